What follows belongs to an exercise in optimizing a design on an open flow for small area, a short achievable clock period and few clock cycles; a production flow would make more cautious choices.
Where RTL was checked, it was by simulation tests only, not by an equivalence proof against the original.
Order is by start time. A run may have started before the one above it ended, and the first run may already hold edits.
The series may have gaps, and a smaller design here may also do less where the tests do not look.
Only the layout flow was run in runs 2 to 5, 13 to 16, 26 and 29 to 32; the RTL was not checked for function there.

File: config.mk
export PLATFORM = sky130hd
export DESIGN_NAME = fft8_top
export DESIGN_NICKNAME = fft8_top
export VERILOG_FILES = /design/flow/design.v
export SDC_FILE = /design/flow/constraint.sdc
export NUM_CORES = 4
export LEC_CHECK = 0
export CAP_MARGIN = 20
export CORE_MARGIN = 2
export CORE_UTILIZATION = 40
export SLEW_MARGIN = 20
File: constraint.sdc
create_clock -name core_clock -period 15.0 [get_ports {clk}]
set_input_delay 3.0000 -clock core_clock [delete_from_list [all_inputs] [get_ports {clk}]]
set_output_delay 3.0000 -clock core_clock [all_outputs]
set_load 0.01 [all_outputs]
File: design.v
module fft8_ctrl #(
    parameter N        = 8,
    parameter WIDTH    = 12,
    parameter FRACTION = 8
)(
    input  wire clk,
    input  wire rst,
    input  wire start,
    output reg  done,
    output reg  [$clog2(N)-1:0] raddr1,
    output reg  [$clog2(N)-1:0] raddr2,
    output reg                  we1,
    output reg  [$clog2(N)-1:0] waddr1,
    output reg                  we2,
    output reg  [$clog2(N)-1:0] waddr2,
    output reg  [1:0]           tw_addr
);
    localparam IDLE  = 2'd0;
    localparam STAGE = 2'd1;
    localparam DONE  = 2'd2;
    reg [1:0] state;
    reg [1:0] stage;          
    reg [2:0] butterfly_idx;  
    always @(posedge clk or posedge rst) begin
        if (rst) begin
            state <= IDLE;
            stage <= 0;
            butterfly_idx <= 0;
            done <= 0;
        end else begin
            case (state)
                IDLE: begin
                    done <= 0;
                    if (start) begin
                        stage <= 0;
                        butterfly_idx <= 0;
                        state <= STAGE;
                    end
                end
                STAGE: begin
                    if (butterfly_idx == 3 ) begin      
                        butterfly_idx <= 0;
                        if (stage == 2) begin
                            state <= DONE;
                        end else begin
                            stage <= stage + 1;
                        end
                    end else begin
                        butterfly_idx <= butterfly_idx + 1;
                    end
                end
                DONE: begin
                    done <= 1;
                    state <= IDLE;
                end
            endcase
        end
    end
    always @(*) begin
        raddr1 = 0;
        raddr2 = 0;
        waddr1 = 0;
        waddr2 = 0;
        we1    = 0;
        we2    = 0;
        tw_addr = 0;
        if (state == STAGE) begin
            case (stage)
                2'd0: begin
                    raddr1  = {butterfly_idx[1:0], 1'b0};
                    raddr2  = {butterfly_idx[1:0], 1'b1};
                    tw_addr = 2'd0;
                end
                2'd1: begin
                    raddr1  = {butterfly_idx[1], 1'b0, butterfly_idx[0]};
                    raddr2  = {butterfly_idx[1], 1'b1, butterfly_idx[0]};
                    tw_addr = {butterfly_idx[0], 1'b0};
                end
                default: begin
                    raddr1  = {1'b0, butterfly_idx[1:0]};
                    raddr2  = {1'b1, butterfly_idx[1:0]};
                    tw_addr = butterfly_idx[1:0];
                end
            endcase
            waddr1 = raddr1;
            waddr2 = raddr2;
            we1 = 1;
            we2 = 1;
        end
    end
endmodule
module twiddle_rom #(
    parameter WIDTH    = 12,
    parameter FRACTION = 8
)(
    input  wire [1:0] addr,                   
    output reg  signed [WIDTH-1:0] w_re,      
    output reg  signed [WIDTH-1:0] w_im       
);
    always @(*) begin
        case (addr)
            2'd0: begin
                w_re = 12'sd256;    
                w_im = 12'sd0;      
            end
            2'd1: begin
                w_re = 12'sd181;    
                w_im = -12'sd181;   
            end
            2'd2: begin
                w_re = 12'sd0;      
                w_im = -12'sd256;   
            end
            2'd3: begin
                w_re = -12'sd181;   
                w_im = -12'sd181;   
            end
            default: begin
                w_re = 12'sd0;
                w_im = 12'sd0;
            end
        endcase
    end
endmodule
module regfile_fft #(
    parameter N        = 8,    
    parameter WIDTH    = 12,   
    parameter FRACTION = 8     
)(
    input  wire clk,
    input  wire rst,
    input  wire load,
    input  wire [$clog2(N)-1:0] load_addr,
    input  wire signed [WIDTH-1:0] load_re,
    input  wire signed [WIDTH-1:0] load_im,
    input  wire [$clog2(N)-1:0] raddr1,
    input  wire [$clog2(N)-1:0] raddr2,
    output reg  signed [WIDTH-1:0] rdata1_re,
    output reg  signed [WIDTH-1:0] rdata1_im,
    output reg  signed [WIDTH-1:0] rdata2_re,
    output reg  signed [WIDTH-1:0] rdata2_im,
    input  wire we1,
    input  wire [$clog2(N)-1:0] waddr1,
    input  wire signed [WIDTH-1:0] wdata1_re,
    input  wire signed [WIDTH-1:0] wdata1_im,
    input  wire we2,
    input  wire [$clog2(N)-1:0] waddr2,
    input  wire signed [WIDTH-1:0] wdata2_re,
    input  wire signed [WIDTH-1:0] wdata2_im,
    input  wire [$clog2(N)-1:0] out_addr,
    output reg  signed [WIDTH-1:0] out_data_re,
    output reg  signed [WIDTH-1:0] out_data_im
);
    reg signed [WIDTH-1:0] mem_re [0:N-1];
    reg signed [WIDTH-1:0] mem_im [0:N-1];
    integer i;
    always @(posedge clk or posedge rst) begin
        if (rst) begin
            for (i = 0; i < N; i = i + 1) begin
                mem_re[i] <= 0;
                mem_im[i] <= 0;
            end
        end else begin
            if (load) begin
                mem_re[load_addr] <= load_re;
                mem_im[load_addr] <= load_im;
            end else begin
                if (we1) begin
                    mem_re[waddr1] <= wdata1_re;
                    mem_im[waddr1] <= wdata1_im;
                end
                if (we2) begin
                    mem_re[waddr2] <= wdata2_re;
                    mem_im[waddr2] <= wdata2_im;
                end
            end
        end
    end
    always @(*) begin
        rdata1_re = mem_re[raddr1];
        rdata1_im = mem_im[raddr1];
        rdata2_re = mem_re[raddr2];
        rdata2_im = mem_im[raddr2];
        out_data_re = mem_re[out_addr];
        out_data_im = mem_im[out_addr];
    end
endmodule
module butterfly #(
    parameter WIDTH    = 12,  
    parameter FRACTION = 8    
)(
    input  signed [WIDTH-1:0] u_re,
    input  signed [WIDTH-1:0] u_im,
    input  signed [WIDTH-1:0] v_re,
    input  signed [WIDTH-1:0] v_im,
    input  signed [WIDTH-1:0] w_re,
    input  signed [WIDTH-1:0] w_im,
    output signed [WIDTH-1:0] out1_re,
    output signed [WIDTH-1:0] out1_im,
    output signed [WIDTH-1:0] out2_re,
    output signed [WIDTH-1:0] out2_im
);
    wire signed [2*WIDTH-1:0] mult_re = (v_re * w_re) - (v_im * w_im);
    wire signed [2*WIDTH-1:0] mult_im = (v_re * w_im) + (v_im * w_re);
    wire signed [WIDTH-1:0] t_re = mult_re >>> FRACTION;   
    wire signed [WIDTH-1:0] t_im = mult_im >>> FRACTION;
    assign out1_re = u_re + t_re;
    assign out1_im = u_im + t_im;
    assign out2_re = u_re - t_re;
    assign out2_im = u_im - t_im;
endmodule
module fft8_top #(
parameter N= 8,
parameter WIDTH= 12,
parameter FRACTION = 8
)(
input  wire clk,
input  wire rst,
input  wire start,
input  wire load,
input  wire [$clog2(N)-1:0] load_addr,
input  wire signed [WIDTH-1:0] data_in_re,
input  wire signed [WIDTH-1:0] data_in_im,
input  wire [$clog2(N)-1:0] out_addr,
output wire done,
output wire signed [WIDTH-1:0] data_out_re,
output wire signed [WIDTH-1:0] data_out_im
);
wire [$clog2(N)-1:0] raddr1, raddr2, waddr1, waddr2;
wire we1, we2;
wire signed [WIDTH-1:0] u_re, u_im, v_re, v_im;
wire signed [WIDTH-1:0] out1_re, out1_im, out2_re, out2_im;
wire [1:0] tw_addr;
wire signed [WIDTH-1:0] tw_re, tw_im;
fft8_ctrl #(.N(N)) ctrl (
.clk(clk), .rst(rst), .start(start), .done(done),
.raddr1(raddr1), .raddr2(raddr2),
.we1(we1), .waddr1(waddr1),
.we2(we2), .waddr2(waddr2),
.tw_addr(tw_addr)
);
twiddle_rom #(.WIDTH(WIDTH), .FRACTION(FRACTION)) rom (
.addr(tw_addr),
.w_re(tw_re),
.w_im(tw_im)
);
regfile_fft #(.N(N), .WIDTH(WIDTH), .FRACTION(FRACTION)) regs (
.clk(clk), .rst(rst),
.load(load), .load_addr(load_addr),
.load_re(data_in_re), .load_im(data_in_im),
.raddr1(raddr1), .raddr2(raddr2),
.rdata1_re(u_re), .rdata1_im(u_im),
.rdata2_re(v_re), .rdata2_im(v_im),
.we1(we1), .waddr1(waddr1),
.wdata1_re(out1_re), .wdata1_im(out1_im),
.we2(we2), .waddr2(waddr2),
.wdata2_re(out2_re), .wdata2_im(out2_im),
.out_addr(out_addr),
.out_data_re(data_out_re),
.out_data_im(data_out_im)
);
butterfly #(.WIDTH(WIDTH), .FRACTION(FRACTION)) bfly (
.u_re(u_re), .u_im(u_im),
.v_re(v_re), .v_im(v_im),
.w_re(tw_re), .w_im(tw_im),
.out1_re(out1_re), .out1_im(out1_im),
.out2_re(out2_re), .out2_im(out2_im)
);
endmodule
File: run.sh
#!/bin/bash
# synth_recipe.tcl (not shown) runs the flow's synth.tcl, then flattens the netlist and writes it again
# the make line also repeats each setting of config.mk as NAME=value (left out here)
make -C /OpenROAD-flow-scripts/flow DESIGN_CONFIG=/design/flow/config.mk WORK_HOME=/design/flow/orfs CLKGATE_MAP_FILE= SYNTH_SCRIPT=/design/flow/synth_recipe.tcl finish
==> results.toml, run 1 <==
[place]
io_buffers = 58
post-place-ws_ns = 2.11
hpwl_um = 92600
gp_congestion = 0.998

[worst_setup_path]
crit_arrival_ns = 13.69
crit_type = "flop to flop"
crit_fanout = 23
cp_slowest_cell = "a2111oi_0"
cp_top_family = "compound AO/OA/AOI/OAI gates"
start_kind = "flop"
r2r_cells = 42
crit_buf_inv = 7
slowest_delay_ns = 0.88
end_kind = "flop"
cp.depth = 42
crit_top_cell = "inv_1"
cp.required_ns = 15.39

[cts]
clk_pin_slew_ns = 0.08
h-tree-depth = 4
post_cts_buffers = 0
cts-hold-fix-buffers = 0
cts-resized-gates = 0
cts_buffers = 17
cts_sinks = 200
cts-root-buf = "clkbuf_16"
cts_tree = "yes"
clockBufferDepth = 2
clk_latency_ns = 0.49

[sta]
worst_slew_pin_slew_ns = 1.25
tns_ns = 0
finClkSkew_ns = 0.0186
drv_slew = 0
layout_setup_ws_ns = 1.70
clock.fmax_mhz = 75.2
finalCriticalPeriod_ns = 13.30
finalHoldViolCount = 0
setup_violations = 0
finalCritPeriodShare_pct = 88.6
rsz0062_at_grt = "false"
slew_headroom_pct = 16.6

[route]
drc = 0
post_drt_via_cell_ratio = 6.19
drtIter0Drc = 4250
wire_per_inst_um = 27.4
drtPass1Iterations = 10
drt-total-wl_um = 129000
vias = 29100
antenna_left = 0

[floorplan]
start_util_pct = 40.3
dieHeight_um = 288
core_area_um2 = 80300
die-area_um2 = 83200
ioPinCount = 59
num_rows = 104
die-width_um = 288

[synth]
yosys.area_share.simple_pct = 11.2
synth_cells = 3670
synth_compound_area_share_pct = 19.9
synth_top_area_share_pct = 24.5
synth_warnings = 5
synthTopCellsByArea = "fa_1 (24%), dfrtp_1 (15%), ha_1 (11%)"
synth-adder-area-share_pct = 35.8
synth_mux_area_share_pct = 3.71
ys_seq_area_share_pct = 15.5
syn_area_um2 = 32400
synth_cell_types = 88
synth_area_leader_cell = "fa_1"
synth_seq_cells = 200
synth-edff-count = 0
syn_area_per_cell_um2 = 8.82
synth_top_family_by_area = "adder cells"
synth_xor_area_share_pct = 3.77
synthFlopType = "dfrtp_1"
ys_async_sr_fraction_pct = 100

[global_route]
grt.total_usage_pct = 31.2
grt_overflow = 0
grt_pass1_wl_um = 192000
grt_max_degree = 81
antenna_found_initial = 4
grt_pass1_vias = 29300

[final_layout]
syn2layout_area_growth_pct = 7.46
drive_gt1_share_pct = 6.66
fillers = 7960
final_nets = 4358

[worst_hold_path]
hold_class = "flop to flop"
worstHoldPathCells = 1

[run_status]
status = "timing/DRC/antenna clean"

[flow_run]
max_cap_viol_count = 0
## per-stage QoR
| step | hold slack [ns] | std cells | utilization (%) | instance area (µm²) |
|---|---|---|---|---|
| 5_1_grt | 0.509 | 4709 | 43.3 | 34800 |
| 2_1_floorplan | 0.452 | 3670 | - | 32400 |
| 4_1_cts | 0.489 | 4707 | 43.3 | 34700 |
| 3_3_place_gp | 0.465 | 4675 | 42.6 | 34200 |
| 3_5_place_dp | 0.471 | 4675 | 42.6 | 34200 |
| 6_report | 0.485 | 4710 | 43.3 | 34800 |
## path summary, 6_finish.rpt
path / to / start / slack [ns]
min in group asynchronous: regs.mem_re[4][2] / rst / 3.01
setup reg to reg: regs.mem_im[4][11] / ctrl.stage[1] / 1.70
setup / recovery: regs.mem_im[4][11] / ctrl.stage[1] / 1.70
hold reg to reg: ctrl.done / ctrl.done / 0.49
hold / removal: ctrl.done / ctrl.done / 0.49
max in group asynchronous: regs.mem_re[0][6] / rst / 10.53
## synth_stat cells, types with 18 or more instances
library cell	instances
and2_1	27
nor3_1	22
mux4_2	20
o22ai_1	21
buf_1	23
dfrtp_1	200
clkbuf_1	160
o221ai_1	32
o31ai_1	18
mux2_2	24
xor2_1	25
nor2_1	311
nand2b_1	38
fa_1	396
o211ai_1	53
inv_1	667
o21ai_0	137
a221oi_1	50
a211oi_1	38
a22o_1	25
a31oi_1	49
a222oi_1	55
nand3_1	55
a22oi_1	48
a21oi_1	171
ha_1	292
and3_1	18
o21bai_1	34
mux2i_1	48
a221o_1	28
a21o_1	25
o21a_1	20
nand2_1	248
or2_2	21
xnor2_1	84
## routing by layer
metal | routed length [µm] | vias up | GRT usage (%) | share of wire (%)
met5 | 34 | - | 0.0568 | 0.026
li1 | - | 12400 | - | -
met4 | 8430 | 6 | 17.0 | 6.5
met3 | 15000 | 507 | 8.37 | 12
met1 | 49600 | 14300 | 40.0 | 38
met2 | 56000 | 1955 | 47.9 | 43
## layout by cell type, fill, tap and decap left out, types with 16 or more instances in the layout
master           count
o21a_1              20
o21bai_1            34
and3_1              16
ha_1               292
nand3_1             55
a21o_1              25
mux4_2              20
a221oi_1            50
o22ai_1             21
o221ai_1            32
clkbuf_16           17
a21oi_1            171
a222oi_1            55
clkdlybuf4s50_1     54
nand2_1            247
dfrtp_1            200
nor2_1             305
o21ai_0            136
inv_1              666
xor2_1              24
or2_2               21
a31oi_1             49
a22oi_1             48
mux2_2              24
nand2b_1            38
and2_1              25
a211oi_1            37
a221o_1             28
o211ai_1            53
buf_4               86
a22o_1              25
mux2i_1             48
xnor2_1             83
o31ai_1             17
fa_1               396
nor3_1              20
## sequential cells by signal, indices dropped and copies added, names as in the netlist
signal and cells:
ctrl.stage 2, ctrl.butterfly_idx 3, ctrl.state 2, regs.mem_re 96, regs.mem_im 96, ctrl.done 1
## area by class of cell
| type | count | area, µm² | share of cell area (%) |
|---|---|---|---|
| antenna | 1 | 2.50 | 0.00720 |
| clock buffer | 19 | 433 | 1.24 |
| inverter | 667 | 2510 | 7.22 |
| sequential | 200 | 5000 | 14.4 |
| multi-input combinational | 2604 | 24100 | 69.4 |
| timing repair buffer | 146 | 1240 | 3.57 |
| clock inverter | 13 | 113 | 0.324 |
| tap | 1060 | 1330 | 3.81 |
## logic make-up after synthesis
family | after synthesis
AOI/OAI and AO/OA | 902
xor gates and xnor gates | 122
muxes | 92
and+or+nand+nor | 799
DFF | 200
buffers and inverters | 866
adders and majority gates | 689
Testbench counts, summed over its fixed seeds: cycles 9,600.
Power of run 1 is not shown: default switching activity piles up to over one toggle a cycle in this logic, so the estimate is an artifact.
==> run 2: changes to the inputs <==
==> design.v (replaced) <==
module rca #(parameter W = 12) (
    input  wire [W-1:0] a,
    input  wire [W-1:0] b,
    input  wire         ci,
    output wire [W-1:0] s
);
    wire [W:0] c;
    assign c[0] = ci;
    genvar i;
    generate for (i = 0; i < W; i = i + 1) begin : g
        assign s[i]   = a[i] ^ b[i] ^ c[i];
        assign c[i+1] = (a[i] & b[i]) | (c[i] & (a[i] ^ b[i]));
    end endgenerate
endmodule
module accum (
    input  wire [11:0] acc,
    input  wire        clr,
    input  wire [11:0] op,
    input  wire        neg,
    output wire [11:0] nxt
);
    rca #(12) add (.a(acc & {12{~clr}}), .b(op ^ {12{neg}}), .ci(neg), .s(nxt));
endmodule
module tw_bfly (
    input  wire signed [11:0] ur, ui, vr, vi,
    input  wire               m,
    output wire [11:0]        ar, ai, br, bi
);
    wire signed [12:0] S = vr + vi;
    wire signed [12:0] D = vi - vr;
    wire signed [20:0] P1 = S * 181;
    wire signed [20:0] P2 = D * 181;
    wire [11:0] F1 = P1[19:8];
    wire [11:0] F2 = P2[19:8];
    wire nzS = m & (|S[7:0]);
    wire nzD = m & (|D[7:0]);
    rca #(12) a0 (.a(ur), .b(F1),  .ci(nzS),  .s(ar));
    rca #(12) a1 (.a(ur), .b(~F1), .ci(~nzS), .s(br));
    rca #(12) a2 (.a(ui), .b(F2),  .ci(nzD),  .s(ai));
    rca #(12) a3 (.a(ui), .b(~F2), .ci(~nzD), .s(bi));
endmodule
module fft8_top #(
parameter N= 8,
parameter WIDTH= 12,
parameter FRACTION = 8
)(
input  wire clk,
input  wire rst,
input  wire start,
input  wire load,
input  wire [$clog2(N)-1:0] load_addr,
input  wire signed [WIDTH-1:0] data_in_re,
input  wire signed [WIDTH-1:0] data_in_im,
input  wire [$clog2(N)-1:0] out_addr,
output reg  done,
output reg  signed [WIDTH-1:0] data_out_re,
output reg  signed [WIDTH-1:0] data_out_im
);
reg fresh;    
reg ph1;      
always @(posedge clk or posedge rst) begin
    if (rst) begin
        done  <= 1'b0;
        ph1   <= 1'b0;
        fresh <= 1'b1;
    end else begin
        ph1  <= start;
        done <= ph1;
        if (start) fresh <= 1'b1;
        else if (load) fresh <= 1'b0;
    end
end
wire [2:0]  e   = load_addr;
wire        clr = load & fresh;
wire [11:0] xr  = data_in_re & {12{load}};
wire [11:0] xi  = data_in_im & {12{load}};
wire [11:0] pr  = xr, pi_ = xi;
wire [11:0] ar_ = e[2] ? xi : xr, ai_ = e[2] ? xr : xi;
wire        lo  = ~e[2], hi = e[2];
wire [11:0] br_ = e[1] ? xi : xr, bi_ = e[1] ? xr : xi;
wire [11:0] blr = br_ & {12{lo}}, bli = bi_ & {12{lo}};
wire [11:0] bhr = br_ & {12{hi}}, bhi = bi_ & {12{hi}};
wire n4    = e[2];
wire n2r   = e[2] ? e[1]  : e[1];      
wire n2i   = e[2] ? ~e[1] : e[1];
wire n6r   = e[2] ? ~e[1] : e[1];      
wire n6i   = e[2] ? e[1]  : e[1];
wire nc1r  = e[0];
wire nc1i  = e[1] ? ~e[0] : e[0];
wire nc3r  = e[1] ? ~e[0] : e[0];
wire nc3i  = e[0];
reg [11:0] q0r, q0i, q2r, q2i, q4r, q4i, q6r, q6i;
reg [11:0] uar, uai, var_, vai, ucr, uci, vcr, vci;
wire [11:0] n0r, n0i, n2r_, n2i_, n4r, n4i, n6r_, n6i_;
wire [11:0] nuar, nuai, nvar, nvai, nucr, nuci, nvcr, nvci;
accum A0r (.acc(q0r), .clr(clr), .op(pr),  .neg(1'b0), .nxt(n0r));
accum A0i (.acc(q0i), .clr(clr), .op(pi_), .neg(1'b0), .nxt(n0i));
accum A4r (.acc(q4r), .clr(clr), .op(pr),  .neg(n4),   .nxt(n4r));
accum A4i (.acc(q4i), .clr(clr), .op(pi_), .neg(n4),   .nxt(n4i));
accum A2r (.acc(q2r), .clr(clr), .op(ar_), .neg(n2r),  .nxt(n2r_));
accum A2i (.acc(q2i), .clr(clr), .op(ai_), .neg(n2i),  .nxt(n2i_));
accum A6r (.acc(q6r), .clr(clr), .op(ar_), .neg(n6r),  .nxt(n6r_));
accum A6i (.acc(q6i), .clr(clr), .op(ai_), .neg(n6i),  .nxt(n6i_));
accum Aur (.acc(uar), .clr(clr), .op(blr), .neg(nc1r), .nxt(nuar));
accum Aui (.acc(uai), .clr(clr), .op(bli), .neg(nc1i), .nxt(nuai));
accum Avr (.acc(var_),.clr(clr), .op(bhr), .neg(nc1r), .nxt(nvar));
accum Avi (.acc(vai), .clr(clr), .op(bhi), .neg(nc1i), .nxt(nvai));
accum Acr (.acc(ucr), .clr(clr), .op(blr), .neg(nc3r), .nxt(nucr));
accum Aci (.acc(uci), .clr(clr), .op(bli), .neg(nc3i), .nxt(nuci));
accum Adr (.acc(vcr), .clr(clr), .op(bhr), .neg(nc3r), .nxt(nvcr));
accum Adi (.acc(vci), .clr(clr), .op(bhi), .neg(nc3i), .nxt(nvci));
wire [11:0] tar, tai, tbr, tbi;
tw_bfly tw (.ur(uar), .ui(uai), .vr(var_), .vi(vai), .m(ph1),
            .ar(tar), .ai(tai), .br(tbr), .bi(tbi));
always @(posedge clk) begin
    q0r <= n0r;  q0i <= n0i;
    q2r <= n2r_; q2i <= n2i_;
    q4r <= n4r;  q4i <= n4i;
    q6r <= n6r_; q6i <= n6i_;
    if (start) begin
        ucr <= tar;  uci <= tai;
        vcr <= tbr;  vci <= tbi;
        uar <= uci;  uai <= ucr;
        var_ <= vci; vai <= vcr;
    end else if (ph1) begin
        uar <= tbi;  uai <= tbr;
        var_ <= tai; vai <= tar;
        ucr <= nucr; uci <= nuci;
        vcr <= nvcr; vci <= nvci;
    end else begin
        uar <= nuar; uai <= nuai;
        var_ <= nvar; vai <= nvai;
        ucr <= nucr; uci <= nuci;
        vcr <= nvcr; vci <= nvci;
    end
end
always @(*) begin
    case (out_addr)
        3'd0: begin data_out_re = q0r;  data_out_im = q0i; end
        3'd1: begin data_out_re = ucr;  data_out_im = uci; end
        3'd2: begin data_out_re = q2r;  data_out_im = q2i; end
        3'd3: begin data_out_re = uar;  data_out_im = uai; end
        3'd4: begin data_out_re = q4r;  data_out_im = q4i; end
        3'd5: begin data_out_re = vcr;  data_out_im = vci; end
        3'd6: begin data_out_re = q6r;  data_out_im = q6i; end
        default: begin data_out_re = var_; data_out_im = vai; end
    endcase
end
endmodule
==> results.toml, run 2 <==
[run_status]
status = "timing/DRC/antenna clean"

[final_layout]
final_cell_mix = "nand2_1 (291), fa_1 (272), inv_1 (255)"
final_common_cell = "nand2_1"
fillers = 5028
final_nets = 2667
syn2layout_area_growth_pct = 8.24
drive_gt1_share_pct = 6.00

[route]
post_drt_via_cell_ratio = 5.26
drtIter0Drc = 1500
drt-total-wl_um = 58700
wire_per_inst_um = 20.1
drc = 0
antenna_left = 0
vias = 15400
drtPass1Iterations = 7

[worst_setup_path]
startpoint = "var_[2]"
crit_fanout = 7
r2r_cells = 38
crit_top_cell = "fa_1"
start_kind = "flop"
cp_slowest_cell = "fa_1"
endpoint = "uai[10]"
r2r_slack_ns = 4.46
crit_arrival_ns = 10.92
rr_endpoint = "uai[10]"
cp.required_ns = 15.38
crit_type = "flop to flop"
r2r-start = "var_[2]"
slowest_delay_ns = 0.51
end_kind = "flop"

[sta]
rsz0062_at_grt = "false"
slew_headroom_pct = 27.3
drv_slew = 0
finalHoldViolCount = 0
finClkSkew_ns = 0.0164
setup_violations = 0
tns_ns = 0
worst_slew_pin_slew_ns = 1.09
clock.fmax_mhz = 94.9
finalCriticalPeriod_ns = 10.54
finalCritPeriodShare_pct = 70.2

[floorplan]
die-area_um2 = 53300
core_area_um2 = 51100
die-width_um = 231
num_rows = 83
start_util_pct = 40.3
ioPinCount = 59
dieHeight_um = 231

[synth]
synth_area_leader_cell = "fa_1"
ys_async_sr_fraction_pct = 1.54
synth-edff-count = 0
yosysMostFrequentCell = "nand2_1"
synth_cell_types = 68
ys_seq_area_share_pct = 19.1
synth_seq_cells = 195
synthTopCellsByArea = "fa_1 (26%), dfxtp_1 (19%), ha_1 (8.4%)"
syn_area_um2 = 20600
syn_area_per_cell_um2 = 9.14
ys_top_cells_by_count = "nand2_1 (292), fa_1 (272), inv_1 (255)"
synthFlopType = "dfxtp_1"
synth_top_area_share_pct = 26.5
synth_cells = 2252
synth_warnings = 1

[cts]
post_cts_buffers = 0
clk_latency_ns = 0.47
cts-hold-fix-buffers = 0
cts-resized-gates = 0
cts_sinks = 195
cts-root-buf = "clkbuf_16"
cts_tree = "yes"
h-tree-depth = 4
clk_pin_slew_ns = 0.08
cts_buffers = 17
clockBufferDepth = 2

[global_route]
grt_max_degree = 101
grt.total_usage_pct = 22.6
grt_overflow = 0
grt_pass1_wl_um = 91700
antenna_found_initial = 0
grt_pass1_vias = 15700

[place]
gp_congestion = 0.903
hpwl_um = 46600
io_buffers = 58

[flow_run]
max_cap_viol_count = 0

[worst_hold_path]
hold_class = "flop to flop"
[run 2: changes by cell type in the layout (fill, tap and decap cells not counted), moves of 55 or more]
cell | before | now
inv_1 | 666 | 255
dfrtp_1 | 200 | 1
dfxtp_1 | 0 | 192
nor2_1 | 305 | 121
ha_1 | 292 | 138
fa_1 | 396 | 272
xnor2_1 | 83 | 194
buf_4 | 86 | 18
a21oi_1 | 171 | 110
a222oi_1 | 55 | 0
[run 2: cell type report]
type / count / area, µm² / share of cell area (%)
diodes: 2 / 5.00 / 0.0225
repair buffers: 75 / 677 / 3.04
multi-input cells: 1677 / 15200 / 68.4
clock buffers: 21 / 460 / 2.07
inverters: 257 / 965 / 4.33
well taps: 680 / 851 / 3.82
clock inverters: 10 / 158 / 0.708
flip-flops and latches: 195 / 3920 / 17.6
[run 2: cell families after synthesis]
family | Yosys count | synth area share [%]
multiplexers | 113 | 6.25
buffers and inverters | 380 | 6.98
XOR/XNOR | 249 | 10.6
AND/OR/NAND/NOR | 541 | 11.4
flip-flops | 195 | 19.1
adder cells (fa/ha/maj) | 410 | 34.9
AO/OA/AOI/OAI | 364 | 10.8
[run 2: metal layers]
| metal | up-vias | GRT usage (%) | wire length (µm) |
|---|---|---|---|
| met4 | 0 | 5.52 | 1090 |
| met2 | 494 | 35.8 | 27000 |
| met3 | 51 | 2.63 | 3670 |
| met1 | 7614 | 32.9 | 27000 |
| li1 | 7193 | - | - |
| met5 | - | 0 | 0 |
[run 2: worst min path at each step]
stage,from,end,slack [ns],cells after the start
6_report,vci[7],var_[7],0.50,2
5_1_grt,vci[7],var_[7],0.52,2
4_1_cts,uci[9],uar[9],0.50,2
3_5_place_dp,uci[1],uar[1],0.47,2
3_3_place_gp,uci[1],uar[1],0.47,2
2_1_floorplan,ph1,done,0.37,0
[run 2: per-stage QoR]
step / utilization (%) / hold WS, ns / setup WS [ns] / cells / area (µm²)
2_1_floorplan: - / 0.370 / 5.49 / 2252 / 20600
3_3_place_gp: 42.4 / 0.466 / 4.44 / 2884 / 21600
3_5_place_dp: 42.4 / 0.474 / 4.35 / 2884 / 21600
4_1_cts: 43.6 / 0.497 / 4.35 / 2915 / 22300
5_1_grt: 43.6 / 0.524 / 3.94 / 2915 / 22300
6_report: 43.6 / 0.500 / 4.46 / 2917 / 22300
[run 2: worst max-delay path, delay by kind of cell, from the launching register on]
kind                     cells  cell delay (ns)
AND/OR/NAND/NOR              6             0.81
XOR/XNOR                     1             0.50
adder cells (fa/ha/maj)     17             6.72
flip-flops                   1             0.39
buffers and inverters        7             0.57
multiplexers                 1             0.25
AO/OA/AOI/OAI                6             1.21
Power of run 2 is left out for the same reason.
==> run 3: changes to the inputs <==
==> design.v (replaced) <==
module rca #(parameter W = 6) (
    input  wire [W-1:0] a,
    input  wire [W-1:0] b,
    input  wire         ci,
    output wire [W-1:0] s,
    output wire         co
);
    wire [W:0] c;
    assign c[0] = ci;
    genvar i;
    generate for (i = 0; i < W; i = i + 1) begin : g
        assign s[i]   = a[i] ^ b[i] ^ c[i];
        assign c[i+1] = (a[i] & b[i]) | (c[i] & (a[i] ^ b[i]));
    end endgenerate
    assign co = c[W];
endmodule
module accum (
    input  wire [11:0] acc,
    input  wire        pend,
    input  wire        clr,
    input  wire [11:0] op,
    input  wire        neg,
    output wire [11:0] nxt,
    output wire        npend
);
    wire [11:0] a = acc & {12{~clr}};
    wire [11:0] b = op ^ {12{neg}};
    wire        unused;
    rca #(6) lo (.a(a[5:0]),  .b(b[5:0]),  .ci(neg),          .s(nxt[5:0]),  .co(npend));
    rca #(6) hi (.a(a[11:6]), .b(b[11:6]), .ci(pend & ~clr),  .s(nxt[11:6]), .co(unused));
endmodule
module resolve (
    input  wire [11:0] acc,
    input  wire        pend,
    output wire [11:0] v
);
    assign v = {acc[11:6] + {5'b0, pend}, acc[5:0]};
endmodule
function [11:0] f181;
    input [12:0] x;
    reg [19:0] p;
    begin
        p = ({7'b0, x} << 7) + ({7'b0, x} << 5) + ({7'b0, x} << 4) + ({7'b0, x} << 2) + {7'b0, x}
            + (x[12] ? 20'h96000 : 20'h0);
        f181 = p[19:8];
    end
endfunction
module tw_bfly (
    input  wire signed [11:0] ur, ui, vr, vi,
    input  wire               m,
    output wire [11:0]        ar, ai, br, bi
);
    wire signed [12:0] S = vr + vi;
    wire signed [12:0] D = vi - vr;
    wire [11:0] F1 = f181(S);
    wire [11:0] F2 = f181(D);
    wire nzS = m & (|S[7:0]);
    wire nzD = m & (|D[7:0]);
    assign ar = ur + F1 + nzS;
    assign br = ur + ~F1 + !nzS;
    assign ai = ui + F2 + nzD;
    assign bi = ui + ~F2 + !nzD;
endmodule
module fft8_top #(
parameter N= 8,
parameter WIDTH= 12,
parameter FRACTION = 8
)(
input  wire clk,
input  wire rst,
input  wire start,
input  wire load,
input  wire [$clog2(N)-1:0] load_addr,
input  wire signed [WIDTH-1:0] data_in_re,
input  wire signed [WIDTH-1:0] data_in_im,
input  wire [$clog2(N)-1:0] out_addr,
output reg  done,
output reg  signed [WIDTH-1:0] data_out_re,
output reg  signed [WIDTH-1:0] data_out_im
);
reg fresh;    
reg ph1;      
always @(posedge clk or posedge rst) begin
    if (rst) begin
        done  <= 1'b0;
        ph1   <= 1'b0;
        fresh <= 1'b1;
    end else begin
        ph1  <= start;
        done <= ph1;
        if (start) fresh <= 1'b1;
        else if (load) fresh <= 1'b0;
    end
end
wire [2:0]  e   = load_addr;
wire        clr = load & fresh;
wire [11:0] xr  = data_in_re & {12{load}};
wire [11:0] xi  = data_in_im & {12{load}};
wire [11:0] ar_ = e[2] ? xi : xr, ai_ = e[2] ? xr : xi;
wire [11:0] br_ = e[1] ? xi : xr, bi_ = e[1] ? xr : xi;
wire [11:0] blr = br_ & {12{~e[2]}}, bli = bi_ & {12{~e[2]}};
wire [11:0] bhr = br_ & {12{e[2]}},  bhi = bi_ & {12{e[2]}};
wire n4   = load & e[2];
wire n2r  = load & e[1];                    
wire n2i  = load & (e[2] ^ e[1]);
wire n6r  = load & (e[2] ^ e[1]);           
wire n6i  = load & e[1];
wire nc1r = load & e[0];
wire nc1i = load & (e[1] ^ e[0]);
wire nc3r = load & (e[1] ^ e[0]);
wire nc3i = load & e[0];
reg [11:0] q0r, q0i, q2r, q2i, q4r, q4i, q6r, q6i;
reg [11:0] uar, uai, var_, vai, ucr, uci, vcr, vci;
reg [15:0] pend;    
wire [11:0] n0r, n0i, n2r_, n2i_, n4r, n4i, n6r_, n6i_;
wire [11:0] nuar, nuai, nvar, nvai, nucr, nuci, nvcr, nvci;
wire [15:0] npend;
accum A0r (.acc(q0r), .pend(pend[0]),  .clr(clr), .op(xr),  .neg(1'b0), .nxt(n0r),  .npend(npend[0]));
accum A0i (.acc(q0i), .pend(pend[1]),  .clr(clr), .op(xi),  .neg(1'b0), .nxt(n0i),  .npend(npend[1]));
accum A4r (.acc(q4r), .pend(pend[2]),  .clr(clr), .op(xr),  .neg(n4),   .nxt(n4r),  .npend(npend[2]));
accum A4i (.acc(q4i), .pend(pend[3]),  .clr(clr), .op(xi),  .neg(n4),   .nxt(n4i),  .npend(npend[3]));
accum A2r (.acc(q2r), .pend(pend[4]),  .clr(clr), .op(ar_), .neg(n2r),  .nxt(n2r_), .npend(npend[4]));
accum A2i (.acc(q2i), .pend(pend[5]),  .clr(clr), .op(ai_), .neg(n2i),  .nxt(n2i_), .npend(npend[5]));
accum A6r (.acc(q6r), .pend(pend[6]),  .clr(clr), .op(ar_), .neg(n6r),  .nxt(n6r_), .npend(npend[6]));
accum A6i (.acc(q6i), .pend(pend[7]),  .clr(clr), .op(ai_), .neg(n6i),  .nxt(n6i_), .npend(npend[7]));
accum Aur (.acc(uar), .pend(pend[8]),  .clr(clr), .op(blr), .neg(nc1r), .nxt(nuar), .npend(npend[8]));
accum Aui (.acc(uai), .pend(pend[9]),  .clr(clr), .op(bli), .neg(nc1i), .nxt(nuai), .npend(npend[9]));
accum Avr (.acc(var_),.pend(pend[10]), .clr(clr), .op(bhr), .neg(nc1r), .nxt(nvar), .npend(npend[10]));
accum Avi (.acc(vai), .pend(pend[11]), .clr(clr), .op(bhi), .neg(nc1i), .nxt(nvai), .npend(npend[11]));
accum Acr (.acc(ucr), .pend(pend[12]), .clr(clr), .op(blr), .neg(nc3r), .nxt(nucr), .npend(npend[12]));
accum Aci (.acc(uci), .pend(pend[13]), .clr(clr), .op(bli), .neg(nc3i), .nxt(nuci), .npend(npend[13]));
accum Adr (.acc(vcr), .pend(pend[14]), .clr(clr), .op(bhr), .neg(nc3r), .nxt(nvcr), .npend(npend[14]));
accum Adi (.acc(vci), .pend(pend[15]), .clr(clr), .op(bhi), .neg(nc3i), .nxt(nvci), .npend(npend[15]));
wire [11:0] rur, rui, rvr, rvi;
resolve Rur (.acc(uar),  .pend(pend[8]),  .v(rur));
resolve Rui (.acc(uai),  .pend(pend[9]),  .v(rui));
resolve Rvr (.acc(var_), .pend(pend[10]), .v(rvr));
resolve Rvi (.acc(vai),  .pend(pend[11]), .v(rvi));
wire [11:0] tar, tai, tbr, tbi;
tw_bfly tw (.ur(rur), .ui(rui), .vr(rvr), .vi(rvi), .m(ph1),
            .ar(tar), .ai(tai), .br(tbr), .bi(tbi));
always @(posedge clk) begin
    pend <= npend;
    q0r <= n0r;  q0i <= n0i;
    q2r <= n2r_; q2i <= n2i_;
    q4r <= n4r;  q4i <= n4i;
    q6r <= n6r_; q6i <= n6i_;
    if (start) begin
        ucr <= tar;  uci <= tai;
        vcr <= tbr;  vci <= tbi;
        uar <= nuci; uai <= nucr;
        var_ <= nvci; vai <= nvcr;
    end else if (ph1) begin
        uar <= tbi;  uai <= tbr;
        var_ <= tai; vai <= tar;
        ucr <= nucr; uci <= nuci;
        vcr <= nvcr; vci <= nvci;
    end else begin
        uar <= nuar; uai <= nuai;
        var_ <= nvar; vai <= nvai;
        ucr <= nucr; uci <= nuci;
        vcr <= nvcr; vci <= nvci;
    end
end
always @(*) begin
    case (out_addr)
        3'd0: begin data_out_re = q0r;  data_out_im = q0i; end
        3'd1: begin data_out_re = ucr;  data_out_im = uci; end
        3'd2: begin data_out_re = q2r;  data_out_im = q2i; end
        3'd3: begin data_out_re = uar;  data_out_im = uai; end
        3'd4: begin data_out_re = q4r;  data_out_im = q4i; end
        3'd5: begin data_out_re = vcr;  data_out_im = vci; end
        3'd6: begin data_out_re = q6r;  data_out_im = q6i; end
        default: begin data_out_re = var_; data_out_im = vai; end
    endcase
end
endmodule
==> results.toml, run 3 <==
[route]
post_drt_via_cell_ratio = 5.29
wire_per_inst_um = 19.1
drc = 0
vias = 16900
drtIter0Drc = 1369
drtPass1Iterations = 6
drt-total-wl_um = 61000
antenna_left = 0

[final_layout]
top_register = "pend"
drive_gt1_share_pct = 5.22
final_common_cell = "nand2_1"
largest_reg_flops = 16
final_cell_mix = "nand2_1 (296), inv_1 (263), fa_1 (216)"
antenna_cells = 0
syn2layout_area_growth_pct = 8.34
final_nets = 2864

[sta]
slew_headroom_pct = 32.3
drv_slew = 0
finalCriticalPeriod_ns = 8.87
layout_setup_ws_ns = 6.13
rsz0062_at_grt = "false"
worst_slew_pin_slew_ns = 1.00
tns_ns = 0
clock.fmax_mhz = 113
finClkSkew_ns = 0.0214
finalHoldViolCount = 0
finalCritPeriodShare_pct = 59.1
setup_violations = 0

[flow_run]
max_cap_viol_count = 0

[worst_setup_path]
cp_top_family = "simple AND/OR/NAND/NOR gates"
path_cells = "buf_2 > buf_4 > nand2b_1 > nor2_1 > a21oi_1 > nand3_1 > o21ai_0 > a22oi_1 > clkdlybuf4s50_1"
start_kind = "input port"
cp_slowest_cell = "clkdlybuf4s50_1"
startpoint = "out_addr[0]"
crit_fanout = 54
crit_buf_inv = 3
crit_arrival_ns = 5.87
end_kind = "primary output"
slowest_delay_ns = 0.61
cp.required_ns = 12.00
crit_type = "input port to primary output"
r2r-start = "var_[2]"

[cts]
cts-hold-fix-buffers = 0
cts-resized-gates = 0
clk_latency_ns = 0.55
cts-root-buf = "clkbuf_16"
clockBufferDepth = 3
post_cts_buffers = 0
cts_buffers = 23
cts_sinks = 211
h-tree-depth = 1
clk_pin_slew_ns = 0.06
cts_tree = "yes"

[synth]
synth_top_area_share_pct = 20.0
synth_seq_cells = 211
synth_warnings = 2
yosysMostFrequentCell = "nand2_1"
ys_seq_area_share_pct = 19.6
ys_async_sr_fraction_pct = 1.42
ys_top_cells_by_count = "nand2_1 (299), inv_1 (263), fa_1 (216)"
synth_cells = 2512
synthFlopType = "dfxtp_1"
syn_area_per_cell_um2 = 8.62
synth-edff-count = 0
synth_cell_types = 70
synthTopCellsByArea = "fa_1 (20%), dfxtp_1 (19%), ha_1 (8.1%)"
syn_area_um2 = 21700
synth_area_leader_cell = "fa_1"

[place]
io_buffers = 58
gp_congestion = 0.898
post-place-ws_ns = 6.21
hpwl_um = 48100

[floorplan]
start_util_pct = 40.3
ioPinCount = 59
dieHeight_um = 237
die-width_um = 237
core_area_um2 = 53700
die-area_um2 = 56000
num_rows = 85

[global_route]
grt_max_degree = 84
grt_pass1_vias = 17100
antenna_found_initial = 0
grt.total_usage_pct = 22.0
grt_overflow = 0
grt_pass1_wl_um = 97400

[worst_hold_path]
hold_class = "flop to flop"
hold_start = "q2i[0]"

[run_status]
status = "timing/DRC/antenna clean"
[run 3: cell count changes after synthesis, sizes merged, moves of 24 or more]
cell / change
xor2: +74
nor2: +61
fa: -56
a21oi: +36
mux2: -30
and2: +27
nand3: +25
buf: +24
[run 3: logic make-up after synthesis]
group,after synthesis,share of synthesized area (%)
DFF,211,19.6
and+or+nand+nor,700,14.4
xor gates and xnor gates,318,13.1
muxes,103,5.70
adders and majority gates,356,28.1
AOI/OAI and AO/OA,418,12.0
buffers and inverters,406,7.25
[run 3: layer usage]
| metal | share of wire (%) | wire, µm | GRT usage (%) | vias up |
|---|---|---|---|---|
| li1 | - | - | - | 8038 |
| met1 | 46 | 28100 | 31.0 | 8284 |
| met2 | 47 | 28800 | 36.7 | 478 |
| met3 | 5.2 | 3170 | 2.15 | 55 |
| met4 | 1.6 | 968 | 4.26 | 0 |
| met5 | 0 | 0 | 0 | - |
[run 3: final cells by class]
class	count	area, µm²
clock inverters	12	150
clock buffers	30	642
well taps	696	871
flip-flops and latches	211	4240
fillers	5229	30200
inverters	265	997
repair buffers	78	703
multi-input cells	1895	15900
[run 3: metrics by stage]
stage | std cells | util (%) | area, µm² | hold slack [ns]
global placement | 3145 | 42.2 | 22700 | 0.489
finish | 3187 | 43.7 | 23500 | 0.494
CTS | 3187 | 43.7 | 23500 | 0.494
detailed placement | 3145 | 42.2 | 22700 | 0.485
floorplan | 2512 | - | 21700 | 0.352
global route | 3187 | 43.7 | 23500 | 0.527
[run 3: worst reg2reg max path, cell delays in order, from the launching register on]
cell and delay, ns:
dfxtp_1 0.45, inv_1 0.08, ha_1 0.39, nor2b_1 0.17, o21ai_0 0.20, a21oi_1 0.16
o21ai_0 0.34, nand2b_1 0.12, xnor2_1 0.68, fa_1 0.55, ha_1 0.31, xnor2_1 0.22
fa_1 0.46, ha_1 0.22, or3_1 0.41, o2111ai_1 0.24, a21oi_1 0.19, o21ai_0 0.16
nor2b_1 0.30, xnor2_1 0.14, ha_1 0.46, nor4_1 0.09, a211oi_1 0.48, nand2_1 0.12
a21oi_1 0.22, xor2_1 0.31, o21ai_0 0.13
[run 3: path summary, 6_finish.rpt]
path                                        to  slack [ns]  depth (start not counted)
worst max-delay path            data_out_im[8]        6.13                          9
worst min-delay path                    q2i[0]        0.49                          2
worst max register to register         vci[11]        7.25                         26
worst min register to register          q2i[0]        0.49                          2
max in group asynchronous                fresh       12.05                          2
min in group asynchronous                 done        2.69                          2
Power of run 3 is left out for the same reason.
==> run 4: changes to the inputs <==
==> flow/run.sh (new file) <==
#!/bin/bash
# Standard layout (standard.sh: standard synthesis, floorplan, place,
# CTS, route, finish), with the timing repair asked to leave 6.5 ns of setup
# slack at the design's clock period.  The constraints are unchanged.
set -euo pipefail
bash standard.sh SETUP_SLACK_MARGIN=6.5 finish > standard_flow.log 2>&1
==> standard.sh (new file) <==
#!/bin/bash
# synth_recipe.tcl (not shown) runs the flow's synth.tcl, then flattens the netlist and writes it again
# the make line also repeats each setting of config.mk as NAME=value (left out here)
make -C /OpenROAD-flow-scripts/flow DESIGN_CONFIG=/design/flow/config.mk WORK_HOME=/design/flow/orfs CLKGATE_MAP_FILE= SYNTH_SCRIPT=/design/flow/synth_recipe.tcl "${@:-finish}"
removed: run.sh
==> results.toml, run 4 <==
[final_layout]
drive_gt1_share_pct = 5.38
stdcell_area_um2 = 23500
syn2layout_area_growth_pct = 8.47
final_nets = 2864
largest_reg_flops = 16
multi_input_area_um2 = 15900
fillers = 5227
final_cell_mix = "nand2_1 (295), inv_1 (263), fa_1 (216)"
regArea_um2 = 4240
final_common_cell = "nand2_1"
antenna_cells = 0
top_register = "pend"
final_cells = 3187
utilization_pct = 43.7

[worst_setup_path]
end_kind = "primary output"
crit_type = "input port to primary output"
r2r_cells = 26
cp.required_ns = 12.00
crit_fanout = 69
start_kind = "input port"
crit_arrival_ns = 5.38

[sta]
worst_slew_pin_slew_ns = 0.921
finalCritPeriodShare_pct = 55.8
slew_headroom_pct = 37.8
drv_slew = 0
clock.fmax_mhz = 119
finalCriticalPeriod_ns = 8.38
finClkSkew_ns = 0.0181
setup_violations = 0
finalHoldViolCount = 0
rsz0062_at_grt = "true"
tns_ns = 0

[cts]
cts_buffers = 23
clk_pin_slew_ns = 0.06
cts-hold-fix-buffers = 0
cts_tree = "yes"
h-tree-depth = 1
cts-root-buf = "clkbuf_16"
cts_sinks = 211
clockBufferDepth = 3
clk_latency_ns = 0.55

[synth]
yosysMostFrequentCell = "nand2_1"
ys_async_sr_fraction_pct = 1.42
synth_top_area_share_pct = 20.0
synth_area_leader_cell = "fa_1"
synth_cells = 2512
ys_top_cells_by_count = "nand2_1 (299), inv_1 (263), fa_1 (216)"
synthTopCellsByArea = "fa_1 (20%), dfxtp_1 (19%), ha_1 (8.1%)"
synth_seq_cells = 211
synth_warnings = 2
ys_seq_area_share_pct = 19.6
synth_cell_types = 70
syn_area_per_cell_um2 = 8.62
synthFlopType = "dfxtp_1"
synth-edff-count = 0
syn_area_um2 = 21700

[floorplan]
dieHeight_um = 237
die-area_um2 = 56000
ioPinCount = 59
core_area_um2 = 53700
num_rows = 85
start_util_pct = 40.3
die-width_um = 237

[global_route]
grt_pass1_vias = 17100
grt_max_degree = 84
grt.total_usage_pct = 22.0
grt_pass1_wl_um = 97500
grt_overflow = 0
antenna_found_initial = 0

[worst_hold_path]
hold_class = "flop to flop"
worstHoldPathCells = 2

[route]
drtIter0Drc = 1346
post_drt_via_cell_ratio = 5.28
drt-total-wl_um = 61100
drtPass1Iterations = 7
antenna_left = 0
drc = 0
wire_per_inst_um = 19.2
vias = 16800

[run_status]
status = "timing/DRC/antenna clean"

[place]
gp_congestion = 0.898
hpwl_um = 48100
dpl_cell_area_um2 = 22700
io_buffers = 58
dpl.cell_count = 3145

[flow_run]
max_cap_viol_count = 0
run 4: cell counts after synthesis:
Identical to the previous run, type by type.
run 4: worst paths after layout:
| check | to | startpoint | slack [ns] |
|---|---|---|---|
| max | data_out_im[8] | out_addr[1] | 6.62 |
| max reg2reg | vci[11] | var_[2] | 7.26 |
| min | q2i[0] | q2i[0] | 0.49 |
| max in group asynchronous | fresh | rst | 12.04 |
| min in group asynchronous | done | rst | 2.69 |
| min reg2reg | q2i[0] | q2i[0] | 0.49 |
run 4: layout make-up:
class | instances | area share (%)
Multi-Input combinational cell | 1895 | 67.6
Timing Repair Buffer | 78 | 3.03
Clock buffer | 30 | 2.73
Tap cell | 696 | 3.71
Clock inverter | 12 | 0.639
Sequential cell | 211 | 18.1
Inverter | 265 | 4.25
run 4: logic make-up after synthesis:
logic type / synth area share [%]
XOR/XNOR: 13.1
multiplexers: 5.70
adder cells (fa/ha/maj): 28.1
AO/OA/AOI/OAI: 12.0
flip-flops: 19.6
buffers and inverters: 7.25
AND/OR/NAND/NOR: 14.4
run 4: layer usage:
metal	up-vias	routed length, µm	GRT usage [%]
met1	8270	28100	31.1
met4	0	953	4.26
li1	8031	-	-
met3	54	3020	2.15
met5	-	0	0
met2	473	28900	36.7
run 4: critical path, cell delays in order:
cell,delay [ns]
buf_2,0.09
buf_6,0.42
nor2b_1,0.20
buf_4,0.20
a22oi_1,0.10
nor2_1,0.10
a21oi_1,0.07
nand3_1,0.08
o21ai_0,0.08
a22oi_1,0.34
clkdlybuf4s50_1,0.61
run 4: what timing repair did:
item,CTS,global route
resized for setup,6,2
buffers inserted,0,0
endpoints found under the setup margin,19,2
gates cloned,0,0
run 4: per-stage QoR:
stage | setup slack, ns | hold slack (ns)
after floorplan | 7.39 | 0.352
after detailed placement | 6.21 | 0.485
after global placement | 6.17 | 0.489
after global routing | 6.50 | 0.527
final | 6.62 | 0.495
after CTS | 6.64 | 0.494
Power of run 4 is left out for the same reason.
==> run 5: changes to the inputs <==
==> flow/run.sh (replaced) <==
#!/bin/bash
# Standard layout (standard.sh: standard synthesis, floorplan, place,
# CTS, route, finish), with the timing repair asked to leave 7.5 ns of setup
# slack at the design's clock period.  The constraints are unchanged.
set -euo pipefail
bash standard.sh SETUP_SLACK_MARGIN=7.5 finish > standard_flow.log 2>&1
==> results.toml, run 5 <==
[global_route]
grt_overflow = 0
gr-usage-met3_pct = 1.85
grt.met2_usage_pct = 37.6
top_usage_layer = "met2"
antenna_found_initial = 2
grt_pass1_wl_um = 99100
grt_pass1_vias = 17300
grt.total_usage_pct = 22.6
grt_max_degree = 92
grtUsageMet1_pct = 31.2

[route]
wire_per_inst_um = 19.6
post_drt_via_cell_ratio = 5.31
drt-total-wl_um = 63400
vias = 17200
antenna_left = 0
drc = 0
drtIter0Drc = 1214
drtPass1Iterations = 5

[worst_setup_path]
r2r_slack_ns = 7.82
startpoint = "out_addr[1]"
cp.required_ns = 12.00
crit_type = "input port to primary output"
start_kind = "input port"
crit_arrival_ns = 4.51
endpoint = "data_out_re[8]"
cp_slowest_cell = "mux4_2"
r2r_cells = 27
end_kind = "primary output"
crit_fanout = 5
path_cells = "buf_6 > clkbuf_16 > buf_4 > mux4_2 > mux2_2 > dlygate4sd2_1"
r2r-start = "var_[1]"
rr_endpoint = "vcr[10]"
slowest_delay_ns = 0.48

[cts]
h-tree-depth = 1
cts-root-buf = "clkbuf_16"
clk_pin_slew_ns = 0.06
cts_buffers = 24
cts_tree = "yes"
clk_latency_ns = 0.54
cts-hold-fix-buffers = 0
cts_sinks = 211
clockBufferDepth = 3

[final_layout]
multi_input_area_um2 = 16200
largest_reg_flops = 16
drive_gt1_share_pct = 9.08
final_cell_mix = "nand2_1 (295), inv_1 (263), fa_1 (216)"
top_register = "pend"
final_common_cell = "nand2_1"
fillers = 5083
syn2layout_area_growth_pct = 12.9
regArea_um2 = 4240
antenna_cells = 0
final_cells = 3230
final_nets = 2906

[sta]
clock.fmax_mhz = 133
drv_slew = 0
finClkSkew_ns = 0.0109
setup_violations = 0
finalCritPeriodShare_pct = 50.1
slew_headroom_pct = 37.2
worst_slew_pin_slew_ns = 0.941
rsz0062_at_grt = "true"
finalHoldViolCount = 0
finalCriticalPeriod_ns = 7.51
tns_ns = 0

[synth]
syn_area_per_cell_um2 = 8.62
synth_cells = 2512
synthTopCellsByArea = "fa_1 (20%), dfxtp_1 (19%), ha_1 (8.1%)"
synthFlopType = "dfxtp_1"
synth_top_area_share_pct = 20.0
yosysMostFrequentCell = "nand2_1"
synth_seq_cells = 211
ys_top_cells_by_count = "nand2_1 (299), inv_1 (263), fa_1 (216)"
synth_cell_types = 70
ys_async_sr_fraction_pct = 1.42
synth_warnings = 2
syn_area_um2 = 21700
ys_seq_area_share_pct = 19.6
synth_area_leader_cell = "fa_1"
synth-edff-count = 0

[run_status]
status = "timing/DRC/antenna clean"

[worst_hold_path]
hold_class = "flop to flop"

[floorplan]
start_util_pct = 40.3
ioPinCount = 59
die-width_um = 237
num_rows = 85
core_area_um2 = 53700
dieHeight_um = 237
die-area_um2 = 56000

[place]
io_buffers = 58
dpl.cell_count = 3144
hpwl_um = 47900
gp_congestion = 0.904

[flow_run]
max_cap_viol_count = 0
-- run 5: cell counts after synthesis --
Identical to the previous run, type by type.
-- run 5: per-stage QoR --
step           area [µm²]  setup slack (ns)  util [%]  hold slack, ns
6_report            24400              7.49      45.5           0.505
3_5_place_dp        22700              6.21      42.2           0.492
3_3_place_gp        22700              6.21      42.2           0.494
4_1_cts             24100              7.38      44.8           0.503
5_1_grt             24400              7.48      45.5           0.545
2_1_floorplan       21700              7.55         -           0.352
-- run 5: cell type report --
cell class,count,share of cell area [%]
tap,696,3.56
clock buffer,34,2.90
multi-input combinational,1895,66.3
sequential,211,17.4
inverter,265,4.08
clock inverter,10,0.732
timing repair buffer,119,5.11
-- run 5: cell families (layout without fill, tap and decap cells) --
logic type | Yosys count | count (layout) | share of synthesized area, %
xor gates and xnor gates | 318 | 318 | 13.1
adders and majority gates | 356 | 356 | 28.1
buffers and inverters | 406 | 428 | 7.25
AOI/OAI and AO/OA | 418 | 418 | 12.0
muxes | 103 | 103 | 5.70
and+or+nand+nor | 700 | 700 | 14.4
DFF | 211 | 211 | 19.6
-- run 5: how the worst min path moves through the flow --
stage,startpoint,endpoint,slack (ns),cells past startpoint
after floorplan,ph1,done,0.35,0
after detailed placement,q2i[0],q2i[0],0.49,2
after global placement,q2i[0],q2i[0],0.49,2
after CTS,q2i[0],q2i[0],0.50,2
after global routing,q2i[0],q2i[0],0.54,2
final,q2i[0],q2i[0],0.50,2
-- run 5: critical path: cells and delay by family --
kind / cells / cell delay [ns]
buf+inv: 4 / 0.71
mux: 2 / 0.79
-- run 5: routing by layer --
metal	wire length (µm)	part of all wire, %
met1	28300	45
met2	30100	48
met3	3130	4.9
met4	1800	2.8
met5	13	0.021
-- run 5: what timing repair did --
item,in CTS,in global routing
cloned,7,2
buffers inserted,17,16
setup endpoints to repair,34,50
hold endpoints to repair,0,0
gates resized for setup,84,55
pin swaps,4,14
Power of run 5 is left out for the same reason.
==> run 6: changes to the inputs <==
==> design.v (replaced) <==
module fa1 (input wire a, input wire b, input wire c, output wire s, output wire co);
    assign s  = a ^ b ^ c;
    assign co = (a & b) | (c & (a ^ b));
endmodule
module ha1 (input wire a, input wire b, output wire s, output wire co);
    assign s  = a ^ b;
    assign co = a & b;
endmodule
module fft8_top #(
parameter N= 8,
parameter WIDTH= 12,
parameter FRACTION = 8
)(
input  wire clk,
input  wire rst,
input  wire start,
input  wire load,
input  wire [$clog2(N)-1:0] load_addr,
input  wire signed [WIDTH-1:0] data_in_re,
input  wire signed [WIDTH-1:0] data_in_im,
input  wire [$clog2(N)-1:0] out_addr,
output reg  done,
output reg  signed [WIDTH-1:0] data_out_re,
output reg  signed [WIDTH-1:0] data_out_im
);
reg fresh;    
reg ph1;      
always @(posedge clk or posedge rst) begin
    if (rst) begin
        done  <= 1'b0;
        ph1   <= 1'b0;
        fresh <= 1'b1;
    end else begin
        ph1  <= start;
        done <= ph1;
        if (start) fresh <= 1'b1;
        else if (load) fresh <= 1'b0;
    end
end
wire [2:0]  e   = load_addr;
wire        clr = load & fresh;
wire [11:0] xr  = data_in_re & {12{load}};
wire [11:0] xi  = data_in_im & {12{load}};
wire [11:0] ar_ = e[2] ? xi : xr, ai_ = e[2] ? xr : xi;
wire [11:0] br_ = e[1] ? xi : xr, bi_ = e[1] ? xr : xi;
wire [11:0] blr = br_ & {12{~e[2]}}, bli = bi_ & {12{~e[2]}};
wire [11:0] bhr = br_ & {12{e[2]}},  bhi = bi_ & {12{e[2]}};
wire n4   = load & e[2];
wire n2r  = load & e[1];                    
wire n2i  = load & (e[2] ^ e[1]);
wire n6r  = load & (e[2] ^ e[1]);           
wire n6i  = load & e[1];
wire nc1r = load & e[0];
wire nc1i = load & (e[1] ^ e[0]);
wire nc3r = load & (e[1] ^ e[0]);
wire nc3i = load & e[0];
reg  [11:0] acc [0:15];
reg  [15:0] pend;
wire [11:0] nxt [0:15];
wire [15:0] npend;
wire [11:0] op  [0:15];
wire [15:0] neg;
assign op[0]  = xr;  assign neg[0]  = 1'b0;
assign op[1]  = xi;  assign neg[1]  = 1'b0;
assign op[2]  = ar_; assign neg[2]  = n2r;
assign op[3]  = ai_; assign neg[3]  = n2i;
assign op[4]  = xr;  assign neg[4]  = n4;
assign op[5]  = xi;  assign neg[5]  = n4;
assign op[6]  = ar_; assign neg[6]  = n6r;
assign op[7]  = ai_; assign neg[7]  = n6i;
assign op[8]  = blr; assign neg[8]  = nc1r;
assign op[9]  = bli; assign neg[9]  = nc1i;
assign op[10] = bhr; assign neg[10] = nc1r;
assign op[11] = bhi; assign neg[11] = nc1i;
assign op[12] = blr; assign neg[12] = nc3r;
assign op[13] = bli; assign neg[13] = nc3i;
assign op[14] = bhr; assign neg[14] = nc3r;
assign op[15] = bhi; assign neg[15] = nc3i;
wire [11:0] aa0 = acc[0] & {12{~clr}};
wire [11:0] ob0 = op[0] ^ {12{neg[0]}};
wire A0_s1, A0_c1; fa1 F1 (.a(aa0[0]), .b(ob0[0]), .c(neg[0]), .s(A0_s1), .co(A0_c1));
wire A0_s2, A0_c2; fa1 F2 (.a(aa0[1]), .b(ob0[1]), .c(A0_c1), .s(A0_s2), .co(A0_c2));
wire A0_s3, A0_c3; fa1 F3 (.a(aa0[2]), .b(ob0[2]), .c(A0_c2), .s(A0_s3), .co(A0_c3));
wire A0_s4, A0_c4; fa1 F4 (.a(aa0[3]), .b(ob0[3]), .c(A0_c3), .s(A0_s4), .co(A0_c4));
wire A0_s5, A0_c5; fa1 F5 (.a(aa0[4]), .b(ob0[4]), .c(A0_c4), .s(A0_s5), .co(A0_c5));
wire A0_s6, A0_c6; fa1 F6 (.a(aa0[5]), .b(ob0[5]), .c(A0_c5), .s(A0_s6), .co(A0_c6));
wire A0_s7, A0_c7; fa1 F7 (.a(aa0[6]), .b(ob0[6]), .c((pend[0] & ~clr)), .s(A0_s7), .co(A0_c7));
wire A0_s8, A0_c8; fa1 F8 (.a(aa0[7]), .b(ob0[7]), .c(A0_c7), .s(A0_s8), .co(A0_c8));
wire A0_s9, A0_c9; fa1 F9 (.a(aa0[8]), .b(ob0[8]), .c(A0_c8), .s(A0_s9), .co(A0_c9));
wire A0_s10, A0_c10; fa1 F10 (.a(aa0[9]), .b(ob0[9]), .c(A0_c9), .s(A0_s10), .co(A0_c10));
wire A0_s11, A0_c11; fa1 F11 (.a(aa0[10]), .b(ob0[10]), .c(A0_c10), .s(A0_s11), .co(A0_c11));
wire A0_s12, A0_c12; fa1 F12 (.a(aa0[11]), .b(ob0[11]), .c(A0_c11), .s(A0_s12), .co(A0_c12));
assign nxt[0] = {A0_s12, A0_s11, A0_s10, A0_s9, A0_s8, A0_s7, A0_s6, A0_s5, A0_s4, A0_s3, A0_s2, A0_s1};
assign npend[0] = A0_c6;
wire [11:0] aa1 = acc[1] & {12{~clr}};
wire [11:0] ob1 = op[1] ^ {12{neg[1]}};
wire A1_s13, A1_c13; fa1 F13 (.a(aa1[0]), .b(ob1[0]), .c(neg[1]), .s(A1_s13), .co(A1_c13));
wire A1_s14, A1_c14; fa1 F14 (.a(aa1[1]), .b(ob1[1]), .c(A1_c13), .s(A1_s14), .co(A1_c14));
wire A1_s15, A1_c15; fa1 F15 (.a(aa1[2]), .b(ob1[2]), .c(A1_c14), .s(A1_s15), .co(A1_c15));
wire A1_s16, A1_c16; fa1 F16 (.a(aa1[3]), .b(ob1[3]), .c(A1_c15), .s(A1_s16), .co(A1_c16));
wire A1_s17, A1_c17; fa1 F17 (.a(aa1[4]), .b(ob1[4]), .c(A1_c16), .s(A1_s17), .co(A1_c17));
wire A1_s18, A1_c18; fa1 F18 (.a(aa1[5]), .b(ob1[5]), .c(A1_c17), .s(A1_s18), .co(A1_c18));
wire A1_s19, A1_c19; fa1 F19 (.a(aa1[6]), .b(ob1[6]), .c((pend[1] & ~clr)), .s(A1_s19), .co(A1_c19));
wire A1_s20, A1_c20; fa1 F20 (.a(aa1[7]), .b(ob1[7]), .c(A1_c19), .s(A1_s20), .co(A1_c20));
wire A1_s21, A1_c21; fa1 F21 (.a(aa1[8]), .b(ob1[8]), .c(A1_c20), .s(A1_s21), .co(A1_c21));
wire A1_s22, A1_c22; fa1 F22 (.a(aa1[9]), .b(ob1[9]), .c(A1_c21), .s(A1_s22), .co(A1_c22));
wire A1_s23, A1_c23; fa1 F23 (.a(aa1[10]), .b(ob1[10]), .c(A1_c22), .s(A1_s23), .co(A1_c23));
wire A1_s24, A1_c24; fa1 F24 (.a(aa1[11]), .b(ob1[11]), .c(A1_c23), .s(A1_s24), .co(A1_c24));
assign nxt[1] = {A1_s24, A1_s23, A1_s22, A1_s21, A1_s20, A1_s19, A1_s18, A1_s17, A1_s16, A1_s15, A1_s14, A1_s13};
assign npend[1] = A1_c18;
wire [11:0] aa2 = acc[2] & {12{~clr}};
wire [11:0] ob2 = op[2] ^ {12{neg[2]}};
wire A2_s25, A2_c25; fa1 F25 (.a(aa2[0]), .b(ob2[0]), .c(neg[2]), .s(A2_s25), .co(A2_c25));
wire A2_s26, A2_c26; fa1 F26 (.a(aa2[1]), .b(ob2[1]), .c(A2_c25), .s(A2_s26), .co(A2_c26));
wire A2_s27, A2_c27; fa1 F27 (.a(aa2[2]), .b(ob2[2]), .c(A2_c26), .s(A2_s27), .co(A2_c27));
wire A2_s28, A2_c28; fa1 F28 (.a(aa2[3]), .b(ob2[3]), .c(A2_c27), .s(A2_s28), .co(A2_c28));
wire A2_s29, A2_c29; fa1 F29 (.a(aa2[4]), .b(ob2[4]), .c(A2_c28), .s(A2_s29), .co(A2_c29));
wire A2_s30, A2_c30; fa1 F30 (.a(aa2[5]), .b(ob2[5]), .c(A2_c29), .s(A2_s30), .co(A2_c30));
wire A2_s31, A2_c31; fa1 F31 (.a(aa2[6]), .b(ob2[6]), .c((pend[2] & ~clr)), .s(A2_s31), .co(A2_c31));
wire A2_s32, A2_c32; fa1 F32 (.a(aa2[7]), .b(ob2[7]), .c(A2_c31), .s(A2_s32), .co(A2_c32));
wire A2_s33, A2_c33; fa1 F33 (.a(aa2[8]), .b(ob2[8]), .c(A2_c32), .s(A2_s33), .co(A2_c33));
wire A2_s34, A2_c34; fa1 F34 (.a(aa2[9]), .b(ob2[9]), .c(A2_c33), .s(A2_s34), .co(A2_c34));
wire A2_s35, A2_c35; fa1 F35 (.a(aa2[10]), .b(ob2[10]), .c(A2_c34), .s(A2_s35), .co(A2_c35));
wire A2_s36, A2_c36; fa1 F36 (.a(aa2[11]), .b(ob2[11]), .c(A2_c35), .s(A2_s36), .co(A2_c36));
assign nxt[2] = {A2_s36, A2_s35, A2_s34, A2_s33, A2_s32, A2_s31, A2_s30, A2_s29, A2_s28, A2_s27, A2_s26, A2_s25};
assign npend[2] = A2_c30;
wire [11:0] aa3 = acc[3] & {12{~clr}};
wire [11:0] ob3 = op[3] ^ {12{neg[3]}};
wire A3_s37, A3_c37; fa1 F37 (.a(aa3[0]), .b(ob3[0]), .c(neg[3]), .s(A3_s37), .co(A3_c37));
wire A3_s38, A3_c38; fa1 F38 (.a(aa3[1]), .b(ob3[1]), .c(A3_c37), .s(A3_s38), .co(A3_c38));
wire A3_s39, A3_c39; fa1 F39 (.a(aa3[2]), .b(ob3[2]), .c(A3_c38), .s(A3_s39), .co(A3_c39));
wire A3_s40, A3_c40; fa1 F40 (.a(aa3[3]), .b(ob3[3]), .c(A3_c39), .s(A3_s40), .co(A3_c40));
wire A3_s41, A3_c41; fa1 F41 (.a(aa3[4]), .b(ob3[4]), .c(A3_c40), .s(A3_s41), .co(A3_c41));
wire A3_s42, A3_c42; fa1 F42 (.a(aa3[5]), .b(ob3[5]), .c(A3_c41), .s(A3_s42), .co(A3_c42));
wire A3_s43, A3_c43; fa1 F43 (.a(aa3[6]), .b(ob3[6]), .c((pend[3] & ~clr)), .s(A3_s43), .co(A3_c43));
wire A3_s44, A3_c44; fa1 F44 (.a(aa3[7]), .b(ob3[7]), .c(A3_c43), .s(A3_s44), .co(A3_c44));
wire A3_s45, A3_c45; fa1 F45 (.a(aa3[8]), .b(ob3[8]), .c(A3_c44), .s(A3_s45), .co(A3_c45));
wire A3_s46, A3_c46; fa1 F46 (.a(aa3[9]), .b(ob3[9]), .c(A3_c45), .s(A3_s46), .co(A3_c46));
wire A3_s47, A3_c47; fa1 F47 (.a(aa3[10]), .b(ob3[10]), .c(A3_c46), .s(A3_s47), .co(A3_c47));
wire A3_s48, A3_c48; fa1 F48 (.a(aa3[11]), .b(ob3[11]), .c(A3_c47), .s(A3_s48), .co(A3_c48));
assign nxt[3] = {A3_s48, A3_s47, A3_s46, A3_s45, A3_s44, A3_s43, A3_s42, A3_s41, A3_s40, A3_s39, A3_s38, A3_s37};
assign npend[3] = A3_c42;
wire [11:0] aa4 = acc[4] & {12{~clr}};
wire [11:0] ob4 = op[4] ^ {12{neg[4]}};
wire A4_s49, A4_c49; fa1 F49 (.a(aa4[0]), .b(ob4[0]), .c(neg[4]), .s(A4_s49), .co(A4_c49));
wire A4_s50, A4_c50; fa1 F50 (.a(aa4[1]), .b(ob4[1]), .c(A4_c49), .s(A4_s50), .co(A4_c50));
wire A4_s51, A4_c51; fa1 F51 (.a(aa4[2]), .b(ob4[2]), .c(A4_c50), .s(A4_s51), .co(A4_c51));
wire A4_s52, A4_c52; fa1 F52 (.a(aa4[3]), .b(ob4[3]), .c(A4_c51), .s(A4_s52), .co(A4_c52));
wire A4_s53, A4_c53; fa1 F53 (.a(aa4[4]), .b(ob4[4]), .c(A4_c52), .s(A4_s53), .co(A4_c53));
wire A4_s54, A4_c54; fa1 F54 (.a(aa4[5]), .b(ob4[5]), .c(A4_c53), .s(A4_s54), .co(A4_c54));
wire A4_s55, A4_c55; fa1 F55 (.a(aa4[6]), .b(ob4[6]), .c((pend[4] & ~clr)), .s(A4_s55), .co(A4_c55));
wire A4_s56, A4_c56; fa1 F56 (.a(aa4[7]), .b(ob4[7]), .c(A4_c55), .s(A4_s56), .co(A4_c56));
wire A4_s57, A4_c57; fa1 F57 (.a(aa4[8]), .b(ob4[8]), .c(A4_c56), .s(A4_s57), .co(A4_c57));
wire A4_s58, A4_c58; fa1 F58 (.a(aa4[9]), .b(ob4[9]), .c(A4_c57), .s(A4_s58), .co(A4_c58));
wire A4_s59, A4_c59; fa1 F59 (.a(aa4[10]), .b(ob4[10]), .c(A4_c58), .s(A4_s59), .co(A4_c59));
wire A4_s60, A4_c60; fa1 F60 (.a(aa4[11]), .b(ob4[11]), .c(A4_c59), .s(A4_s60), .co(A4_c60));
assign nxt[4] = {A4_s60, A4_s59, A4_s58, A4_s57, A4_s56, A4_s55, A4_s54, A4_s53, A4_s52, A4_s51, A4_s50, A4_s49};
assign npend[4] = A4_c54;
wire [11:0] aa5 = acc[5] & {12{~clr}};
wire [11:0] ob5 = op[5] ^ {12{neg[5]}};
wire A5_s61, A5_c61; fa1 F61 (.a(aa5[0]), .b(ob5[0]), .c(neg[5]), .s(A5_s61), .co(A5_c61));
wire A5_s62, A5_c62; fa1 F62 (.a(aa5[1]), .b(ob5[1]), .c(A5_c61), .s(A5_s62), .co(A5_c62));
wire A5_s63, A5_c63; fa1 F63 (.a(aa5[2]), .b(ob5[2]), .c(A5_c62), .s(A5_s63), .co(A5_c63));
wire A5_s64, A5_c64; fa1 F64 (.a(aa5[3]), .b(ob5[3]), .c(A5_c63), .s(A5_s64), .co(A5_c64));
wire A5_s65, A5_c65; fa1 F65 (.a(aa5[4]), .b(ob5[4]), .c(A5_c64), .s(A5_s65), .co(A5_c65));
wire A5_s66, A5_c66; fa1 F66 (.a(aa5[5]), .b(ob5[5]), .c(A5_c65), .s(A5_s66), .co(A5_c66));
wire A5_s67, A5_c67; fa1 F67 (.a(aa5[6]), .b(ob5[6]), .c((pend[5] & ~clr)), .s(A5_s67), .co(A5_c67));
wire A5_s68, A5_c68; fa1 F68 (.a(aa5[7]), .b(ob5[7]), .c(A5_c67), .s(A5_s68), .co(A5_c68));
wire A5_s69, A5_c69; fa1 F69 (.a(aa5[8]), .b(ob5[8]), .c(A5_c68), .s(A5_s69), .co(A5_c69));
wire A5_s70, A5_c70; fa1 F70 (.a(aa5[9]), .b(ob5[9]), .c(A5_c69), .s(A5_s70), .co(A5_c70));
wire A5_s71, A5_c71; fa1 F71 (.a(aa5[10]), .b(ob5[10]), .c(A5_c70), .s(A5_s71), .co(A5_c71));
wire A5_s72, A5_c72; fa1 F72 (.a(aa5[11]), .b(ob5[11]), .c(A5_c71), .s(A5_s72), .co(A5_c72));
assign nxt[5] = {A5_s72, A5_s71, A5_s70, A5_s69, A5_s68, A5_s67, A5_s66, A5_s65, A5_s64, A5_s63, A5_s62, A5_s61};
assign npend[5] = A5_c66;
wire [11:0] aa6 = acc[6] & {12{~clr}};
wire [11:0] ob6 = op[6] ^ {12{neg[6]}};
wire A6_s73, A6_c73; fa1 F73 (.a(aa6[0]), .b(ob6[0]), .c(neg[6]), .s(A6_s73), .co(A6_c73));
wire A6_s74, A6_c74; fa1 F74 (.a(aa6[1]), .b(ob6[1]), .c(A6_c73), .s(A6_s74), .co(A6_c74));
wire A6_s75, A6_c75; fa1 F75 (.a(aa6[2]), .b(ob6[2]), .c(A6_c74), .s(A6_s75), .co(A6_c75));
wire A6_s76, A6_c76; fa1 F76 (.a(aa6[3]), .b(ob6[3]), .c(A6_c75), .s(A6_s76), .co(A6_c76));
wire A6_s77, A6_c77; fa1 F77 (.a(aa6[4]), .b(ob6[4]), .c(A6_c76), .s(A6_s77), .co(A6_c77));
wire A6_s78, A6_c78; fa1 F78 (.a(aa6[5]), .b(ob6[5]), .c(A6_c77), .s(A6_s78), .co(A6_c78));
wire A6_s79, A6_c79; fa1 F79 (.a(aa6[6]), .b(ob6[6]), .c((pend[6] & ~clr)), .s(A6_s79), .co(A6_c79));
wire A6_s80, A6_c80; fa1 F80 (.a(aa6[7]), .b(ob6[7]), .c(A6_c79), .s(A6_s80), .co(A6_c80));
wire A6_s81, A6_c81; fa1 F81 (.a(aa6[8]), .b(ob6[8]), .c(A6_c80), .s(A6_s81), .co(A6_c81));
wire A6_s82, A6_c82; fa1 F82 (.a(aa6[9]), .b(ob6[9]), .c(A6_c81), .s(A6_s82), .co(A6_c82));
wire A6_s83, A6_c83; fa1 F83 (.a(aa6[10]), .b(ob6[10]), .c(A6_c82), .s(A6_s83), .co(A6_c83));
wire A6_s84, A6_c84; fa1 F84 (.a(aa6[11]), .b(ob6[11]), .c(A6_c83), .s(A6_s84), .co(A6_c84));
assign nxt[6] = {A6_s84, A6_s83, A6_s82, A6_s81, A6_s80, A6_s79, A6_s78, A6_s77, A6_s76, A6_s75, A6_s74, A6_s73};
assign npend[6] = A6_c78;
wire [11:0] aa7 = acc[7] & {12{~clr}};
wire [11:0] ob7 = op[7] ^ {12{neg[7]}};
wire A7_s85, A7_c85; fa1 F85 (.a(aa7[0]), .b(ob7[0]), .c(neg[7]), .s(A7_s85), .co(A7_c85));
wire A7_s86, A7_c86; fa1 F86 (.a(aa7[1]), .b(ob7[1]), .c(A7_c85), .s(A7_s86), .co(A7_c86));
wire A7_s87, A7_c87; fa1 F87 (.a(aa7[2]), .b(ob7[2]), .c(A7_c86), .s(A7_s87), .co(A7_c87));
wire A7_s88, A7_c88; fa1 F88 (.a(aa7[3]), .b(ob7[3]), .c(A7_c87), .s(A7_s88), .co(A7_c88));
wire A7_s89, A7_c89; fa1 F89 (.a(aa7[4]), .b(ob7[4]), .c(A7_c88), .s(A7_s89), .co(A7_c89));
wire A7_s90, A7_c90; fa1 F90 (.a(aa7[5]), .b(ob7[5]), .c(A7_c89), .s(A7_s90), .co(A7_c90));
wire A7_s91, A7_c91; fa1 F91 (.a(aa7[6]), .b(ob7[6]), .c((pend[7] & ~clr)), .s(A7_s91), .co(A7_c91));
wire A7_s92, A7_c92; fa1 F92 (.a(aa7[7]), .b(ob7[7]), .c(A7_c91), .s(A7_s92), .co(A7_c92));
wire A7_s93, A7_c93; fa1 F93 (.a(aa7[8]), .b(ob7[8]), .c(A7_c92), .s(A7_s93), .co(A7_c93));
wire A7_s94, A7_c94; fa1 F94 (.a(aa7[9]), .b(ob7[9]), .c(A7_c93), .s(A7_s94), .co(A7_c94));
wire A7_s95, A7_c95; fa1 F95 (.a(aa7[10]), .b(ob7[10]), .c(A7_c94), .s(A7_s95), .co(A7_c95));
wire A7_s96, A7_c96; fa1 F96 (.a(aa7[11]), .b(ob7[11]), .c(A7_c95), .s(A7_s96), .co(A7_c96));
assign nxt[7] = {A7_s96, A7_s95, A7_s94, A7_s93, A7_s92, A7_s91, A7_s90, A7_s89, A7_s88, A7_s87, A7_s86, A7_s85};
assign npend[7] = A7_c90;
wire [11:0] aa8 = acc[8] & {12{~clr}};
wire [11:0] ob8 = op[8] ^ {12{neg[8]}};
wire A8_s97, A8_c97; fa1 F97 (.a(aa8[0]), .b(ob8[0]), .c(neg[8]), .s(A8_s97), .co(A8_c97));
wire A8_s98, A8_c98; fa1 F98 (.a(aa8[1]), .b(ob8[1]), .c(A8_c97), .s(A8_s98), .co(A8_c98));
wire A8_s99, A8_c99; fa1 F99 (.a(aa8[2]), .b(ob8[2]), .c(A8_c98), .s(A8_s99), .co(A8_c99));
wire A8_s100, A8_c100; fa1 F100 (.a(aa8[3]), .b(ob8[3]), .c(A8_c99), .s(A8_s100), .co(A8_c100));
wire A8_s101, A8_c101; fa1 F101 (.a(aa8[4]), .b(ob8[4]), .c(A8_c100), .s(A8_s101), .co(A8_c101));
wire A8_s102, A8_c102; fa1 F102 (.a(aa8[5]), .b(ob8[5]), .c(A8_c101), .s(A8_s102), .co(A8_c102));
wire A8_s103, A8_c103; fa1 F103 (.a(aa8[6]), .b(ob8[6]), .c((pend[8] & ~clr)), .s(A8_s103), .co(A8_c103));
wire A8_s104, A8_c104; fa1 F104 (.a(aa8[7]), .b(ob8[7]), .c(A8_c103), .s(A8_s104), .co(A8_c104));
wire A8_s105, A8_c105; fa1 F105 (.a(aa8[8]), .b(ob8[8]), .c(A8_c104), .s(A8_s105), .co(A8_c105));
wire A8_s106, A8_c106; fa1 F106 (.a(aa8[9]), .b(ob8[9]), .c(A8_c105), .s(A8_s106), .co(A8_c106));
wire A8_s107, A8_c107; fa1 F107 (.a(aa8[10]), .b(ob8[10]), .c(A8_c106), .s(A8_s107), .co(A8_c107));
wire A8_s108, A8_c108; fa1 F108 (.a(aa8[11]), .b(ob8[11]), .c(A8_c107), .s(A8_s108), .co(A8_c108));
assign nxt[8] = {A8_s108, A8_s107, A8_s106, A8_s105, A8_s104, A8_s103, A8_s102, A8_s101, A8_s100, A8_s99, A8_s98, A8_s97};
assign npend[8] = A8_c102;
wire [11:0] aa9 = acc[9] & {12{~clr}};
wire [11:0] ob9 = op[9] ^ {12{neg[9]}};
wire A9_s109, A9_c109; fa1 F109 (.a(aa9[0]), .b(ob9[0]), .c(neg[9]), .s(A9_s109), .co(A9_c109));
wire A9_s110, A9_c110; fa1 F110 (.a(aa9[1]), .b(ob9[1]), .c(A9_c109), .s(A9_s110), .co(A9_c110));
wire A9_s111, A9_c111; fa1 F111 (.a(aa9[2]), .b(ob9[2]), .c(A9_c110), .s(A9_s111), .co(A9_c111));
wire A9_s112, A9_c112; fa1 F112 (.a(aa9[3]), .b(ob9[3]), .c(A9_c111), .s(A9_s112), .co(A9_c112));
wire A9_s113, A9_c113; fa1 F113 (.a(aa9[4]), .b(ob9[4]), .c(A9_c112), .s(A9_s113), .co(A9_c113));
wire A9_s114, A9_c114; fa1 F114 (.a(aa9[5]), .b(ob9[5]), .c(A9_c113), .s(A9_s114), .co(A9_c114));
wire A9_s115, A9_c115; fa1 F115 (.a(aa9[6]), .b(ob9[6]), .c((pend[9] & ~clr)), .s(A9_s115), .co(A9_c115));
wire A9_s116, A9_c116; fa1 F116 (.a(aa9[7]), .b(ob9[7]), .c(A9_c115), .s(A9_s116), .co(A9_c116));
wire A9_s117, A9_c117; fa1 F117 (.a(aa9[8]), .b(ob9[8]), .c(A9_c116), .s(A9_s117), .co(A9_c117));
wire A9_s118, A9_c118; fa1 F118 (.a(aa9[9]), .b(ob9[9]), .c(A9_c117), .s(A9_s118), .co(A9_c118));
wire A9_s119, A9_c119; fa1 F119 (.a(aa9[10]), .b(ob9[10]), .c(A9_c118), .s(A9_s119), .co(A9_c119));
wire A9_s120, A9_c120; fa1 F120 (.a(aa9[11]), .b(ob9[11]), .c(A9_c119), .s(A9_s120), .co(A9_c120));
assign nxt[9] = {A9_s120, A9_s119, A9_s118, A9_s117, A9_s116, A9_s115, A9_s114, A9_s113, A9_s112, A9_s111, A9_s110, A9_s109};
assign npend[9] = A9_c114;
wire [11:0] aa10 = acc[10] & {12{~clr}};
wire [11:0] ob10 = op[10] ^ {12{neg[10]}};
wire A10_s121, A10_c121; fa1 F121 (.a(aa10[0]), .b(ob10[0]), .c(neg[10]), .s(A10_s121), .co(A10_c121));
wire A10_s122, A10_c122; fa1 F122 (.a(aa10[1]), .b(ob10[1]), .c(A10_c121), .s(A10_s122), .co(A10_c122));
wire A10_s123, A10_c123; fa1 F123 (.a(aa10[2]), .b(ob10[2]), .c(A10_c122), .s(A10_s123), .co(A10_c123));
wire A10_s124, A10_c124; fa1 F124 (.a(aa10[3]), .b(ob10[3]), .c(A10_c123), .s(A10_s124), .co(A10_c124));
wire A10_s125, A10_c125; fa1 F125 (.a(aa10[4]), .b(ob10[4]), .c(A10_c124), .s(A10_s125), .co(A10_c125));
wire A10_s126, A10_c126; fa1 F126 (.a(aa10[5]), .b(ob10[5]), .c(A10_c125), .s(A10_s126), .co(A10_c126));
wire A10_s127, A10_c127; fa1 F127 (.a(aa10[6]), .b(ob10[6]), .c((pend[10] & ~clr)), .s(A10_s127), .co(A10_c127));
wire A10_s128, A10_c128; fa1 F128 (.a(aa10[7]), .b(ob10[7]), .c(A10_c127), .s(A10_s128), .co(A10_c128));
wire A10_s129, A10_c129; fa1 F129 (.a(aa10[8]), .b(ob10[8]), .c(A10_c128), .s(A10_s129), .co(A10_c129));
wire A10_s130, A10_c130; fa1 F130 (.a(aa10[9]), .b(ob10[9]), .c(A10_c129), .s(A10_s130), .co(A10_c130));
wire A10_s131, A10_c131; fa1 F131 (.a(aa10[10]), .b(ob10[10]), .c(A10_c130), .s(A10_s131), .co(A10_c131));
wire A10_s132, A10_c132; fa1 F132 (.a(aa10[11]), .b(ob10[11]), .c(A10_c131), .s(A10_s132), .co(A10_c132));
assign nxt[10] = {A10_s132, A10_s131, A10_s130, A10_s129, A10_s128, A10_s127, A10_s126, A10_s125, A10_s124, A10_s123, A10_s122, A10_s121};
assign npend[10] = A10_c126;
wire [11:0] aa11 = acc[11] & {12{~clr}};
wire [11:0] ob11 = op[11] ^ {12{neg[11]}};
wire A11_s133, A11_c133; fa1 F133 (.a(aa11[0]), .b(ob11[0]), .c(neg[11]), .s(A11_s133), .co(A11_c133));
wire A11_s134, A11_c134; fa1 F134 (.a(aa11[1]), .b(ob11[1]), .c(A11_c133), .s(A11_s134), .co(A11_c134));
wire A11_s135, A11_c135; fa1 F135 (.a(aa11[2]), .b(ob11[2]), .c(A11_c134), .s(A11_s135), .co(A11_c135));
wire A11_s136, A11_c136; fa1 F136 (.a(aa11[3]), .b(ob11[3]), .c(A11_c135), .s(A11_s136), .co(A11_c136));
wire A11_s137, A11_c137; fa1 F137 (.a(aa11[4]), .b(ob11[4]), .c(A11_c136), .s(A11_s137), .co(A11_c137));
wire A11_s138, A11_c138; fa1 F138 (.a(aa11[5]), .b(ob11[5]), .c(A11_c137), .s(A11_s138), .co(A11_c138));
wire A11_s139, A11_c139; fa1 F139 (.a(aa11[6]), .b(ob11[6]), .c((pend[11] & ~clr)), .s(A11_s139), .co(A11_c139));
wire A11_s140, A11_c140; fa1 F140 (.a(aa11[7]), .b(ob11[7]), .c(A11_c139), .s(A11_s140), .co(A11_c140));
wire A11_s141, A11_c141; fa1 F141 (.a(aa11[8]), .b(ob11[8]), .c(A11_c140), .s(A11_s141), .co(A11_c141));
wire A11_s142, A11_c142; fa1 F142 (.a(aa11[9]), .b(ob11[9]), .c(A11_c141), .s(A11_s142), .co(A11_c142));
wire A11_s143, A11_c143; fa1 F143 (.a(aa11[10]), .b(ob11[10]), .c(A11_c142), .s(A11_s143), .co(A11_c143));
wire A11_s144, A11_c144; fa1 F144 (.a(aa11[11]), .b(ob11[11]), .c(A11_c143), .s(A11_s144), .co(A11_c144));
assign nxt[11] = {A11_s144, A11_s143, A11_s142, A11_s141, A11_s140, A11_s139, A11_s138, A11_s137, A11_s136, A11_s135, A11_s134, A11_s133};
assign npend[11] = A11_c138;
wire [11:0] aa12 = acc[12] & {12{~clr}};
wire [11:0] ob12 = op[12] ^ {12{neg[12]}};
wire A12_s145, A12_c145; fa1 F145 (.a(aa12[0]), .b(ob12[0]), .c(neg[12]), .s(A12_s145), .co(A12_c145));
wire A12_s146, A12_c146; fa1 F146 (.a(aa12[1]), .b(ob12[1]), .c(A12_c145), .s(A12_s146), .co(A12_c146));
wire A12_s147, A12_c147; fa1 F147 (.a(aa12[2]), .b(ob12[2]), .c(A12_c146), .s(A12_s147), .co(A12_c147));
wire A12_s148, A12_c148; fa1 F148 (.a(aa12[3]), .b(ob12[3]), .c(A12_c147), .s(A12_s148), .co(A12_c148));
wire A12_s149, A12_c149; fa1 F149 (.a(aa12[4]), .b(ob12[4]), .c(A12_c148), .s(A12_s149), .co(A12_c149));
wire A12_s150, A12_c150; fa1 F150 (.a(aa12[5]), .b(ob12[5]), .c(A12_c149), .s(A12_s150), .co(A12_c150));
wire A12_s151, A12_c151; fa1 F151 (.a(aa12[6]), .b(ob12[6]), .c((pend[12] & ~clr)), .s(A12_s151), .co(A12_c151));
wire A12_s152, A12_c152; fa1 F152 (.a(aa12[7]), .b(ob12[7]), .c(A12_c151), .s(A12_s152), .co(A12_c152));
wire A12_s153, A12_c153; fa1 F153 (.a(aa12[8]), .b(ob12[8]), .c(A12_c152), .s(A12_s153), .co(A12_c153));
wire A12_s154, A12_c154; fa1 F154 (.a(aa12[9]), .b(ob12[9]), .c(A12_c153), .s(A12_s154), .co(A12_c154));
wire A12_s155, A12_c155; fa1 F155 (.a(aa12[10]), .b(ob12[10]), .c(A12_c154), .s(A12_s155), .co(A12_c155));
wire A12_s156, A12_c156; fa1 F156 (.a(aa12[11]), .b(ob12[11]), .c(A12_c155), .s(A12_s156), .co(A12_c156));
assign nxt[12] = {A12_s156, A12_s155, A12_s154, A12_s153, A12_s152, A12_s151, A12_s150, A12_s149, A12_s148, A12_s147, A12_s146, A12_s145};
assign npend[12] = A12_c150;
wire [11:0] aa13 = acc[13] & {12{~clr}};
wire [11:0] ob13 = op[13] ^ {12{neg[13]}};
wire A13_s157, A13_c157; fa1 F157 (.a(aa13[0]), .b(ob13[0]), .c(neg[13]), .s(A13_s157), .co(A13_c157));
wire A13_s158, A13_c158; fa1 F158 (.a(aa13[1]), .b(ob13[1]), .c(A13_c157), .s(A13_s158), .co(A13_c158));
wire A13_s159, A13_c159; fa1 F159 (.a(aa13[2]), .b(ob13[2]), .c(A13_c158), .s(A13_s159), .co(A13_c159));
wire A13_s160, A13_c160; fa1 F160 (.a(aa13[3]), .b(ob13[3]), .c(A13_c159), .s(A13_s160), .co(A13_c160));
wire A13_s161, A13_c161; fa1 F161 (.a(aa13[4]), .b(ob13[4]), .c(A13_c160), .s(A13_s161), .co(A13_c161));
wire A13_s162, A13_c162; fa1 F162 (.a(aa13[5]), .b(ob13[5]), .c(A13_c161), .s(A13_s162), .co(A13_c162));
wire A13_s163, A13_c163; fa1 F163 (.a(aa13[6]), .b(ob13[6]), .c((pend[13] & ~clr)), .s(A13_s163), .co(A13_c163));
wire A13_s164, A13_c164; fa1 F164 (.a(aa13[7]), .b(ob13[7]), .c(A13_c163), .s(A13_s164), .co(A13_c164));
wire A13_s165, A13_c165; fa1 F165 (.a(aa13[8]), .b(ob13[8]), .c(A13_c164), .s(A13_s165), .co(A13_c165));
wire A13_s166, A13_c166; fa1 F166 (.a(aa13[9]), .b(ob13[9]), .c(A13_c165), .s(A13_s166), .co(A13_c166));
wire A13_s167, A13_c167; fa1 F167 (.a(aa13[10]), .b(ob13[10]), .c(A13_c166), .s(A13_s167), .co(A13_c167));
wire A13_s168, A13_c168; fa1 F168 (.a(aa13[11]), .b(ob13[11]), .c(A13_c167), .s(A13_s168), .co(A13_c168));
assign nxt[13] = {A13_s168, A13_s167, A13_s166, A13_s165, A13_s164, A13_s163, A13_s162, A13_s161, A13_s160, A13_s159, A13_s158, A13_s157};
assign npend[13] = A13_c162;
wire [11:0] aa14 = acc[14] & {12{~clr}};
wire [11:0] ob14 = op[14] ^ {12{neg[14]}};
wire A14_s169, A14_c169; fa1 F169 (.a(aa14[0]), .b(ob14[0]), .c(neg[14]), .s(A14_s169), .co(A14_c169));
wire A14_s170, A14_c170; fa1 F170 (.a(aa14[1]), .b(ob14[1]), .c(A14_c169), .s(A14_s170), .co(A14_c170));
wire A14_s171, A14_c171; fa1 F171 (.a(aa14[2]), .b(ob14[2]), .c(A14_c170), .s(A14_s171), .co(A14_c171));
wire A14_s172, A14_c172; fa1 F172 (.a(aa14[3]), .b(ob14[3]), .c(A14_c171), .s(A14_s172), .co(A14_c172));
wire A14_s173, A14_c173; fa1 F173 (.a(aa14[4]), .b(ob14[4]), .c(A14_c172), .s(A14_s173), .co(A14_c173));
wire A14_s174, A14_c174; fa1 F174 (.a(aa14[5]), .b(ob14[5]), .c(A14_c173), .s(A14_s174), .co(A14_c174));
wire A14_s175, A14_c175; fa1 F175 (.a(aa14[6]), .b(ob14[6]), .c((pend[14] & ~clr)), .s(A14_s175), .co(A14_c175));
wire A14_s176, A14_c176; fa1 F176 (.a(aa14[7]), .b(ob14[7]), .c(A14_c175), .s(A14_s176), .co(A14_c176));
wire A14_s177, A14_c177; fa1 F177 (.a(aa14[8]), .b(ob14[8]), .c(A14_c176), .s(A14_s177), .co(A14_c177));
wire A14_s178, A14_c178; fa1 F178 (.a(aa14[9]), .b(ob14[9]), .c(A14_c177), .s(A14_s178), .co(A14_c178));
wire A14_s179, A14_c179; fa1 F179 (.a(aa14[10]), .b(ob14[10]), .c(A14_c178), .s(A14_s179), .co(A14_c179));
wire A14_s180, A14_c180; fa1 F180 (.a(aa14[11]), .b(ob14[11]), .c(A14_c179), .s(A14_s180), .co(A14_c180));
assign nxt[14] = {A14_s180, A14_s179, A14_s178, A14_s177, A14_s176, A14_s175, A14_s174, A14_s173, A14_s172, A14_s171, A14_s170, A14_s169};
assign npend[14] = A14_c174;
wire [11:0] aa15 = acc[15] & {12{~clr}};
wire [11:0] ob15 = op[15] ^ {12{neg[15]}};
wire A15_s181, A15_c181; fa1 F181 (.a(aa15[0]), .b(ob15[0]), .c(neg[15]), .s(A15_s181), .co(A15_c181));
wire A15_s182, A15_c182; fa1 F182 (.a(aa15[1]), .b(ob15[1]), .c(A15_c181), .s(A15_s182), .co(A15_c182));
wire A15_s183, A15_c183; fa1 F183 (.a(aa15[2]), .b(ob15[2]), .c(A15_c182), .s(A15_s183), .co(A15_c183));
wire A15_s184, A15_c184; fa1 F184 (.a(aa15[3]), .b(ob15[3]), .c(A15_c183), .s(A15_s184), .co(A15_c184));
wire A15_s185, A15_c185; fa1 F185 (.a(aa15[4]), .b(ob15[4]), .c(A15_c184), .s(A15_s185), .co(A15_c185));
wire A15_s186, A15_c186; fa1 F186 (.a(aa15[5]), .b(ob15[5]), .c(A15_c185), .s(A15_s186), .co(A15_c186));
wire A15_s187, A15_c187; fa1 F187 (.a(aa15[6]), .b(ob15[6]), .c((pend[15] & ~clr)), .s(A15_s187), .co(A15_c187));
wire A15_s188, A15_c188; fa1 F188 (.a(aa15[7]), .b(ob15[7]), .c(A15_c187), .s(A15_s188), .co(A15_c188));
wire A15_s189, A15_c189; fa1 F189 (.a(aa15[8]), .b(ob15[8]), .c(A15_c188), .s(A15_s189), .co(A15_c189));
wire A15_s190, A15_c190; fa1 F190 (.a(aa15[9]), .b(ob15[9]), .c(A15_c189), .s(A15_s190), .co(A15_c190));
wire A15_s191, A15_c191; fa1 F191 (.a(aa15[10]), .b(ob15[10]), .c(A15_c190), .s(A15_s191), .co(A15_c191));
wire A15_s192, A15_c192; fa1 F192 (.a(aa15[11]), .b(ob15[11]), .c(A15_c191), .s(A15_s192), .co(A15_c192));
assign nxt[15] = {A15_s192, A15_s191, A15_s190, A15_s189, A15_s188, A15_s187, A15_s186, A15_s185, A15_s184, A15_s183, A15_s182, A15_s181};
assign npend[15] = A15_c186;
wire [5:0] ur_c = {pend[8] & (&acc[8][10:6]), pend[8] & (&acc[8][9:6]), pend[8] & (&acc[8][8:6]), pend[8] & (&acc[8][7:6]), pend[8] & acc[8][6], pend[8]};
wire [11:0] ur = {acc[8][11:6] ^ ur_c, acc[8][5:0]};
wire [5:0] ui_c = {pend[9] & (&acc[9][10:6]), pend[9] & (&acc[9][9:6]), pend[9] & (&acc[9][8:6]), pend[9] & (&acc[9][7:6]), pend[9] & acc[9][6], pend[9]};
wire [11:0] ui = {acc[9][11:6] ^ ui_c, acc[9][5:0]};
wire [5:0] vr_c = {pend[10] & (&acc[10][10:6]), pend[10] & (&acc[10][9:6]), pend[10] & (&acc[10][8:6]), pend[10] & (&acc[10][7:6]), pend[10] & acc[10][6], pend[10]};
wire [11:0] vr = {acc[10][11:6] ^ vr_c, acc[10][5:0]};
wire [5:0] vi_c = {pend[11] & (&acc[11][10:6]), pend[11] & (&acc[11][9:6]), pend[11] & (&acc[11][8:6]), pend[11] & (&acc[11][7:6]), pend[11] & acc[11][6], pend[11]};
wire [11:0] vi = {acc[11][11:6] ^ vi_c, acc[11][5:0]};
wire [12:0] S = {vr[11], vr} + {vi[11], vi};
wire [12:0] D = {vi[11], vi} - {vr[11], vr};
wire adjS = ph1 & (|S[7:0]);
wire adjD = ph1 & (|D[7:0]);
wire TS_hs1, TS_hc1; ha1 H1 (.a(S[7]), .b(S[5]), .s(TS_hs1), .co(TS_hc1));
wire TS_s193, TS_c193; fa1 F193 (.a(S[8]), .b(S[6]), .c(S[4]), .s(TS_s193), .co(TS_c193));
wire TS_s194, TS_c194; fa1 F194 (.a(S[9]), .b(S[7]), .c(S[5]), .s(TS_s194), .co(TS_c194));
wire TS_s195, TS_c195; fa1 F195 (.a(S[10]), .b(S[8]), .c(S[6]), .s(TS_s195), .co(TS_c195));
wire TS_s196, TS_c196; fa1 F196 (.a(S[11]), .b(S[9]), .c(S[7]), .s(TS_s196), .co(TS_c196));
wire TS_s197, TS_c197; fa1 F197 (.a(S[12]), .b(S[10]), .c(S[8]), .s(TS_s197), .co(TS_c197));
wire TS_s198, TS_c198; fa1 F198 (.a(S[11]), .b(S[9]), .c(S[8]), .s(TS_s198), .co(TS_c198));
wire TS_hs2, TS_hc2; ha1 H2 (.a(S[5]), .b(S[3]), .s(TS_hs2), .co(TS_hc2));
wire TS_s199, TS_c199; fa1 F199 (.a(S[6]), .b(S[4]), .c(S[2]), .s(TS_s199), .co(TS_c199));
wire TS_s200, TS_c200; fa1 F200 (.a(TS_hs1), .b(S[3]), .c(S[2]), .s(TS_s200), .co(TS_c200));
wire TS_s201, TS_c201; fa1 F201 (.a(TS_hc1), .b(TS_s193), .c(S[3]), .s(TS_s201), .co(TS_c201));
wire TS_s202, TS_c202; fa1 F202 (.a(TS_c193), .b(TS_s194), .c(S[4]), .s(TS_s202), .co(TS_c202));
wire TS_s203, TS_c203; fa1 F203 (.a(TS_c194), .b(TS_s195), .c(S[5]), .s(TS_s203), .co(TS_c203));
wire TS_s204, TS_c204; fa1 F204 (.a(TS_c195), .b(TS_s196), .c(S[6]), .s(TS_s204), .co(TS_c204));
wire TS_s205, TS_c205; fa1 F205 (.a(TS_c196), .b(TS_s197), .c(S[7]), .s(TS_s205), .co(TS_c205));
wire TS_s206, TS_c206; fa1 F206 (.a(TS_c197), .b(TS_s198), .c(S[6]), .s(TS_s206), .co(TS_c206));
wire TS_s207, TS_c207; fa1 F207 (.a(TS_c198), .b(S[10]), .c(S[9]), .s(TS_s207), .co(TS_c207));
wire TS_s208, TS_c208; fa1 F208 (.a(S[11]), .b(S[10]), .c(S[8]), .s(TS_s208), .co(TS_c208));
wire TS_hs3, TS_hc3; ha1 H3 (.a(S[4]), .b(S[2]), .s(TS_hs3), .co(TS_hc3));
wire TS_s209, TS_c209; fa1 F209 (.a(TS_hs2), .b(S[1]), .c(S[0]), .s(TS_s209), .co(TS_c209));
wire TS_s210, TS_c210; fa1 F210 (.a(TS_hc2), .b(TS_s199), .c(S[1]), .s(TS_s210), .co(TS_c210));
wire TS_s211, TS_c211; fa1 F211 (.a(TS_c199), .b(TS_s200), .c(S[0]), .s(TS_s211), .co(TS_c211));
wire TS_s212, TS_c212; fa1 F212 (.a(TS_c200), .b(TS_s201), .c(S[1]), .s(TS_s212), .co(TS_c212));
wire TS_s213, TS_c213; fa1 F213 (.a(TS_c201), .b(TS_s202), .c(S[2]), .s(TS_s213), .co(TS_c213));
wire TS_s214, TS_c214; fa1 F214 (.a(TS_c202), .b(TS_s203), .c(S[3]), .s(TS_s214), .co(TS_c214));
wire TS_s215, TS_c215; fa1 F215 (.a(TS_c203), .b(TS_s204), .c(S[4]), .s(TS_s215), .co(TS_c215));
wire TS_s216, TS_c216; fa1 F216 (.a(TS_c204), .b(TS_s205), .c(S[5]), .s(TS_s216), .co(TS_c216));
wire TS_s217, TS_c217; fa1 F217 (.a(TS_c205), .b(TS_s206), .c(S[12]), .s(TS_s217), .co(TS_c217));
wire TS_s218, TS_c218; fa1 F218 (.a(TS_c206), .b(TS_s207), .c(S[7]), .s(TS_s218), .co(TS_c218));
wire TS_s219, TS_c219; fa1 F219 (.a(TS_c207), .b(TS_s208), .c(S[12]), .s(TS_s219), .co(TS_c219));
wire TS_s220, TS_c220; fa1 F220 (.a(TS_c208), .b(S[11]), .c(S[9]), .s(TS_s220), .co(TS_c220));
wire [19:0] Sr0 = {1'b0, S[11], TS_c220, TS_c219, TS_c218, TS_c217, TS_c216, TS_c215, TS_c214, TS_c213, TS_c212, TS_c211, TS_c210, TS_c209, TS_hc3, TS_hs3, S[3], S[2], S[1], S[0]};
wire [19:0] Sr1 = {1'b0, S[12], S[10], TS_s220, TS_s219, TS_s218, TS_s217, TS_s216, TS_s215, TS_s214, TS_s213, TS_s212, TS_s211, TS_s210, TS_s209, S[0], S[1], S[0], 1'b0, 1'b0};
wire [8:0] Slo = Sr0[7:0] + Sr1[7:0];
wire Sc8 = Slo[8];
wire [11:0] Sh0 = Sr0[19:8], Sh1 = Sr1[19:8];
wire [11:0] Sn0 = ~Sh0, Sn1 = ~Sh1;
wire CSa_s221, CSa_c221; fa1 F221 (.a(ur[0]), .b(Sh0[0]), .c(Sh1[0]), .s(CSa_s221), .co(CSa_c221));
wire CSb_s222, CSb_c222; fa1 F222 (.a(ur[0]), .b(Sn0[0]), .c(Sn1[0]), .s(CSb_s222), .co(CSb_c222));
wire CSa_s223, CSa_c223; fa1 F223 (.a(ur[1]), .b(Sh0[1]), .c(Sh1[1]), .s(CSa_s223), .co(CSa_c223));
wire CSb_s224, CSb_c224; fa1 F224 (.a(ur[1]), .b(Sn0[1]), .c(Sn1[1]), .s(CSb_s224), .co(CSb_c224));
wire CSa_s225, CSa_c225; fa1 F225 (.a(ur[2]), .b(Sh0[2]), .c(Sh1[2]), .s(CSa_s225), .co(CSa_c225));
wire CSb_s226, CSb_c226; fa1 F226 (.a(ur[2]), .b(Sn0[2]), .c(Sn1[2]), .s(CSb_s226), .co(CSb_c226));
wire CSa_s227, CSa_c227; fa1 F227 (.a(ur[3]), .b(Sh0[3]), .c(Sh1[3]), .s(CSa_s227), .co(CSa_c227));
wire CSb_s228, CSb_c228; fa1 F228 (.a(ur[3]), .b(Sn0[3]), .c(Sn1[3]), .s(CSb_s228), .co(CSb_c228));
wire CSa_s229, CSa_c229; fa1 F229 (.a(ur[4]), .b(Sh0[4]), .c(Sh1[4]), .s(CSa_s229), .co(CSa_c229));
wire CSb_s230, CSb_c230; fa1 F230 (.a(ur[4]), .b(Sn0[4]), .c(Sn1[4]), .s(CSb_s230), .co(CSb_c230));
wire CSa_s231, CSa_c231; fa1 F231 (.a(ur[5]), .b(Sh0[5]), .c(Sh1[5]), .s(CSa_s231), .co(CSa_c231));
wire CSb_s232, CSb_c232; fa1 F232 (.a(ur[5]), .b(Sn0[5]), .c(Sn1[5]), .s(CSb_s232), .co(CSb_c232));
wire CSa_s233, CSa_c233; fa1 F233 (.a(ur[6]), .b(Sh0[6]), .c(Sh1[6]), .s(CSa_s233), .co(CSa_c233));
wire CSb_s234, CSb_c234; fa1 F234 (.a(ur[6]), .b(Sn0[6]), .c(Sn1[6]), .s(CSb_s234), .co(CSb_c234));
wire CSa_s235, CSa_c235; fa1 F235 (.a(ur[7]), .b(Sh0[7]), .c(Sh1[7]), .s(CSa_s235), .co(CSa_c235));
wire CSb_s236, CSb_c236; fa1 F236 (.a(ur[7]), .b(Sn0[7]), .c(Sn1[7]), .s(CSb_s236), .co(CSb_c236));
wire CSa_s237, CSa_c237; fa1 F237 (.a(ur[8]), .b(Sh0[8]), .c(Sh1[8]), .s(CSa_s237), .co(CSa_c237));
wire CSb_s238, CSb_c238; fa1 F238 (.a(ur[8]), .b(Sn0[8]), .c(Sn1[8]), .s(CSb_s238), .co(CSb_c238));
wire CSa_s239, CSa_c239; fa1 F239 (.a(ur[9]), .b(Sh0[9]), .c(Sh1[9]), .s(CSa_s239), .co(CSa_c239));
wire CSb_s240, CSb_c240; fa1 F240 (.a(ur[9]), .b(Sn0[9]), .c(Sn1[9]), .s(CSb_s240), .co(CSb_c240));
wire CSa_s241, CSa_c241; fa1 F241 (.a(ur[10]), .b(Sh0[10]), .c(Sh1[10]), .s(CSa_s241), .co(CSa_c241));
wire CSb_s242, CSb_c242; fa1 F242 (.a(ur[10]), .b(Sn0[10]), .c(Sn1[10]), .s(CSb_s242), .co(CSb_c242));
wire CSa_s243, CSa_c243; fa1 F243 (.a(ur[11]), .b(Sh0[11]), .c(Sh1[11]), .s(CSa_s243), .co(CSa_c243));
wire CSb_s244, CSb_c244; fa1 F244 (.a(ur[11]), .b(Sn0[11]), .c(Sn1[11]), .s(CSb_s244), .co(CSb_c244));
wire [11:0] Sas = {CSa_s243, CSa_s241, CSa_s239, CSa_s237, CSa_s235, CSa_s233, CSa_s231, CSa_s229, CSa_s227, CSa_s225, CSa_s223, CSa_s221};
wire [11:0] Sac = {CSa_c241, CSa_c239, CSa_c237, CSa_c235, CSa_c233, CSa_c231, CSa_c229, CSa_c227, CSa_c225, CSa_c223, CSa_c221, adjS};
wire [11:0] Sbs = {CSb_s244, CSb_s242, CSb_s240, CSb_s238, CSb_s236, CSb_s234, CSb_s232, CSb_s230, CSb_s228, CSb_s226, CSb_s224, CSb_s222};
wire [11:0] Sbc = {CSb_c242, CSb_c240, CSb_c238, CSb_c236, CSb_c234, CSb_c232, CSb_c230, CSb_c228, CSb_c226, CSb_c224, CSb_c222, ~adjS};
wire [11:0] tar = Sas + Sac + Sc8;
wire [11:0] tbr = Sbs + Sbc + !Sc8;
wire TD_hs4, TD_hc4; ha1 H4 (.a(D[7]), .b(D[5]), .s(TD_hs4), .co(TD_hc4));
wire TD_s245, TD_c245; fa1 F245 (.a(D[8]), .b(D[6]), .c(D[4]), .s(TD_s245), .co(TD_c245));
wire TD_s246, TD_c246; fa1 F246 (.a(D[9]), .b(D[7]), .c(D[5]), .s(TD_s246), .co(TD_c246));
wire TD_s247, TD_c247; fa1 F247 (.a(D[10]), .b(D[8]), .c(D[6]), .s(TD_s247), .co(TD_c247));
wire TD_s248, TD_c248; fa1 F248 (.a(D[11]), .b(D[9]), .c(D[7]), .s(TD_s248), .co(TD_c248));
wire TD_s249, TD_c249; fa1 F249 (.a(D[12]), .b(D[10]), .c(D[8]), .s(TD_s249), .co(TD_c249));
wire TD_s250, TD_c250; fa1 F250 (.a(D[11]), .b(D[9]), .c(D[8]), .s(TD_s250), .co(TD_c250));
wire TD_hs5, TD_hc5; ha1 H5 (.a(D[5]), .b(D[3]), .s(TD_hs5), .co(TD_hc5));
wire TD_s251, TD_c251; fa1 F251 (.a(D[6]), .b(D[4]), .c(D[2]), .s(TD_s251), .co(TD_c251));
wire TD_s252, TD_c252; fa1 F252 (.a(TD_hs4), .b(D[3]), .c(D[2]), .s(TD_s252), .co(TD_c252));
wire TD_s253, TD_c253; fa1 F253 (.a(TD_hc4), .b(TD_s245), .c(D[3]), .s(TD_s253), .co(TD_c253));
wire TD_s254, TD_c254; fa1 F254 (.a(TD_c245), .b(TD_s246), .c(D[4]), .s(TD_s254), .co(TD_c254));
wire TD_s255, TD_c255; fa1 F255 (.a(TD_c246), .b(TD_s247), .c(D[5]), .s(TD_s255), .co(TD_c255));
wire TD_s256, TD_c256; fa1 F256 (.a(TD_c247), .b(TD_s248), .c(D[6]), .s(TD_s256), .co(TD_c256));
wire TD_s257, TD_c257; fa1 F257 (.a(TD_c248), .b(TD_s249), .c(D[7]), .s(TD_s257), .co(TD_c257));
wire TD_s258, TD_c258; fa1 F258 (.a(TD_c249), .b(TD_s250), .c(D[6]), .s(TD_s258), .co(TD_c258));
wire TD_s259, TD_c259; fa1 F259 (.a(TD_c250), .b(D[10]), .c(D[9]), .s(TD_s259), .co(TD_c259));
wire TD_s260, TD_c260; fa1 F260 (.a(D[11]), .b(D[10]), .c(D[8]), .s(TD_s260), .co(TD_c260));
wire TD_hs6, TD_hc6; ha1 H6 (.a(D[4]), .b(D[2]), .s(TD_hs6), .co(TD_hc6));
wire TD_s261, TD_c261; fa1 F261 (.a(TD_hs5), .b(D[1]), .c(D[0]), .s(TD_s261), .co(TD_c261));
wire TD_s262, TD_c262; fa1 F262 (.a(TD_hc5), .b(TD_s251), .c(D[1]), .s(TD_s262), .co(TD_c262));
wire TD_s263, TD_c263; fa1 F263 (.a(TD_c251), .b(TD_s252), .c(D[0]), .s(TD_s263), .co(TD_c263));
wire TD_s264, TD_c264; fa1 F264 (.a(TD_c252), .b(TD_s253), .c(D[1]), .s(TD_s264), .co(TD_c264));
wire TD_s265, TD_c265; fa1 F265 (.a(TD_c253), .b(TD_s254), .c(D[2]), .s(TD_s265), .co(TD_c265));
wire TD_s266, TD_c266; fa1 F266 (.a(TD_c254), .b(TD_s255), .c(D[3]), .s(TD_s266), .co(TD_c266));
wire TD_s267, TD_c267; fa1 F267 (.a(TD_c255), .b(TD_s256), .c(D[4]), .s(TD_s267), .co(TD_c267));
wire TD_s268, TD_c268; fa1 F268 (.a(TD_c256), .b(TD_s257), .c(D[5]), .s(TD_s268), .co(TD_c268));
wire TD_s269, TD_c269; fa1 F269 (.a(TD_c257), .b(TD_s258), .c(D[12]), .s(TD_s269), .co(TD_c269));
wire TD_s270, TD_c270; fa1 F270 (.a(TD_c258), .b(TD_s259), .c(D[7]), .s(TD_s270), .co(TD_c270));
wire TD_s271, TD_c271; fa1 F271 (.a(TD_c259), .b(TD_s260), .c(D[12]), .s(TD_s271), .co(TD_c271));
wire TD_s272, TD_c272; fa1 F272 (.a(TD_c260), .b(D[11]), .c(D[9]), .s(TD_s272), .co(TD_c272));
wire [19:0] Dr0 = {1'b0, D[11], TD_c272, TD_c271, TD_c270, TD_c269, TD_c268, TD_c267, TD_c266, TD_c265, TD_c264, TD_c263, TD_c262, TD_c261, TD_hc6, TD_hs6, D[3], D[2], D[1], D[0]};
wire [19:0] Dr1 = {1'b0, D[12], D[10], TD_s272, TD_s271, TD_s270, TD_s269, TD_s268, TD_s267, TD_s266, TD_s265, TD_s264, TD_s263, TD_s262, TD_s261, D[0], D[1], D[0], 1'b0, 1'b0};
wire [8:0] Dlo = Dr0[7:0] + Dr1[7:0];
wire Dc8 = Dlo[8];
wire [11:0] Dh0 = Dr0[19:8], Dh1 = Dr1[19:8];
wire [11:0] Dn0 = ~Dh0, Dn1 = ~Dh1;
wire CDa_s273, CDa_c273; fa1 F273 (.a(ui[0]), .b(Dh0[0]), .c(Dh1[0]), .s(CDa_s273), .co(CDa_c273));
wire CDb_s274, CDb_c274; fa1 F274 (.a(ui[0]), .b(Dn0[0]), .c(Dn1[0]), .s(CDb_s274), .co(CDb_c274));
wire CDa_s275, CDa_c275; fa1 F275 (.a(ui[1]), .b(Dh0[1]), .c(Dh1[1]), .s(CDa_s275), .co(CDa_c275));
wire CDb_s276, CDb_c276; fa1 F276 (.a(ui[1]), .b(Dn0[1]), .c(Dn1[1]), .s(CDb_s276), .co(CDb_c276));
wire CDa_s277, CDa_c277; fa1 F277 (.a(ui[2]), .b(Dh0[2]), .c(Dh1[2]), .s(CDa_s277), .co(CDa_c277));
wire CDb_s278, CDb_c278; fa1 F278 (.a(ui[2]), .b(Dn0[2]), .c(Dn1[2]), .s(CDb_s278), .co(CDb_c278));
wire CDa_s279, CDa_c279; fa1 F279 (.a(ui[3]), .b(Dh0[3]), .c(Dh1[3]), .s(CDa_s279), .co(CDa_c279));
wire CDb_s280, CDb_c280; fa1 F280 (.a(ui[3]), .b(Dn0[3]), .c(Dn1[3]), .s(CDb_s280), .co(CDb_c280));
wire CDa_s281, CDa_c281; fa1 F281 (.a(ui[4]), .b(Dh0[4]), .c(Dh1[4]), .s(CDa_s281), .co(CDa_c281));
wire CDb_s282, CDb_c282; fa1 F282 (.a(ui[4]), .b(Dn0[4]), .c(Dn1[4]), .s(CDb_s282), .co(CDb_c282));
wire CDa_s283, CDa_c283; fa1 F283 (.a(ui[5]), .b(Dh0[5]), .c(Dh1[5]), .s(CDa_s283), .co(CDa_c283));
wire CDb_s284, CDb_c284; fa1 F284 (.a(ui[5]), .b(Dn0[5]), .c(Dn1[5]), .s(CDb_s284), .co(CDb_c284));
wire CDa_s285, CDa_c285; fa1 F285 (.a(ui[6]), .b(Dh0[6]), .c(Dh1[6]), .s(CDa_s285), .co(CDa_c285));
wire CDb_s286, CDb_c286; fa1 F286 (.a(ui[6]), .b(Dn0[6]), .c(Dn1[6]), .s(CDb_s286), .co(CDb_c286));
wire CDa_s287, CDa_c287; fa1 F287 (.a(ui[7]), .b(Dh0[7]), .c(Dh1[7]), .s(CDa_s287), .co(CDa_c287));
wire CDb_s288, CDb_c288; fa1 F288 (.a(ui[7]), .b(Dn0[7]), .c(Dn1[7]), .s(CDb_s288), .co(CDb_c288));
wire CDa_s289, CDa_c289; fa1 F289 (.a(ui[8]), .b(Dh0[8]), .c(Dh1[8]), .s(CDa_s289), .co(CDa_c289));
wire CDb_s290, CDb_c290; fa1 F290 (.a(ui[8]), .b(Dn0[8]), .c(Dn1[8]), .s(CDb_s290), .co(CDb_c290));
wire CDa_s291, CDa_c291; fa1 F291 (.a(ui[9]), .b(Dh0[9]), .c(Dh1[9]), .s(CDa_s291), .co(CDa_c291));
wire CDb_s292, CDb_c292; fa1 F292 (.a(ui[9]), .b(Dn0[9]), .c(Dn1[9]), .s(CDb_s292), .co(CDb_c292));
wire CDa_s293, CDa_c293; fa1 F293 (.a(ui[10]), .b(Dh0[10]), .c(Dh1[10]), .s(CDa_s293), .co(CDa_c293));
wire CDb_s294, CDb_c294; fa1 F294 (.a(ui[10]), .b(Dn0[10]), .c(Dn1[10]), .s(CDb_s294), .co(CDb_c294));
wire CDa_s295, CDa_c295; fa1 F295 (.a(ui[11]), .b(Dh0[11]), .c(Dh1[11]), .s(CDa_s295), .co(CDa_c295));
wire CDb_s296, CDb_c296; fa1 F296 (.a(ui[11]), .b(Dn0[11]), .c(Dn1[11]), .s(CDb_s296), .co(CDb_c296));
wire [11:0] Das = {CDa_s295, CDa_s293, CDa_s291, CDa_s289, CDa_s287, CDa_s285, CDa_s283, CDa_s281, CDa_s279, CDa_s277, CDa_s275, CDa_s273};
wire [11:0] Dac = {CDa_c293, CDa_c291, CDa_c289, CDa_c287, CDa_c285, CDa_c283, CDa_c281, CDa_c279, CDa_c277, CDa_c275, CDa_c273, adjD};
wire [11:0] Dbs = {CDb_s296, CDb_s294, CDb_s292, CDb_s290, CDb_s288, CDb_s286, CDb_s284, CDb_s282, CDb_s280, CDb_s278, CDb_s276, CDb_s274};
wire [11:0] Dbc = {CDb_c294, CDb_c292, CDb_c290, CDb_c288, CDb_c286, CDb_c284, CDb_c282, CDb_c280, CDb_c278, CDb_c276, CDb_c274, ~adjD};
wire [11:0] tai = Das + Dac + Dc8;
wire [11:0] tbi = Dbs + Dbc + !Dc8;
always @(posedge clk) begin
    pend <= npend;
    acc[0] <= nxt[0]; acc[1] <= nxt[1]; acc[2] <= nxt[2]; acc[3] <= nxt[3];
    acc[4] <= nxt[4]; acc[5] <= nxt[5]; acc[6] <= nxt[6]; acc[7] <= nxt[7];
    if (start) begin
        acc[12] <= tar;     acc[13] <= tai;
        acc[14] <= tbr;     acc[15] <= tbi;
        acc[8]  <= nxt[13]; acc[9]  <= nxt[12];
        acc[10] <= nxt[15]; acc[11] <= nxt[14];
    end else if (ph1) begin
        acc[8]  <= tbi;     acc[9]  <= tbr;
        acc[10] <= tai;     acc[11] <= tar;
        acc[12] <= nxt[12]; acc[13] <= nxt[13];
        acc[14] <= nxt[14]; acc[15] <= nxt[15];
    end else begin
        acc[8]  <= nxt[8];  acc[9]  <= nxt[9];
        acc[10] <= nxt[10]; acc[11] <= nxt[11];
        acc[12] <= nxt[12]; acc[13] <= nxt[13];
        acc[14] <= nxt[14]; acc[15] <= nxt[15];
    end
end
always @(*) begin
    case (out_addr)
        3'd0: begin data_out_re = acc[0];  data_out_im = acc[1];  end
        3'd1: begin data_out_re = acc[12]; data_out_im = acc[13]; end
        3'd2: begin data_out_re = acc[2];  data_out_im = acc[3];  end
        3'd3: begin data_out_re = acc[8];  data_out_im = acc[9];  end
        3'd4: begin data_out_re = acc[4];  data_out_im = acc[5];  end
        3'd5: begin data_out_re = acc[14]; data_out_im = acc[15]; end
        3'd6: begin data_out_re = acc[6];  data_out_im = acc[7];  end
        default: begin data_out_re = acc[10]; data_out_im = acc[11]; end
    endcase
end
endmodule
--- a/config.mk
+++ b/config.mk
@@ -9,3 +9,5 @@
 export CORE_MARGIN = 2
 export CORE_UTILIZATION = 40
 export SLEW_MARGIN = 20
+export SYNTH_HIERARCHICAL = 1
+export SYNTH_MINIMUM_KEEP_SIZE = 0
==> results.toml, run 6 <==
[synth]
syn_area_um2 = 21100
ys_seq_area_share_pct = 20.1
synthFlopType = "dfxtp_1"
synth_warnings = 8
synth-adder-area-share_pct = 34.0
ys_async_sr_fraction_pct = 1.42
syn_area_per_cell_um2 = 9.96
synth_mux_area_share_pct = 7.68
synth_cell_types = 60
synth_compound_area_share_pct = 9.29
yosysMostFrequentCell = "fa_1"
synth_seq_cells = 211
synth_xor_area_share_pct = 10.1
synth-edff-count = 0
ys_top_cells_by_count = "fa_1 (306), xnor2_1 (214), dfxtp_1 (208)"
yosys.area_share.simple_pct = 14.4
synthTopCellsByArea = "fa_1 (29%), dfxtp_1 (20%), xnor2_1 (8.9%)"
synth_area_leader_cell = "fa_1"
synth_cells = 2120
synth_top_area_share_pct = 29.0
synth_top_family_by_area = "adder cells"

[sta]
finalCritPeriodShare_pct = 50.0
setup_violations = 0
worst_slew_pin_slew_ns = 0.990
tns_ns = 0
drv_slew = 0
finClkSkew_ns = 0.0193
rsz0062_at_grt = "false"
finalCriticalPeriod_ns = 7.50
slew_headroom_pct = 33.7
clock.fmax_mhz = 133
finalHoldViolCount = 0

[worst_setup_path]
r2r_slack_ns = 7.75
slowest_delay_ns = 0.30
cp_top_family = "buffers and inverters"
crit_buf_inv = 4
cp_slowest_cell = "dlygate4sd2_1"
crit_fanout = 4
end_kind = "primary output"
crit_arrival_ns = 4.50
crit_type = "input port to primary output"
cp.required_ns = 12.00
path_cells = "buf_6 > bufbuf_16 > buf_4 > nand2b_4 > o22ai_2 > a221oi_2 > nor2_1 > dlygate4sd2_1"
start_kind = "input port"

[cts]
cts_tree = "yes"
clk_pin_slew_ns = 0.06
cts-hold-fix-buffers = 0
cts-root-buf = "clkbuf_16"
clk_latency_ns = 0.56
h-tree-depth = 1
clockBufferDepth = 3
cts_sinks = 211
cts_buffers = 27

[final_layout]
largest_reg_flops = 192
final_nets = 2579
top_register = "acc"
final_cell_mix = "fa_1 (306), xnor2_1 (211), dfxtp_1 (208)"
multi_input_area_um2 = 16100
reg_top3 = "acc (192), pend (16)"
drive_gt1_share_pct = 9.89
regArea_um2 = 4240
final_common_cell = "fa_1"
fillers = 4925
antenna_cells = 0
syn2layout_area_growth_pct = 13.2

[floorplan]
die-area_um2 = 54600
start_util_pct = 40.3
die-width_um = 234
ioPinCount = 59
num_rows = 84
core_area_um2 = 52300
dieHeight_um = 234

[route]
post_drt_via_cell_ratio = 5.31
drtIter0Drc = 978
antenna_left = 0
drt-total-wl_um = 62200
drtPass1Iterations = 7
drc = 0
vias = 15200
wire_per_inst_um = 21.7

[flow_run]
max_cap_viol_count = 0

[global_route]
grt_pass1_vias = 16300
grt_max_degree = 106
antenna_found_initial = 2
grt.total_usage_pct = 23.6
grt_overflow = 0
grt_pass1_wl_um = 97200

[place]
hpwl_um = 47300
gp_congestion = 0.893
io_buffers = 58

[run_status]
status = "timing/DRC/antenna clean"

[worst_hold_path]
hold_class = "flop to flop"
## run 6: modules after synthesis, one instance, submodules excluded
module    cell area (µm²)  cells inside
ha1                  12.5             1
fft8_top            15100          1818
fa1                  20.0             1
## run 6: layer usage
metal	vias to the layer above	share of wire, %	global-route usage [%]
met3	87	5.0	2.20
met5	-	0	0
met2	434	46	38.4
met4	0	2.8	6.69
met1	7683	46	33.5
li1	6984	-	-
## run 6: path summary, 6_finish.rpt
path                             start              to  cells past startpoint
min in group asynchronous          rst            done                      2
max in group asynchronous          rst           fresh                      2
max                        out_addr[2]  data_out_im[1]                      8
min                            pend[5]       acc[5][6]                      2
min reg2reg                    pend[5]       acc[5][6]                      2
max reg2reg                 acc[10][0]     acc[14][10]                     22
## run 6: logic make-up (layout without fill, tap and decap cells)
family,count (synthesis),after routing
simple gates,607,607
fa+ha+maj,391,391
compound gates,312,312
xor+xnor,243,243
buf+inv,238,284
flops,211,211
mux,116,116
other cells,2,10
## run 6: worst register-to-register path, stage by stage, from the launching register on
cell and delay (ns):
dfxtp_1 0.55, ha_1 0.25, inv_1 0.06, fa_1 0.40, o21bai_1 0.23, nand2_1 0.12, a211oi_1 0.46, nor2_1 0.14
xnor2_2 0.44, fa_1 0.53, fa_1 0.50, fa_1 0.57, inv_1 0.06, fa_1 0.48, inv_1 0.06, fa_1 0.46
fa_1 0.42, nor2b_1 0.19, o31a_1 0.22, nor2_1 0.07, o31ai_1 0.40, xor2_1 0.24, mux2_2 0.32
## run 6: final cells by class
| type | instances | area share [%] |
|---|---|---|
| multi-input cells | 1679 | 67.5 |
| repair buffers | 106 | 5.25 |
| inverters | 129 | 2.09 |
| clock inverters | 8 | 0.393 |
| clock buffers | 41 | 3.42 |
| flip-flops and latches | 211 | 17.7 |
| well taps | 688 | 3.60 |
## run 6: through the flow
stage,std cells,utilization [%],cell area (µm²),hold WS [ns],worst slack (ns)
2_1_floorplan,2128,-,21100,0.352,7.62
3_3_place_gp,2790,42.7,22300,0.586,6.44
3_5_place_dp,2790,42.7,22300,0.584,6.45
4_1_cts,2860,45.4,23800,0.581,7.26
5_1_grt,2862,45.7,23900,0.631,7.51
6_report,2862,45.7,23900,0.599,7.50
## run 6: what timing repair did
item,CTS,global route
setup buffers,11,1
gates cloned,10,1
pin swaps,2,7
setup endpoints to repair,52,44
gates resized for setup,60,32
Testbench counts for the RTL of run 6, summed over its fixed seeds: cycles 5,760.
Power of run 6 is left out for the same reason.
==> run 7: changes to the inputs <==
==> flow/run.sh (replaced) <==
#!/bin/bash
# Standard layout (standard.sh: standard synthesis, floorplan, place,
# CTS, route, finish), with the timing repair asked to leave 8.0 ns of setup
# slack at the design's clock period.  The constraints are unchanged.
set -euo pipefail
bash standard.sh SETUP_SLACK_MARGIN=8.0 finish > standard_flow.log 2>&1
==> results.toml, run 7 <==
[worst_setup_path]
start_kind = "input port"
crit_arrival_ns = 4.29
cp.required_ns = 12.00
r2r_cells = 19
r2r_slack_ns = 8.22
crit_type = "input port to primary output"
end_kind = "primary output"
crit_fanout = 7

[sta]
finClkSkew_ns = 0.0250
slew_headroom_pct = 29.0
tns_ns = 0
finalHoldViolCount = 0
finalCriticalPeriod_ns = 7.29
clock.fmax_mhz = 137
drv_slew = 0
rsz0062_at_grt = "true"
finalCritPeriodShare_pct = 48.6
setup_violations = 0
whs_ns = 0.593
worst_slew_pin_slew_ns = 1.06

[route]
vias = 15600
drt-total-wl_um = 63900
wire_per_inst_um = 22.1
antenna_left = 0
post_drt_via_cell_ratio = 5.39
drc = 0
drtPass1Iterations = 7
drtIter0Drc = 981

[cts]
clockBufferDepth = 3
cts-root-buf = "clkbuf_16"
cts_tree = "yes"
h-tree-depth = 1
cts_buffers = 27
clk_pin_slew_ns = 0.06
cts-hold-fix-buffers = 0
clk_latency_ns = 0.56
cts_sinks = 211

[flow_run]
max_cap_viol_count = 0

[place]
io_buffers = 58
gp_congestion = 0.855
hpwl_um = 47600

[synth]
ys_seq_area_share_pct = 20.1
synth_xor_area_share_pct = 10.1
synth_cell_types = 60
synth_seq_cells = 211
yosys.area_share.simple_pct = 14.4
synth_mux_area_share_pct = 7.68
synth-edff-count = 0
ys_top_cells_by_count = "fa_1 (306), xnor2_1 (214), dfxtp_1 (208)"
synth_top_family_by_area = "adder cells"
ys_async_sr_fraction_pct = 1.42
yosysMostFrequentCell = "fa_1"
synthTopCellsByArea = "fa_1 (29%), dfxtp_1 (20%), xnor2_1 (8.9%)"
synth_warnings = 8
synth_cells = 2120
syn_area_um2 = 21100
synth_compound_area_share_pct = 9.29
synth_top_area_share_pct = 29.0
synthFlopType = "dfxtp_1"
synth-adder-area-share_pct = 34.0
syn_area_per_cell_um2 = 9.96
synth_area_leader_cell = "fa_1"

[final_layout]
syn2layout_area_growth_pct = 16.4
drive_gt1_share_pct = 13.9
largest_reg_flops = 192
final_cell_mix = "fa_1 (306), xnor2_1 (211), dfxtp_1 (206)"
antenna_cells = 0
top_register = "acc"
final_common_cell = "fa_1"
reg_top3 = "acc (192), pend (16)"
final_nets = 2612
fillers = 4958

[worst_hold_path]
worstHoldPathCells = 2
hold_class = "flop to flop"

[global_route]
antenna_found_initial = 3
grt_max_degree = 105
grt_pass1_vias = 16300
grt_overflow = 0
grt_pass1_wl_um = 98200
grt.total_usage_pct = 24.0

[run_status]
status = "timing/DRC/antenna clean"

[floorplan]
core_area_um2 = 52300
die-area_um2 = 54600
num_rows = 84
start_util_pct = 40.3
dieHeight_um = 234
ioPinCount = 59
die-width_um = 234
## run 7: changes by cell type in the layout (fill, tap and decap cells not counted), moves of 12 or more
cell,change
nand2_1,-12
nand2_2,+12
buf_2,+12
buf_4,+16
dlygate4sd2_1,-13
buf_6,+16
## run 7: layout make-up
cell class / count / area (µm²) / area share [%]
flip-flops and latches: 211 / 4240 / 17.3
clock buffers: 41 / 798 / 3.25
multi-input cells: 1679 / 16400 / 66.7
inverters: 129 / 515 / 2.10
clock inverters: 6 / 80.1 / 0.326
well taps: 688 / 861 / 3.50
repair buffers: 139 / 1680 / 6.84
## run 7: cell families (layout without fill, tap and decap cells)
family	Yosys count	after routing
XOR/XNOR	243	243
AO/OA/AOI/OAI	312	312
flip-flops	211	211
multiplexers	116	116
buffers and inverters	238	315
other	2	10
adder cells (fa/ha/maj)	391	391
AND/OR/NAND/NOR	607	607
## run 7: per-stage QoR
| step | util, % | std cells | setup WS, ns | area (µm²) |
|---|---|---|---|---|
| floorplan | - | 2128 | 7.89 | 21200 |
| global placement | 42.7 | 2791 | 6.19 | 22300 |
| detailed placement | 42.7 | 2791 | 6.20 | 22300 |
| CTS | 46.4 | 2880 | 7.75 | 24300 |
| global route | 46.9 | 2893 | 7.70 | 24600 |
| finish | 46.9 | 2893 | 7.71 | 24600 |
## run 7: final timing paths
path,startpoint,endpoint
setup / recovery,out_addr[1],data_out_re[2]
hold / removal,pend[0],acc[0][6]
setup reg to reg,acc[11][6],acc[14][9]
hold reg to reg,pend[0],acc[0][6]
max in group asynchronous,rst,fresh
min in group asynchronous,rst,done
## run 7: timing repair
item | in CTS | in global routing
resized for setup | 217 | 54
endpoints found under the setup margin | 119 | 72
gates cloned | 13 | 0
pin swaps | 35 | 13
setup buffers | 29 | 13
## run 7: Yosys stat by module, one instance, submodules excluded
module / cell area [µm²] / cells inside
fa1: 20.0 / 1
ha1: 12.5 / 1
fft8_top: 15100 / 1818
## run 7: worst max-delay path: stages
cell and delay (ns):
buf_12 0.12, buf_16 0.14, clkinvlp_4 0.08, buf_12 0.14
nor2_2 0.05, a311oi_2 0.24, a31oi_1 0.07, a21oi_1 0.20
nor2_1 0.09, buf_2 0.15
## run 7: layer usage
metal	track usage (%)	share of wire (%)	vias to the layer above	routed length [µm]
li1	-	-	7054	-
met1	33.6	45	7985	28700
met2	39.8	47	461	30000
met3	2.61	5.4	95	3450
met4	6.21	2.7	2	1740
met5	0	0.014	-	9
Power of run 7 is left out for the same reason.
==> run 8: changes to the inputs <==
==> flow/run.sh (replaced) <==
#!/bin/bash
# Standard layout (standard.sh: standard synthesis, floorplan, place,
# CTS, route, finish), with the timing repair asked to leave 7.5 ns of setup
# slack at the design's clock period.  The constraints are unchanged.
set -euo pipefail
bash standard.sh SETUP_SLACK_MARGIN=7.5 finish > standard_flow.log 2>&1
--- a/config.mk
+++ b/config.mk
@@ -8,6 +8,8 @@
 export CAP_MARGIN = 20
 export CORE_MARGIN = 2
 export CORE_UTILIZATION = 40
+export CTS_BUF_LIST = sky130_fd_sc_hd__clkbuf_4 sky130_fd_sc_hd__clkbuf_8
+export CTS_CLUSTER_SIZE = 30
 export SLEW_MARGIN = 20
 export SYNTH_HIERARCHICAL = 1
 export SYNTH_MINIMUM_KEEP_SIZE = 0
==> results.toml, run 8 <==
[floorplan]
ioPinCount = 59
num_rows = 84
core_area_um2 = 52300
die-area_um2 = 54600
die-width_um = 234
dieHeight_um = 234
start_util_pct = 40.3

[global_route]
grt_max_degree = 106
grt.total_usage_pct = 23.6
grt_pass1_wl_um = 97300
grt_pass1_vias = 16500
antenna_found_initial = 2
grt_overflow = 0

[synth]
synth_warnings = 8
ys_async_sr_fraction_pct = 1.42
synthFlopType = "dfxtp_1"
synth_seq_cells = 211
ys_seq_area_share_pct = 20.1
syn_area_um2 = 21100
synth_top_area_share_pct = 29.0
synth-edff-count = 0
ys_top_cells_by_count = "fa_1 (306), xnor2_1 (214), dfxtp_1 (208)"
synth_area_leader_cell = "fa_1"
synth_cells = 2120
yosysMostFrequentCell = "fa_1"
synthTopCellsByArea = "fa_1 (29%), dfxtp_1 (20%), xnor2_1 (8.9%)"
synth_cell_types = 60
syn_area_per_cell_um2 = 9.96

[cts]
cts-hold-fix-buffers = 0
clk_latency_ns = 0.58
clk_pin_slew_ns = 0.05
cts-root-buf = "clkbuf_8"
cts_buffers = 42
clockBufferDepth = 3
cts_sinks = 211
h-tree-depth = 2
cts_tree = "yes"

[route]
vias = 15300
drt-total-wl_um = 62300
wire_per_inst_um = 21.5
post_drt_via_cell_ratio = 5.29
drc = 0
drtPass1Iterations = 5
drtIter0Drc = 1081
antenna_left = 0

[sta]
finalHoldViolCount = 0
setup_violations = 0
rsz0062_at_grt = "false"
worst_slew_pin_slew_ns = 1.03
finalCritPeriodShare_pct = 49.9
clock.fmax_mhz = 134
finalCriticalPeriod_ns = 7.49
tns_ns = 0
drv_slew = 0
layout_setup_ws_ns = 7.51
slew_headroom_pct = 30.9
finClkSkew_ns = 0.0284

[final_layout]
top_register = "acc"
antenna_cells = 0
largest_reg_flops = 192
final_nets = 2598
final_common_cell = "fa_1"
reg_top3 = "acc (192), pend (16)"
syn2layout_area_growth_pct = 13.2
drive_gt1_share_pct = 11.4
final_cell_mix = "fa_1 (306), xnor2_1 (211), dfxtp_1 (208)"
fillers = 4947

[worst_setup_path]
cp.required_ns = 12.00
path_cells = "buf_6 > bufbuf_16 > buf_4 > nand2b_4 > o22ai_2 > a221oi_2 > nor2_1 > dlygate4sd2_1"
crit_fanout = 4
slowest_delay_ns = 0.29
crit_buf_inv = 4
start_kind = "input port"
cp_slowest_cell = "bufbuf_16"
crit_arrival_ns = 4.49
cp_top_family = "buffers and inverters"
crit_type = "input port to primary output"
end_kind = "primary output"

[worst_hold_path]
hold_class = "flop to flop"

[place]
hpwl_um = 47300
gp_congestion = 0.893
io_buffers = 58
post-place-ws_ns = 6.45

[flow_run]
max_cap_viol_count = 0

[run_status]
status = "timing/DRC/antenna clean"
## run 8: worst paths after layout
path | start | end | slack (ns) | cells after the start
worst min-delay path | pend[5] | acc[5][6] | 0.60 | 2
worst max register to register | acc[11][0] | acc[15][10] | 7.77 | 21
min in group asynchronous | rst | done | 2.65 | 2
worst max-delay path | out_addr[2] | data_out_im[1] | 7.51 | 8
max in group asynchronous | rst | fresh | 12.07 | 2
worst min register to register | pend[5] | acc[5][6] | 0.60 | 2
## run 8: area by class of cell
cell class / count / area [µm²] / share of cell area (%)
Tap cell: 688 / 861 / 3.60
Timing Repair Buffer: 110 / 1260 / 5.29
Clock inverter: 10 / 55.1 / 0.230
Sequential cell: 211 / 4240 / 17.7
Clock buffer: 66 / 846 / 3.54
Multi-Input combinational cell: 1679 / 16100 / 67.5
Inverter: 129 / 499 / 2.09
## run 8: logic make-up after synthesis
| family | Yosys count | synth area share, % |
|---|---|---|
| AOI/OAI and AO/OA | 312 | 9.29 |
| xor gates and xnor gates | 243 | 10.1 |
| adders and majority gates | 391 | 34.0 |
| buffers and inverters | 238 | 4.35 |
| DFF | 211 | 20.1 |
| muxes | 116 | 7.68 |
| other | 2 | 0.0356 |
| and+or+nand+nor | 607 | 14.4 |
## run 8: Yosys stat by module, one instance, submodules excluded
module	copies in the design	area [µm²]
fa1	296	20.0
fft8_top	1	15100
ha1	6	12.5
## run 8: per-layer routing
layer  up-vias  wire length [µm]  track usage (%)  share of wire (%)
met5         -                20                0              0.032
met3       105              3410             2.77                5.5
li1       7031                 -                -                  -
met2       459             28500             37.9                 46
met4         2              1890             7.20                3.0
met1      7700             28500             33.5                 46
## run 8: what timing repair did
| item | 4_1_cts | 5_1_grt |
|---|---|---|
| cloned | 9 | 1 |
| buffers inserted | 11 | 6 |
| gates resized for setup | 60 | 31 |
| setup endpoints to repair | 48 | 36 |
| pin swaps | 2 | 7 |
## run 8: per-stage QoR
step	instances	util (%)	hold slack [ns]	area [µm²]
global route	2893	45.7	0.626	23900
finish	2893	45.7	0.600	23900
global placement	2790	42.7	0.586	22300
detailed placement	2790	42.7	0.584	22300
floorplan	2128	-	0.352	21100
CTS	2886	45.3	0.598	23700
## run 8: worst register-to-register path, cell delays in order (launching register included)
cell and delay (ns):
dfxtp_1 0.46, inv_1 0.14, ha_1 0.22, fa_1 0.44, nand3b_1 0.23, a21oi_1 0.16
nor2_1 0.07, xor2_1 0.73, fa_1 0.60, fa_1 0.51, fa_1 0.57, inv_1 0.06
fa_1 0.47, inv_1 0.05, fa_1 0.46, fa_1 0.42, nor2b_1 0.20, o31a_1 0.20
nor2_1 0.06, o31ai_1 0.52, xor2_1 0.23, mux2_2 0.32
Power of run 8 is left out for the same reason.
==> run 9: changes to the inputs <==
==> config.mk (replaced) <==
export PLATFORM = sky130hd
export DESIGN_NAME = fft8_top
export DESIGN_NICKNAME = fft8_top
export VERILOG_FILES = /design/flow/design.v
export SDC_FILE = /design/flow/constraint.sdc
export NUM_CORES = 4
export LEC_CHECK = 0
export CAP_MARGIN = 10
export CORE_MARGIN = 2
export CORE_UTILIZATION = 55
export SLEW_MARGIN = 10
export SYNTH_HIERARCHICAL = 1
export SYNTH_MINIMUM_KEEP_SIZE = 0
==> results.toml, run 9 <==
[synth]
synth_mux_area_share_pct = 7.68
yosysMostFrequentCell = "fa_1"
synth_compound_area_share_pct = 9.29
synth-edff-count = 0
synth_seq_cells = 211
synth_xor_area_share_pct = 10.1
ys_top_cells_by_count = "fa_1 (306), xnor2_1 (214), dfxtp_1 (208)"
syn_area_um2 = 21100
syn_area_per_cell_um2 = 9.96
synth_top_family_by_area = "adder cells"
ys_seq_area_share_pct = 20.1
ys_async_sr_fraction_pct = 1.42
synth-adder-area-share_pct = 34.0
synth_top_area_share_pct = 29.0
yosys.area_share.simple_pct = 14.4
synth_area_leader_cell = "fa_1"
synth_warnings = 8
synthFlopType = "dfxtp_1"
synth_cell_types = 60
synth_cells = 2120
synthTopCellsByArea = "fa_1 (29%), dfxtp_1 (20%), xnor2_1 (8.9%)"

[final_layout]
fillers = 3241
multi_input_area_um2 = 16100
final_common_cell = "fa_1"
regArea_um2 = 4240
antenna_cells = 0
final_nets = 2580
reg_top3 = "acc (192), pend (16)"
syn2layout_area_growth_pct = 11.2
drive_gt1_share_pct = 9.12
top_register = "acc"
largest_reg_flops = 192
final_cell_mix = "fa_1 (306), xnor2_1 (214), dfxtp_1 (208)"

[global_route]
grtUsageMet1_pct = 47.6
grt_max_degree = 105
grt.total_usage_pct = 31.9
top_usage_layer = "met2"
grt.met2_usage_pct = 49.8
gr-usage-met3_pct = 3.46
antenna_found_initial = 4
grt_overflow = 0
grt_pass1_wl_um = 94200
grt_pass1_vias = 15800

[floorplan]
die-width_um = 200
core_area_um2 = 37800
die-area_um2 = 40000
start_util_pct = 55.9
dieHeight_um = 200
num_rows = 71
ioPinCount = 59

[cts]
clk_pin_slew_ns = 0.06
cts_tree = "yes"
cts_sinks = 211
cts-root-buf = "clkbuf_16"
clk_latency_ns = 0.56
clockBufferDepth = 3
cts_buffers = 27
h-tree-depth = 1

[route]
wire_per_inst_um = 22.6
drtPass1Iterations = 6
post_drt_via_cell_ratio = 5.71
drc = 0
drtIter0Drc = 1278
antenna_left = 0
drt-total-wl_um = 60700
vias = 15300

[place]
hpwl_um = 46600
io_buffers = 58
gp_congestion = 0.946

[sta]
finalCriticalPeriod_ns = 7.63
finalHoldViolCount = 0
tns_ns = 0
setup_violations = 0
slew_headroom_pct = 34.5
worst_slew_pin_slew_ns = 0.977
drv_slew = 0
finalCritPeriodShare_pct = 50.9
clock.fmax_mhz = 131
finClkSkew_ns = 0.0208
rsz0062_at_grt = "true"

[worst_setup_path]
r2r_slack_ns = 7.81
cp.required_ns = 12.00
slowest_delay_ns = 0.34
cp_top_family = "buffers and inverters"
crit_buf_inv = 3
r2r_cells = 23
cp_slowest_cell = "mux2_2"
crit_type = "input port to primary output"
start_kind = "input port"
rr_endpoint = "acc[14][6]"
crit_fanout = 8
crit_arrival_ns = 4.63
end_kind = "primary output"
path_cells = "buf_6 > bufbuf_16 > mux2_2 > a221oi_2 > a31oi_1 > o22a_1 > dlygate4sd2_1"
r2r-start = "acc[10][0]"

[worst_hold_path]
hold_start = "pend[0]"
hold_class = "flop to flop"
whs_endpoint = "acc[0][6]"
worstHoldPathCells = 2

[run_status]
status = "timing/DRC/antenna clean"

[flow_run]
max_cap_viol_count = 0
==> run 9: changes by cell type in the layout (fill, tap and decap cells not counted), sizes merged <==
| cell | delta |
|---|---|
| inv | -1 |
| bufinv | +1 |
| clkinv | -3 |
| buf | -1 |
| bufbuf | -2 |
| clkdlybuf4s15 | +1 |
| clkbuf | -32 |
| dlygate4sd2 | -2 |
| dlymetal6s2s | +4 |
| clkdlybuf4s50 | +1 |
==> run 9: layout make-up <==
cell class	instances	area share, %
Multi-Input combinational cell	1679	68.4
Sequential cell	211	18.1
Timing Repair Buffer	107	5.23
Clock buffer	38	3.22
Tap cell	511	2.72
Inverter	129	2.12
Clock inverter	7	0.277
==> run 9: per-layer routing <==
metal	share of wire (%)	up-vias
met5	0.038	-
met4	2.8	4
met3	6.3	92
met2	44	510
met1	46	7704
li1	-	6999
==> run 9: worst reg2reg max path: stages (launching register included) <==
cell and delay (ns):
dfxtp_1 0.52, ha_1 0.24, inv_1 0.06, fa_1 0.40
o21bai_1 0.22, nand2_1 0.13, a211oi_1 0.58, nor2_1 0.11
xnor2_1 0.15, buf_4 0.18, fa_1 0.59, fa_1 0.46
fa_1 0.57, inv_1 0.06, fa_1 0.47, inv_1 0.05
fa_1 0.46, fa_1 0.43, nor2b_1 0.20, o31a_1 0.27
o21ai_0 0.15, nor2b_1 0.17, xnor2_1 0.41, mux2_2 0.25
==> run 9: what timing repair did <==
action / CTS / global route
gates cloned: 9 / 1
pin swaps: 2 / 1
buffers inserted: 6 / 3
endpoints found under the hold margin: 0 / 0
hold buffers: 0 / 0
gates resized for setup: 46 / 22
setup endpoints to repair: 47 / 32
==> run 9: metrics by stage <==
stage	instances	hold slack, ns	setup slack (ns)	area, µm²	util (%)
finish	2682	0.593	7.37	23500	62.2
global route	2682	0.630	7.35	23500	62.2
CTS	2678	0.599	7.30	23400	61.9
detailed placement	2618	0.587	6.54	22100	58.7
global placement	2618	0.581	6.56	22100	58.7
floorplan	2128	0.352	7.62	21100	-
==> run 9: how the worst max path moves through the flow <==
stage | start | end | slack (ns) | cells after the start
after CTS | out_addr[2] | data_out_im[2] | 7.30 | 7
after global routing | out_addr[2] | data_out_re[6] | 7.35 | 7
final | out_addr[2] | data_out_re[6] | 7.37 | 7
after floorplan | out_addr[0] | data_out_re[1] | 7.62 | 4
after global placement | out_addr[1] | data_out_re[2] | 6.56 | 9
after detailed placement | out_addr[1] | data_out_re[2] | 6.54 | 9
==> run 9: kinds of logic after synthesis <==
group           after synthesis
mux                         116
simple gates                607
xor+xnor                    243
buf+inv                     238
flops                       211
compound gates              312
other cells                   2
fa+ha+maj                   391
==> run 9: Yosys stat by module, one instance, submodules excluded <==
| module | times used | cell area [µm²] | flip-flops and latches |
|---|---|---|---|
| fft8_top | 1 | 15100 | 211 |
| ha1 | 6 | 12.5 | 0 |
| fa1 | 296 | 20.0 | 0 |
Power of run 9 is left out for the same reason.
==> run 10: changes to the inputs <==
--- a/design.v
+++ b/design.v
@@ -482,16 +482,11 @@
     pend <= npend;
     acc[0] <= nxt[0]; acc[1] <= nxt[1]; acc[2] <= nxt[2]; acc[3] <= nxt[3];
     acc[4] <= nxt[4]; acc[5] <= nxt[5]; acc[6] <= nxt[6]; acc[7] <= nxt[7];
-    if (start) begin
-        acc[12] <= tar;     acc[13] <= tai;
-        acc[14] <= tbr;     acc[15] <= tbi;
+    if (start | ph1) begin
         acc[8]  <= nxt[13]; acc[9]  <= nxt[12];
         acc[10] <= nxt[15]; acc[11] <= nxt[14];
-    end else if (ph1) begin
-        acc[8]  <= tbi;     acc[9]  <= tbr;
-        acc[10] <= tai;     acc[11] <= tar;
-        acc[12] <= nxt[12]; acc[13] <= nxt[13];
-        acc[14] <= nxt[14]; acc[15] <= nxt[15];
+        acc[12] <= tai;     acc[13] <= tar;
+        acc[14] <= tbi;     acc[15] <= tbr;
     end else begin
         acc[8]  <= nxt[8];  acc[9]  <= nxt[9];
         acc[10] <= nxt[10]; acc[11] <= nxt[11];
@@ -502,13 +497,13 @@
 always @(*) begin
     case (out_addr)
         3'd0: begin data_out_re = acc[0];  data_out_im = acc[1];  end
-        3'd1: begin data_out_re = acc[12]; data_out_im = acc[13]; end
+        3'd1: begin data_out_re = acc[8];  data_out_im = acc[9];  end
         3'd2: begin data_out_re = acc[2];  data_out_im = acc[3];  end
-        3'd3: begin data_out_re = acc[8];  data_out_im = acc[9];  end
+        3'd3: begin data_out_re = acc[14]; data_out_im = acc[15]; end
         3'd4: begin data_out_re = acc[4];  data_out_im = acc[5];  end
-        3'd5: begin data_out_re = acc[14]; data_out_im = acc[15]; end
+        3'd5: begin data_out_re = acc[10]; data_out_im = acc[11]; end
         3'd6: begin data_out_re = acc[6];  data_out_im = acc[7];  end
-        default: begin data_out_re = acc[10]; data_out_im = acc[11]; end
+        default: begin data_out_re = acc[12]; data_out_im = acc[13]; end
     endcase
 end
 endmodule
==> config.mk (replaced) <==
export PLATFORM = sky130hd
export DESIGN_NAME = fft8_top
export DESIGN_NICKNAME = fft8_top
export VERILOG_FILES = /design/flow/design.v
export SDC_FILE = /design/flow/constraint.sdc
export NUM_CORES = 4
export LEC_CHECK = 0
export CAP_MARGIN = 20
export CORE_MARGIN = 2
export CORE_UTILIZATION = 40
export SLEW_MARGIN = 20
export SYNTH_HIERARCHICAL = 1
export SYNTH_MINIMUM_KEEP_SIZE = 0
==> results.toml, run 10 <==
[run_status]
status = "timing/DRC/antenna clean"

[worst_setup_path]
crit_buf_inv = 3
crit_arrival_ns = 4.72
slowest_delay_ns = 0.53
cp.required_ns = 12.00
r2r_cells = 23
crit_type = "input port to primary output"
crit_fanout = 11
cp_top_family = "buffers and inverters"
cp_slowest_cell = "clkdlybuf4s50_1"
path_cells = "buf_6 > buf_16 > mux2i_4 > nor2_2 > a311oi_2 > a31oi_2 > o22a_1 > clkdlybuf4s50_1"
start_kind = "input port"
cp.depth = 8
end_kind = "primary output"

[final_layout]
syn2layout_area_growth_pct = 13.7
fillers = 5022
final_cell_mix = "fa_1 (306), nand2_1 (254), and2_1 (230)"
drive_gt1_share_pct = 11.0
top_register = "acc"
final_cells = 3042
largest_reg_flops = 192
final_nets = 2751
final_common_cell = "fa_1"
reg_top3 = "acc (192), pend (16)"

[route]
wire_per_inst_um = 23.9
drtIter0Drc = 1410
antenna_left = 0
drtPass1Iterations = 5
drc = 0
vias = 17000
post_drt_via_cell_ratio = 5.58
drt-total-wl_um = 72600

[floorplan]
core_area_um2 = 53700
num_rows = 85
dieHeight_um = 237
die-width_um = 237
ioPinCount = 59
start_util_pct = 40.3
die-area_um2 = 56000

[place]
dpl.cell_count = 2962
hpwl_um = 53600
io_buffers = 58
gp_congestion = 0.939

[sta]
setup_violations = 0
worst_slew_pin_slew_ns = 1.01
clock.fmax_mhz = 130
finClkSkew_ns = 0.0200
rsz0062_at_grt = "true"
slew_headroom_pct = 32.9
drv_slew = 0
tns_ns = 0
finalHoldViolCount = 0
finalCriticalPeriod_ns = 7.72
finalCritPeriodShare_pct = 51.4

[cts]
cts_tree = "yes"
cts-hold-fix-buffers = 0
cts-root-buf = "clkbuf_16"
clk_latency_ns = 0.58
h-tree-depth = 1
cts_sinks = 211
clk_pin_slew_ns = 0.06
clockBufferDepth = 3
cts_buffers = 27

[synth]
synthFlopType = "dfxtp_1"
ys_async_sr_fraction_pct = 1.42
synth_area_leader_cell = "fa_1"
synth_warnings = 8
synth_cells = 2315
synth_seq_cells = 211
syn_area_um2 = 21700
synth-edff-count = 0
ys_top_cells_by_count = "fa_1 (306), nand2_1 (256), and2_1 (230)"
synth_top_area_share_pct = 28.3
yosysMostFrequentCell = "fa_1"
ys_seq_area_share_pct = 19.6
synth_cell_types = 65
synthTopCellsByArea = "fa_1 (28%), dfxtp_1 (19%), and2_1 (6.6%)"
syn_area_per_cell_um2 = 9.36

[global_route]
grt_overflow = 0
grt_max_degree = 120
antenna_found_initial = 7
grt.total_usage_pct = 25.8
grt_pass1_vias = 17500
grt_pass1_wl_um = 109000

[worst_hold_path]
hold_class = "flop to flop"
worstHoldPathCells = 0

[flow_run]
max_cap_viol_count = 0
==> run 10: changes by cell type in the layout (fill, tap and decap cells not counted), moves of 28 or more <==
| cell | before | now |
|---|---|---|
| xnor2_1 | 214 | 88 |
| a21oi_1 | 65 | 101 |
| o21ai_0 | 110 | 48 |
| nand2_1 | 182 | 254 |
| nor2_1 | 105 | 183 |
| inv_1 | 124 | 88 |
| a22oi_1 | 15 | 47 |
| and2_1 | 202 | 230 |
| xor2_1 | 29 | 111 |
| nand2b_1 | 17 | 83 |
| mux2i_1 | 33 | 4 |
==> run 10: per-stage QoR <==
stage,hold slack [ns],utilization (%),setup slack (ns),cell area (µm²)
final,0.599,45.9,7.28,24600
after floorplan,0.445,-,7.67,21700
after CTS,0.605,45.2,7.27,24300
after detailed placement,0.591,42.4,6.32,22800
after global routing,0.641,45.9,7.26,24600
after global placement,0.580,42.4,6.37,22800
==> run 10: Yosys stat by module, one instance, submodules excluded <==
module / area, µm² / times used / flip-flops and latches / cells
fft8_top: 15700 / 1 / 211 / 2013
fa1: 20.0 / 296 / 0 / 1
ha1: 12.5 / 6 / 0 / 1
==> run 10: path summary, 6_finish.rpt <==
path / startpoint / end / slack [ns]
max: out_addr[2] / data_out_re[4] / 7.28
min: ph1 / done / 0.60
max reg2reg: acc[11][1] / acc[15][10] / 7.83
min reg2reg: ph1 / done / 0.60
max in group asynchronous: rst / fresh / 12.18
min in group asynchronous: rst / done / 2.61
==> run 10: layout make-up <==
type	instances	area (µm²)	share of cell area, %
antenna	1	2.50	0.0102
inverter	89	337	1.37
tap	696	871	3.54
sequential	211	4240	17.2
clock buffer	41	818	3.32
clock inverter	7	77.6	0.315
timing repair buffer	106	1190	4.82
multi-input combinational	1891	17100	69.4
==> run 10: timing repair <==
| action | CTS | global route |
|---|---|---|
| resized for setup | 75 | 55 |
| gates cloned | 8 | 4 |
| setup buffers | 11 | 8 |
| pin swaps | 3 | 10 |
| setup endpoints to repair | 41 | 45 |
==> run 10: cell families after synthesis <==
kind of cell             Yosys count  share of synthesized area (%)
AO/OA/AOI/OAI                    356                           10.7
XOR/XNOR                         206                           8.33
adder cells (fa/ha/maj)          391                           33.2
buffers and inverters            224                           3.97
flip-flops                       211                           19.6
multiplexers                      90                           5.36
other                              2                         0.0347
AND/OR/NAND/NOR                  835                           18.8
==> run 10: layer usage <==
metal  share of wire [%]  track usage [%]
met2                  45             40.8
met4                 3.9             8.50
met5               0.014                0
met1                  42             34.5
met3                 9.4             6.69
Testbench counts for the RTL of run 10, summed over its fixed seeds: cycles 5,760.
Power of run 10 is left out for the same reason.
==> run 11: changes to the inputs <==
--- a/design.v
+++ b/design.v
@@ -482,11 +482,16 @@
     pend <= npend;
     acc[0] <= nxt[0]; acc[1] <= nxt[1]; acc[2] <= nxt[2]; acc[3] <= nxt[3];
     acc[4] <= nxt[4]; acc[5] <= nxt[5]; acc[6] <= nxt[6]; acc[7] <= nxt[7];
-    if (start | ph1) begin
+    if (start) begin
+        acc[12] <= tar;     acc[13] <= tai;
+        acc[14] <= tbr;     acc[15] <= tbi;
         acc[8]  <= nxt[13]; acc[9]  <= nxt[12];
         acc[10] <= nxt[15]; acc[11] <= nxt[14];
-        acc[12] <= tai;     acc[13] <= tar;
-        acc[14] <= tbi;     acc[15] <= tbr;
+    end else if (ph1) begin
+        acc[8]  <= tbi;     acc[9]  <= tbr;
+        acc[10] <= tai;     acc[11] <= tar;
+        acc[12] <= nxt[12]; acc[13] <= nxt[13];
+        acc[14] <= nxt[14]; acc[15] <= nxt[15];
     end else begin
         acc[8]  <= nxt[8];  acc[9]  <= nxt[9];
         acc[10] <= nxt[10]; acc[11] <= nxt[11];
@@ -497,13 +502,13 @@
 always @(*) begin
     case (out_addr)
         3'd0: begin data_out_re = acc[0];  data_out_im = acc[1];  end
-        3'd1: begin data_out_re = acc[8];  data_out_im = acc[9];  end
+        3'd1: begin data_out_re = acc[12]; data_out_im = acc[13]; end
         3'd2: begin data_out_re = acc[2];  data_out_im = acc[3];  end
-        3'd3: begin data_out_re = acc[14]; data_out_im = acc[15]; end
+        3'd3: begin data_out_re = acc[8];  data_out_im = acc[9];  end
         3'd4: begin data_out_re = acc[4];  data_out_im = acc[5];  end
-        3'd5: begin data_out_re = acc[10]; data_out_im = acc[11]; end
+        3'd5: begin data_out_re = acc[14]; data_out_im = acc[15]; end
         3'd6: begin data_out_re = acc[6];  data_out_im = acc[7];  end
-        default: begin data_out_re = acc[12]; data_out_im = acc[13]; end
+        default: begin data_out_re = acc[10]; data_out_im = acc[11]; end
     endcase
 end
 endmodule
--- a/config.mk
+++ b/config.mk
@@ -8,6 +8,8 @@
 export CAP_MARGIN = 20
 export CORE_MARGIN = 2
 export CORE_UTILIZATION = 40
+export CTS_CLUSTER_DIAMETER = 60
+export CTS_CLUSTER_SIZE = 30
 export SLEW_MARGIN = 20
 export SYNTH_HIERARCHICAL = 1
 export SYNTH_MINIMUM_KEEP_SIZE = 0
==> results.toml, run 11 <==
[run_status]
status = "timing/DRC/antenna clean"

[synth]
yosysMostFrequentCell = "fa_1"
synth_warnings = 8
syn_area_um2 = 21100
synthFlopType = "dfxtp_1"
synth-edff-count = 0
ys_top_cells_by_count = "fa_1 (306), xnor2_1 (214), dfxtp_1 (208)"
synth_area_leader_cell = "fa_1"
syn_area_per_cell_um2 = 9.96
ys_async_sr_fraction_pct = 1.42
synthTopCellsByArea = "fa_1 (29%), dfxtp_1 (20%), xnor2_1 (8.9%)"
synth_top_area_share_pct = 29.0
ys_seq_area_share_pct = 20.1
synth_cell_types = 60
synth_cells = 2120
synth_seq_cells = 211

[final_layout]
reg_top3 = "acc (192), pend (16)"
largest_reg_flops = 192
top_register = "acc"
fillers = 4933
final_common_cell = "fa_1"
syn2layout_area_growth_pct = 13.1
drive_gt1_share_pct = 10.1
final_nets = 2579
final_cell_mix = "fa_1 (306), xnor2_1 (211), dfxtp_1 (208)"

[floorplan]
num_rows = 84
die-area_um2 = 54600
dieHeight_um = 234
die-width_um = 234
ioPinCount = 59
core_area_um2 = 52300
start_util_pct = 40.3

[sta]
finalHoldViolCount = 0
finalCriticalPeriod_ns = 7.49
setup_violations = 0
clock.fmax_mhz = 133
finalCritPeriodShare_pct = 50.0
rsz0062_at_grt = "false"
slew_headroom_pct = 32.2
finClkSkew_ns = 0.0177
drv_slew = 0
tns_ns = 0
layout_setup_ws_ns = 7.51
worst_slew_pin_slew_ns = 1.01

[route]
drc = 0
post_drt_via_cell_ratio = 5.33
antenna_left = 0
wire_per_inst_um = 21.8
drt-total-wl_um = 62300
vias = 15300
drtIter0Drc = 1009
drtPass1Iterations = 5

[place]
io_buffers = 58
gp_congestion = 0.893
post-place-ws_ns = 6.45
hpwl_um = 47300

[worst_setup_path]
crit_fanout = 4
r2r_slack_ns = 7.77
start_kind = "input port"
cp.required_ns = 12.00
crit_type = "input port to primary output"
crit_arrival_ns = 4.49
end_kind = "primary output"

[global_route]
grt_pass1_wl_um = 97100
grt_pass1_vias = 16300
grt_max_degree = 106
antenna_found_initial = 2
grt_overflow = 0
grt.total_usage_pct = 23.5

[cts]
cts_sinks = 211
cts_buffers = 27
cts_tree = "yes"
clk_latency_ns = 0.56
cts-root-buf = "clkbuf_16"
clk_pin_slew_ns = 0.06
clockBufferDepth = 3
h-tree-depth = 1
cts-hold-fix-buffers = 0

[flow_run]
max_cap_viol_count = 0

[worst_hold_path]
hold_class = "flop to flop"
## run 11: worst paths after layout
kind,depth (start not counted),end,from
min in group asynchronous,2,done,rst
max in group asynchronous,2,fresh,rst
max reg2reg,22,acc[14][10],acc[10][0]
min,2,acc[5][6],pend[5]
max,8,data_out_im[1],out_addr[2]
min reg2reg,2,acc[5][6],pend[5]
## run 11: cell families (layout without fill, tap and decap cells)
| kind of cell | Yosys count | in the layout | share of synthesized area (%) |
|---|---|---|---|
| adders and majority gates | 391 | 391 | 34.0 |
| AOI/OAI and AO/OA | 312 | 312 | 9.29 |
| buffers and inverters | 238 | 283 | 4.35 |
| muxes | 116 | 116 | 7.68 |
| DFF | 211 | 211 | 20.1 |
| other | 2 | 11 | 0.0356 |
| and+or+nand+nor | 607 | 607 | 14.4 |
| xor gates and xnor gates | 243 | 243 | 10.1 |
## run 11: metrics by stage
stage          hold WS, ns  area (µm²)  util (%)  cells
2_1_floorplan        0.352       21100         -   2128
3_3_place_gp         0.586       22300      42.7   2790
3_5_place_dp         0.584       22300      42.7   2790
4_1_cts              0.598       23800      45.4   2859
5_1_grt              0.632       23900      45.6   2861
6_report             0.601       23900      45.6   2862
## run 11: area by class of cell
cell class	instances	area, µm²	share of cell area, %
Antenna cell	1	2.50	0.0105
Sequential cell	211	4240	17.7
Tap cell	688	861	3.60
Inverter	129	499	2.09
Clock inverter	18	188	0.786
Multi-Input combinational cell	1679	16100	67.6
Timing Repair Buffer	106	1250	5.25
Clock buffer	30	707	2.96
## run 11: layer usage
| metal | GRT usage (%) | routed length (µm) |
|---|---|---|
| met5 | 0 | 0 |
| met4 | 5.93 | 1670 |
| met3 | 2.43 | 3200 |
| met2 | 38.5 | 28700 |
| met1 | 33.5 | 28700 |
## run 11: timing repair
action                     4_1_cts  5_1_grt
gates resized for setup         60       33
gates cloned                    10        1
pin swaps                        2        7
setup endpoints to repair       51       37
buffers inserted                11        1
## run 11: worst max-delay path, cell delays in order
cell,delay [ns]
buf_6,0.13
bufbuf_16,0.28
buf_4,0.12
nand2b_4,0.19
o22ai_2,0.10
a221oi_2,0.27
nor2_1,0.10
dlygate4sd2_1,0.30
## run 11: Yosys stat by module, one instance, submodules excluded
module,copies in the design,cells inside,flip-flops and latches,cell area [µm²]
fft8_top,1,1818,211,15100
fa1,296,1,0,20.0
ha1,6,1,0,12.5
Testbench counts for the RTL of run 11, summed over its fixed seeds: cycles 5,760.
Power of run 11 is left out for the same reason.
==> run 12: changes to the inputs <==
--- a/config.mk
+++ b/config.mk
@@ -5,11 +5,10 @@
 export SDC_FILE = /design/flow/constraint.sdc
 export NUM_CORES = 4
 export LEC_CHECK = 0
+export ABC_AREA = 1
 export CAP_MARGIN = 20
 export CORE_MARGIN = 2
 export CORE_UTILIZATION = 40
-export CTS_CLUSTER_DIAMETER = 60
-export CTS_CLUSTER_SIZE = 30
 export SLEW_MARGIN = 20
 export SYNTH_HIERARCHICAL = 1
 export SYNTH_MINIMUM_KEEP_SIZE = 0
==> results.toml, run 12 <==
[cts]
h-tree-depth = 1
cts-root-buf = "clkbuf_16"
clk_pin_slew_ns = 0.06
clk_latency_ns = 0.56
cts_buffers = 24
clockBufferDepth = 3
cts_sinks = 211
cts_tree = "yes"

[worst_setup_path]
cp.required_ns = 12.00
r2r-start = "acc[10][3]"
rr_endpoint = "acc[11][4]"
crit_arrival_ns = 4.47
r2r_cells = 22
end_kind = "primary output"
crit_type = "input port to primary output"
crit_fanout = 24
r2r_slack_ns = 8.00
start_kind = "input port"

[sta]
clock.fmax_mhz = 134
slew_headroom_pct = 40.1
finClkSkew_ns = 0.0253
finalCritPeriodShare_pct = 49.8
worst_slew_pin_slew_ns = 0.896
finalCriticalPeriod_ns = 7.47
rsz0062_at_grt = "true"
finalHoldViolCount = 0
setup_violations = 0
tns_ns = 0
drv_slew = 0

[synth]
ys_seq_area_share_pct = 19.7
synthTopCellsByArea = "fa_1 (28%), dfxtp_1 (19%), nand2_1 (9.6%)"
synthFlopType = "dfxtp_1"
syn_area_per_cell_um2 = 7.77
synth_seq_cells = 211
ys_async_sr_fraction_pct = 1.42
synth_cells = 2768
yosysMostFrequentCell = "nand2_1"
synth_cell_types = 38
ys_top_cells_by_count = "nand2_1 (548), inv_1 (462), nor2_1 (365)"
syn_area_um2 = 21500
synth_area_leader_cell = "fa_1"
synth_warnings = 8
synth-edff-count = 0
synth_top_area_share_pct = 28.5

[final_layout]
syn2layout_area_growth_pct = 10.3
reg_top3 = "acc (192), pend (16)"
final_cell_mix = "nand2_1 (546), inv_1 (458), nor2_1 (364)"
regArea_um2 = 4240
fillers = 5347
drive_gt1_share_pct = 3.61
final_common_cell = "nand2_1"
largest_reg_flops = 192
multi_input_area_um2 = 15200
top_register = "acc"
final_nets = 3209
antenna_cells = 0

[global_route]
antenna_found_initial = 2
gr-usage-met3_pct = 3.62
grt_max_degree = 90
grtUsageMet1_pct = 38.2
grt.met2_usage_pct = 44.2
grt_overflow = 0
grt.total_usage_pct = 27.5
top_usage_layer = "met2"
grt_pass1_vias = 18700
grt_pass1_wl_um = 116000

[route]
drc = 0
drt-total-wl_um = 76600
antenna_left = 0
wire_per_inst_um = 21.9
drtPass1Iterations = 6
vias = 18600
post_drt_via_cell_ratio = 5.33
drtIter0Drc = 1810

[floorplan]
die-width_um = 236
ioPinCount = 59
start_util_pct = 40.7
dieHeight_um = 236
die-area_um2 = 55600
num_rows = 84
core_area_um2 = 52900

[run_status]
status = "timing/DRC/antenna clean"

[flow_run]
max_cap_viol_count = 0

[worst_hold_path]
worstHoldPathCells = 2
whs_endpoint = "fresh"
hold_class = "flop to flop"
hold_start = "fresh"

[place]
gp_congestion = 0.979
io_buffers = 58
hpwl_um = 62200
## run 12: per-module statistics from Yosys, one instance, submodules excluded
| module | cells | cell area (µm²) | copies in the design | flip-flops and latches |
|---|---|---|---|---|
| fa1 | 1 | 20.0 | 296 | 0 |
| fft8_top | 2466 | 15500 | 1 | 211 |
| ha1 | 1 | 12.5 | 6 | 0 |
## run 12: final cells by class
| class | count | share of cell area (%) |
|---|---|---|
| clock buffer | 39 | 3.07 |
| clock inverter | 4 | 0.190 |
| inverter | 466 | 7.54 |
| multi-input combinational | 1993 | 64.0 |
| sequential | 211 | 17.9 |
| tap | 688 | 3.63 |
| timing repair buffer | 86 | 3.58 |
| timing repair inverter | 2 | 0.0686 |
## run 12: repair_timing
item | CTS | global route
endpoints found under the setup margin | 63 | 24
hold buffers | 0 | 0
setup buffers | 7 | 3
pin swaps | 2 | 0
cloned | 5 | 2
gates resized for setup | 79 | 15
## run 12: critical path: stages
cell,delay [ns]
buf_6,0.18
inv_2,0.12
nand3_1,0.14
buf_12,0.21
o22ai_1,0.10
a21oi_1,0.13
o211ai_1,0.22
dlygate4sd2_1,0.36
## run 12: cell families after synthesis
kind of cell	count (synthesis)	share of synthesized area [%]
compound gates	360	9.72
xor+xnor	182	7.41
fa+ha+maj	391	33.4
buf+inv	576	10.5
flops	211	19.7
other cells	2	0.0349
simple gates	1046	19.2
## run 12: worst max path at each step
stage | start | to | slack (ns) | cells after the start
after floorplan | out_addr[2] | data_out_im[0] | 8.17 | 6
after global placement | out_addr[2] | data_out_im[8] | 6.11 | 7
after detailed placement | out_addr[2] | data_out_im[8] | 6.06 | 7
after CTS | out_addr[0] | data_out_im[8] | 7.49 | 8
after global routing | load | acc[13][5] | 7.47 | 14
final | out_addr[0] | data_out_im[8] | 7.53 | 8
## run 12: through the flow
stage / hold WS, ns / cells / setup WS [ns] / utilization [%] / cell area, µm²
6_report: 0.476 / 3489 / 7.53 / 44.9 / 23700
5_1_grt: 0.507 / 3489 / 7.47 / 44.9 / 23700
4_1_cts: 0.477 / 3484 / 7.49 / 44.7 / 23600
3_5_place_dp: 0.475 / 3429 / 6.06 / 42.8 / 22600
3_3_place_gp: 0.457 / 3429 / 6.11 / 42.8 / 22600
2_1_floorplan: 0.352 / 2776 / 8.17 / - / 21500
## run 12: metal layers
layer  part of all wire, %  vias to the layer above
met3                   7.9                      162
li1                      -                     8545
met2                    46                      843
met5                 0.017                        -
met4                   3.9                        2
met1                    42                     9057
Power of run 12 is left out for the same reason.
==> run 13: changes to the inputs <==
--- a/design.v
+++ b/design.v
@@ -6,6 +6,34 @@
     assign s  = a ^ b;
     assign co = a & b;
 endmodule
+module add13 (input wire [12:0] a, input wire [12:0] b, input wire ci, output wire [12:0] s);
+    assign s = a + b + ci;
+endmodule
+module add12 (input wire [11:0] a, input wire [11:0] b, input wire ci, output wire [11:0] s);
+    assign s = a + b + ci;
+endmodule
+module cy8 (input wire [7:0] a, input wire [7:0] b, output wire co);
+    wire [8:0] t = a + b;
+    assign co = t[8];
+endmodule
+module omux8 (input wire d0, input wire d1, input wire d2, input wire d3,
+              input wire d4, input wire d5, input wire d6, input wire d7,
+              input wire [2:0] s, output wire y);
+    reg r;
+    always @(*) begin
+        case (s)
+            3'd0: r = d0;
+            3'd1: r = d1;
+            3'd2: r = d2;
+            3'd3: r = d3;
+            3'd4: r = d4;
+            3'd5: r = d5;
+            3'd6: r = d6;
+            default: r = d7;
+        endcase
+    end
+    assign y = r;
+endmodule
 module fft8_top #(
 parameter N= 8,
 parameter WIDTH= 12,
@@ -340,8 +368,9 @@
 wire [11:0] vr = {acc[10][11:6] ^ vr_c, acc[10][5:0]};
 wire [5:0] vi_c = {pend[11] & (&acc[11][10:6]), pend[11] & (&acc[11][9:6]), pend[11] & (&acc[11][8:6]), pend[11] & (&acc[11][7:6]), pend[11] & acc[11][6], pend[11]};
 wire [11:0] vi = {acc[11][11:6] ^ vi_c, acc[11][5:0]};
-wire [12:0] S = {vr[11], vr} + {vi[11], vi};
-wire [12:0] D = {vi[11], vi} - {vr[11], vr};
+wire [12:0] S, D;
+add13 AS (.a({vr[11], vr}), .b({vi[11], vi}), .ci(1'b0), .s(S));
+add13 AD (.a(~{vr[11], vr}), .b({vi[11], vi}), .ci(1'b1), .s(D));
 wire adjS = ph1 & (|S[7:0]);
 wire adjD = ph1 & (|D[7:0]);
 wire TS_hs1, TS_hc1; ha1 H1 (.a(S[7]), .b(S[5]), .s(TS_hs1), .co(TS_hc1));
@@ -377,8 +406,7 @@
 wire TS_s220, TS_c220; fa1 F220 (.a(TS_c208), .b(S[11]), .c(S[9]), .s(TS_s220), .co(TS_c220));
 wire [19:0] Sr0 = {1'b0, S[11], TS_c220, TS_c219, TS_c218, TS_c217, TS_c216, TS_c215, TS_c214, TS_c213, TS_c212, TS_c211, TS_c210, TS_c209, TS_hc3, TS_hs3, S[3], S[2], S[1], S[0]};
 wire [19:0] Sr1 = {1'b0, S[12], S[10], TS_s220, TS_s219, TS_s218, TS_s217, TS_s216, TS_s215, TS_s214, TS_s213, TS_s212, TS_s211, TS_s210, TS_s209, S[0], S[1], S[0], 1'b0, 1'b0};
-wire [8:0] Slo = Sr0[7:0] + Sr1[7:0];
-wire Sc8 = Slo[8];
+wire Sc8; cy8 LS (.a(Sr0[7:0]), .b(Sr1[7:0]), .co(Sc8));
 wire [11:0] Sh0 = Sr0[19:8], Sh1 = Sr1[19:8];
 wire [11:0] Sn0 = ~Sh0, Sn1 = ~Sh1;
 wire CSa_s221, CSa_c221; fa1 F221 (.a(ur[0]), .b(Sh0[0]), .c(Sh1[0]), .s(CSa_s221), .co(CSa_c221));
@@ -409,8 +437,9 @@
 wire [11:0] Sac = {CSa_c241, CSa_c239, CSa_c237, CSa_c235, CSa_c233, CSa_c231, CSa_c229, CSa_c227, CSa_c225, CSa_c223, CSa_c221, adjS};
 wire [11:0] Sbs = {CSb_s244, CSb_s242, CSb_s240, CSb_s238, CSb_s236, CSb_s234, CSb_s232, CSb_s230, CSb_s228, CSb_s226, CSb_s224, CSb_s222};
 wire [11:0] Sbc = {CSb_c242, CSb_c240, CSb_c238, CSb_c236, CSb_c234, CSb_c232, CSb_c230, CSb_c228, CSb_c226, CSb_c224, CSb_c222, ~adjS};
-wire [11:0] tar = Sas + Sac + Sc8;
-wire [11:0] tbr = Sbs + Sbc + !Sc8;
+wire [11:0] tar, tbr;
+add12 FAS (.a(Sas), .b(Sac), .ci(Sc8), .s(tar));
+add12 FBS (.a(Sbs), .b(Sbc), .ci(!Sc8), .s(tbr));
 wire TD_hs4, TD_hc4; ha1 H4 (.a(D[7]), .b(D[5]), .s(TD_hs4), .co(TD_hc4));
 wire TD_s245, TD_c245; fa1 F245 (.a(D[8]), .b(D[6]), .c(D[4]), .s(TD_s245), .co(TD_c245));
 wire TD_s246, TD_c246; fa1 F246 (.a(D[9]), .b(D[7]), .c(D[5]), .s(TD_s246), .co(TD_c246));
@@ -444,8 +473,7 @@
 wire TD_s272, TD_c272; fa1 F272 (.a(TD_c260), .b(D[11]), .c(D[9]), .s(TD_s272), .co(TD_c272));
 wire [19:0] Dr0 = {1'b0, D[11], TD_c272, TD_c271, TD_c270, TD_c269, TD_c268, TD_c267, TD_c266, TD_c265, TD_c264, TD_c263, TD_c262, TD_c261, TD_hc6, TD_hs6, D[3], D[2], D[1], D[0]};
 wire [19:0] Dr1 = {1'b0, D[12], D[10], TD_s272, TD_s271, TD_s270, TD_s269, TD_s268, TD_s267, TD_s266, TD_s265, TD_s264, TD_s263, TD_s262, TD_s261, D[0], D[1], D[0], 1'b0, 1'b0};
-wire [8:0] Dlo = Dr0[7:0] + Dr1[7:0];
-wire Dc8 = Dlo[8];
+wire Dc8; cy8 LD (.a(Dr0[7:0]), .b(Dr1[7:0]), .co(Dc8));
 wire [11:0] Dh0 = Dr0[19:8], Dh1 = Dr1[19:8];
 wire [11:0] Dn0 = ~Dh0, Dn1 = ~Dh1;
 wire CDa_s273, CDa_c273; fa1 F273 (.a(ui[0]), .b(Dh0[0]), .c(Dh1[0]), .s(CDa_s273), .co(CDa_c273));
@@ -476,8 +504,9 @@
 wire [11:0] Dac = {CDa_c293, CDa_c291, CDa_c289, CDa_c287, CDa_c285, CDa_c283, CDa_c281, CDa_c279, CDa_c277, CDa_c275, CDa_c273, adjD};
 wire [11:0] Dbs = {CDb_s296, CDb_s294, CDb_s292, CDb_s290, CDb_s288, CDb_s286, CDb_s284, CDb_s282, CDb_s280, CDb_s278, CDb_s276, CDb_s274};
 wire [11:0] Dbc = {CDb_c294, CDb_c292, CDb_c290, CDb_c288, CDb_c286, CDb_c284, CDb_c282, CDb_c280, CDb_c278, CDb_c276, CDb_c274, ~adjD};
-wire [11:0] tai = Das + Dac + Dc8;
-wire [11:0] tbi = Dbs + Dbc + !Dc8;
+wire [11:0] tai, tbi;
+add12 FAD (.a(Das), .b(Dac), .ci(Dc8), .s(tai));
+add12 FBD (.a(Dbs), .b(Dbc), .ci(!Dc8), .s(tbi));
 always @(posedge clk) begin
     pend <= npend;
     acc[0] <= nxt[0]; acc[1] <= nxt[1]; acc[2] <= nxt[2]; acc[3] <= nxt[3];
@@ -499,16 +528,18 @@
         acc[14] <= nxt[14]; acc[15] <= nxt[15];
     end
 end
+wire [11:0] ore, oim;
+genvar gi;
+generate for (gi = 0; gi < 12; gi = gi + 1) begin : om
+    omux8 OR_ (.d0(acc[0][gi]), .d1(acc[12][gi]), .d2(acc[2][gi]), .d3(acc[8][gi]),
+               .d4(acc[4][gi]), .d5(acc[14][gi]), .d6(acc[6][gi]), .d7(acc[10][gi]),
+               .s(out_addr), .y(ore[gi]));
+    omux8 OI_ (.d0(acc[1][gi]), .d1(acc[13][gi]), .d2(acc[3][gi]), .d3(acc[9][gi]),
+               .d4(acc[5][gi]), .d5(acc[15][gi]), .d6(acc[7][gi]), .d7(acc[11][gi]),
+               .s(out_addr), .y(oim[gi]));
+end endgenerate
 always @(*) begin
-    case (out_addr)
-        3'd0: begin data_out_re = acc[0];  data_out_im = acc[1];  end
-        3'd1: begin data_out_re = acc[12]; data_out_im = acc[13]; end
-        3'd2: begin data_out_re = acc[2];  data_out_im = acc[3];  end
-        3'd3: begin data_out_re = acc[8];  data_out_im = acc[9];  end
-        3'd4: begin data_out_re = acc[4];  data_out_im = acc[5];  end
-        3'd5: begin data_out_re = acc[14]; data_out_im = acc[15]; end
-        3'd6: begin data_out_re = acc[6];  data_out_im = acc[7];  end
-        default: begin data_out_re = acc[10]; data_out_im = acc[11]; end
-    endcase
+    data_out_re = ore;
+    data_out_im = oim;
 end
 endmodule
--- a/config.mk
+++ b/config.mk
@@ -5,7 +5,6 @@
 export SDC_FILE = /design/flow/constraint.sdc
 export NUM_CORES = 4
 export LEC_CHECK = 0
-export ABC_AREA = 1
 export CAP_MARGIN = 20
 export CORE_MARGIN = 2
 export CORE_UTILIZATION = 40
==> results.toml, run 13 <==
[route]
antenna_left = 0
drc = 0
wl_met2_um = 32000
wire_per_inst_um = 24.2
vias = 15400
route.met3.wl_um = 4820
drtPass1Iterations = 5
post_drt_via_cell_ratio = 5.50
wl_met1_um = 28200
highest_layer = "met5"
drt-total-wl_um = 67700
drtIter0Drc = 1040

[synth]
synthTopCellsByArea = "fa_1 (28%), dfxtp_1 (19%), and2_1 (6.9%)"
synth_top_area_share_pct = 27.8
synth_cell_types = 59
synth_warnings = 10
synth_mux_area_share_pct = 13.7
ys_seq_area_share_pct = 19.2
ys_async_sr_fraction_pct = 1.42
syn_area_per_cell_um2 = 10.8
yosys.area_share.simple_pct = 15.3
synth-edff-count = 0
synth_area_leader_cell = "fa_1"
yosysMostFrequentCell = "fa_1"
synth_cells = 2041
synth_seq_cells = 211
synth_xor_area_share_pct = 8.15
synthFlopType = "dfxtp_1"
synth_compound_area_share_pct = 7.14
ys_top_cells_by_count = "fa_1 (308), and2_1 (244), dfxtp_1 (208)"
syn_area_um2 = 22100
synth_top_family_by_area = "adder cells"
synth-adder-area-share_pct = 32.7

[sta]
finalHoldViolCount = 0
finalCritPeriodShare_pct = 50.2
slew_headroom_pct = 32.6
finClkSkew_ns = 0.0217
rsz0062_at_grt = "true"
finalCriticalPeriod_ns = 7.53
drv_slew = 0
setup_violations = 0
worst_slew_pin_slew_ns = 1.01
tns_ns = 0
clock.fmax_mhz = 133

[final_layout]
final_nets = 2503
final_common_cell = "fa_1"
multi_input_area_um2 = 17200
reg_top3 = "acc (192), pend (16)"
final_cell_mix = "fa_1 (308), and2_1 (244), dfxtp_1 (207)"
regArea_um2 = 4240
syn2layout_area_growth_pct = 10.7
largest_reg_flops = 192
final_cells = 2800
fillers = 5105
top_register = "acc"
drive_gt1_share_pct = 12.1

[worst_setup_path]
crit_arrival_ns = 4.53
crit_fanout = 5
crit_type = "input port to primary output"
path_cells = "buf_16 > buf_12 > buf_12 > mux4_1 > mux2_2 > dlygate4sd2_1"
end_kind = "primary output"
cp_slowest_cell = "mux4_1"
slowest_delay_ns = 0.52
crit_top_cell = "buf_12"
crit_buf_inv = 4
cp_top_family = "multiplexers"
start_kind = "input port"
cp.required_ns = 12.00

[cts]
cts_sinks = 211
cts-hold-fix-buffers = 0
h-tree-depth = 1
cts_buffers = 26
clk_latency_ns = 0.57
cts-root-buf = "clkbuf_16"
clockBufferDepth = 3
cts_tree = "yes"
clk_pin_slew_ns = 0.06

[run_status]
status = "timing/DRC/antenna clean"

[floorplan]
die-width_um = 239
die-area_um2 = 57200
start_util_pct = 40.3
core_area_um2 = 54900
ioPinCount = 59
num_rows = 86
dieHeight_um = 239

[place]
hpwl_um = 52700
io_buffers = 58
gp_congestion = 0.881
dpl.cell_count = 2734

[global_route]
grt_pass1_wl_um = 102000
grt_max_degree = 100
antenna_found_initial = 7
grt_overflow = 0
grt_pass1_vias = 16300
grt.total_usage_pct = 24.1

[flow_run]
max_cap_viol_count = 0

[worst_hold_path]
hold_class = "flop to flop"
## run 13: cells by family after synthesis
logic type,Yosys count
buf+inv,180
xor+xnor,206
mux,216
compound gates,257
other cells,2
simple gates,575
fa+ha+maj,394
flops,211
## run 13: modules after synthesis, one instance, submodules excluded
module / flip-flops and latches / cell area, µm²
add12: 0 / 479
add13: 0 / 556
cy8: 0 / 141
fa1: 0 / 20.0
fft8_top: 211 / 11300
ha1: 0 / 12.5
omux8: 0 / 63.8
## run 13: path summary, 6_finish.rpt
check | from | endpoint | slack, ns | depth (start not counted)
setup / recovery | out_addr[0] | data_out_re[2] | 7.47 | 6
hold / removal | pend[7] | acc[7][6] | 0.62 | 2
setup reg to reg | acc[11][0] | acc[9][8] | 7.79 | 22
hold reg to reg | pend[7] | acc[7][6] | 0.62 | 2
max in group asynchronous | rst | fresh | 12.07 | 2
min in group asynchronous | rst | done | 2.68 | 2
## run 13: area by class of cell
cell class / count / share of cell area, %
Tap cell: 704 / 3.60
Clock buffer: 35 / 3.08
Timing Repair Buffer: 89 / 3.80
Multi-Input combinational cell: 1665 / 70.3
Clock inverter: 12 / 0.608
Inverter: 82 / 1.26
Sequential cell: 211 / 17.3
Antenna cell: 2 / 0.0204
## run 13: repair_timing
| action | CTS | global route |
|---|---|---|
| resized for setup | 61 | 45 |
| endpoints found under the hold margin | 0 | 0 |
| setup buffers | 10 | 2 |
| setup endpoints to repair | 44 | 48 |
| cloned | 4 | 1 |
| pin swaps | 1 | 2 |
## run 13: routing by layer
layer,global-route usage (%),vias up
met5,0,-
met4,9.13,2
met3,4.58,118
met1,31.6,7824
li1,-,6927
met2,39.7,517
## run 13: metrics by stage
| stage | area (µm²) | hold WS, ns | worst slack [ns] | utilization [%] |
|---|---|---|---|---|
| 2_1_floorplan | 22200 | 0.349 | 8.20 | - |
| 3_3_place_gp | 23200 | 0.589 | 6.72 | 42.3 |
| 3_5_place_dp | 23200 | 0.590 | 6.57 | 42.3 |
| 4_1_cts | 24400 | 0.620 | 7.34 | 44.5 |
| 5_1_grt | 24500 | 0.626 | 7.43 | 44.6 |
| 6_report | 24500 | 0.615 | 7.47 | 44.6 |
## run 13: worst min-delay path: cells and delay by family, from the launching register on
family / cells / cell delay [ns]
and+or+nand+nor: 1 / 0.13
DFF: 1 / 0.30
adders and majority gates: 1 / 0.16
Power of run 13 is left out for the same reason.
==> run 14: changes to the inputs <==
--- a/config.mk
+++ b/config.mk
@@ -5,6 +5,7 @@
 export SDC_FILE = /design/flow/constraint.sdc
 export NUM_CORES = 4
 export LEC_CHECK = 0
+export ABC_AREA = 1
 export CAP_MARGIN = 20
 export CORE_MARGIN = 2
 export CORE_UTILIZATION = 40
==> results.toml, run 14 <==
[sta]
clock.fmax_mhz = 134
finalCriticalPeriod_ns = 7.44
rsz0062_at_grt = "false"
worst_slew_pin_slew_ns = 1.01
tns_ns = 0
slew_headroom_pct = 32.3
drv_slew = 0
finalHoldViolCount = 0
finClkSkew_ns = 0.0323
finalCritPeriodShare_pct = 49.6
setup_violations = 0

[cts]
clockBufferDepth = 3
h-tree-depth = 1
cts_buffers = 25
clk_latency_ns = 0.57
cts-hold-fix-buffers = 0
cts_sinks = 211
cts_tree = "yes"
cts-root-buf = "clkbuf_16"
post_cts_buffers = 0
clk_pin_slew_ns = 0.06

[global_route]
grt_pass1_wl_um = 128000
grt.met2_usage_pct = 41.3
top_usage_layer = "met2"
grt_pass1_vias = 21000
grt_max_degree = 98
grt_overflow = 0
antenna_found_initial = 1
grtUsageMet1_pct = 38.9
gr-usage-met3_pct = 3.56
grt.total_usage_pct = 27.0

[route]
drtPass1Iterations = 6
post_drt_via_cell_ratio = 5.12
drc = 0
antenna_left = 0
drt-total-wl_um = 85200
vias = 22500
wire_per_inst_um = 19.4
drtIter0Drc = 2393

[final_layout]
syn2layout_area_growth_pct = 9.16
antenna_cells = 0
final_nets = 4022
final_common_cell = "nand2_1"
final_cell_mix = "nand2_1 (1274), inv_1 (526), nand3_1 (404)"
drive_gt1_share_pct = 3.96
final_cells = 4384
largest_reg_flops = 192
reg_top3 = "acc (192), pend (16)"
top_register = "acc"

[synth]
synth_cell_types = 25
synth_seq_cells = 211
synth_warnings = 10
ys_async_sr_fraction_pct = 1.42
synth_cells = 3597
ys_seq_area_share_pct = 17.7
syn_area_per_cell_um2 = 6.67
synth-edff-count = 0
syn_area_um2 = 24000
synth_area_leader_cell = "fa_1"
synthFlopType = "dfxtp_1"
synth_top_area_share_pct = 25.7
ys_top_cells_by_count = "nand2_1 (1277), inv_1 (527), nand3_1 (404)"
synthTopCellsByArea = "fa_1 (26%), nand2_1 (20%), dfxtp_1 (17%)"
yosysMostFrequentCell = "nand2_1"

[worst_setup_path]
end_kind = "primary output"
crit_arrival_ns = 4.44
start_kind = "input port"
cp.required_ns = 12.00
crit_fanout = 18
crit_type = "input port to primary output"
r2r-start = "acc[11][0]"
startpoint = "out_addr[1]"
r2r_cells = 23
rr_endpoint = "acc[9][6]"
r2r_slack_ns = 8.23

[floorplan]
num_rows = 89
core_area_um2 = 59100
die-width_um = 249
start_util_pct = 40.6
dieHeight_um = 249
ioPinCount = 59
die-area_um2 = 61900

[run_status]
status = "timing/DRC/antenna clean"

[place]
io_buffers = 58
hpwl_um = 66100
dpl.cell_count = 4334
gp_congestion = 0.932

[worst_hold_path]
whs_endpoint = "fresh"
worstHoldPathCells = 2
hold_start = "fresh"
hold_class = "flop to flop"

[flow_run]
max_cap_viol_count = 0
[run 14: final cells by class]
class                      instances  area [µm²]
clock buffer                      32         682
clock inverter                    12         148
fill                            6151       33000
inverter                         561        2110
multi-input combinational       2714       17100
sequential                       211        4240
tap                              773         967
timing repair buffer              81         888
[run 14: how the worst max path moves through the flow]
stage	cells after the start	end
2_1_floorplan	17	acc[11][5]
3_3_place_gp	7	data_out_re[9]
3_5_place_dp	8	data_out_re[9]
4_1_cts	7	data_out_re[10]
5_1_grt	14	acc[9][11]
6_report	7	data_out_re[8]
[run 14: what timing repair did]
action                                  in CTS  in global routing
gates cloned                                 1                  5
endpoints found under the setup margin      33                 33
resized for setup                           16                 10
pin swaps                                    0                  1
[run 14: stage by stage]
| stage | util [%] | hold WS (ns) | worst slack [ns] | area (µm²) |
|---|---|---|---|---|
| floorplan | - | 0.352 | 8.52 | 24000 |
| global placement | 42.5 | 0.459 | 6.67 | 25100 |
| detailed placement | 42.5 | 0.464 | 6.64 | 25100 |
| CTS | 44.0 | 0.476 | 7.48 | 26000 |
| global route | 44.3 | 0.545 | 7.51 | 26200 |
| finish | 44.3 | 0.477 | 7.56 | 26200 |
[run 14: critical path, cell delays in order]
cell and delay [ns]:
clkbuf_4 0.21, buf_16 0.21, inv_1 0.08, nand3_1 0.08, nand3_1 0.09, nand2_2 0.17
clkdlybuf4s50_1 0.56
[run 14: metal layers]
layer	vias to the layer above	routed length (µm)	part of all wire [%]
li1	10900	-	-
met1	10500	37500	44
met2	915	37200	44
met3	158	6710	7.9
met4	0	3750	4.4
met5	-	0	0
[run 14: cells by family after synthesis]
logic type               after synthesis  share of synthesized area, %
flip-flops                           211                          17.7
AND/OR/NAND/NOR                     2090                          35.6
AO/OA/AOI/OAI                        162                          3.40
adder cells (fa/ha/maj)              394                          30.2
other                                  2                        0.0313
buffers and inverters                687                          11.2
XOR/XNOR                              51                          1.86
[run 14: Yosys stat by module (local to each module, per instance)]
module    flops+latches  cells  cell area [µm²]  times used
fft8_top            211   2059            11800           1
omux8                 0     18             75.1          24
add13                 0    135              718           2
fa1                   0      1             20.0         296
add12                 0    122              652           4
cy8                   0     23              156           2
ha1                   0      1             12.5           6
Power of run 14 is left out for the same reason.
==> run 15: changes to the inputs <==
==> flow/run.sh (replaced) <==
#!/bin/bash
# Standard layout (standard.sh: standard synthesis, floorplan, place,
# CTS, route, finish), with the timing repair asked to leave 8.0 ns of setup
# slack at the design's clock period.  The constraints are unchanged.
set -euo pipefail
bash standard.sh SETUP_SLACK_MARGIN=8.0 finish > standard_flow.log 2>&1
--- a/config.mk
+++ b/config.mk
@@ -5,7 +5,6 @@
 export SDC_FILE = /design/flow/constraint.sdc
 export NUM_CORES = 4
 export LEC_CHECK = 0
-export ABC_AREA = 1
 export CAP_MARGIN = 20
 export CORE_MARGIN = 2
 export CORE_UTILIZATION = 40
==> results.toml, run 15 <==
[final_layout]
top_register = "acc"
stdcell_area_um2 = 25100
final_nets = 2526
utilization_pct = 45.8
regArea_um2 = 4250
drive_gt1_share_pct = 17.1
fillers = 5056
multi_input_area_um2 = 17400
final_cell_mix = "fa_1 (304), and2_1 (244), dfxtp_1 (200)"
final_common_cell = "fa_1"
reg_top3 = "acc (192), pend (16)"
syn2layout_area_growth_pct = 13.4
largest_reg_flops = 192

[global_route]
grt_pass1_wl_um = 104000
grt_overflow = 0
grt_pass1_vias = 16500
grt.total_usage_pct = 24.7
antenna_found_initial = 8
grt_max_degree = 100

[worst_setup_path]
rr_endpoint = "acc[8][9]"
startpoint = "out_addr[0]"
start_kind = "input port"
r2r_cells = 22
r2r_slack_ns = 8.23
cp.required_ns = 12.00
endpoint = "data_out_re[4]"
crit_type = "input port to primary output"
crit_fanout = 7
r2r-start = "acc[10][8]"
end_kind = "primary output"
crit_arrival_ns = 4.40

[cts]
cts_buffers = 26
clk_latency_ns = 0.57
clockBufferDepth = 3
cts-hold-fix-buffers = 0
clk_pin_slew_ns = 0.06
cts_tree = "yes"
cts_sinks = 211
h-tree-depth = 1
cts-root-buf = "clkbuf_16"

[place]
hpwl_um = 52700
gp_congestion = 0.881
io_buffers = 58
dpl_cell_area_um2 = 23200
post-place-ws_ns = 6.57

[sta]
tns_ns = 0
setup_violations = 0
clock.fmax_mhz = 135
finalCriticalPeriod_ns = 7.40
finalCritPeriodShare_pct = 49.4
worst_slew_pin_slew_ns = 1.03
drv_slew = 0
slew_headroom_pct = 31.4
layout_setup_ws_ns = 7.60
finClkSkew_ns = 0.0294
finalHoldViolCount = 0
rsz0062_at_grt = "true"

[floorplan]
num_rows = 86
start_util_pct = 40.3
ioPinCount = 59
core_area_um2 = 54900
dieHeight_um = 239
die-area_um2 = 57200
die-width_um = 239

[synth]
ys_top_cells_by_count = "fa_1 (308), and2_1 (244), dfxtp_1 (208)"
synth_top_area_share_pct = 27.8
synth_area_leader_cell = "fa_1"
synthFlopType = "dfxtp_1"
syn_area_um2 = 22100
synth_warnings = 10
ys_async_sr_fraction_pct = 1.42
yosysMostFrequentCell = "fa_1"
synth_cell_types = 59
synth_cells = 2041
syn_area_per_cell_um2 = 10.8
synth-edff-count = 0
synth_seq_cells = 211
synthTopCellsByArea = "fa_1 (28%), dfxtp_1 (19%), and2_1 (6.9%)"
ys_seq_area_share_pct = 19.2

[route]
drt-total-wl_um = 69100
drc = 0
wire_per_inst_um = 24.5
vias = 15500
drtPass1Iterations = 7
post_drt_via_cell_ratio = 5.51
drtIter0Drc = 1170
antenna_left = 0

[run_status]
status = "timing/DRC/antenna clean"

[worst_hold_path]
hold_class = "flop to flop"

[flow_run]
max_cap_viol_count = 0
run 15: cell types whose count changed after synthesis, moves of 51 or more:
| cell | change |
|---|---|
| mux2i_1 | +96 |
| nand2_1 | -1206 |
| nand2b_1 | +51 |
| and2_1 | +244 |
| xnor2_1 | +169 |
| nand3_1 | -375 |
| mux2_2 | +72 |
| inv_1 | -445 |
| nor2_1 | -287 |
run 15: through the flow:
stage / hold WS (ns) / std cells
CTS: 0.621 / 2815
global placement: 0.589 / 2734
detailed placement: 0.590 / 2734
finish: 0.616 / 2822
global route: 0.626 / 2822
floorplan: 0.349 / 2055
run 15: worst min path at each step:
| stage | startpoint | endpoint | slack, ns | cells past startpoint |
|---|---|---|---|---|
| final | pend[7] | acc[7][6] | 0.62 | 2 |
| after global routing | pend[0] | acc[0][6] | 0.63 | 2 |
| after CTS | pend[7] | acc[7][6] | 0.62 | 2 |
| after detailed placement | fresh | fresh | 0.59 | 1 |
| after global placement | fresh | fresh | 0.59 | 1 |
| after floorplan | ph1 | done | 0.35 | 0 |
run 15: what timing repair did:
item / 4_1_cts / 5_1_grt
buffers inserted: 26 / 6
gates cloned: 8 / 0
pin swaps: 5 / 7
setup endpoints to repair: 102 / 78
gates resized for setup: 243 / 58
run 15: final cells by class:
| type | count | area share, % |
|---|---|---|
| Antenna cell | 1 | 0.00997 |
| Clock buffer | 35 | 3.01 |
| Clock inverter | 12 | 0.593 |
| Inverter | 82 | 1.23 |
| Multi-Input combinational cell | 1665 | 69.1 |
| Sequential cell | 211 | 16.9 |
| Tap cell | 704 | 3.51 |
| Timing Repair Buffer | 112 | 5.58 |
run 15: worst max-delay path, cell delays in order:
cell	delay [ns]
buf_16	0.15
buf_12	0.15
buf_8	0.14
mux4_2	0.50
mux2_4	0.32
buf_6	0.13
run 15: cell families after synthesis:
kind of cell             count (synthesis)  share of synthesized area [%]
AO/OA/AOI/OAI                          257                           7.14
XOR/XNOR                               206                           8.15
adder cells (fa/ha/maj)                394                           32.7
buffers and inverters                  180                           3.83
flip-flops                             211                           19.2
multiplexers                           216                           13.7
other                                    2                         0.0339
AND/OR/NAND/NOR                        575                           15.3
run 15: modules after synthesis (local to each module, per instance):
module / flip-flops and latches / copies in the design / cells inside / area, µm²
fa1: 0 / 296 / 1 / 20.0
add12: 0 / 4 / 60 / 479
ha1: 0 / 6 / 1 / 12.5
add13: 0 / 2 / 66 / 556
omux8: 0 / 24 / 3 / 63.8
cy8: 0 / 2 / 16 / 141
fft8_top: 211 / 1 / 1263 / 11300
run 15: metal layers:
metal / GRT usage (%) / routed length (µm) / up-vias
li1: - / - / 6948
met1: 32.1 / 28500 / 7880
met2: 40.5 / 32500 / 567
met3: 4.71 / 4850 / 150
met4: 9.75 / 3190 / 4
met5: 0 / 21 / -
Power of run 15 is left out for the same reason.
==> run 16: changes to the inputs <==
--- a/design.v
+++ b/design.v
@@ -6,34 +6,6 @@
     assign s  = a ^ b;
     assign co = a & b;
 endmodule
-module add13 (input wire [12:0] a, input wire [12:0] b, input wire ci, output wire [12:0] s);
-    assign s = a + b + ci;
-endmodule
-module add12 (input wire [11:0] a, input wire [11:0] b, input wire ci, output wire [11:0] s);
-    assign s = a + b + ci;
-endmodule
-module cy8 (input wire [7:0] a, input wire [7:0] b, output wire co);
-    wire [8:0] t = a + b;
-    assign co = t[8];
-endmodule
-module omux8 (input wire d0, input wire d1, input wire d2, input wire d3,
-              input wire d4, input wire d5, input wire d6, input wire d7,
-              input wire [2:0] s, output wire y);
-    reg r;
-    always @(*) begin
-        case (s)
-            3'd0: r = d0;
-            3'd1: r = d1;
-            3'd2: r = d2;
-            3'd3: r = d3;
-            3'd4: r = d4;
-            3'd5: r = d5;
-            3'd6: r = d6;
-            default: r = d7;
-        endcase
-    end
-    assign y = r;
-endmodule
 module fft8_top #(
 parameter N= 8,
 parameter WIDTH= 12,
@@ -368,9 +340,8 @@
 wire [11:0] vr = {acc[10][11:6] ^ vr_c, acc[10][5:0]};
 wire [5:0] vi_c = {pend[11] & (&acc[11][10:6]), pend[11] & (&acc[11][9:6]), pend[11] & (&acc[11][8:6]), pend[11] & (&acc[11][7:6]), pend[11] & acc[11][6], pend[11]};
 wire [11:0] vi = {acc[11][11:6] ^ vi_c, acc[11][5:0]};
-wire [12:0] S, D;
-add13 AS (.a({vr[11], vr}), .b({vi[11], vi}), .ci(1'b0), .s(S));
-add13 AD (.a(~{vr[11], vr}), .b({vi[11], vi}), .ci(1'b1), .s(D));
+wire [12:0] S = {vr[11], vr} + {vi[11], vi};
+wire [12:0] D = {vi[11], vi} - {vr[11], vr};
 wire adjS = ph1 & (|S[7:0]);
 wire adjD = ph1 & (|D[7:0]);
 wire TS_hs1, TS_hc1; ha1 H1 (.a(S[7]), .b(S[5]), .s(TS_hs1), .co(TS_hc1));
@@ -406,7 +377,8 @@
 wire TS_s220, TS_c220; fa1 F220 (.a(TS_c208), .b(S[11]), .c(S[9]), .s(TS_s220), .co(TS_c220));
 wire [19:0] Sr0 = {1'b0, S[11], TS_c220, TS_c219, TS_c218, TS_c217, TS_c216, TS_c215, TS_c214, TS_c213, TS_c212, TS_c211, TS_c210, TS_c209, TS_hc3, TS_hs3, S[3], S[2], S[1], S[0]};
 wire [19:0] Sr1 = {1'b0, S[12], S[10], TS_s220, TS_s219, TS_s218, TS_s217, TS_s216, TS_s215, TS_s214, TS_s213, TS_s212, TS_s211, TS_s210, TS_s209, S[0], S[1], S[0], 1'b0, 1'b0};
-wire Sc8; cy8 LS (.a(Sr0[7:0]), .b(Sr1[7:0]), .co(Sc8));
+wire [8:0] Slo = Sr0[7:0] + Sr1[7:0];
+wire Sc8 = Slo[8];
 wire [11:0] Sh0 = Sr0[19:8], Sh1 = Sr1[19:8];
 wire [11:0] Sn0 = ~Sh0, Sn1 = ~Sh1;
 wire CSa_s221, CSa_c221; fa1 F221 (.a(ur[0]), .b(Sh0[0]), .c(Sh1[0]), .s(CSa_s221), .co(CSa_c221));
@@ -437,76 +409,133 @@
 wire [11:0] Sac = {CSa_c241, CSa_c239, CSa_c237, CSa_c235, CSa_c233, CSa_c231, CSa_c229, CSa_c227, CSa_c225, CSa_c223, CSa_c221, adjS};
 wire [11:0] Sbs = {CSb_s244, CSb_s242, CSb_s240, CSb_s238, CSb_s236, CSb_s234, CSb_s232, CSb_s230, CSb_s228, CSb_s226, CSb_s224, CSb_s222};
 wire [11:0] Sbc = {CSb_c242, CSb_c240, CSb_c238, CSb_c236, CSb_c234, CSb_c232, CSb_c230, CSb_c228, CSb_c226, CSb_c224, CSb_c222, ~adjS};
-wire [11:0] tar, tbr;
-add12 FAS (.a(Sas), .b(Sac), .ci(Sc8), .s(tar));
-add12 FBS (.a(Sbs), .b(Sbc), .ci(!Sc8), .s(tbr));
-wire TD_hs4, TD_hc4; ha1 H4 (.a(D[7]), .b(D[5]), .s(TD_hs4), .co(TD_hc4));
-wire TD_s245, TD_c245; fa1 F245 (.a(D[8]), .b(D[6]), .c(D[4]), .s(TD_s245), .co(TD_c245));
-wire TD_s246, TD_c246; fa1 F246 (.a(D[9]), .b(D[7]), .c(D[5]), .s(TD_s246), .co(TD_c246));
-wire TD_s247, TD_c247; fa1 F247 (.a(D[10]), .b(D[8]), .c(D[6]), .s(TD_s247), .co(TD_c247));
-wire TD_s248, TD_c248; fa1 F248 (.a(D[11]), .b(D[9]), .c(D[7]), .s(TD_s248), .co(TD_c248));
-wire TD_s249, TD_c249; fa1 F249 (.a(D[12]), .b(D[10]), .c(D[8]), .s(TD_s249), .co(TD_c249));
-wire TD_s250, TD_c250; fa1 F250 (.a(D[11]), .b(D[9]), .c(D[8]), .s(TD_s250), .co(TD_c250));
-wire TD_hs5, TD_hc5; ha1 H5 (.a(D[5]), .b(D[3]), .s(TD_hs5), .co(TD_hc5));
-wire TD_s251, TD_c251; fa1 F251 (.a(D[6]), .b(D[4]), .c(D[2]), .s(TD_s251), .co(TD_c251));
-wire TD_s252, TD_c252; fa1 F252 (.a(TD_hs4), .b(D[3]), .c(D[2]), .s(TD_s252), .co(TD_c252));
-wire TD_s253, TD_c253; fa1 F253 (.a(TD_hc4), .b(TD_s245), .c(D[3]), .s(TD_s253), .co(TD_c253));
-wire TD_s254, TD_c254; fa1 F254 (.a(TD_c245), .b(TD_s246), .c(D[4]), .s(TD_s254), .co(TD_c254));
-wire TD_s255, TD_c255; fa1 F255 (.a(TD_c246), .b(TD_s247), .c(D[5]), .s(TD_s255), .co(TD_c255));
-wire TD_s256, TD_c256; fa1 F256 (.a(TD_c247), .b(TD_s248), .c(D[6]), .s(TD_s256), .co(TD_c256));
-wire TD_s257, TD_c257; fa1 F257 (.a(TD_c248), .b(TD_s249), .c(D[7]), .s(TD_s257), .co(TD_c257));
-wire TD_s258, TD_c258; fa1 F258 (.a(TD_c249), .b(TD_s250), .c(D[6]), .s(TD_s258), .co(TD_c258));
-wire TD_s259, TD_c259; fa1 F259 (.a(TD_c250), .b(D[10]), .c(D[9]), .s(TD_s259), .co(TD_c259));
-wire TD_s260, TD_c260; fa1 F260 (.a(D[11]), .b(D[10]), .c(D[8]), .s(TD_s260), .co(TD_c260));
-wire TD_hs6, TD_hc6; ha1 H6 (.a(D[4]), .b(D[2]), .s(TD_hs6), .co(TD_hc6));
-wire TD_s261, TD_c261; fa1 F261 (.a(TD_hs5), .b(D[1]), .c(D[0]), .s(TD_s261), .co(TD_c261));
-wire TD_s262, TD_c262; fa1 F262 (.a(TD_hc5), .b(TD_s251), .c(D[1]), .s(TD_s262), .co(TD_c262));
-wire TD_s263, TD_c263; fa1 F263 (.a(TD_c251), .b(TD_s252), .c(D[0]), .s(TD_s263), .co(TD_c263));
-wire TD_s264, TD_c264; fa1 F264 (.a(TD_c252), .b(TD_s253), .c(D[1]), .s(TD_s264), .co(TD_c264));
-wire TD_s265, TD_c265; fa1 F265 (.a(TD_c253), .b(TD_s254), .c(D[2]), .s(TD_s265), .co(TD_c265));
-wire TD_s266, TD_c266; fa1 F266 (.a(TD_c254), .b(TD_s255), .c(D[3]), .s(TD_s266), .co(TD_c266));
-wire TD_s267, TD_c267; fa1 F267 (.a(TD_c255), .b(TD_s256), .c(D[4]), .s(TD_s267), .co(TD_c267));
-wire TD_s268, TD_c268; fa1 F268 (.a(TD_c256), .b(TD_s257), .c(D[5]), .s(TD_s268), .co(TD_c268));
-wire TD_s269, TD_c269; fa1 F269 (.a(TD_c257), .b(TD_s258), .c(D[12]), .s(TD_s269), .co(TD_c269));
-wire TD_s270, TD_c270; fa1 F270 (.a(TD_c258), .b(TD_s259), .c(D[7]), .s(TD_s270), .co(TD_c270));
-wire TD_s271, TD_c271; fa1 F271 (.a(TD_c259), .b(TD_s260), .c(D[12]), .s(TD_s271), .co(TD_c271));
-wire TD_s272, TD_c272; fa1 F272 (.a(TD_c260), .b(D[11]), .c(D[9]), .s(TD_s272), .co(TD_c272));
-wire [19:0] Dr0 = {1'b0, D[11], TD_c272, TD_c271, TD_c270, TD_c269, TD_c268, TD_c267, TD_c266, TD_c265, TD_c264, TD_c263, TD_c262, TD_c261, TD_hc6, TD_hs6, D[3], D[2], D[1], D[0]};
-wire [19:0] Dr1 = {1'b0, D[12], D[10], TD_s272, TD_s271, TD_s270, TD_s269, TD_s268, TD_s267, TD_s266, TD_s265, TD_s264, TD_s263, TD_s262, TD_s261, D[0], D[1], D[0], 1'b0, 1'b0};
-wire Dc8; cy8 LD (.a(Dr0[7:0]), .b(Dr1[7:0]), .co(Dc8));
+wire ISa_s245, ISa_c245; fa1 F245 (.a(Sas[0]), .b(Sac[0]), .c(Sc8), .s(ISa_s245), .co(ISa_c245));
+wire ISa_s246, ISa_c246; fa1 F246 (.a(Sas[1]), .b(Sac[1]), .c(ISa_c245), .s(ISa_s246), .co(ISa_c246));
+wire ISa_s247, ISa_c247; fa1 F247 (.a(Sas[2]), .b(Sac[2]), .c(ISa_c246), .s(ISa_s247), .co(ISa_c247));
+wire ISa_s248, ISa_c248; fa1 F248 (.a(Sas[3]), .b(Sac[3]), .c(ISa_c247), .s(ISa_s248), .co(ISa_c248));
+wire ISa_s249, ISa_c249; fa1 F249 (.a(Sas[4]), .b(Sac[4]), .c(ISa_c248), .s(ISa_s249), .co(ISa_c249));
+wire ISa_s250, ISa_c250; fa1 F250 (.a(Sas[5]), .b(Sac[5]), .c(ISa_c249), .s(ISa_s250), .co(ISa_c250));
+wire ISa_hs4, ISa_hc4; ha1 H4 (.a(Sas[6]), .b(Sac[6]), .s(ISa_hs4), .co(ISa_hc4));
+wire ISa_s251, ISa_c251; fa1 F251 (.a(Sas[7]), .b(Sac[7]), .c(ISa_hc4), .s(ISa_s251), .co(ISa_c251));
+wire ISa_s252, ISa_c252; fa1 F252 (.a(Sas[8]), .b(Sac[8]), .c(ISa_c251), .s(ISa_s252), .co(ISa_c252));
+wire ISa_s253, ISa_c253; fa1 F253 (.a(Sas[9]), .b(Sac[9]), .c(ISa_c252), .s(ISa_s253), .co(ISa_c253));
+wire ISa_s254, ISa_c254; fa1 F254 (.a(Sas[10]), .b(Sac[10]), .c(ISa_c253), .s(ISa_s254), .co(ISa_c254));
+wire ISa_s255, ISa_c255; fa1 F255 (.a(Sas[11]), .b(Sac[11]), .c(ISa_c254), .s(ISa_s255), .co(ISa_c255));
+wire [5:0] ISa_h = {ISa_s255, ISa_s254, ISa_s253, ISa_s252, ISa_s251, ISa_hs4};
+wire [5:0] ISa_k = {ISa_c250 & (&ISa_h[4:0]), ISa_c250 & (&ISa_h[3:0]), ISa_c250 & (&ISa_h[2:0]), ISa_c250 & (&ISa_h[1:0]), ISa_c250 & ISa_h[0], ISa_c250};
+wire [11:0] tar = {ISa_h ^ ISa_k, ISa_s250, ISa_s249, ISa_s248, ISa_s247, ISa_s246, ISa_s245};
+wire Sc8n = ~Sc8;
+wire ISb_s256, ISb_c256; fa1 F256 (.a(Sbs[0]), .b(Sbc[0]), .c(Sc8n), .s(ISb_s256), .co(ISb_c256));
+wire ISb_s257, ISb_c257; fa1 F257 (.a(Sbs[1]), .b(Sbc[1]), .c(ISb_c256), .s(ISb_s257), .co(ISb_c257));
+wire ISb_s258, ISb_c258; fa1 F258 (.a(Sbs[2]), .b(Sbc[2]), .c(ISb_c257), .s(ISb_s258), .co(ISb_c258));
+wire ISb_s259, ISb_c259; fa1 F259 (.a(Sbs[3]), .b(Sbc[3]), .c(ISb_c258), .s(ISb_s259), .co(ISb_c259));
+wire ISb_s260, ISb_c260; fa1 F260 (.a(Sbs[4]), .b(Sbc[4]), .c(ISb_c259), .s(ISb_s260), .co(ISb_c260));
+wire ISb_s261, ISb_c261; fa1 F261 (.a(Sbs[5]), .b(Sbc[5]), .c(ISb_c260), .s(ISb_s261), .co(ISb_c261));
+wire ISb_hs5, ISb_hc5; ha1 H5 (.a(Sbs[6]), .b(Sbc[6]), .s(ISb_hs5), .co(ISb_hc5));
+wire ISb_s262, ISb_c262; fa1 F262 (.a(Sbs[7]), .b(Sbc[7]), .c(ISb_hc5), .s(ISb_s262), .co(ISb_c262));
+wire ISb_s263, ISb_c263; fa1 F263 (.a(Sbs[8]), .b(Sbc[8]), .c(ISb_c262), .s(ISb_s263), .co(ISb_c263));
+wire ISb_s264, ISb_c264; fa1 F264 (.a(Sbs[9]), .b(Sbc[9]), .c(ISb_c263), .s(ISb_s264), .co(ISb_c264));
+wire ISb_s265, ISb_c265; fa1 F265 (.a(Sbs[10]), .b(Sbc[10]), .c(ISb_c264), .s(ISb_s265), .co(ISb_c265));
+wire ISb_s266, ISb_c266; fa1 F266 (.a(Sbs[11]), .b(Sbc[11]), .c(ISb_c265), .s(ISb_s266), .co(ISb_c266));
+wire [5:0] ISb_h = {ISb_s266, ISb_s265, ISb_s264, ISb_s263, ISb_s262, ISb_hs5};
+wire [5:0] ISb_k = {ISb_c261 & (&ISb_h[4:0]), ISb_c261 & (&ISb_h[3:0]), ISb_c261 & (&ISb_h[2:0]), ISb_c261 & (&ISb_h[1:0]), ISb_c261 & ISb_h[0], ISb_c261};
+wire [11:0] tbr = {ISb_h ^ ISb_k, ISb_s261, ISb_s260, ISb_s259, ISb_s258, ISb_s257, ISb_s256};
+wire TD_hs6, TD_hc6; ha1 H6 (.a(D[7]), .b(D[5]), .s(TD_hs6), .co(TD_hc6));
+wire TD_s267, TD_c267; fa1 F267 (.a(D[8]), .b(D[6]), .c(D[4]), .s(TD_s267), .co(TD_c267));
+wire TD_s268, TD_c268; fa1 F268 (.a(D[9]), .b(D[7]), .c(D[5]), .s(TD_s268), .co(TD_c268));
+wire TD_s269, TD_c269; fa1 F269 (.a(D[10]), .b(D[8]), .c(D[6]), .s(TD_s269), .co(TD_c269));
+wire TD_s270, TD_c270; fa1 F270 (.a(D[11]), .b(D[9]), .c(D[7]), .s(TD_s270), .co(TD_c270));
+wire TD_s271, TD_c271; fa1 F271 (.a(D[12]), .b(D[10]), .c(D[8]), .s(TD_s271), .co(TD_c271));
+wire TD_s272, TD_c272; fa1 F272 (.a(D[11]), .b(D[9]), .c(D[8]), .s(TD_s272), .co(TD_c272));
+wire TD_hs7, TD_hc7; ha1 H7 (.a(D[5]), .b(D[3]), .s(TD_hs7), .co(TD_hc7));
+wire TD_s273, TD_c273; fa1 F273 (.a(D[6]), .b(D[4]), .c(D[2]), .s(TD_s273), .co(TD_c273));
+wire TD_s274, TD_c274; fa1 F274 (.a(TD_hs6), .b(D[3]), .c(D[2]), .s(TD_s274), .co(TD_c274));
+wire TD_s275, TD_c275; fa1 F275 (.a(TD_hc6), .b(TD_s267), .c(D[3]), .s(TD_s275), .co(TD_c275));
+wire TD_s276, TD_c276; fa1 F276 (.a(TD_c267), .b(TD_s268), .c(D[4]), .s(TD_s276), .co(TD_c276));
+wire TD_s277, TD_c277; fa1 F277 (.a(TD_c268), .b(TD_s269), .c(D[5]), .s(TD_s277), .co(TD_c277));
+wire TD_s278, TD_c278; fa1 F278 (.a(TD_c269), .b(TD_s270), .c(D[6]), .s(TD_s278), .co(TD_c278));
+wire TD_s279, TD_c279; fa1 F279 (.a(TD_c270), .b(TD_s271), .c(D[7]), .s(TD_s279), .co(TD_c279));
+wire TD_s280, TD_c280; fa1 F280 (.a(TD_c271), .b(TD_s272), .c(D[6]), .s(TD_s280), .co(TD_c280));
+wire TD_s281, TD_c281; fa1 F281 (.a(TD_c272), .b(D[10]), .c(D[9]), .s(TD_s281), .co(TD_c281));
+wire TD_s282, TD_c282; fa1 F282 (.a(D[11]), .b(D[10]), .c(D[8]), .s(TD_s282), .co(TD_c282));
+wire TD_hs8, TD_hc8; ha1 H8 (.a(D[4]), .b(D[2]), .s(TD_hs8), .co(TD_hc8));
+wire TD_s283, TD_c283; fa1 F283 (.a(TD_hs7), .b(D[1]), .c(D[0]), .s(TD_s283), .co(TD_c283));
+wire TD_s284, TD_c284; fa1 F284 (.a(TD_hc7), .b(TD_s273), .c(D[1]), .s(TD_s284), .co(TD_c284));
+wire TD_s285, TD_c285; fa1 F285 (.a(TD_c273), .b(TD_s274), .c(D[0]), .s(TD_s285), .co(TD_c285));
+wire TD_s286, TD_c286; fa1 F286 (.a(TD_c274), .b(TD_s275), .c(D[1]), .s(TD_s286), .co(TD_c286));
+wire TD_s287, TD_c287; fa1 F287 (.a(TD_c275), .b(TD_s276), .c(D[2]), .s(TD_s287), .co(TD_c287));
+wire TD_s288, TD_c288; fa1 F288 (.a(TD_c276), .b(TD_s277), .c(D[3]), .s(TD_s288), .co(TD_c288));
+wire TD_s289, TD_c289; fa1 F289 (.a(TD_c277), .b(TD_s278), .c(D[4]), .s(TD_s289), .co(TD_c289));
+wire TD_s290, TD_c290; fa1 F290 (.a(TD_c278), .b(TD_s279), .c(D[5]), .s(TD_s290), .co(TD_c290));
+wire TD_s291, TD_c291; fa1 F291 (.a(TD_c279), .b(TD_s280), .c(D[12]), .s(TD_s291), .co(TD_c291));
+wire TD_s292, TD_c292; fa1 F292 (.a(TD_c280), .b(TD_s281), .c(D[7]), .s(TD_s292), .co(TD_c292));
+wire TD_s293, TD_c293; fa1 F293 (.a(TD_c281), .b(TD_s282), .c(D[12]), .s(TD_s293), .co(TD_c293));
+wire TD_s294, TD_c294; fa1 F294 (.a(TD_c282), .b(D[11]), .c(D[9]), .s(TD_s294), .co(TD_c294));
+wire [19:0] Dr0 = {1'b0, D[11], TD_c294, TD_c293, TD_c292, TD_c291, TD_c290, TD_c289, TD_c288, TD_c287, TD_c286, TD_c285, TD_c284, TD_c283, TD_hc8, TD_hs8, D[3], D[2], D[1], D[0]};
+wire [19:0] Dr1 = {1'b0, D[12], D[10], TD_s294, TD_s293, TD_s292, TD_s291, TD_s290, TD_s289, TD_s288, TD_s287, TD_s286, TD_s285, TD_s284, TD_s283, D[0], D[1], D[0], 1'b0, 1'b0};
+wire [8:0] Dlo = Dr0[7:0] + Dr1[7:0];
+wire Dc8 = Dlo[8];
 wire [11:0] Dh0 = Dr0[19:8], Dh1 = Dr1[19:8];
 wire [11:0] Dn0 = ~Dh0, Dn1 = ~Dh1;
-wire CDa_s273, CDa_c273; fa1 F273 (.a(ui[0]), .b(Dh0[0]), .c(Dh1[0]), .s(CDa_s273), .co(CDa_c273));
-wire CDb_s274, CDb_c274; fa1 F274 (.a(ui[0]), .b(Dn0[0]), .c(Dn1[0]), .s(CDb_s274), .co(CDb_c274));
-wire CDa_s275, CDa_c275; fa1 F275 (.a(ui[1]), .b(Dh0[1]), .c(Dh1[1]), .s(CDa_s275), .co(CDa_c275));
-wire CDb_s276, CDb_c276; fa1 F276 (.a(ui[1]), .b(Dn0[1]), .c(Dn1[1]), .s(CDb_s276), .co(CDb_c276));
-wire CDa_s277, CDa_c277; fa1 F277 (.a(ui[2]), .b(Dh0[2]), .c(Dh1[2]), .s(CDa_s277), .co(CDa_c277));
-wire CDb_s278, CDb_c278; fa1 F278 (.a(ui[2]), .b(Dn0[2]), .c(Dn1[2]), .s(CDb_s278), .co(CDb_c278));
-wire CDa_s279, CDa_c279; fa1 F279 (.a(ui[3]), .b(Dh0[3]), .c(Dh1[3]), .s(CDa_s279), .co(CDa_c279));
-wire CDb_s280, CDb_c280; fa1 F280 (.a(ui[3]), .b(Dn0[3]), .c(Dn1[3]), .s(CDb_s280), .co(CDb_c280));
-wire CDa_s281, CDa_c281; fa1 F281 (.a(ui[4]), .b(Dh0[4]), .c(Dh1[4]), .s(CDa_s281), .co(CDa_c281));
-wire CDb_s282, CDb_c282; fa1 F282 (.a(ui[4]), .b(Dn0[4]), .c(Dn1[4]), .s(CDb_s282), .co(CDb_c282));
-wire CDa_s283, CDa_c283; fa1 F283 (.a(ui[5]), .b(Dh0[5]), .c(Dh1[5]), .s(CDa_s283), .co(CDa_c283));
-wire CDb_s284, CDb_c284; fa1 F284 (.a(ui[5]), .b(Dn0[5]), .c(Dn1[5]), .s(CDb_s284), .co(CDb_c284));
-wire CDa_s285, CDa_c285; fa1 F285 (.a(ui[6]), .b(Dh0[6]), .c(Dh1[6]), .s(CDa_s285), .co(CDa_c285));
-wire CDb_s286, CDb_c286; fa1 F286 (.a(ui[6]), .b(Dn0[6]), .c(Dn1[6]), .s(CDb_s286), .co(CDb_c286));
-wire CDa_s287, CDa_c287; fa1 F287 (.a(ui[7]), .b(Dh0[7]), .c(Dh1[7]), .s(CDa_s287), .co(CDa_c287));
-wire CDb_s288, CDb_c288; fa1 F288 (.a(ui[7]), .b(Dn0[7]), .c(Dn1[7]), .s(CDb_s288), .co(CDb_c288));
-wire CDa_s289, CDa_c289; fa1 F289 (.a(ui[8]), .b(Dh0[8]), .c(Dh1[8]), .s(CDa_s289), .co(CDa_c289));
-wire CDb_s290, CDb_c290; fa1 F290 (.a(ui[8]), .b(Dn0[8]), .c(Dn1[8]), .s(CDb_s290), .co(CDb_c290));
-wire CDa_s291, CDa_c291; fa1 F291 (.a(ui[9]), .b(Dh0[9]), .c(Dh1[9]), .s(CDa_s291), .co(CDa_c291));
-wire CDb_s292, CDb_c292; fa1 F292 (.a(ui[9]), .b(Dn0[9]), .c(Dn1[9]), .s(CDb_s292), .co(CDb_c292));
-wire CDa_s293, CDa_c293; fa1 F293 (.a(ui[10]), .b(Dh0[10]), .c(Dh1[10]), .s(CDa_s293), .co(CDa_c293));
-wire CDb_s294, CDb_c294; fa1 F294 (.a(ui[10]), .b(Dn0[10]), .c(Dn1[10]), .s(CDb_s294), .co(CDb_c294));
-wire CDa_s295, CDa_c295; fa1 F295 (.a(ui[11]), .b(Dh0[11]), .c(Dh1[11]), .s(CDa_s295), .co(CDa_c295));
-wire CDb_s296, CDb_c296; fa1 F296 (.a(ui[11]), .b(Dn0[11]), .c(Dn1[11]), .s(CDb_s296), .co(CDb_c296));
-wire [11:0] Das = {CDa_s295, CDa_s293, CDa_s291, CDa_s289, CDa_s287, CDa_s285, CDa_s283, CDa_s281, CDa_s279, CDa_s277, CDa_s275, CDa_s273};
-wire [11:0] Dac = {CDa_c293, CDa_c291, CDa_c289, CDa_c287, CDa_c285, CDa_c283, CDa_c281, CDa_c279, CDa_c277, CDa_c275, CDa_c273, adjD};
-wire [11:0] Dbs = {CDb_s296, CDb_s294, CDb_s292, CDb_s290, CDb_s288, CDb_s286, CDb_s284, CDb_s282, CDb_s280, CDb_s278, CDb_s276, CDb_s274};
-wire [11:0] Dbc = {CDb_c294, CDb_c292, CDb_c290, CDb_c288, CDb_c286, CDb_c284, CDb_c282, CDb_c280, CDb_c278, CDb_c276, CDb_c274, ~adjD};
-wire [11:0] tai, tbi;
-add12 FAD (.a(Das), .b(Dac), .ci(Dc8), .s(tai));
-add12 FBD (.a(Dbs), .b(Dbc), .ci(!Dc8), .s(tbi));
+wire CDa_s295, CDa_c295; fa1 F295 (.a(ui[0]), .b(Dh0[0]), .c(Dh1[0]), .s(CDa_s295), .co(CDa_c295));
+wire CDb_s296, CDb_c296; fa1 F296 (.a(ui[0]), .b(Dn0[0]), .c(Dn1[0]), .s(CDb_s296), .co(CDb_c296));
+wire CDa_s297, CDa_c297; fa1 F297 (.a(ui[1]), .b(Dh0[1]), .c(Dh1[1]), .s(CDa_s297), .co(CDa_c297));
+wire CDb_s298, CDb_c298; fa1 F298 (.a(ui[1]), .b(Dn0[1]), .c(Dn1[1]), .s(CDb_s298), .co(CDb_c298));
+wire CDa_s299, CDa_c299; fa1 F299 (.a(ui[2]), .b(Dh0[2]), .c(Dh1[2]), .s(CDa_s299), .co(CDa_c299));
+wire CDb_s300, CDb_c300; fa1 F300 (.a(ui[2]), .b(Dn0[2]), .c(Dn1[2]), .s(CDb_s300), .co(CDb_c300));
+wire CDa_s301, CDa_c301; fa1 F301 (.a(ui[3]), .b(Dh0[3]), .c(Dh1[3]), .s(CDa_s301), .co(CDa_c301));
+wire CDb_s302, CDb_c302; fa1 F302 (.a(ui[3]), .b(Dn0[3]), .c(Dn1[3]), .s(CDb_s302), .co(CDb_c302));
+wire CDa_s303, CDa_c303; fa1 F303 (.a(ui[4]), .b(Dh0[4]), .c(Dh1[4]), .s(CDa_s303), .co(CDa_c303));
+wire CDb_s304, CDb_c304; fa1 F304 (.a(ui[4]), .b(Dn0[4]), .c(Dn1[4]), .s(CDb_s304), .co(CDb_c304));
+wire CDa_s305, CDa_c305; fa1 F305 (.a(ui[5]), .b(Dh0[5]), .c(Dh1[5]), .s(CDa_s305), .co(CDa_c305));
+wire CDb_s306, CDb_c306; fa1 F306 (.a(ui[5]), .b(Dn0[5]), .c(Dn1[5]), .s(CDb_s306), .co(CDb_c306));
+wire CDa_s307, CDa_c307; fa1 F307 (.a(ui[6]), .b(Dh0[6]), .c(Dh1[6]), .s(CDa_s307), .co(CDa_c307));
+wire CDb_s308, CDb_c308; fa1 F308 (.a(ui[6]), .b(Dn0[6]), .c(Dn1[6]), .s(CDb_s308), .co(CDb_c308));
+wire CDa_s309, CDa_c309; fa1 F309 (.a(ui[7]), .b(Dh0[7]), .c(Dh1[7]), .s(CDa_s309), .co(CDa_c309));
+wire CDb_s310, CDb_c310; fa1 F310 (.a(ui[7]), .b(Dn0[7]), .c(Dn1[7]), .s(CDb_s310), .co(CDb_c310));
+wire CDa_s311, CDa_c311; fa1 F311 (.a(ui[8]), .b(Dh0[8]), .c(Dh1[8]), .s(CDa_s311), .co(CDa_c311));
+wire CDb_s312, CDb_c312; fa1 F312 (.a(ui[8]), .b(Dn0[8]), .c(Dn1[8]), .s(CDb_s312), .co(CDb_c312));
+wire CDa_s313, CDa_c313; fa1 F313 (.a(ui[9]), .b(Dh0[9]), .c(Dh1[9]), .s(CDa_s313), .co(CDa_c313));
+wire CDb_s314, CDb_c314; fa1 F314 (.a(ui[9]), .b(Dn0[9]), .c(Dn1[9]), .s(CDb_s314), .co(CDb_c314));
+wire CDa_s315, CDa_c315; fa1 F315 (.a(ui[10]), .b(Dh0[10]), .c(Dh1[10]), .s(CDa_s315), .co(CDa_c315));
+wire CDb_s316, CDb_c316; fa1 F316 (.a(ui[10]), .b(Dn0[10]), .c(Dn1[10]), .s(CDb_s316), .co(CDb_c316));
+wire CDa_s317, CDa_c317; fa1 F317 (.a(ui[11]), .b(Dh0[11]), .c(Dh1[11]), .s(CDa_s317), .co(CDa_c317));
+wire CDb_s318, CDb_c318; fa1 F318 (.a(ui[11]), .b(Dn0[11]), .c(Dn1[11]), .s(CDb_s318), .co(CDb_c318));
+wire [11:0] Das = {CDa_s317, CDa_s315, CDa_s313, CDa_s311, CDa_s309, CDa_s307, CDa_s305, CDa_s303, CDa_s301, CDa_s299, CDa_s297, CDa_s295};
+wire [11:0] Dac = {CDa_c315, CDa_c313, CDa_c311, CDa_c309, CDa_c307, CDa_c305, CDa_c303, CDa_c301, CDa_c299, CDa_c297, CDa_c295, adjD};
+wire [11:0] Dbs = {CDb_s318, CDb_s316, CDb_s314, CDb_s312, CDb_s310, CDb_s308, CDb_s306, CDb_s304, CDb_s302, CDb_s300, CDb_s298, CDb_s296};
+wire [11:0] Dbc = {CDb_c316, CDb_c314, CDb_c312, CDb_c310, CDb_c308, CDb_c306, CDb_c304, CDb_c302, CDb_c300, CDb_c298, CDb_c296, ~adjD};
+wire IDa_s319, IDa_c319; fa1 F319 (.a(Das[0]), .b(Dac[0]), .c(Dc8), .s(IDa_s319), .co(IDa_c319));
+wire IDa_s320, IDa_c320; fa1 F320 (.a(Das[1]), .b(Dac[1]), .c(IDa_c319), .s(IDa_s320), .co(IDa_c320));
+wire IDa_s321, IDa_c321; fa1 F321 (.a(Das[2]), .b(Dac[2]), .c(IDa_c320), .s(IDa_s321), .co(IDa_c321));
+wire IDa_s322, IDa_c322; fa1 F322 (.a(Das[3]), .b(Dac[3]), .c(IDa_c321), .s(IDa_s322), .co(IDa_c322));
+wire IDa_s323, IDa_c323; fa1 F323 (.a(Das[4]), .b(Dac[4]), .c(IDa_c322), .s(IDa_s323), .co(IDa_c323));
+wire IDa_s324, IDa_c324; fa1 F324 (.a(Das[5]), .b(Dac[5]), .c(IDa_c323), .s(IDa_s324), .co(IDa_c324));
+wire IDa_hs9, IDa_hc9; ha1 H9 (.a(Das[6]), .b(Dac[6]), .s(IDa_hs9), .co(IDa_hc9));
+wire IDa_s325, IDa_c325; fa1 F325 (.a(Das[7]), .b(Dac[7]), .c(IDa_hc9), .s(IDa_s325), .co(IDa_c325));
+wire IDa_s326, IDa_c326; fa1 F326 (.a(Das[8]), .b(Dac[8]), .c(IDa_c325), .s(IDa_s326), .co(IDa_c326));
+wire IDa_s327, IDa_c327; fa1 F327 (.a(Das[9]), .b(Dac[9]), .c(IDa_c326), .s(IDa_s327), .co(IDa_c327));
+wire IDa_s328, IDa_c328; fa1 F328 (.a(Das[10]), .b(Dac[10]), .c(IDa_c327), .s(IDa_s328), .co(IDa_c328));
+wire IDa_s329, IDa_c329; fa1 F329 (.a(Das[11]), .b(Dac[11]), .c(IDa_c328), .s(IDa_s329), .co(IDa_c329));
+wire [5:0] IDa_h = {IDa_s329, IDa_s328, IDa_s327, IDa_s326, IDa_s325, IDa_hs9};
+wire [5:0] IDa_k = {IDa_c324 & (&IDa_h[4:0]), IDa_c324 & (&IDa_h[3:0]), IDa_c324 & (&IDa_h[2:0]), IDa_c324 & (&IDa_h[1:0]), IDa_c324 & IDa_h[0], IDa_c324};
+wire [11:0] tai = {IDa_h ^ IDa_k, IDa_s324, IDa_s323, IDa_s322, IDa_s321, IDa_s320, IDa_s319};
+wire Dc8n = ~Dc8;
+wire IDb_s330, IDb_c330; fa1 F330 (.a(Dbs[0]), .b(Dbc[0]), .c(Dc8n), .s(IDb_s330), .co(IDb_c330));
+wire IDb_s331, IDb_c331; fa1 F331 (.a(Dbs[1]), .b(Dbc[1]), .c(IDb_c330), .s(IDb_s331), .co(IDb_c331));
+wire IDb_s332, IDb_c332; fa1 F332 (.a(Dbs[2]), .b(Dbc[2]), .c(IDb_c331), .s(IDb_s332), .co(IDb_c332));
+wire IDb_s333, IDb_c333; fa1 F333 (.a(Dbs[3]), .b(Dbc[3]), .c(IDb_c332), .s(IDb_s333), .co(IDb_c333));
+wire IDb_s334, IDb_c334; fa1 F334 (.a(Dbs[4]), .b(Dbc[4]), .c(IDb_c333), .s(IDb_s334), .co(IDb_c334));
+wire IDb_s335, IDb_c335; fa1 F335 (.a(Dbs[5]), .b(Dbc[5]), .c(IDb_c334), .s(IDb_s335), .co(IDb_c335));
+wire IDb_hs10, IDb_hc10; ha1 H10 (.a(Dbs[6]), .b(Dbc[6]), .s(IDb_hs10), .co(IDb_hc10));
+wire IDb_s336, IDb_c336; fa1 F336 (.a(Dbs[7]), .b(Dbc[7]), .c(IDb_hc10), .s(IDb_s336), .co(IDb_c336));
+wire IDb_s337, IDb_c337; fa1 F337 (.a(Dbs[8]), .b(Dbc[8]), .c(IDb_c336), .s(IDb_s337), .co(IDb_c337));
+wire IDb_s338, IDb_c338; fa1 F338 (.a(Dbs[9]), .b(Dbc[9]), .c(IDb_c337), .s(IDb_s338), .co(IDb_c338));
+wire IDb_s339, IDb_c339; fa1 F339 (.a(Dbs[10]), .b(Dbc[10]), .c(IDb_c338), .s(IDb_s339), .co(IDb_c339));
+wire IDb_s340, IDb_c340; fa1 F340 (.a(Dbs[11]), .b(Dbc[11]), .c(IDb_c339), .s(IDb_s340), .co(IDb_c340));
+wire [5:0] IDb_h = {IDb_s340, IDb_s339, IDb_s338, IDb_s337, IDb_s336, IDb_hs10};
+wire [5:0] IDb_k = {IDb_c335 & (&IDb_h[4:0]), IDb_c335 & (&IDb_h[3:0]), IDb_c335 & (&IDb_h[2:0]), IDb_c335 & (&IDb_h[1:0]), IDb_c335 & IDb_h[0], IDb_c335};
+wire [11:0] tbi = {IDb_h ^ IDb_k, IDb_s335, IDb_s334, IDb_s333, IDb_s332, IDb_s331, IDb_s330};
 always @(posedge clk) begin
     pend <= npend;
     acc[0] <= nxt[0]; acc[1] <= nxt[1]; acc[2] <= nxt[2]; acc[3] <= nxt[3];
@@ -528,18 +557,16 @@
         acc[14] <= nxt[14]; acc[15] <= nxt[15];
     end
 end
-wire [11:0] ore, oim;
-genvar gi;
-generate for (gi = 0; gi < 12; gi = gi + 1) begin : om
-    omux8 OR_ (.d0(acc[0][gi]), .d1(acc[12][gi]), .d2(acc[2][gi]), .d3(acc[8][gi]),
-               .d4(acc[4][gi]), .d5(acc[14][gi]), .d6(acc[6][gi]), .d7(acc[10][gi]),
-               .s(out_addr), .y(ore[gi]));
-    omux8 OI_ (.d0(acc[1][gi]), .d1(acc[13][gi]), .d2(acc[3][gi]), .d3(acc[9][gi]),
-               .d4(acc[5][gi]), .d5(acc[15][gi]), .d6(acc[7][gi]), .d7(acc[11][gi]),
-               .s(out_addr), .y(oim[gi]));
-end endgenerate
 always @(*) begin
-    data_out_re = ore;
-    data_out_im = oim;
+    case (out_addr)
+        3'd0: begin data_out_re = acc[0];  data_out_im = acc[1];  end
+        3'd1: begin data_out_re = acc[12]; data_out_im = acc[13]; end
+        3'd2: begin data_out_re = acc[2];  data_out_im = acc[3];  end
+        3'd3: begin data_out_re = acc[8];  data_out_im = acc[9];  end
+        3'd4: begin data_out_re = acc[4];  data_out_im = acc[5];  end
+        3'd5: begin data_out_re = acc[14]; data_out_im = acc[15]; end
+        3'd6: begin data_out_re = acc[6];  data_out_im = acc[7];  end
+        default: begin data_out_re = acc[10]; data_out_im = acc[11]; end
+    endcase
 end
 endmodule
==> flow/run.sh (replaced) <==
#!/bin/bash
# Standard layout (standard.sh: standard synthesis, floorplan, place,
# CTS, route, finish), with the timing repair asked to leave 7.5 ns of setup
# slack at the design's clock period.  The constraints are unchanged.
set -euo pipefail
bash standard.sh SETUP_SLACK_MARGIN=7.5 finish > standard_flow.log 2>&1
==> results.toml, run 16 <==
[worst_hold_path]
whs_endpoint = "done"
worstHoldPathCells = 0
hold_start = "ph1"
hold_class = "flop to flop"

[route]
drtIter0Drc = 1130
wire_per_inst_um = 22.5
antenna_left = 0
drtPass1Iterations = 5
drt-total-wl_um = 65500
vias = 16000
drc = 0
post_drt_via_cell_ratio = 5.50

[final_layout]
regArea_um2 = 4260
top_register = "acc"
antenna_cells = 0
multi_input_area_um2 = 17500
drive_gt1_share_pct = 18.9
final_common_cell = "fa_1"
final_nets = 2625
reg_top3 = "acc (192), pend (16)"
fillers = 4969
largest_reg_flops = 192
syn2layout_area_growth_pct = 17.7
final_cell_mix = "fa_1 (314), and2_1 (228), dfxtp_1 (197)"

[worst_setup_path]
r2r-start = "acc[11][0]"
crit_type = "input port to primary output"
rr_endpoint = "acc[10][10]"
end_kind = "primary output"
r2r_cells = 26
start_kind = "input port"
crit_fanout = 6
r2r_slack_ns = 7.51
crit_arrival_ns = 4.49
cp.required_ns = 12.00

[synth]
synth-adder-area-share_pct = 34.7
ys_async_sr_fraction_pct = 1.42
synthTopCellsByArea = "fa_1 (32%), dfxtp_1 (19%), and2_1 (6.6%)"
synth_cells = 2152
synth_compound_area_share_pct = 10.2
syn_area_per_cell_um2 = 10.1
synth_mux_area_share_pct = 7.39
synth_area_leader_cell = "fa_1"
synth_warnings = 8
synth_top_family_by_area = "adder cells"
yosysMostFrequentCell = "fa_1"
synth_xor_area_share_pct = 8.06
synthFlopType = "dfxtp_1"
synth_cell_types = 71
syn_area_um2 = 21600
synth_seq_cells = 211
synth-edff-count = 0
ys_top_cells_by_count = "fa_1 (342), and2_1 (228), dfxtp_1 (208)"
synth_top_area_share_pct = 31.7
yosys.area_share.simple_pct = 16.3
ys_seq_area_share_pct = 19.6

[sta]
tns_ns = 0
finClkSkew_ns = 0.0156
setup_violations = 0
rsz0062_at_grt = "true"
drv_slew = 0
finalCritPeriodShare_pct = 50.0
clock.fmax_mhz = 133
slew_headroom_pct = 26.2
finalCriticalPeriod_ns = 7.49
worst_slew_pin_slew_ns = 1.11
finalHoldViolCount = 0

[global_route]
grt_pass1_vias = 17100
grt_overflow = 0
grt_max_degree = 102
grt_pass1_wl_um = 102000
grt.total_usage_pct = 23.7
antenna_found_initial = 2

[place]
hpwl_um = 48600
io_buffers = 58
gp_congestion = 0.889

[floorplan]
ioPinCount = 59
dieHeight_um = 237
core_area_um2 = 53600
num_rows = 85
start_util_pct = 40.4
die-width_um = 237
die-area_um2 = 55900

[cts]
clockBufferDepth = 3
cts-hold-fix-buffers = 0
cts_sinks = 211
cts_tree = "yes"
cts-root-buf = "clkbuf_16"
clk_latency_ns = 0.57
h-tree-depth = 1
cts_buffers = 28
clk_pin_slew_ns = 0.06

[run_status]
status = "timing/DRC/antenna clean"

[flow_run]
max_cap_viol_count = 0
-- run 16: changes by cell type in the layout (fill, tap and decap cells not counted), moves of 24 or more --
cell and change:
buf_4 +48, fa_2 +24, mux2i_1 -59, a22oi_1 +57, ha_1 -49, xor2_1 +78, nand2b_1 +25, mux2_2 +41
buf_6 -25, xnor2_1 -85, nand2_1 +45, mux4_2 -31, nor2_1 +99
-- run 16: metal layers --
metal  global-route usage [%]  vias up  share of wire (%)
met5                        0        -              0.029
met4                     7.02        4                3.2
met1                     31.1     8245                 41
li1                         -     7190                  -
met3                     3.42      101                5.9
met2                     40.7      493                 49
-- run 16: cells by family after synthesis --
| logic type | count (synthesis) |
|---|---|
| xor gates and xnor gates | 199 |
| adders and majority gates | 394 |
| AOI/OAI and AO/OA | 330 |
| muxes | 137 |
| and+or+nand+nor | 675 |
| buffers and inverters | 204 |
| DFF | 211 |
| other | 2 |
-- run 16: how the worst max path moves through the flow --
stage           startpoint              to  cells past startpoint
2_1_floorplan   acc[11][0]      acc[8][10]                     25
3_3_place_gp   out_addr[2]  data_out_im[8]                      8
3_5_place_dp   out_addr[2]  data_out_im[8]                      8
4_1_cts         acc[10][4]     acc[10][10]                     24
5_1_grt         acc[10][2]     acc[10][10]                     24
6_report       out_addr[1]  data_out_re[3]                      7
-- run 16: repair_timing --
action                     in CTS  in global routing
gates cloned                    7                  0
setup buffers                  37                 18
gates resized for setup       193                 89
setup endpoints to repair      80                 73
pin swaps                      52                 57
-- run 16: worst max-delay path: stages --
cell	delay, ns
buf_6	0.13
bufbuf_16	0.30
mux2_2	0.35
a221oi_2	0.25
a31oi_1	0.07
o22a_1	0.23
buf_2	0.17
-- run 16: final cells by class --
| class | instances | share of cell area, % |
|---|---|---|
| multi-input combinational | 1745 | 68.8 |
| sequential | 211 | 16.7 |
| timing repair buffer | 145 | 5.66 |
| tap | 696 | 3.42 |
| clock buffer | 39 | 3.35 |
| inverter | 66 | 1.00 |
| clock inverter | 13 | 0.992 |
-- run 16: Yosys stat by module, one instance, submodules excluded --
module	copies in the design	area [µm²]	flops+latches	cells inside
fft8_top	1	14700	211	1802
ha1	10	12.5	0	1
fa1	340	20.0	0	1
-- run 16: through the flow --
step           area, µm²  utilization [%]  setup WS (ns)  hold WS [ns]  instances
6_report           25500             47.5           7.51         0.384       2915
5_1_grt            25500             47.5           7.35         0.393       2915
4_1_cts            25000             46.6           7.37         0.386       2897
3_5_place_dp       22700             42.4           6.32         0.371       2801
3_3_place_gp       22700             42.4           6.37         0.371       2801
2_1_floorplan      21700                -           7.54         0.389       2160
Power of run 16 is left out for the same reason.
==> run 17: changes to the inputs <==
==> design.v: back to that of run 6 <==
==> flow/run.sh (replaced) <==
#!/bin/bash
# Standard layout (standard.sh: standard synthesis, floorplan, place,
# CTS, route, finish), with the timing repair asked to leave 8.0 ns of setup
# slack at the design's clock period.  The constraints are unchanged.
set -euo pipefail
bash standard.sh SETUP_SLACK_MARGIN=8.0 finish > standard_flow.log 2>&1
--- a/config.mk
+++ b/config.mk
@@ -5,6 +5,7 @@
 export SDC_FILE = /design/flow/constraint.sdc
 export NUM_CORES = 4
 export LEC_CHECK = 0
+export ABC_AREA = 1
 export CAP_MARGIN = 20
 export CORE_MARGIN = 2
 export CORE_UTILIZATION = 40
==> results.toml, run 17 <==
[final_layout]
largest_reg_flops = 192
final_nets = 3241
final_common_cell = "nand2_1"
antenna_cells = 0
top_register = "acc"
final_cell_mix = "nand2_1 (545), inv_1 (456), nor2_1 (364)"
stdcell_area_um2 = 24700
utilization_pct = 46.7
reg_top3 = "acc (192), pend (16)"
drive_gt1_share_pct = 6.85
syn2layout_area_growth_pct = 14.7
fillers = 5217

[worst_hold_path]
hold_start = "fresh"
worstHoldPathCells = 2
whs_endpoint = "fresh"
hold_class = "flop to flop"

[synth]
yosysMostFrequentCell = "nand2_1"
synth_warnings = 8
synth_top_area_share_pct = 28.5
synthFlopType = "dfxtp_1"
syn_area_um2 = 21500
ys_top_cells_by_count = "nand2_1 (548), inv_1 (462), nor2_1 (365)"
synth_cells = 2768
synth_seq_cells = 211
synth-edff-count = 0
syn_area_per_cell_um2 = 7.77
ys_seq_area_share_pct = 19.7
synthTopCellsByArea = "fa_1 (28%), dfxtp_1 (19%), nand2_1 (9.6%)"
synth_area_leader_cell = "fa_1"
synth_cell_types = 38
ys_async_sr_fraction_pct = 1.42

[worst_setup_path]
start_kind = "input port"
r2r_cells = 22
crit_arrival_ns = 4.26
r2r_slack_ns = 8.39
cp.required_ns = 12.00
crit_fanout = 24
rr_endpoint = "acc[8][4]"
crit_type = "input port to primary output"
r2r-start = "pend[10]"
end_kind = "primary output"

[cts]
cts-root-buf = "clkbuf_16"
cts_tree = "yes"
clk_latency_ns = 0.57
clockBufferDepth = 3
cts_buffers = 24
h-tree-depth = 1
clk_pin_slew_ns = 0.06
cts_sinks = 211
cts-hold-fix-buffers = 0

[route]
vias = 19100
drc = 0
post_drt_via_cell_ratio = 5.42
drtIter0Drc = 2022
drt-total-wl_um = 80600
wire_per_inst_um = 22.9
drtPass1Iterations = 6
antenna_left = 0

[floorplan]
ioPinCount = 59
die-area_um2 = 55600
die-width_um = 236
dieHeight_um = 236
start_util_pct = 40.7
core_area_um2 = 52900
num_rows = 84

[sta]
finalCritPeriodShare_pct = 48.4
finalHoldViolCount = 0
tns_ns = 0
rsz0062_at_grt = "true"
drv_slew = 0
worst_slew_pin_slew_ns = 0.860
layout_setup_ws_ns = 7.74
finClkSkew_ns = 0.0234
finalCriticalPeriod_ns = 7.26
slew_headroom_pct = 42.6
setup_violations = 0
clock.fmax_mhz = 138

[place]
gp_congestion = 0.979
hpwl_um = 62200
io_buffers = 58
post-place-ws_ns = 6.06
dpl_cell_area_um2 = 22600

[global_route]
antenna_found_initial = 3
grt_max_degree = 83
grt_overflow = 0
grt_pass1_wl_um = 119000
grt_pass1_vias = 19000
grt.total_usage_pct = 28.4

[flow_run]
max_cap_viol_count = 0

[run_status]
status = "timing/DRC/antenna clean"
run 17: worst max-delay path by stage:
| stage | start | to |
|---|---|---|
| 2_1_floorplan | out_addr[2] | data_out_im[0] |
| 3_3_place_gp | out_addr[2] | data_out_im[8] |
| 3_5_place_dp | out_addr[2] | data_out_im[8] |
| 4_1_cts | out_addr[0] | data_out_im[8] |
| 5_1_grt | out_addr[0] | data_out_re[10] |
| 6_report | out_addr[0] | data_out_im[8] |
run 17: layer usage:
metal  wire, µm  share of wire (%)  vias up  track usage, %
met3       6760                8.4      256            3.93
met2      36500                 45      910            45.5
met4       4330                5.4        2            11.6
li1           -                  -     8632               -
met1      33000                 41     9280            38.6
met5         11              0.014        -               0
run 17: cells by family (layout without fill, tap and decap cells):
group | Yosys count | in the layout | synth area share (%)
simple gates | 1046 | 1055 | 19.2
buf+inv | 576 | 624 | 10.5
fa+ha+maj | 391 | 391 | 33.4
compound gates | 360 | 360 | 9.72
flops | 211 | 211 | 19.7
xor+xnor | 182 | 182 | 7.41
other cells | 2 | 10 | 0.0349
run 17: final cells by class:
| class | count | area [µm²] | share of cell area [%] |
|---|---|---|---|
| Clock buffer | 39 | 728 | 2.95 |
| Clock inverter | 4 | 45.0 | 0.183 |
| Inverter | 466 | 1820 | 7.39 |
| Multi-Input combinational cell | 1998 | 15500 | 63.0 |
| Sequential cell | 211 | 4240 | 17.2 |
| Tap cell | 688 | 861 | 3.49 |
| Timing Repair Buffer | 112 | 1410 | 5.70 |
| Timing Repair inverter | 3 | 25.0 | 0.101 |
run 17: stage by stage:
stage,hold WS [ns],std cells
final,0.480,3521
after CTS,0.484,3510
after global routing,0.514,3521
after global placement,0.457,3429
after floorplan,0.352,2776
after detailed placement,0.475,3429
run 17: what timing repair did:
action / in CTS / in global routing
pin swaps: 21 / 16
setup buffers: 23 / 5
cloned: 15 / 6
setup endpoints to repair: 108 / 58
resized for setup: 197 / 62
run 17: Yosys stat by module, one instance, submodules excluded:
| module | cell area [µm²] | copies in the design | cells inside | flip-flops and latches |
|---|---|---|---|---|
| fa1 | 20.0 | 296 | 1 | 0 |
| fft8_top | 15500 | 1 | 2466 | 211 |
| ha1 | 12.5 | 6 | 1 | 0 |
run 17: worst max-delay path, stage by stage:
cell      delay, ns
buf_16         0.13
nor2_4         0.21
nand2_8        0.19
o22ai_1        0.19
nor2_1         0.08
o211ai_1       0.23
buf_2          0.23
Testbench counts for the RTL of run 17, summed over its fixed seeds: cycles 5,760.
Power of run 17 is left out for the same reason.
==> run 18: changes to the inputs <==
==> flow/run.sh (replaced) <==
#!/bin/bash
# Standard layout (standard.sh: standard synthesis, floorplan, place,
# CTS, route, finish), with the timing repair asked to leave 7.75 ns of setup
# slack at the design's clock period.  The constraints are unchanged.
set -euo pipefail
bash standard.sh SETUP_SLACK_MARGIN=7.75 finish > standard_flow.log 2>&1
--- a/config.mk
+++ b/config.mk
@@ -5,7 +5,6 @@
 export SDC_FILE = /design/flow/constraint.sdc
 export NUM_CORES = 4
 export LEC_CHECK = 0
-export ABC_AREA = 1
 export CAP_MARGIN = 20
 export CORE_MARGIN = 2
 export CORE_UTILIZATION = 40
==> results.toml, run 18 <==
[worst_setup_path]
path_cells = "buf_16 > buf_16 > mux2_4 > a221oi_2 > a31oi_1 > o22a_1 > buf_2"
crit_fanout = 5
rr_endpoint = "acc[14][10]"
startpoint = "out_addr[2]"
crit_buf_inv = 3
slowest_delay_ns = 0.30
r2r-start = "acc[10][1]"
crit_type = "input port to primary output"
crit_top_cell = "buf_16"
end_kind = "primary output"
crit_arrival_ns = 4.25
cp_slowest_cell = "mux2_4"
endpoint = "data_out_re[6]"
cp.depth = 7
cp.required_ns = 12.00
cp_top_family = "compound AO/OA/AOI/OAI gates"
r2r_slack_ns = 7.93
r2r_cells = 19
start_kind = "input port"

[place]
hpwl_um = 47100
io_buffers = 58
gp_congestion = 0.928
post-place-ws_ns = 6.35

[global_route]
grt_overflow = 0
antenna_found_initial = 1
grt_max_degree = 102
grt_pass1_wl_um = 96000
grt_pass1_vias = 16200
grt.total_usage_pct = 23.2

[sta]
finalHoldViolCount = 0
drv_slew = 0
worst_slew_pin_slew_ns = 1.15
finalCriticalPeriod_ns = 7.25
slew_headroom_pct = 22.7
tns_ns = 0
rsz0062_at_grt = "true"
setup_violations = 0
finalCritPeriodShare_pct = 48.3
finClkSkew_ns = 0.0232
clock.fmax_mhz = 138
layout_setup_ws_ns = 7.75

[synth]
synth-edff-count = 0
synth_seq_cells = 211
synth_cells = 2120
synthFlopType = "dfxtp_1"
ys_async_sr_fraction_pct = 1.42
synthTopCellsByArea = "fa_1 (29%), dfxtp_1 (20%), xnor2_1 (8.9%)"
yosysMostFrequentCell = "fa_1"
synth_cell_types = 60
ys_seq_area_share_pct = 20.1
ys_top_cells_by_count = "fa_1 (306), xnor2_1 (214), dfxtp_1 (208)"
synth_xor_area_share_pct = 10.1
syn_area_per_cell_um2 = 9.96
synth_mux_area_share_pct = 7.68
syn_area_um2 = 21100
synth_area_leader_cell = "fa_1"
synth_top_area_share_pct = 29.0
synth_compound_area_share_pct = 9.29
yosys.area_share.simple_pct = 14.4
synth_warnings = 8
synth_top_family_by_area = "adder cells"
synth-adder-area-share_pct = 34.0

[route]
drt-total-wl_um = 62100
post_drt_via_cell_ratio = 5.38
drtPass1Iterations = 4
drc = 0
drtIter0Drc = 1076
antenna_left = 0
vias = 15400
wire_per_inst_um = 21.6

[cts]
h-tree-depth = 1
cts_sinks = 211
cts_tree = "yes"
clk_latency_ns = 0.56
cts-root-buf = "clkbuf_16"
clockBufferDepth = 3
cts-hold-fix-buffers = 0
clk_pin_slew_ns = 0.07
cts_buffers = 27

[final_layout]
drive_gt1_share_pct = 11.8
largest_reg_flops = 192
antenna_cells = 0
top_register = "acc"
final_nets = 2585
final_common_cell = "fa_1"
final_cell_mix = "fa_1 (306), xnor2_1 (210), dfxtp_1 (208)"
reg_top3 = "acc (192), pend (16)"
syn2layout_area_growth_pct = 14.3

[worst_hold_path]
hold_start = "ph1"
hold_class = "flop to flop"

[floorplan]
die-area_um2 = 54600
start_util_pct = 40.3
dieHeight_um = 234
num_rows = 84
core_area_um2 = 52300
die-width_um = 234
ioPinCount = 59

[run_status]
status = "timing/DRC/antenna clean"

[flow_run]
max_cap_viol_count = 0
[run 18: modules after synthesis, one instance, submodules excluded]
module | times used | cells | cell area, µm² | flip-flops and latches
fft8_top | 1 | 1818 | 15100 | 211
ha1 | 6 | 1 | 12.5 | 0
fa1 | 296 | 1 | 20.0 | 0
[run 18: through the flow]
step / util (%) / cells / instance area (µm²) / hold slack, ns
2_1_floorplan: - / 2128 / 21200 / 0.352
3_3_place_gp: 42.6 / 2787 / 22300 / 0.428
3_5_place_dp: 42.6 / 2787 / 22300 / 0.419
4_1_cts: 45.7 / 2861 / 23900 / 0.436
5_1_grt: 46.1 / 2868 / 24100 / 0.472
6_report: 46.1 / 2868 / 24100 / 0.433
[run 18: cell type report]
class / count / area [µm²]
Multi-Input combinational cell: 1679 / 16300
Tap cell: 688 / 861
Clock inverter: 14 / 139
Inverter: 129 / 512
Fill cell: 4950 / 28200
Clock buffer: 35 / 746
Sequential cell: 211 / 4240
Timing Repair Buffer: 112 / 1380
[run 18: kinds of logic after synthesis]
kind of cell,count (synthesis)
and+or+nand+nor,607
xor gates and xnor gates,243
other,2
DFF,211
buffers and inverters,238
adders and majority gates,391
muxes,116
AOI/OAI and AO/OA,312
[run 18: per-layer routing]
layer	wire length, µm	up-vias	GRT usage, %	part of all wire [%]
met2	29100	402	38.2	47
met3	2770	81	2.01	4.5
met5	0	-	0	0
li1	-	7022	-	-
met4	1370	0	5.02	2.2
met1	28900	7922	33.3	46
[run 18: worst min-delay path by stage]
stage | endpoint | cells past startpoint
2_1_floorplan | done | 0
3_3_place_gp | done | 0
3_5_place_dp | done | 0
4_1_cts | done | 0
5_1_grt | done | 0
6_report | done | 0
[run 18: what timing repair did]
item	4_1_cts	5_1_grt
pin swaps	11	12
resized for setup	154	48
cloned	13	2
setup endpoints to repair	84	57
setup buffers	12	5
hold endpoints to repair	0	0
[run 18: worst reg2reg max path, cell delays in order (launching register included)]
cell and delay, ns:
dfxtp_1 0.54, inv_1 0.19, fa_1 0.49, o21bai_1 0.25, a21oi_1 0.13, xnor2_1 0.73
fa_1 0.60, fa_1 0.50, fa_1 0.56, inv_1 0.06, fa_1 0.48, inv_1 0.05
fa_1 0.46, fa_1 0.42, nor2b_1 0.19, o31a_1 0.22, nor2_1 0.07, o31ai_1 0.46
xor2_1 0.24, mux2_2 0.32
Power of run 18 is left out for the same reason.
==> run 19: changes to the inputs <==
--- a/config.mk
+++ b/config.mk
@@ -5,9 +5,10 @@
 export SDC_FILE = /design/flow/constraint.sdc
 export NUM_CORES = 4
 export LEC_CHECK = 0
+export ABC_AREA = 1
 export CAP_MARGIN = 20
 export CORE_MARGIN = 2
-export CORE_UTILIZATION = 40
+export CORE_UTILIZATION = 50
 export SLEW_MARGIN = 20
 export SYNTH_HIERARCHICAL = 1
 export SYNTH_MINIMUM_KEEP_SIZE = 0
==> results.toml, run 19 <==
[worst_setup_path]
startpoint = "out_addr[1]"
crit_buf_inv = 5
cp.required_ns = 12.00
path_cells = "buf_16 > buf_12 > buf_12 > nand3_4 > buf_4 > o22ai_1 > a21oi_1 > o211ai_1 > clkbuf_2"
start_kind = "input port"
crit_arrival_ns = 4.28
end_kind = "primary output"
cp_slowest_cell = "buf_4"
crit_fanout = 6
slowest_delay_ns = 0.20
cp_top_family = "buffers and inverters"
crit_type = "input port to primary output"
crit_top_cell = "buf_12"
r2r-start = "acc[10][2]"

[cts]
clk_latency_ns = 0.57
cts_tree = "yes"
h-tree-depth = 1
cts_sinks = 211
cts-root-buf = "clkbuf_16"
clk_pin_slew_ns = 0.06
clockBufferDepth = 3
cts_buffers = 27

[sta]
finalHoldViolCount = 0
rsz0062_at_grt = "true"
worst_slew_pin_slew_ns = 0.915
tns_ns = 0
finClkSkew_ns = 0.0308
setup_violations = 0
clock.fmax_mhz = 137
finalCritPeriodShare_pct = 48.5
finalCriticalPeriod_ns = 7.28
slew_headroom_pct = 39.0
drv_slew = 0

[final_layout]
fillers = 4010
final_nets = 3250
top_register = "acc"
reg_top3 = "acc (192), pend (16)"
syn2layout_area_growth_pct = 12.9
final_cell_mix = "nand2_1 (544), inv_1 (457), nor2_1 (364)"
multi_input_area_um2 = 15400
final_common_cell = "nand2_1"
drive_gt1_share_pct = 6.15
largest_reg_flops = 192
regArea_um2 = 4240
stdcell_area_um2 = 24300

[place]
hpwl_um = 62300
io_buffers = 58
gp_congestion = 0.989
dpl_cell_area_um2 = 22400

[global_route]
grt_pass1_wl_um = 119000
grt_overflow = 0
grt_pass1_vias = 19200
grt_max_degree = 94
antenna_found_initial = 1
grt.total_usage_pct = 36.5

[synth]
synth_warnings = 8
synth_cells = 2768
syn_area_per_cell_um2 = 7.77
yosysMostFrequentCell = "nand2_1"
synthFlopType = "dfxtp_1"
ys_async_sr_fraction_pct = 1.42
synth_cell_types = 38
synth_area_leader_cell = "fa_1"
synth_top_area_share_pct = 28.5
ys_seq_area_share_pct = 19.7
synth-edff-count = 0
synth_seq_cells = 211
syn_area_um2 = 21500
ys_top_cells_by_count = "nand2_1 (548), inv_1 (462), nor2_1 (365)"
synthTopCellsByArea = "fa_1 (28%), dfxtp_1 (19%), nand2_1 (9.6%)"

[route]
drtIter0Drc = 2169
antenna_left = 0
vias = 19200
drt-total-wl_um = 80300
post_drt_via_cell_ratio = 5.68
drc = 0
wire_per_inst_um = 23.7
drtPass1Iterations = 7

[floorplan]
num_rows = 75
core_area_um2 = 42200
die-area_um2 = 44700
ioPinCount = 59
dieHeight_um = 211
start_util_pct = 50.9
die-width_um = 211

[flow_run]
max_cap_viol_count = 0

[worst_hold_path]
hold_class = "flop to flop"
hold_start = "fresh"

[run_status]
status = "timing/DRC/antenna clean"
run 19: cell count changes after synthesis, sizes merged, moves of 37 or more:
cell   change
and2     -203
inv      +339
mux2      -49
nand2    +367
nand3     +82
nor2     +257
nor2b     -37
o22ai     +70
xnor2    -181
xor2     +120
run 19: final timing paths:
kind / slack (ns) / end / depth (start not counted)
worst max-delay path: 7.72 / data_out_re[2] / 9
worst min-delay path: 0.49 / fresh / 2
worst max register to register: 8.09 / acc[10][4] / 25
worst min register to register: 0.49 / fresh / 2
max in group asynchronous: 12.12 / fresh / 2
min in group asynchronous: 2.64 / done / 2
run 19: cells by family after synthesis:
| family | Yosys count | synth area share (%) |
|---|---|---|
| simple gates | 1046 | 19.2 |
| xor+xnor | 182 | 7.41 |
| compound gates | 360 | 9.72 |
| other cells | 2 | 0.0349 |
| fa+ha+maj | 391 | 33.4 |
| flops | 211 | 19.7 |
| buf+inv | 576 | 10.5 |
run 19: cell type report:
class | instances | share of cell area, %
sequential | 211 | 17.5
clock buffer | 41 | 3.33
antenna | 1 | 0.0103
timing repair inverter | 3 | 0.103
clock inverter | 8 | 0.387
inverter | 466 | 7.46
tap | 539 | 2.78
timing repair buffer | 118 | 5.21
multi-input combinational | 1998 | 63.2
run 19: timing repair:
| action | 4_1_cts | 5_1_grt |
|---|---|---|
| gates resized for setup | 146 | 46 |
| endpoints found under the setup margin | 106 | 41 |
| pin swaps | 12 | 10 |
| hold buffers | 0 | 0 |
| cloned | 12 | 3 |
| buffers inserted | 34 | 7 |
run 19: through the flow:
stage                     hold slack (ns)  utilization, %  setup WS [ns]  cells
final                               0.486            57.5           7.72   3385
after global routing                0.527            57.5           7.70   3384
after CTS                           0.475            56.9           7.73   3374
after detailed placement            0.466            53.1           6.09   3279
after global placement              0.459            53.1           6.09   3279
after floorplan                     0.352               -           8.17   2776
run 19: metal layers:
layer  vias to the layer above  routed length (µm)  part of all wire, %  GRT usage, %
met3                       268                7060                  8.8          7.08
li1                       8635                   -                    -             -
met5                         -                  14                0.017             0
met4                         2                4960                  6.2          19.0
met1                      9374               31800                   40          47.1
met2                       958               36500                   45          58.4
run 19: per-module statistics from Yosys (local to each module, per instance):
module    flops+latches  times used
ha1                   0           6
fft8_top            211           1
fa1                   0         296
run 19: worst min-delay path: cells and delay by family, from the launching register on:
family	cells	cell delay, ns
DFF	1	0.37
AOI/OAI and AO/OA	1	0.06
buffers and inverters	1	0.04
Power of run 19 is left out for the same reason.
==> run 20: changes to the inputs <==
--- a/config.mk
+++ b/config.mk
@@ -8,7 +8,7 @@
 export ABC_AREA = 1
 export CAP_MARGIN = 20
 export CORE_MARGIN = 2
-export CORE_UTILIZATION = 50
+export CORE_UTILIZATION = 40
 export SLEW_MARGIN = 20
 export SYNTH_HIERARCHICAL = 1
 export SYNTH_MINIMUM_KEEP_SIZE = 0
==> results.toml, run 20 <==
[worst_setup_path]
r2r_cells = 22
crit_type = "input port to primary output"
crit_arrival_ns = 4.27
end_kind = "primary output"
cp.required_ns = 12.00
crit_fanout = 12
start_kind = "input port"

[route]
wire_per_inst_um = 22.2
antenna_left = 0
post_drt_via_cell_ratio = 5.35
vias = 18700
drt-total-wl_um = 77800
drtPass1Iterations = 6
drtIter0Drc = 1908
drc = 0

[final_layout]
largest_reg_flops = 192
syn2layout_area_growth_pct = 11.7
drive_gt1_share_pct = 4.87
stdcell_area_um2 = 24000
top_register = "acc"
final_cell_mix = "nand2_1 (545), inv_1 (458), nor2_1 (364)"
reg_top3 = "acc (192), pend (16)"
final_common_cell = "nand2_1"
fillers = 5304
final_nets = 3220
utilization_pct = 45.4

[synth]
synth_cell_types = 38
synthTopCellsByArea = "fa_1 (28%), dfxtp_1 (19%), nand2_1 (9.6%)"
synth_area_leader_cell = "fa_1"
ys_seq_area_share_pct = 19.7
synth-edff-count = 0
synth_cells = 2768
synth_warnings = 8
syn_area_per_cell_um2 = 7.77
synthFlopType = "dfxtp_1"
syn_area_um2 = 21500
synth_seq_cells = 211
synth_top_area_share_pct = 28.5
ys_top_cells_by_count = "nand2_1 (548), inv_1 (462), nor2_1 (365)"
ys_async_sr_fraction_pct = 1.42
yosysMostFrequentCell = "nand2_1"

[global_route]
grt_overflow = 0
grt_max_degree = 90
grt.total_usage_pct = 27.8
antenna_found_initial = 2
grt_pass1_wl_um = 116000
grt_pass1_vias = 18800

[floorplan]
start_util_pct = 40.7
die-area_um2 = 55600
num_rows = 84
ioPinCount = 59
die-width_um = 236
core_area_um2 = 52900
dieHeight_um = 236

[sta]
tns_ns = 0
finClkSkew_ns = 0.0236
clock.fmax_mhz = 137
drv_slew = 0
finalHoldViolCount = 0
finalCriticalPeriod_ns = 7.27
layout_setup_ws_ns = 7.73
worst_slew_pin_slew_ns = 0.893
setup_violations = 0
slew_headroom_pct = 40.2
finalCritPeriodShare_pct = 48.5
rsz0062_at_grt = "true"

[cts]
cts-hold-fix-buffers = 0
cts_tree = "yes"
clk_pin_slew_ns = 0.06
clockBufferDepth = 3
clk_latency_ns = 0.56
cts-root-buf = "clkbuf_16"
cts_buffers = 24
cts_sinks = 211
h-tree-depth = 1

[place]
dpl_cell_area_um2 = 22600
io_buffers = 58
post-place-ws_ns = 6.06
hpwl_um = 62200
gp_congestion = 0.979

[flow_run]
max_cap_viol_count = 0

[worst_hold_path]
worstHoldPathCells = 2
hold_class = "flop to flop"

[run_status]
status = "timing/DRC/antenna clean"
[run 20: cell type report]
class	instances	area [µm²]	area share (%)
repair inverters	3	25.0	0.104
multi-input cells	1993	15200	63.5
clock buffers	39	728	3.03
flip-flops and latches	211	4240	17.7
inverters	466	1810	7.52
repair buffers	96	1070	4.45
diodes	1	2.50	0.0104
well taps	688	861	3.58
clock inverters	4	45.0	0.187
[run 20: cells by family (layout without fill, tap and decap cells)]
family                   Yosys count  in the layout  synth area share (%)
AO/OA/AOI/OAI                    360            360                  9.72
XOR/XNOR                         182            182                  7.41
buffers and inverters            576            608                  10.5
AND/OR/NAND/NOR                 1046           1050                  19.2
adder cells (fa/ha/maj)          391            391                  33.4
other                              2             11                0.0349
flip-flops                       211            211                  19.7
[run 20: path summary, 6_finish.rpt]
path / startpoint / to / slack [ns]
max: out_addr[1] / data_out_im[9] / 7.73
min: fresh / fresh / 0.48
max reg2reg: pend[10] / acc[8][4] / 8.04
min reg2reg: fresh / fresh / 0.48
max in group asynchronous: rst / fresh / 12.11
min in group asynchronous: rst / done / 2.65
[run 20: routing by layer]
layer  global-route usage, %  share of wire (%)  vias up
li1                        -                  -     8553
met5                       0                  0        -
met1                    37.6                 42     9081
met4                    10.9                4.6        0
met3                    4.81                8.4      197
met2                    44.2                 45      882
[run 20: timing repair]
action | in CTS | in global routing
setup buffers | 13 | 3
cloned | 8 | 4
resized for setup | 134 | 36
setup endpoints to repair | 91 | 45
pin swaps | 6 | 5
[run 20: stage by stage]
step	instances	hold WS, ns
global route	3500	0.514
CTS	3493	0.477
global placement	3429	0.457
detailed placement	3429	0.475
finish	3501	0.485
floorplan	2776	0.352
[run 20: worst max-delay path, cell delays in order]
cell	delay (ns)
buf_8	0.14
inv_4	0.14
nand3_4	0.24
o22ai_1	0.24
nor2_1	0.07
o211ai_1	0.15
clkdlybuf4s15_2	0.29
[run 20: modules after synthesis (local to each module, per instance)]
module,flip-flops and latches,cells inside
fft8_top,211,2466
fa1,0,1
ha1,0,1
Power of run 20 is left out for the same reason.
==> run 21: changes to the inputs <==
--- a/design.v
+++ b/design.v
@@ -482,16 +482,11 @@
     pend <= npend;
     acc[0] <= nxt[0]; acc[1] <= nxt[1]; acc[2] <= nxt[2]; acc[3] <= nxt[3];
     acc[4] <= nxt[4]; acc[5] <= nxt[5]; acc[6] <= nxt[6]; acc[7] <= nxt[7];
-    if (start) begin
-        acc[12] <= tar;     acc[13] <= tai;
-        acc[14] <= tbr;     acc[15] <= tbi;
+    if (start | ph1) begin
         acc[8]  <= nxt[13]; acc[9]  <= nxt[12];
         acc[10] <= nxt[15]; acc[11] <= nxt[14];
-    end else if (ph1) begin
-        acc[8]  <= tbi;     acc[9]  <= tbr;
-        acc[10] <= tai;     acc[11] <= tar;
-        acc[12] <= nxt[12]; acc[13] <= nxt[13];
-        acc[14] <= nxt[14]; acc[15] <= nxt[15];
+        acc[12] <= tai;     acc[13] <= tar;
+        acc[14] <= tbi;     acc[15] <= tbr;
     end else begin
         acc[8]  <= nxt[8];  acc[9]  <= nxt[9];
         acc[10] <= nxt[10]; acc[11] <= nxt[11];
@@ -502,13 +497,13 @@
 always @(*) begin
     case (out_addr)
         3'd0: begin data_out_re = acc[0];  data_out_im = acc[1];  end
-        3'd1: begin data_out_re = acc[12]; data_out_im = acc[13]; end
+        3'd1: begin data_out_re = acc[8];  data_out_im = acc[9];  end
         3'd2: begin data_out_re = acc[2];  data_out_im = acc[3];  end
-        3'd3: begin data_out_re = acc[8];  data_out_im = acc[9];  end
+        3'd3: begin data_out_re = acc[14]; data_out_im = acc[15]; end
         3'd4: begin data_out_re = acc[4];  data_out_im = acc[5];  end
-        3'd5: begin data_out_re = acc[14]; data_out_im = acc[15]; end
+        3'd5: begin data_out_re = acc[10]; data_out_im = acc[11]; end
         3'd6: begin data_out_re = acc[6];  data_out_im = acc[7];  end
-        default: begin data_out_re = acc[10]; data_out_im = acc[11]; end
+        default: begin data_out_re = acc[12]; data_out_im = acc[13]; end
     endcase
 end
 endmodule
--- a/config.mk
+++ b/config.mk
@@ -5,7 +5,6 @@
 export SDC_FILE = /design/flow/constraint.sdc
 export NUM_CORES = 4
 export LEC_CHECK = 0
-export ABC_AREA = 1
 export CAP_MARGIN = 20
 export CORE_MARGIN = 2
 export CORE_UTILIZATION = 40
==> results.toml, run 21 <==
[run_status]
status = "timing/DRC/antenna clean"

[synth]
synth_cells = 2315
ys_seq_area_share_pct = 19.6
synth_warnings = 8
ys_async_sr_fraction_pct = 1.42
syn_area_per_cell_um2 = 9.36
ys_top_cells_by_count = "fa_1 (306), nand2_1 (256), and2_1 (230)"
yosysMostFrequentCell = "fa_1"
synth_top_area_share_pct = 28.3
synth_area_leader_cell = "fa_1"
synthTopCellsByArea = "fa_1 (28%), dfxtp_1 (19%), and2_1 (6.6%)"
synth_cell_types = 65
synth-edff-count = 0
synthFlopType = "dfxtp_1"
syn_area_um2 = 21700
synth_seq_cells = 211

[worst_setup_path]
r2r_cells = 25
end_kind = "primary output"
cp_top_family = "buffers and inverters"
cp.required_ns = 12.00
crit_fanout = 7
start_kind = "input port"
crit_type = "input port to primary output"
crit_top_cell = "buf_12"
slowest_delay_ns = 0.36
crit_buf_inv = 3
cp.depth = 6
cp_slowest_cell = "mux4_2"
crit_arrival_ns = 4.32
path_cells = "buf_12 > buf_12 > mux4_2 > nor2_4 > a211oi_2 > dlygate4sd2_1"

[global_route]
grt.total_usage_pct = 26.2
grt_pass1_vias = 17700
antenna_found_initial = 1
grt_pass1_wl_um = 111000
grt_max_degree = 98
grt_overflow = 0

[route]
wire_per_inst_um = 23.8
drt-total-wl_um = 72700
vias = 17100
drc = 0
post_drt_via_cell_ratio = 5.59
route.met3.wl_um = 5500
drtPass1Iterations = 5
wl_met1_um = 31000
highest_layer = "met4"
wl_met2_um = 32600
antenna_left = 0
drtIter0Drc = 1487

[cts]
clockBufferDepth = 3
h-tree-depth = 1
cts_sinks = 211
clk_latency_ns = 0.57
cts-root-buf = "clkbuf_16"
cts_tree = "yes"
clk_pin_slew_ns = 0.06
cts-hold-fix-buffers = 0
cts_buffers = 27

[place]
hpwl_um = 54000
gp_congestion = 0.910
io_buffers = 58

[sta]
finClkSkew_ns = 0.0158
clock.fmax_mhz = 137
rsz0062_at_grt = "true"
finalHoldViolCount = 0
tns_ns = 0
drv_slew = 0
setup_violations = 0
whs_ns = 0.605
finalCritPeriodShare_pct = 48.8
worst_slew_pin_slew_ns = 1.11
finalCriticalPeriod_ns = 7.32
slew_headroom_pct = 26.1

[floorplan]
dieHeight_um = 237
start_util_pct = 40.3
num_rows = 85
ioPinCount = 59
die-width_um = 237
core_area_um2 = 53700
die-area_um2 = 56000

[final_layout]
final_nets = 2765
final_common_cell = "fa_1"
fillers = 4961
final_cell_mix = "fa_1 (306), nand2_1 (254), and2_1 (229)"
antenna_cells = 0
drive_gt1_share_pct = 13.6
reg_top3 = "acc (192), pend (16)"
top_register = "acc"
largest_reg_flops = 192
syn2layout_area_growth_pct = 15.6

[worst_hold_path]
hold_class = "flop to flop"
worstHoldPathCells = 2

[flow_run]
max_cap_viol_count = 0
==> run 21: what timing repair did <==
item,in CTS,in global routing
buffers inserted,25,6
cloned,14,0
endpoints found under the hold margin,0,0
setup endpoints to repair,51,41
pin swaps,29,11
resized for setup,209,45
==> run 21: path summary, 6_finish.rpt <==
kind | start | to | slack, ns
min in group asynchronous | rst | done | 2.61
min | pend[4] | acc[4][6] | 0.60
max in group asynchronous | rst | fresh | 12.16
min reg2reg | pend[4] | acc[4][6] | 0.60
max reg2reg | acc[11][0] | acc[14][10] | 8.03
max | out_addr[0] | data_out_re[0] | 7.68
==> run 21: worst min-delay path, delay by kind of cell (launching register included) <==
family / cells / cell delay, ns
DFF: 1 / 0.30
adders and majority gates: 1 / 0.15
and+or+nand+nor: 1 / 0.13
==> run 21: per-module statistics from Yosys (local to each module, per instance) <==
module	cell area [µm²]	flops+latches	times used	cells
fa1	20.0	0	296	1
fft8_top	15700	211	1	2013
ha1	12.5	0	6	1
==> run 21: final cells by class <==
cell class,count,area (µm²),share of cell area (%)
Multi-Input combinational cell,1890,17300,69.0
Sequential cell,211,4250,17.0
Timing Repair Buffer,121,1420,5.65
Tap cell,696,871,3.48
Clock buffer,41,828,3.31
Inverter,89,337,1.34
Clock inverter,7,75.1,0.300
==> run 21: cells by family after synthesis <==
| logic type | count (synthesis) | share of synthesized area (%) |
|---|---|---|
| fa+ha+maj | 391 | 33.2 |
| flops | 211 | 19.6 |
| xor+xnor | 206 | 8.33 |
| mux | 90 | 5.36 |
| compound gates | 356 | 10.7 |
| buf+inv | 224 | 3.97 |
| simple gates | 835 | 18.8 |
| other cells | 2 | 0.0347 |
==> run 21: routing by layer <==
metal	vias up	GRT usage, %
li1	7623	-
met1	8611	35.9
met2	678	41.1
met3	157	4.62
met4	0	10.7
met5	-	0
==> run 21: per-stage QoR <==
stage | util, % | setup slack (ns) | std cells | area, µm²
detailed placement | 42.5 | 6.25 | 2962 | 22800
CTS | 46.2 | 7.66 | 3049 | 24800
finish | 46.6 | 7.68 | 3055 | 25000
floorplan | - | 7.72 | 2323 | 21700
global route | 46.6 | 7.66 | 3055 | 25000
global placement | 42.5 | 6.30 | 2962 | 22800
Testbench counts for the RTL of run 21, summed over its fixed seeds: cycles 5,760.
Power of run 21 is left out for the same reason.
==> run 22: changes to the inputs <==
--- a/config.mk
+++ b/config.mk
@@ -5,6 +5,7 @@
 export SDC_FILE = /design/flow/constraint.sdc
 export NUM_CORES = 4
 export LEC_CHECK = 0
+export ABC_AREA = 1
 export CAP_MARGIN = 20
 export CORE_MARGIN = 2
 export CORE_UTILIZATION = 40
==> results.toml, run 22 <==
[global_route]
grt_pass1_vias = 18100
antenna_found_initial = 0
grt_pass1_wl_um = 113000
grt.total_usage_pct = 28.4
grt_max_degree = 83
grt_overflow = 0

[route]
drt-total-wl_um = 74800
post_drt_via_cell_ratio = 5.24
drtPass1Iterations = 8
vias = 17700
wire_per_inst_um = 22.1
drtIter0Drc = 1448
antenna_left = 0
drc = 0

[synth]
ys_top_cells_by_count = "nand2_1 (486), inv_1 (444), nor2_1 (318)"
synth_warnings = 8
synth_cell_types = 39
syn_area_per_cell_um2 = 7.96
synth-edff-count = 0
syn_area_um2 = 20900
synthFlopType = "dfxtp_1"
synth_top_area_share_pct = 29.4
yosysMostFrequentCell = "nand2_1"
ys_async_sr_fraction_pct = 1.42
synth_seq_cells = 211
synth_area_leader_cell = "fa_1"
synthTopCellsByArea = "fa_1 (29%), dfxtp_1 (20%), nand2_1 (8.7%)"
ys_seq_area_share_pct = 20.3
synth_cells = 2620

[sta]
clock.fmax_mhz = 137
tns_ns = 0
slew_headroom_pct = 33.3
layout_setup_ws_ns = 7.68
drv_slew = 0
finalCritPeriodShare_pct = 48.8
finalCriticalPeriod_ns = 7.32
setup_violations = 0
whs_ns = 0.468
finClkSkew_ns = 0.0295
rsz0062_at_grt = "true"
finalHoldViolCount = 0
worst_slew_pin_slew_ns = 1.00

[floorplan]
start_util_pct = 40.6
ioPinCount = 59
die-area_um2 = 54000
dieHeight_um = 232
core_area_um2 = 51400
num_rows = 83
die-width_um = 232

[final_layout]
final_cell_mix = "nand2_1 (482), inv_1 (440), nor2_1 (316)"
final_common_cell = "nand2_1"
top_register = "acc"
stdcell_area_um2 = 23700
drive_gt1_share_pct = 6.94
syn2layout_area_growth_pct = 13.6
final_nets = 3103
reg_top3 = "acc (192), pend (16)"
antenna_cells = 0
fillers = 5146
largest_reg_flops = 192

[cts]
clockBufferDepth = 3
cts_tree = "yes"
cts-hold-fix-buffers = 0
clk_pin_slew_ns = 0.06
cts_sinks = 211
cts-root-buf = "clkbuf_16"
cts_buffers = 26
h-tree-depth = 1
clk_latency_ns = 0.58

[place]
gp_congestion = 0.995
dpl_cell_area_um2 = 22000
post-place-ws_ns = 6.19
hpwl_um = 58800
io_buffers = 58

[worst_setup_path]
cp_slowest_cell = "buf_8"
cp_top_family = "buffers and inverters"
crit_fanout = 6
r2r-start = "acc[11][0]"
rr_endpoint = "acc[14][8]"
cp.required_ns = 12.00
r2r_cells = 26
start_kind = "input port"
end_kind = "primary output"
slowest_delay_ns = 0.21
crit_type = "input port to primary output"
crit_buf_inv = 5
r2r_slack_ns = 8.30
path_cells = "buf_16 > clkinvlp_4 > buf_8 > nand3_4 > buf_6 > o22ai_2 > a21oi_1 > o211ai_1 > buf_2"
crit_arrival_ns = 4.32

[worst_hold_path]
whs_endpoint = "fresh"
hold_class = "flop to flop"
hold_start = "fresh"
worstHoldPathCells = 2

[run_status]
status = "timing/DRC/antenna clean"

[flow_run]
max_cap_viol_count = 0
run 22: cell count changes in the layout (fill, tap and decap cells not counted), moves of 82 or more:
cell,previous run,this run
and2_1,229,0
inv_1,88,440
nand2_1,254,482
nand2b_1,83,0
nand3_1,9,91
nor2_1,179,316
run 22: worst max-delay path by stage:
stage                           start               to  slack [ns]  depth (start not counted)
after CTS                 out_addr[2]   data_out_re[9]        7.67                          8
final                     out_addr[2]   data_out_re[8]        7.68                          9
after detailed placement  out_addr[2]  data_out_im[10]        6.19                          7
after floorplan           out_addr[2]   data_out_im[1]        8.17                          6
after global routing      out_addr[2]   data_out_re[8]        7.62                          9
after global placement    out_addr[2]  data_out_im[10]        6.24                          7
run 22: logic make-up (layout without fill, tap and decap cells):
family,Yosys count,count (layout),share of synthesized area (%)
buf+inv,549,604,10.4
other cells,2,10,0.0360
xor+xnor,176,176,7.39
simple gates,935,948,17.8
compound gates,356,356,9.63
fa+ha+maj,391,391,34.5
flops,211,211,20.3
run 22: routing by layer:
metal  wire length [µm]  GRT usage (%)  vias up  part of all wire [%]
met4               4900           14.3        0                   6.6
met2              34300           46.3      678                    46
met5                  0              0        -                     0
met3               4680           3.13      181                   6.3
met1              30800           37.3     8654                    41
li1                   -              -     8186                     -
run 22: area by class of cell:
class                      instances  area [µm²]  area share, %
clock buffer                      37         732           3.09
clock inverter                     9         109          0.459
inverter                         450        1720           7.27
multi-input combinational       1881       15000           63.2
sequential                       211        4240           17.9
tap                              680         851           3.59
timing repair buffer             107        1060           4.49
timing repair inverter             1        7.51         0.0317
run 22: worst reg2reg max path, delay by kind of cell (launching register included):
| family | cells | cell delay, ns |
|---|---|---|
| AOI/OAI and AO/OA | 3 | 0.60 |
| xor gates and xnor gates | 1 | 0.60 |
| adders and majority gates | 8 | 3.69 |
| buffers and inverters | 5 | 0.52 |
| DFF | 1 | 0.32 |
| and+or+nand+nor | 9 | 0.82 |
run 22: Yosys stat by module, one instance, submodules excluded:
module | flops+latches | copies in the design | cell area, µm²
fa1 | 0 | 296 | 20.0
fft8_top | 211 | 1 | 14900
ha1 | 0 | 6 | 12.5
run 22: metrics by stage:
| step | utilization, % | std cells |
|---|---|---|
| 3_3_place_gp | 42.7 | 3280 |
| 5_1_grt | 46.1 | 3376 |
| 6_report | 46.1 | 3376 |
| 3_5_place_dp | 42.7 | 3280 |
| 4_1_cts | 45.4 | 3364 |
| 2_1_floorplan | - | 2628 |
run 22: timing repair:
action,CTS,global route
buffers inserted,24,10
endpoints found under the setup margin,60,49
gates cloned,14,2
pin swaps,14,16
resized for setup,167,53
Power of run 22 is left out for the same reason.
==> run 23: changes to the inputs <==
--- a/config.mk
+++ b/config.mk
@@ -8,7 +8,7 @@
 export ABC_AREA = 1
 export CAP_MARGIN = 20
 export CORE_MARGIN = 2
-export CORE_UTILIZATION = 40
+export CORE_UTILIZATION = 30
 export SLEW_MARGIN = 20
 export SYNTH_HIERARCHICAL = 1
 export SYNTH_MINIMUM_KEEP_SIZE = 0
==> results.toml, run 23 <==
[worst_setup_path]
end_kind = "primary output"
cp.required_ns = 12.00
r2r-start = "acc[10][3]"
crit_type = "input port to primary output"
crit_fanout = 7
path_cells = "buf_12 > clkinvlp_4 > buf_6 > nand3_4 > o22ai_1 > a21oi_1 > o211ai_1 > buf_2"
cp_slowest_cell = "buf_6"
start_kind = "input port"
slowest_delay_ns = 0.22
rr_endpoint = "acc[13][8]"
r2r_cells = 25
crit_arrival_ns = 4.37
r2r_slack_ns = 8.30

[floorplan]
dieHeight_um = 268
core_area_um2 = 68700
die-width_um = 268
num_rows = 96
ioPinCount = 59
start_util_pct = 30.3
die-area_um2 = 71600

[worst_hold_path]
hold_start = "fresh"
worstHoldPathCells = 2
whs_endpoint = "fresh"
hold_class = "flop to flop"

[final_layout]
top_register = "acc"
largest_reg_flops = 192
final_nets = 3095
fillers = 7316
syn2layout_area_growth_pct = 15.4
reg_top3 = "acc (192), pend (16)"
drive_gt1_share_pct = 6.69
final_common_cell = "nand2_1"
final_cell_mix = "nand2_1 (483), inv_1 (440), nor2_1 (316)"

[place]
gp_congestion = 0.955
io_buffers = 58
hpwl_um = 58000

[sta]
drv_slew = 0
whs_ns = 0.474
setup_violations = 0
finalCriticalPeriod_ns = 7.37
rsz0062_at_grt = "true"
finalCritPeriodShare_pct = 49.1
worst_slew_pin_slew_ns = 0.994
clock.fmax_mhz = 136
tns_ns = 0
finalHoldViolCount = 0
slew_headroom_pct = 33.5
finClkSkew_ns = 0.0349

[cts]
clk_latency_ns = 0.59
cts-hold-fix-buffers = 0
clockBufferDepth = 3
cts_buffers = 27
cts_sinks = 211
clk_pin_slew_ns = 0.07
cts_tree = "yes"
cts-root-buf = "clkbuf_16"
h-tree-depth = 1

[synth]
synth_seq_cells = 211
ys_async_sr_fraction_pct = 1.42
synth_warnings = 8
synthTopCellsByArea = "fa_1 (29%), dfxtp_1 (20%), nand2_1 (8.7%)"
ys_top_cells_by_count = "nand2_1 (486), inv_1 (444), nor2_1 (318)"
ys_seq_area_share_pct = 20.3
yosysMostFrequentCell = "nand2_1"
synth-edff-count = 0
synth_cells = 2620
syn_area_per_cell_um2 = 7.96
synthFlopType = "dfxtp_1"
synth_top_area_share_pct = 29.4
syn_area_um2 = 20900
synth_cell_types = 39
synth_area_leader_cell = "fa_1"

[route]
drc = 0
drtPass1Iterations = 6
drtIter0Drc = 1701
drt-total-wl_um = 74300
post_drt_via_cell_ratio = 4.88
antenna_left = 0
wire_per_inst_um = 20.5
vias = 17700

[global_route]
grt.total_usage_pct = 21.1
grt_overflow = 0
grt_pass1_vias = 17500
antenna_found_initial = 0
grt_pass1_wl_um = 111000
grt_max_degree = 84

[run_status]
status = "timing/DRC/antenna clean"

[flow_run]
max_cap_viol_count = 0
## run 23: timing repair
| action | CTS | global route |
|---|---|---|
| buffers inserted | 20 | 3 |
| pin swaps | 11 | 18 |
| gates cloned | 13 | 3 |
| endpoints found under the setup margin | 49 | 53 |
| gates resized for setup | 158 | 52 |
## run 23: area by class of cell
| cell class | instances | area (µm²) | share of cell area [%] |
|---|---|---|---|
| multi-input cells | 1878 | 14900 | 61.9 |
| flip-flops and latches | 211 | 4240 | 17.6 |
| inverters | 450 | 1710 | 7.11 |
| well taps | 931 | 1160 | 4.84 |
| repair buffers | 101 | 1050 | 4.37 |
| clock buffers | 35 | 736 | 3.06 |
| clock inverters | 15 | 249 | 1.03 |
| repair inverters | 1 | 7.51 | 0.0312 |
| diodes | 3 | 7.51 | 0.0312 |
## run 23: cell families (layout without fill, tap and decap cells)
logic type | Yosys count | in the layout | synth area share, %
simple gates | 935 | 945 | 17.8
compound gates | 356 | 356 | 9.63
flops | 211 | 211 | 20.3
xor+xnor | 176 | 176 | 7.39
buf+inv | 549 | 602 | 10.4
other cells | 2 | 13 | 0.0360
fa+ha+maj | 391 | 391 | 34.5
## run 23: worst max path at each step
stage,endpoint,slack [ns],cells after the start,startpoint
floorplan,data_out_im[1],8.17,6,out_addr[2]
global placement,data_out_re[9],6.20,7,out_addr[2]
detailed placement,data_out_re[10],6.14,7,out_addr[2]
CTS,data_out_re[10],7.70,8,out_addr[2]
global route,data_out_im[0],7.62,9,out_addr[1]
finish,data_out_im[0],7.63,8,out_addr[2]
## run 23: through the flow
stage	setup slack [ns]	instance area, µm²	util, %	std cells
final	7.63	24100	35.0	3625
after global routing	7.62	24100	35.0	3622
after CTS	7.70	23800	34.7	3616
after detailed placement	6.14	22300	32.4	3533
after global placement	6.20	22300	32.4	3533
after floorplan	8.17	20900	-	2628
## run 23: per-layer routing
layer | track usage, % | up-vias | wire length (µm)
met3 | 3.80 | 222 | 6370
met4 | 10.7 | 0 | 4680
met1 | 28.7 | 8505 | 31400
met2 | 32.0 | 794 | 31900
li1 | - | 8174 | -
met5 | 0 | - | 0
## run 23: worst max-delay path, delay by kind of cell
kind | cells | cell delay (ns)
buffers and inverters | 4 | 0.70
AOI/OAI and AO/OA | 3 | 0.45
and+or+nand+nor | 1 | 0.20
## run 23: modules after synthesis (local to each module, per instance)
module    cells inside  cell area, µm²  flops+latches
fa1                  1            20.0              0
ha1                  1            12.5              0
fft8_top          2318           14900            211
Power of run 23 is left out for the same reason.
==> run 24: changes to the inputs <==
--- a/config.mk
+++ b/config.mk
@@ -8,7 +8,7 @@
 export ABC_AREA = 1
 export CAP_MARGIN = 20
 export CORE_MARGIN = 2
-export CORE_UTILIZATION = 30
+export CORE_UTILIZATION = 25
 export SLEW_MARGIN = 20
 export SYNTH_HIERARCHICAL = 1
 export SYNTH_MINIMUM_KEEP_SIZE = 0
==> results.toml, run 24 <==
[synth]
synthTopCellsByArea = "fa_1 (29%), dfxtp_1 (20%), nand2_1 (8.7%)"
syn_area_per_cell_um2 = 7.96
syn_area_um2 = 20900
synth_mux_area_share_pct = 0
ys_top_cells_by_count = "nand2_1 (486), inv_1 (444), nor2_1 (318)"
synth_warnings = 8
synth-adder-area-share_pct = 34.5
synth_top_area_share_pct = 29.4
synth-edff-count = 0
synth_cell_types = 39
synth_compound_area_share_pct = 9.62
yosysMostFrequentCell = "nand2_1"
synth_cells = 2620
synth_area_leader_cell = "fa_1"
synth_xor_area_share_pct = 7.39
synth_seq_cells = 211
ys_seq_area_share_pct = 20.3
synth_top_family_by_area = "adder cells"
ys_async_sr_fraction_pct = 1.42
yosys.area_share.simple_pct = 17.8
synthFlopType = "dfxtp_1"

[sta]
worst_slew_pin_slew_ns = 0.964
drv_slew = 0
finalHoldViolCount = 0
setup_violations = 0
finalCriticalPeriod_ns = 7.28
tns_ns = 0
slew_headroom_pct = 35.5
rsz0062_at_grt = "true"
finalCritPeriodShare_pct = 48.5
clock.fmax_mhz = 137
finClkSkew_ns = 0.0207

[run_status]
status = "timing/DRC/antenna clean"

[floorplan]
num_rows = 105
start_util_pct = 25.3
ioPinCount = 59
core_area_um2 = 82400
die-width_um = 293
die-area_um2 = 85700
dieHeight_um = 293

[global_route]
grt_max_degree = 85
grt_overflow = 0
grt_pass1_wl_um = 109000
antenna_found_initial = 2
grt_pass1_vias = 17200
grt.total_usage_pct = 17.0

[route]
wire_per_inst_um = 19.9
antenna_left = 0
vias = 17700
drtPass1Iterations = 6
drt-total-wl_um = 74600
drc = 0
post_drt_via_cell_ratio = 4.71
drtIter0Drc = 1970

[cts]
cts_tree = "yes"
cts_buffers = 26
h-tree-depth = 1
cts-hold-fix-buffers = 0
clk_pin_slew_ns = 0.06
clockBufferDepth = 3
cts-root-buf = "clkbuf_16"
cts_sinks = 211
clk_latency_ns = 0.56

[worst_setup_path]
r2r-start = "acc[10][0]"
end_kind = "primary output"
cp_slowest_cell = "nand3_4"
path_cells = "buf_12 > inv_6 > nand3_4 > buf_4 > o22ai_1 > nor2_1 > o211ai_1 > buf_2"
crit_buf_inv = 4
cp.required_ns = 12.00
r2r_cells = 24
rr_endpoint = "acc[13][8]"
cp_top_family = "buffers and inverters"
start_kind = "input port"
crit_fanout = 9
crit_arrival_ns = 4.28
r2r_slack_ns = 8.30
crit_type = "input port to primary output"
slowest_delay_ns = 0.20

[final_layout]
top_register = "acc"
largest_reg_flops = 192
final_common_cell = "nand2_1"
reg_top3 = "acc (192), pend (16)"
final_cell_mix = "nand2_1 (482), inv_1 (440), nor2_1 (316)"
syn2layout_area_growth_pct = 15.5
drive_gt1_share_pct = 5.74
final_nets = 3096

[place]
gp_congestion = 0.942
io_buffers = 58
hpwl_um = 58900

[worst_hold_path]
hold_class = "flop to flop"
hold_start = "fresh"
whs_endpoint = "fresh"
worstHoldPathCells = 2

[flow_run]
max_cap_viol_count = 0
## run 24: cell counts after synthesis
No cell type changed its count.
## run 24: cell type report
cell class	instances	area, µm²
repair buffers	106	1150
flip-flops and latches	211	4240
clock inverters	7	92.6
diodes	1	2.50
multi-input cells	1875	14800
repair inverters	1	7.51
fillers	8797	58300
well taps	1070	1340
clock buffers	35	746
inverters	450	1730
## run 24: metrics by stage
step	instances	setup slack, ns	cell area [µm²]	utilization [%]	hold WS (ns)
CTS	3732	7.70	23600	28.7	0.468
global placement	3673	6.18	22500	27.3	0.452
global route	3755	7.72	24100	29.2	0.511
finish	3756	7.72	24100	29.2	0.473
floorplan	2628	8.17	20900	-	0.405
detailed placement	3673	6.11	22500	27.3	0.462
## run 24: cells by family (layout without fill, tap and decap cells)
group | count (synthesis) | count (layout)
XOR/XNOR | 176 | 176
other | 2 | 11
AO/OA/AOI/OAI | 356 | 356
adder cells (fa/ha/maj) | 391 | 391
AND/OR/NAND/NOR | 935 | 942
buffers and inverters | 549 | 599
flip-flops | 211 | 211
## run 24: worst max-delay path by stage
stage,depth (start not counted),start,end,slack (ns)
floorplan,6,out_addr[2],data_out_im[1],8.17
detailed placement,7,out_addr[2],data_out_re[6],6.11
CTS,8,out_addr[1],data_out_re[8],7.70
finish,8,out_addr[0],data_out_im[10],7.72
global placement,7,out_addr[2],data_out_re[9],6.18
global route,7,out_addr[0],data_out_re[11],7.72
## run 24: worst register-to-register path, cell delays in order, from the launching register on
cell and delay [ns]:
dfxtp_1 0.56, ha_1 0.28, inv_1 0.07, fa_1 0.38, inv_1 0.13, nand3_1 0.09
nand3_1 0.13, nand2_1 0.06, nand2_1 0.13, xor2_1 0.63, fa_1 0.54, fa_1 0.49
fa_1 0.52, fa_1 0.51, inv_1 0.06, fa_1 0.49, fa_1 0.42, inv_1 0.08
nand2_1 0.06, o21ai_0 0.45, nand2_1 0.13, nand2_1 0.09, nand2_1 0.05, nand3_1 0.10
o21ai_0 0.10
## run 24: modules after synthesis, one instance, submodules excluded
| module | cells inside | copies in the design | cell area [µm²] |
|---|---|---|---|
| fft8_top | 2318 | 1 | 14900 |
| fa1 | 1 | 296 | 20.0 |
| ha1 | 1 | 6 | 12.5 |
## run 24: metal layers
metal  GRT usage (%)  vias up  part of all wire, %
li1                -     8161                    -
met1            23.9     8585                   43
met2            25.9      761                   43
met3            2.31      181                  7.9
met4            7.22        0                  5.3
met5               0        -                    0
## run 24: timing repair
item,CTS,global route
setup buffers,12,14
gates cloned,5,9
setup endpoints to repair,57,40
gates resized for setup,142,45
pin swaps,5,13
Power of run 24 is left out for the same reason.
==> run 25: changes to the inputs <==
--- a/config.mk
+++ b/config.mk
@@ -8,7 +8,7 @@
 export ABC_AREA = 1
 export CAP_MARGIN = 20
 export CORE_MARGIN = 2
-export CORE_UTILIZATION = 25
+export CORE_UTILIZATION = 35
 export SLEW_MARGIN = 20
 export SYNTH_HIERARCHICAL = 1
 export SYNTH_MINIMUM_KEEP_SIZE = 0
==> results.toml, run 25 <==
[floorplan]
dieHeight_um = 248
die-area_um2 = 61500
die-width_um = 248
num_rows = 89
core_area_um2 = 58900
start_util_pct = 35.4
ioPinCount = 59

[final_layout]
utilization_pct = 39.9
largest_reg_flops = 192
top_register = "acc"
regArea_um2 = 4240
fillers = 5989
antenna_cells = 0
final_nets = 3088
drive_gt1_share_pct = 5.59
stdcell_area_um2 = 23500
final_cells = 3456
reg_top3 = "acc (192), pend (16)"
final_common_cell = "nand2_1"
multi_input_area_um2 = 14700
final_cell_mix = "nand2_1 (483), inv_1 (440), nor2_1 (316)"
syn2layout_area_growth_pct = 12.8

[place]
dpl_cell_area_um2 = 22100
hpwl_um = 56200
gp_congestion = 0.974
io_buffers = 58
dpl.cell_count = 3374

[synth]
synth_top_area_share_pct = 29.4
syn_area_um2 = 20900
synth_area_leader_cell = "fa_1"
synth-edff-count = 0
ys_seq_area_share_pct = 20.3
synth_cells = 2620
ys_top_cells_by_count = "nand2_1 (486), inv_1 (444), nor2_1 (318)"
ys_async_sr_fraction_pct = 1.42
synthFlopType = "dfxtp_1"
synth_cell_types = 39
synth_seq_cells = 211
syn_area_per_cell_um2 = 7.96
yosysMostFrequentCell = "nand2_1"
synth_warnings = 8
synthTopCellsByArea = "fa_1 (29%), dfxtp_1 (20%), nand2_1 (8.7%)"

[run_status]
status = "timing/DRC/antenna clean"

[sta]
clock.fmax_mhz = 138
finalCriticalPeriod_ns = 7.25
rsz0062_at_grt = "true"
slew_headroom_pct = 37.8
finalHoldViolCount = 0
finClkSkew_ns = 0.0343
tns_ns = 0
finalCritPeriodShare_pct = 48.3
drv_slew = 0
setup_violations = 0
worst_slew_pin_slew_ns = 0.924

[worst_setup_path]
crit_fanout = 8
cp_slowest_cell = "clkdlybuf4s15_2"
cp.required_ns = 12.00
start_kind = "input port"
slowest_delay_ns = 0.26
path_cells = "buf_12 > inv_8 > buf_4 > nand3_4 > o22ai_1 > a21oi_1 > o211ai_1 > clkdlybuf4s15_2"
end_kind = "primary output"
crit_arrival_ns = 4.25
r2r_cells = 25
crit_type = "input port to primary output"

[cts]
clk_pin_slew_ns = 0.06
cts_tree = "yes"
clk_latency_ns = 0.58
clockBufferDepth = 3
h-tree-depth = 1
cts_sinks = 211
cts-root-buf = "clkbuf_16"
cts_buffers = 26

[global_route]
grt_max_degree = 82
grt_pass1_wl_um = 107000
antenna_found_initial = 1
grt_overflow = 0
grt.total_usage_pct = 23.4
grt_pass1_vias = 17400

[worst_hold_path]
hold_class = "flop to flop"
worstHoldPathCells = 2

[route]
drt-total-wl_um = 70700
post_drt_via_cell_ratio = 5.05
drtIter0Drc = 1777
vias = 17500
drc = 0
drtPass1Iterations = 6
antenna_left = 0
wire_per_inst_um = 20.5

[flow_run]
max_cap_viol_count = 0
==> run 25: cell counts after synthesis <==
Identical to the previous run, type by type.
==> run 25: repair_timing <==
item                                    in CTS  in global routing
resized for setup                          140                 33
gates cloned                                 8                  2
hold buffers                                 0                  0
endpoints found under the setup margin      65                 48
buffers inserted                            23                  1
pin swaps                                    8                  4
==> run 25: worst max-delay path: cells and delay by family <==
family	cells	cell delay, ns
and+or+nand+nor	1	0.16
buffers and inverters	4	0.67
AOI/OAI and AO/OA	3	0.40
==> run 25: path summary, 6_finish.rpt <==
kind	start	end	slack (ns)
hold / removal	fresh	fresh	0.48
max in group asynchronous	rst	fresh	12.02
setup reg to reg	acc[10][3]	acc[13][8]	8.40
hold reg to reg	fresh	fresh	0.48
min in group asynchronous	rst	done	2.71
setup / recovery	out_addr[2]	data_out_im[9]	7.75
==> run 25: layout make-up <==
cell class,count,share of cell area (%)
clock buffer,31,2.89
clock inverter,17,1.07
inverter,450,7.34
multi-input combinational,1875,62.6
sequential,211,18.0
tap,773,4.11
timing repair buffer,98,3.88
timing repair inverter,1,0.0319
==> run 25: logic make-up (layout without fill, tap and decap cells) <==
group | after synthesis | in the layout | share of synthesized area, %
and+or+nand+nor | 935 | 942 | 17.8
buffers and inverters | 549 | 597 | 10.4
adders and majority gates | 391 | 391 | 34.5
AOI/OAI and AO/OA | 356 | 356 | 9.63
DFF | 211 | 211 | 20.3
xor gates and xnor gates | 176 | 176 | 7.39
other | 2 | 10 | 0.0360
==> run 25: stage by stage <==
stage,worst slack [ns],hold WS [ns]
floorplan,8.17,0.405
global placement,6.25,0.454
detailed placement,6.21,0.460
CTS,7.64,0.468
global route,7.74,0.494
finish,7.75,0.477
==> run 25: metal layers <==
layer  global-route usage [%]  wire length [µm]  part of all wire (%)  up-vias
li1                         -                 -                     -     8163
met1                     31.5             29900                    42     8376
met2                     36.8             31200                    44      740
met3                     4.36              5950                   8.4      177
met4                     9.95              3750                   5.3        2
met5                        0                13                 0.018        -
==> run 25: Yosys stat by module (local to each module, per instance) <==
module	area, µm²	flops+latches	copies in the design
fft8_top	14900	211	1
fa1	20.0	0	296
ha1	12.5	0	6
Power of run 25 is left out for the same reason.
==> run 26: changes to the inputs <==
--- a/design.v
+++ b/design.v
@@ -2,6 +2,27 @@
     assign s  = a ^ b ^ c;
     assign co = (a & b) | (c & (a ^ b));
 endmodule
+module gand (input wire a, input wire k, output wire y);
+    assign y = a & k;
+endmodule
+module omux8 (input wire d0, input wire d1, input wire d2, input wire d3,
+              input wire d4, input wire d5, input wire d6, input wire d7,
+              input wire [2:0] s, output wire y);
+    reg r;
+    always @(*) begin
+        case (s)
+            3'd0: r = d0;
+            3'd1: r = d1;
+            3'd2: r = d2;
+            3'd3: r = d3;
+            3'd4: r = d4;
+            3'd5: r = d5;
+            3'd6: r = d6;
+            default: r = d7;
+        endcase
+    end
+    assign y = r;
+endmodule
 module ha1 (input wire a, input wire b, output wire s, output wire co);
     assign s  = a ^ b;
     assign co = a & b;
@@ -76,7 +97,8 @@
 assign op[13] = bli; assign neg[13] = nc3i;
 assign op[14] = bhr; assign neg[14] = nc3r;
 assign op[15] = bhi; assign neg[15] = nc3i;
-wire [11:0] aa0 = acc[0] & {12{~clr}};
+wire keep = ~clr;
+wire [11:0] aa0; gand G0 [11:0] (.a(acc[0]), .k(keep), .y(aa0));
 wire [11:0] ob0 = op[0] ^ {12{neg[0]}};
 wire A0_s1, A0_c1; fa1 F1 (.a(aa0[0]), .b(ob0[0]), .c(neg[0]), .s(A0_s1), .co(A0_c1));
 wire A0_s2, A0_c2; fa1 F2 (.a(aa0[1]), .b(ob0[1]), .c(A0_c1), .s(A0_s2), .co(A0_c2));
@@ -92,7 +114,7 @@
 wire A0_s12, A0_c12; fa1 F12 (.a(aa0[11]), .b(ob0[11]), .c(A0_c11), .s(A0_s12), .co(A0_c12));
 assign nxt[0] = {A0_s12, A0_s11, A0_s10, A0_s9, A0_s8, A0_s7, A0_s6, A0_s5, A0_s4, A0_s3, A0_s2, A0_s1};
 assign npend[0] = A0_c6;
-wire [11:0] aa1 = acc[1] & {12{~clr}};
+wire [11:0] aa1; gand G1 [11:0] (.a(acc[1]), .k(keep), .y(aa1));
 wire [11:0] ob1 = op[1] ^ {12{neg[1]}};
 wire A1_s13, A1_c13; fa1 F13 (.a(aa1[0]), .b(ob1[0]), .c(neg[1]), .s(A1_s13), .co(A1_c13));
 wire A1_s14, A1_c14; fa1 F14 (.a(aa1[1]), .b(ob1[1]), .c(A1_c13), .s(A1_s14), .co(A1_c14));
@@ -108,7 +130,7 @@
 wire A1_s24, A1_c24; fa1 F24 (.a(aa1[11]), .b(ob1[11]), .c(A1_c23), .s(A1_s24), .co(A1_c24));
 assign nxt[1] = {A1_s24, A1_s23, A1_s22, A1_s21, A1_s20, A1_s19, A1_s18, A1_s17, A1_s16, A1_s15, A1_s14, A1_s13};
 assign npend[1] = A1_c18;
-wire [11:0] aa2 = acc[2] & {12{~clr}};
+wire [11:0] aa2; gand G2 [11:0] (.a(acc[2]), .k(keep), .y(aa2));
 wire [11:0] ob2 = op[2] ^ {12{neg[2]}};
 wire A2_s25, A2_c25; fa1 F25 (.a(aa2[0]), .b(ob2[0]), .c(neg[2]), .s(A2_s25), .co(A2_c25));
 wire A2_s26, A2_c26; fa1 F26 (.a(aa2[1]), .b(ob2[1]), .c(A2_c25), .s(A2_s26), .co(A2_c26));
@@ -124,7 +146,7 @@
 wire A2_s36, A2_c36; fa1 F36 (.a(aa2[11]), .b(ob2[11]), .c(A2_c35), .s(A2_s36), .co(A2_c36));
 assign nxt[2] = {A2_s36, A2_s35, A2_s34, A2_s33, A2_s32, A2_s31, A2_s30, A2_s29, A2_s28, A2_s27, A2_s26, A2_s25};
 assign npend[2] = A2_c30;
-wire [11:0] aa3 = acc[3] & {12{~clr}};
+wire [11:0] aa3; gand G3 [11:0] (.a(acc[3]), .k(keep), .y(aa3));
 wire [11:0] ob3 = op[3] ^ {12{neg[3]}};
 wire A3_s37, A3_c37; fa1 F37 (.a(aa3[0]), .b(ob3[0]), .c(neg[3]), .s(A3_s37), .co(A3_c37));
 wire A3_s38, A3_c38; fa1 F38 (.a(aa3[1]), .b(ob3[1]), .c(A3_c37), .s(A3_s38), .co(A3_c38));
@@ -140,7 +162,7 @@
 wire A3_s48, A3_c48; fa1 F48 (.a(aa3[11]), .b(ob3[11]), .c(A3_c47), .s(A3_s48), .co(A3_c48));
 assign nxt[3] = {A3_s48, A3_s47, A3_s46, A3_s45, A3_s44, A3_s43, A3_s42, A3_s41, A3_s40, A3_s39, A3_s38, A3_s37};
 assign npend[3] = A3_c42;
-wire [11:0] aa4 = acc[4] & {12{~clr}};
+wire [11:0] aa4; gand G4 [11:0] (.a(acc[4]), .k(keep), .y(aa4));
 wire [11:0] ob4 = op[4] ^ {12{neg[4]}};
 wire A4_s49, A4_c49; fa1 F49 (.a(aa4[0]), .b(ob4[0]), .c(neg[4]), .s(A4_s49), .co(A4_c49));
 wire A4_s50, A4_c50; fa1 F50 (.a(aa4[1]), .b(ob4[1]), .c(A4_c49), .s(A4_s50), .co(A4_c50));
@@ -156,7 +178,7 @@
 wire A4_s60, A4_c60; fa1 F60 (.a(aa4[11]), .b(ob4[11]), .c(A4_c59), .s(A4_s60), .co(A4_c60));
 assign nxt[4] = {A4_s60, A4_s59, A4_s58, A4_s57, A4_s56, A4_s55, A4_s54, A4_s53, A4_s52, A4_s51, A4_s50, A4_s49};
 assign npend[4] = A4_c54;
-wire [11:0] aa5 = acc[5] & {12{~clr}};
+wire [11:0] aa5; gand G5 [11:0] (.a(acc[5]), .k(keep), .y(aa5));
 wire [11:0] ob5 = op[5] ^ {12{neg[5]}};
 wire A5_s61, A5_c61; fa1 F61 (.a(aa5[0]), .b(ob5[0]), .c(neg[5]), .s(A5_s61), .co(A5_c61));
 wire A5_s62, A5_c62; fa1 F62 (.a(aa5[1]), .b(ob5[1]), .c(A5_c61), .s(A5_s62), .co(A5_c62));
@@ -172,7 +194,7 @@
 wire A5_s72, A5_c72; fa1 F72 (.a(aa5[11]), .b(ob5[11]), .c(A5_c71), .s(A5_s72), .co(A5_c72));
 assign nxt[5] = {A5_s72, A5_s71, A5_s70, A5_s69, A5_s68, A5_s67, A5_s66, A5_s65, A5_s64, A5_s63, A5_s62, A5_s61};
 assign npend[5] = A5_c66;
-wire [11:0] aa6 = acc[6] & {12{~clr}};
+wire [11:0] aa6; gand G6 [11:0] (.a(acc[6]), .k(keep), .y(aa6));
 wire [11:0] ob6 = op[6] ^ {12{neg[6]}};
 wire A6_s73, A6_c73; fa1 F73 (.a(aa6[0]), .b(ob6[0]), .c(neg[6]), .s(A6_s73), .co(A6_c73));
 wire A6_s74, A6_c74; fa1 F74 (.a(aa6[1]), .b(ob6[1]), .c(A6_c73), .s(A6_s74), .co(A6_c74));
@@ -188,7 +210,7 @@
 wire A6_s84, A6_c84; fa1 F84 (.a(aa6[11]), .b(ob6[11]), .c(A6_c83), .s(A6_s84), .co(A6_c84));
 assign nxt[6] = {A6_s84, A6_s83, A6_s82, A6_s81, A6_s80, A6_s79, A6_s78, A6_s77, A6_s76, A6_s75, A6_s74, A6_s73};
 assign npend[6] = A6_c78;
-wire [11:0] aa7 = acc[7] & {12{~clr}};
+wire [11:0] aa7; gand G7 [11:0] (.a(acc[7]), .k(keep), .y(aa7));
 wire [11:0] ob7 = op[7] ^ {12{neg[7]}};
 wire A7_s85, A7_c85; fa1 F85 (.a(aa7[0]), .b(ob7[0]), .c(neg[7]), .s(A7_s85), .co(A7_c85));
 wire A7_s86, A7_c86; fa1 F86 (.a(aa7[1]), .b(ob7[1]), .c(A7_c85), .s(A7_s86), .co(A7_c86));
@@ -204,7 +226,7 @@
 wire A7_s96, A7_c96; fa1 F96 (.a(aa7[11]), .b(ob7[11]), .c(A7_c95), .s(A7_s96), .co(A7_c96));
 assign nxt[7] = {A7_s96, A7_s95, A7_s94, A7_s93, A7_s92, A7_s91, A7_s90, A7_s89, A7_s88, A7_s87, A7_s86, A7_s85};
 assign npend[7] = A7_c90;
-wire [11:0] aa8 = acc[8] & {12{~clr}};
+wire [11:0] aa8; gand G8 [11:0] (.a(acc[8]), .k(keep), .y(aa8));
 wire [11:0] ob8 = op[8] ^ {12{neg[8]}};
 wire A8_s97, A8_c97; fa1 F97 (.a(aa8[0]), .b(ob8[0]), .c(neg[8]), .s(A8_s97), .co(A8_c97));
 wire A8_s98, A8_c98; fa1 F98 (.a(aa8[1]), .b(ob8[1]), .c(A8_c97), .s(A8_s98), .co(A8_c98));
@@ -220,7 +242,7 @@
 wire A8_s108, A8_c108; fa1 F108 (.a(aa8[11]), .b(ob8[11]), .c(A8_c107), .s(A8_s108), .co(A8_c108));
 assign nxt[8] = {A8_s108, A8_s107, A8_s106, A8_s105, A8_s104, A8_s103, A8_s102, A8_s101, A8_s100, A8_s99, A8_s98, A8_s97};
 assign npend[8] = A8_c102;
-wire [11:0] aa9 = acc[9] & {12{~clr}};
+wire [11:0] aa9; gand G9 [11:0] (.a(acc[9]), .k(keep), .y(aa9));
 wire [11:0] ob9 = op[9] ^ {12{neg[9]}};
 wire A9_s109, A9_c109; fa1 F109 (.a(aa9[0]), .b(ob9[0]), .c(neg[9]), .s(A9_s109), .co(A9_c109));
 wire A9_s110, A9_c110; fa1 F110 (.a(aa9[1]), .b(ob9[1]), .c(A9_c109), .s(A9_s110), .co(A9_c110));
@@ -236,7 +258,7 @@
 wire A9_s120, A9_c120; fa1 F120 (.a(aa9[11]), .b(ob9[11]), .c(A9_c119), .s(A9_s120), .co(A9_c120));
 assign nxt[9] = {A9_s120, A9_s119, A9_s118, A9_s117, A9_s116, A9_s115, A9_s114, A9_s113, A9_s112, A9_s111, A9_s110, A9_s109};
 assign npend[9] = A9_c114;
-wire [11:0] aa10 = acc[10] & {12{~clr}};
+wire [11:0] aa10; gand G10 [11:0] (.a(acc[10]), .k(keep), .y(aa10));
 wire [11:0] ob10 = op[10] ^ {12{neg[10]}};
 wire A10_s121, A10_c121; fa1 F121 (.a(aa10[0]), .b(ob10[0]), .c(neg[10]), .s(A10_s121), .co(A10_c121));
 wire A10_s122, A10_c122; fa1 F122 (.a(aa10[1]), .b(ob10[1]), .c(A10_c121), .s(A10_s122), .co(A10_c122));
@@ -252,7 +274,7 @@
 wire A10_s132, A10_c132; fa1 F132 (.a(aa10[11]), .b(ob10[11]), .c(A10_c131), .s(A10_s132), .co(A10_c132));
 assign nxt[10] = {A10_s132, A10_s131, A10_s130, A10_s129, A10_s128, A10_s127, A10_s126, A10_s125, A10_s124, A10_s123, A10_s122, A10_s121};
 assign npend[10] = A10_c126;
-wire [11:0] aa11 = acc[11] & {12{~clr}};
+wire [11:0] aa11; gand G11 [11:0] (.a(acc[11]), .k(keep), .y(aa11));
 wire [11:0] ob11 = op[11] ^ {12{neg[11]}};
 wire A11_s133, A11_c133; fa1 F133 (.a(aa11[0]), .b(ob11[0]), .c(neg[11]), .s(A11_s133), .co(A11_c133));
 wire A11_s134, A11_c134; fa1 F134 (.a(aa11[1]), .b(ob11[1]), .c(A11_c133), .s(A11_s134), .co(A11_c134));
@@ -268,7 +290,7 @@
 wire A11_s144, A11_c144; fa1 F144 (.a(aa11[11]), .b(ob11[11]), .c(A11_c143), .s(A11_s144), .co(A11_c144));
 assign nxt[11] = {A11_s144, A11_s143, A11_s142, A11_s141, A11_s140, A11_s139, A11_s138, A11_s137, A11_s136, A11_s135, A11_s134, A11_s133};
 assign npend[11] = A11_c138;
-wire [11:0] aa12 = acc[12] & {12{~clr}};
+wire [11:0] aa12; gand G12 [11:0] (.a(acc[12]), .k(keep), .y(aa12));
 wire [11:0] ob12 = op[12] ^ {12{neg[12]}};
 wire A12_s145, A12_c145; fa1 F145 (.a(aa12[0]), .b(ob12[0]), .c(neg[12]), .s(A12_s145), .co(A12_c145));
 wire A12_s146, A12_c146; fa1 F146 (.a(aa12[1]), .b(ob12[1]), .c(A12_c145), .s(A12_s146), .co(A12_c146));
@@ -284,7 +306,7 @@
 wire A12_s156, A12_c156; fa1 F156 (.a(aa12[11]), .b(ob12[11]), .c(A12_c155), .s(A12_s156), .co(A12_c156));
 assign nxt[12] = {A12_s156, A12_s155, A12_s154, A12_s153, A12_s152, A12_s151, A12_s150, A12_s149, A12_s148, A12_s147, A12_s146, A12_s145};
 assign npend[12] = A12_c150;
-wire [11:0] aa13 = acc[13] & {12{~clr}};
+wire [11:0] aa13; gand G13 [11:0] (.a(acc[13]), .k(keep), .y(aa13));
 wire [11:0] ob13 = op[13] ^ {12{neg[13]}};
 wire A13_s157, A13_c157; fa1 F157 (.a(aa13[0]), .b(ob13[0]), .c(neg[13]), .s(A13_s157), .co(A13_c157));
 wire A13_s158, A13_c158; fa1 F158 (.a(aa13[1]), .b(ob13[1]), .c(A13_c157), .s(A13_s158), .co(A13_c158));
@@ -300,7 +322,7 @@
 wire A13_s168, A13_c168; fa1 F168 (.a(aa13[11]), .b(ob13[11]), .c(A13_c167), .s(A13_s168), .co(A13_c168));
 assign nxt[13] = {A13_s168, A13_s167, A13_s166, A13_s165, A13_s164, A13_s163, A13_s162, A13_s161, A13_s160, A13_s159, A13_s158, A13_s157};
 assign npend[13] = A13_c162;
-wire [11:0] aa14 = acc[14] & {12{~clr}};
+wire [11:0] aa14; gand G14 [11:0] (.a(acc[14]), .k(keep), .y(aa14));
 wire [11:0] ob14 = op[14] ^ {12{neg[14]}};
 wire A14_s169, A14_c169; fa1 F169 (.a(aa14[0]), .b(ob14[0]), .c(neg[14]), .s(A14_s169), .co(A14_c169));
 wire A14_s170, A14_c170; fa1 F170 (.a(aa14[1]), .b(ob14[1]), .c(A14_c169), .s(A14_s170), .co(A14_c170));
@@ -316,7 +338,7 @@
 wire A14_s180, A14_c180; fa1 F180 (.a(aa14[11]), .b(ob14[11]), .c(A14_c179), .s(A14_s180), .co(A14_c180));
 assign nxt[14] = {A14_s180, A14_s179, A14_s178, A14_s177, A14_s176, A14_s175, A14_s174, A14_s173, A14_s172, A14_s171, A14_s170, A14_s169};
 assign npend[14] = A14_c174;
-wire [11:0] aa15 = acc[15] & {12{~clr}};
+wire [11:0] aa15; gand G15 [11:0] (.a(acc[15]), .k(keep), .y(aa15));
 wire [11:0] ob15 = op[15] ^ {12{neg[15]}};
 wire A15_s181, A15_c181; fa1 F181 (.a(aa15[0]), .b(ob15[0]), .c(neg[15]), .s(A15_s181), .co(A15_c181));
 wire A15_s182, A15_c182; fa1 F182 (.a(aa15[1]), .b(ob15[1]), .c(A15_c181), .s(A15_s182), .co(A15_c182));
@@ -494,16 +516,13 @@
         acc[14] <= nxt[14]; acc[15] <= nxt[15];
     end
 end
+wire [11:0] ore, oim;
+omux8 OR_ [11:0] (.d0(acc[0]), .d1(acc[8]),  .d2(acc[2]), .d3(acc[14]),
+                  .d4(acc[4]), .d5(acc[10]), .d6(acc[6]), .d7(acc[12]), .s(out_addr), .y(ore));
+omux8 OI_ [11:0] (.d0(acc[1]), .d1(acc[9]),  .d2(acc[3]), .d3(acc[15]),
+                  .d4(acc[5]), .d5(acc[11]), .d6(acc[7]), .d7(acc[13]), .s(out_addr), .y(oim));
 always @(*) begin
-    case (out_addr)
-        3'd0: begin data_out_re = acc[0];  data_out_im = acc[1];  end
-        3'd1: begin data_out_re = acc[8];  data_out_im = acc[9];  end
-        3'd2: begin data_out_re = acc[2];  data_out_im = acc[3];  end
-        3'd3: begin data_out_re = acc[14]; data_out_im = acc[15]; end
-        3'd4: begin data_out_re = acc[4];  data_out_im = acc[5];  end
-        3'd5: begin data_out_re = acc[10]; data_out_im = acc[11]; end
-        3'd6: begin data_out_re = acc[6];  data_out_im = acc[7];  end
-        default: begin data_out_re = acc[12]; data_out_im = acc[13]; end
-    endcase
+    data_out_re = ore;
+    data_out_im = oim;
 end
 endmodule
==> results.toml, run 26 <==
[run_status]
status = "timing/DRC/antenna clean"

[place]
io_buffers = 58
hpwl_um = 49400
gp_congestion = 0.899

[global_route]
grt_pass1_wl_um = 101000
grt_pass1_vias = 17700
grt.total_usage_pct = 20.5
antenna_found_initial = 0
grt_max_degree = 87
grt_overflow = 0

[synth]
synth_top_area_share_pct = 28.3
ys_top_cells_by_count = "nand2_1 (903), inv_1 (491), fa_1 (306)"
syn_area_um2 = 21600
synth-edff-count = 0
syn_area_per_cell_um2 = 7.55
ys_seq_area_share_pct = 19.6
ys_async_sr_fraction_pct = 1.42
synthTopCellsByArea = "fa_1 (28%), dfxtp_1 (19%), nand2_1 (16%)"
synth_area_leader_cell = "fa_1"
yosysMostFrequentCell = "nand2_1"
synth_seq_cells = 211
synth_cell_types = 41
synth_cells = 2865
synth_warnings = 9
synthFlopType = "dfxtp_1"

[sta]
rsz0062_at_grt = "true"
worst_slew_pin_slew_ns = 1.02
finalCritPeriodShare_pct = 48.0
slew_headroom_pct = 31.9
setup_violations = 0
clock.fmax_mhz = 139
tns_ns = 0
drv_slew = 0
finalHoldViolCount = 0
finalCriticalPeriod_ns = 7.19
finClkSkew_ns = 0.0162

[floorplan]
dieHeight_um = 253
die-area_um2 = 63800
core_area_um2 = 61400
die-width_um = 253
start_util_pct = 35.2
num_rows = 91
ioPinCount = 59

[final_layout]
reg_top3 = "acc (192), pend (16)"
top_register = "acc"
largest_reg_flops = 192
drive_gt1_share_pct = 4.17
syn2layout_area_growth_pct = 12.7
final_nets = 3354
antenna_cells = 0
final_common_cell = "nand2_1"
final_cell_mix = "nand2_1 (902), inv_1 (491), fa_1 (306)"

[flow_run]
max_cap_viol_count = 0

[cts]
cts_buffers = 25
clockBufferDepth = 3
h-tree-depth = 1
cts_sinks = 211
clk_pin_slew_ns = 0.07
cts_tree = "yes"
clk_latency_ns = 0.55
cts-root-buf = "clkbuf_16"

[worst_setup_path]
start_kind = "input port"
crit_arrival_ns = 4.19
cp.required_ns = 12.00
crit_type = "input port to primary output"
crit_fanout = 17
end_kind = "primary output"

[worst_hold_path]
hold_class = "flop to flop"

[route]
antenna_left = 0
drtPass1Iterations = 6
drc = 0
post_drt_via_cell_ratio = 4.80
drtIter0Drc = 1425
wire_per_inst_um = 17.2
vias = 17900
drt-total-wl_um = 64300
run 26: changes by cell type after synthesis, sizes merged, moves of 27 or more:
| cell | change |
|---|---|
| a21oi | -27 |
| inv | +71 |
| nand2 | +416 |
| nand3 | +136 |
| o22ai | -72 |
| nor2 | -214 |
run 26: area by class of cell:
type	count	area [µm²]
Multi-Input combinational cell	2079	15200
Clock buffer	32	672
Sequential cell	211	4240
Fill cell	6264	37000
Timing Repair Buffer	90	1120
Tap cell	790	988
Clock inverter	13	153
Inverter	522	1960
run 26: worst max-delay path: stages:
cell,delay [ns]
buf_16,0.15
bufbuf_16,0.32
inv_2,0.06
nand2_1,0.05
nand3_1,0.06
nand3_1,0.09
nand2_1,0.11
dlygate4sd2_1,0.31
run 26: final timing paths:
path	start	endpoint	slack [ns]	depth (start not counted)
worst max register to register	acc[10][6]	acc[12][8]	8.22	23
worst min-delay path	ph1	done	0.56	0
worst max-delay path	out_addr[0]	data_out_im[8]	7.81	8
worst min register to register	ph1	done	0.56	0
max in group asynchronous	rst	fresh	12.11	2
min in group asynchronous	rst	done	2.65	2
run 26: layer usage:
layer,up-vias,global-route usage [%],wire (µm)
met3,103,2.09,3500
met1,8482,28.0,28300
met2,550,34.3,30400
met5,-,0,0
li1,8791,-,-
met4,0,5.80,2040
run 26: cell families after synthesis:
| kind of cell | share of synthesized area [%] |
|---|---|
| buf+inv | 10.5 |
| xor+xnor | 7.13 |
| fa+ha+maj | 33.3 |
| other cells | 0.0347 |
| compound gates | 5.71 |
| flops | 19.6 |
| simple gates | 23.7 |
run 26: Yosys stat by module (local to each module, per instance):
| module | flip-flops and latches | times used | cells |
|---|---|---|---|
| fft8_top | 211 | 1 | 1747 |
| omux8 | 0 | 24 | 18 |
| fa1 | 0 | 296 | 1 |
| ha1 | 0 | 6 | 1 |
| gand | 0 | 192 | 2 |
run 26: timing repair:
item,4_1_cts,5_1_grt
hold buffers,0,0
endpoints found under the setup margin,40,63
gates resized for setup,35,34
pin swaps,1,0
endpoints found under the hold margin,0,0
setup buffers,1,6
gates cloned,7,2
run 26: metrics by stage:
step	setup WS (ns)	utilization (%)	instance area, µm²	cells	hold slack, ns
6_report	7.81	39.7	24400	3737	0.564
5_1_grt	7.72	39.7	24400	3737	0.590
4_1_cts	7.66	39.3	24100	3729	0.584
3_5_place_dp	6.64	37.5	23000	3676	0.562
3_3_place_gp	6.63	37.5	23000	3676	0.560
2_1_floorplan	8.02	-	21700	2873	0.403
Power of run 26 is left out for the same reason.
==> run 27: changes to the inputs <==
==> design.v: back to that of run 10 <==
==> flow/run.sh (replaced) <==
#!/bin/bash
# Standard layout (standard.sh: standard synthesis, floorplan, place,
# CTS, route, finish), with the timing repair asked to leave 7.6 ns of setup
# slack at the design's clock period.  The constraints are unchanged.
set -euo pipefail
bash standard.sh SETUP_SLACK_MARGIN=7.6 finish > standard_flow.log 2>&1
==> results.toml, run 27 <==
[worst_setup_path]
end_kind = "primary output"
r2r-start = "acc[10][6]"
crit_buf_inv = 4
start_kind = "input port"
cp_slowest_cell = "dlygate4sd2_1"
crit_type = "input port to primary output"
slowest_delay_ns = 0.33
crit_fanout = 9
cp_top_family = "buffers and inverters"
crit_arrival_ns = 4.45
startpoint = "out_addr[2]"
cp.required_ns = 12.00
path_cells = "buf_8 > inv_6 > nand3_4 > buf_4 > o22ai_1 > nor2_1 > o211ai_1 > dlygate4sd2_1"

[global_route]
grt_max_degree = 82
grt_pass1_vias = 17200
grt_pass1_wl_um = 106000
grt.total_usage_pct = 23.2
antenna_found_initial = 2
grt_overflow = 0

[floorplan]
dieHeight_um = 248
die-area_um2 = 61500
start_util_pct = 35.4
die-width_um = 248
core_area_um2 = 58900
num_rows = 89
ioPinCount = 59

[synth]
syn_area_per_cell_um2 = 7.96
synth_seq_cells = 211
synth_cell_types = 39
synth_area_leader_cell = "fa_1"
synth_warnings = 8
synth_cells = 2620
synthFlopType = "dfxtp_1"
ys_top_cells_by_count = "nand2_1 (486), inv_1 (444), nor2_1 (318)"
synthTopCellsByArea = "fa_1 (29%), dfxtp_1 (20%), nand2_1 (8.7%)"
yosysMostFrequentCell = "nand2_1"
ys_seq_area_share_pct = 20.3
syn_area_um2 = 20900
synth_top_area_share_pct = 29.4
ys_async_sr_fraction_pct = 1.42
synth-edff-count = 0

[place]
hpwl_um = 56200
gp_congestion = 0.974
io_buffers = 58

[cts]
cts_sinks = 211
cts_tree = "yes"
cts_buffers = 26
clockBufferDepth = 3
h-tree-depth = 1
clk_pin_slew_ns = 0.07
clk_latency_ns = 0.58
cts-root-buf = "clkbuf_16"

[sta]
worst_slew_pin_slew_ns = 0.857
drv_slew = 0
tns_ns = 0
clock.fmax_mhz = 134
setup_violations = 0
finalHoldViolCount = 0
finClkSkew_ns = 0.0342
rsz0062_at_grt = "true"
slew_headroom_pct = 42.7
finalCritPeriodShare_pct = 49.7
finalCriticalPeriod_ns = 7.45

[final_layout]
final_cell_mix = "nand2_1 (484), inv_1 (440), nor2_1 (316)"
drive_gt1_share_pct = 4.53
largest_reg_flops = 192
final_common_cell = "nand2_1"
fillers = 5995
final_nets = 3077
reg_top3 = "acc (192), pend (16)"
syn2layout_area_growth_pct = 12.1
top_register = "acc"
regArea_um2 = 4240
multi_input_area_um2 = 14700

[worst_hold_path]
hold_class = "flop to flop"
hold_start = "fresh"

[flow_run]
max_cap_viol_count = 0

[route]
vias = 17500
post_drt_via_cell_ratio = 5.07
drtIter0Drc = 1641
drc = 0
wire_per_inst_um = 20.5
drt-total-wl_um = 70600
antenna_left = 0
drtPass1Iterations = 6

[run_status]
status = "timing/DRC/antenna clean"
[run 27: path summary, 6_finish.rpt]
kind / slack, ns / cells past startpoint / end
min in group asynchronous: 2.72 / 2 / done
max in group asynchronous: 12.01 / 2 / fresh
worst min register to register: 0.48 / 2 / fresh
worst min-delay path: 0.48 / 2 / fresh
worst max register to register: 8.40 / 24 / acc[12][8]
worst max-delay path: 7.55 / 8 / data_out_re[0]
[run 27: cells by family after synthesis]
group | synth area share [%]
and+or+nand+nor | 17.8
DFF | 20.3
buffers and inverters | 10.4
adders and majority gates | 34.5
other | 0.0360
xor gates and xnor gates | 7.39
AOI/OAI and AO/OA | 9.63
[run 27: final cells by class]
type                            instances  share of cell area (%)
Antenna cell                            1                  0.0107
Clock buffer                           31                    2.91
Clock inverter                         17                    1.08
Inverter                              450                    7.35
Multi-Input combinational cell       1876                    62.9
Sequential cell                       211                    18.1
Tap cell                              773                    4.14
Timing Repair Buffer                   86                    3.46
Timing Repair inverter                  1                  0.0321
[run 27: routing by layer]
metal / global-route usage, % / vias to the layer above / part of all wire, % / routed length [µm]
met5: 0 / - / 0 / 0
li1: - / 8130 / - / -
met3: 3.94 / 174 / 8.5 / 5970
met4: 8.98 / 0 / 5.1 / 3630
met2: 36.9 / 776 / 44 / 31300
met1: 31.5 / 8392 / 42 / 29700
[run 27: what timing repair did]
item,4_1_cts,5_1_grt
endpoints found under the setup margin,44,27
gates cloned,7,2
hold buffers,0,0
pin swaps,3,2
resized for setup,81,33
buffers inserted,10,4
[run 27: modules after synthesis, one instance, submodules excluded]
| module | times used | cells |
|---|---|---|
| fa1 | 296 | 1 |
| ha1 | 6 | 1 |
| fft8_top | 1 | 2318 |
[run 27: worst reg2reg max path: cells and delay by family (launching register included)]
family / cells / cell delay (ns)
simple gates: 6 / 0.56
xor+xnor: 2 / 0.89
fa+ha+maj: 8 / 3.63
compound gates: 3 / 0.69
flops: 1 / 0.33
buf+inv: 5 / 0.42
[run 27: through the flow]
stage          hold slack (ns)  util [%]  std cells  instance area [µm²]  setup WS [ns]
3_5_place_dp             0.460      37.5       3374                22100           6.21
5_1_grt                  0.498      39.7       3445                23400           7.56
6_report                 0.477      39.7       3446                23400           7.55
2_1_floorplan            0.405         -       2628                20900           8.17
4_1_cts                  0.468      39.6       3439                23300           7.58
3_3_place_gp             0.454      37.5       3374                22100           6.25
Testbench counts for the RTL of run 27, summed over its fixed seeds: cycles 5,760.
Power of run 27 is left out for the same reason.
==> run 28: changes to the inputs <==
==> flow/run.sh (replaced) <==
#!/bin/bash
# Standard layout (standard.sh: standard synthesis, floorplan, place,
# CTS, route, finish), with the timing repair asked to leave 7.9 ns of setup
# slack at the design's clock period.  The constraints are unchanged.
set -euo pipefail
bash standard.sh SETUP_SLACK_MARGIN=7.9 finish > standard_flow.log 2>&1
==> results.toml, run 28 <==
[worst_setup_path]
start_kind = "input port"
cp_slowest_cell = "nor2_4"
path_cells = "buf_16 > nor2_4 > buf_12 > nand2_8 > o22ai_1 > nor2_1 > o211ai_1 > buf_2"
r2r-start = "acc[10][3]"
crit_arrival_ns = 4.22
crit_buf_inv = 3
slowest_delay_ns = 0.20
crit_type = "input port to primary output"
r2r_cells = 25
end_kind = "primary output"
startpoint = "out_addr[1]"
rr_endpoint = "acc[13][8]"
cp.required_ns = 12.00
cp.depth = 8
crit_fanout = 12
r2r_slack_ns = 8.41
cp_top_family = "buffers and inverters"

[sta]
tns_ns = 0
setup_violations = 0
finClkSkew_ns = 0.0327
finalCriticalPeriod_ns = 7.22
rsz0062_at_grt = "true"
worst_slew_pin_slew_ns = 0.871
clock.fmax_mhz = 138
drv_slew = 0
finalCritPeriodShare_pct = 48.1
slew_headroom_pct = 41.9
finalHoldViolCount = 0

[synth]
syn_area_per_cell_um2 = 7.96
synth-adder-area-share_pct = 34.5
synth_cells = 2620
synth-edff-count = 0
yosysMostFrequentCell = "nand2_1"
syn_area_um2 = 20900
synth_seq_cells = 211
synthTopCellsByArea = "fa_1 (29%), dfxtp_1 (20%), nand2_1 (8.7%)"
ys_top_cells_by_count = "nand2_1 (486), inv_1 (444), nor2_1 (318)"
synth_warnings = 8
synthFlopType = "dfxtp_1"
ys_async_sr_fraction_pct = 1.42
ys_seq_area_share_pct = 20.3
yosys.area_share.simple_pct = 17.8
synth_top_area_share_pct = 29.4
synth_area_leader_cell = "fa_1"
synth_compound_area_share_pct = 9.62
synth_xor_area_share_pct = 7.39
synth_top_family_by_area = "adder cells"
synth_mux_area_share_pct = 0
synth_cell_types = 39

[global_route]
grt.total_usage_pct = 23.4
gr-usage-met3_pct = 4.74
grt_max_degree = 82
top_usage_layer = "met2"
antenna_found_initial = 2
grt_pass1_vias = 17400
grt_pass1_wl_um = 107000
grtUsageMet1_pct = 31.3
grt_overflow = 0
grt.met2_usage_pct = 37.0

[run_status]
status = "timing/DRC/antenna clean"

[route]
drtIter0Drc = 1911
drtPass1Iterations = 6
post_drt_via_cell_ratio = 5.08
antenna_left = 0
drc = 0
vias = 17600
wire_per_inst_um = 20.8
drt-total-wl_um = 72400

[final_layout]
fillers = 5928
final_cell_mix = "nand2_1 (482), inv_1 (439), nor2_1 (315)"
final_nets = 3105
largest_reg_flops = 192
multi_input_area_um2 = 15000
top_register = "acc"
final_common_cell = "nand2_1"
reg_top3 = "acc (192), pend (16)"
stdcell_area_um2 = 24100
syn2layout_area_growth_pct = 15.6
regArea_um2 = 4240
drive_gt1_share_pct = 7.33

[floorplan]
num_rows = 89
die-area_um2 = 61500
dieHeight_um = 248
die-width_um = 248
start_util_pct = 35.4
core_area_um2 = 58900
ioPinCount = 59

[place]
gp_congestion = 0.974
dpl_cell_area_um2 = 22100
hpwl_um = 56200
io_buffers = 58

[flow_run]
max_cap_viol_count = 0

[cts]
cts_buffers = 26
clockBufferDepth = 3
clk_latency_ns = 0.58
cts_tree = "yes"
cts-root-buf = "clkbuf_16"
cts_sinks = 211
clk_pin_slew_ns = 0.07
h-tree-depth = 1

[worst_hold_path]
worstHoldPathCells = 2
whs_endpoint = "fresh"
hold_start = "fresh"
hold_class = "flop to flop"
## run 28: cell counts after synthesis
Identical to the previous run, type by type.
## run 28: modules after synthesis (local to each module, per instance)
module	area [µm²]	times used	cells	flip-flops and latches
fft8_top	14900	1	2318	211
fa1	20.0	296	1	0
ha1	12.5	6	1	0
## run 28: how the worst max path moves through the flow
stage | endpoint | slack (ns)
floorplan | data_out_im[1] | 8.17
global placement | data_out_re[9] | 6.25
detailed placement | data_out_re[9] | 6.21
CTS | data_out_re[10] | 7.83
global route | data_out_im[4] | 7.77
finish | data_out_im[11] | 7.78
## run 28: stage by stage
step / setup WS (ns) / std cells / hold WS (ns) / util [%]
floorplan: 8.17 / 2628 / 0.405 / -
global placement: 6.25 / 3374 / 0.454 / 37.5
detailed placement: 6.21 / 3374 / 0.460 / 37.5
CTS: 7.83 / 3455 / 0.468 / 40.0
global route: 7.77 / 3473 / 0.497 / 40.9
finish: 7.78 / 3474 / 0.478 / 40.9
## run 28: area by class of cell
cell class	count	share of cell area, %
timing repair buffer	111	5.05
clock buffer	31	2.82
antenna	1	0.0104
inverter	450	7.29
multi-input combinational	1877	62.1
timing repair inverter	3	0.104
sequential	211	17.6
tap	773	4.01
clock inverter	17	1.04
## run 28: routing by layer
layer / wire length (µm) / up-vias
li1: - / 8201
met1: 30100 / 8462
met2: 31700 / 758
met3: 6460 / 214
met4: 4150 / 2
met5: 12 / -
## run 28: logic make-up (layout without fill, tap and decap cells)
group / Yosys count / count (layout)
AO/OA/AOI/OAI: 356 / 356
other: 2 / 11
buffers and inverters: 549 / 612
adder cells (fa/ha/maj): 391 / 391
XOR/XNOR: 176 / 176
flip-flops: 211 / 211
AND/OR/NAND/NOR: 935 / 944
## run 28: repair_timing
| item | 4_1_cts | 5_1_grt |
|---|---|---|
| gates cloned | 9 | 7 |
| endpoints found under the setup margin | 74 | 57 |
| buffers inserted | 24 | 11 |
| gates resized for setup | 195 | 56 |
| pin swaps | 14 | 22 |
| hold buffers | 0 | 0 |
## run 28: worst min-delay path, cell delays in order, from the launching register on
cell	delay [ns]
dfstp_2	0.38
inv_1	0.05
o21bai_1	0.05
Power of run 28 is left out for the same reason.
==> run 29: changes to the inputs <==
--- a/design.v
+++ b/design.v
@@ -409,77 +409,129 @@
 wire [11:0] Sac = {CSa_c241, CSa_c239, CSa_c237, CSa_c235, CSa_c233, CSa_c231, CSa_c229, CSa_c227, CSa_c225, CSa_c223, CSa_c221, adjS};
 wire [11:0] Sbs = {CSb_s244, CSb_s242, CSb_s240, CSb_s238, CSb_s236, CSb_s234, CSb_s232, CSb_s230, CSb_s228, CSb_s226, CSb_s224, CSb_s222};
 wire [11:0] Sbc = {CSb_c242, CSb_c240, CSb_c238, CSb_c236, CSb_c234, CSb_c232, CSb_c230, CSb_c228, CSb_c226, CSb_c224, CSb_c222, ~adjS};
-wire [11:0] tar = Sas + Sac + Sc8;
-wire [11:0] tbr = Sbs + Sbc + !Sc8;
-wire TD_hs4, TD_hc4; ha1 H4 (.a(D[7]), .b(D[5]), .s(TD_hs4), .co(TD_hc4));
-wire TD_s245, TD_c245; fa1 F245 (.a(D[8]), .b(D[6]), .c(D[4]), .s(TD_s245), .co(TD_c245));
-wire TD_s246, TD_c246; fa1 F246 (.a(D[9]), .b(D[7]), .c(D[5]), .s(TD_s246), .co(TD_c246));
-wire TD_s247, TD_c247; fa1 F247 (.a(D[10]), .b(D[8]), .c(D[6]), .s(TD_s247), .co(TD_c247));
-wire TD_s248, TD_c248; fa1 F248 (.a(D[11]), .b(D[9]), .c(D[7]), .s(TD_s248), .co(TD_c248));
-wire TD_s249, TD_c249; fa1 F249 (.a(D[12]), .b(D[10]), .c(D[8]), .s(TD_s249), .co(TD_c249));
-wire TD_s250, TD_c250; fa1 F250 (.a(D[11]), .b(D[9]), .c(D[8]), .s(TD_s250), .co(TD_c250));
-wire TD_hs5, TD_hc5; ha1 H5 (.a(D[5]), .b(D[3]), .s(TD_hs5), .co(TD_hc5));
-wire TD_s251, TD_c251; fa1 F251 (.a(D[6]), .b(D[4]), .c(D[2]), .s(TD_s251), .co(TD_c251));
-wire TD_s252, TD_c252; fa1 F252 (.a(TD_hs4), .b(D[3]), .c(D[2]), .s(TD_s252), .co(TD_c252));
-wire TD_s253, TD_c253; fa1 F253 (.a(TD_hc4), .b(TD_s245), .c(D[3]), .s(TD_s253), .co(TD_c253));
-wire TD_s254, TD_c254; fa1 F254 (.a(TD_c245), .b(TD_s246), .c(D[4]), .s(TD_s254), .co(TD_c254));
-wire TD_s255, TD_c255; fa1 F255 (.a(TD_c246), .b(TD_s247), .c(D[5]), .s(TD_s255), .co(TD_c255));
-wire TD_s256, TD_c256; fa1 F256 (.a(TD_c247), .b(TD_s248), .c(D[6]), .s(TD_s256), .co(TD_c256));
-wire TD_s257, TD_c257; fa1 F257 (.a(TD_c248), .b(TD_s249), .c(D[7]), .s(TD_s257), .co(TD_c257));
-wire TD_s258, TD_c258; fa1 F258 (.a(TD_c249), .b(TD_s250), .c(D[6]), .s(TD_s258), .co(TD_c258));
-wire TD_s259, TD_c259; fa1 F259 (.a(TD_c250), .b(D[10]), .c(D[9]), .s(TD_s259), .co(TD_c259));
-wire TD_s260, TD_c260; fa1 F260 (.a(D[11]), .b(D[10]), .c(D[8]), .s(TD_s260), .co(TD_c260));
-wire TD_hs6, TD_hc6; ha1 H6 (.a(D[4]), .b(D[2]), .s(TD_hs6), .co(TD_hc6));
-wire TD_s261, TD_c261; fa1 F261 (.a(TD_hs5), .b(D[1]), .c(D[0]), .s(TD_s261), .co(TD_c261));
-wire TD_s262, TD_c262; fa1 F262 (.a(TD_hc5), .b(TD_s251), .c(D[1]), .s(TD_s262), .co(TD_c262));
-wire TD_s263, TD_c263; fa1 F263 (.a(TD_c251), .b(TD_s252), .c(D[0]), .s(TD_s263), .co(TD_c263));
-wire TD_s264, TD_c264; fa1 F264 (.a(TD_c252), .b(TD_s253), .c(D[1]), .s(TD_s264), .co(TD_c264));
-wire TD_s265, TD_c265; fa1 F265 (.a(TD_c253), .b(TD_s254), .c(D[2]), .s(TD_s265), .co(TD_c265));
-wire TD_s266, TD_c266; fa1 F266 (.a(TD_c254), .b(TD_s255), .c(D[3]), .s(TD_s266), .co(TD_c266));
-wire TD_s267, TD_c267; fa1 F267 (.a(TD_c255), .b(TD_s256), .c(D[4]), .s(TD_s267), .co(TD_c267));
-wire TD_s268, TD_c268; fa1 F268 (.a(TD_c256), .b(TD_s257), .c(D[5]), .s(TD_s268), .co(TD_c268));
-wire TD_s269, TD_c269; fa1 F269 (.a(TD_c257), .b(TD_s258), .c(D[12]), .s(TD_s269), .co(TD_c269));
-wire TD_s270, TD_c270; fa1 F270 (.a(TD_c258), .b(TD_s259), .c(D[7]), .s(TD_s270), .co(TD_c270));
-wire TD_s271, TD_c271; fa1 F271 (.a(TD_c259), .b(TD_s260), .c(D[12]), .s(TD_s271), .co(TD_c271));
-wire TD_s272, TD_c272; fa1 F272 (.a(TD_c260), .b(D[11]), .c(D[9]), .s(TD_s272), .co(TD_c272));
-wire [19:0] Dr0 = {1'b0, D[11], TD_c272, TD_c271, TD_c270, TD_c269, TD_c268, TD_c267, TD_c266, TD_c265, TD_c264, TD_c263, TD_c262, TD_c261, TD_hc6, TD_hs6, D[3], D[2], D[1], D[0]};
-wire [19:0] Dr1 = {1'b0, D[12], D[10], TD_s272, TD_s271, TD_s270, TD_s269, TD_s268, TD_s267, TD_s266, TD_s265, TD_s264, TD_s263, TD_s262, TD_s261, D[0], D[1], D[0], 1'b0, 1'b0};
+wire Qtar_s245, Qtar_c245; fa1 F245 (.a(Sas[0]), .b(Sac[0]), .c(Sc8), .s(Qtar_s245), .co(Qtar_c245));
+wire Qtar_s246, Qtar_c246; fa1 F246 (.a(Sas[1]), .b(Sac[1]), .c(Qtar_c245), .s(Qtar_s246), .co(Qtar_c246));
+wire Qtar_s247, Qtar_c247; fa1 F247 (.a(Sas[2]), .b(Sac[2]), .c(Qtar_c246), .s(Qtar_s247), .co(Qtar_c247));
+wire Qtar_s248, Qtar_c248; fa1 F248 (.a(Sas[3]), .b(Sac[3]), .c(Qtar_c247), .s(Qtar_s248), .co(Qtar_c248));
+wire Qtar_s249, Qtar_c249; fa1 F249 (.a(Sas[4]), .b(Sac[4]), .c(Qtar_c248), .s(Qtar_s249), .co(Qtar_c249));
+wire Qtar_s250, Qtar_c250; fa1 F250 (.a(Sas[5]), .b(Sac[5]), .c(Qtar_c249), .s(Qtar_s250), .co(Qtar_c250));
+wire Qtar_hs4, Qtar_hc4; ha1 H4 (.a(Sas[6]), .b(Sac[6]), .s(Qtar_hs4), .co(Qtar_hc4));
+wire Qtar_s251, Qtar_c251; fa1 F251 (.a(Sas[7]), .b(Sac[7]), .c(Qtar_hc4), .s(Qtar_s251), .co(Qtar_c251));
+wire Qtar_s252, Qtar_c252; fa1 F252 (.a(Sas[8]), .b(Sac[8]), .c(Qtar_c251), .s(Qtar_s252), .co(Qtar_c252));
+wire Qtar_s253, Qtar_c253; fa1 F253 (.a(Sas[9]), .b(Sac[9]), .c(Qtar_c252), .s(Qtar_s253), .co(Qtar_c253));
+wire Qtar_s254, Qtar_c254; fa1 F254 (.a(Sas[10]), .b(Sac[10]), .c(Qtar_c253), .s(Qtar_s254), .co(Qtar_c254));
+wire Qtar_s255, Qtar_c255; fa1 F255 (.a(Sas[11]), .b(Sac[11]), .c(Qtar_c254), .s(Qtar_s255), .co(Qtar_c255));
+wire [11:0] tar = {Qtar_s255, Qtar_s254, Qtar_s253, Qtar_s252, Qtar_s251, Qtar_hs4, Qtar_s250, Qtar_s249, Qtar_s248, Qtar_s247, Qtar_s246, Qtar_s245};
+wire tar_p = Qtar_c250;
+wire Qtbr_s256, Qtbr_c256; fa1 F256 (.a(Sbs[0]), .b(Sbc[0]), .c(!Sc8), .s(Qtbr_s256), .co(Qtbr_c256));
+wire Qtbr_s257, Qtbr_c257; fa1 F257 (.a(Sbs[1]), .b(Sbc[1]), .c(Qtbr_c256), .s(Qtbr_s257), .co(Qtbr_c257));
+wire Qtbr_s258, Qtbr_c258; fa1 F258 (.a(Sbs[2]), .b(Sbc[2]), .c(Qtbr_c257), .s(Qtbr_s258), .co(Qtbr_c258));
+wire Qtbr_s259, Qtbr_c259; fa1 F259 (.a(Sbs[3]), .b(Sbc[3]), .c(Qtbr_c258), .s(Qtbr_s259), .co(Qtbr_c259));
+wire Qtbr_s260, Qtbr_c260; fa1 F260 (.a(Sbs[4]), .b(Sbc[4]), .c(Qtbr_c259), .s(Qtbr_s260), .co(Qtbr_c260));
+wire Qtbr_s261, Qtbr_c261; fa1 F261 (.a(Sbs[5]), .b(Sbc[5]), .c(Qtbr_c260), .s(Qtbr_s261), .co(Qtbr_c261));
+wire Qtbr_hs5, Qtbr_hc5; ha1 H5 (.a(Sbs[6]), .b(Sbc[6]), .s(Qtbr_hs5), .co(Qtbr_hc5));
+wire Qtbr_s262, Qtbr_c262; fa1 F262 (.a(Sbs[7]), .b(Sbc[7]), .c(Qtbr_hc5), .s(Qtbr_s262), .co(Qtbr_c262));
+wire Qtbr_s263, Qtbr_c263; fa1 F263 (.a(Sbs[8]), .b(Sbc[8]), .c(Qtbr_c262), .s(Qtbr_s263), .co(Qtbr_c263));
+wire Qtbr_s264, Qtbr_c264; fa1 F264 (.a(Sbs[9]), .b(Sbc[9]), .c(Qtbr_c263), .s(Qtbr_s264), .co(Qtbr_c264));
+wire Qtbr_s265, Qtbr_c265; fa1 F265 (.a(Sbs[10]), .b(Sbc[10]), .c(Qtbr_c264), .s(Qtbr_s265), .co(Qtbr_c265));
+wire Qtbr_s266, Qtbr_c266; fa1 F266 (.a(Sbs[11]), .b(Sbc[11]), .c(Qtbr_c265), .s(Qtbr_s266), .co(Qtbr_c266));
+wire [11:0] tbr = {Qtbr_s266, Qtbr_s265, Qtbr_s264, Qtbr_s263, Qtbr_s262, Qtbr_hs5, Qtbr_s261, Qtbr_s260, Qtbr_s259, Qtbr_s258, Qtbr_s257, Qtbr_s256};
+wire tbr_p = Qtbr_c261;
+wire TD_hs6, TD_hc6; ha1 H6 (.a(D[7]), .b(D[5]), .s(TD_hs6), .co(TD_hc6));
+wire TD_s267, TD_c267; fa1 F267 (.a(D[8]), .b(D[6]), .c(D[4]), .s(TD_s267), .co(TD_c267));
+wire TD_s268, TD_c268; fa1 F268 (.a(D[9]), .b(D[7]), .c(D[5]), .s(TD_s268), .co(TD_c268));
+wire TD_s269, TD_c269; fa1 F269 (.a(D[10]), .b(D[8]), .c(D[6]), .s(TD_s269), .co(TD_c269));
+wire TD_s270, TD_c270; fa1 F270 (.a(D[11]), .b(D[9]), .c(D[7]), .s(TD_s270), .co(TD_c270));
+wire TD_s271, TD_c271; fa1 F271 (.a(D[12]), .b(D[10]), .c(D[8]), .s(TD_s271), .co(TD_c271));
+wire TD_s272, TD_c272; fa1 F272 (.a(D[11]), .b(D[9]), .c(D[8]), .s(TD_s272), .co(TD_c272));
+wire TD_hs7, TD_hc7; ha1 H7 (.a(D[5]), .b(D[3]), .s(TD_hs7), .co(TD_hc7));
+wire TD_s273, TD_c273; fa1 F273 (.a(D[6]), .b(D[4]), .c(D[2]), .s(TD_s273), .co(TD_c273));
+wire TD_s274, TD_c274; fa1 F274 (.a(TD_hs6), .b(D[3]), .c(D[2]), .s(TD_s274), .co(TD_c274));
+wire TD_s275, TD_c275; fa1 F275 (.a(TD_hc6), .b(TD_s267), .c(D[3]), .s(TD_s275), .co(TD_c275));
+wire TD_s276, TD_c276; fa1 F276 (.a(TD_c267), .b(TD_s268), .c(D[4]), .s(TD_s276), .co(TD_c276));
+wire TD_s277, TD_c277; fa1 F277 (.a(TD_c268), .b(TD_s269), .c(D[5]), .s(TD_s277), .co(TD_c277));
+wire TD_s278, TD_c278; fa1 F278 (.a(TD_c269), .b(TD_s270), .c(D[6]), .s(TD_s278), .co(TD_c278));
+wire TD_s279, TD_c279; fa1 F279 (.a(TD_c270), .b(TD_s271), .c(D[7]), .s(TD_s279), .co(TD_c279));
+wire TD_s280, TD_c280; fa1 F280 (.a(TD_c271), .b(TD_s272), .c(D[6]), .s(TD_s280), .co(TD_c280));
+wire TD_s281, TD_c281; fa1 F281 (.a(TD_c272), .b(D[10]), .c(D[9]), .s(TD_s281), .co(TD_c281));
+wire TD_s282, TD_c282; fa1 F282 (.a(D[11]), .b(D[10]), .c(D[8]), .s(TD_s282), .co(TD_c282));
+wire TD_hs8, TD_hc8; ha1 H8 (.a(D[4]), .b(D[2]), .s(TD_hs8), .co(TD_hc8));
+wire TD_s283, TD_c283; fa1 F283 (.a(TD_hs7), .b(D[1]), .c(D[0]), .s(TD_s283), .co(TD_c283));
+wire TD_s284, TD_c284; fa1 F284 (.a(TD_hc7), .b(TD_s273), .c(D[1]), .s(TD_s284), .co(TD_c284));
+wire TD_s285, TD_c285; fa1 F285 (.a(TD_c273), .b(TD_s274), .c(D[0]), .s(TD_s285), .co(TD_c285));
+wire TD_s286, TD_c286; fa1 F286 (.a(TD_c274), .b(TD_s275), .c(D[1]), .s(TD_s286), .co(TD_c286));
+wire TD_s287, TD_c287; fa1 F287 (.a(TD_c275), .b(TD_s276), .c(D[2]), .s(TD_s287), .co(TD_c287));
+wire TD_s288, TD_c288; fa1 F288 (.a(TD_c276), .b(TD_s277), .c(D[3]), .s(TD_s288), .co(TD_c288));
+wire TD_s289, TD_c289; fa1 F289 (.a(TD_c277), .b(TD_s278), .c(D[4]), .s(TD_s289), .co(TD_c289));
+wire TD_s290, TD_c290; fa1 F290 (.a(TD_c278), .b(TD_s279), .c(D[5]), .s(TD_s290), .co(TD_c290));
+wire TD_s291, TD_c291; fa1 F291 (.a(TD_c279), .b(TD_s280), .c(D[12]), .s(TD_s291), .co(TD_c291));
+wire TD_s292, TD_c292; fa1 F292 (.a(TD_c280), .b(TD_s281), .c(D[7]), .s(TD_s292), .co(TD_c292));
+wire TD_s293, TD_c293; fa1 F293 (.a(TD_c281), .b(TD_s282), .c(D[12]), .s(TD_s293), .co(TD_c293));
+wire TD_s294, TD_c294; fa1 F294 (.a(TD_c282), .b(D[11]), .c(D[9]), .s(TD_s294), .co(TD_c294));
+wire [19:0] Dr0 = {1'b0, D[11], TD_c294, TD_c293, TD_c292, TD_c291, TD_c290, TD_c289, TD_c288, TD_c287, TD_c286, TD_c285, TD_c284, TD_c283, TD_hc8, TD_hs8, D[3], D[2], D[1], D[0]};
+wire [19:0] Dr1 = {1'b0, D[12], D[10], TD_s294, TD_s293, TD_s292, TD_s291, TD_s290, TD_s289, TD_s288, TD_s287, TD_s286, TD_s285, TD_s284, TD_s283, D[0], D[1], D[0], 1'b0, 1'b0};
 wire [8:0] Dlo = Dr0[7:0] + Dr1[7:0];
 wire Dc8 = Dlo[8];
 wire [11:0] Dh0 = Dr0[19:8], Dh1 = Dr1[19:8];
 wire [11:0] Dn0 = ~Dh0, Dn1 = ~Dh1;
-wire CDa_s273, CDa_c273; fa1 F273 (.a(ui[0]), .b(Dh0[0]), .c(Dh1[0]), .s(CDa_s273), .co(CDa_c273));
-wire CDb_s274, CDb_c274; fa1 F274 (.a(ui[0]), .b(Dn0[0]), .c(Dn1[0]), .s(CDb_s274), .co(CDb_c274));
-wire CDa_s275, CDa_c275; fa1 F275 (.a(ui[1]), .b(Dh0[1]), .c(Dh1[1]), .s(CDa_s275), .co(CDa_c275));
-wire CDb_s276, CDb_c276; fa1 F276 (.a(ui[1]), .b(Dn0[1]), .c(Dn1[1]), .s(CDb_s276), .co(CDb_c276));
-wire CDa_s277, CDa_c277; fa1 F277 (.a(ui[2]), .b(Dh0[2]), .c(Dh1[2]), .s(CDa_s277), .co(CDa_c277));
-wire CDb_s278, CDb_c278; fa1 F278 (.a(ui[2]), .b(Dn0[2]), .c(Dn1[2]), .s(CDb_s278), .co(CDb_c278));
-wire CDa_s279, CDa_c279; fa1 F279 (.a(ui[3]), .b(Dh0[3]), .c(Dh1[3]), .s(CDa_s279), .co(CDa_c279));
-wire CDb_s280, CDb_c280; fa1 F280 (.a(ui[3]), .b(Dn0[3]), .c(Dn1[3]), .s(CDb_s280), .co(CDb_c280));
-wire CDa_s281, CDa_c281; fa1 F281 (.a(ui[4]), .b(Dh0[4]), .c(Dh1[4]), .s(CDa_s281), .co(CDa_c281));
-wire CDb_s282, CDb_c282; fa1 F282 (.a(ui[4]), .b(Dn0[4]), .c(Dn1[4]), .s(CDb_s282), .co(CDb_c282));
-wire CDa_s283, CDa_c283; fa1 F283 (.a(ui[5]), .b(Dh0[5]), .c(Dh1[5]), .s(CDa_s283), .co(CDa_c283));
-wire CDb_s284, CDb_c284; fa1 F284 (.a(ui[5]), .b(Dn0[5]), .c(Dn1[5]), .s(CDb_s284), .co(CDb_c284));
-wire CDa_s285, CDa_c285; fa1 F285 (.a(ui[6]), .b(Dh0[6]), .c(Dh1[6]), .s(CDa_s285), .co(CDa_c285));
-wire CDb_s286, CDb_c286; fa1 F286 (.a(ui[6]), .b(Dn0[6]), .c(Dn1[6]), .s(CDb_s286), .co(CDb_c286));
-wire CDa_s287, CDa_c287; fa1 F287 (.a(ui[7]), .b(Dh0[7]), .c(Dh1[7]), .s(CDa_s287), .co(CDa_c287));
-wire CDb_s288, CDb_c288; fa1 F288 (.a(ui[7]), .b(Dn0[7]), .c(Dn1[7]), .s(CDb_s288), .co(CDb_c288));
-wire CDa_s289, CDa_c289; fa1 F289 (.a(ui[8]), .b(Dh0[8]), .c(Dh1[8]), .s(CDa_s289), .co(CDa_c289));
-wire CDb_s290, CDb_c290; fa1 F290 (.a(ui[8]), .b(Dn0[8]), .c(Dn1[8]), .s(CDb_s290), .co(CDb_c290));
-wire CDa_s291, CDa_c291; fa1 F291 (.a(ui[9]), .b(Dh0[9]), .c(Dh1[9]), .s(CDa_s291), .co(CDa_c291));
-wire CDb_s292, CDb_c292; fa1 F292 (.a(ui[9]), .b(Dn0[9]), .c(Dn1[9]), .s(CDb_s292), .co(CDb_c292));
-wire CDa_s293, CDa_c293; fa1 F293 (.a(ui[10]), .b(Dh0[10]), .c(Dh1[10]), .s(CDa_s293), .co(CDa_c293));
-wire CDb_s294, CDb_c294; fa1 F294 (.a(ui[10]), .b(Dn0[10]), .c(Dn1[10]), .s(CDb_s294), .co(CDb_c294));
-wire CDa_s295, CDa_c295; fa1 F295 (.a(ui[11]), .b(Dh0[11]), .c(Dh1[11]), .s(CDa_s295), .co(CDa_c295));
-wire CDb_s296, CDb_c296; fa1 F296 (.a(ui[11]), .b(Dn0[11]), .c(Dn1[11]), .s(CDb_s296), .co(CDb_c296));
-wire [11:0] Das = {CDa_s295, CDa_s293, CDa_s291, CDa_s289, CDa_s287, CDa_s285, CDa_s283, CDa_s281, CDa_s279, CDa_s277, CDa_s275, CDa_s273};
-wire [11:0] Dac = {CDa_c293, CDa_c291, CDa_c289, CDa_c287, CDa_c285, CDa_c283, CDa_c281, CDa_c279, CDa_c277, CDa_c275, CDa_c273, adjD};
-wire [11:0] Dbs = {CDb_s296, CDb_s294, CDb_s292, CDb_s290, CDb_s288, CDb_s286, CDb_s284, CDb_s282, CDb_s280, CDb_s278, CDb_s276, CDb_s274};
-wire [11:0] Dbc = {CDb_c294, CDb_c292, CDb_c290, CDb_c288, CDb_c286, CDb_c284, CDb_c282, CDb_c280, CDb_c278, CDb_c276, CDb_c274, ~adjD};
-wire [11:0] tai = Das + Dac + Dc8;
-wire [11:0] tbi = Dbs + Dbc + !Dc8;
+wire CDa_s295, CDa_c295; fa1 F295 (.a(ui[0]), .b(Dh0[0]), .c(Dh1[0]), .s(CDa_s295), .co(CDa_c295));
+wire CDb_s296, CDb_c296; fa1 F296 (.a(ui[0]), .b(Dn0[0]), .c(Dn1[0]), .s(CDb_s296), .co(CDb_c296));
+wire CDa_s297, CDa_c297; fa1 F297 (.a(ui[1]), .b(Dh0[1]), .c(Dh1[1]), .s(CDa_s297), .co(CDa_c297));
+wire CDb_s298, CDb_c298; fa1 F298 (.a(ui[1]), .b(Dn0[1]), .c(Dn1[1]), .s(CDb_s298), .co(CDb_c298));
+wire CDa_s299, CDa_c299; fa1 F299 (.a(ui[2]), .b(Dh0[2]), .c(Dh1[2]), .s(CDa_s299), .co(CDa_c299));
+wire CDb_s300, CDb_c300; fa1 F300 (.a(ui[2]), .b(Dn0[2]), .c(Dn1[2]), .s(CDb_s300), .co(CDb_c300));
+wire CDa_s301, CDa_c301; fa1 F301 (.a(ui[3]), .b(Dh0[3]), .c(Dh1[3]), .s(CDa_s301), .co(CDa_c301));
+wire CDb_s302, CDb_c302; fa1 F302 (.a(ui[3]), .b(Dn0[3]), .c(Dn1[3]), .s(CDb_s302), .co(CDb_c302));
+wire CDa_s303, CDa_c303; fa1 F303 (.a(ui[4]), .b(Dh0[4]), .c(Dh1[4]), .s(CDa_s303), .co(CDa_c303));
+wire CDb_s304, CDb_c304; fa1 F304 (.a(ui[4]), .b(Dn0[4]), .c(Dn1[4]), .s(CDb_s304), .co(CDb_c304));
+wire CDa_s305, CDa_c305; fa1 F305 (.a(ui[5]), .b(Dh0[5]), .c(Dh1[5]), .s(CDa_s305), .co(CDa_c305));
+wire CDb_s306, CDb_c306; fa1 F306 (.a(ui[5]), .b(Dn0[5]), .c(Dn1[5]), .s(CDb_s306), .co(CDb_c306));
+wire CDa_s307, CDa_c307; fa1 F307 (.a(ui[6]), .b(Dh0[6]), .c(Dh1[6]), .s(CDa_s307), .co(CDa_c307));
+wire CDb_s308, CDb_c308; fa1 F308 (.a(ui[6]), .b(Dn0[6]), .c(Dn1[6]), .s(CDb_s308), .co(CDb_c308));
+wire CDa_s309, CDa_c309; fa1 F309 (.a(ui[7]), .b(Dh0[7]), .c(Dh1[7]), .s(CDa_s309), .co(CDa_c309));
+wire CDb_s310, CDb_c310; fa1 F310 (.a(ui[7]), .b(Dn0[7]), .c(Dn1[7]), .s(CDb_s310), .co(CDb_c310));
+wire CDa_s311, CDa_c311; fa1 F311 (.a(ui[8]), .b(Dh0[8]), .c(Dh1[8]), .s(CDa_s311), .co(CDa_c311));
+wire CDb_s312, CDb_c312; fa1 F312 (.a(ui[8]), .b(Dn0[8]), .c(Dn1[8]), .s(CDb_s312), .co(CDb_c312));
+wire CDa_s313, CDa_c313; fa1 F313 (.a(ui[9]), .b(Dh0[9]), .c(Dh1[9]), .s(CDa_s313), .co(CDa_c313));
+wire CDb_s314, CDb_c314; fa1 F314 (.a(ui[9]), .b(Dn0[9]), .c(Dn1[9]), .s(CDb_s314), .co(CDb_c314));
+wire CDa_s315, CDa_c315; fa1 F315 (.a(ui[10]), .b(Dh0[10]), .c(Dh1[10]), .s(CDa_s315), .co(CDa_c315));
+wire CDb_s316, CDb_c316; fa1 F316 (.a(ui[10]), .b(Dn0[10]), .c(Dn1[10]), .s(CDb_s316), .co(CDb_c316));
+wire CDa_s317, CDa_c317; fa1 F317 (.a(ui[11]), .b(Dh0[11]), .c(Dh1[11]), .s(CDa_s317), .co(CDa_c317));
+wire CDb_s318, CDb_c318; fa1 F318 (.a(ui[11]), .b(Dn0[11]), .c(Dn1[11]), .s(CDb_s318), .co(CDb_c318));
+wire [11:0] Das = {CDa_s317, CDa_s315, CDa_s313, CDa_s311, CDa_s309, CDa_s307, CDa_s305, CDa_s303, CDa_s301, CDa_s299, CDa_s297, CDa_s295};
+wire [11:0] Dac = {CDa_c315, CDa_c313, CDa_c311, CDa_c309, CDa_c307, CDa_c305, CDa_c303, CDa_c301, CDa_c299, CDa_c297, CDa_c295, adjD};
+wire [11:0] Dbs = {CDb_s318, CDb_s316, CDb_s314, CDb_s312, CDb_s310, CDb_s308, CDb_s306, CDb_s304, CDb_s302, CDb_s300, CDb_s298, CDb_s296};
+wire [11:0] Dbc = {CDb_c316, CDb_c314, CDb_c312, CDb_c310, CDb_c308, CDb_c306, CDb_c304, CDb_c302, CDb_c300, CDb_c298, CDb_c296, ~adjD};
+wire Qtai_s319, Qtai_c319; fa1 F319 (.a(Das[0]), .b(Dac[0]), .c(Dc8), .s(Qtai_s319), .co(Qtai_c319));
+wire Qtai_s320, Qtai_c320; fa1 F320 (.a(Das[1]), .b(Dac[1]), .c(Qtai_c319), .s(Qtai_s320), .co(Qtai_c320));
+wire Qtai_s321, Qtai_c321; fa1 F321 (.a(Das[2]), .b(Dac[2]), .c(Qtai_c320), .s(Qtai_s321), .co(Qtai_c321));
+wire Qtai_s322, Qtai_c322; fa1 F322 (.a(Das[3]), .b(Dac[3]), .c(Qtai_c321), .s(Qtai_s322), .co(Qtai_c322));
+wire Qtai_s323, Qtai_c323; fa1 F323 (.a(Das[4]), .b(Dac[4]), .c(Qtai_c322), .s(Qtai_s323), .co(Qtai_c323));
+wire Qtai_s324, Qtai_c324; fa1 F324 (.a(Das[5]), .b(Dac[5]), .c(Qtai_c323), .s(Qtai_s324), .co(Qtai_c324));
+wire Qtai_hs9, Qtai_hc9; ha1 H9 (.a(Das[6]), .b(Dac[6]), .s(Qtai_hs9), .co(Qtai_hc9));
+wire Qtai_s325, Qtai_c325; fa1 F325 (.a(Das[7]), .b(Dac[7]), .c(Qtai_hc9), .s(Qtai_s325), .co(Qtai_c325));
+wire Qtai_s326, Qtai_c326; fa1 F326 (.a(Das[8]), .b(Dac[8]), .c(Qtai_c325), .s(Qtai_s326), .co(Qtai_c326));
+wire Qtai_s327, Qtai_c327; fa1 F327 (.a(Das[9]), .b(Dac[9]), .c(Qtai_c326), .s(Qtai_s327), .co(Qtai_c327));
+wire Qtai_s328, Qtai_c328; fa1 F328 (.a(Das[10]), .b(Dac[10]), .c(Qtai_c327), .s(Qtai_s328), .co(Qtai_c328));
+wire Qtai_s329, Qtai_c329; fa1 F329 (.a(Das[11]), .b(Dac[11]), .c(Qtai_c328), .s(Qtai_s329), .co(Qtai_c329));
+wire [11:0] tai = {Qtai_s329, Qtai_s328, Qtai_s327, Qtai_s326, Qtai_s325, Qtai_hs9, Qtai_s324, Qtai_s323, Qtai_s322, Qtai_s321, Qtai_s320, Qtai_s319};
+wire tai_p = Qtai_c324;
+wire Qtbi_s330, Qtbi_c330; fa1 F330 (.a(Dbs[0]), .b(Dbc[0]), .c(!Dc8), .s(Qtbi_s330), .co(Qtbi_c330));
+wire Qtbi_s331, Qtbi_c331; fa1 F331 (.a(Dbs[1]), .b(Dbc[1]), .c(Qtbi_c330), .s(Qtbi_s331), .co(Qtbi_c331));
+wire Qtbi_s332, Qtbi_c332; fa1 F332 (.a(Dbs[2]), .b(Dbc[2]), .c(Qtbi_c331), .s(Qtbi_s332), .co(Qtbi_c332));
+wire Qtbi_s333, Qtbi_c333; fa1 F333 (.a(Dbs[3]), .b(Dbc[3]), .c(Qtbi_c332), .s(Qtbi_s333), .co(Qtbi_c333));
+wire Qtbi_s334, Qtbi_c334; fa1 F334 (.a(Dbs[4]), .b(Dbc[4]), .c(Qtbi_c333), .s(Qtbi_s334), .co(Qtbi_c334));
+wire Qtbi_s335, Qtbi_c335; fa1 F335 (.a(Dbs[5]), .b(Dbc[5]), .c(Qtbi_c334), .s(Qtbi_s335), .co(Qtbi_c335));
+wire Qtbi_hs10, Qtbi_hc10; ha1 H10 (.a(Dbs[6]), .b(Dbc[6]), .s(Qtbi_hs10), .co(Qtbi_hc10));
+wire Qtbi_s336, Qtbi_c336; fa1 F336 (.a(Dbs[7]), .b(Dbc[7]), .c(Qtbi_hc10), .s(Qtbi_s336), .co(Qtbi_c336));
+wire Qtbi_s337, Qtbi_c337; fa1 F337 (.a(Dbs[8]), .b(Dbc[8]), .c(Qtbi_c336), .s(Qtbi_s337), .co(Qtbi_c337));
+wire Qtbi_s338, Qtbi_c338; fa1 F338 (.a(Dbs[9]), .b(Dbc[9]), .c(Qtbi_c337), .s(Qtbi_s338), .co(Qtbi_c338));
+wire Qtbi_s339, Qtbi_c339; fa1 F339 (.a(Dbs[10]), .b(Dbc[10]), .c(Qtbi_c338), .s(Qtbi_s339), .co(Qtbi_c339));
+wire Qtbi_s340, Qtbi_c340; fa1 F340 (.a(Dbs[11]), .b(Dbc[11]), .c(Qtbi_c339), .s(Qtbi_s340), .co(Qtbi_c340));
+wire [11:0] tbi = {Qtbi_s340, Qtbi_s339, Qtbi_s338, Qtbi_s337, Qtbi_s336, Qtbi_hs10, Qtbi_s335, Qtbi_s334, Qtbi_s333, Qtbi_s332, Qtbi_s331, Qtbi_s330};
+wire tbi_p = Qtbi_c335;
 always @(posedge clk) begin
-    pend <= npend;
+    pend[11:0] <= npend[11:0];
     acc[0] <= nxt[0]; acc[1] <= nxt[1]; acc[2] <= nxt[2]; acc[3] <= nxt[3];
     acc[4] <= nxt[4]; acc[5] <= nxt[5]; acc[6] <= nxt[6]; acc[7] <= nxt[7];
     if (start | ph1) begin
@@ -487,23 +539,33 @@
         acc[10] <= nxt[15]; acc[11] <= nxt[14];
         acc[12] <= tai;     acc[13] <= tar;
         acc[14] <= tbi;     acc[15] <= tbr;
+        pend[12] <= tai_p;  pend[13] <= tar_p;
+        pend[14] <= tbi_p;  pend[15] <= tbr_p;
     end else begin
         acc[8]  <= nxt[8];  acc[9]  <= nxt[9];
         acc[10] <= nxt[10]; acc[11] <= nxt[11];
         acc[12] <= nxt[12]; acc[13] <= nxt[13];
         acc[14] <= nxt[14]; acc[15] <= nxt[15];
+        pend[15:12] <= npend[15:12];
     end
 end
+wire [11:0] rw [12:15];
+genvar gk;
+generate for (gk = 12; gk < 16; gk = gk + 1) begin : rs
+    wire [5:0] c = {pend[gk] & (&acc[gk][10:6]), pend[gk] & (&acc[gk][9:6]), pend[gk] & (&acc[gk][8:6]),
+                    pend[gk] & (&acc[gk][7:6]), pend[gk] & acc[gk][6], pend[gk]};
+    assign rw[gk] = {acc[gk][11:6] ^ c, acc[gk][5:0]};
+end endgenerate
 always @(*) begin
     case (out_addr)
         3'd0: begin data_out_re = acc[0];  data_out_im = acc[1];  end
         3'd1: begin data_out_re = acc[8];  data_out_im = acc[9];  end
         3'd2: begin data_out_re = acc[2];  data_out_im = acc[3];  end
-        3'd3: begin data_out_re = acc[14]; data_out_im = acc[15]; end
+        3'd3: begin data_out_re = rw[14];  data_out_im = rw[15];  end
         3'd4: begin data_out_re = acc[4];  data_out_im = acc[5];  end
         3'd5: begin data_out_re = acc[10]; data_out_im = acc[11]; end
         3'd6: begin data_out_re = acc[6];  data_out_im = acc[7];  end
-        default: begin data_out_re = acc[12]; data_out_im = acc[13]; end
+        default: begin data_out_re = rw[12];  data_out_im = rw[13];  end
     endcase
 end
 endmodule
==> flow/run.sh (replaced) <==
#!/bin/bash
# Standard layout (standard.sh: standard synthesis, floorplan, place,
# CTS, route, finish), with the timing repair asked to leave 7.75 ns of setup
# slack at the design's clock period.  The constraints are unchanged.
set -euo pipefail
bash standard.sh SETUP_SLACK_MARGIN=7.75 finish > standard_flow.log 2>&1
==> results.toml, run 29 <==
[run_status]
status = "timing/DRC/antenna clean"

[cts]
h-tree-depth = 1
clk_latency_ns = 0.55
cts_buffers = 24
cts_sinks = 211
clockBufferDepth = 3
cts-root-buf = "clkbuf_16"
clk_pin_slew_ns = 0.06
cts_tree = "yes"

[sta]
setup_violations = 0
layout_setup_ws_ns = 7.67
rsz0062_at_grt = "true"
worst_slew_pin_slew_ns = 0.903
drv_slew = 0
clock.fmax_mhz = 136
finalCritPeriodShare_pct = 48.9
finalHoldViolCount = 0
tns_ns = 0
slew_headroom_pct = 39.8
finClkSkew_ns = 0.0110
finalCriticalPeriod_ns = 7.33

[place]
hpwl_um = 44000
post-place-ws_ns = 6.06
gp_congestion = 0.894
io_buffers = 58

[route]
drt-total-wl_um = 59700
vias = 15000
post_drt_via_cell_ratio = 4.99
antenna_left = 0
drc = 0
drtIter0Drc = 1204
wire_per_inst_um = 19.9
drtPass1Iterations = 7

[final_layout]
largest_reg_flops = 192
syn2layout_area_growth_pct = 17.6
drive_gt1_share_pct = 15.5
top_register = "acc"
final_common_cell = "fa_1"
final_nets = 2655
antenna_cells = 0
final_cell_mix = "fa_1 (335), inv_1 (326), nor2_1 (268)"
reg_top3 = "acc (192), pend (16)"
fillers = 5466

[worst_setup_path]
r2r-start = "acc[10][0]"
cp.required_ns = 12.00
end_kind = "primary output"
crit_arrival_ns = 4.33
r2r_cells = 16
r2r_slack_ns = 7.94
start_kind = "input port"
crit_type = "input port to primary output"
rr_endpoint = "acc[13][5]"
crit_fanout = 12

[synth]
ys_top_cells_by_count = "fa_1 (342), inv_1 (335), nor2_1 (271)"
ys_async_sr_fraction_pct = 1.42
ys_seq_area_share_pct = 21.4
synth_seq_cells = 211
synth_area_leader_cell = "fa_1"
syn_area_per_cell_um2 = 9.26
synth_top_area_share_pct = 34.6
synth_cells = 2137
yosysMostFrequentCell = "fa_1"
synthFlopType = "dfxtp_1"
syn_area_um2 = 19800
synthTopCellsByArea = "fa_1 (35%), dfxtp_1 (21%), xor2_1 (6.5%)"
synth_cell_types = 41
synth_warnings = 8
synth-edff-count = 0

[floorplan]
die-width_um = 242
die-area_um2 = 58500
core_area_um2 = 56200
num_rows = 87
start_util_pct = 35.2
dieHeight_um = 242
ioPinCount = 59

[worst_hold_path]
worstHoldPathCells = 2
whs_endpoint = "fresh"
hold_class = "flop to flop"
hold_start = "fresh"

[global_route]
grt_pass1_wl_um = 92000
grt_max_degree = 67
grt_pass1_vias = 15800
antenna_found_initial = 2
grt.total_usage_pct = 20.4
grt_overflow = 0

[flow_run]
max_cap_viol_count = 0
run 29: changes by cell type in the layout (fill, tap and decap cells not counted), moves of 40 or more:
cell and delta:
o21ai_0 -75, nand2_1 -246, nor2_1 -47, mux2_2 +92, ha_1 -40, inv_1 -113
nand3_1 -45
run 29: cell type report:
class | count | area, µm² | area share [%]
Clock inverter | 8 | 65.1 | 0.279
Inverter | 344 | 1360 | 5.84
Multi-Input combinational cell | 1513 | 14500 | 62.2
Sequential cell | 211 | 4240 | 18.2
Clock buffer | 36 | 727 | 3.12
Timing Repair inverter | 1 | 8.76 | 0.0376
Tap cell | 756 | 946 | 4.06
Timing Repair Buffer | 132 | 1450 | 6.23
run 29: how the worst max path moves through the flow:
stage	start	endpoint	slack (ns)
after global placement	out_addr[2]	data_out_im[11]	6.15
after floorplan	out_addr[0]	data_out_im[1]	8.16
after global routing	out_addr[0]	data_out_re[11]	7.62
after CTS	out_addr[0]	data_out_im[11]	7.70
final	out_addr[1]	data_out_im[4]	7.67
after detailed placement	out_addr[2]	data_out_im[11]	6.06
run 29: per-module statistics from Yosys, one instance, submodules excluded:
module	flops+latches	times used	cells inside	area [µm²]
fft8_top	211	1	1787	12900
fa1	0	340	1	20.0
ha1	0	10	1	12.5
run 29: critical path: stages:
cell,delay (ns)
buf_16,0.13
inv_4,0.18
nand3_4,0.29
o22ai_2,0.22
a21oi_2,0.06
o211ai_1,0.21
buf_2,0.22
run 29: cell families after synthesis:
| kind of cell | Yosys count | synth area share (%) |
|---|---|---|
| XOR/XNOR | 174 | 7.70 |
| AND/OR/NAND/NOR | 604 | 12.2 |
| adder cells (fa/ha/maj) | 394 | 37.9 |
| flip-flops | 211 | 21.4 |
| buffers and inverters | 430 | 8.76 |
| other | 2 | 0.0379 |
| AO/OA/AOI/OAI | 230 | 6.77 |
| multiplexers | 92 | 5.23 |
run 29: repair_timing:
action | CTS | global route
cloned | 14 | 1
gates resized for setup | 206 | 80
hold buffers | 0 | 0
pin swaps | 25 | 26
endpoints found under the setup margin | 81 | 53
setup buffers | 39 | 17
endpoints found under the hold margin | 0 | 0
run 29: metrics by stage:
| step | std cells | hold slack (ns) | instance area (µm²) | util (%) |
|---|---|---|---|---|
| after global placement | 2886 | 0.452 | 21000 | 37.4 |
| after detailed placement | 2886 | 0.462 | 21000 | 37.4 |
| after global routing | 3001 | 0.499 | 23300 | 41.5 |
| after floorplan | 2145 | 0.426 | 19800 | - |
| after CTS | 2983 | 0.478 | 22900 | 40.7 |
| final | 3001 | 0.474 | 23300 | 41.5 |
run 29: layer usage:
| metal | routed length, µm | part of all wire, % | track usage, % | up-vias |
|---|---|---|---|---|
| met5 | 13 | 0.022 | 0 | - |
| li1 | - | - | - | 6776 |
| met4 | 2160 | 3.6 | 6.43 | 2 |
| met2 | 28700 | 48 | 34.3 | 493 |
| met3 | 3980 | 6.7 | 2.42 | 118 |
| met1 | 24900 | 42 | 27.3 | 7578 |
Power of run 29 is left out for the same reason.
==> run 30: changes to the inputs <==
--- a/config.mk
+++ b/config.mk
@@ -8,7 +8,7 @@
 export ABC_AREA = 1
 export CAP_MARGIN = 20
 export CORE_MARGIN = 2
-export CORE_UTILIZATION = 35
+export CORE_UTILIZATION = 40
 export SLEW_MARGIN = 20
 export SYNTH_HIERARCHICAL = 1
 export SYNTH_MINIMUM_KEEP_SIZE = 0
==> results.toml, run 30 <==
[cts]
clk_latency_ns = 0.57
cts_buffers = 25
clk_pin_slew_ns = 0.06
cts-hold-fix-buffers = 0
cts-root-buf = "clkbuf_16"
clockBufferDepth = 3
cts_sinks = 211
h-tree-depth = 1
cts_tree = "yes"

[sta]
finalCritPeriodShare_pct = 49.2
setup_violations = 0
rsz0062_at_grt = "true"
clock.fmax_mhz = 135
tns_ns = 0
finClkSkew_ns = 0.0228
finalHoldViolCount = 0
worst_slew_pin_slew_ns = 1.04
finalCriticalPeriod_ns = 7.39
slew_headroom_pct = 30.8
drv_slew = 0

[synth]
synthFlopType = "dfxtp_1"
synth_seq_cells = 211
synth-edff-count = 0
synth_mux_area_share_pct = 5.23
syn_area_um2 = 19800
synth_xor_area_share_pct = 7.70
synth_top_family_by_area = "adder cells"
ys_async_sr_fraction_pct = 1.42
synthTopCellsByArea = "fa_1 (35%), dfxtp_1 (21%), xor2_1 (6.5%)"
synth_compound_area_share_pct = 6.77
synth_top_area_share_pct = 34.6
synth_warnings = 8
synth-adder-area-share_pct = 37.9
synth_cell_types = 41
synth_cells = 2137
ys_seq_area_share_pct = 21.4
syn_area_per_cell_um2 = 9.26
ys_top_cells_by_count = "fa_1 (342), inv_1 (335), nor2_1 (271)"
yosys.area_share.simple_pct = 12.2
yosysMostFrequentCell = "fa_1"
synth_area_leader_cell = "fa_1"

[worst_setup_path]
path_cells = "buf_16 > clkinvlp_4 > buf_6 > nand3_4 > buf_6 > o22ai_2 > nor2_1 > o211ai_1 > buf_2"
cp_slowest_cell = "buf_2"
slowest_delay_ns = 0.21
crit_arrival_ns = 4.39
cp.required_ns = 12.00
cp_top_family = "buffers and inverters"
r2r-start = "pend[10]"
crit_type = "input port to primary output"
crit_top_cell = "buf_6"
crit_fanout = 5
startpoint = "out_addr[0]"
start_kind = "input port"
crit_buf_inv = 5
end_kind = "primary output"

[route]
wl_met1_um = 24100
antenna_left = 0
wl_met2_um = 28400
highest_layer = "met4"
drtPass1Iterations = 6
drtIter0Drc = 1432
drc = 0
wire_per_inst_um = 20.3
drt-total-wl_um = 59300
vias = 15000
route.met3.wl_um = 3900
post_drt_via_cell_ratio = 5.14

[global_route]
grt_overflow = 0
grt.total_usage_pct = 23.5
grt_pass1_vias = 16100
grt_pass1_wl_um = 90800
antenna_found_initial = 0
grt_max_degree = 93

[final_layout]
final_common_cell = "fa_1"
drive_gt1_share_pct = 16.2
syn2layout_area_growth_pct = 17.0
largest_reg_flops = 192
utilization_pct = 47.4
fillers = 4589
antenna_cells = 0
reg_top3 = "acc (192), pend (16)"
final_cells = 2917
final_nets = 2664
top_register = "acc"
final_cell_mix = "fa_1 (339), inv_1 (323), nor2_1 (263)"

[worst_hold_path]
hold_class = "flop to flop"
hold_start = "fresh"

[place]
io_buffers = 58
hpwl_um = 44300
dpl.cell_count = 2796
gp_congestion = 0.936

[floorplan]
ioPinCount = 59
num_rows = 81
dieHeight_um = 226
die-width_um = 226
core_area_um2 = 48800
start_util_pct = 40.5
die-area_um2 = 51300

[flow_run]
max_cap_viol_count = 0

[run_status]
status = "timing/DRC/antenna clean"
## run 30: path summary, 6_finish.rpt
check / to / slack (ns) / cells past startpoint
max in group asynchronous: fresh / 12.18 / 2
worst min register to register: fresh / 0.47 / 2
worst max-delay path: data_out_im[4] / 7.61 / 9
min in group asynchronous: ph1 / 2.61 / 2
worst min-delay path: fresh / 0.47 / 2
worst max register to register: acc[14][5] / 7.99 / 21
## run 30: final cells by class
class	count	area, µm²	area share (%)
Clock inverter	8	93.8	0.405
Clock buffer	36	737	3.18
Timing Repair inverter	1	8.76	0.0378
Inverter	344	1350	5.81
Multi-Input combinational cell	1514	14600	62.8
Timing Repair Buffer	139	1350	5.82
Sequential cell	211	4250	18.3
Tap cell	664	831	3.59
## run 30: routing by layer
metal	GRT usage (%)	vias to the layer above
li1	-	6783
met1	29.9	7443
met2	39.7	584
met3	4.03	188
met4	9.34	0
met5	0	-
## run 30: logic make-up (layout without fill, tap and decap cells)
group,count (synthesis),after routing
AOI/OAI and AO/OA,230,230
xor gates and xnor gates,174,174
adders and majority gates,394,394
buffers and inverters,430,528
DFF,211,211
muxes,92,92
other,2,10
and+or+nand+nor,604,614
## run 30: per-stage QoR
| step | hold WS, ns | area, µm² | setup WS [ns] |
|---|---|---|---|
| 2_1_floorplan | 0.426 | 19800 | 8.16 |
| 3_3_place_gp | 0.451 | 20900 | 6.20 |
| 3_5_place_dp | 0.454 | 20900 | 6.11 |
| 4_1_cts | 0.463 | 22500 | 7.70 |
| 5_1_grt | 0.494 | 23200 | 7.62 |
| 6_report | 0.475 | 23200 | 7.61 |
## run 30: tightest hold or removal path, cell delays in order, from the launching register on
cell      delay (ns)
dfstp_2         0.37
inv_1           0.05
o21bai_1        0.05
## run 30: repair_timing
action	4_1_cts	5_1_grt
pin swaps	22	29
cloned	9	2
buffers inserted	34	32
gates resized for setup	188	98
endpoints found under the setup margin	58	58
## run 30: per-module statistics from Yosys (local to each module, per instance)
| module | flops+latches | cell area, µm² | cells | times used |
|---|---|---|---|---|
| fa1 | 0 | 20.0 | 1 | 340 |
| ha1 | 0 | 12.5 | 1 | 10 |
| fft8_top | 211 | 12900 | 1787 | 1 |
Power of run 30 is left out for the same reason.
==> run 31: changes to the inputs <==
==> flow/run.sh (replaced) <==
#!/bin/bash
# Standard layout (standard.sh: standard synthesis, floorplan, place,
# CTS, route, finish), with the timing repair asked to leave 7.6 ns of setup
# slack at the design's clock period.  The constraints are unchanged.
set -euo pipefail
bash standard.sh SETUP_SLACK_MARGIN=7.6 finish > standard_flow.log 2>&1
--- a/config.mk
+++ b/config.mk
@@ -8,7 +8,7 @@
 export ABC_AREA = 1
 export CAP_MARGIN = 20
 export CORE_MARGIN = 2
-export CORE_UTILIZATION = 40
+export CORE_UTILIZATION = 35
 export SLEW_MARGIN = 20
 export SYNTH_HIERARCHICAL = 1
 export SYNTH_MINIMUM_KEEP_SIZE = 0
==> results.toml, run 31 <==
[final_layout]
final_nets = 2632
syn2layout_area_growth_pct = 15.0
largest_reg_flops = 192
antenna_cells = 0
final_common_cell = "fa_1"
drive_gt1_share_pct = 12.7
reg_top3 = "acc (192), pend (16)"
top_register = "acc"
final_cell_mix = "fa_1 (342), inv_1 (328), nor2_1 (269)"

[synth]
yosysMostFrequentCell = "fa_1"
synth_top_area_share_pct = 34.6
syn_area_per_cell_um2 = 9.26
synthTopCellsByArea = "fa_1 (35%), dfxtp_1 (21%), xor2_1 (6.5%)"
ys_async_sr_fraction_pct = 1.42
synth_warnings = 8
syn_area_um2 = 19800
ys_top_cells_by_count = "fa_1 (342), inv_1 (335), nor2_1 (271)"
synth_cells = 2137
synth_cell_types = 41
synth-edff-count = 0
synth_seq_cells = 211
synthFlopType = "dfxtp_1"
synth_area_leader_cell = "fa_1"
ys_seq_area_share_pct = 21.4

[sta]
finalCriticalPeriod_ns = 7.62
worst_slew_pin_slew_ns = 0.888
drv_slew = 0
finClkSkew_ns = 0.0105
rsz0062_at_grt = "true"
tns_ns = 0
finalHoldViolCount = 0
setup_violations = 0
clock.fmax_mhz = 131
slew_headroom_pct = 40.8
finalCritPeriodShare_pct = 50.8

[route]
antenna_left = 0
drc = 0
drtIter0Drc = 1102
vias = 14600
drt-total-wl_um = 57900
post_drt_via_cell_ratio = 4.92
drtPass1Iterations = 5
wire_per_inst_um = 19.4

[floorplan]
ioPinCount = 59
dieHeight_um = 242
start_util_pct = 35.2
core_area_um2 = 56200
die-width_um = 242
die-area_um2 = 58500
num_rows = 87

[flow_run]
max_cap_viol_count = 0

[global_route]
grt_pass1_vias = 15500
grt_max_degree = 84
antenna_found_initial = 1
grt_pass1_wl_um = 89100
grt_overflow = 0
grt.total_usage_pct = 19.6

[cts]
cts_tree = "yes"
cts_buffers = 24
cts_sinks = 211
h-tree-depth = 1
clockBufferDepth = 3
cts-root-buf = "clkbuf_16"
clk_latency_ns = 0.54
clk_pin_slew_ns = 0.06
cts-hold-fix-buffers = 0

[worst_setup_path]
crit_arrival_ns = 4.62
end_kind = "primary output"
r2r_slack_ns = 7.84
crit_type = "input port to primary output"
crit_fanout = 20
start_kind = "input port"
cp.required_ns = 12.00

[run_status]
status = "timing/DRC/antenna clean"

[worst_hold_path]
hold_class = "flop to flop"

[place]
gp_congestion = 0.894
io_buffers = 58
hpwl_um = 44000
[run 31: cell counts after synthesis]
No cell type changed its count.
[run 31: cell type report]
class	instances	area, µm²
inverters	344	1370
fillers	5549	33400
multi-input cells	1510	14200
repair buffers	112	1160
flip-flops and latches	211	4240
well taps	756	946
repair inverters	1	8.76
clock inverters	8	65.1
clock buffers	36	727
[run 31: metal layers]
layer | track usage (%) | up-vias | share of wire (%)
li1 | - | 6724 | -
met1 | 25.9 | 7387 | 43
met2 | 33.4 | 441 | 48
met3 | 2.76 | 87 | 5.6
met4 | 5.63 | 2 | 3.0
met5 | 0 | - | 0.026
[run 31: per-stage QoR]
step / instances / utilization, % / instance area, µm² / hold slack [ns] / setup slack [ns]
6_report: 2978 / 40.5 / 22800 / 0.474 / 7.38
5_1_grt: 2978 / 40.5 / 22800 / 0.499 / 7.33
4_1_cts: 2959 / 39.9 / 22400 / 0.478 / 7.38
3_5_place_dp: 2886 / 37.4 / 21000 / 0.462 / 6.06
3_3_place_gp: 2886 / 37.4 / 21000 / 0.452 / 6.15
2_1_floorplan: 2145 / - / 19800 / 0.426 / 8.16
[run 31: logic make-up (layout without fill, tap and decap cells)]
group                      after synthesis  in the layout  share of synthesized area, %
buffers and inverters                  430            501                          8.76
DFF                                    211            211                          21.4
xor gates and xnor gates               174            174                          7.70
and+or+nand+nor                        604            610                          12.2
AOI/OAI and AO/OA                      230            230                          6.77
adders and majority gates              394            394                          37.9
other                                    2             10                        0.0379
muxes                                   92             92                          5.23
[run 31: per-module statistics from Yosys (local to each module, per instance)]
module    cells  times used  flip-flops and latches  area, µm²
fa1           1         340                       0       20.0
ha1           1          10                       0       12.5
fft8_top   1787           1                     211      12900
[run 31: path summary, 6_finish.rpt]
kind,endpoint,cells past startpoint,startpoint
min reg2reg,fresh,2,fresh
min in group asynchronous,ph1,2,rst
max reg2reg,acc[14][5],24,acc[11][0]
max,data_out_im[11],8,out_addr[2]
max in group asynchronous,fresh,2,rst
min,fresh,2,fresh
[run 31: timing repair]
item | 4_1_cts | 5_1_grt
pin swaps | 9 | 12
buffers inserted | 22 | 15
cloned | 7 | 4
resized for setup | 122 | 75
setup endpoints to repair | 68 | 55
[run 31: critical path, cell delays in order]
cell	delay (ns)
buf_16	0.13
nand3_4	0.31
clkinvlp_4	0.25
nor2_1	0.19
o221ai_1	0.14
nor2_1	0.20
a21oi_1	0.11
dlygate4sd2_1	0.30
Power of run 31 is left out for the same reason.
==> run 32: changes to the inputs <==
--- a/design.v
+++ b/design.v
@@ -2,6 +2,24 @@
     assign s  = a ^ b ^ c;
     assign co = (a & b) | (c & (a ^ b));
 endmodule
+module omux8 (input wire d0, input wire d1, input wire d2, input wire d3,
+              input wire d4, input wire d5, input wire d6, input wire d7,
+              input wire [2:0] s, output wire y);
+    reg r;
+    always @(*) begin
+        case (s)
+            3'd0: r = d0;
+            3'd1: r = d1;
+            3'd2: r = d2;
+            3'd3: r = d3;
+            3'd4: r = d4;
+            3'd5: r = d5;
+            3'd6: r = d6;
+            default: r = d7;
+        endcase
+    end
+    assign y = r;
+endmodule
 module ha1 (input wire a, input wire b, output wire s, output wire co);
     assign s  = a ^ b;
     assign co = a & b;
@@ -556,16 +574,13 @@
                     pend[gk] & (&acc[gk][7:6]), pend[gk] & acc[gk][6], pend[gk]};
     assign rw[gk] = {acc[gk][11:6] ^ c, acc[gk][5:0]};
 end endgenerate
+wire [11:0] ore, oim;
+omux8 OR_ [11:0] (.d0(acc[0]), .d1(acc[8]),  .d2(acc[2]), .d3(rw[14]),
+                  .d4(acc[4]), .d5(acc[10]), .d6(acc[6]), .d7(rw[12]), .s(out_addr), .y(ore));
+omux8 OI_ [11:0] (.d0(acc[1]), .d1(acc[9]),  .d2(acc[3]), .d3(rw[15]),
+                  .d4(acc[5]), .d5(acc[11]), .d6(acc[7]), .d7(rw[13]), .s(out_addr), .y(oim));
 always @(*) begin
-    case (out_addr)
-        3'd0: begin data_out_re = acc[0];  data_out_im = acc[1];  end
-        3'd1: begin data_out_re = acc[8];  data_out_im = acc[9];  end
-        3'd2: begin data_out_re = acc[2];  data_out_im = acc[3];  end
-        3'd3: begin data_out_re = rw[14];  data_out_im = rw[15];  end
-        3'd4: begin data_out_re = acc[4];  data_out_im = acc[5];  end
-        3'd5: begin data_out_re = acc[10]; data_out_im = acc[11]; end
-        3'd6: begin data_out_re = acc[6];  data_out_im = acc[7];  end
-        default: begin data_out_re = rw[12];  data_out_im = rw[13];  end
-    endcase
+    data_out_re = ore;
+    data_out_im = oim;
 end
 endmodule
==> flow/run.sh (replaced) <==
#!/bin/bash
# Standard layout (standard.sh: standard synthesis, floorplan, place,
# CTS, route, finish), with the timing repair asked to leave 7.75 ns of setup
# slack at the design's clock period.  The constraints are unchanged.
set -euo pipefail
bash standard.sh SETUP_SLACK_MARGIN=7.75 finish > standard_flow.log 2>&1
==> results.toml, run 32 <==
[sta]
rsz0062_at_grt = "true"
worst_slew_pin_slew_ns = 0.998
finalCriticalPeriod_ns = 7.30
finalHoldViolCount = 0
setup_violations = 0
tns_ns = 0
finalCritPeriodShare_pct = 48.6
slew_headroom_pct = 33.3
finClkSkew_ns = 0.0229
drv_slew = 0
clock.fmax_mhz = 137

[route]
drt-total-wl_um = 57800
drtIter0Drc = 1093
antenna_left = 0
drc = 0
drtPass1Iterations = 5
vias = 15500
wire_per_inst_um = 17.8
post_drt_via_cell_ratio = 4.79

[synth]
synth_top_area_share_pct = 33.2
synthFlopType = "dfxtp_1"
synth-edff-count = 0
synth_seq_cells = 211
ys_async_sr_fraction_pct = 1.42
ys_top_cells_by_count = "nand2_1 (451), inv_1 (380), fa_1 (342)"
synthTopCellsByArea = "fa_1 (33%), dfxtp_1 (20%), nand2_1 (8.2%)"
synth_cells = 2395
ys_seq_area_share_pct = 20.6
synth_cell_types = 36
syn_area_per_cell_um2 = 8.61
yosysMostFrequentCell = "nand2_1"
synth_area_leader_cell = "fa_1"
synth_warnings = 9
syn_area_um2 = 20600

[final_layout]
antenna_cells = 0
regArea_um2 = 4260
drive_gt1_share_pct = 11.3
final_common_cell = "nand2_1"
multi_input_area_um2 = 14800
final_nets = 2888
largest_reg_flops = 192
syn2layout_area_growth_pct = 14.9
top_register = "acc"
reg_top3 = "acc (192), pend (16)"
final_cell_mix = "nand2_1 (439), inv_1 (374), fa_1 (337)"
fillers = 5770

[cts]
h-tree-depth = 1
clk_latency_ns = 0.55
cts-root-buf = "clkbuf_16"
clk_pin_slew_ns = 0.06
cts_sinks = 211
cts-hold-fix-buffers = 0
clockBufferDepth = 3
cts_buffers = 25
cts_tree = "yes"

[global_route]
grt_pass1_vias = 16600
grt_pass1_wl_um = 91600
grt_overflow = 0
grt_max_degree = 84
antenna_found_initial = 0
grt.total_usage_pct = 19.4

[place]
hpwl_um = 43900
io_buffers = 58
gp_congestion = 0.864

[run_status]
status = "timing/DRC/antenna clean"

[worst_setup_path]
crit_type = "input port to primary output"
path_cells = "buf_16 > buf_16 > nand2_1 > nand3_1 > nand3_1 > nand2_1 > clkdlybuf4s50_1"
end_kind = "primary output"
crit_fanout = 23
cp_slowest_cell = "clkdlybuf4s50_1"
start_kind = "input port"
slowest_delay_ns = 0.56
cp.required_ns = 12.00
crit_arrival_ns = 4.30
cp_top_family = "buffers and inverters"
crit_buf_inv = 3

[floorplan]
die-width_um = 247
num_rows = 88
die-area_um2 = 60900
start_util_pct = 35.6
core_area_um2 = 57900
ioPinCount = 59
dieHeight_um = 247

[flow_run]
max_cap_viol_count = 0

[worst_hold_path]
hold_class = "flop to flop"
-- run 32: changes by cell type in the layout (fill, tap and decap cells not counted), moves of 17 or more --
cell     change
o22ai_1     -58
inv_2       +25
nand3_1    +119
inv_1       +46
a21oi_1     -18
nand2_1    +203
o21ai_0     +32
o21ai_1     -32
nor2_1      -17
-- run 32: per-layer routing --
metal	routed length (µm)	GRT usage (%)	share of wire, %
met5	0	0	0
met1	24300	24.8	42
met2	29200	34.6	51
met4	1970	5.63	3.4
met3	2270	1.83	3.9
-- run 32: stage by stage --
step,instances,util [%],area [µm²],hold WS [ns],worst slack (ns)
CTS,3218,40.1,23200,0.472,7.62
detailed placement,3164,37.8,21900,0.462,6.22
global placement,3164,37.8,21900,0.453,6.36
floorplan,2403,-,20600,0.420,8.23
finish,3240,40.9,23700,0.486,7.70
global route,3240,40.9,23700,0.506,7.60
-- run 32: final timing paths --
| path | start | end | slack [ns] | cells after the start |
|---|---|---|---|---|
| worst min-delay path | fresh | fresh | 0.49 | 2 |
| worst max register to register | acc[10][7] | acc[13][11] | 7.95 | 23 |
| max in group asynchronous | rst | fresh | 12.16 | 2 |
| worst max-delay path | out_addr[0] | data_out_im[8] | 7.70 | 7 |
| worst min register to register | fresh | fresh | 0.49 | 2 |
| min in group asynchronous | rst | ph1 | 2.62 | 2 |
-- run 32: layout make-up --
type | instances | share of cell area, %
multi-input combinational | 1707 | 62.4
sequential | 211 | 18.0
inverter | 409 | 6.66
timing repair buffer | 104 | 5.65
tap | 765 | 4.04
clock buffer | 37 | 2.96
clock inverter | 5 | 0.243
timing repair inverter | 2 | 0.0740
-- run 32: repair_timing --
item,4_1_cts,5_1_grt
resized for setup,73,73
endpoints found under the setup margin,80,39
pin swaps,3,13
cloned,10,4
buffers inserted,2,18
-- run 32: modules after synthesis (local to each module, per instance) --
module / flops+latches / cells inside
omux8: 0 / 18
fft8_top: 211 / 1613
ha1: 0 / 1
fa1: 0 / 1
-- run 32: worst reg2reg max path: stages (launching register included) --
cell	delay, ns
dfxtp_2	0.44
nand4_1	0.25
nor2_2	0.17
nand2_1	0.11
xor2_2	0.17
inv_1	0.09
ha_4	0.35
inv_4	0.11
nor3_4	0.19
nand4_1	0.27
nand4_1	0.22
nand2_4	0.12
fa_2	0.60
fa_1	0.44
fa_1	0.46
fa_1	0.41
ha_1	0.21
fa_1	0.42
fa_1	0.41
fa_1	0.39
fa_1	0.39
fa_1	0.47
nor2_2	0.16
a21oi_1	0.06
-- run 32: cell families after synthesis --
group                      count (synthesis)  synth area share, %
AOI/OAI and AO/OA                        125                 3.22
buffers and inverters                    485                 9.33
xor gates and xnor gates                 180                 7.65
muxes                                     92                 5.02
adders and majority gates                394                 36.4
DFF                                      211                 20.6
other                                      2               0.0364
and+or+nand+nor                          906                 17.8
Power of run 32 is left out for the same reason.

[what the ideal ports hide]
Ports are ideal in the flow. The routed layouts listed here were re-timed in OpenROAD. Step 1 sets driving cells, clkbuf_16 on the clock port and buf_2 on the other inputs (assumed; they add their load-dependent delay and slew). Step 2 also shifts input and output timing later by t, the mid clock arrival at the registers, as if the neighbouring blocks saw the same clock. a / b / c = no drivers / after step 1 / after step 2; a / b = the first two.
run | t (ns) | slack for setup (ns) | clock arrival spread, ns
run 1 | 0.538 | 1.705 / 1.705 / 1.705 | 0.019 / 0.019
run 2 | 0.514 | 4.465 / 4.465 / 4.391 | 0.017 / 0.017
run 3 | 0.589 | 6.129 / 6.107 / 6.107 | 0.022 / 0.023
run 4 | 0.590 | 6.623 / 6.598 / 6.598 | 0.020 / 0.020
run 5 | 0.591 | 7.487 / 7.386 / 7.248 | 0.012 / 0.012
run 6 | 0.607 | 7.505 / 7.468 / 7.082 | 0.019 / 0.019
run 7 | 0.603 | 7.709 / 7.573 / 7.526 | 0.025 / 0.025
run 8 | 0.615 | 7.512 / 7.476 / 7.104 | 0.028 / 0.029
run 9 | 0.601 | 7.370 / 7.332 / 7.060 | 0.021 / 0.021
run 10 | 0.623 | 7.283 / 7.253 / 7.127 | 0.021 / 0.022
run 11 | 0.611 | 7.506 / 7.469 / 7.076 | 0.018 / 0.018
run 12 | 0.597 | 7.530 / 7.488 / 7.049 | 0.027 / 0.027
run 13 | 0.617 | 7.466 / 7.370 / 7.129 | 0.022 / 0.022
run 14 | 0.609 | 7.564 / 7.444 / 6.989 | 0.033 / 0.032
run 15 | 0.615 | 7.597 / 7.500 / 7.500 | 0.030 / 0.029
run 16 | 0.618 | 7.505 / 7.467 / 7.088 | 0.018 / 0.018
run 17 | 0.605 | 7.743 / 7.664 / 7.490 | 0.026 / 0.026
run 18 | 0.605 | 7.750 / 7.622 / 7.349 | 0.024 / 0.023
run 19 | 0.621 | 7.725 / 7.633 / 7.275 | 0.034 / 0.034
run 20 | 0.599 | 7.726 / 7.683 / 7.315 | 0.025 / 0.025
run 21 | 0.625 | 7.684 / 7.619 / 7.283 | 0.016 / 0.015
run 22 | 0.625 | 7.678 / 7.587 / 7.230 | 0.034 / 0.034
run 23 | 0.629 | 7.630 / 7.565 / 7.350 | 0.035 / 0.035
run 24 | 0.605 | 7.718 / 7.670 / 7.261 | 0.023 / 0.024
run 25 | 0.619 | 7.754 / 7.703 / 7.247 | 0.034 / 0.035
run 26 | 0.601 | 7.806 / 7.582 / 7.293 | 0.017 / 0.017
run 27 | 0.617 | 7.551 / 7.508 / 7.210 | 0.035 / 0.034
run 28 | 0.619 | 7.778 / 7.678 / 7.449 | 0.033 / 0.033
run 29 | 0.589 | 7.670 / 7.610 / 7.257 | 0.013 / 0.013
run 30 | 0.607 | 7.614 / 7.553 / 7.248 | 0.026 / 0.026
run 31 | 0.580 | 7.380 / 7.300 / 7.158 | 0.010 / 0.010
run 32 | 0.597 | 7.703 / 7.579 / 7.282 | 0.023 / 0.023
After both steps every run listed still meets setup and hold. For run 14, which loses most, drivers alone change the setup slack by -0.120 ns; drivers and shift together by -0.575 ns.
